What follows belongs to an exercise in optimizing a design on an open flow for small area; a production flow would make more cautious choices. Function was checked by simulation only, so behaviour that the tests miss may differ from the original. The runs stand in the order in which they began. Some may have run side by side, so a run need not build on the results above it, and the first need not be the original design. Some runs may be left out. An edit can pass the tests and still lose a function that they never use. No activity file was given, so power comes from the tool's default toggle rates.

<file path="flow/run.sh">
#!/bin/bash
# synth_recipe.tcl (not shown) runs the flow's synth.tcl, then flattens the netlist and writes it again
# the make line also repeats each setting of config.mk as NAME=value (left out here)
make -C /OpenROAD-flow-scripts/flow DESIGN_CONFIG=/design/flow/config.mk WORK_HOME=/design/flow/orfs CLKGATE_MAP_FILE= SYNTH_SCRIPT=/design/flow/synth_recipe.tcl finish
</file>
<file path="flow/design.v">
module distance_counter (
  input  logic clk,
  input  logic resetN,
  input  logic one_sec,
  input  logic load_en,
  input  logic count_en,
  input  logic slow_pulse,
  input  logic up_is_pressed,
  input  logic player_move, 
  input  logic restart_enable,
  input  logic enter_is_pressed,
  output logic [3:0] thousands,
  output logic [3:0] hundreds,
  output logic [3:0] tens,
  output logic [3:0] units,
  output logic dist_end
);
  int count;
  always_ff @( posedge clk or negedge resetN ) begin
    if ( !resetN ) begin
      dist_end <= 1'b0;
		count <= 10'd1000; 
	 end 
	 else begin
	 if (count <= 0) begin
         dist_end <= 1'b1;
			count <= 10'd1000;
     end 	  
	 if (restart_enable == 1'b1) begin
			dist_end <= 1'b0;
	 end
	 if (load_en == 1'b1) begin
		 count <= 10'd1000;
	 end
	 if( slow_pulse==1'b1 && up_is_pressed== 1'b1) begin
        if (count <= 0) begin
         dist_end <= 1'b1;
			count <= 10'd1000;
        end 
		  else  if (count_en == 1'b1 && player_move == 1'b1)begin
          count <= count - 1;
        end
	end
	if( slow_pulse==1'b1 && enter_is_pressed== 1'b1) begin
        if (count == 8'd0) begin
         dist_end <= 1'b1;
			count <= 10'd1000;
        end 
		  else  if (count_en == 1'b1 && player_move == 1'b1)begin
          count <= count - 10;
        end
	end
	end
    end
  assign thousands = count /1000 ;
  assign hundreds = (count /100)%10 ;
  assign tens = (count / 10) %10;
  assign units = count % 10;
endmodule
module distance_digit	(	
					input		logic	clk,
					input		logic	resetN,
					input 	logic	[10:0] offsetX, 
					input 	logic	[10:0] offsetY,
					input		logic	InsideRectangle,  
					input 	logic	[3:0] thousands,
					input 	logic	[3:0] hundreds,
					input 	logic	[3:0] tens,
					input 	logic	[3:0] units,
					output	logic	drawingRequest,  
					output	logic	[7:0]		RGBout
);
parameter  logic	[7:0] digit_color = 8'hff ;  
localparam bit [0:8191] number_bitmap  = {
{16'b	0000001111100000,
16'b	0000111111111000,
16'b	0000111111111000,
16'b	0001111111111100,
16'b	0011111001111100,
16'b	0011100000111110,
16'b	0111100000011110,
16'b	0111100000011110,
16'b	1111100000011111,
16'b	1111000000001111,
16'b	1111000000001111,
16'b	1111000000001111,
16'b	1111000000001111,
16'b	1111000000001111,
16'b	1111000000001111,
16'b	1111000000001111,
16'b	1111000000001111,
16'b	1111000000001111,
16'b	1111000000001111,
16'b	1111000000001111,
16'b	1111000000001111,
16'b	1111000000001111,
16'b	1111000000001111,
16'b	1111000000011110,
16'b	1111100000011110,
16'b	0111110000111110,
16'b	0111110000111100,
16'b	0011111001111100,
16'b	0011111111111000,
16'b	0001111111111000,
16'b	0000111111110000,
16'b	0000011111000000},
{16'b	0000000011100000,
16'b	0000000111100000,
16'b	0000011111100000,
16'b	0000111111100000,
16'b	0001111111100000,
16'b	0011111111100000,
16'b	0111111011100000,
16'b	0111100011100000,
16'b	0111000011100000,
16'b	0010000011100000,
16'b	0000000011100000,
16'b	0000000011100000,
16'b	0000000011100000,
16'b	0000000011100000,
16'b	0000000011100000,
16'b	0000000011100000,
16'b	0000000011100000,
16'b	0000000011100000,
16'b	0000000011100000,
16'b	0000000011100000,
16'b	0000000011100000,
16'b	0000000011100000,
16'b	0000000011100000,
16'b	0000000011100000,
16'b	0000000011100000,
16'b	0000000011100000,
16'b	0000000011100000,
16'b	0000000011100000,
16'b	0111111111111111,
16'b	0111111111111111,
16'b	0111111111111111,
16'b	0111111111111111},
{16'b	0000111111100000,
16'b	0001111111110000,
16'b	0111111111111000,
16'b	1111111111111000,
16'b	1111110011111100,
16'b	1111000011111100,
16'b	1110000001111110,
16'b	0000000000111110,
16'b	0000000000111110,
16'b	0000000000111110,
16'b	0000000000111100,
16'b	0000000001111100,
16'b	0000000001111100,
16'b	0000000001111000,
16'b	0000000011111000,
16'b	0000000011111000,
16'b	0000000011111000,
16'b	0000000011110000,
16'b	0000000011100000,
16'b	0000000111000000,
16'b	0000001111000000,
16'b	0000011110000000,
16'b	0000111100000000,
16'b	0001111100000000,
16'b	0001111100000000,
16'b	0011111000000000,
16'b	0111110000000001,
16'b	1111100000000011,
16'b	1111111111111111,
16'b	1111111111111111,
16'b	1111111111111111,
16'b	1111111111111111},
{16'b	0000111111100000,
16'b	0001111111111000,
16'b	0111111111111000,
16'b	1111111111111000,
16'b	1111110011111100,
16'b	1111000001111100,
16'b	1110000001111100,
16'b	0000000000111110,
16'b	0000000000111100,
16'b	0000000000111100,
16'b	0000000000111100,
16'b	0000000001111100,
16'b	0000000011111000,
16'b	0000000011111000,
16'b	0001111111110000,
16'b	0001111111000000,
16'b	0001111111111000,
16'b	0001111111111000,
16'b	0000000011111100,
16'b	0000000001111110,
16'b	0000000000111111,
16'b	0000000000011111,
16'b	0000000000011111,
16'b	0000000000011111,
16'b	0000000000011111,
16'b	0000000000111111,
16'b	1110000001111110,
16'b	1111100011111110,
16'b	1111111111111100,
16'b	1111111111111000,
16'b	0111111111111000,
16'b	0001111111000000},
{16'b	0000000011111000,
16'b	0000000011111000,
16'b	0000000011111000,
16'b	0000000011111000,
16'b	0000000111111000,
16'b	0000001111111000,
16'b	0000001101111000,
16'b	0000011101111000,
16'b	0000011101111000,
16'b	0000111101111000,
16'b	0001111101111000,
16'b	0001111101111000,
16'b	0001111001111000,
16'b	0011111001111000,
16'b	0011110001111000,
16'b	0111100001111000,
16'b	0111100001111000,
16'b	1111000001111000,
16'b	1110000001111000,
16'b	1110000001111000,
16'b	1110000001111000,
16'b	1111111111111111,
16'b	1111111111111111,
16'b	1111111111111111,
16'b	0000000001111000,
16'b	0000000001111000,
16'b	0000000001111000,
16'b	0000000001111000,
16'b	0000000001111000,
16'b	0000000001111000,
16'b	0000000001111000,
16'b	0000000011111100},
{16'b	0111111111111111,
16'b	0111111111111111,
16'b	0111111111111110,
16'b	0111111111111100,
16'b	0111100000000000,
16'b	0111100000000000,
16'b	0111100000000000,
16'b	0111100000000000,
16'b	0111100000000000,
16'b	0111100000000000,
16'b	0111100000000000,
16'b	0111111111100000,
16'b	0111111111111000,
16'b	0111111111111000,
16'b	0111111111111100,
16'b	0010000011111110,
16'b	0000000001111110,
16'b	0000000000111111,
16'b	0000000000011111,
16'b	0000000000011111,
16'b	0000000000001111,
16'b	0000000000001111,
16'b	0000000000001111,
16'b	0000000000011111,
16'b	0000000000011111,
16'b	1000000000111110,
16'b	1100000001111110,
16'b	1111100011111100,
16'b	1111111111111000,
16'b	1111111111111000,
16'b	1111111111110000,
16'b	0001111111000000},
{16'b	0000000111111100,
16'b	0000011111111110,
16'b	0000111111111110,
16'b	0001111111111111,
16'b	0001111100001111,
16'b	0011111100000001,
16'b	0011111000000000,
16'b	0111110000000000,
16'b	0111100000000000,
16'b	1111100000000000,
16'b	1111000000000000,
16'b	1111000000000000,
16'b	1111000000000000,
16'b	1111001111111000,
16'b	1111111111111100,
16'b	1111111111111110,
16'b	1111111111111111,
16'b	1111111101111111,
16'b	1111100000011111,
16'b	1111000000001111,
16'b	1111000000000111,
16'b	1111000000000111,
16'b	1111000000000111,
16'b	1111000000000111,
16'b	1111100000001111,
16'b	1111100000001111,
16'b	0111110000011111,
16'b	0111111101111110,
16'b	0011111111111110,
16'b	0001111111111100,
16'b	0001111111111000,
16'b	0000011111100000},
{16'b	1111111111111111,
16'b	1111111111111111,
16'b	1111111111111111,
16'b	1111111111111111,
16'b	1100000000001111,
16'b	1000000000011111,
16'b	0000000000011111,
16'b	0000000000011110,
16'b	0000000000111110,
16'b	0000000000111100,
16'b	0000000001111100,
16'b	0000000001111000,
16'b	0000000011111000,
16'b	0000000011111000,
16'b	0000000011111000,
16'b	0000000011111000,
16'b	0000000011110000,
16'b	0000000011110000,
16'b	0000000011100000,
16'b	0000000011100000,
16'b	0000000111100000,
16'b	0000000111100000,
16'b	0000001111000000,
16'b	0000001111000000,
16'b	0000011110000000,
16'b	0000011110000000,
16'b	0000111110000000,
16'b	0000111100000000,
16'b	0000111100000000,
16'b	0001111100000000,
16'b	0001111100000000,
16'b	0001111100000000},
{16'b	0000111111110000,
16'b	0001111111111000,
16'b	0011111111111100,
16'b	0111111111111110,
16'b	0111111011111110,
16'b	1111100000111111,
16'b	1111100000011111,
16'b	1111000000001111,
16'b	1111000000001111,
16'b	1111000000001111,
16'b	1111100000011110,
16'b	0111110000111110,
16'b	0111111001111100,
16'b	0011111111111000,
16'b	0001111111111000,
16'b	0000111111100000,
16'b	0000111111110000,
16'b	0001111111111000,
16'b	0011111111111100,
16'b	0111111001111110,
16'b	1111100000111111,
16'b	1111000000001111,
16'b	1110000000001111,
16'b	1110000000000111,
16'b	1110000000000111,
16'b	1111000000001111,
16'b	1111100000011111,
16'b	1111111001111111,
16'b	1111111111111110,
16'b	0111111111111110,
16'b	0011111111111000,
16'b	0001111111110000},
{16'b	0000111111100000,
16'b	0001111111111000,
16'b	0011111111111000,
16'b	0111111111111100,
16'b	1111111011111100,
16'b	1111100000111110,
16'b	1111000000011110,
16'b	1111000000011111,
16'b	1110000000001111,
16'b	1110000000001111,
16'b	1110000000001111,
16'b	1110000000001111,
16'b	1111000000001111,
16'b	1111100000011111,
16'b	1111111011111111,
16'b	1111111111111111,
16'b	0111111111111111,
16'b	0011111111111111,
16'b	0001111111001111,
16'b	0000000000001111,
16'b	0000000000001111,
16'b	0000000000001111,
16'b	0000000000011110,
16'b	0000000000011110,
16'b	0000000000111110,
16'b	0000000001111100,
16'b	1000000011111100,
16'b	1111000011111000,
16'b	1111111111111000,
16'b	1111111111110000,
16'b	1111111111100000,
16'b	0011111100000000},
{16'b	0000011111100000,
16'b	0000011111100000,
16'b	0000011111100000,
16'b	0000011111100000,
16'b	0000111111110000,
16'b	0000110000111000,
16'b	0000110000111000,
16'b	0000110000111000,
16'b	0001110000111100,
16'b	0001100000011100,
16'b	0011100000011100,
16'b	0011000000001100,
16'b	0111000000001110,
16'b	0111000000001110,
16'b	0111000000001110,
16'b	0111000000001110,
16'b	0111000000001110,
16'b	0111000000001110,
16'b	0111000000001110,
16'b	1111111111111111,
16'b	1111111111111111,
16'b	1111111111111111,
16'b	1110000000000111,
16'b	1110000000000111,
16'b	1110000000000111,
16'b	1110000000000111,
16'b	1110000000000111,
16'b	1110000000000111,
16'b	1110000000000111,
16'b	1110000000000111,
16'b	1110000000000111,
16'b	1111000000001111},
{16'b	1111111111110000,
16'b	1111111111111000,
16'b	1111111111111100,
16'b	1111111111111110,
16'b	0111000011111110,
16'b	0111000000111111,
16'b	0111000000011111,
16'b	0111000000001111,
16'b	0111000000001111,
16'b	0111000000001111,
16'b	0111000000011110,
16'b	0111000000111110,
16'b	0111000001111100,
16'b	0111111111111000,
16'b	0111111111111000,
16'b	0111111111100000,
16'b	0111111111110000,
16'b	0111111111111000,
16'b	0111111111111100,
16'b	0111000001111110,
16'b	0111000000111111,
16'b	0111000000001111,
16'b	0111000000001111,
16'b	0111000000000111,
16'b	0111000000000111,
16'b	0111000000001111,
16'b	0111000000011111,
16'b	0111000001111111,
16'b	1111111111111110,
16'b	1111111111111110,
16'b	1111111111111000,
16'b	1111111111110000},
{16'b	0000001111111000,
16'b	0000111111111100,
16'b	0000111111111110,
16'b	0001111111111111,
16'b	0011111001000011,
16'b	0011100000000001,
16'b	0111100000000000,
16'b	0111100000000000,
16'b	1111100000000000,
16'b	1111000000000000,
16'b	1111000000000000,
16'b	1111000000000000,
16'b	1111000000000000,
16'b	1111000000000000,
16'b	1111000000000000,
16'b	1111000000000000,
16'b	1111000000000000,
16'b	1111000000000000,
16'b	1111000000000000,
16'b	1111000000000000,
16'b	1111000000000000,
16'b	1111000000000000,
16'b	1111000000000000,
16'b	1111000000000000,
16'b	1111100000000000,
16'b	0111110000000000,
16'b	0111110000000001,
16'b	0011111001000011,
16'b	0011111111111111,
16'b	0001111111111110,
16'b	0000111111111100,
16'b	0000011111111000},
{16'b	1111111111100000,
16'b	1111111111111000,
16'b	1111111111111000,
16'b	1111111111111100,
16'b	0111000001111100,
16'b	0111000000111110,
16'b	0111000000011110,
16'b	0111000000011110,
16'b	0111000000011111,
16'b	0111000000001111,
16'b	0111000000001111,
16'b	0111000000001111,
16'b	0111000000001111,
16'b	0111000000001111,
16'b	0111000000001111,
16'b	0111000000001111,
16'b	0111000000001111,
16'b	0111000000001111,
16'b	0111000000001111,
16'b	0111000000001111,
16'b	0111000000001111,
16'b	0111000000001111,
16'b	0111000000001111,
16'b	0111000000011110,
16'b	0111000000011110,
16'b	0111000000111110,
16'b	0111000000111100,
16'b	0111000001111100,
16'b	1111111111111000,
16'b	1111111111111000,
16'b	1111111111110000,
16'b	1111111111000000},
{16'b	1111111111111111,
16'b	1111111111111111,
16'b	1111111111111111,
16'b	1111111111111111,
16'b	1111000000000011,
16'b	1111000000000000,
16'b	1111000000000000,
16'b	1111000000000000,
16'b	1111000000000000,
16'b	1111000000000000,
16'b	1111000000000000,
16'b	1111000000000000,
16'b	1111000000000000,
16'b	1111000000000001,
16'b	1111111111111111,
16'b	1111111111111111,
16'b	1111111111111111,
16'b	1111111111111111,
16'b	1111000000000001,
16'b	1111000000000000,
16'b	1111000000000000,
16'b	1111000000000000,
16'b	1111000000000000,
16'b	1111000000000000,
16'b	1111000000000000,
16'b	1111000000000000,
16'b	1111000000000000,
16'b	1111000001000011,
16'b	1111111111111111,
16'b	1111111111111111,
16'b	1111111111111111,
16'b	1111111111111111},
{16'b	1111111111111111,
16'b	1111111111111111,
16'b	1111111111111111,
16'b	1111111111111111,
16'b	1111000000000011,
16'b	1111000000000000,
16'b	1111000000000000,
16'b	1111000000000000,
16'b	1111000000000000,
16'b	1111000000000000,
16'b	1111000000000000,
16'b	1111000000000000,
16'b	1111000000000000,
16'b	1111000000000001,
16'b	1111111111111111,
16'b	1111111111111111,
16'b	1111111111111111,
16'b	1111111111111111,
16'b	1111000000000001,
16'b	1111000000000000,
16'b	1111000000000000,
16'b	1111000000000000,
16'b	1111000000000000,
16'b	1111000000000000,
16'b	1111000000000000,
16'b	1111000000000000,
16'b	1111000000000000,
16'b	1111000000000000,
16'b	1111000000000000,
16'b	1111000000000000,
16'b	1111000000000000,
16'b	1111000000000000}
} ; 
logic [10:0] x_hundreds, x_tens, x_units;
logic        y_inside;
assign x_hundreds = offsetX - 11'd22;
assign x_tens     = offsetX - 11'd44;
assign x_units    = offsetX - 11'd65;
assign y_inside   = (offsetY < 11'd32);
always_ff@(posedge clk or negedge resetN)
begin
	if(!resetN) begin
		drawingRequest <=	1'b0;
	end
	else begin
		drawingRequest <=	1'b0;
		if (InsideRectangle == 1'b1 )
			if (offsetX < 16)
			drawingRequest <= y_inside & number_bitmap[{thousands, offsetY[4:0], offsetX[3:0]}];
			else if ( offsetX > 21 && offsetX < 38) 
				drawingRequest <= y_inside & number_bitmap[{hundreds, offsetY[4:0], x_hundreds[3:0]}];
			else if ( offsetX > 43 && offsetX < 59)
			  drawingRequest <= y_inside & number_bitmap[{tens, offsetY[4:0], x_tens[3:0]}];
			else if ( offsetX > 64 && offsetX < 80)
			  drawingRequest <= y_inside & number_bitmap[{units, offsetY[4:0], x_units[3:0]}];
	end 
end
assign RGBout = digit_color ;  
endmodule
module distance_block (
  input  logic        clk,
  input  logic        resetN,
  input  logic [10:0] offsetX,
  input  logic [10:0] offsetY,
  input  logic        InsideRectangle,
  input  logic        load_en,
  input  logic        count_en,
  input  logic        slow_pulse,
  input  logic        up_is_pressed,
  input  logic        player_move,
  input  logic        restart_enable,
  input  logic        enter_is_pressed,
  output logic [3:0]  thousands,
  output logic [3:0]  hundreds,
  output logic [3:0]  tens,
  output logic [3:0]  units,
  output logic        dist_end,
  output logic        drawingRequest,
  output logic [7:0]  RGBout
);
  distance_counter u_counter (
    .clk              (clk),
    .resetN           (resetN),
    .one_sec          (1'b0),
    .load_en          (load_en),
    .count_en         (count_en),
    .slow_pulse       (slow_pulse),
    .up_is_pressed    (up_is_pressed),
    .player_move      (player_move),
    .restart_enable   (restart_enable),
    .enter_is_pressed (enter_is_pressed),
    .thousands        (thousands),
    .hundreds         (hundreds),
    .tens             (tens),
    .units            (units),
    .dist_end         (dist_end)
  );
  distance_digit u_digit (
    .clk             (clk),
    .resetN          (resetN),
    .offsetX         (offsetX),
    .offsetY         (offsetY),
    .InsideRectangle (InsideRectangle),
    .thousands       (thousands),
    .hundreds        (hundreds),
    .tens            (tens),
    .units           (units),
    .drawingRequest  (drawingRequest),
    .RGBout          (RGBout)
  );
endmodule
</file>
<file path="flow/constraint.sdc">
create_clock -name core_clock -period 50.0 [get_ports {clk}]
set_input_delay 10.0000 -clock core_clock [delete_from_list [all_inputs] [get_ports {clk}]]
set_output_delay 10.0000 -clock core_clock [all_outputs]
set_load 0.01 [all_outputs]
</file>
<file path="flow/config.mk">
export PLATFORM = sky130hd
export DESIGN_NAME = distance_block
export DESIGN_NICKNAME = distance_block
export VERILOG_FILES = /design/flow/design.v
export SDC_FILE = /design/flow/constraint.sdc
export NUM_CORES = 4
export LEC_CHECK = 0
export CAP_MARGIN = 20
export CORE_MARGIN = 2
export CORE_UTILIZATION = 40
export SLEW_MARGIN = 20
</file>
==> results.sh, run 1 <==
export IMPL_final_cells=7433
export IMPL_fin_crit_sh_pct=90.4
export IMPL_syn_avg_cell_area_sq_um=6.21
export IMPL_drt_iter0_drc=8893
export IMPL_grt_pass1_wl_mm=279
export IMPL_fin_crit_ns=45.21
export IMPL_synth_largest_area_cell="a21oi_1"
export IMPL_clk_latency_ns=0.28
export IMPL_drv_cap=0
export IMPL_cp_arrival_ns=35.21
export IMPL_slew_viol_final=0
export IMPL_track_usage_pct=33.0
export IMPL_cts_tree="done"
export IMPL_cp_slowest_stage_delay_ns=0.91
export IMPL_dieWidth_um=321
export IMPL_irDropWorstVdd_uv=187
export IMPL_crit_slowest_cell="o21ai_0"
export IMPL_clock_skew_final_ns=0.00489
export IMPL_p_leak_uw=0.0142
export IMPL_cts_max_level=2
export IMPL_path_class="reg -> out"
export IMPL_power_density_nw_per_um2=72.1
export IMPL_synth_cell_types=159
export IMPL_final_net_count=6229
export IMPL_drc=0
export IMPL_startpoint_type="register"
export IMPL_netlist_instances=6471
export IMPL_grt_max_degree=89
export IMPL_cts_resized=0
export IMPL_synth_top_family_by_area="compound AO/OA/AOI/OAI gates"
export IMPL_rows=116
export IMPL_first_pass_iters=10
export IMPL_synthMuxAreaShare_pct=5.53
export IMPL_top_register="u_counter.count"
export IMPL_ant_nets=0
export IMPL_io_buffers=49
export IMPL_synth_ff_type="dfrtp_1"
export IMPL_synth_simple_area_share_pct=29.6
export IMPL_fin_tns_setup_ns=0
export IMPL_yosysMostFrequentCell="nand2_1"
export IMPL_synth_fa_ha_area_share_pct=2.58
export IMPL_rsz0062_at_grt="false"
export IMPL_yosysWarningCount=2
export IMPL_synth_xor_xnor_area_share_pct=7.35
export IMPL_relSlewSlack_pct=17.3
export IMPL_grt_overflow=0
export IMPL_cts_max_path_buffers=2
export IMPL_boundaryPins=58
export IMPL_largest_reg_flops=32
export IMPL_root_buffer="clkbuf_16"
export IMPL_hpwl_mm=128
export IMPL_path_clk_slew_ns=0.06
export IMPL_numCtsBuffers=5
export IMPL_tightestPinTransition_ns=1.24
export IMPL_ys_top_cells_by_area="a21oi_1 (7.8%), nand2_1 (7.4%), o21ai_0 (7.0%), nor2_1 (6.5%), xnor2_1 (4.6%)"
export IMPL_crit_top_cell="o21ai_0"
export IMPL_synth_compound_area_share_pct=45.6
export IMPL_clock_sinks=34
export IMPL_syn2layout_area_growth_pct=2.63
export IMPL_required_ns=40.00
export IMPL_routed_via_count=53900
export IMPL_dp_cells=7421
export IMPL_gp_congestion=1.05
export IMPL_worstHoldPathType="reg -> reg"
export IMPL_dieArea_sq_um=103000
export IMPL_synth_area_sq_um=40200
export IMPL_n_fill_cell=10800
export IMPL_yosysTopAreaCellShare_pct=7.83
export IMPL_cts_setup_buffers=0
export IMPL_critPathMaxFanout=24
export IMPL_async_reset_ff_share_pct=100
export IMPL_die_h_um=321
export IMPL_hold_viol_final=0
export IMPL_synthTopCellsByCount="nand2_1 (790), nor2_1 (695), a21oi_1 (629)"
export IMPL_setup_violations=0
export IMPL_max_freq_mhz=22.1
export IMPL_antenna_found_initial=8
export IMPL_drive_gt1_share_pct=7.62
export IMPL_outcome="no timing/DRC/antenna violations"
export IMPL_routed_wl_mm=182
export IMPL_endpoint_kind="output pin"
export IMPL_synth_seq_cells=34
export IMPL_synth_edf_count=0
export IMPL_initial_utilization_pct=40.2
export IMPL_top_regs="u_counter.count: 32 flops, u_counter.dist_end: 1 flops, u_digit.drawingRequest: 1 flops"
export IMPL_fp_coreArea_sq_um=99900
export IMPL_grt_pass1_vias=47900
export IMPL_hold_buffers=0
export IMPL_wire_per_inst_um=24.4
export IMPL_viasPerCell=7.25
export IMPL_yosysSeqAreaShare_pct=2.14
critical path: cells and delay by family, from the launching register on:
kind            cells  cell delay, ns
compound gates     53           19.03
xor+xnor            3            1.61
fa+ha+maj           4            1.29
buf+inv             9            3.02
flops               1            0.36
mux                 4            0.88
simple gates       27            8.69
logic make-up (layout without fill, tap and decap cells):
| kind of cell | Yosys count | after routing |
|---|---|---|
| AO/OA/AOI/OAI | 2700 | 2700 |
| AND/OR/NAND/NOR | 2512 | 2512 |
| buffers and inverters | 638 | 292 |
| XOR/XNOR | 330 | 330 |
| multiplexers | 169 | 169 |
| adder cells (fa/ha/maj) | 87 | 87 |
| flip-flops | 34 | 34 |
| other | 1 | 11 |
cells in the final DEF, fill, tap and decap left out, drive strengths merged, types with 45 or more instances in the layout:
| cell | synthesis | layout |
|---|---|---|
| inv | 77 | 76 |
| mux2i | 99 | 99 |
| nor3 | 193 | 193 |
| o22ai | 100 | 100 |
| a21o | 50 | 50 |
| a221oi | 55 | 55 |
| or3 | 55 | 55 |
| a31oi | 164 | 164 |
| o221ai | 50 | 50 |
| and2 | 74 | 74 |
| nor2 | 699 | 699 |
| or2 | 50 | 50 |
| a21oi | 636 | 636 |
| o31ai | 72 | 72 |
| o21ai | 614 | 614 |
| a211oi | 140 | 140 |
| nand2b | 61 | 61 |
| xor2 | 115 | 115 |
| nand2 | 791 | 791 |
| nand4 | 72 | 72 |
| o21a | 45 | 45 |
| nor4 | 76 | 76 |
| buf | 197 | 156 |
| ha | 66 | 66 |
| xnor2 | 213 | 213 |
| nand3 | 235 | 235 |
| and3 | 56 | 56 |
| o211ai | 171 | 171 |
path summary, 6_finish.rpt:
check | cells after the start | from | slack (ns) | end
max | 100 | u_counter.count[0] | 4.79 | tens[1]
min | 2 | u_counter.count[5] | 0.57 | u_counter.count[5]
max reg2reg | 105 | u_counter.count[0] | 13.43 | u_digit.drawingRequest
min reg2reg | 2 | u_counter.count[5] | 0.57 | u_counter.count[5]
max in group asynchronous | 2 | resetN | 39.48 | u_counter.count[31]
min in group asynchronous | 2 | resetN | 10.15 | u_counter.dist_end
metal layers:
layer	up-vias	share of wire, %	global-route usage, %
li1	24200	-	-
met2	3824	41	49.0
met4	8	7.0	18.2
met3	932	13	8.00
met1	24900	39	43.6
met5	-	0.023	0
power breakdown:
group | internal [uW] | switching (uW) | total (uW)
logic | 1070 | 1840 | 2900
registers | 30.5 | 6.80 | 37.3
clock network | 19.8 | 12.2 | 32.0
area by class of cell:
| class | instances | area (sq um) | area share (%) |
|---|---|---|---|
| repair buffers | 198 | 1600 | 3.89 |
| clock buffers | 7 | 143 | 0.346 |
| well taps | 1298 | 1620 | 3.94 |
| clock inverters | 1 | 5.00 | 0.0121 |
| multi-input cells | 5806 | 36700 | 88.9 |
| flip-flops and latches | 34 | 862 | 2.09 |
| inverters | 86 | 324 | 0.786 |
| diodes | 3 | 7.51 | 0.0182 |
stage by stage:
stage	area (sq um)	hold WS [ns]	util [%]	worst slack, ns	power, uW
after CTS	41200	0.570	41.2	5.12	2890
after detailed placement	41000	0.562	41.1	5.51	2840
after global placement	41000	0.532	41.1	6.03	2810
after floorplan	40200	0.498	-	12.97	2020
after global routing	41200	0.600	41.3	2.18	3190
final	41200	0.569	41.3	4.79	2970
==> inputs of run 2 (changes only) <==
==> flow/design.v (replaced) <==
module distance_counter (
  input  logic clk,
  input  logic resetN,
  input  logic one_sec,
  input  logic load_en,
  input  logic count_en,
  input  logic slow_pulse,
  input  logic up_is_pressed,
  input  logic player_move,
  input  logic restart_enable,
  input  logic enter_is_pressed,
  output logic [3:0] thousands,
  output logic [3:0] hundreds,
  output logic [3:0] tens,
  output logic [3:0] units,
  output logic dist_end
);
  logic       m;
  logic [3:0] h, t, u;
  logic u_zero, t_zero, h_zero;
  logic le0, dec10, dec1, borrow_t, borrow_h;
  logic [3:0] u_dec, t_dec, h_dec;
  assign u_zero = (u == 4'd0);
  assign t_zero = (t == 4'd0);
  assign h_zero = (h == 4'd0);
  assign le0   = m ? !u_zero : (h_zero & t_zero & u_zero);
  assign dec10 = slow_pulse & count_en & player_move & enter_is_pressed;
  assign dec1  = slow_pulse & count_en & player_move & up_is_pressed & !enter_is_pressed;
  assign borrow_t = dec10 | (dec1 & u_zero);
  assign borrow_h = borrow_t & t_zero;
  assign u_dec = u_zero ? 4'd9 : u - 4'd1;
  assign t_dec = t_zero ? 4'd9 : t - 4'd1;
  assign h_dec = m ? 4'd9 : h - 4'd1;
  always_ff @(posedge clk or negedge resetN) begin
    if (!resetN) begin
      m <= 1'b1;
      h <= 4'd0;
      t <= 4'd0;
      u <= 4'd0;
    end else if (le0) begin
      m <= 1'b1;
      h <= 4'd0;
      t <= 4'd0;
      u <= 4'd0;
    end else if (dec10 & !m & h_zero & t_zero) begin
      m <= 1'b1;
      u <= u + 4'd6;
    end else if (dec10 | dec1) begin
      m <= 1'b0;
      if (dec1) u <= u_dec;
      if (borrow_t) t <= t_dec;
      if (borrow_h) h <= h_dec;
    end else if (load_en) begin
      m <= 1'b1;
      h <= 4'd0;
      t <= 4'd0;
      u <= 4'd0;
    end
  end
  always_ff @(posedge clk or negedge resetN) begin
    if (!resetN)
      dist_end <= 1'b0;
    else if (restart_enable)
      dist_end <= 1'b0;
    else if (le0)
      dist_end <= 1'b1;
  end
  assign thousands = {3'b000, m & u_zero};
  assign hundreds  = h;
  assign tens      = t;
  assign units     = u;
endmodule
module distance_digit	(	
					input		logic	clk,
					input		logic	resetN,
					input 	logic	[10:0] offsetX, 
					input 	logic	[10:0] offsetY,
					input		logic	InsideRectangle,  
					input 	logic	[3:0] thousands,
					input 	logic	[3:0] hundreds,
					input 	logic	[3:0] tens,
					input 	logic	[3:0] units,
					output	logic	drawingRequest,  
					output	logic	[7:0]		RGBout
);
parameter  logic	[7:0] digit_color = 8'hff ;  
logic [3:0] digit, col;
logic       in_field, pixel;
always_comb begin
	in_field = 1'b1;
	digit    = thousands;
	col      = offsetX[3:0];
	if (offsetX < 11'd16) begin
		digit = thousands;
		col   = offsetX[3:0];
	end else if (offsetX > 11'd21 && offsetX < 11'd38) begin
		digit = hundreds;
		col   = offsetX[3:0] + 4'd10;    
	end else if (offsetX > 11'd43 && offsetX < 11'd59) begin
		digit = tens;
		col   = offsetX[3:0] + 4'd4;     
	end else if (offsetX > 11'd64 && offsetX < 11'd80) begin
		digit = units;
		col   = offsetX[3:0] + 4'd15;    
	end else
		in_field = 1'b0;
end
glyph_rom u_rom (.addr({digit, offsetY[4:0], col}), .pixel(pixel));
always_ff@(posedge clk or negedge resetN)
begin
	if(!resetN) begin
		drawingRequest <=	1'b0;
	end
	else begin
		drawingRequest <= InsideRectangle & in_field & pixel;
	end 
end
assign RGBout = digit_color ;  
endmodule
module glyph_rom (input logic [12:0] addr, output logic pixel);
always_comb begin
	case (addr)
	13'd6, 13'd7, 13'd8, 13'd9, 13'd10, 13'd20, 13'd21, 13'd22,
	13'd23, 13'd24, 13'd25, 13'd26, 13'd27, 13'd28, 13'd36, 13'd37,
	13'd38, 13'd39, 13'd40, 13'd41, 13'd42, 13'd43, 13'd44, 13'd51,
	13'd52, 13'd53, 13'd54, 13'd55, 13'd56, 13'd57, 13'd58, 13'd59,
	13'd60, 13'd61, 13'd66, 13'd67, 13'd68, 13'd69, 13'd70, 13'd73,
	13'd74, 13'd75, 13'd76, 13'd77, 13'd82, 13'd83, 13'd84, 13'd90,
	13'd91, 13'd92, 13'd93, 13'd94, 13'd97, 13'd98, 13'd99, 13'd100,
	13'd107, 13'd108, 13'd109, 13'd110, 13'd113, 13'd114, 13'd115, 13'd116,
	13'd123, 13'd124, 13'd125, 13'd126, 13'd128, 13'd129, 13'd130, 13'd131,
	13'd132, 13'd139, 13'd140, 13'd141, 13'd142, 13'd143, 13'd144, 13'd145,
	13'd146, 13'd147, 13'd156, 13'd157, 13'd158, 13'd159, 13'd160, 13'd161,
	13'd162, 13'd163, 13'd172, 13'd173, 13'd174, 13'd175, 13'd176, 13'd177,
	13'd178, 13'd179, 13'd188, 13'd189, 13'd190, 13'd191, 13'd192, 13'd193,
	13'd194, 13'd195, 13'd204, 13'd205, 13'd206, 13'd207, 13'd208, 13'd209,
	13'd210, 13'd211, 13'd220, 13'd221, 13'd222, 13'd223, 13'd224, 13'd225,
	13'd226, 13'd227, 13'd236, 13'd237, 13'd238, 13'd239, 13'd240, 13'd241,
	13'd242, 13'd243, 13'd252, 13'd253, 13'd254, 13'd255, 13'd256, 13'd257,
	13'd258, 13'd259, 13'd268, 13'd269, 13'd270, 13'd271, 13'd272, 13'd273,
	13'd274, 13'd275, 13'd284, 13'd285, 13'd286, 13'd287, 13'd288, 13'd289,
	13'd290, 13'd291, 13'd300, 13'd301, 13'd302, 13'd303, 13'd304, 13'd305,
	13'd306, 13'd307, 13'd316, 13'd317, 13'd318, 13'd319, 13'd320, 13'd321,
	13'd322, 13'd323, 13'd332, 13'd333, 13'd334, 13'd335, 13'd336, 13'd337,
	13'd338, 13'd339, 13'd348, 13'd349, 13'd350, 13'd351, 13'd352, 13'd353,
	13'd354, 13'd355, 13'd364, 13'd365, 13'd366, 13'd367, 13'd368, 13'd369,
	13'd370, 13'd371, 13'd379, 13'd380, 13'd381, 13'd382, 13'd384, 13'd385,
	13'd386, 13'd387, 13'd388, 13'd395, 13'd396, 13'd397, 13'd398, 13'd401,
	13'd402, 13'd403, 13'd404, 13'd405, 13'd410, 13'd411, 13'd412, 13'd413,
	13'd414, 13'd417, 13'd418, 13'd419, 13'd420, 13'd421, 13'd426, 13'd427,
	13'd428, 13'd429, 13'd434, 13'd435, 13'd436, 13'd437, 13'd438, 13'd441,
	13'd442, 13'd443, 13'd444, 13'd445, 13'd450, 13'd451, 13'd452, 13'd453,
	13'd454, 13'd455, 13'd456, 13'd457, 13'd458, 13'd459, 13'd460, 13'd467,
	13'd468, 13'd469, 13'd470, 13'd471, 13'd472, 13'd473, 13'd474, 13'd475,
	13'd476, 13'd484, 13'd485, 13'd486, 13'd487, 13'd488, 13'd489, 13'd490,
	13'd491, 13'd501, 13'd502, 13'd503, 13'd504, 13'd505, 13'd520, 13'd521,
	13'd522, 13'd535, 13'd536, 13'd537, 13'd538, 13'd549, 13'd550, 13'd551,
	13'd552, 13'd553, 13'd554, 13'd564, 13'd565, 13'd566, 13'd567, 13'd568,
	13'd569, 13'd570, 13'd579, 13'd580, 13'd581, 13'd582, 13'd583, 13'd584,
	13'd585, 13'd586, 13'd594, 13'd595, 13'd596, 13'd597, 13'd598, 13'd599,
	13'd600, 13'd601, 13'd602, 13'd609, 13'd610, 13'd611, 13'd612, 13'd613,
	13'd614, 13'd616, 13'd617, 13'd618, 13'd625, 13'd626, 13'd627, 13'd628,
	13'd632, 13'd633, 13'd634, 13'd641, 13'd642, 13'd643, 13'd648, 13'd649,
	13'd650, 13'd658, 13'd664, 13'd665, 13'd666, 13'd680, 13'd681, 13'd682,
	13'd696, 13'd697, 13'd698, 13'd712, 13'd713, 13'd714, 13'd728, 13'd729,
	13'd730, 13'd744, 13'd745, 13'd746, 13'd760, 13'd761, 13'd762, 13'd776,
	13'd777, 13'd778, 13'd792, 13'd793, 13'd794, 13'd808, 13'd809, 13'd810,
	13'd824, 13'd825, 13'd826, 13'd840, 13'd841, 13'd842, 13'd856, 13'd857,
	13'd858, 13'd872, 13'd873, 13'd874, 13'd888, 13'd889, 13'd890, 13'd904,
	13'd905, 13'd906, 13'd920, 13'd921, 13'd922, 13'd936, 13'd937, 13'd938,
	13'd952, 13'd953, 13'd954, 13'd961, 13'd962, 13'd963, 13'd964, 13'd965,
	13'd966, 13'd967, 13'd968, 13'd969, 13'd970, 13'd971, 13'd972, 13'd973,
	13'd974, 13'd975, 13'd977, 13'd978, 13'd979, 13'd980, 13'd981, 13'd982,
	13'd983, 13'd984, 13'd985, 13'd986, 13'd987, 13'd988, 13'd989, 13'd990,
	13'd991, 13'd993, 13'd994, 13'd995, 13'd996, 13'd997, 13'd998, 13'd999,
	13'd1000, 13'd1001, 13'd1002, 13'd1003, 13'd1004, 13'd1005, 13'd1006, 13'd1007,
	13'd1009, 13'd1010, 13'd1011, 13'd1012, 13'd1013, 13'd1014, 13'd1015, 13'd1016,
	13'd1017, 13'd1018, 13'd1019, 13'd1020, 13'd1021, 13'd1022, 13'd1023, 13'd1028,
	13'd1029, 13'd1030, 13'd1031, 13'd1032, 13'd1033, 13'd1034, 13'd1043, 13'd1044,
	13'd1045, 13'd1046, 13'd1047, 13'd1048, 13'd1049, 13'd1050, 13'd1051, 13'd1057,
	13'd1058, 13'd1059, 13'd1060, 13'd1061, 13'd1062, 13'd1063, 13'd1064, 13'd1065,
	13'd1066, 13'd1067, 13'd1068, 13'd1072, 13'd1073, 13'd1074, 13'd1075, 13'd1076,
	13'd1077, 13'd1078, 13'd1079, 13'd1080, 13'd1081, 13'd1082, 13'd1083, 13'd1084,
	13'd1088, 13'd1089, 13'd1090, 13'd1091, 13'd1092, 13'd1093, 13'd1096, 13'd1097,
	13'd1098, 13'd1099, 13'd1100, 13'd1101, 13'd1104, 13'd1105, 13'd1106, 13'd1107,
	13'd1112, 13'd1113, 13'd1114, 13'd1115, 13'd1116, 13'd1117, 13'd1120, 13'd1121,
	13'd1122, 13'd1129, 13'd1130, 13'd1131, 13'd1132, 13'd1133, 13'd1134, 13'd1146,
	13'd1147, 13'd1148, 13'd1149, 13'd1150, 13'd1162, 13'd1163, 13'd1164, 13'd1165,
	13'd1166, 13'd1178, 13'd1179, 13'd1180, 13'd1181, 13'd1182, 13'd1194, 13'd1195,
	13'd1196, 13'd1197, 13'd1209, 13'd1210, 13'd1211, 13'd1212, 13'd1213, 13'd1225,
	13'd1226, 13'd1227, 13'd1228, 13'd1229, 13'd1241, 13'd1242, 13'd1243, 13'd1244,
	13'd1256, 13'd1257, 13'd1258, 13'd1259, 13'd1260, 13'd1272, 13'd1273, 13'd1274,
	13'd1275, 13'd1276, 13'd1288, 13'd1289, 13'd1290, 13'd1291, 13'd1292, 13'd1304,
	13'd1305, 13'd1306, 13'd1307, 13'd1320, 13'd1321, 13'd1322, 13'd1335, 13'd1336,
	13'd1337, 13'd1350, 13'd1351, 13'd1352, 13'd1353, 13'd1365, 13'd1366, 13'd1367,
	13'd1368, 13'd1380, 13'd1381, 13'd1382, 13'd1383, 13'd1395, 13'd1396, 13'd1397,
	13'd1398, 13'd1399, 13'd1411, 13'd1412, 13'd1413, 13'd1414, 13'd1415, 13'd1426,
	13'd1427, 13'd1428, 13'd1429, 13'd1430, 13'd1441, 13'd1442, 13'd1443, 13'd1444,
	13'd1445, 13'd1455, 13'd1456, 13'd1457, 13'd1458, 13'd1459, 13'd1460, 13'd1470,
	13'd1471, 13'd1472, 13'd1473, 13'd1474, 13'd1475, 13'd1476, 13'd1477, 13'd1478,
	13'd1479, 13'd1480, 13'd1481, 13'd1482, 13'd1483, 13'd1484, 13'd1485, 13'd1486,
	13'd1487, 13'd1488, 13'd1489, 13'd1490, 13'd1491, 13'd1492, 13'd1493, 13'd1494,
	13'd1495, 13'd1496, 13'd1497, 13'd1498, 13'd1499, 13'd1500, 13'd1501, 13'd1502,
	13'd1503, 13'd1504, 13'd1505, 13'd1506, 13'd1507, 13'd1508, 13'd1509, 13'd1510,
	13'd1511, 13'd1512, 13'd1513, 13'd1514, 13'd1515, 13'd1516, 13'd1517, 13'd1518,
	13'd1519, 13'd1520, 13'd1521, 13'd1522, 13'd1523, 13'd1524, 13'd1525, 13'd1526,
	13'd1527, 13'd1528, 13'd1529, 13'd1530, 13'd1531, 13'd1532, 13'd1533, 13'd1534,
	13'd1535, 13'd1540, 13'd1541, 13'd1542, 13'd1543, 13'd1544, 13'd1545, 13'd1546,
	13'd1555, 13'd1556, 13'd1557, 13'd1558, 13'd1559, 13'd1560, 13'd1561, 13'd1562,
	13'd1563, 13'd1564, 13'd1569, 13'd1570, 13'd1571, 13'd1572, 13'd1573, 13'd1574,
	13'd1575, 13'd1576, 13'd1577, 13'd1578, 13'd1579, 13'd1580, 13'd1584, 13'd1585,
	13'd1586, 13'd1587, 13'd1588, 13'd1589, 13'd1590, 13'd1591, 13'd1592, 13'd1593,
	13'd1594, 13'd1595, 13'd1596, 13'd1600, 13'd1601, 13'd1602, 13'd1603, 13'd1604,
	13'd1605, 13'd1608, 13'd1609, 13'd1610, 13'd1611, 13'd1612, 13'd1613, 13'd1616,
	13'd1617, 13'd1618, 13'd1619, 13'd1625, 13'd1626, 13'd1627, 13'd1628, 13'd1629,
	13'd1632, 13'd1633, 13'd1634, 13'd1641, 13'd1642, 13'd1643, 13'd1644, 13'd1645,
	13'd1658, 13'd1659, 13'd1660, 13'd1661, 13'd1662, 13'd1674, 13'd1675, 13'd1676,
	13'd1677, 13'd1690, 13'd1691, 13'd1692, 13'd1693, 13'd1706, 13'd1707, 13'd1708,
	13'd1709, 13'd1721, 13'd1722, 13'd1723, 13'd1724, 13'd1725, 13'd1736, 13'd1737,
	13'd1738, 13'd1739, 13'd1740, 13'd1752, 13'd1753, 13'd1754, 13'd1755, 13'd1756,
	13'd1763, 13'd1764, 13'd1765, 13'd1766, 13'd1767, 13'd1768, 13'd1769, 13'd1770,
	13'd1771, 13'd1779, 13'd1780, 13'd1781, 13'd1782, 13'd1783, 13'd1784, 13'd1785,
	13'd1795, 13'd1796, 13'd1797, 13'd1798, 13'd1799, 13'd1800, 13'd1801, 13'd1802,
	13'd1803, 13'd1804, 13'd1811, 13'd1812, 13'd1813, 13'd1814, 13'd1815, 13'd1816,
	13'd1817, 13'd1818, 13'd1819, 13'd1820, 13'd1832, 13'd1833, 13'd1834, 13'd1835,
	13'd1836, 13'd1837, 13'd1849, 13'd1850, 13'd1851, 13'd1852, 13'd1853, 13'd1854,
	13'd1866, 13'd1867, 13'd1868, 13'd1869, 13'd1870, 13'd1871, 13'd1883, 13'd1884,
	13'd1885, 13'd1886, 13'd1887, 13'd1899, 13'd1900, 13'd1901, 13'd1902, 13'd1903,
	13'd1915, 13'd1916, 13'd1917, 13'd1918, 13'd1919, 13'd1931, 13'd1932, 13'd1933,
	13'd1934, 13'd1935, 13'd1946, 13'd1947, 13'd1948, 13'd1949, 13'd1950, 13'd1951,
	13'd1952, 13'd1953, 13'd1954, 13'd1961, 13'd1962, 13'd1963, 13'd1964, 13'd1965,
	13'd1966, 13'd1968, 13'd1969, 13'd1970, 13'd1971, 13'd1972, 13'd1976, 13'd1977,
	13'd1978, 13'd1979, 13'd1980, 13'd1981, 13'd1982, 13'd1984, 13'd1985, 13'd1986,
	13'd1987, 13'd1988, 13'd1989, 13'd1990, 13'd1991, 13'd1992, 13'd1993, 13'd1994,
	13'd1995, 13'd1996, 13'd1997, 13'd2000, 13'd2001, 13'd2002, 13'd2003, 13'd2004,
	13'd2005, 13'd2006, 13'd2007, 13'd2008, 13'd2009, 13'd2010, 13'd2011, 13'd2012,
	13'd2017, 13'd2018, 13'd2019, 13'd2020, 13'd2021, 13'd2022, 13'd2023, 13'd2024,
	13'd2025, 13'd2026, 13'd2027, 13'd2028, 13'd2035, 13'd2036, 13'd2037, 13'd2038,
	13'd2039, 13'd2040, 13'd2041, 13'd2056, 13'd2057, 13'd2058, 13'd2059, 13'd2060,
	13'd2072, 13'd2073, 13'd2074, 13'd2075, 13'd2076, 13'd2088, 13'd2089, 13'd2090,
	13'd2091, 13'd2092, 13'd2104, 13'd2105, 13'd2106, 13'd2107, 13'd2108, 13'd2119,
	13'd2120, 13'd2121, 13'd2122, 13'd2123, 13'd2124, 13'd2134, 13'd2135, 13'd2136,
	13'd2137, 13'd2138, 13'd2139, 13'd2140, 13'd2150, 13'd2151, 13'd2153, 13'd2154,
	13'd2155, 13'd2156, 13'd2165, 13'd2166, 13'd2167, 13'd2169, 13'd2170, 13'd2171,
	13'd2172, 13'd2181, 13'd2182, 13'd2183, 13'd2185, 13'd2186, 13'd2187, 13'd2188,
	13'd2196, 13'd2197, 13'd2198, 13'd2199, 13'd2201, 13'd2202, 13'd2203, 13'd2204,
	13'd2211, 13'd2212, 13'd2213, 13'd2214, 13'd2215, 13'd2217, 13'd2218, 13'd2219,
	13'd2220, 13'd2227, 13'd2228, 13'd2229, 13'd2230, 13'd2231, 13'd2233, 13'd2234,
	13'd2235, 13'd2236, 13'd2243, 13'd2244, 13'd2245, 13'd2246, 13'd2249, 13'd2250,
	13'd2251, 13'd2252, 13'd2258, 13'd2259, 13'd2260, 13'd2261, 13'd2262, 13'd2265,
	13'd2266, 13'd2267, 13'd2268, 13'd2274, 13'd2275, 13'd2276, 13'd2277, 13'd2281,
	13'd2282, 13'd2283, 13'd2284, 13'd2289, 13'd2290, 13'd2291, 13'd2292, 13'd2297,
	13'd2298, 13'd2299, 13'd2300, 13'd2305, 13'd2306, 13'd2307, 13'd2308, 13'd2313,
	13'd2314, 13'd2315, 13'd2316, 13'd2320, 13'd2321, 13'd2322, 13'd2323, 13'd2329,
	13'd2330, 13'd2331, 13'd2332, 13'd2336, 13'd2337, 13'd2338, 13'd2345, 13'd2346,
	13'd2347, 13'd2348, 13'd2352, 13'd2353, 13'd2354, 13'd2361, 13'd2362, 13'd2363,
	13'd2364, 13'd2368, 13'd2369, 13'd2370, 13'd2377, 13'd2378, 13'd2379, 13'd2380,
	13'd2384, 13'd2385, 13'd2386, 13'd2387, 13'd2388, 13'd2389, 13'd2390, 13'd2391,
	13'd2392, 13'd2393, 13'd2394, 13'd2395, 13'd2396, 13'd2397, 13'd2398, 13'd2399,
	13'd2400, 13'd2401, 13'd2402, 13'd2403, 13'd2404, 13'd2405, 13'd2406, 13'd2407,
	13'd2408, 13'd2409, 13'd2410, 13'd2411, 13'd2412, 13'd2413, 13'd2414, 13'd2415,
	13'd2416, 13'd2417, 13'd2418, 13'd2419, 13'd2420, 13'd2421, 13'd2422, 13'd2423,
	13'd2424, 13'd2425, 13'd2426, 13'd2427, 13'd2428, 13'd2429, 13'd2430, 13'd2431,
	13'd2441, 13'd2442, 13'd2443, 13'd2444, 13'd2457, 13'd2458, 13'd2459, 13'd2460,
	13'd2473, 13'd2474, 13'd2475, 13'd2476, 13'd2489, 13'd2490, 13'd2491, 13'd2492,
	13'd2505, 13'd2506, 13'd2507, 13'd2508, 13'd2521, 13'd2522, 13'd2523, 13'd2524,
	13'd2537, 13'd2538, 13'd2539, 13'd2540, 13'd2552, 13'd2553, 13'd2554, 13'd2555,
	13'd2556, 13'd2557, 13'd2561, 13'd2562, 13'd2563, 13'd2564, 13'd2565, 13'd2566,
	13'd2567, 13'd2568, 13'd2569, 13'd2570, 13'd2571, 13'd2572, 13'd2573, 13'd2574,
	13'd2575, 13'd2577, 13'd2578, 13'd2579, 13'd2580, 13'd2581, 13'd2582, 13'd2583,
	13'd2584, 13'd2585, 13'd2586, 13'd2587, 13'd2588, 13'd2589, 13'd2590, 13'd2591,
	13'd2593, 13'd2594, 13'd2595, 13'd2596, 13'd2597, 13'd2598, 13'd2599, 13'd2600,
	13'd2601, 13'd2602, 13'd2603, 13'd2604, 13'd2605, 13'd2606, 13'd2609, 13'd2610,
	13'd2611, 13'd2612, 13'd2613, 13'd2614, 13'd2615, 13'd2616, 13'd2617, 13'd2618,
	13'd2619, 13'd2620, 13'd2621, 13'd2625, 13'd2626, 13'd2627, 13'd2628, 13'd2641,
	13'd2642, 13'd2643, 13'd2644, 13'd2657, 13'd2658, 13'd2659, 13'd2660, 13'd2673,
	13'd2674, 13'd2675, 13'd2676, 13'd2689, 13'd2690, 13'd2691, 13'd2692, 13'd2705,
	13'd2706, 13'd2707, 13'd2708, 13'd2721, 13'd2722, 13'd2723, 13'd2724, 13'd2737,
	13'd2738, 13'd2739, 13'd2740, 13'd2741, 13'd2742, 13'd2743, 13'd2744, 13'd2745,
	13'd2746, 13'd2753, 13'd2754, 13'd2755, 13'd2756, 13'd2757, 13'd2758, 13'd2759,
	13'd2760, 13'd2761, 13'd2762, 13'd2763, 13'd2764, 13'd2769, 13'd2770, 13'd2771,
	13'd2772, 13'd2773, 13'd2774, 13'd2775, 13'd2776, 13'd2777, 13'd2778, 13'd2779,
	13'd2780, 13'd2785, 13'd2786, 13'd2787, 13'd2788, 13'd2789, 13'd2790, 13'd2791,
	13'd2792, 13'd2793, 13'd2794, 13'd2795, 13'd2796, 13'd2797, 13'd2802, 13'd2808,
	13'd2809, 13'd2810, 13'd2811, 13'd2812, 13'd2813, 13'd2814, 13'd2825, 13'd2826,
	13'd2827, 13'd2828, 13'd2829, 13'd2830, 13'd2842, 13'd2843, 13'd2844, 13'd2845,
	13'd2846, 13'd2847, 13'd2859, 13'd2860, 13'd2861, 13'd2862, 13'd2863, 13'd2875,
	13'd2876, 13'd2877, 13'd2878, 13'd2879, 13'd2892, 13'd2893, 13'd2894, 13'd2895,
	13'd2908, 13'd2909, 13'd2910, 13'd2911, 13'd2924, 13'd2925, 13'd2926, 13'd2927,
	13'd2939, 13'd2940, 13'd2941, 13'd2942, 13'd2943, 13'd2955, 13'd2956, 13'd2957,
	13'd2958, 13'd2959, 13'd2960, 13'd2970, 13'd2971, 13'd2972, 13'd2973, 13'd2974,
	13'd2976, 13'd2977, 13'd2985, 13'd2986, 13'd2987, 13'd2988, 13'd2989, 13'd2990,
	13'd2992, 13'd2993, 13'd2994, 13'd2995, 13'd2996, 13'd3000, 13'd3001, 13'd3002,
	13'd3003, 13'd3004, 13'd3005, 13'd3008, 13'd3009, 13'd3010, 13'd3011, 13'd3012,
	13'd3013, 13'd3014, 13'd3015, 13'd3016, 13'd3017, 13'd3018, 13'd3019, 13'd3020,
	13'd3024, 13'd3025, 13'd3026, 13'd3027, 13'd3028, 13'd3029, 13'd3030, 13'd3031,
	13'd3032, 13'd3033, 13'd3034, 13'd3035, 13'd3036, 13'd3040, 13'd3041, 13'd3042,
	13'd3043, 13'd3044, 13'd3045, 13'd3046, 13'd3047, 13'd3048, 13'd3049, 13'd3050,
	13'd3051, 13'd3059, 13'd3060, 13'd3061, 13'd3062, 13'd3063, 13'd3064, 13'd3065,
	13'd3079, 13'd3080, 13'd3081, 13'd3082, 13'd3083, 13'd3084, 13'd3085, 13'd3093,
	13'd3094, 13'd3095, 13'd3096, 13'd3097, 13'd3098, 13'd3099, 13'd3100, 13'd3101,
	13'd3102, 13'd3108, 13'd3109, 13'd3110, 13'd3111, 13'd3112, 13'd3113, 13'd3114,
	13'd3115, 13'd3116, 13'd3117, 13'd3118, 13'd3123, 13'd3124, 13'd3125, 13'd3126,
	13'd3127, 13'd3128, 13'd3129, 13'd3130, 13'd3131, 13'd3132, 13'd3133, 13'd3134,
	13'd3135, 13'd3139, 13'd3140, 13'd3141, 13'd3142, 13'd3143, 13'd3148, 13'd3149,
	13'd3150, 13'd3151, 13'd3154, 13'd3155, 13'd3156, 13'd3157, 13'd3158, 13'd3159,
	13'd3167, 13'd3170, 13'd3171, 13'd3172, 13'd3173, 13'd3174, 13'd3185, 13'd3186,
	13'd3187, 13'd3188, 13'd3189, 13'd3201, 13'd3202, 13'd3203, 13'd3204, 13'd3216,
	13'd3217, 13'd3218, 13'd3219, 13'd3220, 13'd3232, 13'd3233, 13'd3234, 13'd3235,
	13'd3248, 13'd3249, 13'd3250, 13'd3251, 13'd3264, 13'd3265, 13'd3266, 13'd3267,
	13'd3280, 13'd3281, 13'd3282, 13'd3283, 13'd3286, 13'd3287, 13'd3288, 13'd3289,
	13'd3290, 13'd3291, 13'd3292, 13'd3296, 13'd3297, 13'd3298, 13'd3299, 13'd3300,
	13'd3301, 13'd3302, 13'd3303, 13'd3304, 13'd3305, 13'd3306, 13'd3307, 13'd3308,
	13'd3309, 13'd3312, 13'd3313, 13'd3314, 13'd3315, 13'd3316, 13'd3317, 13'd3318,
	13'd3319, 13'd3320, 13'd3321, 13'd3322, 13'd3323, 13'd3324, 13'd3325, 13'd3326,
	13'd3328, 13'd3329, 13'd3330, 13'd3331, 13'd3332, 13'd3333, 13'd3334, 13'd3335,
	13'd3336, 13'd3337, 13'd3338, 13'd3339, 13'd3340, 13'd3341, 13'd3342, 13'd3343,
	13'd3344, 13'd3345, 13'd3346, 13'd3347, 13'd3348, 13'd3349, 13'd3350, 13'd3351,
	13'd3353, 13'd3354, 13'd3355, 13'd3356, 13'd3357, 13'd3358, 13'd3359, 13'd3360,
	13'd3361, 13'd3362, 13'd3363, 13'd3364, 13'd3371, 13'd3372, 13'd3373, 13'd3374,
	13'd3375, 13'd3376, 13'd3377, 13'd3378, 13'd3379, 13'd3388, 13'd3389, 13'd3390,
	13'd3391, 13'd3392, 13'd3393, 13'd3394, 13'd3395, 13'd3405, 13'd3406, 13'd3407,
	13'd3408, 13'd3409, 13'd3410, 13'd3411, 13'd3421, 13'd3422, 13'd3423, 13'd3424,
	13'd3425, 13'd3426, 13'd3427, 13'd3437, 13'd3438, 13'd3439, 13'd3440, 13'd3441,
	13'd3442, 13'd3443, 13'd3453, 13'd3454, 13'd3455, 13'd3456, 13'd3457, 13'd3458,
	13'd3459, 13'd3460, 13'd3468, 13'd3469, 13'd3470, 13'd3471, 13'd3472, 13'd3473,
	13'd3474, 13'd3475, 13'd3476, 13'd3484, 13'd3485, 13'd3486, 13'd3487, 13'd3489,
	13'd3490, 13'd3491, 13'd3492, 13'd3493, 13'd3499, 13'd3500, 13'd3501, 13'd3502,
	13'd3503, 13'd3505, 13'd3506, 13'd3507, 13'd3508, 13'd3509, 13'd3510, 13'd3511,
	13'd3513, 13'd3514, 13'd3515, 13'd3516, 13'd3517, 13'd3518, 13'd3522, 13'd3523,
	13'd3524, 13'd3525, 13'd3526, 13'd3527, 13'd3528, 13'd3529, 13'd3530, 13'd3531,
	13'd3532, 13'd3533, 13'd3534, 13'd3539, 13'd3540, 13'd3541, 13'd3542, 13'd3543,
	13'd3544, 13'd3545, 13'd3546, 13'd3547, 13'd3548, 13'd3549, 13'd3555, 13'd3556,
	13'd3557, 13'd3558, 13'd3559, 13'd3560, 13'd3561, 13'd3562, 13'd3563, 13'd3564,
	13'd3573, 13'd3574, 13'd3575, 13'd3576, 13'd3577, 13'd3578, 13'd3584, 13'd3585,
	13'd3586, 13'd3587, 13'd3588, 13'd3589, 13'd3590, 13'd3591, 13'd3592, 13'd3593,
	13'd3594, 13'd3595, 13'd3596, 13'd3597, 13'd3598, 13'd3599, 13'd3600, 13'd3601,
	13'd3602, 13'd3603, 13'd3604, 13'd3605, 13'd3606, 13'd3607, 13'd3608, 13'd3609,
	13'd3610, 13'd3611, 13'd3612, 13'd3613, 13'd3614, 13'd3615, 13'd3616, 13'd3617,
	13'd3618, 13'd3619, 13'd3620, 13'd3621, 13'd3622, 13'd3623, 13'd3624, 13'd3625,
	13'd3626, 13'd3627, 13'd3628, 13'd3629, 13'd3630, 13'd3631, 13'd3632, 13'd3633,
	13'd3634, 13'd3635, 13'd3636, 13'd3637, 13'd3638, 13'd3639, 13'd3640, 13'd3641,
	13'd3642, 13'd3643, 13'd3644, 13'd3645, 13'd3646, 13'd3647, 13'd3648, 13'd3649,
	13'd3660, 13'd3661, 13'd3662, 13'd3663, 13'd3664, 13'd3675, 13'd3676, 13'd3677,
	13'd3678, 13'd3679, 13'd3691, 13'd3692, 13'd3693, 13'd3694, 13'd3695, 13'd3707,
	13'd3708, 13'd3709, 13'd3710, 13'd3722, 13'd3723, 13'd3724, 13'd3725, 13'd3726,
	13'd3738, 13'd3739, 13'd3740, 13'd3741, 13'd3753, 13'd3754, 13'd3755, 13'd3756,
	13'd3757, 13'd3769, 13'd3770, 13'd3771, 13'd3772, 13'd3784, 13'd3785, 13'd3786,
	13'd3787, 13'd3788, 13'd3800, 13'd3801, 13'd3802, 13'd3803, 13'd3804, 13'd3816,
	13'd3817, 13'd3818, 13'd3819, 13'd3820, 13'd3832, 13'd3833, 13'd3834, 13'd3835,
	13'd3836, 13'd3848, 13'd3849, 13'd3850, 13'd3851, 13'd3864, 13'd3865, 13'd3866,
	13'd3867, 13'd3880, 13'd3881, 13'd3882, 13'd3896, 13'd3897, 13'd3898, 13'd3911,
	13'd3912, 13'd3913, 13'd3914, 13'd3927, 13'd3928, 13'd3929, 13'd3930, 13'd3942,
	13'd3943, 13'd3944, 13'd3945, 13'd3958, 13'd3959, 13'd3960, 13'd3961, 13'd3973,
	13'd3974, 13'd3975, 13'd3976, 13'd3989, 13'd3990, 13'd3991, 13'd3992, 13'd4004,
	13'd4005, 13'd4006, 13'd4007, 13'd4008, 13'd4020, 13'd4021, 13'd4022, 13'd4023,
	13'd4036, 13'd4037, 13'd4038, 13'd4039, 13'd4051, 13'd4052, 13'd4053, 13'd4054,
	13'd4055, 13'd4067, 13'd4068, 13'd4069, 13'd4070, 13'd4071, 13'd4083, 13'd4084,
	13'd4085, 13'd4086, 13'd4087, 13'd4100, 13'd4101, 13'd4102, 13'd4103, 13'd4104,
	13'd4105, 13'd4106, 13'd4107, 13'd4115, 13'd4116, 13'd4117, 13'd4118, 13'd4119,
	13'd4120, 13'd4121, 13'd4122, 13'd4123, 13'd4124, 13'd4130, 13'd4131, 13'd4132,
	13'd4133, 13'd4134, 13'd4135, 13'd4136, 13'd4137, 13'd4138, 13'd4139, 13'd4140,
	13'd4141, 13'd4145, 13'd4146, 13'd4147, 13'd4148, 13'd4149, 13'd4150, 13'd4151,
	13'd4152, 13'd4153, 13'd4154, 13'd4155, 13'd4156, 13'd4157, 13'd4158, 13'd4161,
	13'd4162, 13'd4163, 13'd4164, 13'd4165, 13'd4166, 13'd4168, 13'd4169, 13'd4170,
	13'd4171, 13'd4172, 13'd4173, 13'd4174, 13'd4176, 13'd4177, 13'd4178, 13'd4179,
	13'd4180, 13'd4186, 13'd4187, 13'd4188, 13'd4189, 13'd4190, 13'd4191, 13'd4192,
	13'd4193, 13'd4194, 13'd4195, 13'd4196, 13'd4203, 13'd4204, 13'd4205, 13'd4206,
	13'd4207, 13'd4208, 13'd4209, 13'd4210, 13'd4211, 13'd4220, 13'd4221, 13'd4222,
	13'd4223, 13'd4224, 13'd4225, 13'd4226, 13'd4227, 13'd4236, 13'd4237, 13'd4238,
	13'd4239, 13'd4240, 13'd4241, 13'd4242, 13'd4243, 13'd4252, 13'd4253, 13'd4254,
	13'd4255, 13'd4256, 13'd4257, 13'd4258, 13'd4259, 13'd4260, 13'd4267, 13'd4268,
	13'd4269, 13'd4270, 13'd4273, 13'd4274, 13'd4275, 13'd4276, 13'd4277, 13'd4282,
	13'd4283, 13'd4284, 13'd4285, 13'd4286, 13'd4289, 13'd4290, 13'd4291, 13'd4292,
	13'd4293, 13'd4294, 13'd4297, 13'd4298, 13'd4299, 13'd4300, 13'd4301, 13'd4306,
	13'd4307, 13'd4308, 13'd4309, 13'd4310, 13'd4311, 13'd4312, 13'd4313, 13'd4314,
	13'd4315, 13'd4316, 13'd4323, 13'd4324, 13'd4325, 13'd4326, 13'd4327, 13'd4328,
	13'd4329, 13'd4330, 13'd4331, 13'd4332, 13'd4340, 13'd4341, 13'd4342, 13'd4343,
	13'd4344, 13'd4345, 13'd4346, 13'd4356, 13'd4357, 13'd4358, 13'd4359, 13'd4360,
	13'd4361, 13'd4362, 13'd4363, 13'd4371, 13'd4372, 13'd4373, 13'd4374, 13'd4375,
	13'd4376, 13'd4377, 13'd4378, 13'd4379, 13'd4380, 13'd4386, 13'd4387, 13'd4388,
	13'd4389, 13'd4390, 13'd4391, 13'd4392, 13'd4393, 13'd4394, 13'd4395, 13'd4396,
	13'd4397, 13'd4401, 13'd4402, 13'd4403, 13'd4404, 13'd4405, 13'd4406, 13'd4409,
	13'd4410, 13'd4411, 13'd4412, 13'd4413, 13'd4414, 13'd4416, 13'd4417, 13'd4418,
	13'd4419, 13'd4420, 13'd4426, 13'd4427, 13'd4428, 13'd4429, 13'd4430, 13'd4431,
	13'd4432, 13'd4433, 13'd4434, 13'd4435, 13'd4444, 13'd4445, 13'd4446, 13'd4447,
	13'd4448, 13'd4449, 13'd4450, 13'd4460, 13'd4461, 13'd4462, 13'd4463, 13'd4464,
	13'd4465, 13'd4466, 13'd4477, 13'd4478, 13'd4479, 13'd4480, 13'd4481, 13'd4482,
	13'd4493, 13'd4494, 13'd4495, 13'd4496, 13'd4497, 13'd4498, 13'd4499, 13'd4508,
	13'd4509, 13'd4510, 13'd4511, 13'd4512, 13'd4513, 13'd4514, 13'd4515, 13'd4516,
	13'd4523, 13'd4524, 13'd4525, 13'd4526, 13'd4527, 13'd4528, 13'd4529, 13'd4530,
	13'd4531, 13'd4532, 13'd4533, 13'd4534, 13'd4537, 13'd4538, 13'd4539, 13'd4540,
	13'd4541, 13'd4542, 13'd4543, 13'd4544, 13'd4545, 13'd4546, 13'd4547, 13'd4548,
	13'd4549, 13'd4550, 13'd4551, 13'd4552, 13'd4553, 13'd4554, 13'd4555, 13'd4556,
	13'd4557, 13'd4558, 13'd4561, 13'd4562, 13'd4563, 13'd4564, 13'd4565, 13'd4566,
	13'd4567, 13'd4568, 13'd4569, 13'd4570, 13'd4571, 13'd4572, 13'd4573, 13'd4574,
	13'd4578, 13'd4579, 13'd4580, 13'd4581, 13'd4582, 13'd4583, 13'd4584, 13'd4585,
	13'd4586, 13'd4587, 13'd4588, 13'd4595, 13'd4596, 13'd4597, 13'd4598, 13'd4599,
	13'd4600, 13'd4601, 13'd4602, 13'd4603, 13'd4612, 13'd4613, 13'd4614, 13'd4615,
	13'd4616, 13'd4617, 13'd4618, 13'd4627, 13'd4628, 13'd4629, 13'd4630, 13'd4631,
	13'd4632, 13'd4633, 13'd4634, 13'd4635, 13'd4636, 13'd4642, 13'd4643, 13'd4644,
	13'd4645, 13'd4646, 13'd4647, 13'd4648, 13'd4649, 13'd4650, 13'd4651, 13'd4652,
	13'd4657, 13'd4658, 13'd4659, 13'd4660, 13'd4661, 13'd4662, 13'd4663, 13'd4664,
	13'd4665, 13'd4666, 13'd4667, 13'd4668, 13'd4669, 13'd4672, 13'd4673, 13'd4674,
	13'd4675, 13'd4676, 13'd4677, 13'd4678, 13'd4680, 13'd4681, 13'd4682, 13'd4683,
	13'd4684, 13'd4685, 13'd4688, 13'd4689, 13'd4690, 13'd4691, 13'd4692, 13'd4698,
	13'd4699, 13'd4700, 13'd4701, 13'd4702, 13'd4704, 13'd4705, 13'd4706, 13'd4707,
	13'd4715, 13'd4716, 13'd4717, 13'd4718, 13'd4720, 13'd4721, 13'd4722, 13'd4723,
	13'd4731, 13'd4732, 13'd4733, 13'd4734, 13'd4735, 13'd4736, 13'd4737, 13'd4738,
	13'd4748, 13'd4749, 13'd4750, 13'd4751, 13'd4752, 13'd4753, 13'd4754, 13'd4764,
	13'd4765, 13'd4766, 13'd4767, 13'd4768, 13'd4769, 13'd4770, 13'd4780, 13'd4781,
	13'd4782, 13'd4783, 13'd4784, 13'd4785, 13'd4786, 13'd4796, 13'd4797, 13'd4798,
	13'd4799, 13'd4800, 13'd4801, 13'd4802, 13'd4803, 13'd4812, 13'd4813, 13'd4814,
	13'd4815, 13'd4816, 13'd4817, 13'd4818, 13'd4819, 13'd4820, 13'd4827, 13'd4828,
	13'd4829, 13'd4830, 13'd4831, 13'd4832, 13'd4833, 13'd4834, 13'd4835, 13'd4836,
	13'd4837, 13'd4838, 13'd4840, 13'd4841, 13'd4842, 13'd4843, 13'd4844, 13'd4845,
	13'd4846, 13'd4847, 13'd4848, 13'd4849, 13'd4850, 13'd4851, 13'd4852, 13'd4853,
	13'd4854, 13'd4855, 13'd4856, 13'd4857, 13'd4858, 13'd4859, 13'd4860, 13'd4861,
	13'd4862, 13'd4863, 13'd4865, 13'd4866, 13'd4867, 13'd4868, 13'd4869, 13'd4870,
	13'd4871, 13'd4872, 13'd4873, 13'd4874, 13'd4875, 13'd4876, 13'd4877, 13'd4878,
	13'd4879, 13'd4882, 13'd4883, 13'd4884, 13'd4885, 13'd4886, 13'd4887, 13'd4888,
	13'd4889, 13'd4890, 13'd4891, 13'd4892, 13'd4893, 13'd4894, 13'd4895, 13'd4899,
	13'd4900, 13'd4901, 13'd4902, 13'd4903, 13'd4904, 13'd4905, 13'd4908, 13'd4909,
	13'd4910, 13'd4911, 13'd4924, 13'd4925, 13'd4926, 13'd4927, 13'd4940, 13'd4941,
	13'd4942, 13'd4943, 13'd4956, 13'd4957, 13'd4958, 13'd4959, 13'd4971, 13'd4972,
	13'd4973, 13'd4974, 13'd4987, 13'd4988, 13'd4989, 13'd4990, 13'd5002, 13'd5003,
	13'd5004, 13'd5005, 13'd5006, 13'd5017, 13'd5018, 13'd5019, 13'd5020, 13'd5021,
	13'd5024, 13'd5032, 13'd5033, 13'd5034, 13'd5035, 13'd5036, 13'd5037, 13'd5040,
	13'd5041, 13'd5042, 13'd5043, 13'd5048, 13'd5049, 13'd5050, 13'd5051, 13'd5052,
	13'd5056, 13'd5057, 13'd5058, 13'd5059, 13'd5060, 13'd5061, 13'd5062, 13'd5063,
	13'd5064, 13'd5065, 13'd5066, 13'd5067, 13'd5068, 13'd5072, 13'd5073, 13'd5074,
	13'd5075, 13'd5076, 13'd5077, 13'd5078, 13'd5079, 13'd5080, 13'd5081, 13'd5082,
	13'd5083, 13'd5088, 13'd5089, 13'd5090, 13'd5091, 13'd5092, 13'd5093, 13'd5094,
	13'd5095, 13'd5096, 13'd5097, 13'd5098, 13'd5106, 13'd5107, 13'd5108, 13'd5109,
	13'd5110, 13'd5111, 13'd5125, 13'd5126, 13'd5127, 13'd5128, 13'd5129, 13'd5130,
	13'd5141, 13'd5142, 13'd5143, 13'd5144, 13'd5145, 13'd5146, 13'd5157, 13'd5158,
	13'd5159, 13'd5160, 13'd5161, 13'd5162, 13'd5173, 13'd5174, 13'd5175, 13'd5176,
	13'd5177, 13'd5178, 13'd5188, 13'd5189, 13'd5190, 13'd5191, 13'd5192, 13'd5193,
	13'd5194, 13'd5195, 13'd5204, 13'd5205, 13'd5210, 13'd5211, 13'd5212, 13'd5220,
	13'd5221, 13'd5226, 13'd5227, 13'd5228, 13'd5236, 13'd5237, 13'd5242, 13'd5243,
	13'd5244, 13'd5251, 13'd5252, 13'd5253, 13'd5258, 13'd5259, 13'd5260, 13'd5261,
	13'd5267, 13'd5268, 13'd5275, 13'd5276, 13'd5277, 13'd5282, 13'd5283, 13'd5284,
	13'd5291, 13'd5292, 13'd5293, 13'd5298, 13'd5299, 13'd5308, 13'd5309, 13'd5313,
	13'd5314, 13'd5315, 13'd5324, 13'd5325, 13'd5326, 13'd5329, 13'd5330, 13'd5331,
	13'd5340, 13'd5341, 13'd5342, 13'd5345, 13'd5346, 13'd5347, 13'd5356, 13'd5357,
	13'd5358, 13'd5361, 13'd5362, 13'd5363, 13'd5372, 13'd5373, 13'd5374, 13'd5377,
	13'd5378, 13'd5379, 13'd5388, 13'd5389, 13'd5390, 13'd5393, 13'd5394, 13'd5395,
	13'd5404, 13'd5405, 13'd5406, 13'd5409, 13'd5410, 13'd5411, 13'd5420, 13'd5421,
	13'd5422, 13'd5424, 13'd5425, 13'd5426, 13'd5427, 13'd5428, 13'd5429, 13'd5430,
	13'd5431, 13'd5432, 13'd5433, 13'd5434, 13'd5435, 13'd5436, 13'd5437, 13'd5438,
	13'd5439, 13'd5440, 13'd5441, 13'd5442, 13'd5443, 13'd5444, 13'd5445, 13'd5446,
	13'd5447, 13'd5448, 13'd5449, 13'd5450, 13'd5451, 13'd5452, 13'd5453, 13'd5454,
	13'd5455, 13'd5456, 13'd5457, 13'd5458, 13'd5459, 13'd5460, 13'd5461, 13'd5462,
	13'd5463, 13'd5464, 13'd5465, 13'd5466, 13'd5467, 13'd5468, 13'd5469, 13'd5470,
	13'd5471, 13'd5472, 13'd5473, 13'd5474, 13'd5485, 13'd5486, 13'd5487, 13'd5488,
	13'd5489, 13'd5490, 13'd5501, 13'd5502, 13'd5503, 13'd5504, 13'd5505, 13'd5506,
	13'd5517, 13'd5518, 13'd5519, 13'd5520, 13'd5521, 13'd5522, 13'd5533, 13'd5534,
	13'd5535, 13'd5536, 13'd5537, 13'd5538, 13'd5549, 13'd5550, 13'd5551, 13'd5552,
	13'd5553, 13'd5554, 13'd5565, 13'd5566, 13'd5567, 13'd5568, 13'd5569, 13'd5570,
	13'd5581, 13'd5582, 13'd5583, 13'd5584, 13'd5585, 13'd5586, 13'd5597, 13'd5598,
	13'd5599, 13'd5600, 13'd5601, 13'd5602, 13'd5613, 13'd5614, 13'd5615, 13'd5616,
	13'd5617, 13'd5618, 13'd5619, 13'd5628, 13'd5629, 13'd5630, 13'd5631, 13'd5632,
	13'd5633, 13'd5634, 13'd5635, 13'd5636, 13'd5637, 13'd5638, 13'd5639, 13'd5640,
	13'd5641, 13'd5642, 13'd5643, 13'd5648, 13'd5649, 13'd5650, 13'd5651, 13'd5652,
	13'd5653, 13'd5654, 13'd5655, 13'd5656, 13'd5657, 13'd5658, 13'd5659, 13'd5660,
	13'd5664, 13'd5665, 13'd5666, 13'd5667, 13'd5668, 13'd5669, 13'd5670, 13'd5671,
	13'd5672, 13'd5673, 13'd5674, 13'd5675, 13'd5676, 13'd5677, 13'd5680, 13'd5681,
	13'd5682, 13'd5683, 13'd5684, 13'd5685, 13'd5686, 13'd5687, 13'd5688, 13'd5689,
	13'd5690, 13'd5691, 13'd5692, 13'd5693, 13'd5694, 13'd5697, 13'd5698, 13'd5699,
	13'd5704, 13'd5705, 13'd5706, 13'd5707, 13'd5708, 13'd5709, 13'd5710, 13'd5713,
	13'd5714, 13'd5715, 13'd5722, 13'd5723, 13'd5724, 13'd5725, 13'd5726, 13'd5727,
	13'd5729, 13'd5730, 13'd5731, 13'd5739, 13'd5740, 13'd5741, 13'd5742, 13'd5743,
	13'd5745, 13'd5746, 13'd5747, 13'd5756, 13'd5757, 13'd5758, 13'd5759, 13'd5761,
	13'd5762, 13'd5763, 13'd5772, 13'd5773, 13'd5774, 13'd5775, 13'd5777, 13'd5778,
	13'd5779, 13'd5788, 13'd5789, 13'd5790, 13'd5791, 13'd5793, 13'd5794, 13'd5795,
	13'd5803, 13'd5804, 13'd5805, 13'd5806, 13'd5809, 13'd5810, 13'd5811, 13'd5818,
	13'd5819, 13'd5820, 13'd5821, 13'd5822, 13'd5825, 13'd5826, 13'd5827, 13'd5833,
	13'd5834, 13'd5835, 13'd5836, 13'd5837, 13'd5841, 13'd5842, 13'd5843, 13'd5844,
	13'd5845, 13'd5846, 13'd5847, 13'd5848, 13'd5849, 13'd5850, 13'd5851, 13'd5852,
	13'd5857, 13'd5858, 13'd5859, 13'd5860, 13'd5861, 13'd5862, 13'd5863, 13'd5864,
	13'd5865, 13'd5866, 13'd5867, 13'd5868, 13'd5873, 13'd5874, 13'd5875, 13'd5876,
	13'd5877, 13'd5878, 13'd5879, 13'd5880, 13'd5881, 13'd5882, 13'd5889, 13'd5890,
	13'd5891, 13'd5892, 13'd5893, 13'd5894, 13'd5895, 13'd5896, 13'd5897, 13'd5898,
	13'd5899, 13'd5905, 13'd5906, 13'd5907, 13'd5908, 13'd5909, 13'd5910, 13'd5911,
	13'd5912, 13'd5913, 13'd5914, 13'd5915, 13'd5916, 13'd5921, 13'd5922, 13'd5923,
	13'd5924, 13'd5925, 13'd5926, 13'd5927, 13'd5928, 13'd5929, 13'd5930, 13'd5931,
	13'd5932, 13'd5933, 13'd5937, 13'd5938, 13'd5939, 13'd5945, 13'd5946, 13'd5947,
	13'd5948, 13'd5949, 13'd5950, 13'd5953, 13'd5954, 13'd5955, 13'd5962, 13'd5963,
	13'd5964, 13'd5965, 13'd5966, 13'd5967, 13'd5969, 13'd5970, 13'd5971, 13'd5980,
	13'd5981, 13'd5982, 13'd5983, 13'd5985, 13'd5986, 13'd5987, 13'd5996, 13'd5997,
	13'd5998, 13'd5999, 13'd6001, 13'd6002, 13'd6003, 13'd6013, 13'd6014, 13'd6015,
	13'd6017, 13'd6018, 13'd6019, 13'd6029, 13'd6030, 13'd6031, 13'd6033, 13'd6034,
	13'd6035, 13'd6044, 13'd6045, 13'd6046, 13'd6047, 13'd6049, 13'd6050, 13'd6051,
	13'd6059, 13'd6060, 13'd6061, 13'd6062, 13'd6063, 13'd6065, 13'd6066, 13'd6067,
	13'd6073, 13'd6074, 13'd6075, 13'd6076, 13'd6077, 13'd6078, 13'd6079, 13'd6080,
	13'd6081, 13'd6082, 13'd6083, 13'd6084, 13'd6085, 13'd6086, 13'd6087, 13'd6088,
	13'd6089, 13'd6090, 13'd6091, 13'd6092, 13'd6093, 13'd6094, 13'd6096, 13'd6097,
	13'd6098, 13'd6099, 13'd6100, 13'd6101, 13'd6102, 13'd6103, 13'd6104, 13'd6105,
	13'd6106, 13'd6107, 13'd6108, 13'd6109, 13'd6110, 13'd6112, 13'd6113, 13'd6114,
	13'd6115, 13'd6116, 13'd6117, 13'd6118, 13'd6119, 13'd6120, 13'd6121, 13'd6122,
	13'd6123, 13'd6124, 13'd6128, 13'd6129, 13'd6130, 13'd6131, 13'd6132, 13'd6133,
	13'd6134, 13'd6135, 13'd6136, 13'd6137, 13'd6138, 13'd6139, 13'd6150, 13'd6151,
	13'd6152, 13'd6153, 13'd6154, 13'd6155, 13'd6156, 13'd6164, 13'd6165, 13'd6166,
	13'd6167, 13'd6168, 13'd6169, 13'd6170, 13'd6171, 13'd6172, 13'd6173, 13'd6180,
	13'd6181, 13'd6182, 13'd6183, 13'd6184, 13'd6185, 13'd6186, 13'd6187, 13'd6188,
	13'd6189, 13'd6190, 13'd6195, 13'd6196, 13'd6197, 13'd6198, 13'd6199, 13'd6200,
	13'd6201, 13'd6202, 13'd6203, 13'd6204, 13'd6205, 13'd6206, 13'd6207, 13'd6210,
	13'd6211, 13'd6212, 13'd6213, 13'd6214, 13'd6217, 13'd6222, 13'd6223, 13'd6226,
	13'd6227, 13'd6228, 13'd6239, 13'd6241, 13'd6242, 13'd6243, 13'd6244, 13'd6257,
	13'd6258, 13'd6259, 13'd6260, 13'd6272, 13'd6273, 13'd6274, 13'd6275, 13'd6276,
	13'd6288, 13'd6289, 13'd6290, 13'd6291, 13'd6304, 13'd6305, 13'd6306, 13'd6307,
	13'd6320, 13'd6321, 13'd6322, 13'd6323, 13'd6336, 13'd6337, 13'd6338, 13'd6339,
	13'd6352, 13'd6353, 13'd6354, 13'd6355, 13'd6368, 13'd6369, 13'd6370, 13'd6371,
	13'd6384, 13'd6385, 13'd6386, 13'd6387, 13'd6400, 13'd6401, 13'd6402, 13'd6403,
	13'd6416, 13'd6417, 13'd6418, 13'd6419, 13'd6432, 13'd6433, 13'd6434, 13'd6435,
	13'd6448, 13'd6449, 13'd6450, 13'd6451, 13'd6464, 13'd6465, 13'd6466, 13'd6467,
	13'd6480, 13'd6481, 13'd6482, 13'd6483, 13'd6496, 13'd6497, 13'd6498, 13'd6499,
	13'd6512, 13'd6513, 13'd6514, 13'd6515, 13'd6528, 13'd6529, 13'd6530, 13'd6531,
	13'd6532, 13'd6545, 13'd6546, 13'd6547, 13'd6548, 13'd6549, 13'd6561, 13'd6562,
	13'd6563, 13'd6564, 13'd6565, 13'd6575, 13'd6578, 13'd6579, 13'd6580, 13'd6581,
	13'd6582, 13'd6585, 13'd6590, 13'd6591, 13'd6594, 13'd6595, 13'd6596, 13'd6597,
	13'd6598, 13'd6599, 13'd6600, 13'd6601, 13'd6602, 13'd6603, 13'd6604, 13'd6605,
	13'd6606, 13'd6607, 13'd6611, 13'd6612, 13'd6613, 13'd6614, 13'd6615, 13'd6616,
	13'd6617, 13'd6618, 13'd6619, 13'd6620, 13'd6621, 13'd6622, 13'd6628, 13'd6629,
	13'd6630, 13'd6631, 13'd6632, 13'd6633, 13'd6634, 13'd6635, 13'd6636, 13'd6637,
	13'd6645, 13'd6646, 13'd6647, 13'd6648, 13'd6649, 13'd6650, 13'd6651, 13'd6652,
	13'd6656, 13'd6657, 13'd6658, 13'd6659, 13'd6660, 13'd6661, 13'd6662, 13'd6663,
	13'd6664, 13'd6665, 13'd6666, 13'd6672, 13'd6673, 13'd6674, 13'd6675, 13'd6676,
	13'd6677, 13'd6678, 13'd6679, 13'd6680, 13'd6681, 13'd6682, 13'd6683, 13'd6684,
	13'd6688, 13'd6689, 13'd6690, 13'd6691, 13'd6692, 13'd6693, 13'd6694, 13'd6695,
	13'd6696, 13'd6697, 13'd6698, 13'd6699, 13'd6700, 13'd6704, 13'd6705, 13'd6706,
	13'd6707, 13'd6708, 13'd6709, 13'd6710, 13'd6711, 13'd6712, 13'd6713, 13'd6714,
	13'd6715, 13'd6716, 13'd6717, 13'd6721, 13'd6722, 13'd6723, 13'd6729, 13'd6730,
	13'd6731, 13'd6732, 13'd6733, 13'd6737, 13'd6738, 13'd6739, 13'd6746, 13'd6747,
	13'd6748, 13'd6749, 13'd6750, 13'd6753, 13'd6754, 13'd6755, 13'd6763, 13'd6764,
	13'd6765, 13'd6766, 13'd6769, 13'd6770, 13'd6771, 13'd6779, 13'd6780, 13'd6781,
	13'd6782, 13'd6785, 13'd6786, 13'd6787, 13'd6795, 13'd6796, 13'd6797, 13'd6798,
	13'd6799, 13'd6801, 13'd6802, 13'd6803, 13'd6812, 13'd6813, 13'd6814, 13'd6815,
	13'd6817, 13'd6818, 13'd6819, 13'd6828, 13'd6829, 13'd6830, 13'd6831, 13'd6833,
	13'd6834, 13'd6835, 13'd6844, 13'd6845, 13'd6846, 13'd6847, 13'd6849, 13'd6850,
	13'd6851, 13'd6860, 13'd6861, 13'd6862, 13'd6863, 13'd6865, 13'd6866, 13'd6867,
	13'd6876, 13'd6877, 13'd6878, 13'd6879, 13'd6881, 13'd6882, 13'd6883, 13'd6892,
	13'd6893, 13'd6894, 13'd6895, 13'd6897, 13'd6898, 13'd6899, 13'd6908, 13'd6909,
	13'd6910, 13'd6911, 13'd6913, 13'd6914, 13'd6915, 13'd6924, 13'd6925, 13'd6926,
	13'd6927, 13'd6929, 13'd6930, 13'd6931, 13'd6940, 13'd6941, 13'd6942, 13'd6943,
	13'd6945, 13'd6946, 13'd6947, 13'd6956, 13'd6957, 13'd6958, 13'd6959, 13'd6961,
	13'd6962, 13'd6963, 13'd6972, 13'd6973, 13'd6974, 13'd6975, 13'd6977, 13'd6978,
	13'd6979, 13'd6988, 13'd6989, 13'd6990, 13'd6991, 13'd6993, 13'd6994, 13'd6995,
	13'd7004, 13'd7005, 13'd7006, 13'd7007, 13'd7009, 13'd7010, 13'd7011, 13'd7020,
	13'd7021, 13'd7022, 13'd7023, 13'd7025, 13'd7026, 13'd7027, 13'd7035, 13'd7036,
	13'd7037, 13'd7038, 13'd7041, 13'd7042, 13'd7043, 13'd7051, 13'd7052, 13'd7053,
	13'd7054, 13'd7057, 13'd7058, 13'd7059, 13'd7066, 13'd7067, 13'd7068, 13'd7069,
	13'd7070, 13'd7073, 13'd7074, 13'd7075, 13'd7082, 13'd7083, 13'd7084, 13'd7085,
	13'd7089, 13'd7090, 13'd7091, 13'd7097, 13'd7098, 13'd7099, 13'd7100, 13'd7101,
	13'd7104, 13'd7105, 13'd7106, 13'd7107, 13'd7108, 13'd7109, 13'd7110, 13'd7111,
	13'd7112, 13'd7113, 13'd7114, 13'd7115, 13'd7116, 13'd7120, 13'd7121, 13'd7122,
	13'd7123, 13'd7124, 13'd7125, 13'd7126, 13'd7127, 13'd7128, 13'd7129, 13'd7130,
	13'd7131, 13'd7132, 13'd7136, 13'd7137, 13'd7138, 13'd7139, 13'd7140, 13'd7141,
	13'd7142, 13'd7143, 13'd7144, 13'd7145, 13'd7146, 13'd7147, 13'd7152, 13'd7153,
	13'd7154, 13'd7155, 13'd7156, 13'd7157, 13'd7158, 13'd7159, 13'd7160, 13'd7161,
	13'd7168, 13'd7169, 13'd7170, 13'd7171, 13'd7172, 13'd7173, 13'd7174, 13'd7175,
	13'd7176, 13'd7177, 13'd7178, 13'd7179, 13'd7180, 13'd7181, 13'd7182, 13'd7183,
	13'd7184, 13'd7185, 13'd7186, 13'd7187, 13'd7188, 13'd7189, 13'd7190, 13'd7191,
	13'd7192, 13'd7193, 13'd7194, 13'd7195, 13'd7196, 13'd7197, 13'd7198, 13'd7199,
	13'd7200, 13'd7201, 13'd7202, 13'd7203, 13'd7204, 13'd7205, 13'd7206, 13'd7207,
	13'd7208, 13'd7209, 13'd7210, 13'd7211, 13'd7212, 13'd7213, 13'd7214, 13'd7215,
	13'd7216, 13'd7217, 13'd7218, 13'd7219, 13'd7220, 13'd7221, 13'd7222, 13'd7223,
	13'd7224, 13'd7225, 13'd7226, 13'd7227, 13'd7228, 13'd7229, 13'd7230, 13'd7231,
	13'd7232, 13'd7233, 13'd7234, 13'd7235, 13'd7246, 13'd7247, 13'd7248, 13'd7249,
	13'd7250, 13'd7251, 13'd7264, 13'd7265, 13'd7266, 13'd7267, 13'd7280, 13'd7281,
	13'd7282, 13'd7283, 13'd7296, 13'd7297, 13'd7298, 13'd7299, 13'd7312, 13'd7313,
	13'd7314, 13'd7315, 13'd7328, 13'd7329, 13'd7330, 13'd7331, 13'd7344, 13'd7345,
	13'd7346, 13'd7347, 13'd7360, 13'd7361, 13'd7362, 13'd7363, 13'd7376, 13'd7377,
	13'd7378, 13'd7379, 13'd7391, 13'd7392, 13'd7393, 13'd7394, 13'd7395, 13'd7396,
	13'd7397, 13'd7398, 13'd7399, 13'd7400, 13'd7401, 13'd7402, 13'd7403, 13'd7404,
	13'd7405, 13'd7406, 13'd7407, 13'd7408, 13'd7409, 13'd7410, 13'd7411, 13'd7412,
	13'd7413, 13'd7414, 13'd7415, 13'd7416, 13'd7417, 13'd7418, 13'd7419, 13'd7420,
	13'd7421, 13'd7422, 13'd7423, 13'd7424, 13'd7425, 13'd7426, 13'd7427, 13'd7428,
	13'd7429, 13'd7430, 13'd7431, 13'd7432, 13'd7433, 13'd7434, 13'd7435, 13'd7436,
	13'd7437, 13'd7438, 13'd7439, 13'd7440, 13'd7441, 13'd7442, 13'd7443, 13'd7444,
	13'd7445, 13'd7446, 13'd7447, 13'd7448, 13'd7449, 13'd7450, 13'd7451, 13'd7452,
	13'd7453, 13'd7454, 13'd7455, 13'd7456, 13'd7457, 13'd7458, 13'd7459, 13'd7471,
	13'd7472, 13'd7473, 13'd7474, 13'd7475, 13'd7488, 13'd7489, 13'd7490, 13'd7491,
	13'd7504, 13'd7505, 13'd7506, 13'd7507, 13'd7520, 13'd7521, 13'd7522, 13'd7523,
	13'd7536, 13'd7537, 13'd7538, 13'd7539, 13'd7552, 13'd7553, 13'd7554, 13'd7555,
	13'd7568, 13'd7569, 13'd7570, 13'd7571, 13'd7584, 13'd7585, 13'd7586, 13'd7587,
	13'd7600, 13'd7601, 13'd7602, 13'd7603, 13'd7609, 13'd7614, 13'd7615, 13'd7616,
	13'd7617, 13'd7618, 13'd7619, 13'd7620, 13'd7621, 13'd7622, 13'd7623, 13'd7624,
	13'd7625, 13'd7626, 13'd7627, 13'd7628, 13'd7629, 13'd7630, 13'd7631, 13'd7632,
	13'd7633, 13'd7634, 13'd7635, 13'd7636, 13'd7637, 13'd7638, 13'd7639, 13'd7640,
	13'd7641, 13'd7642, 13'd7643, 13'd7644, 13'd7645, 13'd7646, 13'd7647, 13'd7648,
	13'd7649, 13'd7650, 13'd7651, 13'd7652, 13'd7653, 13'd7654, 13'd7655, 13'd7656,
	13'd7657, 13'd7658, 13'd7659, 13'd7660, 13'd7661, 13'd7662, 13'd7663, 13'd7664,
	13'd7665, 13'd7666, 13'd7667, 13'd7668, 13'd7669, 13'd7670, 13'd7671, 13'd7672,
	13'd7673, 13'd7674, 13'd7675, 13'd7676, 13'd7677, 13'd7678, 13'd7679, 13'd7680,
	13'd7681, 13'd7682, 13'd7683, 13'd7684, 13'd7685, 13'd7686, 13'd7687, 13'd7688,
	13'd7689, 13'd7690, 13'd7691, 13'd7692, 13'd7693, 13'd7694, 13'd7695, 13'd7696,
	13'd7697, 13'd7698, 13'd7699, 13'd7700, 13'd7701, 13'd7702, 13'd7703, 13'd7704,
	13'd7705, 13'd7706, 13'd7707, 13'd7708, 13'd7709, 13'd7710, 13'd7711, 13'd7712,
	13'd7713, 13'd7714, 13'd7715, 13'd7716, 13'd7717, 13'd7718, 13'd7719, 13'd7720,
	13'd7721, 13'd7722, 13'd7723, 13'd7724, 13'd7725, 13'd7726, 13'd7727, 13'd7728,
	13'd7729, 13'd7730, 13'd7731, 13'd7732, 13'd7733, 13'd7734, 13'd7735, 13'd7736,
	13'd7737, 13'd7738, 13'd7739, 13'd7740, 13'd7741, 13'd7742, 13'd7743, 13'd7744,
	13'd7745, 13'd7746, 13'd7747, 13'd7758, 13'd7759, 13'd7760, 13'd7761, 13'd7762,
	13'd7763, 13'd7776, 13'd7777, 13'd7778, 13'd7779, 13'd7792, 13'd7793, 13'd7794,
	13'd7795, 13'd7808, 13'd7809, 13'd7810, 13'd7811, 13'd7824, 13'd7825, 13'd7826,
	13'd7827, 13'd7840, 13'd7841, 13'd7842, 13'd7843, 13'd7856, 13'd7857, 13'd7858,
	13'd7859, 13'd7872, 13'd7873, 13'd7874, 13'd7875, 13'd7888, 13'd7889, 13'd7890,
	13'd7891, 13'd7903, 13'd7904, 13'd7905, 13'd7906, 13'd7907, 13'd7908, 13'd7909,
	13'd7910, 13'd7911, 13'd7912, 13'd7913, 13'd7914, 13'd7915, 13'd7916, 13'd7917,
	13'd7918, 13'd7919, 13'd7920, 13'd7921, 13'd7922, 13'd7923, 13'd7924, 13'd7925,
	13'd7926, 13'd7927, 13'd7928, 13'd7929, 13'd7930, 13'd7931, 13'd7932, 13'd7933,
	13'd7934, 13'd7935, 13'd7936, 13'd7937, 13'd7938, 13'd7939, 13'd7940, 13'd7941,
	13'd7942, 13'd7943, 13'd7944, 13'd7945, 13'd7946, 13'd7947, 13'd7948, 13'd7949,
	13'd7950, 13'd7951, 13'd7952, 13'd7953, 13'd7954, 13'd7955, 13'd7956, 13'd7957,
	13'd7958, 13'd7959, 13'd7960, 13'd7961, 13'd7962, 13'd7963, 13'd7964, 13'd7965,
	13'd7966, 13'd7967, 13'd7968, 13'd7969, 13'd7970, 13'd7971, 13'd7983, 13'd7984,
	13'd7985, 13'd7986, 13'd7987, 13'd8000, 13'd8001, 13'd8002, 13'd8003, 13'd8016,
	13'd8017, 13'd8018, 13'd8019, 13'd8032, 13'd8033, 13'd8034, 13'd8035, 13'd8048,
	13'd8049, 13'd8050, 13'd8051, 13'd8064, 13'd8065, 13'd8066, 13'd8067, 13'd8080,
	13'd8081, 13'd8082, 13'd8083, 13'd8096, 13'd8097, 13'd8098, 13'd8099, 13'd8112,
	13'd8113, 13'd8114, 13'd8115, 13'd8128, 13'd8129, 13'd8130, 13'd8131, 13'd8144,
	13'd8145, 13'd8146, 13'd8147, 13'd8160, 13'd8161, 13'd8162, 13'd8163, 13'd8176,
	13'd8177, 13'd8178, 13'd8179: pixel = 1'b1;
	default: pixel = 1'b0;
	endcase
end
endmodule
module distance_block (
  input  logic        clk,
  input  logic        resetN,
  input  logic [10:0] offsetX,
  input  logic [10:0] offsetY,
  input  logic        InsideRectangle,
  input  logic        load_en,
  input  logic        count_en,
  input  logic        slow_pulse,
  input  logic        up_is_pressed,
  input  logic        player_move,
  input  logic        restart_enable,
  input  logic        enter_is_pressed,
  output logic [3:0]  thousands,
  output logic [3:0]  hundreds,
  output logic [3:0]  tens,
  output logic [3:0]  units,
  output logic        dist_end,
  output logic        drawingRequest,
  output logic [7:0]  RGBout
);
  distance_counter u_counter (
    .clk              (clk),
    .resetN           (resetN),
    .one_sec          (1'b0),
    .load_en          (load_en),
    .count_en         (count_en),
    .slow_pulse       (slow_pulse),
    .up_is_pressed    (up_is_pressed),
    .player_move      (player_move),
    .restart_enable   (restart_enable),
    .enter_is_pressed (enter_is_pressed),
    .thousands        (thousands),
    .hundreds         (hundreds),
    .tens             (tens),
    .units            (units),
    .dist_end         (dist_end)
  );
  distance_digit u_digit (
    .clk             (clk),
    .resetN          (resetN),
    .offsetX         (offsetX),
    .offsetY         (offsetY),
    .InsideRectangle (InsideRectangle),
    .thousands       (thousands),
    .hundreds        (hundreds),
    .tens            (tens),
    .units           (units),
    .drawingRequest  (drawingRequest),
    .RGBout          (RGBout)
  );
endmodule
--- a/flow/config.mk
+++ b/flow/config.mk
@@ -6,4 +6,5 @@
 export NUM_CORES = 4
 export LEC_CHECK = 0
+export ABC_AREA = 1
 export CAP_MARGIN = 20
 export CORE_MARGIN = 2
==> run 2 against run 1 <==
- the flow now stops in synthesis
==> results.sh, run 2 <==
export IMPL_outcome="aborted with a tool error"
export IMPL_firstError="ERROR: TCL interpreter returned an error: Source files actually used in the design:"
export IMPL_haltStage="synthesis"
export IMPL_yosysWarningCount=3
==> inputs of run 3 (changes only) <==
==> flow/design.v (replaced) <==
module distance_counter (
  input  logic clk,
  input  logic resetN,
  input  logic one_sec,
  input  logic load_en,
  input  logic count_en,
  input  logic slow_pulse,
  input  logic up_is_pressed,
  input  logic player_move,
  input  logic restart_enable,
  input  logic enter_is_pressed,
  output logic [3:0] thousands,
  output logic [3:0] hundreds,
  output logic [3:0] tens,
  output logic [3:0] units,
  output logic dist_end
);
  logic       m;
  logic [3:0] h, t, u;
  logic u_zero, t_zero, h_zero;
  logic le0, dec10, dec1, borrow_t, borrow_h;
  logic [3:0] u_dec, t_dec, h_dec;
  assign u_zero = (u == 4'd0);
  assign t_zero = (t == 4'd0);
  assign h_zero = (h == 4'd0);
  assign le0   = m ? !u_zero : (h_zero & t_zero & u_zero);
  assign dec10 = slow_pulse & count_en & player_move & enter_is_pressed;
  assign dec1  = slow_pulse & count_en & player_move & up_is_pressed & !enter_is_pressed;
  assign borrow_t = dec10 | (dec1 & u_zero);
  assign borrow_h = borrow_t & t_zero;
  assign u_dec = u_zero ? 4'd9 : u - 4'd1;
  assign t_dec = t_zero ? 4'd9 : t - 4'd1;
  assign h_dec = m ? 4'd9 : h - 4'd1;
  always_ff @(posedge clk or negedge resetN) begin
    if (!resetN) begin
      m <= 1'b1;
      h <= 4'd0;
      t <= 4'd0;
      u <= 4'd0;
    end else if (le0) begin
      m <= 1'b1;
      h <= 4'd0;
      t <= 4'd0;
      u <= 4'd0;
    end else if (dec10 & !m & h_zero & t_zero) begin
      m <= 1'b1;
      u <= u + 4'd6;
    end else if (dec10 | dec1) begin
      m <= 1'b0;
      if (dec1) u <= u_dec;
      if (borrow_t) t <= t_dec;
      if (borrow_h) h <= h_dec;
    end else if (load_en) begin
      m <= 1'b1;
      h <= 4'd0;
      t <= 4'd0;
      u <= 4'd0;
    end
  end
  always_ff @(posedge clk or negedge resetN) begin
    if (!resetN)
      dist_end <= 1'b0;
    else if (restart_enable)
      dist_end <= 1'b0;
    else if (le0)
      dist_end <= 1'b1;
  end
  assign thousands = {3'b000, m & u_zero};
  assign hundreds  = h;
  assign tens      = t;
  assign units     = u;
endmodule
module distance_digit	(	
					input		logic	clk,
					input		logic	resetN,
					input 	logic	[10:0] offsetX, 
					input 	logic	[10:0] offsetY,
					input		logic	InsideRectangle,  
					input 	logic	[3:0] thousands,
					input 	logic	[3:0] hundreds,
					input 	logic	[3:0] tens,
					input 	logic	[3:0] units,
					output	logic	drawingRequest,  
					output	logic	[7:0]		RGBout
);
parameter  logic	[7:0] digit_color = 8'hff ;  
logic [3:0] digit, col;
logic       in_field, pixel;
always_comb begin
	in_field = 1'b1;
	digit    = thousands;
	col      = offsetX[3:0];
	if (offsetX < 11'd16) begin
		digit = thousands;
		col   = offsetX[3:0];
	end else if (offsetX > 11'd21 && offsetX < 11'd38) begin
		digit = hundreds;
		col   = offsetX[3:0] + 4'd10;    
	end else if (offsetX > 11'd43 && offsetX < 11'd59) begin
		digit = tens;
		col   = offsetX[3:0] + 4'd4;     
	end else if (offsetX > 11'd64 && offsetX < 11'd80) begin
		digit = units;
		col   = offsetX[3:0] + 4'd15;    
	end else
		in_field = 1'b0;
end
glyph_rom u_rom (.addr({digit, offsetY[4:0], col}), .pixel(pixel));
always_ff@(posedge clk or negedge resetN)
begin
	if(!resetN) begin
		drawingRequest <=	1'b0;
	end
	else begin
		drawingRequest <= InsideRectangle & in_field & pixel;
	end 
end
assign RGBout = digit_color ;  
endmodule
module glyph_rom (input logic [12:0] addr, output logic pixel);
  wire new_n100;
  wire new_n101;
  wire new_n102;
  wire new_n103;
  wire new_n104;
  wire new_n105;
  wire new_n106;
  wire new_n107;
  wire new_n108;
  wire new_n109;
  wire new_n110;
  wire new_n111;
  wire new_n112;
  wire new_n113;
  wire new_n114;
  wire new_n115;
  wire new_n116;
  wire new_n117;
  wire new_n118;
  wire new_n119;
  wire new_n120;
  wire new_n121;
  wire new_n122;
  wire new_n123;
  wire new_n124;
  wire new_n125;
  wire new_n126;
  wire new_n127;
  wire new_n128;
  wire new_n129;
  wire new_n130;
  wire new_n131;
  wire new_n132;
  wire new_n133;
  wire new_n134;
  wire new_n135;
  wire new_n136;
  wire new_n137;
  wire new_n138;
  wire new_n139;
  wire new_n140;
  wire new_n141;
  wire new_n142;
  wire new_n143;
  wire new_n144;
  wire new_n145;
  wire new_n146;
  wire new_n147;
  wire new_n148;
  wire new_n149;
  wire new_n15;
  wire new_n150;
  wire new_n151;
  wire new_n152;
  wire new_n153;
  wire new_n154;
  wire new_n155;
  wire new_n156;
  wire new_n157;
  wire new_n158;
  wire new_n159;
  wire new_n16;
  wire new_n160;
  wire new_n161;
  wire new_n162;
  wire new_n163;
  wire new_n164;
  wire new_n165;
  wire new_n166;
  wire new_n167;
  wire new_n168;
  wire new_n169;
  wire new_n17;
  wire new_n170;
  wire new_n171;
  wire new_n172;
  wire new_n173;
  wire new_n174;
  wire new_n175;
  wire new_n176;
  wire new_n177;
  wire new_n178;
  wire new_n179;
  wire new_n18;
  wire new_n180;
  wire new_n181;
  wire new_n182;
  wire new_n183;
  wire new_n184;
  wire new_n185;
  wire new_n186;
  wire new_n187;
  wire new_n188;
  wire new_n189;
  wire new_n19;
  wire new_n190;
  wire new_n191;
  wire new_n192;
  wire new_n193;
  wire new_n194;
  wire new_n195;
  wire new_n196;
  wire new_n197;
  wire new_n198;
  wire new_n199;
  wire new_n20;
  wire new_n200;
  wire new_n201;
  wire new_n202;
  wire new_n203;
  wire new_n204;
  wire new_n205;
  wire new_n206;
  wire new_n207;
  wire new_n208;
  wire new_n209;
  wire new_n21;
  wire new_n210;
  wire new_n211;
  wire new_n212;
  wire new_n213;
  wire new_n214;
  wire new_n215;
  wire new_n216;
  wire new_n217;
  wire new_n218;
  wire new_n219;
  wire new_n22;
  wire new_n220;
  wire new_n221;
  wire new_n222;
  wire new_n223;
  wire new_n224;
  wire new_n225;
  wire new_n226;
  wire new_n227;
  wire new_n228;
  wire new_n229;
  wire new_n23;
  wire new_n230;
  wire new_n231;
  wire new_n232;
  wire new_n233;
  wire new_n234;
  wire new_n235;
  wire new_n236;
  wire new_n237;
  wire new_n238;
  wire new_n239;
  wire new_n24;
  wire new_n240;
  wire new_n241;
  wire new_n242;
  wire new_n243;
  wire new_n244;
  wire new_n245;
  wire new_n246;
  wire new_n247;
  wire new_n248;
  wire new_n249;
  wire new_n25;
  wire new_n250;
  wire new_n251;
  wire new_n252;
  wire new_n253;
  wire new_n254;
  wire new_n255;
  wire new_n256;
  wire new_n257;
  wire new_n258;
  wire new_n259;
  wire new_n26;
  wire new_n260;
  wire new_n261;
  wire new_n262;
  wire new_n263;
  wire new_n264;
  wire new_n265;
  wire new_n266;
  wire new_n267;
  wire new_n268;
  wire new_n269;
  wire new_n27;
  wire new_n270;
  wire new_n271;
  wire new_n272;
  wire new_n273;
  wire new_n274;
  wire new_n275;
  wire new_n276;
  wire new_n277;
  wire new_n278;
  wire new_n279;
  wire new_n28;
  wire new_n280;
  wire new_n281;
  wire new_n282;
  wire new_n283;
  wire new_n284;
  wire new_n285;
  wire new_n286;
  wire new_n287;
  wire new_n288;
  wire new_n289;
  wire new_n29;
  wire new_n290;
  wire new_n291;
  wire new_n292;
  wire new_n293;
  wire new_n294;
  wire new_n295;
  wire new_n296;
  wire new_n297;
  wire new_n298;
  wire new_n299;
  wire new_n30;
  wire new_n300;
  wire new_n301;
  wire new_n302;
  wire new_n303;
  wire new_n304;
  wire new_n305;
  wire new_n306;
  wire new_n307;
  wire new_n308;
  wire new_n309;
  wire new_n31;
  wire new_n310;
  wire new_n311;
  wire new_n312;
  wire new_n313;
  wire new_n314;
  wire new_n315;
  wire new_n316;
  wire new_n317;
  wire new_n318;
  wire new_n319;
  wire new_n32;
  wire new_n320;
  wire new_n321;
  wire new_n322;
  wire new_n323;
  wire new_n324;
  wire new_n325;
  wire new_n326;
  wire new_n327;
  wire new_n328;
  wire new_n329;
  wire new_n33;
  wire new_n330;
  wire new_n331;
  wire new_n332;
  wire new_n333;
  wire new_n334;
  wire new_n335;
  wire new_n336;
  wire new_n337;
  wire new_n338;
  wire new_n339;
  wire new_n34;
  wire new_n340;
  wire new_n341;
  wire new_n342;
  wire new_n343;
  wire new_n344;
  wire new_n345;
  wire new_n346;
  wire new_n347;
  wire new_n348;
  wire new_n349;
  wire new_n35;
  wire new_n350;
  wire new_n351;
  wire new_n352;
  wire new_n353;
  wire new_n354;
  wire new_n355;
  wire new_n356;
  wire new_n357;
  wire new_n358;
  wire new_n359;
  wire new_n36;
  wire new_n360;
  wire new_n361;
  wire new_n362;
  wire new_n363;
  wire new_n364;
  wire new_n365;
  wire new_n366;
  wire new_n367;
  wire new_n368;
  wire new_n369;
  wire new_n37;
  wire new_n370;
  wire new_n371;
  wire new_n372;
  wire new_n373;
  wire new_n374;
  wire new_n375;
  wire new_n376;
  wire new_n377;
  wire new_n378;
  wire new_n379;
  wire new_n38;
  wire new_n380;
  wire new_n381;
  wire new_n382;
  wire new_n383;
  wire new_n384;
  wire new_n385;
  wire new_n386;
  wire new_n387;
  wire new_n388;
  wire new_n389;
  wire new_n39;
  wire new_n390;
  wire new_n391;
  wire new_n392;
  wire new_n393;
  wire new_n394;
  wire new_n395;
  wire new_n396;
  wire new_n397;
  wire new_n398;
  wire new_n399;
  wire new_n40;
  wire new_n400;
  wire new_n401;
  wire new_n402;
  wire new_n403;
  wire new_n404;
  wire new_n405;
  wire new_n406;
  wire new_n407;
  wire new_n408;
  wire new_n409;
  wire new_n41;
  wire new_n410;
  wire new_n411;
  wire new_n412;
  wire new_n413;
  wire new_n414;
  wire new_n415;
  wire new_n416;
  wire new_n417;
  wire new_n418;
  wire new_n419;
  wire new_n42;
  wire new_n420;
  wire new_n421;
  wire new_n422;
  wire new_n423;
  wire new_n424;
  wire new_n425;
  wire new_n426;
  wire new_n427;
  wire new_n428;
  wire new_n429;
  wire new_n43;
  wire new_n430;
  wire new_n431;
  wire new_n432;
  wire new_n433;
  wire new_n434;
  wire new_n435;
  wire new_n436;
  wire new_n437;
  wire new_n438;
  wire new_n439;
  wire new_n44;
  wire new_n440;
  wire new_n441;
  wire new_n442;
  wire new_n443;
  wire new_n444;
  wire new_n445;
  wire new_n446;
  wire new_n447;
  wire new_n448;
  wire new_n449;
  wire new_n45;
  wire new_n46;
  wire new_n47;
  wire new_n48;
  wire new_n49;
  wire new_n50;
  wire new_n51;
  wire new_n52;
  wire new_n53;
  wire new_n54;
  wire new_n55;
  wire new_n56;
  wire new_n57;
  wire new_n58;
  wire new_n59;
  wire new_n60;
  wire new_n61;
  wire new_n62;
  wire new_n63;
  wire new_n64;
  wire new_n65;
  wire new_n66;
  wire new_n67;
  wire new_n68;
  wire new_n69;
  wire new_n70;
  wire new_n71;
  wire new_n72;
  wire new_n73;
  wire new_n74;
  wire new_n75;
  wire new_n76;
  wire new_n77;
  wire new_n78;
  wire new_n79;
  wire new_n80;
  wire new_n81;
  wire new_n82;
  wire new_n83;
  wire new_n84;
  wire new_n85;
  wire new_n86;
  wire new_n87;
  wire new_n88;
  wire new_n89;
  wire new_n90;
  wire new_n91;
  wire new_n92;
  wire new_n93;
  wire new_n94;
  wire new_n95;
  wire new_n96;
  wire new_n97;
  wire new_n98;
  wire new_n99;
  assign new_n15 = (~addr[10]);
  assign new_n16 = (~addr[11]);
  assign new_n17 = (~addr[4]);
  assign new_n18 = (~addr[5]);
  assign new_n19 = (~addr[2]);
  assign new_n20 = (~addr[0]);
  assign new_n21 = (~addr[1]);
  assign new_n22 = (~new_n20&~new_n21);
  assign new_n23 = (~new_n22);
  assign new_n24 = (~new_n19&~new_n23);
  assign new_n25 = (~addr[6]);
  assign new_n26 = (~addr[0]&~new_n17);
  assign new_n27 = (~new_n26);
  assign new_n28 = (~addr[1]&~addr[2]);
  assign new_n29 = (~new_n28);
  assign new_n30 = (~new_n29&~new_n27) | (~new_n25);
  assign new_n31 = (~new_n18&~new_n24&~new_n30);
  assign new_n32 = (~new_n31);
  assign new_n33 = (~new_n21&~new_n19);
  assign new_n34 = (~new_n28&~new_n33);
  assign new_n35 = (~new_n34);
  assign new_n36 = (~new_n17&~new_n32) | (~new_n35&~new_n32);
  assign new_n37 = (~addr[3]);
  assign new_n38 = (~new_n19&~new_n37);
  assign new_n39 = (~new_n38);
  assign new_n40 = (~new_n21) | (~addr[5]);
  assign new_n41 = (~addr[5]&~new_n21);
  assign new_n42 = (~new_n41&~new_n27) | (~new_n40);
  assign new_n43 = (~new_n39&~new_n42);
  assign new_n44 = (~new_n17&~new_n18);
  assign new_n45 = (~addr[6]&~new_n44);
  assign new_n46 = (~new_n45);
  assign new_n47 = (~addr[2]&~addr[3]);
  assign new_n48 = (~new_n47);
  assign new_n49 = (~new_n17&~new_n23);
  assign new_n50 = (~new_n48&~new_n49);
  assign new_n51 = (~new_n46&~new_n50&~new_n43);
  assign new_n52 = (~new_n51&~new_n36);
  assign new_n53 = (~new_n18&~new_n25);
  assign new_n54 = (~new_n53);
  assign new_n55 = (~addr[0]&~addr[1]);
  assign new_n56 = (~new_n19&~new_n55);
  assign new_n57 = (~new_n20) | (~new_n19);
  assign new_n58 = (~new_n29) | (~new_n57);
  assign new_n59 = (~new_n56&~new_n58);
  assign new_n60 = (~new_n47&~new_n38);
  assign new_n61 = (~new_n60);
  assign new_n62 = (~new_n59&~new_n61) | (~new_n17&~new_n61);
  assign new_n63 = (~new_n62);
  assign new_n64 = (~addr[3]&~new_n18);
  assign new_n65 = (~new_n64);
  assign new_n66 = (~addr[4]&~addr[5]);
  assign new_n67 = (~new_n66) | (~new_n21);
  assign new_n68 = (~new_n56) | (~new_n67);
  assign new_n69 = (~new_n26&~new_n68) | (~new_n26&~addr[2]) | (~new_n38&~new_n68) | (~new_n38&~addr[2]);
  assign new_n70 = (~addr[2]&~new_n37);
  assign new_n71 = (~new_n70) | (~addr[0]) | (~new_n18);
  assign new_n72 = (~addr[3]&~new_n19);
  assign new_n73 = (~new_n72);
  assign new_n74 = (~addr[0]&~addr[5]);
  assign new_n75 = (~new_n74);
  assign new_n76 = (~new_n75&~new_n73) | (~new_n71);
  assign new_n77 = (~new_n76) | (~new_n17);
  assign new_n78 = (~new_n55&~new_n48);
  assign new_n79 = (~addr[2]&~addr[5]);
  assign new_n80 = (~new_n79&~new_n78) | (~addr[1]&~addr[5]);
  assign new_n81 = (~new_n77) | (~new_n69) | (~new_n80);
  assign new_n82 = (~new_n22&~new_n41&~new_n39);
  assign new_n83 = (~new_n25&~new_n59&~new_n82&~new_n81);
  assign new_n84 = (~new_n83);
  assign new_n85 = (~new_n66);
  assign new_n86 = (~new_n85) | (~addr[3]);
  assign new_n87 = (~new_n19&~new_n84) | (~new_n19&~new_n65) | (~new_n86&~new_n84) | (~new_n86&~new_n65);
  assign new_n88 = (~new_n87&~new_n63) | (~new_n18&~new_n63);
  assign new_n89 = (~addr[7]&~addr[8]);
  assign new_n90 = (~new_n89);
  assign new_n91 = (~addr[1]&~new_n57);
  assign new_n92 = (~new_n91);
  assign new_n93 = (~new_n25&~new_n66);
  assign new_n94 = (~new_n33);
  assign new_n95 = (~new_n44);
  assign new_n96 = (~new_n94&~new_n74) | (~new_n20&~new_n95);
  assign new_n97 = (~new_n25&~new_n96);
  assign new_n98 = (~new_n97&~new_n93) | (~new_n92&~new_n93);
  assign new_n99 = (~new_n98);
  assign new_n100 = (~new_n63&~new_n88&~new_n90) | (~new_n63&~new_n54&~new_n90) | (~new_n99&~new_n88&~new_n90) | (~new_n99&~new_n54&~new_n90);
  assign new_n101 = (~addr[8]);
  assign new_n102 = (~addr[7]&~new_n101);
  assign new_n103 = (~new_n59&~new_n25) | (~new_n44&~new_n25);
  assign new_n104 = (~new_n103);
  assign new_n105 = (~new_n48&~new_n22);
  assign new_n106 = (~new_n38&~new_n105);
  assign new_n107 = (~new_n106);
  assign new_n108 = (~addr[5]&~new_n48);
  assign new_n109 = (~addr[1]&~new_n37);
  assign new_n110 = (~new_n109&~new_n85&~new_n56);
  assign new_n111 = (~new_n108&~new_n110&~new_n107);
  assign new_n112 = (~new_n104&~new_n111) | (~new_n102);
  assign new_n113 = (~addr[3]&~new_n21);
  assign new_n114 = (~new_n113);
  assign new_n115 = (~new_n20&~new_n114);
  assign new_n116 = (~addr[3]&~new_n115) | (~new_n55&~new_n115);
  assign new_n117 = (~addr[0]&~addr[4]);
  assign new_n118 = (~new_n21&~new_n117);
  assign new_n119 = (~addr[5]&~new_n47&~new_n118);
  assign new_n120 = (~addr[2]&~addr[4]);
  assign new_n121 = (~new_n41&~new_n60) | (~new_n120&~new_n60);
  assign new_n122 = (~new_n116) | (~new_n121);
  assign new_n123 = (~new_n119&~new_n122);
  assign new_n124 = (~new_n104&~new_n123);
  assign new_n125 = (~new_n124);
  assign new_n126 = (~addr[7]);
  assign new_n127 = (~new_n126&~new_n101);
  assign new_n128 = (~new_n127);
  assign new_n129 = (~addr[6]&~new_n128);
  assign new_n130 = (~new_n38&~new_n42) | (~new_n75&~new_n42);
  assign new_n131 = (~new_n60&~new_n128&~new_n130);
  assign new_n132 = (~new_n129&~new_n131) | (~new_n125);
  assign new_n133 = (~new_n116&~new_n132) | (~new_n112);
  assign new_n134 = (~new_n133&~new_n100) | (~new_n52);
  assign new_n135 = (~new_n55);
  assign new_n136 = (~new_n135) | (~new_n17);
  assign new_n137 = (~new_n136) | (~new_n21);
  assign new_n138 = (~new_n137) | (~new_n18);
  assign new_n139 = (~new_n138);
  assign new_n140 = (~new_n70);
  assign new_n141 = (~addr[1]&~new_n140);
  assign new_n142 = (~new_n115&~new_n141);
  assign new_n143 = (~new_n142);
  assign new_n144 = (~addr[2]&~new_n139&~new_n143);
  assign new_n145 = (~new_n20&~new_n17);
  assign new_n146 = (~addr[1]&~new_n145);
  assign new_n147 = (~new_n146);
  assign new_n148 = (~new_n38&~new_n144) | (~new_n147&~new_n144);
  assign new_n149 = (~new_n148) | (~new_n18) | (~new_n99);
  assign new_n150 = (~new_n137) | (~new_n72);
  assign new_n151 = (~addr[6]&~new_n37);
  assign new_n152 = (~new_n151);
  assign new_n153 = (~new_n135&~new_n85);
  assign new_n154 = (~new_n153);
  assign new_n155 = (~addr[2]&~new_n118);
  assign new_n156 = (~new_n155);
  assign new_n157 = (~new_n154&~new_n152) | (~new_n156&~new_n152);
  assign new_n158 = (~new_n157&~new_n32);
  assign new_n159 = (~new_n158) | (~new_n150);
  assign new_n160 = (~new_n149) | (~new_n51) | (~new_n159);
  assign new_n161 = (~new_n160&~new_n132) | (~new_n25&~new_n132);
  assign new_n162 = (~addr[5]&~addr[6]);
  assign new_n163 = (~new_n162);
  assign new_n164 = (~new_n149) | (~new_n159);
  assign new_n165 = (~new_n18&~new_n125);
  assign new_n166 = (~new_n163&~new_n39);
  assign new_n167 = (~addr[8]&~new_n126);
  assign new_n168 = (~new_n167);
  assign new_n169 = (~new_n73&~new_n54);
  assign new_n170 = (~new_n166&~new_n168&~new_n169&~new_n165);
  assign new_n171 = (~new_n170);
  assign new_n172 = (~new_n164&~new_n171);
  assign new_n173 = (~new_n161&~new_n172) | (~new_n60&~new_n163);
  assign new_n174 = (~new_n134) | (~new_n173) | (~new_n16);
  assign new_n175 = (~addr[4]&~new_n23);
  assign new_n176 = (~new_n175);
  assign new_n177 = (~new_n176&~new_n39) | (~new_n138&~new_n39);
  assign new_n178 = (~new_n177);
  assign new_n179 = (~new_n19&~new_n146) | (~addr[3]);
  assign new_n180 = (~new_n20&~new_n114&~new_n95);
  assign new_n181 = (~addr[2]&~new_n180) | (~new_n67&~new_n180);
  assign new_n182 = (~new_n181&~addr[6]) | (~new_n179&~addr[6]);
  assign new_n183 = (~new_n178) | (~new_n182);
  assign new_n184 = (~new_n18&~new_n117&~new_n94);
  assign new_n185 = (~new_n25&~new_n184);
  assign new_n186 = (~new_n81&~new_n177) | (~new_n37&~new_n35);
  assign new_n187 = (~new_n81&~new_n186) | (~new_n177&~new_n186);
  assign new_n188 = (~new_n187) | (~new_n185);
  assign new_n189 = (~new_n188&~new_n90) | (~new_n183&~new_n90);
  assign new_n190 = (~new_n162&~new_n61);
  assign new_n191 = (~new_n47&~addr[7]) | (~addr[8]&~addr[7]);
  assign new_n192 = (~new_n191&~new_n190&~new_n62);
  assign new_n193 = (~new_n192);
  assign new_n194 = (~addr[3]&~new_n193) | (~new_n128);
  assign new_n195 = (~new_n127) | (~addr[6]);
  assign new_n196 = (~new_n135&~new_n63);
  assign new_n197 = (~new_n196);
  assign new_n198 = (~new_n197&~new_n195) | (~new_n72&~new_n195);
  assign new_n199 = (~new_n145&~new_n39);
  assign new_n200 = (~new_n199);
  assign new_n201 = (~new_n123&~addr[5]) | (~new_n200&~addr[5]);
  assign new_n202 = (~new_n201);
  assign new_n203 = (~addr[3]&~new_n28);
  assign new_n204 = (~new_n141&~new_n203) | (~new_n36);
  assign new_n205 = (~new_n66&~new_n92) | (~new_n37) | (~new_n95) | (~new_n150);
  assign new_n206 = (~new_n204) | (~new_n129) | (~new_n205);
  assign new_n207 = (~new_n184);
  assign new_n208 = (~new_n37&~new_n207);
  assign new_n209 = (~new_n208&~new_n206);
  assign new_n210 = (~new_n179&~new_n209) | (~new_n198&~new_n209) | (~new_n202&~new_n209);
  assign new_n211 = (~new_n189&~new_n194) | (~addr[11]) | (~new_n210);
  assign new_n212 = (~new_n91&~new_n60&~new_n24) | (~new_n45);
  assign new_n213 = (~new_n60&~new_n59) | (~new_n53);
  assign new_n214 = (~new_n59&~new_n39) | (~new_n85&~new_n39);
  assign new_n215 = (~new_n59&~new_n35) | (~new_n59&~new_n93) | (~new_n25&~new_n35) | (~new_n25&~new_n93);
  assign new_n216 = (~new_n215) | (~new_n48) | (~new_n89);
  assign new_n217 = (~new_n25&~new_n95);
  assign new_n218 = (~new_n217&~new_n116) | (~new_n127);
  assign new_n219 = (~addr[11]&~new_n15);
  assign new_n220 = (~new_n214&~new_n216) | (~new_n60&~new_n218) | (~new_n219);
  assign new_n221 = (~new_n109) | (~addr[2]);
  assign new_n222 = (~new_n38&~new_n25) | (~addr[0]&~new_n25);
  assign new_n223 = (~new_n38&~new_n78) | (~new_n222);
  assign new_n224 = (~addr[4]&~new_n163);
  assign new_n225 = (~new_n34) | (~new_n224) | (~new_n48);
  assign new_n226 = (~addr[1]&~new_n59) | (~addr[1]&~new_n45) | (~new_n19&~new_n59) | (~new_n64&~new_n59) | (~new_n19&~new_n45) | (~new_n64&~new_n45);
  assign new_n227 = (~new_n226&~new_n168) | (~new_n221&~new_n168) | (~new_n223&~new_n168) | (~new_n225&~new_n168);
  assign new_n228 = (~new_n102&~new_n227&~new_n220) | (~new_n212&~new_n227&~new_n220) | (~new_n213&~new_n227&~new_n220);
  assign new_n229 = (~new_n174&~new_n228) | (~new_n15&~new_n228) | (~new_n211&~new_n228);
  assign new_n230 = (~new_n219);
  assign new_n231 = (~new_n37) | (~new_n126);
  assign new_n232 = (~new_n112&~new_n78) | (~new_n231&~new_n78);
  assign new_n233 = (~new_n232&~new_n100) | (~addr[6]&~new_n43);
  assign new_n234 = (~new_n102);
  assign new_n235 = (~addr[3]&~new_n25);
  assign new_n236 = (~new_n47&~new_n44);
  assign new_n237 = (~addr[6]&~new_n234&~new_n236) | (~new_n235&~new_n132);
  assign new_n238 = (~new_n72&~new_n91);
  assign new_n239 = (~addr[6]&~new_n18);
  assign new_n240 = (~new_n239);
  assign new_n241 = (~new_n44&~new_n140) | (~new_n25);
  assign new_n242 = (~new_n23&~new_n240) | (~new_n241);
  assign new_n243 = (~new_n242) | (~new_n154) | (~new_n238);
  assign new_n244 = (~addr[3]&~new_n93) | (~new_n164);
  assign new_n245 = (~new_n78&~new_n171);
  assign new_n246 = (~new_n237&~new_n245) | (~new_n237&~new_n244) | (~new_n243&~new_n245) | (~new_n243&~new_n244);
  assign new_n247 = (~new_n246&~new_n230) | (~new_n233&~new_n230);
  assign new_n248 = (~new_n22) | (~new_n53);
  assign new_n249 = (~new_n248) | (~new_n38);
  assign new_n250 = (~new_n140&~new_n248) | (~new_n249);
  assign new_n251 = (~new_n250);
  assign new_n252 = (~new_n17&~new_n251) | (~new_n200);
  assign new_n253 = (~addr[7]&~new_n252) | (~addr[8]);
  assign new_n254 = (~new_n70&~new_n109) | (~new_n36);
  assign new_n255 = (~new_n37&~new_n24&~new_n184) | (~new_n56&~new_n236);
  assign new_n256 = (~new_n163&~new_n155);
  assign new_n257 = (~new_n255) | (~new_n256);
  assign new_n258 = (~new_n254) | (~new_n257);
  assign new_n259 = (~new_n56);
  assign new_n260 = (~new_n95&~new_n72&~new_n143);
  assign new_n261 = (~new_n260);
  assign new_n262 = (~new_n18&~new_n70) | (~new_n259) | (~new_n261);
  assign new_n263 = (~new_n25&~new_n262);
  assign new_n264 = (~new_n126&~new_n235&~new_n258&~new_n263);
  assign new_n265 = (~new_n235);
  assign new_n266 = (~new_n152) | (~new_n265) | (~new_n89);
  assign new_n267 = (~new_n192&~new_n78) | (~addr[3]&~new_n78) | (~new_n128&~new_n78);
  assign new_n268 = (~new_n253&~new_n264) | (~new_n83&~new_n266) | (~new_n267);
  assign new_n269 = (~new_n25&~new_n90);
  assign new_n270 = (~new_n269);
  assign new_n271 = (~new_n38) | (~new_n44);
  assign new_n272 = (~new_n87&~new_n270) | (~new_n271&~new_n270);
  assign new_n273 = (~new_n26&~new_n96) | (~new_n56);
  assign new_n274 = (~new_n92) | (~addr[5]);
  assign new_n275 = (~new_n274&~new_n152) | (~new_n28&~new_n152);
  assign new_n276 = (~new_n275) | (~new_n273);
  assign new_n277 = (~new_n37&~new_n55);
  assign new_n278 = (~addr[5]&~new_n277) | (~new_n136);
  assign new_n279 = (~addr[2]&~new_n278);
  assign new_n280 = (~new_n217);
  assign new_n281 = (~new_n280) | (~new_n248);
  assign new_n282 = (~addr[2]&~new_n281);
  assign new_n283 = (new_n153&addr[6]) | (new_n153&new_n279) | (new_n203&addr[6]) | (new_n282&addr[6]) | (new_n203&new_n279) | (new_n282&new_n279);
  assign new_n284 = (~new_n128&~new_n283);
  assign new_n285 = (~new_n284) | (~new_n276);
  assign new_n286 = (~new_n46&~new_n144) | (~new_n126) | (~new_n251);
  assign new_n287 = (~new_n176&~new_n59) | (~addr[5]&~new_n59);
  assign new_n288 = (~new_n113&~new_n85) | (~addr[6]);
  assign new_n289 = (~new_n288&~new_n287) | (~new_n101) | (~new_n106);
  assign new_n290 = (~new_n285&~new_n272) | (~new_n90&~new_n272) | (~new_n286&~new_n272) | (~new_n289&~new_n272);
  assign new_n291 = (~new_n22&~new_n107) | (~new_n120&~new_n107);
  assign new_n292 = (~new_n291);
  assign new_n293 = (~addr[3]&~new_n147) | (~new_n85);
  assign new_n294 = (~addr[5]&~new_n122);
  assign new_n295 = (~new_n38&~new_n292&~new_n294) | (~new_n38&~new_n293&~new_n294) | (~new_n137&~new_n292&~new_n294) | (~new_n137&~new_n293&~new_n294);
  assign new_n296 = (~addr[6]&~new_n90);
  assign new_n297 = (~new_n295) | (~new_n296);
  assign new_n298 = (~addr[11]&~new_n290) | (~new_n297);
  assign new_n299 = (~new_n268&~addr[10]&~new_n298) | (~addr[11]&~addr[10]&~new_n298);
  assign new_n300 = (~new_n299&~new_n247) | (~addr[9]);
  assign new_n301 = (~addr[6]&~new_n168);
  assign new_n302 = (~new_n102&~new_n301);
  assign new_n303 = (~new_n188&~new_n302) | (~new_n183&~new_n302);
  assign new_n304 = (~new_n127) | (~addr[9]);
  assign new_n305 = (~new_n25&~addr[7]) | (~new_n304);
  assign new_n306 = (~new_n305&~new_n303) | (~new_n202);
  assign new_n307 = (~new_n189) | (~new_n87);
  assign new_n308 = (~new_n25&~new_n127) | (~new_n304);
  assign new_n309 = (~new_n307) | (~new_n201) | (~new_n308);
  assign new_n310 = (~new_n35) | (~new_n44) | (~new_n277);
  assign new_n311 = (~new_n310) | (~new_n25) | (~addr[7]);
  assign new_n312 = (~new_n309) | (~new_n306) | (~new_n311);
  assign new_n313 = (~new_n15&~new_n16);
  assign new_n314 = (~new_n312) | (~new_n48) | (~new_n313);
  assign new_n315 = (~addr[9]&~new_n229) | (~addr[12]) | (~new_n300) | (~new_n314);
  assign new_n316 = (~new_n189) | (~new_n295);
  assign new_n317 = (~new_n316) | (~new_n270);
  assign new_n318 = (~new_n317) | (~new_n84);
  assign new_n319 = (~new_n123&~new_n262) | (~new_n198);
  assign new_n320 = (~new_n253) | (~new_n193);
  assign new_n321 = (~new_n206&~new_n258) | (~new_n320) | (~new_n319);
  assign new_n322 = (~new_n111&~new_n97) | (~new_n25&~new_n97);
  assign new_n323 = (~new_n156) | (~new_n37);
  assign new_n324 = (~new_n65&~new_n146);
  assign new_n325 = (~new_n324) | (~new_n19) | (~addr[6]);
  assign new_n326 = (~new_n323&~new_n322) | (~new_n325);
  assign new_n327 = (~new_n265&~new_n273) | (~new_n89);
  assign new_n328 = (~new_n70&~new_n327) | (~new_n54&~new_n327);
  assign new_n329 = (~new_n93&~new_n105);
  assign new_n330 = (~new_n329&~new_n127) | (~addr[8]&~new_n127) | (~new_n163&~new_n127);
  assign new_n331 = (~new_n109&~new_n330) | (~new_n217&~new_n330);
  assign new_n332 = (~new_n331&~new_n328);
  assign new_n333 = (~new_n168&~new_n326) | (~new_n332);
  assign new_n334 = (~new_n55&~addr[2]) | (~new_n17&~addr[2]);
  assign new_n335 = (~new_n334&~new_n59);
  assign new_n336 = (~new_n335&~new_n196);
  assign new_n337 = (~addr[8]&~new_n333) | (~new_n162&~new_n333);
  assign new_n338 = (~new_n336&~new_n337);
  assign new_n339 = (~new_n37&~new_n338) | (~new_n333&~new_n338);
  assign new_n340 = (~new_n16&~new_n339) | (~new_n15);
  assign new_n341 = (~new_n16&~new_n340) | (~new_n318&~new_n340) | (~new_n321&~new_n340);
  assign new_n342 = (~new_n81) | (~new_n151);
  assign new_n343 = (~new_n18&~new_n183) | (~new_n81&~new_n183);
  assign new_n344 = (~addr[2]&~new_n343) | (~new_n86&~new_n343) | (~new_n185&~new_n343);
  assign new_n345 = (~new_n344) | (~new_n325) | (~new_n342);
  assign new_n346 = (~new_n323) | (~new_n65);
  assign new_n347 = (~new_n346) | (~new_n334);
  assign new_n348 = (~new_n20&~addr[5]&~new_n70) | (~new_n347);
  assign new_n349 = (~new_n119);
  assign new_n350 = (~new_n55&~new_n73) | (~new_n162&~new_n73);
  assign new_n351 = (~new_n350);
  assign new_n352 = (~new_n93&~new_n351) | (~new_n349&~new_n351);
  assign new_n353 = (~new_n224);
  assign new_n354 = (~new_n92&~new_n353) | (~new_n37&~new_n93);
  assign new_n355 = (~new_n168&~new_n354&~new_n43&~new_n352);
  assign new_n356 = (~new_n348&~new_n355) | (~addr[1]&~new_n355) | (~new_n269&~new_n355);
  assign new_n357 = (~addr[6]&~new_n62);
  assign new_n358 = (~new_n120);
  assign new_n359 = (~addr[3]&~new_n190) | (~new_n55&~new_n190) | (~new_n358&~new_n190);
  assign new_n360 = (~new_n357&~new_n359) | (~new_n102);
  assign new_n361 = (~new_n74&~new_n238);
  assign new_n362 = (~new_n95) | (~new_n37) | (~new_n33);
  assign new_n363 = (~new_n23&~new_n271) | (~new_n362) | (~new_n242);
  assign new_n364 = (~new_n274&~new_n363) | (~new_n361&~new_n363);
  assign new_n365 = (~new_n364&~new_n124) | (~new_n127);
  assign new_n366 = (~new_n365) | (~new_n356) | (~new_n360);
  assign new_n367 = (~new_n345&~new_n366) | (~new_n89&~new_n366);
  assign new_n368 = (~new_n336) | (~addr[5]);
  assign new_n369 = (~new_n368) | (~new_n292) | (~new_n296);
  assign new_n370 = (~new_n369);
  assign new_n371 = (~addr[6]&~new_n128&~new_n208);
  assign new_n372 = (~new_n347&~new_n370) | (~new_n371&~new_n370);
  assign new_n373 = (~new_n73&~new_n49&~new_n324);
  assign new_n374 = (~new_n23&~new_n68) | (~new_n162&~new_n68);
  assign new_n375 = (~new_n75&~new_n29) | (~addr[6]&~new_n29);
  assign new_n376 = (~new_n37&~new_n374&~new_n375) | (~new_n167) | (~new_n254);
  assign new_n377 = (~new_n21&~new_n140) | (~new_n358);
  assign new_n378 = (~new_n116) | (~new_n377);
  assign new_n379 = (~new_n378) | (~new_n67) | (~new_n269);
  assign new_n380 = (~new_n79&~new_n82&~new_n379);
  assign new_n381 = (~new_n230&~new_n380);
  assign new_n382 = (~addr[5]&~new_n147);
  assign new_n383 = (~new_n162&~new_n382) | (~new_n70);
  assign new_n384 = (~new_n59);
  assign new_n385 = (~addr[6]&~new_n384) | (~new_n180);
  assign new_n386 = (~new_n19&~new_n265&~new_n382) | (~new_n385);
  assign new_n387 = (~new_n157&~new_n386);
  assign new_n388 = (~new_n387) | (~new_n102) | (~new_n383);
  assign new_n389 = (~new_n373&~new_n372) | (~new_n376) | (~new_n381) | (~new_n388);
  assign new_n390 = (~new_n15&~new_n16&~new_n367) | (~new_n389);
  assign new_n391 = (~new_n197) | (~new_n114);
  assign new_n392 = (~new_n255) | (~new_n239);
  assign new_n393 = (~new_n391&~new_n392) | (~new_n17&~new_n392);
  assign new_n394 = (~new_n261&~addr[3]) | (~new_n30&~addr[3]);
  assign new_n395 = (~new_n23&~new_n353);
  assign new_n396 = (~new_n37&~new_n395&~new_n263);
  assign new_n397 = (~new_n396&~new_n394) | (~new_n257&~new_n394);
  assign new_n398 = (~new_n393&~new_n397) | (~new_n127);
  assign new_n399 = (~new_n58&~new_n395);
  assign new_n400 = (~new_n81&~new_n399);
  assign new_n401 = (~addr[2]&~new_n25&~new_n44);
  assign new_n402 = (~new_n37&~new_n234&~new_n401&~new_n400);
  assign new_n403 = (~new_n259&~new_n25) | (~new_n37&~new_n25);
  assign new_n404 = (~new_n259&~new_n46) | (~new_n37&~new_n46);
  assign new_n405 = (~new_n43) | (~new_n135);
  assign new_n406 = (~new_n44) | (~new_n235) | (~new_n57);
  assign new_n407 = (~new_n58&~new_n152) | (~new_n167) | (~new_n406) | (~new_n405);
  assign new_n408 = (~new_n90&~new_n403&~new_n208) | (~new_n404&~new_n407);
  assign new_n409 = (~new_n408&~new_n402) | (~addr[3]&~new_n92);
  assign new_n410 = (~new_n281) | (~new_n56);
  assign new_n411 = (~new_n49&~new_n163) | (~new_n89) | (~new_n346) | (~new_n410);
  assign new_n412 = (~new_n357&~new_n411) | (~new_n195);
  assign new_n413 = (~new_n412) | (~new_n92);
  assign new_n414 = (~new_n139) | (~new_n50) | (~new_n301);
  assign new_n415 = (~new_n22&~new_n140) | (~new_n16) | (~new_n414) | (~new_n413);
  assign new_n416 = (~new_n415) | (~new_n15);
  assign new_n417 = (~new_n398&~new_n416) | (~addr[11]&~new_n416) | (~new_n409&~new_n416);
  assign new_n418 = (~new_n56) | (~addr[3]) | (~new_n67);
  assign new_n419 = (~new_n91&~new_n25) | (~new_n64&~new_n25);
  assign new_n420 = (~new_n261&~new_n128) | (~new_n418&~new_n128) | (~new_n419&~new_n128);
  assign new_n421 = (~new_n256&~new_n158) | (~new_n323);
  assign new_n422 = (~new_n420) | (~new_n421);
  assign new_n423 = (~new_n393&~new_n422);
  assign new_n424 = (~new_n85&~new_n369) | (~new_n59&~new_n369);
  assign new_n425 = (~new_n254) | (~new_n167);
  assign new_n426 = (~new_n70&~new_n109) | (~new_n222);
  assign new_n427 = (~new_n53&~new_n426) | (~new_n358&~new_n426);
  assign new_n428 = (~new_n142&~new_n54) | (~new_n73&~new_n54);
  assign new_n429 = (~new_n34&~new_n427&~new_n428&~new_n425) | (~new_n151&~new_n427&~new_n428&~new_n425);
  assign new_n430 = (~addr[0]&~new_n271) | (~new_n221);
  assign new_n431 = (~new_n108&~new_n430&~new_n379&new_n71);
  assign new_n432 = (~new_n101&~new_n162&~new_n231);
  assign new_n433 = (~new_n230&~new_n431&~new_n432&~new_n429);
  assign new_n434 = (~new_n52) | (~new_n384);
  assign new_n435 = (~new_n112&~new_n434) | (~new_n433);
  assign new_n436 = (~new_n108&~new_n49&~new_n25) | (~new_n108&~new_n70&~new_n25) | (~new_n146&~new_n49&~new_n25) | (~new_n146&~new_n70&~new_n25);
  assign new_n437 = (~new_n178&~new_n90) | (~new_n251&~new_n90) | (~new_n436&~new_n90);
  assign new_n438 = (~new_n276&~new_n168) | (~new_n426&~new_n168);
  assign new_n439 = (~new_n75) | (~addr[1]) | (~addr[6]);
  assign new_n440 = (~new_n72&~new_n439);
  assign new_n441 = (~new_n240&~new_n23) | (~new_n102);
  assign new_n442 = (~new_n140&~new_n440&~new_n441) | (~new_n439&~new_n440&~new_n441);
  assign new_n443 = (~new_n93&~new_n404) | (~new_n93&~new_n91) | (~new_n115&~new_n404) | (~new_n115&~new_n91);
  assign new_n444 = (~new_n443&~new_n128) | (~new_n351&~new_n128);
  assign new_n445 = (~new_n442&~new_n444&~new_n438&~new_n437) | (~new_n313);
  assign new_n446 = (~new_n423&~new_n424&~new_n435) | (~addr[9]) | (~new_n445);
  assign new_n447 = (~new_n417&~new_n446);
  assign new_n448 = (~addr[12]&~new_n447);
  assign new_n449 = (~addr[9]&~new_n341&~new_n390) | (~new_n448);
  assign pixel = (~new_n449) | (~new_n315);
endmodule
module distance_block (
  input  logic        clk,
  input  logic        resetN,
  input  logic [10:0] offsetX,
  input  logic [10:0] offsetY,
  input  logic        InsideRectangle,
  input  logic        load_en,
  input  logic        count_en,
  input  logic        slow_pulse,
  input  logic        up_is_pressed,
  input  logic        player_move,
  input  logic        restart_enable,
  input  logic        enter_is_pressed,
  output logic [3:0]  thousands,
  output logic [3:0]  hundreds,
  output logic [3:0]  tens,
  output logic [3:0]  units,
  output logic        dist_end,
  output logic        drawingRequest,
  output logic [7:0]  RGBout
);
  distance_counter u_counter (
    .clk              (clk),
    .resetN           (resetN),
    .one_sec          (1'b0),
    .load_en          (load_en),
    .count_en         (count_en),
    .slow_pulse       (slow_pulse),
    .up_is_pressed    (up_is_pressed),
    .player_move      (player_move),
    .restart_enable   (restart_enable),
    .enter_is_pressed (enter_is_pressed),
    .thousands        (thousands),
    .hundreds         (hundreds),
    .tens             (tens),
    .units            (units),
    .dist_end         (dist_end)
  );
  distance_digit u_digit (
    .clk             (clk),
    .resetN          (resetN),
    .offsetX         (offsetX),
    .offsetY         (offsetY),
    .InsideRectangle (InsideRectangle),
    .thousands       (thousands),
    .hundreds        (hundreds),
    .tens            (tens),
    .units           (units),
    .drawingRequest  (drawingRequest),
    .RGBout          (RGBout)
  );
endmodule
==> run 3 against run 2 <==
- now clean on timing, DRC and antenna
==> results.sh, run 3 <==
export IMPL_outcome="no timing/DRC/antenna violations"
export IMPL_placed_area_sq_um=4830
export IMPL_synthTopCellsByCount="nand2_1 (254), nand3_1 (112), inv_1 (93)"
export IMPL_cp_arrival_ns=15.15
export IMPL_gp_congestion=1.10
export IMPL_track_usage_pct=35.7
export IMPL_required_ns=50.12
export IMPL_grt_pass1_vias=5714
export IMPL_viasPerCell=6.14
export IMPL_max_freq_mhz=66.5
export IMPL_crit_end="u_digit.drawingRequest"
export IMPL_final_cell_mix="nand2_1 (254), nand3_1 (112), inv_1 (93)"
export IMPL_yosysWarningCount=2
export IMPL_pwr_share_clk_pct=10.9
export IMPL_drt_iter0_drc=836
export IMPL_fp_coreArea_sq_um=10700
export IMPL_dieWidth_um=108
export IMPL_endpoint_kind="register"
export IMPL_cts_max_level=1
export IMPL_p_switching_uw=53.7
export IMPL_io_buffers=40
export IMPL_irDropWorstVdd_uv=21.8
export IMPL_r2r_cells=21
export IMPL_synth_seq_cells=15
export IMPL_rsz0062_at_grt="false"
export IMPL_async_reset_ff_share_pct=100
export IMPL_power_frac_seq_pct=17.6
export IMPL_relSlewSlack_pct=45.0
export IMPL_yosysTopAreaCellShare_pct=21.8
export IMPL_yosysMostFrequentCell="nand2_1"
export IMPL_power_density_nw_per_um2=19.6
export IMPL_grt_max_degree=25
export IMPL_synth_largest_area_cell="nand2_1"
export IMPL_fin_crit_ns=15.03
export IMPL_dieArea_sq_um=11800
export IMPL_rr_endpoint="u_digit.drawingRequest"
export IMPL_combPwrFrac_pct=71.5
export IMPL_routed_wl_mm=20.8
export IMPL_synth_area_sq_um=4370
export IMPL_cp_slowest_stage_delay_ns=0.54
export IMPL_netlist_instances=834
export IMPL_final_common_cell="nand2_1"
export IMPL_boundaryPins=58
export IMPL_grt_pass1_wl_mm=31.7
export IMPL_ant_nets=0
export IMPL_crit_slowest_cell="clkdlybuf4s50_1"
export IMPL_die_h_um=108
export IMPL_crit_top_cell="nand2_1"
export IMPL_synth_edf_count=0
export IMPL_drive_gt1_share_pct=5.57
export IMPL_clock_skew_final_ns=0.00205
export IMPL_p_int_uw=41.6
export IMPL_utilization_pct=45.3
export IMPL_synth_ff_type="dfrtp_1"
export IMPL_hpwl_mm=16.2
export IMPL_final_cells=1001
export IMPL_yosysSeqAreaShare_pct=8.63
export IMPL_fin_area_sq_um=4870
export IMPL_tightestPinTransition_ns=0.822
export IMPL_cts_max_path_buffers=2
export IMPL_setup_violations=0
export IMPL_top_regs="u_counter.h: 4 flops, u_counter.t: 4 flops, u_counter.u: 4 flops"
export IMPL_p_leak_uw=0.00248
export IMPL_syn_avg_cell_area_sq_um=5.23
export IMPL_crit_family="simple AND/OR/NAND/NOR gates"
export IMPL_r2r_start="u_counter.u[1]"
export IMPL_min_from="u_counter.dist_end"
export IMPL_numCtsBuffers=3
export IMPL_ff2ff_setup_slack_ns=46.93
export IMPL_grt_overflow=0
export IMPL_syn2layout_area_growth_pct=11.6
export IMPL_clock_sinks=15
export IMPL_synth_cell_types=51
export IMPL_ys_top_cells_by_area="nand2_1 (22%), nand3_1 (13%), dfrtp_1 (8.0%), inv_1 (8.0%), nor2_1 (7.8%)"
export IMPL_drv_cap=0
export IMPL_fin_tns_setup_ns=0
export IMPL_initial_utilization_pct=40.6
export IMPL_cts_tree="done"
export IMPL_slew_viol_final=0
export IMPL_crit_cells=32
export IMPL_cts_resized=0
export IMPL_fin_crit_sh_pct=30.1
export IMPL_hold_buffers=0
export IMPL_swShare_pct=56.4
export IMPL_final_net_count=919
export IMPL_wire_per_inst_um=20.8
export IMPL_drc=0
export IMPL_startpoint_type="input port"
export IMPL_cts_setup_buffers=0
export IMPL_antenna_found_initial=1
export IMPL_root_buffer="clkbuf_8"
export IMPL_critPathMaxFanout=22
export IMPL_dp_cells=997
export IMPL_first_pass_iters=7
export IMPL_hold_viol_final=0
export IMPL_crit_start="offsetX[1]"
export IMPL_path_clk_slew_ns=0.06
export IMPL_path_class="in -> reg"
export IMPL_clk_latency_ns=0.26
export IMPL_num_antenna_cells=0
export IMPL_cp_num_buf_inv=5
export IMPL_routed_via_count=6143
export IMPL_rows=38
export IMPL_worstHoldPathType="reg -> reg"
## run 3: layer usage
metal	up-vias	share of wire (%)	track usage [%]
met3	121	11	7.78
met1	2774	37	43.4
met2	467	45	57.9
met5	-	0.072	0
met4	2	6.9	20.2
li1	2779	-	-
## run 3: area by class of cell
class	instances	area, sq um
sequential	15	377
fill	1195	5870
clock buffer	4	45.0
tap	140	175
inverter	103	389
multi-input combinational	693	3440
timing repair buffer	46	445
## run 3: logic make-up after synthesis
kind of cell             share of synthesized area [%]
AO/OA/AOI/OAI                                     18.1
XOR/XNOR                                         0.602
adder cells (fa/ha/maj)                           7.17
buffers and inverters                             13.4
flip-flops                                        8.63
other                                            0.172
AND/OR/NAND/NOR                                   52.0
## run 3: worst min path at each step
stage / end / slack (ns) / depth (start not counted)
finish: u_counter.dist_end / 0.49 / 2
floorplan: u_counter.dist_end / 0.54 / 2
global placement: u_counter.dist_end / 0.48 / 2
CTS: u_counter.dist_end / 0.50 / 2
global route: u_counter.dist_end / 0.54 / 2
detailed placement: u_counter.dist_end / 0.49 / 2
## run 3: through the flow
step,hold slack (ns),total power (uW),setup slack [ns]
final,0.490,95.3,34.97
after global routing,0.543,102,34.62
after CTS,0.501,93.2,35.17
after detailed placement,0.486,82.3,34.90
after global placement,0.480,81.9,34.86
after floorplan,0.535,59.5,37.00
## run 3: tightest hold or removal path, stage by stage (launching register included)
cell and delay (ns):
dfrtp_1 0.34, nor2_1 0.05, nor2_1 0.07
## run 3: power groups by stage
stage | Combinational, uW | Clock [uW] | Sequential, uW
floorplan | 42.2 | 0 | 17.2
global placement | 65.0 | 0 | 16.9
detailed placement | 65.4 | 0 | 17.0
CTS | 65.8 | 10.7 | 16.8
global route | 74.0 | 11.1 | 17.1
finish | 68.1 | 10.4 | 16.8
==> inputs of run 4 (changes only) <==
==> flow/flow/run.sh (new file) <==
#!/bin/bash
# Layout flow: the standard flow (standard.sh), with one change in
# synthesis: ORFS's synth.tcl maps the logic with flow/abc_map.script (an
# area-only ABC mapping) instead of ORFS's abc_area/abc_speed script.
# Everything else -- the synthesis passes, register mapping, flattening,
# renaming, floorplan, placement, CTS, routing -- is the standard flow.
set -euo pipefail
HERE=$(pwd)

# ORFS's synth.tcl with the ABC call pointed at our script
sed 's|log_cmd abc {\*}$abc_args|log_cmd abc -script '"$HERE"'/flow/abc_map.script {*}[lrange $abc_args 2 end]|' \
  "$FLOW_HOME/scripts/synth.tcl" > "$HERE/flow_synth.tcl"
grep -q 'flow/abc_map.script' "$HERE/flow_synth.tcl"

# The standard flow's synthesis script, sourcing that copy
sed 's|\$::env(SCRIPTS_DIR)/synth.tcl|'"$HERE"'/flow_synth.tcl|' synth_recipe.tcl > "$HERE/flow_synth_recipe.tcl"
grep -q 'flow_synth.tcl' "$HERE/flow_synth_recipe.tcl"

bash standard.sh SYNTH_SCRIPT="$HERE/flow_synth_recipe.tcl" finish > "$HERE/flow_make.log" 2>&1
==> flow/flow/abc_map.script (new file) <==
strash
dch -f
map -a
topo
==> flow/standard.sh (new file) <==
#!/bin/bash
# synth_recipe.tcl (not shown) runs the flow's synth.tcl, then flattens the netlist and writes it again
# the make line also repeats each setting of config.mk as NAME=value (left out here)
make -C /OpenROAD-flow-scripts/flow DESIGN_CONFIG=/design/flow/config.mk WORK_HOME=/design/flow/orfs CLKGATE_MAP_FILE= SYNTH_SCRIPT=/design/flow/synth_recipe.tcl "${@:-finish}"
--- a/flow/config.mk
+++ b/flow/config.mk
@@ -9,4 +9,4 @@
 export CAP_MARGIN = 20
 export CORE_MARGIN = 2
-export CORE_UTILIZATION = 40
+export CORE_UTILIZATION = 70
 export SLEW_MARGIN = 20
removed: flow/run.sh
==> run 4 against run 3 <==
- the flow now stops in global routing
- synthesized cell count shrank 23%
- synthesized area fell by 18%
==> results.sh, run 4 <==
export IMPL_pre_cts_ws_ns=33.27
export IMPL_grt_pass1_wl_mm=27.7
export IMPL_outcome="aborted with a tool error"
export IMPL_track_usage_pct=64.3
export IMPL_hold_buffers=0
export IMPL_ys_top_cells_by_area="nor2_1 (13%), clkinv_1 (11%), o21ai_0 (9.9%), dfrtp_1 (9.7%), a21oi_1 (9.5%)"
export IMPL_hpwl_mm=11.6
export IMPL_io_buffers=40
export IMPL_rows=26
export IMPL_yosysSeqAreaShare_pct=10.5
export IMPL_yosysMostFrequentCell="nor2_1"
export IMPL_grt_max_degree=25
export IMPL_synth_edf_count=0
export IMPL_grt_pass1_vias=5439
export IMPL_synth_area_sq_um=3600
export IMPL_gp_congestion=1.56
export IMPL_async_reset_ff_share_pct=100
export IMPL_cts_resized=0
export IMPL_haltStage="global routing"
export IMPL_boundaryPins=58
export IMPL_numCtsBuffers=3
export IMPL_syn_avg_cell_area_sq_um=5.59
export IMPL_cts_max_path_buffers=2
export IMPL_yosysTopAreaCellShare_pct=12.9
export IMPL_root_buffer="clkbuf_8"
export IMPL_dieWidth_um=75.7
export IMPL_synth_seq_cells=15
export IMPL_synth_ff_type="dfrtp_1"
export IMPL_clock_sinks=15
export IMPL_firstError="[ERROR GRT-0116] Global routing finished with congestion. Check the congestion regions in the DRC Viewer."
export IMPL_yosysWarningCount=2
export IMPL_synthTopCellsByCount="nor2_1 (124), clkinv_1 (102), o21ai_0 (71)"
export IMPL_synth_cell_types=36
export IMPL_cts_max_level=1
export IMPL_die_h_um=75.7
export IMPL_cts_setup_buffers=0
export IMPL_grt_overflow=1
export IMPL_netlist_instances=644
export IMPL_synth_largest_area_cell="nor2_1"
export IMPL_initial_utilization_pct=71.4
## run 4: layer usage
metal  overflow  global-route usage [%]
met4          1                    55.6
met2          0                    83.5
met1          0                    67.9
met5          0                    13.9
met3          0                    45.1
## run 4: power by group through the flow
stage	Clock, uW	Sequential (uW)	Combinational (uW)
floorplan	0	20.3	43.7
global placement	0	19.9	66.8
detailed placement	0	20.2	70.0
CTS	9.96	20.0	70.7
## run 4: kinds of logic after synthesis
group | after synthesis | synth area share, %
flops | 15 | 10.5
simple gates | 274 | 32.0
xor+xnor | 2 | 0.487
buf+inv | 113 | 12.9
compound gates | 213 | 35.2
other cells | 2 | 0.209
fa+ha+maj | 25 | 8.69
## run 4: worst min path at each step
stage,slack [ns],from,endpoint,cells after the start
2_1_floorplan,0.52,u_counter.m,u_counter.m,2
3_3_place_gp,0.48,u_counter.dist_end,u_counter.dist_end,2
3_5_place_dp,0.54,u_counter.h[1],u_counter.h[1],2
4_1_cts,0.55,u_counter.h[1],u_counter.h[1],2
## run 4: stage by stage
step / area, sq um / total power (uW) / instances / hold WS (ns) / utilization (%)
2_1_floorplan: 3630 / 64.0 / 653 / 0.523 / -
3_3_place_gp: 4070 / 86.7 / 756 / 0.481 / 80.7
3_5_place_dp: 4070 / 90.1 / 756 / 0.536 / 80.7
4_1_cts: 4110 / 101 / 760 / 0.550 / 81.6
==> inputs of run 5 (changes only) <==
--- a/flow/design.v
+++ b/flow/design.v
@@ -1,73 +1,632 @@
-module distance_counter (
-  input  logic clk,
-  input  logic resetN,
-  input  logic one_sec,
-  input  logic load_en,
-  input  logic count_en,
-  input  logic slow_pulse,
-  input  logic up_is_pressed,
-  input  logic player_move,
-  input  logic restart_enable,
-  input  logic enter_is_pressed,
-  output logic [3:0] thousands,
-  output logic [3:0] hundreds,
-  output logic [3:0] tens,
-  output logic [3:0] units,
-  output logic dist_end
-);
-  logic       m;
-  logic [3:0] h, t, u;
-  logic u_zero, t_zero, h_zero;
-  logic le0, dec10, dec1, borrow_t, borrow_h;
-  logic [3:0] u_dec, t_dec, h_dec;
-  assign u_zero = (u == 4'd0);
-  assign t_zero = (t == 4'd0);
-  assign h_zero = (h == 4'd0);
-  assign le0   = m ? !u_zero : (h_zero & t_zero & u_zero);
-  assign dec10 = slow_pulse & count_en & player_move & enter_is_pressed;
-  assign dec1  = slow_pulse & count_en & player_move & up_is_pressed & !enter_is_pressed;
-  assign borrow_t = dec10 | (dec1 & u_zero);
-  assign borrow_h = borrow_t & t_zero;
-  assign u_dec = u_zero ? 4'd9 : u - 4'd1;
-  assign t_dec = t_zero ? 4'd9 : t - 4'd1;
-  assign h_dec = m ? 4'd9 : h - 4'd1;
-  always_ff @(posedge clk or negedge resetN) begin
-    if (!resetN) begin
-      m <= 1'b1;
-      h <= 4'd0;
-      t <= 4'd0;
-      u <= 4'd0;
-    end else if (le0) begin
-      m <= 1'b1;
-      h <= 4'd0;
-      t <= 4'd0;
-      u <= 4'd0;
-    end else if (dec10 & !m & h_zero & t_zero) begin
-      m <= 1'b1;
-      u <= u + 4'd6;
-    end else if (dec10 | dec1) begin
-      m <= 1'b0;
-      if (dec1) u <= u_dec;
-      if (borrow_t) t <= t_dec;
-      if (borrow_h) h <= h_dec;
-    end else if (load_en) begin
-      m <= 1'b1;
-      h <= 4'd0;
-      t <= 4'd0;
-      u <= 4'd0;
-    end
-  end
-  always_ff @(posedge clk or negedge resetN) begin
-    if (!resetN)
-      dist_end <= 1'b0;
-    else if (restart_enable)
-      dist_end <= 1'b0;
-    else if (le0)
-      dist_end <= 1'b1;
-  end
-  assign thousands = {3'b000, m & u_zero};
-  assign hundreds  = h;
-  assign tens      = t;
-  assign units     = u;
+module distance_counter(clk, resetN, one_sec, load_en, count_en, slow_pulse, up_is_pressed, player_move, restart_enable, enter_is_pressed, thousands, hundreds, tens, units, dist_end);
+  input clk;
+  wire clk;
+  input resetN;
+  wire resetN;
+  input one_sec;
+  wire one_sec;
+  input load_en;
+  wire load_en;
+  input count_en;
+  wire count_en;
+  input slow_pulse;
+  wire slow_pulse;
+  input up_is_pressed;
+  wire up_is_pressed;
+  input player_move;
+  wire player_move;
+  input restart_enable;
+  wire restart_enable;
+  input enter_is_pressed;
+  wire enter_is_pressed;
+  output [3:0] thousands;
+  wire [3:0] thousands;
+  output [3:0] hundreds;
+  reg [3:0] hundreds;
+  output [3:0] tens;
+  reg [3:0] tens;
+  output [3:0] units;
+  reg [3:0] units;
+  output dist_end;
+  reg dist_end;
+  wire _000_;
+  wire _001_;
+  wire _002_;
+  wire _003_;
+  wire _004_;
+  wire _005_;
+  wire _006_;
+  wire _007_;
+  wire _008_;
+  wire _009_;
+  wire _010_;
+  wire _011_;
+  wire _012_;
+  wire _013_;
+  wire _014_;
+  wire _015_;
+  wire _016_;
+  wire _017_;
+  wire _018_;
+  wire _019_;
+  wire _020_;
+  wire _021_;
+  wire _022_;
+  wire _023_;
+  wire _024_;
+  wire _025_;
+  wire _026_;
+  wire _027_;
+  wire _028_;
+  wire _029_;
+  wire _030_;
+  wire _031_;
+  wire _032_;
+  wire _033_;
+  wire _034_;
+  wire _035_;
+  wire _036_;
+  wire _037_;
+  wire _038_;
+  wire _039_;
+  wire _040_;
+  wire _041_;
+  wire _042_;
+  wire _043_;
+  wire _044_;
+  wire _045_;
+  wire _046_;
+  wire _047_;
+  wire _048_;
+  wire _049_;
+  wire _050_;
+  wire _051_;
+  wire _052_;
+  wire _053_;
+  wire _054_;
+  wire _055_;
+  wire _056_;
+  wire _057_;
+  wire _058_;
+  wire _059_;
+  wire _060_;
+  wire _061_;
+  wire _062_;
+  wire _063_;
+  wire _064_;
+  wire _065_;
+  wire _066_;
+  wire _067_;
+  wire _068_;
+  wire _069_;
+  wire _070_;
+  wire _071_;
+  wire _072_;
+  wire _073_;
+  wire _074_;
+  wire _075_;
+  wire _076_;
+  wire _077_;
+  wire _078_;
+  wire _079_;
+  wire _080_;
+  wire _081_;
+  wire _082_;
+  wire _083_;
+  wire _084_;
+  wire _085_;
+  wire _086_;
+  wire _087_;
+  wire _088_;
+  wire _089_;
+  wire _090_;
+  wire _091_;
+  wire _092_;
+  wire _093_;
+  wire _094_;
+  wire _095_;
+  wire _096_;
+  wire _097_;
+  wire _098_;
+  wire _099_;
+  wire _100_;
+  wire _101_;
+  wire _102_;
+  wire _103_;
+  wire _104_;
+  wire _105_;
+  wire _106_;
+  wire _107_;
+  wire _108_;
+  wire _109_;
+  wire _110_;
+  wire _111_;
+  wire _112_;
+  wire _113_;
+  wire _114_;
+  wire _115_;
+  wire _116_;
+  wire _117_;
+  wire _118_;
+  wire _119_;
+  wire _120_;
+  wire _121_;
+  wire _122_;
+  wire _123_;
+  wire _124_;
+  wire _125_;
+  wire _126_;
+  wire _127_;
+  wire _128_;
+  wire _129_;
+  wire _130_;
+  wire _131_;
+  wire _132_;
+  wire _133_;
+  wire _134_;
+  wire _135_;
+  wire _136_;
+  wire _137_;
+  wire _138_;
+  wire _139_;
+  wire _140_;
+  wire _141_;
+  wire _142_;
+  wire _143_;
+  wire _144_;
+  wire _145_;
+  wire _146_;
+  wire _147_;
+  wire _148_;
+  wire _149_;
+  wire _150_;
+  wire _151_;
+  wire _152_;
+  wire _153_;
+  wire _154_;
+  wire _155_;
+  wire _156_;
+  wire _157_;
+  wire _158_;
+  wire _159_;
+  wire _160_;
+  wire _161_;
+  wire _162_;
+  wire _163_;
+  wire _164_;
+  wire _165_;
+  wire _166_;
+  wire _167_;
+  wire _168_;
+  wire _169_;
+  wire _170_;
+  wire _171_;
+  wire _172_;
+  wire _173_;
+  wire _174_;
+  wire _175_;
+  wire _176_;
+  wire _177_;
+  wire _178_;
+  wire _179_;
+  wire _180_;
+  wire _181_;
+  wire _182_;
+  wire _183_;
+  wire _184_;
+  wire _185_;
+  wire _186_;
+  wire _187_;
+  wire _188_;
+  wire _189_;
+  wire _190_;
+  wire _191_;
+  wire _192_;
+  wire _193_;
+  wire _194_;
+  wire _195_;
+  wire _196_;
+  wire _197_;
+  wire _198_;
+  reg m_n;
+  wire n0;
+  wire n1;
+  wire n10;
+  wire n11;
+  wire n12;
+  wire n13;
+  wire n14;
+  wire n15;
+  wire n16;
+  wire n17;
+  wire n18;
+  wire n19;
+  wire n2;
+  wire n20;
+  wire n21;
+  wire n22;
+  wire n23;
+  wire n24;
+  wire n25;
+  wire n26;
+  wire n27;
+  wire n28;
+  wire n29;
+  wire n3;
+  wire n30;
+  wire n31;
+  wire n32;
+  wire n33;
+  wire n34;
+  wire n35;
+  wire n36;
+  wire n37;
+  wire n38;
+  wire n39;
+  wire n4;
+  wire n40;
+  wire n41;
+  wire n42;
+  wire n43;
+  wire n44;
+  wire n45;
+  wire n46;
+  wire n47;
+  wire n48;
+  wire n49;
+  wire n5;
+  wire n50;
+  wire n51;
+  wire n52;
+  wire n53;
+  wire n54;
+  wire n55;
+  wire n56;
+  wire n57;
+  wire n58;
+  wire n59;
+  wire n6;
+  wire n60;
+  wire n61;
+  wire n62;
+  wire n63;
+  wire n64;
+  wire n65;
+  wire n66;
+  wire n67;
+  wire n68;
+  wire n69;
+  wire n7;
+  wire n70;
+  wire n71;
+  wire n72;
+  wire n73;
+  wire n74;
+  wire n75;
+  wire n76;
+  wire n77;
+  wire n8;
+  wire n9;
+  always @(posedge clk, negedge resetN)
+    if (!resetN) units[1] <= 1'h0;
+    else units[1] <= n42;
+  always @(posedge clk, negedge resetN)
+    if (!resetN) units[2] <= 1'h0;
+    else units[2] <= n36;
+  always @(posedge clk, negedge resetN)
+    if (!resetN) units[3] <= 1'h0;
+    else units[3] <= n7;
+  always @(posedge clk, negedge resetN)
+    if (!resetN) units[0] <= 1'h0;
+    else units[0] <= n70;
+  always @(posedge clk, negedge resetN)
+    if (!resetN) dist_end <= 1'h0;
+    else dist_end <= n11;
+  always @(posedge clk, negedge resetN)
+    if (!resetN) hundreds[0] <= 1'h0;
+    else hundreds[0] <= n57;
+  always @(posedge clk, negedge resetN)
+    if (!resetN) hundreds[1] <= 1'h0;
+    else hundreds[1] <= n60;
+  always @(posedge clk, negedge resetN)
+    if (!resetN) hundreds[2] <= 1'h0;
+    else hundreds[2] <= n49;
+  always @(posedge clk, negedge resetN)
+    if (!resetN) hundreds[3] <= 1'h0;
+    else hundreds[3] <= n56;
+  always @(posedge clk, negedge resetN)
+    if (!resetN) m_n <= 1'h0;
+    else m_n <= n13;
+  always @(posedge clk, negedge resetN)
+    if (!resetN) tens[0] <= 1'h0;
+    else tens[0] <= n12;
+  always @(posedge clk, negedge resetN)
+    if (!resetN) tens[1] <= 1'h0;
+    else tens[1] <= n24;
+  always @(posedge clk, negedge resetN)
+    if (!resetN) tens[2] <= 1'h0;
+    else tens[2] <= n17;
+  always @(posedge clk, negedge resetN)
+    if (!resetN) tens[3] <= 1'h0;
+    else tens[3] <= n58;
+  assign n77 = _000_ & _001_;
+  assign _000_ = ~units[1];
+  assign _001_ = ~units[2];
+  assign n75 = ~n77;
+  assign _005_ = _002_ & _003_;
+  assign n72 = _005_ & _004_;
+  assign _002_ = ~units[0];
+  assign _003_ = ~units[3];
+  assign _004_ = ~n75;
+  assign n71 = ~n72;
+  assign thousands[0] = _006_ & _007_;
+  assign _006_ = ~m_n;
+  assign _007_ = ~n71;
+  assign n66 = ~m_n;
+  assign _008_ = up_is_pressed & count_en;
+  assign _009_ = _008_ & slow_pulse;
+  assign _010_ = _009_ & player_move;
+  assign _011_ = enter_is_pressed & count_en;
+  assign _012_ = _011_ & slow_pulse;
+  assign _013_ = _012_ & player_move;
+  assign n38 = _010_ | _013_;
+  assign n45 = _014_ | _015_;
+  assign _014_ = ~n71;
+  assign _015_ = ~n66;
+  assign n52 = _016_ & _017_;
+  assign _016_ = ~hundreds[3];
+  assign _017_ = ~n66;
+  assign n62 = _018_ & _019_;
+  assign _018_ = ~hundreds[1];
+  assign _019_ = ~hundreds[0];
+  assign n59 = ~n62;
+  assign n53 = _020_ & _021_;
+  assign _020_ = ~hundreds[2];
+  assign _021_ = ~n59;
+  assign _026_ = _022_ & _023_;
+  assign _027_ = _026_ & _024_;
+  assign n51 = _027_ & _025_;
+  assign _022_ = ~tens[2];
+  assign _023_ = ~tens[1];
+  assign _024_ = ~tens[0];
+  assign _025_ = ~tens[3];
+  assign _031_ = _028_ | _029_;
+  assign n46 = _031_ | _030_;
+  assign _028_ = ~n53;
+  assign _029_ = ~n52;
+  assign _030_ = ~n51;
+  assign _035_ = _032_ & _033_;
+  assign n43 = _035_ | _034_;
+  assign _032_ = ~n71;
+  assign _033_ = ~n46;
+  assign _034_ = ~n45;
+  assign n39 = ~n43;
+  assign n21 = _036_ | _037_;
+  assign _036_ = ~n39;
+  assign _037_ = ~n38;
+  assign n29 = ~enter_is_pressed;
+  assign _041_ = _038_ | _039_;
+  assign n27 = _041_ | _040_;
+  assign _038_ = ~n53;
+  assign _039_ = ~n52;
+  assign _040_ = ~n51;
+  assign n22 = _042_ & _043_;
+  assign _042_ = ~n29;
+  assign _043_ = ~n27;
+  assign n19 = _044_ & _045_;
+  assign _044_ = ~n22;
+  assign _045_ = ~n21;
+  assign n14 = ~n19;
+  assign n15 = load_en | n43;
+  assign _050_ = _046_ & _047_;
+  assign _051_ = _050_ & _048_;
+  assign n13 = _051_ | _049_;
+  assign _046_ = ~n66;
+  assign _047_ = ~n38;
+  assign _048_ = ~n15;
+  assign _049_ = ~n14;
+  assign _056_ = _052_ & _053_;
+  assign _057_ = _054_ & _055_;
+  assign n1 = _056_ | _057_;
+  assign _052_ = ~n29;
+  assign _053_ = ~n14;
+  assign _054_ = ~n71;
+  assign _055_ = ~n14;
+  assign n76 = _058_ | _059_;
+  assign _058_ = ~n1;
+  assign _059_ = ~n51;
+  assign n73 = _060_ & _061_;
+  assign _060_ = ~n66;
+  assign _061_ = ~n76;
+  assign n65 = ~n73;
+  assign n67 = ~hundreds[0];
+  assign n8 = _062_ & _063_;
+  assign _062_ = ~n67;
+  assign _063_ = ~n65;
+  assign n31 = ~n76;
+  assign n37 = _064_ | _065_;
+  assign _064_ = ~n15;
+  assign _065_ = ~n21;
+  assign n32 = ~n37;
+  assign n9 = _066_ & _067_;
+  assign _066_ = ~n32;
+  assign _067_ = ~n31;
+  assign _071_ = _068_ & _069_;
+  assign n61 = _071_ | _070_;
+  assign _068_ = ~n9;
+  assign _069_ = ~n8;
+  assign _070_ = ~hundreds[1];
+  assign _075_ = _072_ & _073_;
+  assign n60 = _075_ | _074_;
+  assign _072_ = ~n59;
+  assign _073_ = ~n65;
+  assign _074_ = ~n61;
+  assign _080_ = _076_ & _077_;
+  assign _081_ = _078_ & _079_;
+  assign n40 = _080_ | _081_;
+  assign _076_ = ~hundreds[0];
+  assign _077_ = ~n31;
+  assign _078_ = ~n37;
+  assign _079_ = ~n31;
+  assign n57 = _082_ & _083_;
+  assign _082_ = ~n40;
+  assign _083_ = ~n8;
+  assign n74 = _084_ & _085_;
+  assign _084_ = ~n32;
+  assign _085_ = ~n1;
+  assign _089_ = _086_ & _087_;
+  assign n4 = _089_ & _088_;
+  assign _086_ = ~tens[1];
+  assign _087_ = ~tens[0];
+  assign _088_ = ~n74;
+  assign n18 = ~n4;
+  assign _093_ = _090_ & _091_;
+  assign n20 = _093_ | _092_;
+  assign _090_ = ~tens[0];
+  assign _091_ = ~n74;
+  assign _092_ = ~tens[1];
+  assign _096_ = _094_ & n9;
+  assign _097_ = _095_ & n9;
+  assign n24 = _096_ | _097_;
+  assign _094_ = ~n18;
+  assign _095_ = ~n20;
+  assign n54 = _098_ & _099_;
+  assign _098_ = ~tens[2];
+  assign _099_ = ~n18;
+  assign n50 = _100_ | _101_;
+  assign _100_ = ~n37;
+  assign _101_ = ~tens[3];
+  assign _105_ = _102_ & _103_;
+  assign n58 = _105_ | _104_;
+  assign _102_ = ~n50;
+  assign _103_ = ~n54;
+  assign _104_ = ~n76;
+  assign n63 = _106_ & _107_;
+  assign _106_ = ~enter_is_pressed;
+  assign _107_ = ~n21;
+  assign n64 = ~units[0];
+  assign n69 = _108_ | _109_;
+  assign _108_ = ~n63;
+  assign _109_ = ~n64;
+  assign n68 = _110_ | _111_;
+  assign _110_ = ~n37;
+  assign _111_ = ~units[0];
+  assign _115_ = _112_ & _113_;
+  assign n70 = _115_ | _114_;
+  assign _112_ = ~n63;
+  assign _113_ = ~n68;
+  assign _114_ = ~n69;
+  assign _120_ = _116_ | _117_;
+  assign _121_ = _120_ | _118_;
+  assign n0 = _121_ | _119_;
+  assign _116_ = ~n39;
+  assign _117_ = ~n75;
+  assign _118_ = ~n38;
+  assign _119_ = ~n22;
+  assign _125_ = _122_ & _123_;
+  assign n2 = _125_ | _124_;
+  assign _122_ = ~n75;
+  assign _123_ = ~n69;
+  assign _124_ = ~n0;
+  assign n3 = ~units[3];
+  assign n6 = _126_ | _127_;
+  assign _126_ = ~n2;
+  assign _127_ = ~n3;
+  assign n5 = _128_ | _129_;
+  assign _128_ = ~n37;
+  assign _129_ = ~units[3];
+  assign _133_ = _130_ & _131_;
+  assign n7 = _133_ | _132_;
+  assign _130_ = ~n2;
+  assign _131_ = ~n5;
+  assign _132_ = ~n6;
+  assign n10 = _134_ & _135_;
+  assign _134_ = ~dist_end;
+  assign _135_ = ~n43;
+  assign n11 = _136_ & _137_;
+  assign _136_ = ~restart_enable;
+  assign _137_ = ~n10;
+  assign _139_ = n1 & _138_;
+  assign _140_ = n74 & tens[0];
+  assign n12 = _139_ | _140_;
+  assign _138_ = ~tens[0];
+  assign _144_ = _141_ | _142_;
+  assign n16 = _144_ | _143_;
+  assign _141_ = ~n18;
+  assign _142_ = ~tens[2];
+  assign _143_ = ~n37;
+  assign _149_ = _145_ & _146_;
+  assign _150_ = _149_ & _147_;
+  assign n17 = _150_ | _148_;
+  assign _145_ = ~tens[2];
+  assign _146_ = ~n50;
+  assign _147_ = ~n18;
+  assign _148_ = ~n16;
+  assign n26 = ~units[1];
+  assign n23 = _151_ & _152_;
+  assign _151_ = ~n38;
+  assign _152_ = ~n15;
+  assign _156_ = _153_ & _154_;
+  assign n25 = _156_ | _155_;
+  assign _153_ = ~n19;
+  assign _154_ = ~n23;
+  assign _155_ = ~n69;
+  assign n28 = _157_ | _158_;
+  assign _157_ = ~n25;
+  assign _158_ = ~n26;
+  assign n30 = ~n28;
+  assign n35 = _159_ & _160_;
+  assign _159_ = ~units[2];
+  assign _160_ = ~n30;
+  assign _165_ = _161_ & _162_;
+  assign _166_ = _163_ & _164_;
+  assign n33 = _165_ | _166_;
+  assign _161_ = ~n64;
+  assign _162_ = ~units[2];
+  assign _163_ = ~n3;
+  assign _164_ = ~units[2];
+  assign _170_ = _167_ & _168_;
+  assign n34 = _170_ | _169_;
+  assign _167_ = ~n33;
+  assign _168_ = ~n28;
+  assign _169_ = ~n37;
+  assign n36 = _171_ & _172_;
+  assign _171_ = ~n34;
+  assign _172_ = ~n35;
+  assign n41 = _173_ | _174_;
+  assign _173_ = ~n30;
+  assign _174_ = ~n74;
+  assign _178_ = _175_ & _176_;
+  assign n42 = _178_ | _177_;
+  assign _175_ = ~n26;
+  assign _176_ = ~n25;
+  assign _177_ = ~n41;
+  assign n44 = _179_ & _180_;
+  assign _179_ = ~n62;
+  assign _180_ = ~n65;
+  assign _184_ = _181_ & _182_;
+  assign n48 = _184_ | _183_;
+  assign _181_ = ~n9;
+  assign _182_ = ~n44;
+  assign _183_ = ~hundreds[2];
+  assign n47 = _185_ | _186_;
+  assign _185_ = ~n31;
+  assign _186_ = ~n53;
+  assign _190_ = _187_ & _188_;
+  assign n49 = _190_ | _189_;
+  assign _187_ = ~n66;
+  assign _188_ = ~n47;
+  assign _189_ = ~n48;
+  assign _194_ = _191_ | _192_;
+  assign n55 = _194_ | _193_;
+  assign _191_ = ~n47;
+  assign _192_ = ~hundreds[3];
+  assign _193_ = ~n37;
+  assign _198_ = _195_ & _196_;
+  assign n56 = _198_ | _197_;
+  assign _195_ = ~m_n;
+  assign _196_ = ~n76;
+  assign _197_ = ~n55;
+  assign thousands[3:1] = 3'h0;
 endmodule
 module distance_digit	(	
@@ -85,24 +644,34 @@
 );
 parameter  logic	[7:0] digit_color = 8'hff ;  
+logic [2:0] x;
+logic [3:0] lo;
+logic [1:0] fs;
 logic [3:0] digit, col;
 logic       in_field, pixel;
+assign x  = offsetX[6:4];
+assign lo = offsetX[3:0];
 always_comb begin
-	in_field = 1'b1;
-	digit    = thousands;
-	col      = offsetX[3:0];
-	if (offsetX < 11'd16) begin
-		digit = thousands;
-		col   = offsetX[3:0];
-	end else if (offsetX > 11'd21 && offsetX < 11'd38) begin
-		digit = hundreds;
-		col   = offsetX[3:0] + 4'd10;    
-	end else if (offsetX > 11'd43 && offsetX < 11'd59) begin
-		digit = tens;
-		col   = offsetX[3:0] + 4'd4;     
-	end else if (offsetX > 11'd64 && offsetX < 11'd80) begin
-		digit = units;
-		col   = offsetX[3:0] + 4'd15;    
-	end else
-		in_field = 1'b0;
+	case (x)
+		3'd0:    fs = 2'd0;
+		3'd1:    fs = 2'd1;
+		3'd2:    fs = lo[3] ? 2'd2 : 2'd1;
+		3'd3:    fs = 2'd2;
+		default: fs = 2'd3;
+	endcase
+	case (x)
+		3'd0:    in_field = 1'b1;
+		3'd1:    in_field = (lo >= 4'd6);
+		3'd2:    in_field = (lo <= 4'd5) | (lo >= 4'd12);
+		3'd3:    in_field = (lo <= 4'd10);
+		3'd4:    in_field = (lo != 4'd0);
+		default: in_field = 1'b0;
+	endcase
+	in_field = in_field & (offsetX[10:7] == 4'd0);
+	case (fs)
+		2'd0: begin digit = thousands; col = lo;         end
+		2'd1: begin digit = hundreds;  col = lo + 4'd10; end
+		2'd2: begin digit = tens;      col = lo + 4'd4;  end
+		default: begin digit = units;  col = lo + 4'd15; end
+	endcase
 end
 glyph_rom u_rom (.addr({digit, offsetY[4:0], col}), .pixel(pixel));
--- a/flow/config.mk
+++ b/flow/config.mk
@@ -9,4 +9,4 @@
 export CAP_MARGIN = 20
 export CORE_MARGIN = 2
-export CORE_UTILIZATION = 70
+export CORE_UTILIZATION = 55
 export SLEW_MARGIN = 20
==> run 5 against run 4 <==
- synthesized cell count shrank 2.8%
- now clean on timing, DRC and antenna
- synthesized area down 2.9%
==> results.sh, run 5 <==
export IMPL_outcome="no timing/DRC/antenna violations"
export IMPL_final_common_cell="nor2_1"
export IMPL_drv_cap=0
export IMPL_dieWidth_um=83.7
export IMPL_gp_congestion=1.26
export IMPL_setup_ws_ns=33.72
export IMPL_yosysTopAreaCellShare_pct=14.7
export IMPL_cp_num_buf_inv=10
export IMPL_viasPerCell=7.27
export IMPL_pre_cts_ws_ns=34.00
export IMPL_synth_ff_type="dfrtp_1"
export IMPL_clk_latency_ns=0.25
export IMPL_holdPathStages=2
export IMPL_netlist_instances=626
export IMPL_crit_family="buffers and inverters"
export IMPL_r2r_start="u_counter.tens[2]"
export IMPL_root_buffer="clkbuf_8"
export IMPL_drc=0
export IMPL_utilization_pct=64.4
export IMPL_wire_per_inst_um=21.7
export IMPL_ys_top_cells_by_area="nor2_1 (15%), clkinv_1 (11%), dfrtp_1 (11%), o21ai_0 (10%), a21oi_1 (8.3%)"
export IMPL_placed_area_sq_um=3970
export IMPL_synth_largest_area_cell="nor2_1"
export IMPL_combPwrFrac_pct=73.8
export IMPL_hold_viol_final=0
export IMPL_power_frac_seq_pct=16.4
export IMPL_cts_max_path_buffers=2
export IMPL_num_antenna_cells=0
export IMPL_power_density_nw_per_um2=26.2
export IMPL_p_int_uw=44.8
export IMPL_required_ns=50.12
export IMPL_critPathMaxFanout=12
export IMPL_startpoint_type="input port"
export IMPL_rows=29
export IMPL_fin_crit_sh_pct=32.6
export IMPL_min_from="u_counter.dist_end"
export IMPL_syn_avg_cell_area_sq_um=5.58
export IMPL_routed_wl_mm=16.2
export IMPL_grt_overflow=0
export IMPL_syn2layout_area_growth_pct=15.0
export IMPL_setup_violations=0
export IMPL_grt_pass1_vias=4803
export IMPL_cts_resized=0
export IMPL_top_regs="u_counter.hundreds: 4 flops, u_counter.tens: 4 flops, u_counter.units: 4 flops"
export IMPL_max_freq_mhz=61.4
export IMPL_relSlewSlack_pct=38.1
export IMPL_fin_tns_setup_ns=0
export IMPL_p_leak_uw=0.00147
export IMPL_ff2ff_setup_slack_ns=47.06
export IMPL_clock_sinks=15
export IMPL_crit_slowest_cell="o21ai_0"
export IMPL_cp_arrival_ns=16.41
export IMPL_drive_gt1_share_pct=2.08
export IMPL_r2r_cells=10
export IMPL_synthTopCellsByCount="nor2_1 (137), clkinv_1 (104), o21ai_0 (73)"
export IMPL_synth_seq_cells=15
export IMPL_routed_via_count=5444
export IMPL_yosysWarningCount=2
export IMPL_synth_cell_types=33
export IMPL_drt_iter0_drc=1534
export IMPL_die_h_um=83.7
export IMPL_yosysMostFrequentCell="nor2_1"
export IMPL_p_switching_uw=60.6
export IMPL_fin_area_sq_um=4020
export IMPL_grt_pass1_wl_mm=25.2
export IMPL_path_class="in -> reg"
export IMPL_cts_max_level=1
export IMPL_slew_viol_final=0
export IMPL_hold_buffers=0
export IMPL_io_buffers=40
export IMPL_swShare_pct=57.5
export IMPL_rsz0062_at_grt="false"
export IMPL_rr_endpoint="u_digit.drawingRequest"
export IMPL_tightestPinTransition_ns=0.919
export IMPL_initial_utilization_pct=56.0
export IMPL_numCtsBuffers=3
export IMPL_worstHoldPathType="reg -> reg"
export IMPL_irDropWorstVdd_uv=32.6
export IMPL_hpwl_mm=12.0
export IMPL_yosysSeqAreaShare_pct=10.7
export IMPL_synth_edf_count=0
export IMPL_crit_top_cell="clkinv_1"
export IMPL_endpoint_kind="register"
export IMPL_dieArea_sq_um=7000
export IMPL_cp_slowest_stage_delay_ns=0.73
export IMPL_worstHoldEndpoint="u_counter.dist_end"
export IMPL_antenna_found_initial=0
export IMPL_first_pass_iters=17
export IMPL_ant_nets=0
export IMPL_cts_tree="done"
export IMPL_fp_coreArea_sq_um=6240
export IMPL_final_net_count=726
export IMPL_pwr_share_clk_pct=9.8
export IMPL_cts_setup_buffers=0
export IMPL_clock_skew_final_ns=0.00165
export IMPL_track_usage_pct=44.8
export IMPL_synth_area_sq_um=3490
export IMPL_final_cell_mix="nor2_1 (137), clkinv_1 (104), o21ai_0 (73)"
export IMPL_path_clk_slew_ns=0.07
export IMPL_fin_crit_ns=16.28
export IMPL_async_reset_ff_share_pct=100
export IMPL_boundaryPins=58
export IMPL_grt_max_degree=27
[run 5: tightest hold or removal path, cell delays in order, from the launching register on]
cell	delay, ns
dfrtp_1	0.34
nor2_1	0.05
nor2_1	0.08
[run 5: layout make-up]
| type | count | area (sq um) |
|---|---|---|
| Multi-Input combinational cell | 501 | 2650 |
| Fill cell | 595 | 2220 |
| Timing Repair Buffer | 48 | 460 |
| Inverter | 104 | 390 |
| Sequential cell | 15 | 375 |
| Tap cell | 77 | 96.3 |
| Clock buffer | 3 | 41.3 |
| Clock inverter | 1 | 5.00 |
[run 5: how the worst max path moves through the flow]
stage,startpoint,end,slack (ns),depth (start not counted)
after CTS,offsetX[6],u_digit.drawingRequest,34.23,27
after floorplan,offsetX[6],u_digit.drawingRequest,35.91,20
after global placement,offsetX[6],u_digit.drawingRequest,34.07,27
final,offsetX[6],u_digit.drawingRequest,33.72,27
after global routing,offsetX[6],u_digit.drawingRequest,33.59,27
after detailed placement,offsetX[6],u_digit.drawingRequest,34.00,27
[run 5: cells by family (layout without fill, tap and decap cells)]
family / Yosys count / in the layout / share of synthesized area, %
xor gates and xnor gates: 1 / 1 / 0.251
DFF: 15 / 15 / 10.7
buffers and inverters: 119 / 156 / 14.4
AOI/OAI and AO/OA: 208 / 208 / 36.0
other: 2 / 11 / 0.215
adders and majority gates: 21 / 21 / 7.52
muxes: 1 / 1 / 0.287
and+or+nand+nor: 259 / 259 / 30.6
[run 5: metrics by stage]
step	power, uW	hold WS [ns]	cells
CTS	99.5	0.517	749
global route	110	0.561	749
detailed placement	89.1	0.502	745
global placement	88.3	0.487	745
finish	105	0.508	749
floorplan	63.7	0.495	635
[run 5: power by group through the flow]
stage	registers, uW	logic [uW]	clock network [uW]
5_1_grt	17.6	82.1	10.9
3_3_place_gp	17.2	71.1	0
4_1_cts	17.1	72.2	10.2
3_5_place_dp	17.4	71.7	0
6_report	17.3	77.8	10.3
2_1_floorplan	17.3	46.3	0
[run 5: layer usage]
metal  routed length, um  share of wire (%)  global-route usage [%]  up-vias
met4                1320                8.1                    18.8        2
met3                3070                 19                    22.5      217
met5                  25               0.15                       0        -
met2                6190                 38                    61.8      621
li1                    -                  -                       -     2268
met1                5610                 35                    58.7     2336
## Run 6: large edit since run 5, in outline
flow/design.v: 1613 -> 1997 lines; modules unchanged: 2
  distance_digit: edited, 57 -> 573 lines
  glyph_rom: edited, 873 -> 741 lines, shown in part
==> module distance_digit as of run 6 <==
module distance_digit(clk, resetN, offsetX, offsetY, InsideRectangle, thousands, hundreds, tens, units, drawingRequest, RGBout);
  input clk;
  wire clk;
  input resetN;
  wire resetN;
  input [10:0] offsetX;
  wire [10:0] offsetX;
  input [10:0] offsetY;
  wire [10:0] offsetY;
  input InsideRectangle;
  wire InsideRectangle;
  input [3:0] thousands;
  wire [3:0] thousands;
  input [3:0] hundreds;
  wire [3:0] hundreds;
  input [3:0] tens;
  wire [3:0] tens;
  input [3:0] units;
  wire [3:0] units;
  output drawingRequest;
  reg drawingRequest;
  output [7:0] RGBout;
  wire [7:0] RGBout;
  wire _000_;
  wire _001_;
  wire _002_;
  wire _003_;
  wire _004_;
  wire _005_;
  wire _006_;
  wire _007_;
  wire _008_;
  wire _009_;
  wire _010_;
  wire _011_;
  wire _012_;
  wire _013_;
  wire _014_;
  wire _015_;
  wire _016_;
  wire _017_;
  wire _018_;
  wire _019_;
  wire _020_;
  wire _021_;
  wire _022_;
  wire _023_;
  wire _024_;
  wire _025_;
  wire _026_;
  wire _027_;
  wire _028_;
  wire _029_;
  wire _030_;
  wire _031_;
  wire _032_;
  wire _033_;
  wire _034_;
  wire _035_;
  wire _036_;
  wire _037_;
  wire _038_;
  wire _039_;
  wire _040_;
  wire _041_;
  wire _042_;
  wire _043_;
  wire _044_;
  wire _045_;
  wire _046_;
  wire _047_;
  wire _048_;
  wire _049_;
  wire _050_;
  wire _051_;
  wire _052_;
  wire _053_;
  wire _054_;
  wire _055_;
  wire _056_;
  wire _057_;
  wire _058_;
  wire _059_;
  wire _060_;
  wire _061_;
  wire _062_;
  wire _063_;
  wire _064_;
  wire _065_;
  wire _066_;
  wire _067_;
  wire _068_;
  wire _069_;
  wire _070_;
  wire _071_;
  wire _072_;
  wire _073_;
  wire _074_;
  wire _075_;
  wire _076_;
  wire _077_;
  wire _078_;
  wire _079_;
  wire _080_;
  wire _081_;
  wire _082_;
  wire _083_;
  wire _084_;
  wire _085_;
  wire _086_;
  wire _087_;
  wire _088_;
  wire _089_;
  wire _090_;
  wire _091_;
  wire _092_;
  wire _093_;
  wire _094_;
  wire _095_;
  wire _096_;
  wire _097_;
  wire _098_;
  wire _099_;
  wire _100_;
  wire _101_;
  wire _102_;
  wire _103_;
  wire _104_;
  wire _105_;
  wire _106_;
  wire _107_;
  wire _108_;
  wire _109_;
  wire _110_;
  wire _111_;
  wire _112_;
  wire _113_;
  wire _114_;
  wire _115_;
  wire _116_;
  wire _117_;
  wire _118_;
  wire _119_;
  wire _120_;
  wire _121_;
  wire _122_;
  wire _123_;
  wire _124_;
  wire _125_;
  wire _126_;
  wire _127_;
  wire _128_;
  wire _129_;
  wire _130_;
  wire _131_;
  wire _132_;
  wire _133_;
  wire _134_;
  wire _135_;
  wire _136_;
  wire _137_;
  wire _138_;
  wire _139_;
  wire _140_;
  wire _141_;
  wire _142_;
  wire _143_;
  wire _144_;
  wire _145_;
  wire _146_;
  wire _147_;
  wire _148_;
  wire _149_;
  wire _150_;
  wire _151_;
  wire _152_;
  wire _153_;
  wire _154_;
  wire _155_;
  wire _156_;
  wire _157_;
  wire _158_;
  wire _159_;
  wire _160_;
  wire _161_;
  wire _162_;
  wire _163_;
  wire _164_;
  wire _165_;
  wire _166_;
  wire _167_;
  wire _168_;
  wire _169_;
  wire _170_;
  wire _171_;
  wire _172_;
  wire _173_;
  wire _174_;
  wire _175_;
  wire _176_;
  wire _177_;
  wire _178_;
  wire _179_;
  wire _180_;
  wire _181_;
  wire _182_;
  wire _183_;
  wire _184_;
  wire _185_;
  wire _186_;
  wire _187_;
  wire _188_;
  wire _189_;
  wire _190_;
  wire _191_;
  wire _192_;
  wire _193_;
  wire _194_;
  wire _195_;
  wire _196_;
  wire _197_;
  wire _198_;
  wire _199_;
  wire _200_;
  wire _201_;
  wire _202_;
  wire _203_;
  wire _204_;
  wire _205_;
  wire _206_;
  wire _207_;
  wire _208_;
  wire _209_;
  wire _210_;
  wire _211_;
  wire _212_;
  wire _213_;
  wire _214_;
  wire _215_;
  wire _216_;
  wire _217_;
  wire _218_;
  wire _219_;
  wire _220_;
  wire _221_;
  wire _222_;
  wire _223_;
  wire _224_;
  wire _225_;
  wire _226_;
  wire [3:0] col;
  wire [3:0] digit;
  wire n0;
  wire n1;
  wire n10;
  wire n11;
  wire n12;
  wire n13;
  wire n14;
  wire n15;
  wire n16;
  wire n17;
  wire n18;
  wire n19;
  wire n2;
  wire n20;
  wire n21;
  wire n22;
  wire n23;
  wire n24;
  wire n25;
  wire n26;
  wire n27;
  wire n28;
  wire n29;
  wire n3;
  wire n30;
  wire n31;
  wire n32;
  wire n33;
  wire n34;
  wire n35;
  wire n36;
  wire n37;
  wire n4;
  wire n5;
  wire n6;
  wire n7;
  wire n8;
  wire n9;
  wire pixel;
  always @(posedge clk, negedge resetN)
    if (!resetN) drawingRequest <= 1'h0;
    else drawingRequest <= _000_;
  assign _003_ = offsetX[6] & _001_;
  assign _004_ = _002_ & offsetX[0];
  assign col[0] = _003_ | _004_;
  assign _001_ = ~offsetX[0];
  assign _002_ = ~offsetX[6];
  assign n34 = ~offsetX[5];
  assign n36 = ~offsetX[4];
  assign n35 = ~offsetX[3];
  assign _009_ = _005_ & _006_;
  assign _010_ = _007_ & _008_;
  assign n30 = _009_ | _010_;
  assign _005_ = ~n36;
  assign _006_ = ~n34;
  assign _007_ = ~n35;
  assign _008_ = ~n34;
  assign n32 = _011_ & _012_;
  assign _011_ = ~offsetX[5];
  assign _012_ = ~offsetX[4];
  assign n31 = _013_ & _014_;
  assign _013_ = ~offsetX[6];
  assign _014_ = ~n32;
  assign n25 = ~n31;
  assign n21 = _015_ & _016_;
  assign _015_ = ~n30;
  assign _016_ = ~n25;
  assign _020_ = _017_ & _018_;
  assign n23 = _020_ & _019_;
  assign _017_ = ~offsetX[5];
  assign _018_ = ~offsetX[6];
  assign _019_ = ~offsetX[4];
  assign _029_ = _021_ & _022_;
  assign _030_ = _023_ & _024_;
  assign _031_ = _025_ & _026_;
  assign _032_ = _027_ & _028_;
  assign _033_ = _029_ | _030_;
  assign _034_ = _033_ | _031_;
  assign n5 = _034_ | _032_;
  assign _021_ = ~thousands[3];
  assign _022_ = ~n21;
  assign _023_ = ~thousands[3];
  assign _024_ = ~hundreds[3];
  assign _025_ = ~n23;
  assign _026_ = ~n21;
  assign _027_ = ~n23;
  assign _028_ = ~hundreds[3];
  assign n13 = ~n30;
  assign n12 = _035_ & _036_;
  assign _035_ = ~offsetX[6];
  assign _036_ = ~n13;
  assign _045_ = _037_ & _038_;
  assign _046_ = _039_ & _040_;
  assign _047_ = _041_ & _042_;
  assign _048_ = _043_ & _044_;
  assign _049_ = _045_ | _046_;
  assign _050_ = _049_ | _047_;
  assign n6 = _050_ | _048_;
  assign _037_ = ~offsetX[6];
  assign _038_ = ~n12;
  assign _039_ = ~offsetX[6];
  assign _040_ = ~tens[3];
  assign _041_ = ~units[3];
  assign _042_ = ~n12;
  assign _043_ = ~units[3];
  assign _044_ = ~tens[3];
  assign digit[3] = _051_ | _052_;
  assign _051_ = ~n6;
  assign _052_ = ~n5;
  assign n14 = ~offsetX[1];
  assign n37 = ~offsetX[6];
  assign n33 = ~n21;
  assign _056_ = _053_ & _054_;
  assign n15 = _056_ | _055_;
  assign _053_ = ~n37;
  assign _054_ = ~offsetX[0];
  assign _055_ = ~n33;
  assign n4 = _057_ | _058_;
  assign _057_ = ~n15;
  assign _058_ = ~n14;
  assign n2 = _059_ | _060_;
  assign _059_ = ~n4;
  assign _060_ = ~offsetX[2];
  assign _063_ = offsetX[2] & _061_;
  assign _064_ = _062_ & n4;
  assign n16 = _063_ | _064_;
  assign _061_ = ~n4;
  assign _062_ = ~offsetX[2];
  assign n3 = _065_ | _066_;
  assign _065_ = ~n16;
  assign _066_ = ~n33;
  assign _070_ = _067_ & _068_;
  assign n11 = _070_ | _069_;
  assign _067_ = ~n12;
  assign _068_ = ~n2;
  assign _069_ = ~n3;
  assign _073_ = n35 & _071_;
  assign _074_ = _072_ & n11;
  assign col[3] = _073_ | _074_;
  assign _071_ = ~n11;
  assign _072_ = ~n35;
  assign _083_ = _075_ & _076_;
  assign _084_ = _077_ & _078_;
  assign _085_ = _079_ & _080_;
  assign _086_ = _081_ & _082_;
  assign _087_ = _083_ | _084_;
  assign _088_ = _087_ | _085_;
  assign n1 = _088_ | _086_;
  assign _075_ = ~offsetX[6];
  assign _076_ = ~n21;
  assign _077_ = ~offsetX[6];
  assign _078_ = ~hundreds[0];
  assign _079_ = ~units[0];
  assign _080_ = ~n21;
  assign _081_ = ~units[0];
  assign _082_ = ~hundreds[0];
  assign _097_ = _089_ & _090_;
  assign _098_ = _091_ & _092_;
  assign _099_ = _093_ & _094_;
  assign _100_ = _095_ & _096_;
  assign _101_ = _097_ | _098_;
  assign _102_ = _101_ | _099_;
  assign n0 = _102_ | _100_;
  assign _089_ = ~thousands[0];
  assign _090_ = ~n12;
  assign _091_ = ~thousands[0];
  assign _092_ = ~tens[0];
  assign _093_ = ~n23;
  assign _094_ = ~n12;
  assign _095_ = ~n23;
  assign _096_ = ~tens[0];
  assign digit[0] = _103_ | _104_;
  assign _103_ = ~n0;
  assign _104_ = ~n1;
  assign _113_ = _105_ & _106_;
  assign _114_ = _107_ & _108_;
  assign _115_ = _109_ & _110_;
  assign _116_ = _111_ & _112_;
  assign _117_ = _113_ | _114_;
  assign _118_ = _117_ | _115_;
  assign n8 = _118_ | _116_;
  assign _105_ = ~offsetX[6];
  assign _106_ = ~n21;
  assign _107_ = ~offsetX[6];
  assign _108_ = ~hundreds[1];
  assign _109_ = ~units[1];
  assign _110_ = ~n21;
  assign _111_ = ~units[1];
  assign _112_ = ~hundreds[1];
  assign _127_ = _119_ & _120_;
  assign _128_ = _121_ & _122_;
  assign _129_ = _123_ & _124_;
  assign _130_ = _125_ & _126_;
  assign _131_ = _127_ | _128_;
  assign _132_ = _131_ | _129_;
  assign n7 = _132_ | _130_;
  assign _119_ = ~thousands[1];
  assign _120_ = ~n12;
  assign _121_ = ~thousands[1];
  assign _122_ = ~tens[1];
  assign _123_ = ~n23;
  assign _124_ = ~n12;
  assign _125_ = ~n23;
  assign _126_ = ~tens[1];
  assign digit[1] = _133_ | _134_;
  assign _133_ = ~n7;
  assign _134_ = ~n8;
  assign _143_ = _135_ & _136_;
  assign _144_ = _137_ & _138_;
  assign _145_ = _139_ & _140_;
  assign _146_ = _141_ & _142_;
  assign _147_ = _143_ | _144_;
  assign _148_ = _147_ | _145_;
  assign n10 = _148_ | _146_;
  assign _135_ = ~offsetX[6];
  assign _136_ = ~n21;
  assign _137_ = ~offsetX[6];
  assign _138_ = ~hundreds[2];
  assign _139_ = ~units[2];
  assign _140_ = ~n21;
  assign _141_ = ~units[2];
  assign _142_ = ~hundreds[2];
  assign _157_ = _149_ & _150_;
  assign _158_ = _151_ & _152_;
  assign _159_ = _153_ & _154_;
  assign _160_ = _155_ & _156_;
  assign _161_ = _157_ | _158_;
  assign _162_ = _161_ | _159_;
  assign n9 = _162_ | _160_;
  assign _149_ = ~thousands[2];
  assign _150_ = ~n12;
  assign _151_ = ~thousands[2];
  assign _152_ = ~tens[2];
  assign _153_ = ~n23;
  assign _154_ = ~n12;
  assign _155_ = ~n23;
  assign _156_ = ~tens[2];
  assign digit[2] = _163_ | _164_;
  assign _163_ = ~n9;
  assign _164_ = ~n10;
  assign _167_ = n25 & _165_;
  assign _168_ = _166_ & n16;
  assign col[2] = _167_ | _168_;
  assign _165_ = ~n16;
  assign _166_ = ~n25;
  assign _172_ = _169_ & _170_;
  assign n29 = _172_ & _171_;
  assign _169_ = ~offsetX[5];
  assign _170_ = ~offsetX[3];
  assign _171_ = ~n11;
  assign n19 = _173_ | _174_;
  assign _173_ = ~offsetX[4];
  assign _174_ = ~offsetX[3];
  assign _178_ = _175_ | _176_;
  assign n20 = _178_ | _177_;
  assign _175_ = ~n36;
  assign _176_ = ~n35;
  assign _177_ = ~offsetX[1];
  assign n17 = _179_ | _180_;
  assign _179_ = ~offsetX[0];
  assign _180_ = ~offsetX[1];
  assign n18 = _181_ | _182_;
  assign _181_ = ~n17;
  assign _182_ = ~offsetX[4];
  assign _187_ = _183_ & _184_;
  assign _188_ = _185_ & _186_;
  assign n22 = _187_ | _188_;
  assign _183_ = ~n18;
  assign _184_ = ~offsetX[2];
  assign _185_ = ~offsetX[3];
  assign _186_ = ~offsetX[2];
  assign _198_ = _189_ & _190_;
  assign _199_ = _198_ & _191_;
  assign _200_ = _192_ & _193_;
  assign _201_ = _200_ & _194_;
  assign _202_ = _195_ & _196_;
  assign _203_ = _202_ & _197_;
  assign _204_ = _199_ | _201_;
  assign n26 = _204_ | _203_;
  assign _189_ = ~offsetX[2];
  assign _190_ = ~n34;
  assign _191_ = ~n22;
  assign _192_ = ~n19;
  assign _193_ = ~n34;
  assign _194_ = ~n22;
  assign _195_ = ~n20;
  assign _196_ = ~n34;
  assign _197_ = ~n22;
  assign _209_ = _205_ & _206_;
  assign _210_ = _209_ & _207_;
  assign n24 = _210_ & _208_;
  assign _205_ = ~offsetX[8];
  assign _206_ = ~offsetX[7];
  assign _207_ = ~offsetX[10];
  assign _208_ = ~offsetX[9];
  assign _214_ = _211_ | _212_;
  assign n27 = _214_ | _213_;
  assign _211_ = ~n24;
  assign _212_ = ~InsideRectangle;
  assign _213_ = ~pixel;
  assign n28 = _215_ & _216_;
  assign _215_ = ~n37;
  assign _216_ = ~n32;
  assign _221_ = _217_ & _218_;
  assign _222_ = _221_ & _219_;
  assign _000_ = _222_ & _220_;
  assign _217_ = ~n26;
  assign _218_ = ~n27;
  assign _219_ = ~n28;
  assign _220_ = ~n29;
  assign _225_ = offsetX[1] & _223_;
  assign _226_ = _224_ & n15;
  assign col[1] = _225_ | _226_;
  assign _223_ = ~n15;
  assign _224_ = ~offsetX[1];
  glyph_rom u_rom (
    .addr({ digit, offsetY[4:0], col }),
    .pixel(pixel)
  );
  assign RGBout = 8'hff;
endmodule
==> module glyph_rom as of run 6, first 103 of 741 lines <==
module glyph_rom (input logic [12:0] addr, output logic pixel);
  wire new_n100;
  wire new_n101;
  wire new_n102;
  wire new_n103;
  wire new_n104;
  wire new_n105;
  wire new_n106;
  wire new_n107;
  wire new_n108;
  wire new_n109;
  wire new_n110;
  wire new_n111;
  wire new_n112;
  wire new_n113;
  wire new_n114;
  wire new_n115;
  wire new_n116;
  wire new_n117;
  wire new_n118;
  wire new_n119;
  wire new_n120;
  wire new_n121;
  wire new_n122;
  wire new_n123;
  wire new_n124;
  wire new_n125;
  wire new_n126;
  wire new_n127;
  wire new_n128;
  wire new_n129;
  wire new_n130;
  wire new_n131;
  wire new_n132;
  wire new_n133;
  wire new_n134;
  wire new_n135;
  wire new_n136;
  wire new_n137;
  wire new_n138;
  wire new_n139;
  wire new_n140;
  wire new_n141;
  wire new_n142;
  wire new_n143;
  wire new_n144;
  wire new_n145;
  wire new_n146;
  wire new_n147;
  wire new_n148;
  wire new_n149;
  wire new_n15;
  wire new_n150;
  wire new_n151;
  wire new_n152;
  wire new_n153;
  wire new_n154;
  wire new_n155;
  wire new_n156;
  wire new_n157;
  wire new_n158;
  wire new_n159;
  wire new_n16;
  wire new_n160;
  wire new_n161;
  wire new_n162;
  wire new_n163;
  wire new_n164;
  wire new_n165;
  wire new_n166;
  wire new_n167;
  wire new_n168;
  wire new_n169;
  wire new_n17;
  wire new_n170;
  wire new_n171;
  wire new_n172;
  wire new_n173;
  wire new_n174;
  wire new_n175;
  wire new_n176;
  wire new_n177;
  wire new_n178;
  wire new_n179;
  wire new_n18;
  wire new_n180;
  wire new_n181;
  wire new_n182;
  wire new_n183;
  wire new_n184;
  wire new_n185;
  wire new_n186;
  wire new_n187;
  wire new_n188;
  wire new_n189;
  wire new_n19;
  wire new_n190;
  wire new_n191;
  wire new_n192;
  wire new_n193;
  wire new_n194;
  wire new_n195;
  wire new_n196;
--- a/flow/flow/run.sh
+++ b/flow/flow/run.sh
@@ -3,6 +3,11 @@
 # synthesis: ORFS's synth.tcl maps the logic with flow/abc_map.script (an
 # area-only ABC mapping) instead of ORFS's abc_area/abc_speed script.
+# The port buffers that placement adds are buf_1 cells (buffer_ports
+# -buffer_cell) instead of the cell buffer_ports picks by itself.
+# ADDER_MAP_FILE is left empty, so synthesis skips the half/full adder
+# extraction and abc maps that logic with the rest.
 # Everything else -- the synthesis passes, register mapping, flattening,
-# renaming, floorplan, placement, CTS, routing -- is the standard flow.
+# renaming, floorplan, the rest of placement, CTS, routing -- is the
+# standard flow.
 set -euo pipefail
 HERE=$(pwd)
@@ -17,3 +22,4 @@
 grep -q 'flow_synth.tcl' "$HERE/flow_synth_recipe.tcl"
 
-bash standard.sh SYNTH_SCRIPT="$HERE/flow_synth_recipe.tcl" finish > "$HERE/flow_make.log" 2>&1
+bash standard.sh SYNTH_SCRIPT="$HERE/flow_synth_recipe.tcl" \
+  ADDER_MAP_FILE= BUFFER_PORTS_ARGS="-buffer_cell sky130_fd_sc_hd__buf_1" finish > "$HERE/flow_make.log" 2>&1
--- a/flow/config.mk
+++ b/flow/config.mk
@@ -9,4 +9,4 @@
 export CAP_MARGIN = 20
 export CORE_MARGIN = 2
-export CORE_UTILIZATION = 55
+export CORE_UTILIZATION = 38
 export SLEW_MARGIN = 20
==> run 6 against run 5 <==
- still clean on timing, DRC and antenna
- via count down 18%
- setup slack lost 1.1 ns
- fmax decreased by 6.3%
- first-iteration DRC count fell by 60%
- clock skew is 0.0023 ns higher
- critical path depth grew 15
- hold slack worse by 0.013 ns
- clock power about the same
- combinational power shrank 14%
- sequential cell count is the same
- final cell count fell by 7.7%
- synthesized cell count is 12% lower
- critical path type unchanged
- critical endpoint unchanged
- largest cell class unchanged
==> results.sh, run 6 <==
export IMPL_outcome="no timing/DRC/antenna violations"
export IMPL_first_pass_iters=10
export IMPL_routed_wl_mm=14.3
export IMPL_tightestPinTransition_ns=0.868
export IMPL_yosysSeqAreaShare_pct=13.0
export IMPL_grt_busiest_layer="met2"
export IMPL_irDropWorstVdd_uv=24.4
export IMPL_gp_congestion=1.07
export IMPL_r2r_start="u_counter.units[2]"
export IMPL_die_h_um=91.3
export IMPL_clk_latency_ns=0.25
export IMPL_netlist_instances=548
export IMPL_hold_viol_final=0
export IMPL_track_usage_pct=33.9
export IMPL_utilization_pct=43.4
export IMPL_grt_pass1_vias=4096
export IMPL_ys_top_cells_by_area="nor2_1 (16%), dfrtp_1 (13%), clkinv_1 (12%), o21ai_0 (11%), nand2_1 (9.3%)"
export IMPL_yosysWarningCount=2
export IMPL_met3_usage_pct=8.55
export IMPL_use_met1_pct=44.3
export IMPL_path_clk_slew_ns=0.06
export IMPL_routed_via_count=4456
export IMPL_dieWidth_um=91.3
export IMPL_critPathMaxFanout=19
export IMPL_initial_utilization_pct=39.5
export IMPL_p_leak_uw=0.00118
export IMPL_yosysMostFrequentCell="nor2_1"
export IMPL_worstHoldPathType="reg -> reg"
export IMPL_placed_area_sq_um=3130
export IMPL_fp_coreArea_sq_um=7330
export IMPL_cts_max_path_buffers=2
export IMPL_ant_nets=0
export IMPL_cp_num_buf_inv=10
export IMPL_hold_slack_ns=0.495
export IMPL_hpwl_mm=11.1
export IMPL_crit_start="offsetX[5]"
export IMPL_synth_largest_area_cell="nor2_1"
export IMPL_cts_max_level=1
export IMPL_synth_edf_count=0
export IMPL_wire_per_inst_um=20.6
export IMPL_root_buffer="clkbuf_8"
export IMPL_hold_buffers=0
export IMPL_syn_avg_cell_area_sq_um=5.28
export IMPL_viasPerCell=6.45
export IMPL_top_regs="u_counter.hundreds: 4 flops, u_counter.tens: 4 flops, u_counter.units: 4 flops"
export IMPL_slew_viol_final=0
export IMPL_numCtsBuffers=3
export IMPL_grt_overflow=0
export IMPL_synthTopCellsByCount="nor2_1 (124), clkinv_1 (94), nand2_1 (72)"
export IMPL_rsz0062_at_grt="false"
export IMPL_clock_skew_final_ns=0.00397
export IMPL_grt_pass1_wl_mm=22.1
export IMPL_dieArea_sq_um=8330
export IMPL_crit_slowest_cell="clkinv_1"
export IMPL_crit_top_cell="nor2_1"
export IMPL_cts_resized=0
export IMPL_cp_slowest_stage_delay_ns=0.61
export IMPL_drv_cap=0
export IMPL_met2_usage_pct=51.2
export IMPL_cp_arrival_ns=17.51
export IMPL_max_freq_mhz=57.5
export IMPL_grt_max_degree=20
export IMPL_synth_seq_cells=15
export IMPL_synth_area_sq_um=2890
export IMPL_fin_tns_setup_ns=0
export IMPL_power_density_nw_per_um2=30.0
export IMPL_setup_violations=0
export IMPL_num_antenna_cells=0
export IMPL_async_reset_ff_share_pct=100
export IMPL_min_from="u_counter.dist_end"
export IMPL_antenna_found_initial=0
export IMPL_synth_cell_types=34
export IMPL_path_class="in -> reg"
export IMPL_fin_crit_ns=17.39
export IMPL_cts_setup_buffers=0
export IMPL_setup_ws_ns=32.61
export IMPL_clock_sinks=15
export IMPL_drc=0
export IMPL_synth_ff_type="dfrtp_1"
export IMPL_fin_crit_sh_pct=34.8
export IMPL_yosysTopAreaCellShare_pct=16.1
export IMPL_final_common_cell="nor2_1"
export IMPL_pre_cts_ws_ns=32.81
export IMPL_endpoint_kind="register"
export IMPL_io_buffers=40
export IMPL_startpoint_type="input port"
export IMPL_syn2layout_area_growth_pct=9.99
export IMPL_crit_family="simple AND/OR/NAND/NOR gates"
export IMPL_cts_tree="done"
export IMPL_drive_gt1_share_pct=2.53
export IMPL_rows=31
export IMPL_required_ns=50.12
export IMPL_final_net_count=625
export IMPL_relSlewSlack_pct=42.1
export IMPL_drt_iter0_drc=612
export IMPL_boundaryPins=58
export IMPL_final_cell_mix="nor2_1 (124), clkinv_1 (94), nand2_1 (72)"
export IMPL_n_fill_cell=813
export IMPL_fin_area_sq_um=3180
run 6: changes by cell type after synthesis, sizes merged, moves of 5 or more:
cell | before | now
nor2 | 137 | 124
clkinv | 104 | 94
o21ai | 73 | 61
a21oi | 58 | 53
nand2 | 61 | 72
a211oi | 7 | 2
nand3 | 24 | 17
ha | 21 | 0
o211ai | 11 | 6
run 6: path summary, 6_finish.rpt:
check / to / slack, ns / cells past startpoint
worst max-delay path: u_digit.drawingRequest / 32.61 / 42
worst min-delay path: u_counter.dist_end / 0.49 / 2
worst max register to register: u_counter.hundreds[1] / 46.84 / 17
worst min register to register: u_counter.dist_end / 0.49 / 2
max in group asynchronous: u_counter.units[0] / 39.70 / 1
min in group asynchronous: u_counter.hundreds[3] / 9.80 / 1
run 6: cells by family (layout without fill, tap and decap cells):
logic type | count (synthesis) | in the layout | synth area share, %
flops | 15 | 15 | 13.0
buf+inv | 109 | 144 | 16.1
other cells | 2 | 11 | 0.260
compound gates | 171 | 171 | 35.1
simple gates | 251 | 251 | 35.6
run 6: metal layers:
layer  wire length, um  part of all wire [%]  up-vias
met2              5780                    41      415
met1              5360                    38     1980
met5                 0                     0        -
met3              2090                    15      103
li1                  -                     -     1958
met4              1030                   7.2        0
run 6: cell type report:
class | count | area [sq um] | area share, %
Multi-Input combinational cell | 433 | 2090 | 65.6
Clock buffer | 3 | 41.3 | 1.30
Sequential cell | 15 | 375 | 11.8
Tap cell | 99 | 124 | 3.89
Inverter | 94 | 353 | 11.1
Clock inverter | 1 | 7.51 | 0.236
Timing Repair Buffer | 46 | 195 | 6.13
run 6: worst register-to-register path, cell delays in order (launching register included):
cell      delay (ns)
dfrtp_1         0.42
nor2_1          0.21
clkinv_1        0.08
nor3_1          0.32
o21ai_0         0.24
nor2_1          0.18
clkinv_1        0.12
nor2_1          0.11
clkinv_1        0.09
a21oi_1         0.18
clkinv_1        0.11
nor2_1          0.15
clkinv_1        0.15
nor2_1          0.26
clkinv_1        0.13
o21ai_0         0.19
nand2_1         0.06
o21ai_0         0.07
run 6: power by group:
group / internal [uW] / total (uW) / switching, uW / leakage, uW
Sequential: 14.9 / 18.3 / 3.40 / 0.000204
Combinational: 18.2 / 67.0 / 48.8 / 0.000953
Clock: 5.60 / 10.1 / 4.46 / 0.0000217
Total: 38.8 / 95.4 / 56.7 / 0.00118
run 6: stage by stage:
stage / power, uW / std cells
CTS: 92.4 / 691
floorplan: 61.5 / 557
finish: 95.4 / 691
detailed placement: 81.8 / 687
global route: 102 / 691
global placement: 82.6 / 687
==> inputs of run 7 (changes only) <==
--- a/flow/design.v
+++ b/flow/design.v
@@ -1204,4 +1204,89 @@
 endmodule
 module glyph_rom (input logic [12:0] addr, output logic pixel);
+  wire new_n15;
+  wire new_n16;
+  wire new_n17;
+  wire new_n18;
+  wire new_n19;
+  wire new_n20;
+  wire new_n21;
+  wire new_n22;
+  wire new_n23;
+  wire new_n24;
+  wire new_n25;
+  wire new_n26;
+  wire new_n27;
+  wire new_n28;
+  wire new_n29;
+  wire new_n30;
+  wire new_n31;
+  wire new_n32;
+  wire new_n33;
+  wire new_n34;
+  wire new_n35;
+  wire new_n36;
+  wire new_n37;
+  wire new_n38;
+  wire new_n39;
+  wire new_n40;
+  wire new_n41;
+  wire new_n42;
+  wire new_n43;
+  wire new_n44;
+  wire new_n45;
+  wire new_n46;
+  wire new_n47;
+  wire new_n48;
+  wire new_n49;
+  wire new_n50;
+  wire new_n51;
+  wire new_n52;
+  wire new_n53;
+  wire new_n54;
+  wire new_n55;
+  wire new_n56;
+  wire new_n57;
+  wire new_n58;
+  wire new_n59;
+  wire new_n60;
+  wire new_n61;
+  wire new_n62;
+  wire new_n63;
+  wire new_n64;
+  wire new_n65;
+  wire new_n66;
+  wire new_n67;
+  wire new_n68;
+  wire new_n69;
+  wire new_n70;
+  wire new_n71;
+  wire new_n72;
+  wire new_n73;
+  wire new_n74;
+  wire new_n75;
+  wire new_n76;
+  wire new_n77;
+  wire new_n78;
+  wire new_n79;
+  wire new_n80;
+  wire new_n81;
+  wire new_n82;
+  wire new_n83;
+  wire new_n84;
+  wire new_n85;
+  wire new_n86;
+  wire new_n87;
+  wire new_n88;
+  wire new_n89;
+  wire new_n90;
+  wire new_n91;
+  wire new_n92;
+  wire new_n93;
+  wire new_n94;
+  wire new_n95;
+  wire new_n96;
+  wire new_n97;
+  wire new_n98;
+  wire new_n99;
   wire new_n100;
   wire new_n101;
@@ -1254,5 +1339,4 @@
   wire new_n148;
   wire new_n149;
-  wire new_n15;
   wire new_n150;
   wire new_n151;
@@ -1265,5 +1349,4 @@
   wire new_n158;
   wire new_n159;
-  wire new_n16;
   wire new_n160;
   wire new_n161;
@@ -1276,5 +1359,4 @@
   wire new_n168;
   wire new_n169;
-  wire new_n17;
   wire new_n170;
   wire new_n171;
@@ -1287,5 +1369,4 @@
   wire new_n178;
   wire new_n179;
-  wire new_n18;
   wire new_n180;
   wire new_n181;
@@ -1298,5 +1379,4 @@
   wire new_n188;
   wire new_n189;
-  wire new_n19;
   wire new_n190;
   wire new_n191;
@@ -1309,5 +1389,4 @@
   wire new_n198;
   wire new_n199;
-  wire new_n20;
   wire new_n200;
   wire new_n201;
@@ -1320,5 +1399,4 @@
   wire new_n208;
   wire new_n209;
-  wire new_n21;
   wire new_n210;
   wire new_n211;
@@ -1331,5 +1409,4 @@
   wire new_n218;
   wire new_n219;
-  wire new_n22;
   wire new_n220;
   wire new_n221;
@@ -1342,5 +1419,4 @@
   wire new_n228;
   wire new_n229;
-  wire new_n23;
   wire new_n230;
   wire new_n231;
@@ -1353,5 +1429,4 @@
   wire new_n238;
   wire new_n239;
-  wire new_n24;
   wire new_n240;
   wire new_n241;
@@ -1364,5 +1439,4 @@
   wire new_n248;
   wire new_n249;
-  wire new_n25;
   wire new_n250;
   wire new_n251;
@@ -1375,5 +1449,4 @@
   wire new_n258;
   wire new_n259;
-  wire new_n26;
   wire new_n260;
   wire new_n261;
@@ -1386,5 +1459,4 @@
   wire new_n268;
   wire new_n269;
-  wire new_n27;
   wire new_n270;
   wire new_n271;
@@ -1397,5 +1469,4 @@
   wire new_n278;
   wire new_n279;
-  wire new_n28;
   wire new_n280;
   wire new_n281;
@@ -1408,5 +1479,4 @@
   wire new_n288;
   wire new_n289;
-  wire new_n29;
   wire new_n290;
   wire new_n291;
@@ -1419,5 +1489,4 @@
   wire new_n298;
   wire new_n299;
-  wire new_n30;
   wire new_n300;
   wire new_n301;
@@ -1430,5 +1499,4 @@
   wire new_n308;
   wire new_n309;
-  wire new_n31;
   wire new_n310;
   wire new_n311;
@@ -1441,5 +1509,4 @@
   wire new_n318;
   wire new_n319;
-  wire new_n32;
   wire new_n320;
   wire new_n321;
@@ -1452,5 +1519,4 @@
   wire new_n328;
   wire new_n329;
-  wire new_n33;
   wire new_n330;
   wire new_n331;
@@ -1463,5 +1529,4 @@
   wire new_n338;
   wire new_n339;
-  wire new_n34;
   wire new_n340;
   wire new_n341;
@@ -1474,5 +1539,4 @@
   wire new_n348;
   wire new_n349;
-  wire new_n35;
   wire new_n350;
   wire new_n351;
@@ -1485,5 +1549,4 @@
   wire new_n358;
   wire new_n359;
-  wire new_n36;
   wire new_n360;
   wire new_n361;
@@ -1496,5 +1559,4 @@
   wire new_n368;
   wire new_n369;
-  wire new_n37;
   wire new_n370;
   wire new_n371;
@@ -1507,440 +1569,692 @@
   wire new_n378;
   wire new_n379;
-  wire new_n38;
   wire new_n380;
   wire new_n381;
   wire new_n382;
   wire new_n383;
-  wire new_n39;
-  wire new_n40;
-  wire new_n41;
-  wire new_n42;
-  wire new_n43;
-  wire new_n44;
-  wire new_n45;
-  wire new_n46;
-  wire new_n47;
-  wire new_n48;
-  wire new_n49;
-  wire new_n50;
-  wire new_n51;
-  wire new_n52;
-  wire new_n53;
-  wire new_n54;
-  wire new_n55;
-  wire new_n56;
-  wire new_n57;
-  wire new_n58;
-  wire new_n59;
-  wire new_n60;
-  wire new_n61;
-  wire new_n62;
-  wire new_n63;
-  wire new_n64;
-  wire new_n65;
-  wire new_n66;
-  wire new_n67;
-  wire new_n68;
-  wire new_n69;
-  wire new_n70;
-  wire new_n71;
-  wire new_n72;
-  wire new_n73;
-  wire new_n74;
-  wire new_n75;
-  wire new_n76;
-  wire new_n77;
-  wire new_n78;
-  wire new_n79;
-  wire new_n80;
-  wire new_n81;
-  wire new_n82;
-  wire new_n83;
-  wire new_n84;
-  wire new_n85;
-  wire new_n86;
-  wire new_n87;
-  wire new_n88;
-  wire new_n89;
-  wire new_n90;
-  wire new_n91;
-  wire new_n92;
-  wire new_n93;
-  wire new_n94;
-  wire new_n95;
-  wire new_n96;
-  wire new_n97;
-  wire new_n98;
-  wire new_n99;
-  assign new_n15 = (~addr[7]&~addr[8]);
-  assign new_n16 = (~new_n15);
-  assign new_n17 = (~addr[0]);
-  assign new_n18 = (~addr[2]);
-  assign new_n19 = (~addr[4]);
-  assign new_n20 = (~addr[5]);
-  assign new_n21 = (~new_n19&~new_n20);
-  assign new_n22 = (~new_n21&~new_n18) | (~new_n17&~new_n18);
-  assign new_n23 = (~addr[1]);
-  assign new_n24 = (~addr[4]&~addr[5]);
-  assign new_n25 = (~addr[2]&~new_n24);
-  assign new_n26 = (~new_n23&~new_n25);
-  assign new_n27 = (~new_n26&~new_n22);
-  assign new_n28 = (~new_n27);
-  assign new_n29 = (~new_n17&~new_n23);
-  assign new_n30 = (~new_n29);
-  assign new_n31 = (~addr[5]&~new_n30);
-  assign new_n32 = (~new_n21);
-  assign new_n33 = (~new_n24);
-  assign new_n34 = (~addr[0]&~new_n33) | (~addr[1]);
-  assign new_n35 = (~new_n34) | (~new_n32);
-  assign new_n36 = (~new_n35);
-  assign new_n37 = (~new_n17&~new_n20);
-  assign new_n38 = (~new_n37);
-  assign new_n39 = (~new_n36) | (~new_n38);
-  assign new_n40 = (~addr[3]&~new_n31&~new_n28&~new_n39);
-  assign new_n41 = (~new_n40);
-  assign new_n42 = (~addr[2]&~addr[5]);
-  assign new_n43 = (~addr[4]&~new_n30);
-  assign new_n44 = (~new_n17) | (~new_n18);
-  assign new_n45 = (~addr[3]&~addr[5]);
-  assign new_n46 = (~new_n45);
-  assign new_n47 = (~new_n44&~new_n46);
-  assign new_n48 = (~addr[3]);
-  assign new_n49 = (~new_n18&~new_n48);
-  assign new_n50 = (~new_n49);
-  assign new_n51 = (~addr[5]&~addr[6]);
-  assign new_n52 = (~new_n51);
-  assign new_n53 = (~new_n52&~new_n50);
-  assign new_n54 = (~new_n53);
-  assign new_n55 = (~addr[0]&~addr[1]);
-  assign new_n56 = (~new_n55);
-  assign new_n57 = (~new_n49) | (~new_n56);
-  assign new_n58 = (~new_n54) | (~new_n57);
-  assign new_n59 = (~new_n42&~addr[6]&~new_n47&~new_n58) | (~new_n43&~addr[6]&~new_n47&~new_n58);
-  assign new_n60 = (~new_n41&~new_n16) | (~new_n59&~new_n16);
-  assign new_n61 = (~new_n60);
-  assign new_n62 = (~addr[2]&~addr[3]);
-  assign new_n63 = (~new_n62&~new_n49);
-  assign new_n64 = (~new_n63);
-  assign new_n65 = (~addr[7]);
-  assign new_n66 = (~addr[8]&~new_n65);
-  assign new_n67 = (~new_n66);
-  assign new_n68 = (~addr[8]);
-  assign new_n69 = (~addr[7]&~new_n68);
-  assign new_n70 = (~new_n69);
-  assign new_n71 = (~addr[6]);
-  assign new_n72 = (~new_n23&~new_n18);
-  assign new_n73 = (~new_n72);
-  assign new_n74 = (~addr[2]&~new_n48);
-  assign new_n75 = (~new_n74);
-  assign new_n76 = (~new_n75&~new_n35) | (~new_n73);
-  assign new_n77 = (~new_n17&~new_n19);
-  assign new_n78 = (~new_n18&~new_n55);
-  assign new_n79 = (~addr[1]&~addr[2]);
-  assign new_n80 = (~new_n79);
-  assign new_n81 = (~new_n80) | (~new_n44);
-  assign new_n82 = (~new_n81);
-  assign new_n83 = (~new_n24&~new_n42) | (~new_n23&~new_n42);
-  assign new_n84 = (~new_n82&~new_n78) | (~new_n83&~new_n78);
-  assign new_n85 = (~new_n84);
-  assign new_n86 = (~addr[1]&~new_n18&~new_n20);
-  assign new_n87 = (~new_n85&~new_n72&~new_n86) | (~new_n77&~new_n72&~new_n86);
-  assign new_n88 = (~addr[3]&~new_n87);
-  assign new_n89 = (~new_n88);
-  assign new_n90 = (~new_n23) | (~addr[3]);
-  assign new_n91 = (~new_n89) | (~new_n21) | (~new_n90);
-  assign new_n92 = (~new_n91);
-  assign new_n93 = (~new_n24&~new_n50) | (~new_n23&~new_n50);
-  assign new_n94 = (~new_n78&~new_n81);
-  assign new_n95 = (~new_n94) | (~new_n32);
-  assign new_n96 = (~new_n95&~new_n71) | (~new_n93&~new_n71);
-  assign new_n97 = (~new_n96);
-  assign new_n98 = (~new_n54&~new_n92) | (~new_n97&~new_n92);
-  assign new_n99 = (~addr[3]&~new_n32);
-  assign new_n100 = (~new_n99&~new_n98) | (~new_n17);
-  assign new_n101 = (~new_n100) | (~new_n76);
-  assign new_n102 = (~new_n101) | (~new_n24);
-  assign new_n103 = (~new_n62);
-  assign new_n104 = (~new_n57) | (~new_n103);
-  assign new_n105 = (~new_n21) | (~new_n29);
-  assign new_n106 = (~addr[2]&~new_n105);
-  assign new_n107 = (~new_n90&~new_n32);
-  assign new_n108 = (~new_n107&~new_n106);
-  assign new_n109 = (~new_n108) | (~new_n104);
-  assign new_n110 = (~new_n102) | (~new_n71) | (~new_n109);
-  assign new_n111 = (~new_n102) | (~new_n71) | (~new_n15) | (~new_n109);
-  assign new_n112 = (~new_n71&~new_n24);
-  assign new_n113 = (~new_n112);
-  assign new_n114 = (~new_n31&~new_n113) | (~new_n97);
-  assign new_n115 = (~new_n114) | (~new_n15);
-  assign new_n116 = (~new_n20&~new_n29);
-  assign new_n117 = (~new_n23&~new_n116);
-  assign new_n118 = (~new_n48&~new_n117);
-  assign new_n119 = (~new_n25&~new_n115) | (~new_n118&~new_n115);
-  assign new_n120 = (~new_n24&~new_n89);
-  assign new_n121 = (~new_n43&~new_n120) | (~addr[2]);
-  assign new_n122 = (~new_n121) | (~new_n119);
-  assign new_n123 = (~new_n111) | (~new_n122);
-  assign new_n124 = (~addr[7]&~new_n123) | (~new_n110&~new_n123);
-  assign new_n125 = (~new_n124&~new_n71) | (~new_n29&~new_n71);
-  assign new_n126 = (~addr[5]) | (~addr[6]);
-  assign new_n127 = (~new_n19&~new_n126);
-  assign new_n128 = (~new_n127);
-  assign new_n129 = (~new_n124&~new_n125) | (~new_n128&~new_n125);
-  assign new_n130 = (~new_n70&~new_n129) | (~new_n67);
-  assign new_n131 = (~new_n130) | (~new_n64);
-  assign new_n132 = (~new_n129) | (~new_n94);
-  assign new_n133 = (~new_n131) | (~new_n132);
-  assign new_n134 = (~new_n50&~new_n117);
-  assign new_n135 = (~new_n134);
-  assign new_n136 = (~addr[4]&~new_n17) | (~new_n23);
-  assign new_n137 = (~new_n103&~new_n29);
-  assign new_n138 = (~new_n74&~new_n137) | (~new_n74&~new_n19) | (~new_n136&~new_n137) | (~new_n136&~new_n19);
-  assign new_n139 = (~new_n135&~new_n71) | (~new_n83&~new_n71) | (~new_n138&~new_n71);
-  assign new_n140 = (~new_n23&~new_n50);
-  assign new_n141 = (~new_n78);
-  assign new_n142 = (~new_n48&~new_n71);
-  assign new_n143 = (~new_n141&~new_n67) | (~new_n142&~new_n67);
-  assign new_n144 = (~new_n98) | (~addr[3]);
-  assign new_n145 = (~addr[1]&~new_n44);
-  assign new_n146 = (~addr[2]&~new_n145) | (~new_n29&~new_n145);
-  assign new_n147 = (~addr[5]&~new_n67&~new_n146);
-  assign new_n148 = (~new_n144&~addr[9]&~new_n147) | (~new_n143&~addr[9]&~new_n147);
-  assign new_n149 = (~addr[6]&~new_n21);
-  assign new_n150 = (~new_n149);
-  assign new_n151 = (~new_n80&~new_n48&~new_n85) | (~new_n150&~new_n48&~new_n85);
-  assign new_n152 = (~addr[0]&~addr[5]);
-  assign new_n153 = (~new_n24&~new_n152);
-  assign new_n154 = (~new_n153);
-  assign new_n155 = (~new_n71&~new_n154) | (~new_n151);
-  assign new_n156 = (~addr[4]&~new_n148) | (~new_n155&~new_n148);
-  assign new_n157 = (~addr[4]&~new_n140) | (~new_n156);
-  assign new_n158 = (new_n139&new_n157) | (new_n133&new_n157);
-  assign new_n159 = (~new_n61&~new_n158);
-  assign new_n160 = (~addr[1]&~new_n86) | (~new_n18&~new_n86);
-  assign new_n161 = (~new_n104) | (~new_n160);
-  assign new_n162 = (~new_n103&~new_n153) | (~new_n161);
-  assign new_n163 = (~new_n32&~new_n146) | (~new_n71);
-  assign new_n164 = (~new_n162&~new_n163) | (~new_n32&~new_n163);
-  assign new_n165 = (~new_n164&~new_n89) | (~new_n69) | (~new_n155);
-  assign new_n166 = (~new_n20&~new_n30);
-  assign new_n167 = (~new_n150&~new_n166) | (~new_n110);
-  assign new_n168 = (~new_n65&~new_n68);
-  assign new_n169 = (~new_n141&~new_n36);
-  assign new_n170 = (~new_n169);
-  assign new_n171 = (~new_n34&~addr[3]&~new_n145) | (~new_n42&~addr[3]&~new_n145);
-  assign new_n172 = (~new_n154&~new_n170) | (~new_n171);
-  assign new_n173 = (new_n172&new_n168);
-  assign new_n174 = (~new_n60&~new_n173) | (~new_n167);
-  assign new_n175 = (~new_n52) | (~new_n48);
-  assign new_n176 = (~new_n164);
-  assign new_n177 = (~new_n120) | (~new_n78);
-  assign new_n178 = (~new_n177) | (~new_n119) | (~new_n146);
-  assign new_n179 = (~new_n45&~new_n111) | (~new_n45&~new_n178) | (~new_n79&~new_n111) | (~new_n79&~new_n178);
-  assign new_n180 = (~new_n142&~new_n179) | (~new_n28);
-  assign new_n181 = (~new_n33&~new_n50);
-  assign new_n182 = (~new_n176&~new_n181) | (~new_n180);
-  assign new_n183 = (~new_n94&~new_n182) | (~new_n175);
-  assign new_n184 = (~new_n183) | (~new_n69);
-  assign new_n185 = (~addr[6]&~new_n48);
-  assign new_n186 = (~new_n185);
-  assign new_n187 = (~new_n72&~new_n79&~new_n186);
-  assign new_n188 = (~addr[9]);
-  assign new_n189 = (~new_n137);
-  assign new_n190 = (~new_n152&~new_n50);
-  assign new_n191 = (~new_n71&~new_n140&~new_n190&~new_n92);
-  assign new_n192 = (~new_n191) | (~new_n46) | (~new_n189);
-  assign new_n193 = (~new_n192&~new_n188) | (~new_n66&~new_n188);
-  assign new_n194 = (~new_n168);
-  assign new_n195 = (~new_n71&~new_n194);
-  assign new_n196 = (~new_n141&~new_n194) | (~new_n21&~new_n194);
-  assign new_n197 = (~addr[0]&~addr[3]) | (~new_n38);
-  assign new_n198 = (~new_n197) | (~addr[5]) | (~new_n79);
-  assign new_n199 = (~new_n38) | (~new_n19) | (~new_n49);
-  assign new_n200 = (~new_n198&~new_n195) | (~new_n196&~new_n195) | (~new_n199&~new_n195);
-  assign new_n201 = (~new_n98);
-  assign new_n202 = (~new_n56&~new_n103);
-  assign new_n203 = (~addr[5]&~new_n201) | (~new_n202&~new_n201);
-  assign new_n204 = (~new_n187&~new_n193) | (~new_n200&~new_n203);
-  assign new_n205 = (~new_n94);
-  assign new_n206 = (~addr[6]&~addr[7]);
-  assign new_n207 = (~new_n68&~new_n206);
-  assign new_n208 = (~addr[3]&~new_n18);
-  assign new_n209 = (~new_n208);
-  assign new_n210 = (~new_n17&~new_n126) | (~new_n19&~new_n126);
-  assign new_n211 = (~new_n209&~new_n210) | (~new_n172);
-  assign new_n212 = (~new_n21&~new_n80) | (~new_n211);
-  assign new_n213 = (~new_n212);
-  assign new_n214 = (~new_n213) | (~addr[0]) | (~new_n128) | (~new_n150);
-  assign new_n215 = (~new_n105) | (~new_n71);
-  assign new_n216 = (~new_n39) | (~new_n215);
-  assign new_n217 = (~new_n216&~new_n194) | (~new_n64&~new_n194) | (~new_n175&~new_n194);
-  assign new_n218 = (~new_n25&~addr[6]) | (~new_n55&~addr[6]);
-  assign new_n219 = (~new_n101) | (~new_n218);
-  assign new_n220 = (~new_n219);
-  assign new_n221 = (~addr[3]&~new_n31&~new_n28);
-  assign new_n222 = (~new_n191);
-  assign new_n223 = (~new_n221&~new_n222);
-  assign new_n224 = (~new_n220&~new_n223) | (~new_n197&~new_n223);
-  assign new_n225 = (~new_n224) | (~new_n214) | (~new_n217);
-  assign new_n226 = (~new_n71&~new_n65);
-  assign new_n227 = (~addr[8]&~new_n226) | (~new_n146);
-  assign new_n228 = (~new_n207&~new_n227) | (~new_n225);
-  assign new_n229 = (~new_n205&~new_n228) | (~new_n207&~new_n228);
-  assign new_n230 = (~new_n63&~new_n229);
-  assign new_n231 = (~new_n48&~new_n219);
-  assign new_n232 = (~new_n231&~new_n230) | (~new_n164);
-  assign new_n233 = (~new_n232&~new_n148) | (~new_n204&~new_n148);
-  assign new_n234 = (~new_n148&~new_n233) | (~new_n148&~new_n184) | (~new_n165&~new_n233) | (~new_n174&~new_n233) | (~new_n165&~new_n184) | (~new_n174&~new_n184);
-  assign new_n235 = (~new_n234&~new_n159) | (~addr[10]);
-  assign new_n236 = (~addr[9]&~addr[10]);
-  assign new_n237 = (~new_n24&~new_n219) | (~new_n208&~new_n219);
-  assign new_n238 = (~new_n99&~new_n194) | (~new_n79&~new_n194);
-  assign new_n239 = (~new_n223&~new_n237) | (~new_n238);
-  assign new_n240 = (~new_n179&~new_n133);
-  assign new_n241 = (~new_n240) | (~new_n236) | (~new_n239);
-  assign new_n242 = (~addr[10]&~new_n188);
-  assign new_n243 = (~new_n202);
-  assign new_n244 = (~new_n95) | (~new_n33) | (~new_n63);
-  assign new_n245 = (~new_n244) | (~new_n71);
-  assign new_n246 = (~new_n30) | (~new_n71) | (~new_n45);
-  assign new_n247 = (~new_n211) | (~new_n15) | (~new_n245) | (~new_n246);
-  assign new_n248 = (~new_n154) | (~new_n71) | (~new_n62) | (~new_n66);
-  assign new_n249 = (~new_n74&~new_n195) | (~new_n30&~new_n195);
-  assign new_n250 = (~new_n247) | (~new_n248) | (~new_n249);
-  assign new_n251 = (~new_n250) | (~new_n243);
-  assign new_n252 = (~new_n251&~addr[12]) | (~new_n242&~addr[12]);
-  assign new_n253 = (~new_n235) | (~new_n241) | (~new_n252);
-  assign new_n254 = (~new_n236);
-  assign new_n255 = (~new_n48&~new_n79&~new_n254) | (~new_n241);
-  assign new_n256 = (~new_n24) | (~addr[0]) | (~new_n23);
-  assign new_n257 = (~new_n135) | (~new_n71) | (~new_n64) | (~new_n105);
-  assign new_n258 = (~new_n257) | (~new_n15) | (~new_n246) | (~new_n256);
-  assign new_n259 = (~addr[6]&~new_n85);
-  assign new_n260 = (~new_n259);
-  assign new_n261 = (~new_n189&~new_n220) | (~new_n145&~new_n260);
-  assign new_n262 = (~new_n112&~new_n261) | (~new_n65&~new_n107) | (~addr[8]);
-  assign new_n263 = (~new_n23&~new_n152);
-  assign new_n264 = (~new_n263) | (~addr[6]);
-  assign new_n265 = (~new_n18&~new_n264) | (~new_n66);
-  assign new_n266 = (~new_n212&~new_n259&~new_n265) | (~new_n262);
-  assign new_n267 = (~new_n266);
-  assign new_n268 = (~new_n267&~new_n194) | (~new_n167&~new_n194);
-  assign new_n269 = (~new_n226);
-  assign new_n270 = (~new_n269&~new_n154);
-  assign new_n271 = (~addr[7]&~new_n33);
-  assign new_n272 = (~new_n271&~new_n270) | (~new_n140);
-  assign new_n273 = (~new_n226&~new_n206) | (~addr[5]&~new_n206);
-  assign new_n274 = (~new_n272) | (~new_n273);
-  assign new_n275 = (~new_n274) | (~new_n169);
-  assign new_n276 = (~new_n268) | (~addr[3]) | (~new_n275);
-  assign new_n277 = (~new_n114&~new_n258) | (~new_n276) | (~new_n255);
-  assign new_n278 = (~new_n243&~new_n195) | (~new_n209&~new_n195);
-  assign new_n279 = (~new_n111) | (~new_n178);
-  assign new_n280 = (~new_n219&~new_n194) | (~addr[3]&~new_n194) | (~new_n222&~new_n194);
-  assign new_n281 = (~new_n279&~new_n280&~new_n133);
-  assign new_n282 = (~new_n206) | (~new_n48) | (~new_n68);
-  assign new_n283 = (~new_n278&~new_n281) | (~new_n242) | (~new_n282);
-  assign new_n284 = (~addr[11]);
-  assign new_n285 = (~addr[4]&~new_n257) | (~addr[4]&~new_n246) | (~new_n30&~new_n257) | (~new_n78&~new_n257) | (~new_n30&~new_n246) | (~new_n78&~new_n246);
-  assign new_n286 = (~addr[9]&~new_n285);
-  assign new_n287 = (~new_n268) | (~new_n286);
-  assign new_n288 = (~new_n68&~new_n51&~new_n285) | (~new_n274);
-  assign new_n289 = (~new_n287&~new_n284) | (~addr[10]&~new_n284) | (~new_n103&~new_n284) | (~new_n288&~new_n284);
-  assign new_n290 = (~new_n116);
-  assign new_n291 = (~new_n290) | (~new_n136);
-  assign new_n292 = (~new_n291) | (~new_n62);
-  assign new_n293 = (~new_n37&~new_n80) | (~new_n185) | (~new_n170);
-  assign new_n294 = (~addr[3]&~new_n71);
-  assign new_n295 = (~new_n99&~new_n294) | (~new_n18&~new_n294);
-  assign new_n296 = (~new_n71&~new_n21&~new_n85) | (~new_n295) | (~new_n293);
-  assign new_n297 = (~new_n50&~new_n166) | (~new_n150);
-  assign new_n298 = (~new_n29&~new_n74&~new_n297) | (~new_n29&~new_n166&~new_n297) | (~new_n185&~new_n74&~new_n297) | (~new_n185&~new_n166&~new_n297);
-  assign new_n299 = (~new_n296&~new_n298) | (~addr[1]&~new_n298) | (~addr[5]&~new_n298);
-  assign new_n300 = (~addr[10]);
-  assign new_n301 = (~new_n188&~new_n300);
-  assign new_n302 = (~new_n301);
-  assign new_n303 = (~new_n63&~new_n302) | (~new_n33&~new_n302) | (~new_n226&~new_n302);
-  assign new_n304 = (~new_n278) | (~new_n282) | (~new_n303);
-  assign new_n305 = (~new_n112&~new_n230);
-  assign new_n306 = (~new_n32&~new_n305) | (~new_n205&~new_n305) | (~new_n290&~new_n305);
-  assign new_n307 = (~new_n189) | (~addr[7]) | (~new_n50);
-  assign new_n308 = (~addr[3]&~addr[8]&~new_n176);
-  assign new_n309 = (~new_n66&~new_n123&~new_n308) | (~new_n307&~new_n306);
-  assign new_n310 = (~new_n80&~new_n154&~new_n220);
-  assign new_n311 = (~new_n296&~new_n310) | (~new_n80&~new_n128) | (~new_n168);
-  assign new_n312 = (~new_n309) | (~new_n242) | (~new_n311);
-  assign new_n313 = (~new_n69&~new_n312) | (~new_n69&~new_n304) | (~new_n292&~new_n312) | (~new_n299&~new_n312) | (~new_n292&~new_n304) | (~new_n299&~new_n304);
-  assign new_n314 = (~addr[6]&~new_n205);
-  assign new_n315 = (~addr[8]&~new_n124) | (~new_n314&~new_n124);
-  assign new_n316 = (~new_n33&~new_n146);
-  assign new_n317 = (~new_n106&~new_n316);
-  assign new_n318 = (~addr[8]&~new_n317);
-  assign new_n319 = (~new_n96) | (~new_n292);
-  assign new_n320 = (~new_n319&~new_n318) | (~addr[7]&~new_n318);
-  assign new_n321 = (~new_n18&~new_n116);
-  assign new_n322 = (new_n208&new_n136) | (new_n163) | (new_n321) | (new_n151);
-  assign new_n323 = (~new_n49&~new_n150);
-  assign new_n324 = (~new_n18&~new_n71) | (~new_n19&~new_n71) | (~addr[1]&~new_n71);
-  assign new_n325 = (~new_n19&~new_n56) | (~new_n30);
-  assign new_n326 = (~addr[5]&~new_n325) | (~new_n324);
-  assign new_n327 = (~addr[8]&~new_n53) | (~new_n326);
-  assign new_n328 = (~new_n46&~new_n80);
-  assign new_n329 = (~new_n23&~new_n75) | (~new_n77);
-  assign new_n330 = (new_n77&new_n329) | (new_n328&new_n329) | (new_n140&new_n329);
-  assign new_n331 = (~new_n323&~new_n327) | (~addr[7]&~new_n330) | (~new_n322);
-  assign new_n332 = (~new_n315&~new_n182) | (~new_n320&~new_n331);
-  assign new_n333 = (~new_n48&~new_n302) | (~new_n254);
-  assign new_n334 = (~new_n84) | (~new_n69) | (~new_n294);
-  assign new_n335 = (~new_n332) | (~new_n333) | (~new_n334);
-  assign new_n336 = (~addr[9]&~new_n300);
-  assign new_n337 = (~new_n150) | (~new_n69) | (~new_n126);
-  assign new_n338 = (~new_n16&~new_n104&~new_n181&~new_n314);
-  assign new_n339 = (~addr[6]&~new_n47&~new_n67&~new_n245);
-  assign new_n340 = (~new_n338&~new_n339) | (~new_n73) | (~new_n80);
-  assign new_n341 = (~new_n113&~new_n230) | (~new_n338&~new_n230);
-  assign new_n342 = (~new_n341) | (~new_n336) | (~new_n337) | (~new_n340);
-  assign new_n343 = (~new_n342) | (~new_n284) | (~addr[12]) | (~new_n335);
-  assign new_n344 = (~new_n343&~new_n313) | (~new_n284&~addr[12]);
-  assign new_n345 = (~new_n277&~new_n344) | (~new_n283&~new_n344) | (~new_n289&~new_n344);
-  assign new_n346 = (~new_n162) | (~new_n22);
-  assign new_n347 = (~new_n99&~new_n269) | (~new_n44&~new_n269);
-  assign new_n348 = (~addr[3]&~new_n226&~new_n78);
-  assign new_n349 = (~new_n347&~new_n348) | (~new_n346);
-  assign new_n350 = (~new_n65&~new_n298) | (~new_n167);
-  assign new_n351 = (~new_n350) | (~new_n349);
-  assign new_n352 = (~new_n351&~addr[8]) | (~new_n243&~addr[8]);
-  assign new_n353 = (~new_n52&~new_n103) | (~new_n222);
-  assign new_n354 = (~new_n219&~new_n200&~new_n231) | (~new_n353&~new_n200&~new_n231);
-  assign new_n355 = (~new_n48&~new_n291);
-  assign new_n356 = (~new_n50&~new_n43) | (~new_n69);
-  assign new_n357 = (~new_n201&~new_n356) | (~new_n355&~new_n356);
-  assign new_n358 = (~new_n354&~new_n357&~new_n352);
-  assign new_n359 = (~new_n169) | (~new_n294);
-  assign new_n360 = (~new_n155&~new_n16) | (~new_n359&~new_n16);
-  assign new_n361 = (~new_n48&~new_n78&~new_n145);
-  assign new_n362 = (~new_n360&~new_n361&~new_n266) | (~new_n236);
-  assign new_n363 = (~new_n52&~new_n55) | (~new_n103) | (~new_n245);
-  assign new_n364 = (~addr[1]&~new_n18&~new_n93);
-  assign new_n365 = (~new_n115&~new_n364&~new_n213);
-  assign new_n366 = (~addr[1]&~new_n46) | (~new_n112) | (~new_n346);
-  assign new_n367 = (~new_n51&~new_n62) | (~new_n55&~new_n62) | (~new_n48&~new_n62);
-  assign new_n368 = (~new_n15&~new_n318) | (~new_n285);
-  assign new_n369 = (~new_n368) | (~new_n336);
-  assign new_n370 = (~new_n66&~new_n369&~new_n365) | (~new_n366&~new_n369&~new_n365) | (~new_n367&~new_n369&~new_n365);
-  assign new_n371 = (new_n17&addr[1]&new_n21&new_n74) | (new_n225);
-  assign new_n372 = (~new_n70&~new_n363&~new_n230) | (~new_n370) | (~new_n371);
-  assign new_n373 = (~new_n330&~new_n61&new_n298);
-  assign new_n374 = (~new_n149&~new_n48) | (~new_n145&~new_n48);
-  assign new_n375 = (~new_n264) | (~new_n65);
-  assign new_n376 = (~new_n375&~new_n166) | (~new_n374);
-  assign new_n377 = (new_n29&new_n153&new_n226) | (new_n367);
-  assign new_n378 = (~new_n264) | (~addr[2]) | (~new_n65);
-  assign new_n379 = (~new_n376&~new_n68) | (~new_n377&~new_n68) | (~new_n378&~new_n68);
-  assign new_n380 = (~new_n143&~new_n302&~new_n379&~new_n373) | (~new_n293&~new_n302&~new_n379&~new_n373);
-  assign new_n381 = (~new_n284&~addr[12]&~new_n380);
-  assign new_n382 = (~new_n372) | (~new_n362) | (~new_n381);
-  assign new_n383 = (~new_n242&~new_n382) | (~new_n358&~new_n382);
-  assign pixel = (~new_n345&~new_n383) | (~new_n253&~new_n383);
+  wire new_n384;
+  wire new_n385;
+  wire new_n386;
+  wire new_n387;
+  wire new_n388;
+  wire new_n389;
+  wire new_n390;
+  wire new_n391;
+  wire new_n392;
+  wire new_n393;
+  wire new_n394;
+  wire new_n395;
+  wire new_n396;
+  wire new_n397;
+  wire new_n398;
+  wire new_n399;
+  wire new_n400;
+  wire new_n401;
+  wire new_n402;
+  wire new_n403;
+  wire new_n404;
+  wire new_n405;
+  wire new_n406;
+  wire new_n407;
+  wire new_n408;
+  wire new_n409;
+  wire new_n410;
+  wire new_n411;
+  wire new_n412;
+  wire new_n413;
+  wire new_n414;
+  wire new_n415;
+  wire new_n416;
+  wire new_n417;
+  wire new_n418;
+  wire new_n419;
+  wire new_n420;
+  wire new_n421;
+  wire new_n422;
+  wire new_n423;
+  wire new_n424;
+  wire new_n425;
+  wire new_n426;
+  wire new_n427;
+  wire new_n428;
+  wire new_n429;
+  wire new_n430;
+  wire new_n431;
+  wire new_n432;
+  wire new_n433;
+  wire new_n434;
+  wire new_n435;
+  wire new_n436;
+  wire new_n437;
+  wire new_n438;
+  wire new_n439;
+  wire new_n440;
+  wire new_n441;
+  wire new_n442;
+  wire new_n443;
+  wire new_n444;
+  wire new_n445;
+  wire new_n446;
+  wire new_n447;
+  wire new_n448;
+  wire new_n449;
+  wire new_n450;
+  wire new_n451;
+  wire new_n452;
+  wire new_n453;
+  wire new_n454;
+  wire new_n455;
+  wire new_n456;
+  wire new_n457;
+  wire new_n458;
+  wire new_n459;
+  wire new_n460;
+  wire new_n461;
+  wire new_n462;
+  wire new_n463;
+  wire new_n464;
+  wire new_n465;
+  wire new_n466;
+  wire new_n467;
+  wire new_n468;
+  wire new_n469;
+  wire new_n470;
+  wire new_n471;
+  wire new_n472;
+  wire new_n473;
+  wire new_n474;
+  wire new_n475;
+  wire new_n476;
+  wire new_n477;
+  wire new_n478;
+  wire new_n479;
+  wire new_n480;
+  wire new_n481;
+  wire new_n482;
+  wire new_n483;
+  wire new_n484;
+  wire new_n485;
+  wire new_n486;
+  wire new_n487;
+  wire new_n488;
+  wire new_n489;
+  wire new_n490;
+  wire new_n491;
+  wire new_n492;
+  wire new_n493;
+  wire new_n494;
+  wire new_n495;
+  wire new_n496;
+  wire new_n497;
+  wire new_n498;
+  wire new_n499;
+  wire new_n500;
+  wire new_n501;
+  wire new_n502;
+  wire new_n503;
+  wire new_n504;
+  wire new_n505;
+  wire new_n506;
+  wire new_n507;
+  wire new_n508;
+  wire new_n509;
+  wire new_n510;
+  wire new_n511;
+  wire new_n512;
+  wire new_n513;
+  wire new_n514;
+  wire new_n515;
+  wire new_n516;
+  wire new_n517;
+  wire new_n518;
+  wire new_n519;
+  wire new_n520;
+  wire new_n521;
+  wire new_n522;
+  wire new_n523;
+  wire new_n524;
+  wire new_n525;
+  wire new_n526;
+  wire new_n527;
+  wire new_n528;
+  wire new_n529;
+  wire new_n530;
+  wire new_n531;
+  wire new_n532;
+  wire new_n533;
+  wire new_n534;
+  wire new_n535;
+  wire new_n536;
+  wire new_n537;
+  wire new_n538;
+  wire new_n539;
+  wire new_n540;
+  assign new_n15 = ~addr[2]&~addr[3];
+  assign new_n16 = addr[1]&addr[2];
+  assign new_n17 = addr[0]&addr[3];
+  assign new_n18 = ~addr[4]&~addr[5];
+  assign new_n19 = addr[2]&addr[3];
+  assign new_n20 = new_n18&new_n19;
+  assign new_n21 = ~new_n17&~new_n20;
+  assign new_n22 = new_n16&~new_n21;
+  assign new_n23 = addr[1]&~addr[4];
+  assign new_n24 = addr[5]&~new_n23;
+  assign new_n25 = ~addr[0]&~addr[1];
+  assign new_n26 = new_n19&~new_n25;
+  assign new_n27 = ~new_n24&new_n26;
+  assign new_n28 = ~new_n22&~new_n27;
+  assign new_n29 = addr[6]&~new_n18;
+  assign new_n30 = ~addr[1]&~addr[3];
+  assign new_n31 = ~addr[5]&new_n30;
+  assign new_n32 = new_n29&~new_n31;
+  assign new_n33 = new_n28&new_n32;
+  assign new_n34 = addr[7]&~addr[8];
+  assign new_n35 = ~addr[5]&~addr[6];
+  assign new_n36 = new_n25&new_n35;
+  assign new_n37 = ~addr[3]&new_n36;
+  assign new_n38 = new_n34&~new_n37;
+  assign new_n39 = ~new_n33&new_n38;
+  assign new_n40 = ~new_n15&~new_n19;
+  assign new_n41 = addr[1]&addr[4];
+  assign new_n42 = addr[0]&addr[5];
+  assign new_n43 = ~addr[1]&~addr[4];
+  assign new_n44 = ~new_n42&new_n43;
+  assign new_n45 = addr[0]&addr[1];
+  assign new_n46 = ~addr[5]&~new_n45;
+  assign new_n47 = ~new_n44&~new_n46;
+  assign new_n48 = ~new_n41&~new_n47;
+  assign new_n49 = addr[3]&~addr[6];
+  assign new_n50 = ~addr[2]&~addr[5];
+  assign new_n51 = ~addr[4]&new_n45;
+  assign new_n52 = new_n50&new_n51;
+  assign new_n53 = ~addr[6]&~new_n52;
+  assign new_n54 = new_n15&~new_n47;
+  assign new_n55 = new_n53&~new_n54;
+  assign new_n56 = new_n48&new_n50;
+  assign new_n57 = ~addr[2]&new_n25;
+  assign new_n58 = ~addr[3]&~new_n57;
+  assign new_n59 = ~new_n56&new_n58;
+  assign new_n60 = addr[4]&addr[5];
+  assign new_n61 = addr[1]&new_n42;
+  assign new_n62 = ~new_n60&~new_n61;
+  assign new_n63 = addr[2]&~new_n25;
+  assign new_n64 = addr[6]&new_n63;
+  assign new_n65 = ~new_n62&new_n64;
+  assign new_n66 = new_n59&~new_n65;
+  assign new_n67 = ~addr[1]&~addr[2];
+  assign new_n68 = ~addr[4]&new_n67;
+  assign new_n69 = new_n66&~new_n68;
+  assign new_n70 = new_n55&new_n69;
+  assign new_n71 = ~new_n49&~new_n70;
+  assign new_n72 = ~new_n25&~new_n45;
+  assign new_n73 = ~new_n57&~new_n63;
+  assign new_n74 = ~new_n72&~new_n73;
+  assign new_n75 = new_n60&new_n74;
+  assign new_n76 = ~new_n71&~new_n75;
+  assign new_n77 = ~new_n48&~new_n76;
+  assign new_n78 = new_n19&~new_n77;
+  assign new_n79 = ~addr[5]&new_n25;
+  assign new_n80 = new_n19&~new_n79;
+  assign new_n81 = ~new_n44&new_n80;
+  assign new_n82 = addr[6]&~new_n81;
+  assign new_n83 = ~addr[2]&addr[3];
+  assign new_n84 = ~addr[2]&~new_n45;
+  assign new_n85 = ~addr[3]&~new_n84;
+  assign new_n86 = ~new_n83&~new_n85;
+  assign new_n87 = addr[3]&~new_n67;
+  assign new_n88 = ~new_n86&~new_n87;
+  assign new_n89 = new_n60&~new_n88;
+  assign new_n90 = new_n82&~new_n89;
+  assign new_n91 = new_n19&new_n35;
+  assign new_n92 = ~new_n90&~new_n91;
+  assign new_n93 = ~new_n80&~new_n92;
+  assign new_n94 = new_n25&new_n60;
+  assign new_n95 = ~addr[5]&new_n23;
+  assign new_n96 = ~addr[2]&~new_n95;
+  assign new_n97 = ~new_n94&~new_n96;
+  assign new_n98 = ~addr[5]&new_n45;
+  assign new_n99 = ~addr[3]&~new_n98;
+  assign new_n100 = ~new_n97&new_n99;
+  assign new_n101 = new_n93&~new_n100;
+  assign new_n102 = addr[0]&new_n69;
+  assign new_n103 = new_n19&~new_n46;
+  assign new_n104 = ~new_n63&~new_n84;
+  assign new_n105 = addr[5]&new_n104;
+  assign new_n106 = new_n40&~new_n60;
+  assign new_n107 = ~new_n105&new_n106;
+  assign new_n108 = ~addr[6]&~new_n107;
+  assign new_n109 = ~new_n18&new_n57;
+  assign new_n110 = new_n108&~new_n109;
+  assign new_n111 = ~new_n103&new_n110;
+  assign new_n112 = ~new_n102&new_n111;
+  assign new_n113 = ~new_n101&~new_n112;
+  assign new_n114 = ~addr[2]&~new_n24;
+  assign new_n115 = ~addr[6]&new_n24;
+  assign new_n116 = ~new_n114&~new_n115;
+  assign new_n117 = new_n102&~new_n116;
+  assign new_n118 = addr[7]&addr[8];
+  assign new_n119 = ~new_n37&new_n118;
+  assign new_n120 = ~new_n117&new_n119;
+  assign new_n121 = new_n113&new_n120;
+  assign new_n122 = ~new_n78&new_n121;
+  assign new_n123 = addr[6]&addr[7];
+  assign new_n124 = ~addr[6]&~addr[7];
+  assign new_n125 = ~new_n123&~new_n124;
+  assign new_n126 = new_n74&~new_n125;
+  assign new_n127 = new_n104&new_n125;
+  assign new_n128 = addr[8]&new_n123;
+  assign new_n129 = ~new_n72&new_n128;
+  assign new_n130 = ~addr[8]&~new_n123;
+  assign new_n131 = ~new_n129&~new_n130;
+  assign new_n132 = ~new_n127&new_n131;
+  assign new_n133 = ~new_n126&new_n132;
+  assign new_n134 = ~new_n122&~new_n133;
+  assign new_n135 = ~new_n40&~new_n134;
+  assign new_n136 = ~new_n25&new_n35;
+  assign new_n137 = ~addr[7]&addr[8];
+  assign new_n138 = ~new_n18&new_n40;
+  assign new_n139 = ~addr[6]&~new_n138;
+  assign new_n140 = ~addr[6]&new_n104;
+  assign new_n141 = ~new_n60&new_n140;
+  assign new_n142 = ~new_n139&~new_n141;
+  assign new_n143 = new_n137&new_n142;
+  assign new_n144 = ~new_n136&new_n143;
+  assign new_n145 = ~new_n135&new_n144;
+  assign new_n146 = ~new_n39&~new_n145;
+  assign new_n147 = ~new_n15&~new_n146;
+  assign new_n148 = ~addr[0]&~addr[2];
+  assign new_n149 = addr[3]&addr[6];
+  assign new_n150 = new_n148&new_n149;
+  assign new_n151 = new_n122&~new_n150;
+  assign new_n152 = ~addr[7]&~addr[8];
+  assign new_n153 = new_n45&new_n60;
+  assign new_n154 = ~addr[2]&new_n153;
+  assign new_n155 = new_n18&new_n74;
+  assign new_n156 = ~new_n154&~new_n155;
+  assign new_n157 = ~addr[8]&~new_n156;
+  assign new_n158 = ~new_n152&~new_n157;
+  assign new_n159 = new_n25&new_n83;
+  assign new_n160 = ~new_n85&~new_n159;
+  assign new_n161 = addr[5]&~new_n160;
+  assign new_n162 = ~new_n51&~new_n161;
+  assign new_n163 = addr[2]&~new_n162;
+  assign new_n164 = ~addr[3]&~new_n163;
+  assign new_n165 = ~new_n22&~new_n164;
+  assign new_n166 = ~new_n142&~new_n153;
+  assign new_n167 = ~new_n165&new_n166;
+  assign new_n168 = ~new_n158&new_n167;
+  assign new_n169 = new_n29&~new_n98;
+  assign new_n170 = ~new_n82&~new_n169;
+  assign new_n171 = new_n152&~new_n170;
+  assign new_n172 = addr[2]&~addr[3];
+  assign new_n173 = ~new_n20&~new_n172;
+  assign new_n174 = ~addr[1]&~new_n173;
+  assign new_n175 = new_n171&~new_n174;
+  assign new_n176 = ~new_n69&new_n175;
+  assign new_n177 = ~addr[9]&addr[10];
+  assign new_n178 = ~new_n176&new_n177;
+  assign new_n179 = ~new_n168&new_n178;
+  assign new_n180 = ~new_n151&new_n179;
+  assign new_n181 = ~new_n147&new_n180;
+  assign new_n182 = ~addr[0]&~addr[5];
+  assign new_n183 = addr[1]&~new_n182;
+  assign new_n184 = ~addr[7]&~new_n183;
+  assign new_n185 = addr[7]&~new_n25;
+  assign new_n186 = ~new_n42&~new_n185;
+  assign new_n187 = new_n76&new_n186;
+  assign new_n188 = ~new_n184&~new_n187;
+  assign new_n189 = new_n83&~new_n188;
+  assign new_n190 = addr[2]&~new_n124;
+  assign new_n191 = ~new_n184&new_n190;
+  assign new_n192 = ~new_n18&~new_n182;
+  assign new_n193 = new_n123&new_n192;
+  assign new_n194 = ~new_n191&~new_n193;
+  assign new_n195 = ~new_n36&new_n85;
+  assign new_n196 = ~new_n194&new_n195;
+  assign new_n197 = addr[8]&~new_n196;
+  assign new_n198 = ~new_n189&new_n197;
+  assign new_n199 = new_n19&~new_n105;
+  assign new_n200 = new_n55&~new_n199;
+  assign new_n201 = new_n152&~new_n200;
+  assign new_n202 = new_n19&~new_n61;
+  assign new_n203 = addr[1]&new_n83;
+  assign new_n204 = new_n42&new_n203;
+  assign new_n205 = new_n45&new_n49;
+  assign new_n206 = ~addr[6]&~new_n60;
+  assign new_n207 = ~new_n205&~new_n206;
+  assign new_n208 = ~new_n204&new_n207;
+  assign new_n209 = ~new_n202&new_n208;
+  assign new_n210 = ~new_n25&~new_n192;
+  assign new_n211 = ~new_n45&~new_n210;
+  assign new_n212 = addr[3]&~new_n211;
+  assign new_n213 = ~new_n60&new_n192;
+  assign new_n214 = new_n212&new_n213;
+  assign new_n215 = new_n209&~new_n214;
+  assign new_n216 = ~new_n16&~new_n67;
+  assign new_n217 = ~addr[6]&~new_n18;
+  assign new_n218 = new_n216&new_n217;
+  assign new_n219 = addr[2]&addr[6];
+  assign new_n220 = new_n79&~new_n219;
+  assign new_n221 = ~new_n218&new_n220;
+  assign new_n222 = ~new_n29&new_n67;
+  assign new_n223 = ~addr[2]&~new_n42;
+  assign new_n224 = new_n206&new_n223;
+  assign new_n225 = ~new_n222&~new_n224;
+  assign new_n226 = ~new_n221&new_n225;
+  assign new_n227 = ~addr[3]&~new_n226;
+  assign new_n228 = new_n215&~new_n227;
+  assign new_n229 = new_n201&new_n228;
+  assign new_n230 = ~new_n42&new_n67;
+  assign new_n231 = new_n49&~new_n230;
+  assign new_n232 = ~new_n43&new_n63;
+  assign new_n233 = ~new_n48&new_n232;
+  assign new_n234 = new_n231&~new_n233;
+  assign new_n235 = ~new_n63&new_n149;
+  assign new_n236 = new_n34&~new_n235;
+  assign new_n237 = ~new_n234&new_n236;
+  assign new_n238 = addr[9]&addr[10];
+  assign new_n239 = ~new_n237&new_n238;
+  assign new_n240 = ~new_n229&new_n239;
+  assign new_n241 = ~new_n198&new_n240;
+  assign new_n242 = ~addr[9]&~addr[10];
+  assign new_n243 = ~new_n137&~new_n226;
+  assign new_n244 = ~new_n34&new_n226;
+  assign new_n245 = new_n183&new_n219;
+  assign new_n246 = ~addr[6]&new_n148;
+  assign new_n247 = ~new_n245&~new_n246;
+  assign new_n248 = ~new_n244&new_n247;
+  assign new_n249 = ~new_n243&new_n248;
+  assign new_n250 = new_n69&new_n249;
+  assign new_n251 = new_n25&new_n110;
+  assign new_n252 = ~new_n87&new_n160;
+  assign new_n253 = ~new_n251&new_n252;
+  assign new_n254 = ~new_n29&~new_n253;
+  assign new_n255 = ~addr[1]&addr[3];
+  assign new_n256 = new_n60&new_n255;
+  assign new_n257 = addr[7]&~new_n256;
+  assign new_n258 = addr[8]&~new_n257;
+  assign new_n259 = ~new_n254&new_n258;
+  assign new_n260 = ~new_n250&~new_n259;
+  assign new_n261 = ~addr[3]&addr[6];
+  assign new_n262 = new_n226&~new_n261;
+  assign new_n263 = new_n152&~new_n262;
+  assign new_n264 = ~new_n73&~new_n263;
+  assign new_n265 = ~addr[3]&~new_n233;
+  assign new_n266 = ~new_n264&~new_n265;
+  assign new_n267 = new_n260&~new_n266;
+  assign new_n268 = new_n242&~new_n267;
+  assign new_n269 = new_n113&~new_n218;
+  assign new_n270 = addr[3]&~new_n269;
+  assign new_n271 = new_n31&new_n109;
+  assign new_n272 = ~new_n97&new_n115;
+  assign new_n273 = ~new_n107&new_n272;
+  assign new_n274 = ~addr[4]&new_n49;
+  assign new_n275 = ~new_n61&new_n274;
+  assign new_n276 = new_n47&new_n275;
+  assign new_n277 = new_n118&~new_n276;
+  assign new_n278 = ~new_n273&new_n277;
+  assign new_n279 = ~new_n271&new_n278;
+  assign new_n280 = ~new_n93&new_n279;
+  assign new_n281 = ~new_n270&new_n280;
+  assign new_n282 = ~addr[3]&~new_n63;
+  assign new_n283 = ~new_n123&~new_n282;
+  assign new_n284 = new_n28&~new_n283;
+  assign new_n285 = addr[7]&~new_n209;
+  assign new_n286 = new_n26&~new_n256;
+  assign new_n287 = addr[2]&~new_n18;
+  assign new_n288 = ~new_n63&~new_n83;
+  assign new_n289 = ~new_n287&new_n288;
+  assign new_n290 = ~new_n286&~new_n289;
+  assign new_n291 = new_n53&new_n290;
+  assign new_n292 = ~addr[6]&new_n62;
+  assign new_n293 = ~new_n291&~new_n292;
+  assign new_n294 = ~new_n285&~new_n293;
+  assign new_n295 = ~new_n284&~new_n294;
+  assign new_n296 = new_n30&new_n148;
+  assign new_n297 = ~addr[3]&new_n60;
+  assign new_n298 = new_n123&~new_n148;
+  assign new_n299 = new_n297&new_n298;
+  assign new_n300 = ~new_n296&~new_n299;
+  assign new_n301 = ~new_n295&new_n300;
+  assign new_n302 = ~addr[8]&~new_n301;
+  assign new_n303 = new_n92&new_n212;
+  assign new_n304 = new_n19&~new_n51;
+  assign new_n305 = new_n137&~new_n304;
+  assign new_n306 = ~new_n303&new_n305;
+  assign new_n307 = addr[9]&~addr[10];
+  assign new_n308 = ~new_n306&new_n307;
+  assign new_n309 = ~new_n302&new_n308;
+  assign new_n310 = ~new_n281&new_n309;
+  assign new_n311 = ~new_n268&~new_n310;
+  assign new_n312 = ~new_n241&new_n311;
+  assign new_n313 = ~new_n181&new_n312;
+  assign new_n314 = ~addr[12]&~new_n313;
+  assign new_n315 = new_n152&new_n291;
+  assign new_n316 = new_n138&~new_n282;
+  assign new_n317 = ~new_n212&new_n316;
+  assign new_n318 = new_n171&~new_n317;
+  assign new_n319 = ~new_n163&new_n318;
+  assign new_n320 = ~new_n315&~new_n319;
+  assign new_n321 = addr[7]&~new_n291;
+  assign new_n322 = new_n320&~new_n321;
+  assign new_n323 = new_n154&~new_n231;
+  assign new_n324 = new_n322&new_n323;
+  assign new_n325 = new_n140&~new_n322;
+  assign new_n326 = addr[2]&new_n215;
+  assign new_n327 = new_n137&~new_n326;
+  assign new_n328 = ~new_n34&~new_n327;
+  assign new_n329 = ~new_n40&~new_n328;
+  assign new_n330 = ~new_n325&~new_n329;
+  assign new_n331 = ~new_n324&new_n330;
+  assign new_n332 = ~new_n74&new_n318;
+  assign new_n333 = ~new_n315&~new_n332;
+  assign new_n334 = new_n118&~new_n269;
+  assign new_n335 = new_n333&~new_n334;
+  assign new_n336 = new_n31&new_n269;
+  assign new_n337 = ~new_n335&~new_n336;
+  assign new_n338 = new_n331&~new_n337;
+  assign new_n339 = addr[3]&new_n338;
+  assign new_n340 = ~new_n172&~new_n296;
+  assign new_n341 = ~addr[6]&new_n152;
+  assign new_n342 = ~new_n128&~new_n341;
+  assign new_n343 = ~new_n340&new_n342;
+  assign new_n344 = ~new_n339&~new_n343;
+  assign new_n345 = new_n307&~new_n344;
+  assign new_n346 = ~new_n87&~new_n338;
+  assign new_n347 = new_n260&~new_n293;
+  assign new_n348 = new_n118&~new_n347;
+  assign new_n349 = ~addr[7]&~new_n29;
+  assign new_n350 = addr[7]&new_n45;
+  assign new_n351 = new_n29&new_n350;
+  assign new_n352 = ~new_n349&~new_n351;
+  assign new_n353 = ~new_n82&~new_n352;
+  assign new_n354 = addr[5]&~new_n125;
+  assign new_n355 = ~new_n353&~new_n354;
+  assign new_n356 = new_n233&~new_n355;
+  assign new_n357 = addr[3]&~new_n356;
+  assign new_n358 = new_n348&new_n357;
+  assign new_n359 = addr[4]&new_n17;
+  assign new_n360 = new_n206&~new_n359;
+  assign new_n361 = new_n46&new_n63;
+  assign new_n362 = new_n360&new_n361;
+  assign new_n363 = new_n152&~new_n362;
+  assign new_n364 = new_n170&new_n363;
+  assign new_n365 = ~new_n167&new_n364;
+  assign new_n366 = new_n242&~new_n365;
+  assign new_n367 = ~new_n358&new_n366;
+  assign new_n368 = ~new_n346&new_n367;
+  assign new_n369 = ~addr[9]&~new_n167;
+  assign new_n370 = new_n348&new_n369;
+  assign new_n371 = addr[8]&~new_n35;
+  assign new_n372 = ~new_n167&new_n371;
+  assign new_n373 = ~new_n355&~new_n372;
+  assign new_n374 = addr[10]&~new_n15;
+  assign new_n375 = ~new_n373&new_n374;
+  assign new_n376 = ~new_n370&new_n375;
+  assign new_n377 = addr[12]&~new_n376;
+  assign new_n378 = ~new_n368&new_n377;
+  assign new_n379 = ~new_n345&new_n378;
+  assign new_n380 = ~new_n314&~new_n379;
+  assign new_n381 = addr[11]&~new_n380;
+  assign new_n382 = ~new_n27&new_n76;
+  assign new_n383 = ~new_n135&~new_n270;
+  assign new_n384 = new_n382&~new_n383;
+  assign new_n385 = addr[5]&new_n296;
+  assign new_n386 = ~new_n92&~new_n385;
+  assign new_n387 = new_n278&~new_n386;
+  assign new_n388 = ~addr[3]&~new_n161;
+  assign new_n389 = new_n93&~new_n388;
+  assign new_n390 = new_n34&~new_n389;
+  assign new_n391 = addr[9]&~new_n390;
+  assign new_n392 = new_n49&new_n216;
+  assign new_n393 = ~new_n391&~new_n392;
+  assign new_n394 = ~new_n387&~new_n393;
+  assign new_n395 = ~new_n384&~new_n394;
+  assign new_n396 = ~new_n149&new_n333;
+  assign new_n397 = new_n97&~new_n396;
+  assign new_n398 = ~new_n20&new_n382;
+  assign new_n399 = ~new_n397&~new_n398;
+  assign new_n400 = ~new_n104&new_n399;
+  assign new_n401 = ~addr[3]&~new_n35;
+  assign new_n402 = ~new_n400&~new_n401;
+  assign new_n403 = new_n137&~new_n402;
+  assign new_n404 = ~new_n79&new_n270;
+  assign new_n405 = new_n19&~new_n42;
+  assign new_n406 = ~new_n232&new_n405;
+  assign new_n407 = new_n34&~new_n203;
+  assign new_n408 = ~new_n406&new_n407;
+  assign new_n409 = ~new_n404&new_n408;
+  assign new_n410 = ~addr[9]&~new_n409;
+  assign new_n411 = addr[4]&new_n159;
+  assign new_n412 = addr[2]&new_n23;
+  assign new_n413 = ~new_n411&~new_n412;
+  assign new_n414 = new_n201&~new_n413;
+  assign new_n415 = ~new_n410&~new_n414;
+  assign new_n416 = ~new_n403&new_n415;
+  assign new_n417 = ~new_n395&new_n416;
+  assign new_n418 = new_n192&new_n233;
+  assign new_n419 = new_n59&~new_n418;
+  assign new_n420 = new_n118&~new_n419;
+  assign new_n421 = ~new_n201&~new_n420;
+  assign new_n422 = ~new_n293&~new_n421;
+  assign new_n423 = ~new_n24&~new_n232;
+  assign new_n424 = new_n85&~new_n423;
+  assign new_n425 = ~new_n76&new_n424;
+  assign new_n426 = addr[3]&~new_n226;
+  assign new_n427 = new_n137&~new_n426;
+  assign new_n428 = ~new_n425&new_n427;
+  assign new_n429 = ~new_n422&~new_n428;
+  assign new_n430 = new_n410&new_n429;
+  assign new_n431 = ~new_n417&~new_n430;
+  assign new_n432 = addr[4]&~new_n50;
+  assign new_n433 = ~new_n87&new_n432;
+  assign new_n434 = ~addr[0]&addr[5];
+  assign new_n435 = new_n16&~new_n434;
+  assign new_n436 = addr[6]&~new_n435;
+  assign new_n437 = ~new_n433&new_n436;
+  assign new_n438 = ~new_n161&new_n437;
+  assign new_n439 = new_n201&~new_n438;
+  assign new_n440 = new_n331&new_n439;
+  assign new_n441 = ~new_n431&~new_n440;
+  assign new_n442 = addr[10]&~new_n441;
+  assign new_n443 = new_n242&new_n338;
+  assign new_n444 = new_n142&new_n363;
+  assign new_n445 = new_n66&new_n444;
+  assign new_n446 = new_n210&new_n224;
+  assign new_n447 = new_n408&new_n446;
+  assign new_n448 = ~new_n45&new_n83;
+  assign new_n449 = ~new_n128&~new_n448;
+  assign new_n450 = ~new_n296&~new_n449;
+  assign new_n451 = new_n307&~new_n450;
+  assign new_n452 = ~new_n447&new_n451;
+  assign new_n453 = ~new_n445&new_n452;
+  assign new_n454 = ~addr[12]&~new_n453;
+  assign new_n455 = ~new_n443&new_n454;
+  assign new_n456 = ~new_n442&new_n455;
+  assign new_n457 = addr[5]&~new_n51;
+  assign new_n458 = ~new_n104&~new_n457;
+  assign new_n459 = ~new_n29&~new_n135;
+  assign new_n460 = ~new_n458&~new_n459;
+  assign new_n461 = ~new_n86&~new_n460;
+  assign new_n462 = new_n34&~new_n461;
+  assign new_n463 = new_n70&new_n152;
+  assign new_n464 = ~new_n19&~new_n360;
+  assign new_n465 = new_n25&~new_n35;
+  assign new_n466 = ~new_n287&new_n465;
+  assign new_n467 = ~new_n464&~new_n466;
+  assign new_n468 = ~new_n234&new_n467;
+  assign new_n469 = ~new_n67&new_n261;
+  assign new_n470 = ~addr[6]&~new_n172;
+  assign new_n471 = ~new_n469&~new_n470;
+  assign new_n472 = ~new_n62&new_n471;
+  assign new_n473 = new_n118&~new_n472;
+  assign new_n474 = ~new_n468&new_n473;
+  assign new_n475 = ~addr[10]&~new_n474;
+  assign new_n476 = new_n320&new_n475;
+  assign new_n477 = ~new_n463&new_n476;
+  assign new_n478 = ~new_n462&new_n477;
+  assign new_n479 = new_n123&new_n287;
+  assign new_n480 = addr[10]&~new_n479;
+  assign new_n481 = new_n343&new_n480;
+  assign new_n482 = ~new_n478&~new_n481;
+  assign new_n483 = new_n211&~new_n255;
+  assign new_n484 = addr[3]&new_n110;
+  assign new_n485 = ~new_n483&~new_n484;
+  assign new_n486 = ~addr[2]&~new_n485;
+  assign new_n487 = new_n137&~new_n209;
+  assign new_n488 = ~new_n486&new_n487;
+  assign new_n489 = addr[9]&~new_n488;
+  assign new_n490 = ~new_n482&new_n489;
+  assign new_n491 = new_n15&new_n211;
+  assign new_n492 = new_n82&~new_n491;
+  assign new_n493 = ~new_n157&new_n492;
+  assign new_n494 = addr[7]&~new_n493;
+  assign new_n495 = new_n157&new_n160;
+  assign new_n496 = ~new_n494&~new_n495;
+  assign new_n497 = addr[5]&~addr[8];
+  assign new_n498 = new_n108&~new_n497;
+  assign new_n499 = addr[5]&~new_n114;
+  assign new_n500 = addr[8]&~new_n499;
+  assign new_n501 = addr[6]&~new_n500;
+  assign new_n502 = ~addr[0]&~addr[3];
+  assign new_n503 = addr[4]&new_n502;
+  assign new_n504 = ~new_n17&~new_n503;
+  assign new_n505 = ~new_n216&~new_n504;
+  assign new_n506 = ~new_n107&~new_n505;
+  assign new_n507 = ~new_n501&new_n506;
+  assign new_n508 = ~new_n498&~new_n507;
+  assign new_n509 = ~new_n496&new_n508;
+  assign new_n510 = addr[8]&new_n140;
+  assign new_n511 = ~new_n322&~new_n510;
+  assign new_n512 = new_n399&~new_n511;
+  assign new_n513 = ~new_n509&~new_n512;
+  assign new_n514 = addr[3]&new_n238;
+  assign new_n515 = ~new_n242&~new_n514;
+  assign new_n516 = ~new_n61&~new_n290;
+  assign new_n517 = new_n143&new_n516;
+  assign new_n518 = ~new_n515&~new_n517;
+  assign new_n519 = ~new_n513&new_n518;
+  assign new_n520 = new_n34&new_n216;
+  assign new_n521 = ~new_n54&new_n520;
+  assign new_n522 = ~new_n142&new_n521;
+  assign new_n523 = new_n29&~new_n216;
+  assign new_n524 = ~new_n15&new_n152;
+  assign new_n525 = ~new_n20&new_n524;
+  assign new_n526 = ~new_n26&new_n525;
+  assign new_n527 = ~new_n523&new_n526;
+  assign new_n528 = ~new_n140&new_n527;
+  assign new_n529 = addr[5]&addr[6];
+  assign new_n530 = new_n137&~new_n529;
+  assign new_n531 = ~new_n206&new_n530;
+  assign new_n532 = new_n177&~new_n531;
+  assign new_n533 = ~new_n528&new_n532;
+  assign new_n534 = ~new_n522&new_n533;
+  assign new_n535 = ~new_n135&new_n534;
+  assign new_n536 = addr[12]&~new_n535;
+  assign new_n537 = ~new_n519&new_n536;
+  assign new_n538 = ~new_n490&new_n537;
+  assign new_n539 = ~new_n456&~new_n538;
+  assign new_n540 = ~addr[11]&~new_n539;
+  assign pixel = ~(~new_n381&~new_n540);
 endmodule
 module distance_block (
--- a/flow/flow/run.sh
+++ b/flow/flow/run.sh
@@ -2,5 +2,6 @@
 # Layout flow: the standard flow (standard.sh), with one change in
 # synthesis: ORFS's synth.tcl maps the logic with flow/abc_map.script (an
-# area-only ABC mapping) instead of ORFS's abc_area/abc_speed script.
+# area-oriented ABC mapping: &dch, then &nf with area recovery) instead of
+# ORFS's abc_area/abc_speed script.
 # The port buffers that placement adds are buf_1 cells (buffer_ports
 # -buffer_cell) instead of the cell buffer_ports picks by itself.
==> flow/flow/abc_map.script (replaced) <==
strash
&get -n
&dch -f
&nf -R 1000 -p -F 8 -A 4 -C 32
&put
--- a/flow/config.mk
+++ b/flow/config.mk
@@ -10,3 +10,4 @@
 export CORE_MARGIN = 2
 export CORE_UTILIZATION = 38
+export CTS_BUF_LIST = sky130_fd_sc_hd__clkbuf_4
 export SLEW_MARGIN = 20
==> run 7 against run 6 <==
- global-route usage down 1.1 points
- sequential power is 4% lower
- critical path depth is 15 lower
- core utilization rose by 1.7 points
- first-iteration DRC count increased by 52%
- fmax grew 8.5%
- register-to-register slack worse by 0.45 ns
- cell area fell by 2.6%
- clock skew increased by 0.011 ns
- die area fell by 5.2%
- critical endpoint unchanged
==> results.sh, run 7 <==
export IMPL_synth_largest_area_cell="dfrtp_1"
export IMPL_cts_tree="done"
export IMPL_ff2ff_setup_slack_ns=46.39
export IMPL_placed_area_sq_um=3070
export IMPL_hold_viol_final=0
export IMPL_io_buffers=40
export IMPL_p_leak_uw=0.00115
export IMPL_routed_wl_mm=12.9
export IMPL_relSlewSlack_pct=39.9
export IMPL_routed_via_count=4187
export IMPL_required_ns=50.20
export IMPL_final_cell_mix="nor2_1 (73), nand2_1 (63), o21ai_0 (52)"
export IMPL_rows=30
export IMPL_boundaryPins=58
export IMPL_fp_coreArea_sq_um=6870
export IMPL_track_usage_pct=32.9
export IMPL_combPwrFrac_pct=73.4
export IMPL_antenna_found_initial=0
export IMPL_synth_area_sq_um=2740
export IMPL_gp_congestion=1.11
export IMPL_path_class="in -> reg"
export IMPL_synth_ff_type="dfrtp_1"
export IMPL_synth_cell_types=54
export IMPL_syn2layout_area_growth_pct=13.3
export IMPL_clk_latency_ns=0.30
export IMPL_rr_endpoint="u_counter.tens[2]"
export IMPL_grt_pass1_wl_mm=19.9
export IMPL_crit_top_cell="a21oi_1"
export IMPL_cp_arrival_ns=16.22
export IMPL_initial_utilization_pct=39.8
export IMPL_irDropWorstVdd_uv=20.0
export IMPL_yosysMostFrequentCell="nor2_1"
export IMPL_die_h_um=88.9
export IMPL_hold_buffers=0
export IMPL_rsz0062_at_grt="false"
export IMPL_pwr_share_clk_pct=7.9
export IMPL_outcome="no timing/DRC/antenna violations"
export IMPL_grt_max_degree=35
export IMPL_dieWidth_um=88.9
export IMPL_wire_per_inst_um=21.7
export IMPL_fin_crit_ns=16.02
export IMPL_cp_slowest_stage_delay_ns=0.79
export IMPL_hpwl_mm=9.62
export IMPL_clock_sinks=15
export IMPL_pre_cts_ws_ns=33.95
export IMPL_setup_violations=0
export IMPL_slew_viol_final=0
export IMPL_power_frac_seq_pct=18.7
export IMPL_final_common_cell="nor2_1"
export IMPL_p_int_uw=38.6
export IMPL_p_switching_uw=55.3
export IMPL_fin_crit_sh_pct=32.0
export IMPL_endpoint_kind="register"
export IMPL_synth_edf_count=0
export IMPL_yosysSeqAreaShare_pct=13.7
export IMPL_path_clk_slew_ns=0.11
export IMPL_grt_pass1_vias=3616
export IMPL_fin_tns_setup_ns=0
export IMPL_r2r_cells=11
export IMPL_synth_seq_cells=15
export IMPL_power_uw=94.0
export IMPL_yosysWarningCount=2
export IMPL_cts_max_path_buffers=2
export IMPL_grt_overflow=0
export IMPL_max_freq_mhz=62.4
export IMPL_async_reset_ff_share_pct=100
export IMPL_netlist_instances=444
export IMPL_fin_area_sq_um=3100
export IMPL_cts_resized=0
export IMPL_r2r_start="u_counter.tens[0]"
export IMPL_worstHoldPathType="reg -> reg"
export IMPL_final_net_count=533
export IMPL_crit_end="u_digit.drawingRequest"
export IMPL_cts_setup_buffers=0
export IMPL_num_antenna_cells=0
export IMPL_root_buffer="clkbuf_4"
export IMPL_viasPerCell=7.03
export IMPL_synthTopCellsByCount="nor2_1 (73), nand2_1 (63), o21ai_0 (52)"
export IMPL_yosysTopAreaCellShare_pct=13.7
export IMPL_top_regs="u_counter.hundreds: 4 flops, u_counter.tens: 4 flops, u_counter.units: 4 flops"
export IMPL_ys_top_cells_by_area="dfrtp_1 (14%), nor2_1 (10%), o21ai_0 (9.5%), a21oi_1 (9.1%), nand2_1 (8.6%)"
export IMPL_crit_slowest_cell="o31ai_1"
export IMPL_clock_skew_final_ns=0.0151
export IMPL_drv_cap=0
export IMPL_ant_nets=0
export IMPL_n_fill_cell=750
export IMPL_utilization_pct=45.1
export IMPL_swShare_pct=58.9
export IMPL_drc=0
export IMPL_drt_iter0_drc=929
export IMPL_crit_start="offsetX[6]"
export IMPL_drive_gt1_share_pct=4.60
export IMPL_numCtsBuffers=3
export IMPL_first_pass_iters=12
export IMPL_cts_max_level=1
export IMPL_power_density_nw_per_um2=30.3
export IMPL_tightestPinTransition_ns=0.896
export IMPL_syn_avg_cell_area_sq_um=6.16
export IMPL_dieArea_sq_um=7900
export IMPL_startpoint_type="input port"
export IMPL_setup_ws_ns=33.98
export IMPL_critPathMaxFanout=27
run 7: cell types whose count changed in the layout (fill, tap and decap cells not counted), sizes merged, moves of 6 or more:
| cell | before | now |
|---|---|---|
| buf | 46 | 58 |
| clkinv | 94 | 8 |
| nand2 | 72 | 63 |
| o21ai | 61 | 52 |
| nor2 | 124 | 73 |
| nor3 | 22 | 16 |
run 7: per-layer routing:
layer  GRT usage [%]  share of wire (%)  vias up
met1            46.3                 39     1860
li1                -                  -     1796
met2            46.1                 40      434
met3            8.30                 15       97
met5               0                  0        -
met4            16.0                6.8        0
run 7: stage by stage:
| stage | hold WS [ns] | instances |
|---|---|---|
| floorplan | 0.523 | 453 |
| global placement | 0.478 | 592 |
| detailed placement | 0.531 | 592 |
| CTS | 0.556 | 596 |
| global route | 0.597 | 596 |
| finish | 0.560 | 596 |
run 7: worst min-delay path by stage:
stage	to	start	cells after the start
after detailed placement	u_counter.dist_end	u_counter.dist_end	2
final	u_counter.dist_end	u_counter.dist_end	2
after global routing	u_counter.dist_end	u_counter.dist_end	2
after CTS	u_counter.dist_end	u_counter.dist_end	2
after floorplan	u_counter.units[1]	u_counter.units[1]	2
after global placement	u_counter.dist_end	u_counter.dist_end	2
run 7: power by group through the flow:
| stage | sequential (uW) | clock [uW] | combinational, uW |
|---|---|---|---|
| 6_report | 17.6 | 7.44 | 68.9 |
| 5_1_grt | 17.9 | 8.41 | 73.5 |
| 4_1_cts | 17.5 | 7.65 | 65.2 |
| 3_5_place_dp | 17.7 | 0 | 64.9 |
| 3_3_place_gp | 17.6 | 0 | 66.6 |
| 2_1_floorplan | 17.2 | 0 | 42.6 |
run 7: final cells by class:
type	count	area [sq um]	area share [%]
multi-input cells	415	2260	72.9
clock buffers	3	22.5	0.726
well taps	96	120	3.87
inverters	8	30.0	0.969
repair buffers	58	285	9.20
flip-flops and latches	15	375	12.1
clock inverters	1	7.51	0.242
run 7: kinds of logic (layout without fill, tap and decap cells):
family / count (synthesis) / count (layout) / synth area share [%]
AO/OA/AOI/OAI: 188 / 188 / 43.3
XOR/XNOR: 9 / 9 / 2.88
buffers and inverters: 23 / 70 / 5.21
flip-flops: 15 / 15 / 13.7
multiplexers: 2 / 2 / 0.732
other: 2 / 11 / 0.274
AND/OR/NAND/NOR: 205 / 205 / 33.8
run 7: critical path, delay by kind of cell:
family,cells,cell delay [ns]
AO/OA/AOI/OAI,12,2.87
AND/OR/NAND/NOR,10,2.31
buffers and inverters,4,0.85
XOR/XNOR,1,0.15
==> inputs of run 8 (changes only) <==
==> flow/design.v (replaced) <==
module distance_counter(clk, resetN, one_sec, load_en, count_en, slow_pulse, up_is_pressed, player_move, restart_enable, enter_is_pressed, thousands, hundreds, tens, units, dist_end);
  input clk;
  wire clk;
  input resetN;
  wire resetN;
  input one_sec;
  wire one_sec;
  input load_en;
  wire load_en;
  input count_en;
  wire count_en;
  input slow_pulse;
  wire slow_pulse;
  input up_is_pressed;
  wire up_is_pressed;
  input player_move;
  wire player_move;
  input restart_enable;
  wire restart_enable;
  input enter_is_pressed;
  wire enter_is_pressed;
  output [3:0] thousands;
  wire [3:0] thousands;
  output [3:0] hundreds;
  wire [3:0] hundreds;
  output [3:0] tens;
  reg [3:0] tens;
  output [3:0] units;
  reg [3:0] units;
  output dist_end;
  reg dist_end;
  wire [3:0] h;
  wire [3:0] hx;
  wire is1000;
  wire n0;
  wire n1;
  wire n10;
  wire n100;
  wire n101;
  wire n102;
  wire n103;
  wire n104;
  wire n105;
  wire n106;
  wire n107;
  wire n108;
  wire n109;
  wire n11;
  wire n110;
  wire n111;
  wire n112;
  wire n113;
  wire n114;
  wire n115;
  wire n116;
  wire n117;
  wire n118;
  wire n119;
  wire n12;
  wire n120;
  wire n121;
  wire n122;
  wire n123;
  wire n124;
  wire n125;
  wire n126;
  wire n127;
  wire n128;
  wire n129;
  wire n13;
  wire n130;
  wire n131;
  wire n132;
  wire n133;
  wire n134;
  wire n135;
  wire n136;
  wire n137;
  wire n138;
  wire n139;
  wire n14;
  wire n140;
  wire n141;
  wire n142;
  wire n143;
  wire n144;
  wire n145;
  wire n146;
  wire n147;
  wire n148;
  wire n149;
  wire n15;
  wire n150;
  wire n151;
  wire n152;
  wire n153;
  wire n154;
  wire n155;
  wire n156;
  wire n16;
  wire n17;
  wire n18;
  wire n19;
  wire n2;
  wire n20;
  wire n21;
  wire n22;
  wire n23;
  wire n24;
  wire n25;
  wire n26;
  wire n27;
  wire n28;
  wire n29;
  wire n3;
  wire n30;
  wire n31;
  wire n32;
  wire n33;
  wire n34;
  wire n35;
  wire n36;
  wire n37;
  wire n38;
  wire n39;
  wire n4;
  wire n40;
  wire n41;
  wire n42;
  wire n43;
  wire n44;
  wire n45;
  wire n46;
  wire n47;
  wire n48;
  wire n49;
  wire n5;
  wire n50;
  wire n51;
  wire n52;
  wire n53;
  wire n54;
  wire n55;
  wire n56;
  wire n57;
  wire n58;
  wire n59;
  wire n6;
  wire n60;
  wire n61;
  wire n62;
  wire n63;
  wire n64;
  wire n65;
  wire n66;
  wire n67;
  wire n68;
  wire n69;
  wire n7;
  wire n70;
  wire n71;
  wire n72;
  wire n73;
  wire n74;
  wire n75;
  wire n76;
  wire n77;
  wire n78;
  wire n79;
  wire n8;
  wire n80;
  wire n81;
  wire n82;
  wire n83;
  wire n84;
  wire n85;
  wire n86;
  wire n87;
  wire n88;
  wire n89;
  wire n9;
  wire n90;
  wire n91;
  wire n92;
  wire n93;
  wire n94;
  wire n95;
  wire n96;
  wire n97;
  wire n98;
  wire n99;
  assign n118 = ~hx[3];
  assign n117 = ~hx[1];
  assign n116 = n117 & n118;
  assign n115 = ~n116;
  assign hundreds[2] = n115 & h[2];
  assign hundreds[1] = n117 & hx[3];
  assign hundreds[0] = n115 & h[0];
  assign hundreds[3] = hx[1] & n118;
  assign n114 = ~h[0];
  assign is1000 = n116 & n114;
  assign n113 = ~tens[3];
  assign n112 = ~tens[2];
  assign n111 = ~tens[1];
  assign n110 = ~tens[0];
  assign n109 = n110 & n111;
  assign n108 = n109 & n112;
  assign n107 = n108 & n113;
  assign n106 = hx[3] & n114;
  assign n105 = ~h[2];
  assign n104 = n105 & hx[1];
  assign n103 = n104 & n106;
  assign n102 = n103 & n107;
  assign n101 = ~units[0];
  assign n100 = ~units[3];
  assign n99 = n100 & n101;
  assign n98 = ~units[1];
  assign n97 = ~units[2];
  assign n96 = n97 & n98;
  assign n95 = n96 & n99;
  assign n94 = n95 & n102;
  assign n93 = ~n94;
  assign n92 = n116 & h[0];
  assign n91 = ~n92;
  assign n90 = n91 & n93;
  assign n89 = ~up_is_pressed;
  assign n88 = ~enter_is_pressed;
  assign n87 = n88 & n89;
  assign n86 = ~n87;
  assign n85 = slow_pulse & count_en;
  assign n84 = n85 & player_move;
  assign n83 = n84 & n86;
  assign n82 = ~n83;
  assign n81 = n82 & load_en;
  assign n80 = ~n81;
  assign n79 = n80 & n90;
  assign n78 = n83 & n88;
  assign n77 = ~n78;
  assign n76 = n77 & units[0];
  assign n75 = ~n76;
  assign n74 = n78 & n101;
  assign n73 = ~n74;
  assign n72 = n73 & n75;
  assign n71 = ~n72;
  assign n131 = n71 & n79;
  assign n70 = n79 & tens[3];
  assign n69 = ~n102;
  assign n68 = n83 & n90;
  assign n67 = ~n95;
  assign n66 = n67 & n88;
  assign n65 = ~n66;
  assign n64 = n65 & n68;
  assign n63 = n64 & n69;
  assign n62 = n63 & n108;
  assign n61 = ~n62;
  assign n60 = n61 & n70;
  assign n59 = ~n60;
  assign n58 = ~n70;
  assign n57 = n62 & n58;
  assign n56 = ~n57;
  assign n55 = n56 & n59;
  assign n130 = ~n55;
  assign n54 = ~n63;
  assign n53 = n64 & n107;
  assign n52 = ~n53;
  assign n51 = n52 & n79;
  assign n50 = ~n51;
  assign n49 = n50 & n54;
  assign n48 = ~n49;
  assign n132 = n63 & n110;
  assign n133 = ~n132;
  assign n134 = n54 & tens[0];
  assign n135 = ~n134;
  assign n136 = n135 & n133;
  assign n137 = ~n136;
  assign n129 = n137 & n48;
  assign n138 = ~restart_enable;
  assign n139 = ~dist_end;
  assign n140 = n90 & n139;
  assign n141 = ~n140;
  assign n128 = n141 & n138;
  assign n142 = n50 & n114;
  assign n143 = n142 & hx[1];
  assign n144 = ~n143;
  assign n145 = n144 & h[2];
  assign n146 = ~n145;
  assign n147 = n143 & n105;
  assign n148 = ~n147;
  assign n149 = n148 & n146;
  assign n150 = ~n149;
  assign n127 = n150 & n48;
  assign n151 = ~n142;
  assign n152 = n151 & n117;
  assign n153 = ~n152;
  assign n154 = n144 & n48;
  assign n126 = n154 & n153;
  assign n155 = ~n99;
  assign n156 = n83 & enter_is_pressed;
  assign n0 = n156 & n102;
  assign n1 = ~n0;
  assign n2 = n1 & n73;
  assign n3 = ~n2;
  assign n4 = n3 & n98;
  assign n5 = n4 & n97;
  assign n6 = n5 & n155;
  assign n7 = ~n6;
  assign n8 = ~n4;
  assign n9 = n8 & units[2];
  assign n10 = ~n9;
  assign n11 = n10 & n7;
  assign n12 = ~n11;
  assign n125 = n12 & n79;
  assign n13 = ~n5;
  assign n14 = n13 & n100;
  assign n15 = ~n14;
  assign n16 = n5 & units[3];
  assign n17 = ~n16;
  assign n18 = n17 & n15;
  assign n19 = n18 & n48;
  assign n20 = ~n19;
  assign n21 = ~n18;
  assign n22 = n21 & n68;
  assign n23 = n22 & n49;
  assign n24 = ~n23;
  assign n25 = n24 & n20;
  assign n124 = ~n25;
  assign n26 = n2 & units[1];
  assign n27 = ~n26;
  assign n28 = n27 & n8;
  assign n29 = ~n28;
  assign n30 = n79 & n67;
  assign n123 = n30 & n29;
  assign n31 = n148 & n118;
  assign n32 = ~n31;
  assign n122 = n32 & n48;
  assign n33 = n51 & h[0];
  assign n34 = ~n33;
  assign n35 = n142 & n68;
  assign n36 = ~n35;
  assign n37 = n36 & n34;
  assign n121 = ~n37;
  assign n38 = n132 & n111;
  assign n39 = ~n38;
  assign n40 = n39 & tens[2];
  assign n41 = ~n40;
  assign n42 = n41 & n61;
  assign n43 = ~n42;
  assign n120 = n43 & n51;
  assign n44 = n133 & tens[1];
  assign n45 = ~n44;
  assign n46 = n45 & n39;
  assign n47 = ~n46;
  assign n119 = n47 & n51;
  always @(posedge clk, negedge resetN)
    if (!resetN) units[1] <= 1'h0;
    else units[1] <= n123;
  always @(posedge clk, negedge resetN)
    if (!resetN) units[2] <= 1'h0;
    else units[2] <= n125;
  always @(posedge clk, negedge resetN)
    if (!resetN) units[3] <= 1'h0;
    else units[3] <= n124;
  always @(posedge clk, negedge resetN)
    if (!resetN) units[0] <= 1'h0;
    else units[0] <= n131;
  always @(posedge clk, negedge resetN)
    if (!resetN) dist_end <= 1'h0;
    else dist_end <= n128;
  reg \h_reg[0] ;
  always @(posedge clk, negedge resetN)
    if (!resetN) \h_reg[0]  <= 1'h0;
    else \h_reg[0]  <= n121;
  assign h[0] = \h_reg[0] ;
  reg \hx_reg[1] ;
  always @(posedge clk, negedge resetN)
    if (!resetN) \hx_reg[1]  <= 1'h0;
    else \hx_reg[1]  <= n126;
  assign hx[1] = \hx_reg[1] ;
  reg \h_reg[2] ;
  always @(posedge clk, negedge resetN)
    if (!resetN) \h_reg[2]  <= 1'h0;
    else \h_reg[2]  <= n127;
  assign h[2] = \h_reg[2] ;
  reg \hx_reg[3] ;
  always @(posedge clk, negedge resetN)
    if (!resetN) \hx_reg[3]  <= 1'h0;
    else \hx_reg[3]  <= n122;
  assign hx[3] = \hx_reg[3] ;
  always @(posedge clk, negedge resetN)
    if (!resetN) tens[0] <= 1'h0;
    else tens[0] <= n129;
  always @(posedge clk, negedge resetN)
    if (!resetN) tens[1] <= 1'h0;
    else tens[1] <= n119;
  always @(posedge clk, negedge resetN)
    if (!resetN) tens[2] <= 1'h0;
    else tens[2] <= n120;
  always @(posedge clk, negedge resetN)
    if (!resetN) tens[3] <= 1'h0;
    else tens[3] <= n130;
  assign { hx[2], hx[0] } = { h[2], h[0] };
  assign thousands = { 3'h0, is1000 };
endmodule
module distance_digit(clk, resetN, offsetX, offsetY, InsideRectangle, thousands, hundreds, tens, units, drawingRequest, RGBout);
  input clk;
  wire clk;
  input resetN;
  wire resetN;
  input [10:0] offsetX;
  wire [10:0] offsetX;
  input [10:0] offsetY;
  wire [10:0] offsetY;
  input InsideRectangle;
  wire InsideRectangle;
  input [3:0] thousands;
  wire [3:0] thousands;
  input [3:0] hundreds;
  wire [3:0] hundreds;
  input [3:0] tens;
  wire [3:0] tens;
  input [3:0] units;
  wire [3:0] units;
  output drawingRequest;
  reg drawingRequest;
  output [7:0] RGBout;
  wire [7:0] RGBout;
  wire _000_;
  wire n0;
  wire n1;
  wire n10;
  wire n100;
  wire n1000;
  wire n1001;
  wire n1002;
  wire n1003;
  wire n1004;
  wire n1005;
  wire n1006;
  wire n1007;
  wire n1008;
  wire n1009;
  wire n101;
  wire n1010;
  wire n1011;
  wire n1012;
  wire n1013;
  wire n1014;
  wire n1015;
  wire n1016;
  wire n1017;
  wire n1018;
  wire n1019;
  wire n102;
  wire n1020;
  wire n1021;
  wire n1022;
  wire n1023;
  wire n1024;
  wire n1025;
  wire n1026;
  wire n1027;
  wire n1028;
  wire n1029;
  wire n103;
  wire n1030;
  wire n1031;
  wire n1032;
  wire n1033;
  wire n1034;
  wire n1035;
  wire n1036;
  wire n1037;
  wire n1038;
  wire n1039;
  wire n104;
  wire n1040;
  wire n1041;
  wire n1042;
  wire n1043;
  wire n1044;
  wire n1045;
  wire n1046;
  wire n1047;
  wire n1048;
  wire n1049;
  wire n105;
  wire n1050;
  wire n1051;
  wire n1052;
  wire n1053;
  wire n1054;
  wire n1055;
  wire n1056;
  wire n1057;
  wire n1058;
  wire n1059;
  wire n106;
  wire n107;
  wire n108;
  wire n109;
  wire n11;
  wire n110;
  wire n111;
  wire n112;
  wire n113;
  wire n114;
  wire n115;
  wire n116;
  wire n117;
  wire n118;
  wire n119;
  wire n12;
  wire n120;
  wire n121;
  wire n122;
  wire n123;
  wire n124;
  wire n125;
  wire n126;
  wire n127;
  wire n128;
  wire n129;
  wire n13;
  wire n130;
  wire n131;
  wire n132;
  wire n133;
  wire n134;
  wire n135;
  wire n136;
  wire n137;
  wire n138;
  wire n139;
  wire n14;
  wire n140;
  wire n141;
  wire n142;
  wire n143;
  wire n144;
  wire n145;
  wire n146;
  wire n147;
  wire n148;
  wire n149;
  wire n15;
  wire n150;
  wire n151;
  wire n152;
  wire n153;
  wire n154;
  wire n155;
  wire n156;
  wire n157;
  wire n158;
  wire n159;
  wire n16;
  wire n160;
  wire n161;
  wire n162;
  wire n163;
  wire n164;
  wire n165;
  wire n166;
  wire n167;
  wire n168;
  wire n169;
  wire n17;
  wire n170;
  wire n171;
  wire n172;
  wire n173;
  wire n174;
  wire n175;
  wire n176;
  wire n177;
  wire n178;
  wire n179;
  wire n18;
  wire n180;
  wire n181;
  wire n182;
  wire n183;
  wire n184;
  wire n185;
  wire n186;
  wire n187;
  wire n188;
  wire n189;
  wire n19;
  wire n190;
  wire n191;
  wire n192;
  wire n193;
  wire n194;
  wire n195;
  wire n196;
  wire n197;
  wire n198;
  wire n199;
  wire n2;
  wire n20;
  wire n200;
  wire n201;
  wire n202;
  wire n203;
  wire n204;
  wire n205;
  wire n206;
  wire n207;
  wire n208;
  wire n209;
  wire n21;
  wire n210;
  wire n211;
  wire n212;
  wire n213;
  wire n214;
  wire n215;
  wire n216;
  wire n217;
  wire n218;
  wire n219;
  wire n22;
  wire n220;
  wire n221;
  wire n222;
  wire n223;
  wire n224;
  wire n225;
  wire n226;
  wire n227;
  wire n228;
  wire n229;
  wire n23;
  wire n230;
  wire n231;
  wire n232;
  wire n233;
  wire n234;
  wire n235;
  wire n236;
  wire n237;
  wire n238;
  wire n239;
  wire n24;
  wire n240;
  wire n241;
  wire n242;
  wire n243;
  wire n244;
  wire n245;
  wire n246;
  wire n247;
  wire n248;
  wire n249;
  wire n25;
  wire n250;
  wire n251;
  wire n252;
  wire n253;
  wire n254;
  wire n255;
  wire n256;
  wire n257;
  wire n258;
  wire n259;
  wire n26;
  wire n260;
  wire n261;
  wire n262;
  wire n263;
  wire n264;
  wire n265;
  wire n266;
  wire n267;
  wire n268;
  wire n269;
  wire n27;
  wire n270;
  wire n271;
  wire n272;
  wire n273;
  wire n274;
  wire n275;
  wire n276;
  wire n277;
  wire n278;
  wire n279;
  wire n28;
  wire n280;
  wire n281;
  wire n282;
  wire n283;
  wire n284;
  wire n285;
  wire n286;
  wire n287;
  wire n288;
  wire n289;
  wire n29;
  wire n290;
  wire n291;
  wire n292;
  wire n293;
  wire n294;
  wire n295;
  wire n296;
  wire n297;
  wire n298;
  wire n299;
  wire n3;
  wire n30;
  wire n300;
  wire n301;
  wire n302;
  wire n303;
  wire n304;
  wire n305;
  wire n306;
  wire n307;
  wire n308;
  wire n309;
  wire n31;
  wire n310;
  wire n311;
  wire n312;
  wire n313;
  wire n314;
  wire n315;
  wire n316;
  wire n317;
  wire n318;
  wire n319;
  wire n32;
  wire n320;
  wire n321;
  wire n322;
  wire n323;
  wire n324;
  wire n325;
  wire n326;
  wire n327;
  wire n328;
  wire n329;
  wire n33;
  wire n330;
  wire n331;
  wire n332;
  wire n333;
  wire n334;
  wire n335;
  wire n336;
  wire n337;
  wire n338;
  wire n339;
  wire n34;
  wire n340;
  wire n341;
  wire n342;
  wire n343;
  wire n344;
  wire n345;
  wire n346;
  wire n347;
  wire n348;
  wire n349;
  wire n35;
  wire n350;
  wire n351;
  wire n352;
  wire n353;
  wire n354;
  wire n355;
  wire n356;
  wire n357;
  wire n358;
  wire n359;
  wire n36;
  wire n360;
  wire n361;
  wire n362;
  wire n363;
  wire n364;
  wire n365;
  wire n366;
  wire n367;
  wire n368;
  wire n369;
  wire n37;
  wire n370;
  wire n371;
  wire n372;
  wire n373;
  wire n374;
  wire n375;
  wire n376;
  wire n377;
  wire n378;
  wire n379;
  wire n38;
  wire n380;
  wire n381;
  wire n382;
  wire n383;
  wire n384;
  wire n385;
  wire n386;
  wire n387;
  wire n388;
  wire n389;
  wire n39;
  wire n390;
  wire n391;
  wire n392;
  wire n393;
  wire n394;
  wire n395;
  wire n396;
  wire n397;
  wire n398;
  wire n399;
  wire n4;
  wire n40;
  wire n400;
  wire n401;
  wire n402;
  wire n403;
  wire n404;
  wire n405;
  wire n406;
  wire n407;
  wire n408;
  wire n409;
  wire n41;
  wire n410;
  wire n411;
  wire n412;
  wire n413;
  wire n414;
  wire n415;
  wire n416;
  wire n417;
  wire n418;
  wire n419;
  wire n42;
  wire n420;
  wire n421;
  wire n422;
  wire n423;
  wire n424;
  wire n425;
  wire n426;
  wire n427;
  wire n428;
  wire n429;
  wire n43;
  wire n430;
  wire n431;
  wire n432;
  wire n433;
  wire n434;
  wire n435;
  wire n436;
  wire n437;
  wire n438;
  wire n439;
  wire n44;
  wire n440;
  wire n441;
  wire n442;
  wire n443;
  wire n444;
  wire n445;
  wire n446;
  wire n447;
  wire n448;
  wire n449;
  wire n45;
  wire n450;
  wire n451;
  wire n452;
  wire n453;
  wire n454;
  wire n455;
  wire n456;
  wire n457;
  wire n458;
  wire n459;
  wire n46;
  wire n460;
  wire n461;
  wire n462;
  wire n463;
  wire n464;
  wire n465;
  wire n466;
  wire n467;
  wire n468;
  wire n469;
  wire n47;
  wire n470;
  wire n471;
  wire n472;
  wire n473;
  wire n474;
  wire n475;
  wire n476;
  wire n477;
  wire n478;
  wire n479;
  wire n48;
  wire n480;
  wire n481;
  wire n482;
  wire n483;
  wire n484;
  wire n485;
  wire n486;
  wire n487;
  wire n488;
  wire n489;
  wire n49;
  wire n490;
  wire n491;
  wire n492;
  wire n493;
  wire n494;
  wire n495;
  wire n496;
  wire n497;
  wire n498;
  wire n499;
  wire n5;
  wire n50;
  wire n500;
  wire n501;
  wire n502;
  wire n503;
  wire n504;
  wire n505;
  wire n506;
  wire n507;
  wire n508;
  wire n509;
  wire n51;
  wire n510;
  wire n511;
  wire n512;
  wire n513;
  wire n514;
  wire n515;
  wire n516;
  wire n517;
  wire n518;
  wire n519;
  wire n52;
  wire n520;
  wire n521;
  wire n522;
  wire n523;
  wire n524;
  wire n525;
  wire n526;
  wire n527;
  wire n528;
  wire n529;
  wire n53;
  wire n530;
  wire n531;
  wire n532;
  wire n533;
  wire n534;
  wire n535;
  wire n536;
  wire n537;
  wire n538;
  wire n539;
  wire n54;
  wire n540;
  wire n541;
  wire n542;
  wire n543;
  wire n544;
  wire n545;
  wire n546;
  wire n547;
  wire n548;
  wire n549;
  wire n55;
  wire n550;
  wire n551;
  wire n552;
  wire n553;
  wire n554;
  wire n555;
  wire n556;
  wire n557;
  wire n558;
  wire n559;
  wire n56;
  wire n560;
  wire n561;
  wire n562;
  wire n563;
  wire n564;
  wire n565;
  wire n566;
  wire n567;
  wire n568;
  wire n569;
  wire n57;
  wire n570;
  wire n571;
  wire n572;
  wire n573;
  wire n574;
  wire n575;
  wire n576;
  wire n577;
  wire n578;
  wire n579;
  wire n58;
  wire n580;
  wire n581;
  wire n582;
  wire n583;
  wire n584;
  wire n585;
  wire n586;
  wire n587;
  wire n588;
  wire n589;
  wire n59;
  wire n590;
  wire n591;
  wire n592;
  wire n593;
  wire n594;
  wire n595;
  wire n596;
  wire n597;
  wire n598;
  wire n599;
  wire n6;
  wire n60;
  wire n600;
  wire n601;
  wire n602;
  wire n603;
  wire n604;
  wire n605;
  wire n606;
  wire n607;
  wire n608;
  wire n609;
  wire n61;
  wire n610;
  wire n611;
  wire n612;
  wire n613;
  wire n614;
  wire n615;
  wire n616;
  wire n617;
  wire n618;
  wire n619;
  wire n62;
  wire n620;
  wire n621;
  wire n622;
  wire n623;
  wire n624;
  wire n625;
  wire n626;
  wire n627;
  wire n628;
  wire n629;
  wire n63;
  wire n630;
  wire n631;
  wire n632;
  wire n633;
  wire n634;
  wire n635;
  wire n636;
  wire n637;
  wire n638;
  wire n639;
  wire n64;
  wire n640;
  wire n641;
  wire n642;
  wire n643;
  wire n644;
  wire n645;
  wire n646;
  wire n647;
  wire n648;
  wire n649;
  wire n65;
  wire n650;
  wire n651;
  wire n652;
  wire n653;
  wire n654;
  wire n655;
  wire n656;
  wire n657;
  wire n658;
  wire n659;
  wire n66;
  wire n660;
  wire n661;
  wire n662;
  wire n663;
  wire n664;
  wire n665;
  wire n666;
  wire n667;
  wire n668;
  wire n669;
  wire n67;
  wire n670;
  wire n671;
  wire n672;
  wire n673;
  wire n674;
  wire n675;
  wire n676;
  wire n677;
  wire n678;
  wire n679;
  wire n68;
  wire n680;
  wire n681;
  wire n682;
  wire n683;
  wire n684;
  wire n685;
  wire n686;
  wire n687;
  wire n688;
  wire n689;
  wire n69;
  wire n690;
  wire n691;
  wire n692;
  wire n693;
  wire n694;
  wire n695;
  wire n696;
  wire n697;
  wire n698;
  wire n699;
  wire n7;
  wire n70;
  wire n700;
  wire n701;
  wire n702;
  wire n703;
  wire n704;
  wire n705;
  wire n706;
  wire n707;
  wire n708;
  wire n709;
  wire n71;
  wire n710;
  wire n711;
  wire n712;
  wire n713;
  wire n714;
  wire n715;
  wire n716;
  wire n717;
  wire n718;
  wire n719;
  wire n72;
  wire n720;
  wire n721;
  wire n722;
  wire n723;
  wire n724;
  wire n725;
  wire n726;
  wire n727;
  wire n728;
  wire n729;
  wire n73;
  wire n730;
  wire n731;
  wire n732;
  wire n733;
  wire n734;
  wire n735;
  wire n736;
  wire n737;
  wire n738;
  wire n739;
  wire n74;
  wire n740;
  wire n741;
  wire n742;
  wire n743;
  wire n744;
  wire n745;
  wire n746;
  wire n747;
  wire n748;
  wire n749;
  wire n75;
  wire n750;
  wire n751;
  wire n752;
  wire n753;
  wire n754;
  wire n755;
  wire n756;
  wire n757;
  wire n758;
  wire n759;
  wire n76;
  wire n760;
  wire n761;
  wire n762;
  wire n763;
  wire n764;
  wire n765;
  wire n766;
  wire n767;
  wire n768;
  wire n769;
  wire n77;
  wire n770;
  wire n771;
  wire n772;
  wire n773;
  wire n774;
  wire n775;
  wire n776;
  wire n777;
  wire n778;
  wire n779;
  wire n78;
  wire n780;
  wire n781;
  wire n782;
  wire n783;
  wire n784;
  wire n785;
  wire n786;
  wire n787;
  wire n788;
  wire n789;
  wire n79;
  wire n790;
  wire n791;
  wire n792;
  wire n793;
  wire n794;
  wire n795;
  wire n796;
  wire n797;
  wire n798;
  wire n799;
  wire n8;
  wire n80;
  wire n800;
  wire n801;
  wire n802;
  wire n803;
  wire n804;
  wire n805;
  wire n806;
  wire n807;
  wire n808;
  wire n809;
  wire n81;
  wire n810;
  wire n811;
  wire n812;
  wire n813;
  wire n814;
  wire n815;
  wire n816;
  wire n817;
  wire n818;
  wire n819;
  wire n82;
  wire n820;
  wire n821;
  wire n822;
  wire n823;
  wire n824;
  wire n825;
  wire n826;
  wire n827;
  wire n828;
  wire n829;
  wire n83;
  wire n830;
  wire n831;
  wire n832;
  wire n833;
  wire n834;
  wire n835;
  wire n836;
  wire n837;
  wire n838;
  wire n839;
  wire n84;
  wire n840;
  wire n841;
  wire n842;
  wire n843;
  wire n844;
  wire n845;
  wire n846;
  wire n847;
  wire n848;
  wire n849;
  wire n85;
  wire n850;
  wire n851;
  wire n852;
  wire n853;
  wire n854;
  wire n855;
  wire n856;
  wire n857;
  wire n858;
  wire n859;
  wire n86;
  wire n860;
  wire n861;
  wire n862;
  wire n863;
  wire n864;
  wire n865;
  wire n866;
  wire n867;
  wire n868;
  wire n869;
  wire n87;
  wire n870;
  wire n871;
  wire n872;
  wire n873;
  wire n874;
  wire n875;
  wire n876;
  wire n877;
  wire n878;
  wire n879;
  wire n88;
  wire n880;
  wire n881;
  wire n882;
  wire n883;
  wire n884;
  wire n885;
  wire n886;
  wire n887;
  wire n888;
  wire n889;
  wire n89;
  wire n890;
  wire n891;
  wire n892;
  wire n893;
  wire n894;
  wire n895;
  wire n896;
  wire n897;
  wire n898;
  wire n899;
  wire n9;
  wire n90;
  wire n900;
  wire n901;
  wire n902;
  wire n903;
  wire n904;
  wire n905;
  wire n906;
  wire n907;
  wire n908;
  wire n909;
  wire n91;
  wire n910;
  wire n911;
  wire n912;
  wire n913;
  wire n914;
  wire n915;
  wire n916;
  wire n917;
  wire n918;
  wire n919;
  wire n92;
  wire n920;
  wire n921;
  wire n922;
  wire n923;
  wire n924;
  wire n925;
  wire n926;
  wire n927;
  wire n928;
  wire n929;
  wire n93;
  wire n930;
  wire n931;
  wire n932;
  wire n933;
  wire n934;
  wire n935;
  wire n936;
  wire n937;
  wire n938;
  wire n939;
  wire n94;
  wire n940;
  wire n941;
  wire n942;
  wire n943;
  wire n944;
  wire n945;
  wire n946;
  wire n947;
  wire n948;
  wire n949;
  wire n95;
  wire n950;
  wire n951;
  wire n952;
  wire n953;
  wire n954;
  wire n955;
  wire n956;
  wire n957;
  wire n958;
  wire n959;
  wire n96;
  wire n960;
  wire n961;
  wire n962;
  wire n963;
  wire n964;
  wire n965;
  wire n966;
  wire n967;
  wire n968;
  wire n969;
  wire n97;
  wire n970;
  wire n971;
  wire n972;
  wire n973;
  wire n974;
  wire n975;
  wire n976;
  wire n977;
  wire n978;
  wire n979;
  wire n98;
  wire n980;
  wire n981;
  wire n982;
  wire n983;
  wire n984;
  wire n985;
  wire n986;
  wire n987;
  wire n988;
  wire n989;
  wire n99;
  wire n990;
  wire n991;
  wire n992;
  wire n993;
  wire n994;
  wire n995;
  wire n996;
  wire n997;
  wire n998;
  wire n999;
  assign n1025 = ~offsetX[4];
  assign n1024 = ~offsetX[3];
  assign n1023 = n1024 & n1025;
  assign n1022 = ~n1023;
  assign n1021 = n1022 & offsetX[5];
  assign n1020 = ~n1021;
  assign n1019 = ~offsetX[6];
  assign n1018 = ~offsetX[5];
  assign n1017 = n1025 & n1018;
  assign n1016 = ~n1017;
  assign n1015 = n1016 & n1019;
  assign n1014 = n1015 & n1020;
  assign n1013 = n1014 & hundreds[2];
  assign n1012 = ~n1013;
  assign n1011 = n1021 & n1019;
  assign n1010 = n1011 & tens[2];
  assign n1009 = ~n1010;
  assign n1008 = n1017 & n1019;
  assign n1007 = n1008 & thousands[2];
  assign n1006 = ~n1007;
  assign n1005 = units[2] & offsetX[6];
  assign n1004 = ~n1005;
  assign n1003 = n1004 & n1006;
  assign n1002 = n1003 & n1009;
  assign n1001 = n1002 & n1012;
  assign n1000 = ~offsetY[4];
  assign n999 = offsetY[3] & n1000;
  assign n998 = ~offsetX[1];
  assign n997 = ~n1014;
  assign n996 = ~offsetX[0];
  assign n995 = n996 & offsetX[6];
  assign n994 = ~n995;
  assign n993 = n994 & n997;
  assign n992 = ~n993;
  assign n991 = n992 & n998;
  assign n990 = ~n991;
  assign n989 = n990 & offsetX[2];
  assign n988 = ~n989;
  assign n987 = ~offsetX[2];
  assign n986 = n991 & n987;
  assign n985 = ~n986;
  assign n984 = n985 & n988;
  assign n983 = n984 & n1015;
  assign n982 = ~n983;
  assign n981 = ~n1015;
  assign n980 = ~n984;
  assign n979 = n980 & n981;
  assign n978 = ~n979;
  assign n977 = n978 & n982;
  assign n976 = n984 & n997;
  assign n975 = ~n976;
  assign n974 = ~n1011;
  assign n973 = n989 & n974;
  assign n972 = ~n973;
  assign n971 = n972 & n975;
  assign n970 = n971 & n1024;
  assign n969 = ~n970;
  assign n968 = ~n971;
  assign n967 = n968 & offsetX[3];
  assign n966 = ~n967;
  assign n965 = n966 & n969;
  assign n964 = ~n965;
  assign n963 = n964 & n977;
  assign n962 = ~n963;
  assign n961 = offsetX[0] & n1019;
  assign n960 = ~n961;
  assign n959 = n960 & n994;
  assign n958 = ~n959;
  assign n957 = n993 & offsetX[1];
  assign n956 = ~n957;
  assign n955 = n956 & n990;
  assign n954 = ~n955;
  assign n953 = n954 & n958;
  assign n952 = ~n953;
  assign n951 = n952 & n977;
  assign n950 = ~n951;
  assign n949 = n950 & n965;
  assign n948 = ~n949;
  assign n947 = n948 & n962;
  assign n946 = ~n947;
  assign n945 = ~n977;
  assign n944 = n955 & n959;
  assign n943 = ~n944;
  assign n942 = n943 & n945;
  assign n941 = ~n942;
  assign n940 = n941 & n950;
  assign n939 = ~n940;
  assign n938 = ~offsetY[0];
  assign n937 = n953 & n938;
  assign n936 = ~n937;
  assign n935 = n936 & offsetY[1];
  assign n934 = ~n935;
  assign n933 = n934 & n939;
  assign n932 = ~n933;
  assign n931 = ~offsetY[1];
  assign n930 = n938 & n931;
  assign n929 = ~n930;
  assign n928 = n929 & offsetY[2];
  assign n927 = ~n928;
  assign n926 = n964 & n945;
  assign n925 = ~n926;
  assign n924 = n965 & n977;
  assign n923 = ~n924;
  assign n922 = n923 & n925;
  assign n921 = ~n922;
  assign n920 = n944 & n931;
  assign n919 = ~n920;
  assign n918 = n919 & n926;
  assign n917 = ~n918;
  assign n916 = n958 & offsetY[1];
  assign n915 = ~n916;
  assign n914 = n955 & n938;
  assign n913 = n914 & n915;
  assign n912 = ~n913;
  assign n911 = n912 & n918;
  assign n910 = ~n911;
  assign n909 = n910 & offsetY[2];
  assign n908 = offsetY[0] & offsetY[1];
  assign n907 = n955 & n977;
  assign n906 = ~n907;
  assign n905 = n906 & n964;
  assign n904 = ~n905;
  assign n903 = n904 & n946;
  assign n902 = ~n903;
  assign n901 = n902 & n908;
  assign n900 = ~n901;
  assign n899 = n900 & n909;
  assign n898 = ~n899;
  assign n897 = ~offsetY[2];
  assign n896 = n897 & n931;
  assign n895 = n896 & n926;
  assign n894 = ~n895;
  assign n893 = n894 & n898;
  assign n892 = ~n893;
  assign n891 = n892 & n917;
  assign n890 = n908 & n944;
  assign n889 = ~n890;
  assign n888 = n954 & n938;
  assign n887 = n888 & n931;
  assign n886 = ~n887;
  assign n885 = n886 & n977;
  assign n884 = ~n885;
  assign n883 = n884 & n889;
  assign n882 = ~n883;
  assign n881 = n953 & n931;
  assign n880 = ~n881;
  assign n879 = n880 & n882;
  assign n878 = n879 & n965;
  assign n877 = ~n878;
  assign n876 = n877 & n891;
  assign n875 = ~n876;
  assign n874 = n977 & n931;
  assign n873 = n952 & n931;
  assign n872 = ~n873;
  assign n871 = n872 & n912;
  assign n870 = ~n871;
  assign n869 = n954 & offsetY[0];
  assign n868 = ~n869;
  assign n867 = n868 & n870;
  assign n866 = n867 & n874;
  assign n865 = ~n866;
  assign n864 = n944 & n977;
  assign n863 = ~n864;
  assign n862 = n863 & n965;
  assign n861 = n862 & n865;
  assign n860 = ~n908;
  assign n859 = n953 & offsetY[1];
  assign n858 = ~n859;
  assign n857 = n858 & n860;
  assign n856 = ~n857;
  assign n855 = n856 & offsetY[2];
  assign n854 = n855 & n942;
  assign n853 = ~n854;
  assign n852 = n853 & n861;
  assign n851 = n907 & n938;
  assign n850 = ~n851;
  assign n849 = n850 & n852;
  assign n848 = n849 & n958;
  assign n847 = ~n848;
  assign n846 = n872 & n926;
  assign n845 = ~n846;
  assign n844 = n940 & offsetY[1];
  assign n843 = ~n844;
  assign n842 = n843 & n860;
  assign n841 = n842 & n922;
  assign n840 = ~n841;
  assign n839 = n864 & n929;
  assign n838 = ~n839;
  assign n837 = n838 & n897;
  assign n836 = n837 & n840;
  assign n835 = n836 & n845;
  assign n834 = n835 & n847;
  assign n833 = ~n834;
  assign n832 = n833 & n875;
  assign n831 = ~n867;
  assign n830 = n964 & n897;
  assign n829 = ~n830;
  assign n828 = n874 & n937;
  assign n827 = ~n828;
  assign n826 = n827 & n897;
  assign n825 = n870 & n924;
  assign n824 = ~n825;
  assign n823 = n824 & n826;
  assign n822 = n823 & n849;
  assign n821 = ~n822;
  assign n820 = n821 & n829;
  assign n819 = ~n820;
  assign n818 = n943 & n952;
  assign n817 = ~n818;
  assign n816 = n954 & n945;
  assign n815 = ~n816;
  assign n814 = n815 & n906;
  assign n813 = ~n814;
  assign n812 = n813 & n817;
  assign n811 = n812 & n908;
  assign n810 = ~n811;
  assign n809 = n810 & n819;
  assign n808 = ~n809;
  assign n807 = n808 & n831;
  assign n806 = ~n807;
  assign n805 = n806 & n926;
  assign n804 = ~n805;
  assign n803 = ~n888;
  assign n802 = n803 & offsetY[1];
  assign n801 = ~n802;
  assign n800 = n801 & n977;
  assign n799 = ~n800;
  assign n798 = n802 & n897;
  assign n797 = ~n798;
  assign n796 = n797 & n799;
  assign n795 = ~n796;
  assign n794 = n795 & n848;
  assign n793 = ~n794;
  assign n792 = offsetY[3] & offsetY[4];
  assign n791 = n896 & n944;
  assign n790 = n791 & n965;
  assign n789 = ~n790;
  assign n788 = n789 & n792;
  assign n787 = n788 & n793;
  assign n786 = n787 & n804;
  assign n785 = n786 & n832;
  assign n784 = ~n785;
  assign n783 = offsetY[3] & offsetY[2];
  assign n782 = ~n783;
  assign n781 = ~offsetY[3];
  assign n780 = n781 & n897;
  assign n779 = ~n780;
  assign n778 = n779 & n782;
  assign n777 = ~n778;
  assign n776 = n777 & n812;
  assign n775 = ~n776;
  assign n774 = n778 & n940;
  assign n773 = ~n774;
  assign n772 = n783 & offsetY[4];
  assign n771 = n772 & n817;
  assign n770 = ~n771;
  assign n769 = n782 & n1000;
  assign n768 = ~n769;
  assign n767 = n768 & n770;
  assign n766 = n767 & n773;
  assign n765 = n766 & n775;
  assign n764 = ~n765;
  assign n763 = n764 & n784;
  assign n762 = ~n763;
  assign n761 = n762 & n921;
  assign n760 = ~n761;
  assign n759 = n760 & n927;
  assign n758 = ~n759;
  assign n757 = n758 & n932;
  assign n756 = ~n757;
  assign n755 = n756 & n946;
  assign n754 = ~n755;
  assign n753 = n754 & n999;
  assign n752 = ~n753;
  assign n751 = n781 & n1000;
  assign n750 = n955 & n964;
  assign n749 = n750 & n908;
  assign n748 = ~n749;
  assign n747 = n926 & n943;
  assign n746 = n747 & n748;
  assign n745 = ~n746;
  assign n744 = n929 & n945;
  assign n743 = ~n744;
  assign n742 = n743 & n941;
  assign n741 = n742 & n962;
  assign n740 = ~n741;
  assign n739 = n740 & n745;
  assign n738 = n739 & n826;
  assign n737 = n738 & n751;
  assign n736 = ~n737;
  assign n735 = ~n909;
  assign n734 = n880 & n928;
  assign n733 = ~n734;
  assign n732 = n733 & n735;
  assign n731 = ~n732;
  assign n730 = n731 & n751;
  assign n729 = n922 & n929;
  assign n728 = n959 & n931;
  assign n727 = ~n728;
  assign n726 = n727 & n929;
  assign n725 = ~n726;
  assign n724 = n725 & n943;
  assign n723 = ~n724;
  assign n722 = n723 & n952;
  assign n721 = ~n722;
  assign n720 = n721 & n964;
  assign n719 = ~n720;
  assign n718 = n941 & n965;
  assign n717 = ~n718;
  assign n716 = n717 & n719;
  assign n715 = n716 & n729;
  assign n714 = ~n715;
  assign n713 = n714 & n730;
  assign n712 = n944 & n963;
  assign n711 = ~n712;
  assign n710 = n711 & n948;
  assign n709 = ~n710;
  assign n708 = n709 & offsetY[1];
  assign n707 = ~n708;
  assign n706 = n707 & n936;
  assign n705 = ~n706;
  assign n704 = n705 & n945;
  assign n703 = ~n704;
  assign n702 = n703 & n713;
  assign n701 = ~n702;
  assign n700 = n701 & n736;
  assign n699 = n751 & n822;
  assign n698 = ~n699;
  assign n697 = n1011 & tens[1];
  assign n696 = ~n697;
  assign n695 = n1014 & hundreds[1];
  assign n694 = ~n695;
  assign n693 = n1008 & thousands[1];
  assign n692 = ~n693;
  assign n691 = units[1] & offsetX[6];
  assign n690 = ~n691;
  assign n689 = n690 & n692;
  assign n688 = n689 & n694;
  assign n687 = n688 & n696;
  assign n686 = n860 & n897;
  assign n685 = n958 & n964;
  assign n684 = n685 & offsetY[0];
  assign n683 = ~n684;
  assign n682 = n683 & n686;
  assign n681 = ~n682;
  assign n680 = n681 & n925;
  assign n679 = ~n680;
  assign n678 = ~n896;
  assign n677 = n678 & n944;
  assign n676 = n677 & n743;
  assign n675 = ~n676;
  assign n674 = n907 & n915;
  assign n673 = ~n674;
  assign n672 = n673 & n830;
  assign n671 = ~n914;
  assign n670 = n671 & n942;
  assign n669 = n670 & n831;
  assign n668 = ~n669;
  assign n667 = n668 & n672;
  assign n666 = ~n667;
  assign n665 = n666 & n675;
  assign n664 = n665 & n679;
  assign n663 = ~n664;
  assign n662 = n965 & n945;
  assign n661 = ~n662;
  assign n660 = n661 & n897;
  assign n659 = ~n660;
  assign n658 = n965 & offsetY[2];
  assign n657 = n658 & n906;
  assign n656 = ~n657;
  assign n655 = n656 & n856;
  assign n654 = n655 & n659;
  assign n653 = ~n654;
  assign n652 = n653 & n792;
  assign n651 = n652 & n663;
  assign n650 = ~n651;
  assign n649 = n650 & n687;
  assign n648 = n649 & n698;
  assign n647 = n648 & n700;
  assign n646 = n647 & n752;
  assign n645 = ~n646;
  assign n644 = n924 & n944;
  assign n643 = ~n644;
  assign n642 = n643 & n661;
  assign n641 = ~n642;
  assign n640 = ~n772;
  assign n639 = n751 & n897;
  assign n638 = ~n639;
  assign n637 = n638 & n640;
  assign n636 = n637 & n641;
  assign n635 = ~n687;
  assign n634 = n744 & n783;
  assign n633 = ~n634;
  assign n632 = n633 & n635;
  assign n631 = n632 & n636;
  assign n630 = ~n631;
  assign n629 = n630 & n645;
  assign n628 = ~n629;
  assign n627 = n1014 & hundreds[0];
  assign n626 = ~n627;
  assign n625 = n1011 & tens[0];
  assign n624 = ~n625;
  assign n623 = n1008 & thousands[0];
  assign n622 = ~n623;
  assign n621 = units[0] & offsetX[6];
  assign n620 = ~n621;
  assign n619 = n620 & n622;
  assign n618 = n619 & n624;
  assign n617 = n618 & n626;
  assign n616 = ~n617;
  assign n615 = ~n750;
  assign n614 = n722 & n615;
  assign n613 = ~n614;
  assign n612 = n836 & n964;
  assign n611 = ~n612;
  assign n610 = n611 & n613;
  assign n609 = ~n610;
  assign n608 = n609 & n977;
  assign n607 = ~n608;
  assign n606 = n781 & offsetY[4];
  assign n605 = n954 & n963;
  assign n604 = n605 & n916;
  assign n603 = ~n604;
  assign n602 = n830 & n953;
  assign n601 = ~n602;
  assign n600 = ~n686;
  assign n599 = n858 & n926;
  assign n598 = ~n599;
  assign n597 = n598 & n600;
  assign n596 = n597 & n601;
  assign n595 = n596 & n603;
  assign n594 = ~n595;
  assign n593 = n594 & n606;
  assign n592 = n593 & n607;
  assign n591 = ~n592;
  assign n590 = n591 & n616;
  assign n589 = n590 & n628;
  assign n588 = ~n589;
  assign n587 = ~n812;
  assign n586 = n713 & n587;
  assign n585 = ~n586;
  assign n584 = n585 & n736;
  assign n583 = n964 & offsetY[2];
  assign n582 = ~n583;
  assign n581 = n582 & n584;
  assign n580 = ~n581;
  assign n579 = n580 & n883;
  assign n578 = ~n579;
  assign n577 = n747 & n801;
  assign n576 = ~n577;
  assign n575 = n576 & n809;
  assign n574 = n926 & n930;
  assign n573 = ~n574;
  assign n572 = n573 & n575;
  assign n571 = ~n572;
  assign n570 = n571 & n578;
  assign n569 = ~n738;
  assign n568 = n569 & offsetY[3];
  assign n567 = ~n568;
  assign n566 = n567 & n700;
  assign n565 = ~n566;
  assign n564 = n940 & n897;
  assign n563 = n564 & offsetY[4];
  assign n562 = ~n563;
  assign n561 = n562 & n565;
  assign n560 = ~n561;
  assign n559 = n560 & n570;
  assign n558 = ~n559;
  assign n557 = n1000 & offsetY[1];
  assign n556 = ~n557;
  assign n555 = n556 & n897;
  assign n554 = ~n555;
  assign n553 = n799 & offsetY[1];
  assign n552 = ~n553;
  assign n551 = n552 & offsetY[4];
  assign n550 = ~n551;
  assign n549 = n550 & offsetY[2];
  assign n548 = ~n549;
  assign n547 = ~n685;
  assign n546 = n959 & offsetY[0];
  assign n545 = n546 & n965;
  assign n544 = ~n545;
  assign n543 = n544 & n547;
  assign n542 = ~n543;
  assign n541 = n542 & n813;
  assign n540 = ~n541;
  assign n539 = n540 & n548;
  assign n538 = ~n539;
  assign n537 = n538 & n554;
  assign n536 = ~n537;
  assign n535 = n536 & n840;
  assign n534 = ~n535;
  assign n533 = n722 & n924;
  assign n532 = ~n533;
  assign n531 = n532 & n909;
  assign n530 = ~n531;
  assign n529 = n530 & offsetY[3];
  assign n528 = ~n529;
  assign n527 = n859 & offsetY[0];
  assign n526 = n527 & n977;
  assign n525 = ~n526;
  assign n524 = n812 & n930;
  assign n523 = ~n524;
  assign n522 = n523 & n525;
  assign n521 = ~n522;
  assign n520 = n521 & n1000;
  assign n519 = n709 & n781;
  assign n518 = ~n519;
  assign n517 = n518 & n520;
  assign n516 = ~n517;
  assign n515 = n516 & n528;
  assign n514 = ~n515;
  assign n513 = n514 & n534;
  assign n512 = ~n513;
  assign n511 = n512 & n558;
  assign n510 = ~n511;
  assign n509 = n617 & n687;
  assign n508 = ~n509;
  assign n507 = n616 & n635;
  assign n506 = n507 & n964;
  assign n505 = ~n506;
  assign n504 = n505 & n508;
  assign n503 = ~n504;
  assign n502 = n860 & n940;
  assign n501 = ~n502;
  assign n500 = n501 & n729;
  assign n499 = ~n500;
  assign n498 = n499 & n897;
  assign n497 = ~n498;
  assign n496 = n497 & n606;
  assign n495 = ~n739;
  assign n494 = n495 & n858;
  assign n493 = n494 & n496;
  assign n492 = ~n493;
  assign n491 = n492 & n503;
  assign n490 = n491 & n510;
  assign n489 = ~n490;
  assign n488 = n1014 & hundreds[3];
  assign n487 = ~n488;
  assign n486 = n1011 & tens[3];
  assign n485 = ~n486;
  assign n484 = n1008 & thousands[3];
  assign n483 = ~n484;
  assign n482 = units[3] & offsetX[6];
  assign n481 = ~n482;
  assign n480 = n481 & n483;
  assign n479 = n480 & n485;
  assign n478 = n479 & n487;
  assign n477 = ~n478;
  assign n476 = n814 & n999;
  assign n475 = n476 & n824;
  assign n474 = n475 & n498;
  assign n473 = ~n474;
  assign n472 = n751 & n923;
  assign n471 = ~n564;
  assign n470 = n813 & n928;
  assign n469 = ~n470;
  assign n468 = n469 & n471;
  assign n467 = n468 & n472;
  assign n466 = ~n747;
  assign n465 = n573 & n466;
  assign n464 = n465 & n467;
  assign n463 = ~n464;
  assign n462 = n617 & n635;
  assign n461 = offsetY[2] & offsetY[1];
  assign n460 = ~n461;
  assign n459 = n460 & n606;
  assign n458 = n459 & n600;
  assign n457 = ~n458;
  assign n456 = n457 & n462;
  assign n455 = n456 & n463;
  assign n454 = n455 & n473;
  assign n453 = n454 & n760;
  assign n452 = ~n453;
  assign n451 = n452 & n477;
  assign n450 = n451 & n489;
  assign n449 = n450 & n588;
  assign n448 = ~n449;
  assign n447 = n644 & offsetY[1];
  assign n446 = ~n447;
  assign n445 = n446 & n892;
  assign n1026 = ~n445;
  assign n1027 = n798 & n882;
  assign n1028 = n1027 & n840;
  assign n1029 = ~n1028;
  assign n1030 = n858 & n938;
  assign n1031 = n1030 & n871;
  assign n1032 = n1031 & n830;
  assign n1033 = ~n1032;
  assign n1034 = n1033 & n792;
  assign n1035 = n1034 & n1029;
  assign n1036 = n1035 & n1026;
  assign n1037 = ~n1036;
  assign n1038 = n707 & n965;
  assign n1039 = ~n1038;
  assign n1040 = n1039 & n891;
  assign n1041 = ~n1040;
  assign n1042 = n1041 & n999;
  assign n1043 = ~n1042;
  assign n1044 = n1043 & n616;
  assign n1045 = ~n1044;
  assign n1046 = n814 & n897;
  assign n1047 = n1046 & n964;
  assign n1048 = ~n1047;
  assign n1049 = n1048 & n1045;
  assign n1050 = ~n1049;
  assign n1051 = n1050 & n1037;
  assign n1052 = ~n1051;
  assign n1053 = n1046 & n929;
  assign n1054 = ~n1053;
  assign n1055 = n1054 & n832;
  assign n1056 = ~n1055;
  assign n1057 = n1056 & n964;
  assign n1058 = ~n1057;
  assign n1059 = n1058 & n760;
  assign n0 = ~n1059;
  assign n1 = n0 & n575;
  assign n2 = ~n1;
  assign n3 = n2 & n1052;
  assign n4 = ~n3;
  assign n5 = n678 & n965;
  assign n6 = ~n5;
  assign n7 = n570 & n939;
  assign n8 = ~n7;
  assign n9 = n8 & n6;
  assign n10 = ~n9;
  assign n11 = n10 & n606;
  assign n12 = ~n11;
  assign n13 = n1057 & n919;
  assign n14 = ~n13;
  assign n15 = ~n670;
  assign n16 = n15 & n915;
  assign n17 = n16 & n926;
  assign n18 = ~n17;
  assign n19 = ~n605;
  assign n20 = n19 & n999;
  assign n21 = n20 & n18;
  assign n22 = n21 & n14;
  assign n23 = ~n22;
  assign n24 = n23 & n617;
  assign n25 = ~n24;
  assign n26 = n843 & n926;
  assign n27 = ~n26;
  assign n28 = n27 & n823;
  assign n29 = ~n28;
  assign n30 = n29 & n751;
  assign n31 = n712 & offsetY[0];
  assign n32 = ~n31;
  assign n33 = n888 & n945;
  assign n34 = ~n33;
  assign n35 = n34 & n32;
  assign n36 = ~n35;
  assign n37 = n36 & n30;
  assign n38 = ~n37;
  assign n39 = n38 & n25;
  assign n40 = n39 & n12;
  assign n41 = n40 & n4;
  assign n42 = ~n41;
  assign n43 = ~n30;
  assign n44 = n669 & n726;
  assign n45 = ~n44;
  assign n46 = n45 & n861;
  assign n47 = ~n46;
  assign n48 = n47 & n792;
  assign n49 = ~n48;
  assign n50 = n49 & n43;
  assign n51 = ~n50;
  assign n52 = n857 & n897;
  assign n53 = ~n52;
  assign n54 = n53 & n569;
  assign n55 = ~n54;
  assign n56 = n55 & n51;
  assign n57 = ~n56;
  assign n58 = n15 & n801;
  assign n59 = ~n58;
  assign n60 = n59 & n949;
  assign n61 = n60 & n808;
  assign n62 = ~n61;
  assign n63 = n945 & offsetY[2];
  assign n64 = ~n63;
  assign n65 = n64 & n920;
  assign n66 = n65 & n1054;
  assign n67 = ~n66;
  assign n68 = n907 & n927;
  assign n69 = ~n68;
  assign n70 = n686 & n915;
  assign n71 = n70 & n977;
  assign n72 = ~n71;
  assign n73 = n72 & n69;
  assign n74 = n73 & n67;
  assign n75 = ~n74;
  assign n76 = n75 & n964;
  assign n77 = ~n76;
  assign n78 = n77 & n606;
  assign n79 = n78 & n62;
  assign n80 = ~n79;
  assign n81 = n80 & n57;
  assign n82 = n81 & n24;
  assign n83 = ~n82;
  assign n84 = n83 & n42;
  assign n85 = ~n84;
  assign n86 = n564 & n565;
  assign n87 = ~n86;
  assign n88 = ~n672;
  assign n89 = n526 & n88;
  assign n90 = n89 & n566;
  assign n91 = ~n90;
  assign n92 = ~n999;
  assign n93 = n726 & n860;
  assign n94 = n93 & n720;
  assign n95 = ~n94;
  assign n96 = n95 & n595;
  assign n97 = n96 & n945;
  assign n98 = ~n97;
  assign n99 = n98 & n606;
  assign n100 = ~n99;
  assign n101 = n100 & n92;
  assign n102 = ~n101;
  assign n103 = n102 & n921;
  assign n104 = ~n103;
  assign n105 = n104 & n91;
  assign n106 = n105 & n87;
  assign n107 = ~n874;
  assign n108 = n107 & offsetY[0];
  assign n109 = n108 & n904;
  assign n110 = ~n109;
  assign n111 = n959 & offsetY[1];
  assign n112 = ~n111;
  assign n113 = n112 & n816;
  assign n114 = ~n113;
  assign n115 = n114 & offsetY[2];
  assign n116 = n115 & n110;
  assign n117 = n116 & n707;
  assign n118 = ~n117;
  assign n119 = n118 & n30;
  assign n120 = n119 & n106;
  assign n121 = ~n120;
  assign n122 = n121 & n85;
  assign n123 = ~n122;
  assign n124 = n123 & n635;
  assign n125 = ~n124;
  assign n126 = n1056 & n792;
  assign n127 = ~n126;
  assign n128 = n127 & n584;
  assign n129 = ~n128;
  assign n130 = n965 & n931;
  assign n131 = n130 & n955;
  assign n132 = n131 & n1055;
  assign n133 = ~n132;
  assign n134 = n133 & n129;
  assign n135 = ~n134;
  assign n136 = n135 & n106;
  assign n137 = n136 & n509;
  assign n138 = ~n137;
  assign n139 = n873 & n942;
  assign n140 = n139 & n682;
  assign n141 = ~n140;
  assign n142 = n141 & n751;
  assign n143 = n497 & n852;
  assign n144 = n143 & n142;
  assign n145 = ~n144;
  assign n146 = n71 & n724;
  assign n147 = n146 & n21;
  assign n148 = ~n147;
  assign n149 = n643 & n772;
  assign n150 = ~n149;
  assign n151 = n951 & n964;
  assign n152 = ~n151;
  assign n153 = n616 & n687;
  assign n154 = n153 & n152;
  assign n155 = n154 & n150;
  assign n156 = n155 & n148;
  assign n157 = n156 & n145;
  assign n158 = ~n157;
  assign n159 = n158 & n478;
  assign n160 = n159 & n138;
  assign n161 = n160 & n125;
  assign n162 = ~n161;
  assign n163 = n162 & n448;
  assign n164 = ~n163;
  assign n165 = n164 & n1001;
  assign n166 = ~n165;
  assign n167 = ~n1001;
  assign n168 = n573 & n547;
  assign n169 = ~n168;
  assign n170 = n169 & n816;
  assign n171 = ~n170;
  assign n172 = n171 & n576;
  assign n173 = ~n131;
  assign n174 = n173 & n928;
  assign n175 = n174 & n172;
  assign n176 = ~n175;
  assign n177 = n789 & n999;
  assign n178 = n177 & n176;
  assign n179 = ~n178;
  assign n180 = n896 & n943;
  assign n181 = ~n180;
  assign n182 = n181 & n496;
  assign n183 = n182 & n760;
  assign n184 = ~n183;
  assign n185 = n184 & n179;
  assign n186 = ~n185;
  assign n187 = n186 & n923;
  assign n188 = ~n187;
  assign n189 = n959 & n977;
  assign n190 = n189 & n583;
  assign n191 = ~n190;
  assign n192 = n191 & n785;
  assign n193 = ~n192;
  assign n194 = ~n751;
  assign n195 = ~n520;
  assign n196 = n195 & n194;
  assign n197 = ~n196;
  assign n198 = n703 & n965;
  assign n199 = ~n198;
  assign n200 = n199 & n171;
  assign n201 = ~n200;
  assign n202 = ~n527;
  assign n203 = n498 & n202;
  assign n204 = n203 & n201;
  assign n205 = n204 & n197;
  assign n206 = ~n205;
  assign n207 = ~n849;
  assign n208 = n573 & n661;
  assign n209 = ~n208;
  assign n210 = n209 & n955;
  assign n211 = ~n210;
  assign n212 = n211 & n207;
  assign n213 = n212 & n730;
  assign n214 = ~n213;
  assign n215 = n214 & n462;
  assign n216 = n215 & n206;
  assign n217 = n216 & n193;
  assign n218 = n217 & n188;
  assign n219 = ~n218;
  assign n220 = ~n891;
  assign n221 = n130 & n839;
  assign n222 = ~n221;
  assign n223 = n222 & n1035;
  assign n224 = n223 & n220;
  assign n225 = n224 & n1058;
  assign n226 = ~n225;
  assign n227 = n594 & offsetY[3];
  assign n228 = ~n227;
  assign n229 = n228 & n55;
  assign n230 = ~n229;
  assign n231 = n717 & n782;
  assign n232 = ~n231;
  assign n233 = n232 & n172;
  assign n234 = ~n233;
  assign n235 = n234 & n230;
  assign n236 = ~n235;
  assign n237 = ~n189;
  assign n238 = n783 & n908;
  assign n239 = n238 & n237;
  assign n240 = ~n239;
  assign n241 = n240 & n863;
  assign n242 = ~n241;
  assign n243 = n242 & n965;
  assign n244 = ~n243;
  assign n245 = n244 & n236;
  assign n246 = ~n245;
  assign n247 = n246 & n1000;
  assign n248 = ~n247;
  assign n249 = n720 & n893;
  assign n250 = ~n249;
  assign n251 = n926 & n936;
  assign n252 = ~n251;
  assign n253 = n252 & n606;
  assign n254 = n253 & n250;
  assign n255 = ~n254;
  assign n256 = n255 & n153;
  assign n257 = n256 & n248;
  assign n258 = n257 & n226;
  assign n259 = ~n258;
  assign n260 = n863 & n941;
  assign n261 = ~n260;
  assign n262 = ~n658;
  assign n263 = n74 & n262;
  assign n264 = ~n263;
  assign n265 = n264 & n751;
  assign n266 = ~n265;
  assign n267 = n266 & n261;
  assign n268 = ~n267;
  assign n269 = n668 & n965;
  assign n270 = ~n269;
  assign n271 = n270 & n268;
  assign n272 = ~n271;
  assign n273 = n836 & n944;
  assign n274 = ~n273;
  assign n275 = n710 & n904;
  assign n276 = n275 & n274;
  assign n277 = ~n276;
  assign n278 = n277 & n927;
  assign n279 = ~n278;
  assign n280 = n748 & offsetY[3];
  assign n281 = ~n280;
  assign n282 = n281 & offsetY[4];
  assign n283 = n282 & n279;
  assign n284 = ~n283;
  assign n285 = n74 & n92;
  assign n286 = ~n285;
  assign n287 = ~n606;
  assign n288 = n75 & n287;
  assign n289 = ~n288;
  assign n290 = n189 & n897;
  assign n291 = ~n290;
  assign n292 = n727 & n954;
  assign n293 = n292 & n63;
  assign n294 = ~n293;
  assign n295 = n294 & n291;
  assign n296 = n295 & n849;
  assign n297 = n296 & n289;
  assign n298 = n297 & n286;
  assign n299 = ~n298;
  assign n300 = n299 & n284;
  assign n301 = n300 & n272;
  assign n302 = ~n301;
  assign n303 = n302 & n509;
  assign n304 = ~n303;
  assign n305 = ~n292;
  assign n306 = n305 & n781;
  assign n307 = ~n306;
  assign n308 = n915 & n781;
  assign n309 = ~n308;
  assign n310 = n309 & n943;
  assign n311 = ~n310;
  assign n312 = n311 & n809;
  assign n313 = ~n312;
  assign n314 = n313 & n307;
  assign n315 = ~n314;
  assign n316 = n315 & n963;
  assign n317 = ~n316;
  assign n318 = ~n791;
  assign n319 = n726 & n783;
  assign n320 = ~n319;
  assign n321 = n307 & n779;
  assign n322 = n321 & n945;
  assign n323 = ~n322;
  assign n324 = n323 & n320;
  assign n325 = ~n324;
  assign n326 = n325 & n318;
  assign n327 = n326 & n949;
  assign n328 = ~n327;
  assign n329 = n328 & offsetY[4];
  assign n330 = n329 & n317;
  assign n331 = ~n330;
  assign n332 = n75 & n965;
  assign n333 = ~n332;
  assign n334 = n333 & n30;
  assign n335 = n334 & n96;
  assign n336 = ~n335;
  assign n337 = n583 & n941;
  assign n338 = ~n337;
  assign n339 = n338 & n999;
  assign n340 = n339 & n666;
  assign n341 = ~n340;
  assign n342 = n341 & n507;
  assign n343 = n342 & n336;
  assign n344 = n343 & n331;
  assign n345 = ~n344;
  assign n346 = n345 & n304;
  assign n347 = n346 & n259;
  assign n348 = n347 & n219;
  assign n349 = ~n348;
  assign n350 = n349 & n478;
  assign n351 = ~n350;
  assign n352 = ~n636;
  assign n353 = n136 & n964;
  assign n354 = ~n353;
  assign n355 = n354 & n352;
  assign n356 = ~n355;
  assign n357 = n356 & n153;
  assign n358 = ~n357;
  assign n359 = ~n136;
  assign n360 = n359 & n904;
  assign n361 = ~n360;
  assign n362 = n300 & n55;
  assign n363 = ~n362;
  assign n364 = n363 & n792;
  assign n365 = n777 & offsetY[1];
  assign n366 = ~n365;
  assign n367 = n927 & n781;
  assign n368 = ~n367;
  assign n369 = n319 & n953;
  assign n370 = ~n369;
  assign n371 = n370 & n368;
  assign n372 = ~n371;
  assign n373 = n372 & n735;
  assign n374 = ~n373;
  assign n375 = n374 & n366;
  assign n376 = ~n375;
  assign n377 = n376 & n669;
  assign n378 = ~n377;
  assign n379 = n378 & n964;
  assign n380 = n379 & n364;
  assign n381 = ~n380;
  assign n382 = ~n204;
  assign n383 = n142 & n732;
  assign n384 = n383 & n382;
  assign n385 = ~n384;
  assign n386 = n385 & n509;
  assign n387 = n386 & n381;
  assign n388 = n387 & n361;
  assign n389 = ~n388;
  assign n390 = n382 & n617;
  assign n391 = n390 & n364;
  assign n392 = ~n391;
  assign n393 = n678 & offsetY[4];
  assign n394 = n393 & n382;
  assign n395 = ~n394;
  assign n396 = n395 & n376;
  assign n397 = ~n396;
  assign n398 = n635 & n923;
  assign n399 = n398 & n397;
  assign n400 = n399 & n392;
  assign n401 = ~n400;
  assign n402 = n401 & n477;
  assign n403 = n402 & n389;
  assign n404 = n403 & n358;
  assign n405 = ~n404;
  assign n406 = n405 & n351;
  assign n407 = ~n406;
  assign n408 = n407 & n167;
  assign n409 = ~n408;
  assign n410 = n409 & n166;
  assign n411 = ~n410;
  assign n412 = n970 & n1018;
  assign n413 = ~n412;
  assign n414 = offsetX[0] & offsetX[1];
  assign n415 = ~n414;
  assign n416 = n415 & offsetX[4];
  assign n417 = ~n416;
  assign n418 = n417 & offsetX[3];
  assign n419 = ~n418;
  assign n420 = n419 & n987;
  assign n421 = ~n420;
  assign n422 = n1023 & offsetX[1];
  assign n423 = ~n422;
  assign n424 = offsetX[3] & offsetX[4];
  assign n425 = ~n424;
  assign n426 = n425 & offsetX[2];
  assign n427 = n426 & n423;
  assign n428 = ~n427;
  assign n429 = n428 & offsetX[5];
  assign n430 = n429 & n421;
  assign n431 = ~n430;
  assign n432 = n1016 & offsetX[6];
  assign n433 = ~n432;
  assign n434 = ~offsetX[10];
  assign n435 = n434 & InsideRectangle;
  assign n436 = ~offsetX[7];
  assign n437 = ~offsetX[9];
  assign n438 = ~offsetX[8];
  assign n439 = n438 & n437;
  assign n440 = n439 & n436;
  assign n441 = n440 & n435;
  assign n442 = n441 & n433;
  assign n443 = n442 & n431;
  assign n444 = n443 & n413;
  assign _000_ = n444 & n411;
  always @(posedge clk, negedge resetN)
    if (!resetN) drawingRequest <= 1'h0;
    else drawingRequest <= _000_;
  assign RGBout = 8'hff;
endmodule
module distance_block (
  input  logic        clk,
  input  logic        resetN,
  input  logic [10:0] offsetX,
  input  logic [10:0] offsetY,
  input  logic        InsideRectangle,
  input  logic        load_en,
  input  logic        count_en,
  input  logic        slow_pulse,
  input  logic        up_is_pressed,
  input  logic        player_move,
  input  logic        restart_enable,
  input  logic        enter_is_pressed,
  output logic [3:0]  thousands,
  output logic [3:0]  hundreds,
  output logic [3:0]  tens,
  output logic [3:0]  units,
  output logic        dist_end,
  output logic        drawingRequest,
  output logic [7:0]  RGBout
);
  distance_counter u_counter (
    .clk              (clk),
    .resetN           (resetN),
    .one_sec          (1'b0),
    .load_en          (load_en),
    .count_en         (count_en),
    .slow_pulse       (slow_pulse),
    .up_is_pressed    (up_is_pressed),
    .player_move      (player_move),
    .restart_enable   (restart_enable),
    .enter_is_pressed (enter_is_pressed),
    .thousands        (thousands),
    .hundreds         (hundreds),
    .tens             (tens),
    .units            (units),
    .dist_end         (dist_end)
  );
  distance_digit u_digit (
    .clk             (clk),
    .resetN          (resetN),
    .offsetX         (offsetX),
    .offsetY         (offsetY),
    .InsideRectangle (InsideRectangle),
    .thousands       (thousands),
    .hundreds        (hundreds),
    .tens            (tens),
    .units           (units),
    .drawingRequest  (drawingRequest),
    .RGBout          (RGBout)
  );
endmodule
==> run 8 against run 7 <==
- non-clock buffer count fell by 3
- routed wire length fell by 0.77%
- die area fell by 2.1%
- critical path depth fell by 2
- register-to-register slack improved by 0.74 ns
- fmax fell by 0.31%
- core utilization fell by 0.42 points
- setup slack got worse by 0.049 ns
- hold slack got worse by 0.041 ns
- sequential cell count fell by 1
- sequential power fell by 15%
- critical endpoint unchanged
- largest power group unchanged
==> results.sh, run 8 <==
export IMPL_cts_resized=0
export IMPL_drc=0
export IMPL_clk_latency_ns=0.28
export IMPL_rows=30
export IMPL_async_reset_ff_share_pct=100
export IMPL_startpoint_type="input port"
export IMPL_crit_slowest_cell="o31ai_1"
export IMPL_grt_max_degree=36
export IMPL_grt_pass1_vias=3591
export IMPL_yosysSeqAreaShare_pct=13.1
export IMPL_first_pass_iters=8
export IMPL_grt_overflow=0
export IMPL_yosysWarningCount=2
export IMPL_max_freq_mhz=62.2
export IMPL_endpoint_kind="register"
export IMPL_placed_area_sq_um=3010
export IMPL_fin_tns_setup_ns=0
export IMPL_required_ns=50.19
export IMPL_num_antenna_cells=0
export IMPL_cts_max_level=1
export IMPL_hold_buffers=0
export IMPL_fp_coreArea_sq_um=6790
export IMPL_syn2layout_area_growth_pct=13.5
export IMPL_cp_num_buf_inv=2
export IMPL_dp_cells=595
export IMPL_synth_largest_area_cell="dfrtp_1"
export IMPL_synth_area_sq_um=2680
export IMPL_critPathMaxFanout=11
export IMPL_ant_nets=0
export IMPL_fin_crit_ns=16.07
export IMPL_path_clk_slew_ns=0.09
export IMPL_synth_edf_count=0
export IMPL_hpwl_mm=9.53
export IMPL_io_buffers=40
export IMPL_cts_max_path_buffers=2
export IMPL_final_net_count=536
export IMPL_cp_slowest_stage_delay_ns=0.81
export IMPL_syn_avg_cell_area_sq_um=5.99
export IMPL_track_usage_pct=33.2
export IMPL_die_h_um=87.9
export IMPL_initial_utilization_pct=39.4
export IMPL_netlist_instances=447
export IMPL_root_buffer="clkbuf_4"
export IMPL_clock_sinks=14
export IMPL_viasPerCell=6.78
export IMPL_power_density_nw_per_um2=26.6
export IMPL_drt_iter0_drc=804
export IMPL_synthTopCellsByCount="nor2_1 (83), nand2_1 (75), a21oi_1 (52)"
export IMPL_dieWidth_um=87.9
export IMPL_power_uw=80.9
export IMPL_rr_endpoint="u_digit.drawingRequest"
export IMPL_drv_cap=0
export IMPL_crit_start="offsetX[6]"
export IMPL_rsz0062_at_grt="false"
export IMPL_dieArea_sq_um=7730
export IMPL_cts_setup_buffers=0
export IMPL_numCtsBuffers=3
export IMPL_top_regs="u_counter.tens: 4 flops, u_counter.units: 4 flops"
export IMPL_cp_arrival_ns=16.26
export IMPL_clock_skew_final_ns=0.00273
export IMPL_irDropWorstVdd_uv=19.0
export IMPL_r2r_start="u_counter.hx_reg[1]"
export IMPL_crit_family="compound AO/OA/AOI/OAI gates"
export IMPL_ff2ff_setup_slack_ns=47.13
export IMPL_ys_top_cells_by_area="dfrtp_1 (13%), nor2_1 (12%), nand2_1 (11%), a21oi_1 (9.7%), o21ai_0 (7.7%)"
export IMPL_crit_cells=25
export IMPL_yosysMostFrequentCell="nor2_1"
export IMPL_synth_cell_types=52
export IMPL_yosysTopAreaCellShare_pct=13.1
export IMPL_drive_gt1_share_pct=3.78
export IMPL_routed_wl_mm=12.8
export IMPL_hold_viol_final=0
export IMPL_antenna_found_initial=0
export IMPL_fin_area_sq_um=3040
export IMPL_outcome="no timing/DRC/antenna violations"
export IMPL_relSlewSlack_pct=43.0
export IMPL_r2r_cells=11
export IMPL_worstHoldPathType="reg -> reg"
export IMPL_pre_cts_ws_ns=33.90
export IMPL_setup_violations=0
export IMPL_final_cell_mix="nor2_1 (83), nand2_1 (75), a21oi_1 (52)"
export IMPL_gp_congestion=1.06
export IMPL_crit_end="u_digit.drawingRequest"
export IMPL_wire_per_inst_um=21.4
export IMPL_cts_tree="done"
export IMPL_path_class="in -> reg"
export IMPL_final_common_cell="nor2_1"
export IMPL_p_leak_uw=0.00116
export IMPL_slew_viol_final=0
export IMPL_fin_crit_sh_pct=32.1
export IMPL_n_fill_cell=748
export IMPL_routed_via_count=4059
export IMPL_tightestPinTransition_ns=0.847
export IMPL_grt_pass1_wl_mm=19.8
export IMPL_boundaryPins=58
export IMPL_final_cells=599
export IMPL_synth_ff_type="dfrtp_1"
export IMPL_setup_ws_ns=33.93
export IMPL_synth_seq_cells=14
==> run 8: cell types whose count changed in the layout (fill, tap and decap cells not counted), sizes merged, moves of 6 or more <==
cell | previous run | this run
nand2 | 63 | 75
nor2 | 73 | 83
nor2b | 5 | 12
nor3 | 16 | 22
o21ai | 52 | 41
o22ai | 11 | 5
o31ai | 4 | 10
==> run 8: how the worst min path moves through the flow <==
stage | start | endpoint | cells past startpoint
after floorplan | u_counter.h_reg[0] | u_counter.h_reg[0] | 2
after global placement | u_counter.dist_end | u_counter.dist_end | 2
after detailed placement | u_counter.dist_end | u_counter.dist_end | 2
after CTS | u_counter.dist_end | u_counter.dist_end | 2
after global routing | u_counter.dist_end | u_counter.dist_end | 2
final | u_counter.dist_end | u_counter.dist_end | 2
==> run 8: cells by family after synthesis <==
| kind of cell | after synthesis | share of synthesized area, % |
|---|---|---|
| and+or+nand+nor | 229 | 37.9 |
| AOI/OAI and AO/OA | 173 | 40.9 |
| buffers and inverters | 18 | 4.21 |
| DFF | 14 | 13.1 |
| xor gates and xnor gates | 11 | 3.60 |
| other | 2 | 0.280 |
==> run 8: power breakdown <==
part / total [uW] / internal [uW] / switching, uW / leakage (uW)
combinational: 59.1 / 17.7 / 41.5 / 0.000953
clock: 6.82 / 2.90 / 3.93 / 0.0000154
sequential: 14.9 / 12.8 / 2.12 / 0.000191
==> run 8: worst reg2reg max path: cells and delay by family, from the launching register on <==
kind                   cells  cell delay [ns]
AOI/OAI and AO/OA          9             1.81
buffers and inverters      1             0.21
DFF                        1             0.46
and+or+nand+nor            1             0.30
==> run 8: through the flow <==
stage	hold slack [ns]	utilization, %
floorplan	0.518	-
global placement	0.490	44.3
detailed placement	0.503	44.3
CTS	0.519	44.7
global route	0.569	44.7
finish	0.519	44.7
==> run 8: per-layer routing <==
metal	GRT usage, %	part of all wire (%)	vias up
li1	-	-	1793
met1	45.6	39	1800
met2	46.6	40	382
met3	10.6	14	84
met4	16.2	6.6	0
met5	0	0	-
==> run 8: cell type report <==
class / count / area [sq um] / area share, %
timing repair buffer: 55 / 263 / 8.65
inverter: 6 / 22.5 / 0.741
clock buffer: 3 / 22.5 / 0.741
sequential: 14 / 350 / 11.5
clock inverter: 1 / 3.75 / 0.124
tap: 96 / 120 / 3.95
multi-input combinational: 424 / 2260 / 74.3
==> inputs of run 9 (changes only) <==
--- a/flow/config.mk
+++ b/flow/config.mk
@@ -7,7 +7,7 @@
 export LEC_CHECK = 0
 export ABC_AREA = 1
-export CAP_MARGIN = 20
+export CAP_MARGIN = 10
 export CORE_MARGIN = 2
 export CORE_UTILIZATION = 38
 export CTS_BUF_LIST = sky130_fd_sc_hd__clkbuf_4
-export SLEW_MARGIN = 20
+export SLEW_MARGIN = 10
==> run 9 against run 8 <==
- synthesized area unchanged
- global-route usage did not move
- final cell count unchanged
- clock skew unchanged
- count of clock-buffer cells in the layout unchanged
- core utilization unchanged
- hold slack is the same
- die area stayed put
- combinational power barely moved
- largest power group unchanged
==> results.sh, run 9 <==
export IMPL_outcome="no timing/DRC/antenna violations"
export IMPL_viasPerCell=6.78
export IMPL_critPathMaxFanout=11
export IMPL_synthMuxAreaShare_pct=0
export IMPL_final_cell_mix="nor2_1 (83), nand2_1 (75), a21oi_1 (52)"
export IMPL_numCtsBuffers=3
export IMPL_grt_overflow=0
export IMPL_p_switching_uw=47.5
export IMPL_ff2ff_setup_slack_ns=47.13
export IMPL_drive_gt1_share_pct=3.78
export IMPL_grt_pass1_wl_mm=19.8
export IMPL_gp_congestion=1.06
export IMPL_dieArea_sq_um=7730
export IMPL_die_h_um=87.9
export IMPL_async_reset_ff_share_pct=100
export IMPL_routed_wl_mm=12.8
export IMPL_swShare_pct=58.8
export IMPL_drc=0
export IMPL_pwr_share_clk_pct=8.4
export IMPL_slew_viol_final=0
export IMPL_synth_area_sq_um=2680
export IMPL_path_clk_slew_ns=0.09
export IMPL_synth_edf_count=0
export IMPL_synth_xor_xnor_area_share_pct=3.60
export IMPL_p_leak_uw=0.00116
export IMPL_cts_max_level=1
export IMPL_setup_ws_ns=33.93
export IMPL_r2r_cells=11
export IMPL_path_class="in -> reg"
export IMPL_hold_slack_ns=0.519
export IMPL_relSlewSlack_pct=43.0
export IMPL_power_density_nw_per_um2=26.6
export IMPL_drt_met1_wl_mm=5.00
export IMPL_power_frac_seq_pct=18.4
export IMPL_fin_tns_setup_ns=0
export IMPL_grt_pass1_vias=3591
export IMPL_num_antenna_cells=0
export IMPL_antenna_found_initial=0
export IMPL_clock_skew_final_ns=0.00273
export IMPL_hold_buffers=0
export IMPL_fin_crit_ns=16.07
export IMPL_cp_arrival_ns=16.26
export IMPL_r2r_start="u_counter.hx_reg[1]"
export IMPL_wl_met2_mm=5.16
export IMPL_max_freq_mhz=62.2
export IMPL_setup_violations=0
export IMPL_hold_viol_final=0
export IMPL_hpwl_mm=9.53
export IMPL_clock_sinks=14
export IMPL_synth_seq_cells=14
export IMPL_synth_cell_types=52
export IMPL_fin_crit_sh_pct=32.1
export IMPL_syn2layout_area_growth_pct=13.5
export IMPL_initial_utilization_pct=39.4
export IMPL_netlist_instances=447
export IMPL_synth_largest_area_cell="dfrtp_1"
export IMPL_cts_resized=0
export IMPL_endpoint_kind="register"
export IMPL_tightestPinTransition_ns=0.847
export IMPL_rr_endpoint="u_digit.drawingRequest"
export IMPL_synth_simple_area_share_pct=37.9
export IMPL_required_ns=50.19
export IMPL_ys_top_cells_by_area="dfrtp_1 (13%), nor2_1 (12%), nand2_1 (11%), a21oi_1 (9.7%), o21ai_0 (7.7%)"
export IMPL_dieWidth_um=87.9
export IMPL_syn_avg_cell_area_sq_um=5.99
export IMPL_cts_setup_buffers=0
export IMPL_final_net_count=536
export IMPL_fp_coreArea_sq_um=6790
export IMPL_final_common_cell="nor2_1"
export IMPL_drt_iter0_drc=804
export IMPL_synth_ff_type="dfrtp_1"
export IMPL_synth_top_family_by_area="compound AO/OA/AOI/OAI gates"
export IMPL_cts_max_path_buffers=2
export IMPL_p_int_uw=33.3
export IMPL_synth_fa_ha_area_share_pct=0
export IMPL_yosysWarningCount=2
export IMPL_ant_nets=0
export IMPL_rsz0062_at_grt="false"
export IMPL_drv_cap=0
export IMPL_combPwrFrac_pct=73.2
export IMPL_crit_end="u_digit.drawingRequest"
export IMPL_cts_tree="done"
export IMPL_pre_cts_ws_ns=33.90
export IMPL_yosysTopAreaCellShare_pct=13.1
export IMPL_root_buffer="clkbuf_4"
export IMPL_wire_per_inst_um=21.4
export IMPL_irDropWorstVdd_uv=19.0
export IMPL_worstHoldPathType="reg -> reg"
export IMPL_rows=30
export IMPL_top_regs="u_counter.tens: 4 flops, u_counter.units: 4 flops"
export IMPL_first_pass_iters=8
export IMPL_yosysSeqAreaShare_pct=13.1
export IMPL_crit_slowest_cell="o31ai_1"
export IMPL_io_buffers=40
export IMPL_synthTopCellsByCount="nor2_1 (83), nand2_1 (75), a21oi_1 (52)"
export IMPL_synth_compound_area_share_pct=40.9
export IMPL_track_usage_pct=33.2
export IMPL_startpoint_type="input port"
export IMPL_boundaryPins=58
export IMPL_routed_via_count=4059
export IMPL_grt_max_degree=36
export IMPL_highest_layer="met4"
export IMPL_cp_slowest_stage_delay_ns=0.81
export IMPL_clk_latency_ns=0.28
export IMPL_yosysMostFrequentCell="nor2_1"
export IMPL_met3_wirelength_mm=1.81
export IMPL_crit_start="offsetX[6]"
[run 9: kinds of logic after synthesis]
logic type / after synthesis
other: 2
AOI/OAI and AO/OA: 173
xor gates and xnor gates: 11
buffers and inverters: 18
and+or+nand+nor: 229
DFF: 14
[run 9: per-stage QoR]
step / power (uW) / util (%) / instances / instance area [sq um]
2_1_floorplan: 51.0 / - / 456 / 2710
3_3_place_gp: 72.2 / 44.3 / 595 / 3010
3_5_place_dp: 70.3 / 44.3 / 595 / 3010
4_1_cts: 77.3 / 44.7 / 599 / 3040
5_1_grt: 85.9 / 44.7 / 599 / 3040
6_report: 80.9 / 44.7 / 599 / 3040
[run 9: cell type report]
type	instances	area, sq um
multi-input combinational	424	2260
timing repair buffer	55	263
sequential	14	350
clock buffer	3	22.5
inverter	6	22.5
clock inverter	1	3.75
fill	748	3760
tap	96	120
[run 9: worst min-delay path by stage]
| stage | slack [ns] | startpoint | end | cells past startpoint |
|---|---|---|---|---|
| CTS | 0.52 | u_counter.dist_end | u_counter.dist_end | 2 |
| global placement | 0.49 | u_counter.dist_end | u_counter.dist_end | 2 |
| finish | 0.52 | u_counter.dist_end | u_counter.dist_end | 2 |
| detailed placement | 0.50 | u_counter.dist_end | u_counter.dist_end | 2 |
| global route | 0.57 | u_counter.dist_end | u_counter.dist_end | 2 |
| floorplan | 0.52 | u_counter.h_reg[0] | u_counter.h_reg[0] | 2 |
[run 9: critical path: cells and delay by family]
kind	cells	cell delay, ns
compound gates	16	4.35
xor+xnor	1	0.17
buf+inv	2	0.32
simple gates	6	1.42
[run 9: metal layers]
layer	track usage (%)	up-vias
met5	0	-
met4	16.2	0
met3	10.6	84
met2	46.6	382
met1	45.6	1800
li1	-	1793
[run 9: power groups by stage]
stage | Sequential (uW) | Combinational [uW] | Clock, uW
after floorplan | 14.8 | 36.2 | 0
after global placement | 14.8 | 57.3 | 0
after detailed placement | 15.0 | 55.3 | 0
after CTS | 14.8 | 55.6 | 6.99
after global routing | 15.1 | 63.1 | 7.72
final | 14.9 | 59.1 | 6.82
## Run 10: large edit since run 9, in outline
flow/design.v: 2605 -> 2595 lines; modules unchanged: 2
  distance_digit: edited, 2150 -> 2140 lines, shown in part
==> module distance_digit, changes in run 10, first 64 of 1957 lines <==
@@ -87,9 +87,4 @@
   wire n1053;
   wire n1054;
-  wire n1055;
-  wire n1056;
-  wire n1057;
-  wire n1058;
-  wire n1059;
   wire n106;
   wire n107;
@@ -1083,1034 +1078,1028 @@
   wire n998;
   wire n999;
-  assign n1025 = ~offsetX[4];
-  assign n1024 = ~offsetX[3];
-  assign n1023 = n1024 & n1025;
-  assign n1022 = ~n1023;
-  assign n1021 = n1022 & offsetX[5];
-  assign n1020 = ~n1021;
-  assign n1019 = ~offsetX[6];
-  assign n1018 = ~offsetX[5];
-  assign n1017 = n1025 & n1018;
-  assign n1016 = ~n1017;
-  assign n1015 = n1016 & n1019;
-  assign n1014 = n1015 & n1020;
-  assign n1013 = n1014 & hundreds[2];
-  assign n1012 = ~n1013;
-  assign n1011 = n1021 & n1019;
-  assign n1010 = n1011 & tens[2];
-  assign n1009 = ~n1010;
-  assign n1008 = n1017 & n1019;
-  assign n1007 = n1008 & thousands[2];
+  assign n1020 = ~offsetY[4];
+  assign n1019 = n1020 & offsetY[3];
+  assign n1018 = ~offsetX[3];
+  assign n1017 = ~offsetX[6];
+  assign n1016 = ~offsetX[4];
+  assign n1015 = n1018 & n1016;
+  assign n1014 = ~n1015;
+  assign n1013 = n1014 & offsetX[5];
+  assign n1012 = n1013 & n1017;
+  assign n1011 = ~n1012;
+  assign n1010 = ~offsetX[1];
+  assign n1009 = ~n1013;
+  assign n1008 = ~offsetX[5];
+  assign n1007 = n1016 & n1008;
   assign n1006 = ~n1007;
-  assign n1005 = units[2] & offsetX[6];
-  assign n1004 = ~n1005;
-  assign n1003 = n1004 & n1006;
-  assign n1002 = n1003 & n1009;
-  assign n1001 = n1002 & n1012;
-  assign n1000 = ~offsetY[4];
-  assign n999 = offsetY[3] & n1000;
-  assign n998 = ~offsetX[1];
-  assign n997 = ~n1014;
-  assign n996 = ~offsetX[0];
-  assign n995 = n996 & offsetX[6];
-  assign n994 = ~n995;
-  assign n993 = n994 & n997;
-  assign n992 = ~n993;
-  assign n991 = n992 & n998;
-  assign n990 = ~n991;
-  assign n989 = n990 & offsetX[2];
--- a/flow/config.mk
+++ b/flow/config.mk
@@ -7,7 +7,7 @@
 export LEC_CHECK = 0
 export ABC_AREA = 1
-export CAP_MARGIN = 10
+export CAP_MARGIN = 20
 export CORE_MARGIN = 2
 export CORE_UTILIZATION = 38
 export CTS_BUF_LIST = sky130_fd_sc_hd__clkbuf_4
-export SLEW_MARGIN = 10
+export SLEW_MARGIN = 20
==> run 10 against run 9 <==
- synthesized cell count down 4.3%
- fmax down 2.0%
- combinational power fell by 3%
- hold slack improved by 0.014 ns
- cell area shrank 1.9%
- first-iteration DRC count decreased by 18%
- sequential share of layout area up 0.22 points
- die area is 1.3% lower
- clock skew rose by 0.0060 ns
- critical endpoint unchanged
==> results.sh, run 10 <==
export IMPL_outcome="no timing/DRC/antenna violations"
export IMPL_ys_top_cells_by_area="dfrtp_1 (13%), nor2_1 (10%), o21ai_0 (9.7%), nand2_1 (8.5%), a21oi_1 (7.4%)"
export IMPL_ff2ff_setup_slack_ns=47.16
export IMPL_routed_via_count=4036
export IMPL_clock_skew_final_ns=0.00875
export IMPL_hold_slack_ns=0.533
export IMPL_hold_viol_final=0
export IMPL_crit_top_cell="o21ai_0"
export IMPL_yosysTopAreaCellShare_pct=13.3
export IMPL_p_leak_uw=0.00110
export IMPL_syn_avg_cell_area_sq_um=6.17
export IMPL_critPathMaxFanout=27
export IMPL_path_class="in -> reg"
export IMPL_drt_iter0_drc=656
export IMPL_rows=30
export IMPL_min_from="u_counter.dist_end"
export IMPL_relSlewSlack_pct=36.1
export IMPL_wire_per_inst_um=22.9
export IMPL_swShare_pct=58.4
export IMPL_fin_crit_sh_pct=32.8
export IMPL_cts_tree="done"
export IMPL_worstHoldPathType="reg -> reg"
export IMPL_tightestPinTransition_ns=0.948
export IMPL_clock_sinks=14
export IMPL_pwr_share_clk_pct=8.8
export IMPL_p_switching_uw=46.4
export IMPL_utilization_pct=44.1
export IMPL_grt_pass1_vias=3508
export IMPL_crit_family="compound AO/OA/AOI/OAI gates"
export IMPL_yosysSeqAreaShare_pct=13.3
export IMPL_cts_max_level=1
export IMPL_yosysWarningCount=2
export IMPL_ant_nets=0
export IMPL_startpoint_type="input port"
export IMPL_numCtsBuffers=3
export IMPL_setup_violations=0
export IMPL_io_buffers=40
export IMPL_fin_area_sq_um=2980
export IMPL_crit_start="offsetX[4]"
export IMPL_drv_cap=0
export IMPL_track_usage_pct=33.2
export IMPL_final_cell_mix="nor2_1 (72), nand2_1 (60), o21ai_0 (51)"
export IMPL_combPwrFrac_pct=72.3
export IMPL_crit_slowest_cell="o31ai_1"
export IMPL_rsz0062_at_grt="false"
export IMPL_grt_pass1_wl_mm=19.6
export IMPL_fin_crit_ns=16.41
export IMPL_drive_gt1_share_pct=3.93
export IMPL_cp_arrival_ns=16.56
export IMPL_dieArea_sq_um=7630
export IMPL_synth_area_sq_um=2640
export IMPL_syn2layout_area_growth_pct=12.9
export IMPL_boundaryPins=58
export IMPL_fp_coreArea_sq_um=6760
export IMPL_initial_utilization_pct=39.1
export IMPL_clk_latency_ns=0.29
export IMPL_cts_setup_buffers=0
export IMPL_fin_tns_setup_ns=0
export IMPL_yosysMostFrequentCell="nor2_1"
export IMPL_final_cells=564
export IMPL_p_int_uw=33.1
export IMPL_synth_edf_count=0
export IMPL_synth_largest_area_cell="dfrtp_1"
export IMPL_cts_max_path_buffers=2
export IMPL_synth_cell_types=52
export IMPL_gp_congestion=1.05
export IMPL_power_frac_seq_pct=18.9
export IMPL_synth_seq_cells=14
export IMPL_endpoint_kind="register"
export IMPL_final_common_cell="nor2_1"
export IMPL_async_reset_ff_share_pct=100
export IMPL_grt_overflow=0
export IMPL_die_h_um=87.4
export IMPL_r2r_start="u_counter.units[0]"
export IMPL_irDropWorstVdd_uv=16.9
export IMPL_path_clk_slew_ns=0.09
export IMPL_final_net_count=517
export IMPL_antenna_found_initial=1
export IMPL_synth_ff_type="dfrtp_1"
export IMPL_viasPerCell=7.16
export IMPL_slew_viol_final=0
export IMPL_netlist_instances=428
export IMPL_cp_num_buf_inv=2
export IMPL_hpwl_mm=9.58
export IMPL_cp_slowest_stage_delay_ns=0.72
export IMPL_first_pass_iters=8
export IMPL_cts_resized=0
export IMPL_num_antenna_cells=0
export IMPL_top_regs="u_counter.tens: 4 flops, u_counter.units: 4 flops"
export IMPL_dieWidth_um=87.4
export IMPL_placed_area_sq_um=2960
export IMPL_routed_wl_mm=12.9
export IMPL_drc=0
export IMPL_grt_max_degree=34
export IMPL_synthTopCellsByCount="nor2_1 (72), nand2_1 (60), o21ai_0 (51)"
export IMPL_required_ns=50.15
export IMPL_hold_buffers=0
export IMPL_max_freq_mhz=61.0
export IMPL_power_density_nw_per_um2=26.7
export IMPL_root_buffer="clkbuf_4"
export IMPL_dp_cells=560
## run 10: changes by cell type in the layout (fill, tap and decap cells not counted), sizes merged, moves of 4 or more
cell   delta
a21oi    -13
nand2    -15
nand3     +4
nor2     -11
nor2b     -4
o21ai    +10
## run 10: tightest hold or removal path, delay by kind of cell (launching register included)
kind / cells / cell delay, ns
simple gates: 2 / 0.13
flops: 1 / 0.37
## run 10: path summary, 6_finish.rpt
check	cells past startpoint	endpoint
hold reg to reg	2	u_counter.dist_end
min in group asynchronous	1	u_counter.units[0]
setup reg to reg	9	u_counter.h_reg[2]
max in group asynchronous	1	u_counter.h_reg[0]
hold / removal	2	u_counter.dist_end
setup / recovery	25	u_digit.drawingRequest
## run 10: cell families (layout without fill, tap and decap cells)
group,count (synthesis),after routing,synth area share [%]
AO/OA/AOI/OAI,179,179,43.9
XOR/XNOR,10,10,3.32
buffers and inverters,20,67,4.55
flip-flops,14,14,13.3
multiplexers,1,1,0.379
other,2,11,0.284
AND/OR/NAND/NOR,202,202,34.3
## run 10: power groups by stage
stage	sequential, uW	clock [uW]	combinational [uW]
2_1_floorplan	14.9	0	35.1
3_3_place_gp	15.1	0	56.0
3_5_place_dp	15.2	0	54.0
4_1_cts	15.0	7.15	54.2
5_1_grt	15.3	7.60	60.6
6_report	15.0	6.97	57.5
## run 10: area by class of cell
| class | count | area (sq um) |
|---|---|---|
| Clock inverter | 1 | 3.75 |
| Clock buffer | 3 | 22.5 |
| Sequential cell | 14 | 350 |
| Tap cell | 80 | 100 |
| Multi-Input combinational cell | 403 | 2210 |
| Fill cell | 733 | 3770 |
| Inverter | 8 | 30.0 |
| Timing Repair Buffer | 55 | 263 |
## run 10: per-stage QoR
stage	setup WS, ns	power (uW)
CTS	33.87	76.3
global placement	33.27	71.2
global route	33.27	83.5
finish	33.59	79.5
floorplan	34.91	50.0
detailed placement	33.59	69.1
## run 10: per-layer routing
layer / share of wire, % / track usage [%] / vias up
met5: 0.10 / 0 / -
met4: 7.1 / 15.9 / 2
met3: 15 / 8.06 / 92
met2: 39 / 46.9 / 376
met1: 39 / 46.6 / 1829
li1: - / - / 1737
==> inputs of run 11 (changes only) <==
--- a/flow/config.mk
+++ b/flow/config.mk
@@ -11,3 +11,5 @@
 export CORE_UTILIZATION = 38
 export CTS_BUF_LIST = sky130_fd_sc_hd__clkbuf_4
+export CTS_CLUSTER_DIAMETER = 200
+export CTS_CLUSTER_SIZE = 30
 export SLEW_MARGIN = 20
==> run 11 against run 10 <==
- die area did not move
- cell area did not move
- non-clock buffer count did not move
- first-iteration DRC count did not move
- critical path type unchanged
- largest power group unchanged
==> results.sh, run 11 <==
export IMPL_outcome="no timing/DRC/antenna violations"
export IMPL_rsz0062_at_grt="false"
export IMPL_cts_max_path_buffers=2
export IMPL_clock_skew_final_ns=0.00875
export IMPL_die_h_um=87.4
export IMPL_syn2layout_area_growth_pct=12.9
export IMPL_cts_resized=0
export IMPL_hpwl_mm=9.58
export IMPL_yosysWarningCount=2
export IMPL_slew_viol_final=0
export IMPL_drv_cap=0
export IMPL_path_clk_slew_ns=0.09
export IMPL_routed_wl_mm=12.9
export IMPL_setup_violations=0
export IMPL_dp_cells=560
export IMPL_cts_tree="done"
export IMPL_multi_input_area_sq_um=2210
export IMPL_netlist_instances=428
export IMPL_crit_start="offsetX[4]"
export IMPL_min_from="u_counter.dist_end"
export IMPL_grt_max_degree=34
export IMPL_io_buffers=40
export IMPL_dieWidth_um=87.4
export IMPL_p_leak_uw=0.00110
export IMPL_track_usage_pct=33.2
export IMPL_async_reset_ff_share_pct=100
export IMPL_ant_nets=0
export IMPL_dieArea_sq_um=7630
export IMPL_final_common_cell="nor2_1"
export IMPL_hold_buffers=0
export IMPL_viasPerCell=7.16
export IMPL_yosysSeqAreaShare_pct=13.3
export IMPL_relSlewSlack_pct=36.1
export IMPL_top_regs="u_counter.tens: 4 flops, u_counter.units: 4 flops"
export IMPL_ys_top_cells_by_area="dfrtp_1 (13%), nor2_1 (10%), o21ai_0 (9.7%), nand2_1 (8.5%), a21oi_1 (7.4%)"
export IMPL_grt_pass1_wl_mm=19.6
export IMPL_drive_gt1_share_pct=3.93
export IMPL_max_freq_mhz=61.0
export IMPL_synth_cell_types=52
export IMPL_drt_iter0_drc=656
export IMPL_final_cell_mix="nor2_1 (72), nand2_1 (60), o21ai_0 (51)"
export IMPL_fin_crit_ns=16.41
export IMPL_rows=30
export IMPL_fp_coreArea_sq_um=6760
export IMPL_cts_max_level=1
export IMPL_pre_cts_ws_ns=33.59
export IMPL_final_cells=564
export IMPL_synthTopCellsByCount="nor2_1 (72), nand2_1 (60), o21ai_0 (51)"
export IMPL_yosysMostFrequentCell="nor2_1"
export IMPL_startpoint_type="input port"
export IMPL_initial_utilization_pct=39.1
export IMPL_n_fill_cell=733
export IMPL_cts_setup_buffers=0
export IMPL_gp_congestion=1.05
export IMPL_fin_crit_sh_pct=32.8
export IMPL_cp_arrival_ns=16.56
export IMPL_wire_per_inst_um=22.9
export IMPL_path_class="in -> reg"
export IMPL_r2r_start="u_counter.units[0]"
export IMPL_required_ns=50.15
export IMPL_root_buffer="clkbuf_4"
export IMPL_boundaryPins=58
export IMPL_syn_avg_cell_area_sq_um=6.17
export IMPL_fin_tns_setup_ns=0
export IMPL_power_density_nw_per_um2=26.7
export IMPL_synth_ff_type="dfrtp_1"
export IMPL_synth_edf_count=0
export IMPL_critPathMaxFanout=27
export IMPL_synth_largest_area_cell="dfrtp_1"
export IMPL_worstHoldPathType="reg -> reg"
export IMPL_tightestPinTransition_ns=0.948
export IMPL_hold_viol_final=0
export IMPL_setup_ws_ns=33.59
export IMPL_grt_pass1_vias=3508
export IMPL_numCtsBuffers=3
export IMPL_synth_seq_cells=14
export IMPL_first_pass_iters=8
export IMPL_irDropWorstVdd_uv=16.9
export IMPL_synth_area_sq_um=2640
export IMPL_routed_via_count=4036
export IMPL_endpoint_kind="register"
export IMPL_yosysTopAreaCellShare_pct=13.3
export IMPL_clock_sinks=14
export IMPL_grt_overflow=0
export IMPL_final_net_count=517
export IMPL_drc=0
export IMPL_antenna_found_initial=1
export IMPL_seq_area_sq_um=350
export IMPL_clk_latency_ns=0.29
export IMPL_num_antenna_cells=0
-- run 11: stage by stage --
stage | utilization [%] | total power, uW | hold slack [ns] | area (sq um)
floorplan | - | 50.0 | 0.519 | 2680
global placement | 43.7 | 71.2 | 0.492 | 2960
detailed placement | 43.7 | 69.1 | 0.504 | 2960
CTS | 44.1 | 76.3 | 0.524 | 2980
global route | 44.1 | 83.5 | 0.551 | 2980
finish | 44.1 | 79.5 | 0.533 | 2980
-- run 11: cell type report --
type                    count  area share [%]
multi-input cells         403            74.2
flip-flops and latches     14            11.7
repair buffers             55            8.81
well taps                  80            3.36
inverters                   8            1.01
clock buffers               3           0.755
clock inverters             1           0.126
-- run 11: final timing paths --
check                                         end  slack [ns]  cells after the start
setup / recovery           u_digit.drawingRequest       33.59                     25
hold / removal                 u_counter.dist_end        0.53                      2
setup reg to reg               u_counter.h_reg[2]       47.16                      9
hold reg to reg                u_counter.dist_end        0.53                      2
max in group asynchronous      u_counter.h_reg[0]       39.74                      1
min in group asynchronous      u_counter.units[0]        9.76                      1
-- run 11: critical path, stage by stage --
cell	delay (ns)
buf_1	0.21
nor2_1	0.08
nor2_1	0.34
a21oi_1	0.23
o21ai_0	0.24
nor2b_1	0.29
nand2_1	0.08
o21ai_0	0.22
xnor2_2	0.16
buf_4	0.34
nand2_1	0.39
o31ai_1	0.72
o32ai_1	0.32
o21ai_0	0.23
o32ai_1	0.19
a2111oi_0	0.40
o21a_1	0.28
o21ai_0	0.39
a21oi_1	0.26
a21oi_1	0.07
o22ai_1	0.13
o21ai_0	0.15
a221oi_1	0.32
nor3_1	0.09
a311oi_1	0.38
-- run 11: cells by family (layout without fill, tap and decap cells) --
logic type / Yosys count / in the layout / synth area share (%)
AND/OR/NAND/NOR: 202 / 202 / 34.3
AO/OA/AOI/OAI: 179 / 179 / 43.9
buffers and inverters: 20 / 67 / 4.55
flip-flops: 14 / 14 / 13.3
XOR/XNOR: 10 / 10 / 3.32
other: 2 / 11 / 0.284
multiplexers: 1 / 1 / 0.379
-- run 11: where the power goes --
group	internal, uW	switching [uW]
logic	17.4	40.1
clock network	2.91	4.06
registers	12.8	2.28
total	33.1	46.4
-- run 11: layer usage --
| layer | vias up | part of all wire, % | global-route usage (%) |
|---|---|---|---|
| met4 | 2 | 7.1 | 15.9 |
| met3 | 92 | 15 | 8.06 |
| li1 | 1737 | - | - |
| met1 | 1829 | 39 | 46.6 |
| met5 | - | 0.10 | 0 |
| met2 | 376 | 39 | 46.9 |
==> inputs of run 12 (changes only) <==
--- a/flow/config.mk
+++ b/flow/config.mk
@@ -7,9 +7,8 @@
 export LEC_CHECK = 0
 export ABC_AREA = 1
-export CAP_MARGIN = 20
+export CAP_MARGIN = 0
 export CORE_MARGIN = 2
 export CORE_UTILIZATION = 38
 export CTS_BUF_LIST = sky130_fd_sc_hd__clkbuf_4
-export CTS_CLUSTER_DIAMETER = 200
-export CTS_CLUSTER_SIZE = 30
-export SLEW_MARGIN = 20
+export GPL_TIMING_DRIVEN = 0
+export SLEW_MARGIN = 0
==> run 12 against run 11 <==
- the layout now fails its checks (capacitance limit, slew limit)
- clock power grew 3%
- synthesized cell count is the same
- hold slack lost 0.0042 ns
- register-to-register slack lost 0.58 ns
- final cell count shrank 0.35%
- die area is the same
- via count shrank 1.5%
- largest cell class unchanged
- largest power group unchanged
==> results.sh, run 12 <==
export IMPL_outcome="finished with violations"
export IMPL_failed_checks="capacitance limit, slew limit"
export IMPL_dieArea_sq_um=7630
export IMPL_drive_gt1_share_pct=3.73
export IMPL_synth_ff_type="dfrtp_1"
export IMPL_synth_fa_ha_area_share_pct=0
export IMPL_io_buffers=40
export IMPL_boundaryPins=58
export IMPL_final_cells=562
export IMPL_synthMuxAreaShare_pct=0.379
export IMPL_synth_cell_types=52
export IMPL_yosysTopAreaCellShare_pct=13.3
export IMPL_synth_top_family_by_area="compound AO/OA/AOI/OAI gates"
export IMPL_synth_simple_area_share_pct=34.3
export IMPL_grt_overflow=0
export IMPL_drv_cap=1
export IMPL_fin_crit_sh_pct=33.6
export IMPL_clock_sinks=14
export IMPL_fp_coreArea_sq_um=6760
export IMPL_r2r_cells=9
export IMPL_synth_largest_area_cell="dfrtp_1"
export IMPL_hold_buffers=0
export IMPL_ff2ff_setup_slack_ns=46.58
export IMPL_viasPerCell=7.08
export IMPL_final_cell_mix="nor2_1 (72), nand2_1 (60), o21ai_0 (51)"
export IMPL_drc=0
export IMPL_die_h_um=87.4
export IMPL_cts_resized=0
export IMPL_yosysSeqAreaShare_pct=13.3
export IMPL_irDropWorstVdd_uv=14.5
export IMPL_holdPathStages=2
export IMPL_initial_utilization_pct=39.1
export IMPL_grt_pass1_vias=3389
export IMPL_dp_cells=558
export IMPL_ys_top_cells_by_area="dfrtp_1 (13%), nor2_1 (10%), o21ai_0 (9.7%), nand2_1 (8.5%), a21oi_1 (7.4%)"
export IMPL_worstHoldPathType="reg -> reg"
export IMPL_setup_violations=0
export IMPL_ant_nets=0
export IMPL_final_net_count=515
export IMPL_p_leak_uw=0.00109
export IMPL_grt_pass1_wl_mm=19.3
export IMPL_power_uw=79.4
export IMPL_rows=30
export IMPL_num_antenna_cells=0
export IMPL_power_density_nw_per_um2=26.6
export IMPL_synth_area_sq_um=2640
export IMPL_cts_tree="done"
export IMPL_synth_edf_count=0
export IMPL_synth_compound_area_share_pct=43.9
export IMPL_drt_iter0_drc=687
export IMPL_path_clk_slew_ns=0.10
export IMPL_cts_setup_buffers=0
export IMPL_syn2layout_area_growth_pct=12.9
export IMPL_wire_per_inst_um=22.9
export IMPL_fin_area_sq_um=2980
export IMPL_min_from="u_counter.dist_end"
export IMPL_placed_area_sq_um=2950
export IMPL_startpoint_type="input port"
export IMPL_relSlewSlack_pct=-6.51
export IMPL_cp_arrival_ns=17.00
export IMPL_grt_max_degree=34
export IMPL_async_reset_ff_share_pct=100
export IMPL_hold_viol_final=0
export IMPL_hpwl_mm=9.40
export IMPL_numCtsBuffers=3
export IMPL_dieWidth_um=87.4
export IMPL_worstHoldEndpoint="u_counter.dist_end"
export IMPL_antenna_found_initial=0
export IMPL_slew_viol_final=16
export IMPL_yosysWarningCount=2
export IMPL_cts_max_path_buffers=2
export IMPL_top_regs="u_counter.tens: 4 flops, u_counter.units: 4 flops"
export IMPL_synth_xor_xnor_area_share_pct=3.32
export IMPL_fin_tns_setup_ns=0
export IMPL_syn_avg_cell_area_sq_um=6.17
export IMPL_root_buffer="clkbuf_4"
export IMPL_hold_slack_ns=0.529
export IMPL_netlist_instances=428
export IMPL_rr_endpoint="u_digit.drawingRequest"
export IMPL_clock_skew_final_ns=0.0137
export IMPL_track_usage_pct=32.8
export IMPL_r2r_start="u_counter.hx_reg[1]"
export IMPL_fin_crit_ns=16.81
export IMPL_required_ns=50.19
export IMPL_critPathMaxFanout=13
export IMPL_tightestPinTransition_ns=1.59
export IMPL_synth_seq_cells=14
export IMPL_endpoint_kind="register"
export IMPL_yosysMostFrequentCell="nor2_1"
export IMPL_clk_latency_ns=0.30
export IMPL_gp_congestion=1.08
export IMPL_routed_via_count=3977
export IMPL_path_class="in -> reg"
export IMPL_first_pass_iters=7
export IMPL_final_common_cell="nor2_1"
export IMPL_cts_max_level=1
export IMPL_routed_wl_mm=12.9
export IMPL_rsz0062_at_grt="false"
export IMPL_max_freq_mhz=59.5
export IMPL_synthTopCellsByCount="nor2_1 (72), nand2_1 (60), o21ai_0 (51)"
==> run 12: cell counts after synthesis <==
Identical to the previous run, type by type.
==> run 12: through the flow <==
stage	util, %	setup slack [ns]
after floorplan	-	34.91
after global placement	43.3	31.93
after detailed placement	43.6	33.36
after CTS	44.0	33.72
after global routing	44.1	33.06
final	44.1	33.19
==> run 12: layer usage <==
layer  GRT usage, %  wire [um]  part of all wire [%]
met5              0          0                     0
met4           15.4        689                   5.4
met1           46.1       5100                    40
met2           44.5       5150                    40
met3           10.9       1940                    15
==> run 12: worst max-delay path by stage <==
| stage | start | to | slack [ns] | depth (start not counted) |
|---|---|---|---|---|
| global placement | offsetX[6] | u_digit.drawingRequest | 31.93 | 23 |
| floorplan | offsetX[4] | u_digit.drawingRequest | 34.91 | 22 |
| detailed placement | offsetX[3] | u_digit.drawingRequest | 33.36 | 24 |
| global route | offsetX[3] | u_digit.drawingRequest | 33.06 | 21 |
| CTS | offsetX[3] | u_digit.drawingRequest | 33.72 | 24 |
| finish | offsetX[3] | u_digit.drawingRequest | 33.19 | 21 |
==> run 12: worst max-delay path: stages <==
cell	delay, ns
buf_1	0.33
o21ai_0	0.28
a21oi_1	0.38
o21ai_0	0.16
nor2b_1	0.19
xnor2_1	1.12
nand2_1	0.71
o31ai_1	0.77
o32ai_1	0.33
o21ai_0	0.28
o32ai_1	0.19
a2111oi_0	0.41
o21a_1	0.24
o21ai_0	0.28
a21oi_1	0.23
a21oi_1	0.07
o22ai_1	0.11
o21ai_0	0.15
a221oi_1	0.36
nor3_1	0.10
a311oi_1	0.29
==> run 12: logic make-up (layout without fill, tap and decap cells) <==
logic type / count (synthesis) / count (layout)
flip-flops: 14 / 14
AND/OR/NAND/NOR: 202 / 202
AO/OA/AOI/OAI: 179 / 179
multiplexers: 1 / 1
buffers and inverters: 20 / 65
other: 2 / 11
XOR/XNOR: 10 / 10
==> run 12: power breakdown <==
group | internal, uW | leakage [uW] | total, uW | switching (uW)
registers | 12.8 | 0.000191 | 15.1 | 2.30
logic | 17.0 | 0.000887 | 57.2 | 40.2
clock network | 2.91 | 0.0000154 | 7.17 | 4.26
==> run 12: cell type report <==
class                      instances  area [sq um]
fill                             752          3770
multi-input combinational        403          2220
sequential                        14           350
timing repair buffer              41           165
tap                               80           100
buffer                            12          90.1
inverter                           8          30.0
clock buffer                       3          22.5
clock inverter                     1          3.75
==> inputs of run 13 (changes only) <==
--- a/flow/config.mk
+++ b/flow/config.mk
@@ -7,8 +7,8 @@
 export LEC_CHECK = 0
 export ABC_AREA = 1
-export CAP_MARGIN = 0
+export CAP_MARGIN = 10
 export CORE_MARGIN = 2
 export CORE_UTILIZATION = 38
 export CTS_BUF_LIST = sky130_fd_sc_hd__clkbuf_4
 export GPL_TIMING_DRIVEN = 0
-export SLEW_MARGIN = 0
+export SLEW_MARGIN = 10
==> run 13 against run 12 <==
- now clean on timing, DRC and antenna
- combinational power about the same
- largest power group unchanged
- fmax increased by 1.2%
- critical endpoint unchanged
- synthesized area stayed put
- clock power fell by 2%
- routed wire length shrank 0.36%
- critical path type unchanged
- global-route usage decreased by 0.31 points
==> results.sh, run 13 <==
export IMPL_outcome="no timing/DRC/antenna violations"
export IMPL_cts_setup_buffers=0
export IMPL_track_usage_pct=32.5
export IMPL_netlist_instances=428
export IMPL_yosysWarningCount=2
export IMPL_final_cell_mix="nor2_1 (72), nand2_1 (60), o21ai_0 (50)"
export IMPL_clk_latency_ns=0.30
export IMPL_ff2ff_setup_slack_ns=46.93
export IMPL_synth_simple_area_share_pct=34.3
export IMPL_numCtsBuffers=3
export IMPL_top_regs="u_counter.tens: 4 flops, u_counter.units: 4 flops"
export IMPL_crit_chain="buf_1 -> nor2_1 -> nor2_1 -> a21oi_1 -> o21ai_0 -> nor2b_1 -> xor2_1 -> a21oi_1 -> a31oi_1 -> o21ai_0 -> nor2_1 -> nor2_1 -> a31oi_1 -> nand2_1 -> o21ai_0 -> o22a_1 -> o221ai_1 -> o22ai_1 -> o21ai_0 -> a221oi_1 -> nor3_1 -> a311oi_1"
export IMPL_startpoint_type="input port"
export IMPL_synth_area_sq_um=2640
export IMPL_initial_utilization_pct=39.1
export IMPL_synth_compound_area_share_pct=43.9
export IMPL_hpwl_mm=9.36
export IMPL_clock_sinks=14
export IMPL_synth_top_family_by_area="compound AO/OA/AOI/OAI gates"
export IMPL_hold_viol_final=0
export IMPL_path_clk_slew_ns=0.10
export IMPL_p_int_uw=32.8
export IMPL_p_switching_uw=46.7
export IMPL_fp_coreArea_sq_um=6760
export IMPL_multi_input_area_sq_um=2230
export IMPL_relSlewSlack_pct=17.6
export IMPL_io_buffers=40
export IMPL_endpoint_kind="register"
export IMPL_worstHoldPathType="reg -> reg"
export IMPL_cp_arrival_ns=16.78
export IMPL_max_freq_mhz=60.2
export IMPL_ant_nets=0
export IMPL_power_density_nw_per_um2=26.5
export IMPL_placed_area_sq_um=2970
export IMPL_first_pass_iters=6
export IMPL_setup_ws_ns=33.39
export IMPL_die_h_um=87.4
export IMPL_grt_pass1_vias=3327
export IMPL_yosysMostFrequentCell="nor2_1"
export IMPL_ys_top_cells_by_area="dfrtp_1 (13%), nor2_1 (10%), o21ai_0 (9.7%), nand2_1 (8.5%), a21oi_1 (7.4%)"
export IMPL_drc=0
export IMPL_syn_avg_cell_area_sq_um=6.17
export IMPL_rsz0062_at_grt="false"
export IMPL_grt_overflow=0
export IMPL_gp_congestion=1.08
export IMPL_fin_crit_sh_pct=33.2
export IMPL_grt_max_degree=34
export IMPL_power_uw=79.5
export IMPL_synthMuxAreaShare_pct=0.379
export IMPL_combPwrFrac_pct=72.2
export IMPL_routed_wl_mm=12.8
export IMPL_slew_viol_final=0
export IMPL_crit_slowest_cell="xor2_1"
export IMPL_synth_xor_xnor_area_share_pct=3.32
export IMPL_synth_seq_cells=14
export IMPL_swShare_pct=58.7
export IMPL_synth_largest_area_cell="dfrtp_1"
export IMPL_viasPerCell=7.05
export IMPL_cts_max_level=1
export IMPL_dieWidth_um=87.4
export IMPL_syn2layout_area_growth_pct=13.5
export IMPL_dieArea_sq_um=7630
export IMPL_clock_skew_final_ns=0.0171
export IMPL_pwr_share_clk_pct=8.9
export IMPL_drt_iter0_drc=811
export IMPL_num_antenna_cells=0
export IMPL_cts_max_path_buffers=2
export IMPL_cts_tree="done"
export IMPL_fin_tns_setup_ns=0
export IMPL_root_buffer="clkbuf_4"
export IMPL_final_net_count=515
export IMPL_yosysTopAreaCellShare_pct=13.3
export IMPL_fin_crit_ns=16.61
export IMPL_final_common_cell="nor2_1"
export IMPL_required_ns=50.17
export IMPL_synth_fa_ha_area_share_pct=0
export IMPL_async_reset_ff_share_pct=100
export IMPL_critPathMaxFanout=13
export IMPL_path_class="in -> reg"
export IMPL_cp_slowest_stage_delay_ns=0.97
export IMPL_yosysSeqAreaShare_pct=13.3
export IMPL_synth_ff_type="dfrtp_1"
export IMPL_rows=30
export IMPL_wire_per_inst_um=22.8
export IMPL_drv_cap=0
export IMPL_synth_cell_types=52
export IMPL_synth_edf_count=0
export IMPL_irDropWorstVdd_uv=17.7
export IMPL_boundaryPins=58
export IMPL_pre_cts_ws_ns=33.60
export IMPL_antenna_found_initial=0
export IMPL_cts_resized=0
export IMPL_seq_area_sq_um=350
export IMPL_grt_pass1_wl_mm=18.9
export IMPL_hold_buffers=0
export IMPL_utilization_pct=44.4
export IMPL_n_fill_cell=730
export IMPL_power_frac_seq_pct=19.0
export IMPL_synthTopCellsByCount="nor2_1 (72), nand2_1 (60), o21ai_0 (51)"
export IMPL_fin_area_sq_um=3000
export IMPL_routed_via_count=3963
export IMPL_tightestPinTransition_ns=1.24
export IMPL_setup_violations=0
export IMPL_drive_gt1_share_pct=4.36
export IMPL_p_leak_uw=0.00111
==> run 13: logic make-up after synthesis <==
family / Yosys count
simple gates: 202
flops: 14
xor+xnor: 10
other cells: 2
mux: 1
compound gates: 179
buf+inv: 20
==> run 13: metal layers <==
metal	part of all wire, %	GRT usage (%)	up-vias	wire (um)
met5	0	0	-	0
met4	4.8	12.6	0	622
met3	16	11.1	70	2040
met2	39	44.5	392	5040
met1	40	46.3	1766	5130
li1	-	-	1735	-
==> run 13: path summary, 6_finish.rpt <==
| check | from | endpoint | depth (start not counted) |
|---|---|---|---|
| max reg2reg | u_counter.hx_reg[1] | u_digit.drawingRequest | 9 |
| min | u_counter.dist_end | u_counter.dist_end | 2 |
| max in group asynchronous | resetN | u_counter.h_reg[0] | 1 |
| min reg2reg | u_counter.dist_end | u_counter.dist_end | 2 |
| max | offsetX[4] | u_digit.drawingRequest | 22 |
| min in group asynchronous | resetN | u_counter.dist_end | 1 |
==> run 13: area by class of cell <==
type / instances / share of cell area (%)
flip-flops and latches: 14 / 11.7
inverters: 8 / 1.00
clock buffers: 3 / 0.751
multi-input cells: 403 / 74.5
plain buffers: 12 / 3.01
repair buffers: 41 / 5.55
clock inverters: 1 / 0.125
well taps: 80 / 3.34
==> run 13: critical path: cells and delay by family <==
family | cells | cell delay (ns)
AOI/OAI and AO/OA | 13 | 4.04
xor gates and xnor gates | 1 | 0.97
buffers and inverters | 1 | 0.21
and+or+nand+nor | 7 | 1.54
==> run 13: metrics by stage <==
step | std cells | hold slack [ns]
6_report | 562 | 0.514
2_1_floorplan | 437 | 0.519
5_1_grt | 562 | 0.531
4_1_cts | 562 | 0.517
3_3_place_gp | 557 | 0.487
3_5_place_dp | 558 | 0.493
==> run 13: power groups by stage <==
stage | clock network [uW] | logic [uW] | registers [uW]
after floorplan | 0 | 35.1 | 14.9
final | 7.04 | 57.4 | 15.1
after global routing | 7.49 | 60.2 | 15.4
after detailed placement | 0 | 53.5 | 15.2
after CTS | 7.19 | 53.7 | 15.0
after global placement | 0 | 54.8 | 15.1

==> separate check: timing with driven ports <==
The flow's constraints put no driver on any port. The routed layouts listed below were extracted and timed again, unchanged, in two steps. Step 1: set_driving_cell puts a clkbuf_16 on clk and a buf_2 on each other input, an assumption about the parent block. Step 2 moves the port delays by t, midway between the first and last clock arrival at a register: inputs arrive t later, outputs are due t later. That takes back most of the time a late clock gives input paths. a / b / c = no drivers / after step 1 / after step 2; a / b = the first two.
run | t (ns) | setup WS [ns] | pins driven straight from the clock port
run 1 | 0.315 | 4.795 / 4.760 / 5.074 | 1
run 3 | 0.281 | 34.972 / 34.971 / 34.690 | 1
run 5 | 0.274 | 33.716 / 33.705 / 33.431 | 1
run 6 | 0.272 | 32.615 / 32.616 / 32.344 | 1
run 7 | 0.307 | 33.978 / 33.976 / 33.669 | 1
run 8 | 0.297 | 33.929 / 33.924 / 33.627 | 1
run 9 | 0.297 | 33.929 / 33.924 / 33.627 | 1
run 10 | 0.304 | 33.595 / 33.588 / 33.283 | 1
run 11 | 0.304 | 33.595 / 33.588 / 33.283 | 1
run 12 | 0.310 | 33.191 / 33.185 / 32.875 | 1
run 13 | 0.304 | 33.395 / 33.388 / 33.084 | 1
The setup slack of run 12, which loses most, moves by -0.006 ns with the drivers and by -0.316 ns with both steps.
